Background: an optimization exercise with open tools, aiming at small area and a short achievable clock period. Do not read the settings as production practice. RTL that was checked went through simulation tests only; none was proved equivalent to the original. Order is by start time. A run may have started before the one above it ended, and the first run may already hold edits. The series may have gaps, and a smaller design here may also do less where the tests do not look. Function not checked in runs 2 to 20, 25 to 27, 29, 33 to 35, 37, 38, 40 to 48, 50, 54, 58 to 61, 64, 75, 76, 83, 84, 86 and 88: the RTL went through the layout flow alone. Power figures rest on the tool's default switching activity, not on a simulated workload.

`design/flow/config.mk`:
```
export PLATFORM = sky130hd
export DESIGN_NAME = fp_mul
export DESIGN_NICKNAME = fp_mul
export VERILOG_FILES = /design/flow/design.v
export SDC_FILE = /design/flow/constraint.sdc
export NUM_CORES = 4
export LEC_CHECK = 0
export CAP_MARGIN = 20
export CORE_MARGIN = 2
export CORE_UTILIZATION = 40
export SLEW_MARGIN = 20
```
`design/flow/constraint.sdc`:
```
create_clock -name core_clock -period 5.3 [get_ports {clk}]
set_input_delay 1.0600 -clock core_clock [delete_from_list [all_inputs] [get_ports {clk}]]
set_output_delay 1.0600 -clock core_clock [all_outputs]
set_load 0.01 [all_outputs]
```
`design/flow/design.v`:
```
module fp1(sig1, sig2, exp1, exp2, sign1, sign2, signew, expnew, signnew);
input wire [10:0] sig1, sig2; 
input wire [3:0] exp1, exp2;
input wire sign1, sign2;
output wire [21:0] signew;
output wire [4:0] expnew;
output wire signnew;
assign expnew = exp1 + exp2 - 3'b111;
assign signew = sig1 * sig2;
assign signnew = sign1 ^ sign2;
endmodule
module fp2(sig, exp, sign, fp_result, under, over);
input wire [21:0] sig;
input wire [4:0] exp;
input wire sign;
output wire [15:0] fp_result;
output wire under, over;
reg [21:0] tempsig;
reg [4:0] tempexp;
reg underflow;
reg overflow;
always @(*)
begin
	if(sig[20]==1'b0)
		begin
			tempsig = sig >> 1;
			tempexp = exp + 1'b1;
		end
	else 
		begin
			tempsig = sig;
			tempexp = exp;
		end
	if (tempexp > 5'd24) underflow = 1'b1;
	else underflow = 1'b0;
	if (tempexp[4]==1) overflow = 1'b1;
	else overflow =1'b0;
end
assign fp_result = {sign, tempexp[3:0], tempsig[19:9] };
assign under = underflow;
assign over = overflow;
endmodule
module fp_mul(clk, op1, op2, result, under, over);
input wire clk;
input wire [15:0] op1, op2;
output reg [15:0] result;
output reg under, over;
reg [15:0] op1reg, op2reg;
wire [21:0] signew;
wire [4:0] expnew;
wire signnew;
wire [15:0] fp_result;
wire fp_under, fp_over;
always @(posedge clk)
begin
	op1reg <= op1;
	op2reg <= op2;
	result <= fp_result;
	under <= fp_under;
	over <= fp_over;
end
fp1 stage1(.sig1(op1reg[10:0]), .sig2(op2reg[10:0]), .exp1(op1reg[14:11]), .exp2(op2reg[14:11]),
	.sign1(op1reg[15]), .sign2(op2reg[15]), .signew(signew), .expnew(expnew), .signnew(signnew));
fp2 stage2(.sig(signew), .exp(expnew), .sign(signnew), .fp_result(fp_result), .under(fp_under), .over(fp_over));
endmodule
```
`design/flow/run.sh`:
```
#!/bin/bash
# synth_recipe.tcl (not shown) runs the flow's synth.tcl, then flattens the netlist and writes it again
# the make line also repeats each setting of config.mk as NAME=value (left out here)
make -C /OpenROAD-flow-scripts/flow DESIGN_CONFIG=/design/flow/config.mk WORK_HOME=/design/flow/orfs CLKGATE_MAP_FILE= SYNTH_SCRIPT=/design/flow/synth_recipe.tcl finish
```
==> impl_metrics.py, run 1 <==
metrics = {
    "hold_path": {
        "holdCritPathClass": "reg2reg",
        "hold_start": "op1reg[15]$_DFF_P_",
        "hold_end": "result[15]$_DFF_P_",
        "hold_depth": 1,
    },
    "cts": {
        "h-tree-depth": 2,
        "cts_buffers": 5,
        "cts_max_path_buffers": 2,
        "cts_hold_buf": 0,
        "clkTransAtPathRegs_ns": 0.08,
        "cts_root_buf": "clkbuf_16",
        "worstSkewPairLatency_ns": 0.31,
        "clock_sinks": 50,
        "cts_tree": "yes",
    },
    "die": {
        "pin_count": 51,
        "die_h_microns": 120,
        "die-area_sq_mm": 0.0144,
        "rows": 42,
        "die_x_microns": 120,
        "core_sq_mm": 0.0132,
        "start_util_pct": 40.7,
    },
    "route": {
        "antenna_left": 0,
        "dr.first_iter.drc_count": 121,
        "via_per_inst": 4.88,
        "vias": 4028,
        "dr.pass1.iters": 4,
        "drc": 0,
        "routedWlPerCell_microns": 14.1,
        "wirelength_microns": 11600,
    },
    "grt": {
        "met1_usage_pct": 22.0,
        "grt_pass1_vias": 4181,
        "overflow": 0,
        "grt_max_degree": 16,
        "grt-busiest-layer": "met2",
        "grt_usage_pct": 17.1,
        "grtUsageMet2_pct": 29.4,
        "grt_use_met3_pct": 2.95,
        "grt_antenna_before_repair": 0,
        "grt_pass1_wl_microns": 19400,
    },
    "setup_path": {
        "path_class": "reg2reg",
        "reg2reg_slack_ns": 0.20,
        "regToRegStartpoint": "op2reg[5]$_DFF_P_",
        "worstPathArrival_ns": 5.32,
        "reg2reg_depth": 17,
        "crit_path_start_kind": "flip-flop",
        "worstPathMaxFanout": 6,
        "crit_path_end_kind": "flip-flop",
        "required_ns": 5.52,
        "r2r-end": "result[7]$_DFF_P_",
    },
    "yosys": {
        "syn_area_sq_mm": 0.00537,
        "synth_top_flop_cell": "dfxtp_1",
        "syn_inst": 566,
        "yosys_warnings": 2,
        "seq_area_frac_synth_pct": 18.6,
        "async_flop_share_pct": 0,
        "syn_area_per_cell_sq_um": 9.49,
        "yosys.cell_types.count": 53,
        "ys_ff_latch": 50,
        "synth_edf_count": 0,
    },
    "sta": {
        "hold_viol": 0,
        "max_freq_mhz": 196,
        "setup_violations": 0,
        "fin_tns_setup_ns": 0,
        "tightest_slew_ns": 0.400,
        "post-route-min-period_ns": 5.10,
        "finalCritPeriodShare_pct": 96.2,
        "relSlewSlack_pct": 73.2,
        "drv_slew": 0,
        "finalClockSkew_ns": 0.0100,
    },
    "run_status": {
        "status": "timing/DRC/antenna clean",
    },
    "layout": {
        "drive_gt1_share_pct": 17.6,
        "diodes": 0,
        "stdcell_area_sq_mm": 0.00671,
        "syn2layout_area_growth_pct": 24.9,
        "final_util_pct": 50.9,
        "nFillCells": 1239,
        "instances_no_fill": 825,
        "num-nets-final": 823,
    },
    "placed_design": {
        "placedInstanceArea_sq_mm": 0.00633,
        "numPortBuffers": 50,
        "dp_cells": 813,
        "place_hpwl_microns": 9710,
        "gp_congestion": 0.836,
    },
    "power_and_ir_drop": {
        "power_uw": 3610,
        "vdd.ir_drop.worst_uv": 286,
        "p_leak_uw": 0.00326,
        "power.density_mw_per_mm2": 539,
    },
    "run": {
        "max_cap_violations": 0,
    },
}
## power breakdown
part	total [uW]	switching, uW	leakage (uW)	internal [uW]
sequential	510	37.9	0.000426	472
clock	331	157	0.0000701	174
combinational	2770	1380	0.00277	1390
## cell usage in the layout (no fill, tap or decap), types with 4 or more instances in the layout
cell type,n
xor2_1,7
dfxtp_2,5
clkbuf_16,5
a21oi_2,4
nand3_1,7
o21a_1,5
ha_4,4
fa_1,78
dfxtp_1,31
a21o_1,5
xnor2_1,10
o21ai_0,6
and2_1,63
buf_4,47
a21oi_1,8
nor3_1,8
dfxtp_4,14
nand2_1,59
ha_1,58
clkdlybuf4s50_1,50
inv_1,107
## repair_timing
action,CTS,global route
resized for setup,17,44
pin swaps,3,21
setup buffers,0,5
endpoints found under the setup margin,15,17
cloned,0,0
## final cells by class
cell class                 count  area, sq um  share of cell area, %
inverter                     110          413                   6.15
multi-input combinational    382         3980                   59.4
clock inverter                 2         13.8                  0.205
sequential                    50         1060                   15.8
tap                          176          220                   3.28
timing repair buffer         100          896                   13.3
clock buffer                   5          125                   1.86
## cell usage after synthesis, drive strengths merged (4+ instances only)
master | instances | area (sq um)
o21a | 5 | 37.5
buf | 4 | 22.5
a21oi | 12 | 63.8
o21ai | 10 | 50.0
fa | 79 | 1580
xnor2 | 11 | 104
nand2 | 61 | 229
ha | 62 | 776
clkbuf | 20 | 75.1
inv | 110 | 413
dfxtp | 50 | 1000
and2 | 65 | 407
nand3 | 7 | 35.0
a21o | 5 | 37.5
nor3 | 8 | 40.0
nor2 | 4 | 17.5
xor2 | 7 | 61.3
## flip-flops by register name (all words and copies together) (netlist names)
signal and cells:
over 1, under 1, op1reg 16, result 16
op2reg 16
## how the worst max path moves through the flow
stage / from / endpoint / cells after the start
2_1_floorplan: op2reg[10]$_DFF_P_ / result[4]$_DFF_P_ / 19
3_3_place_gp: op1reg[0]$_DFF_P_ / result[0]$_DFF_P_ / 19
3_5_place_dp: op1reg[0]$_DFF_P_ / result[0]$_DFF_P_ / 19
4_1_cts: op2reg[9]$_DFF_P_ / result[3]$_DFF_P_ / 19
5_1_grt: op2reg[5]$_DFF_P_ / result[7]$_DFF_P_ / 17
6_report: op2reg[5]$_DFF_P_ / result[7]$_DFF_P_ / 17
## critical path, cell delays in order, from the launching register on
cell,delay (ns)
dfxtp_4,0.37
buf_4,0.14
buf_4,0.13
and2_1,0.16
fa_1,0.50
fa_1,0.58
fa_1,0.44
fa_1,0.49
ha_1,0.32
ha_1,0.33
a21oi_1,0.17
o21ai_1,0.09
a31o_2,0.26
o21ai_4,0.15
nand4_1,0.21
buf_4,0.23
a31o_2,0.24
a221oi_2,0.19
## kinds of logic (layout without fill, tap and decap cells)
| group | count (synthesis) | after routing | share of synthesized area (%) |
|---|---|---|---|
| and+or+nand+nor | 158 | 158 | 15.5 |
| adders and majority gates | 141 | 141 | 43.9 |
| buffers and inverters | 134 | 217 | 9.50 |
| AOI/OAI and AO/OA | 60 | 60 | 8.32 |
| DFF | 50 | 50 | 18.6 |
| xor gates and xnor gates | 18 | 18 | 3.07 |
| muxes | 5 | 5 | 1.05 |
## metrics by stage
stage	worst slack, ns	hold WS (ns)
2_1_floorplan	0.0691	0.406
3_3_place_gp	-0.0520	0.415
3_5_place_dp	-0.114	0.416
4_1_cts	0.00152	0.434
5_1_grt	-0.00588	0.456
6_report	0.202	0.425
## per-layer routing
layer / vias up / routed length, microns
met3: 17 / 431
met1: 2000 / 5050
li1: 1938 / -
met4: 0 / 263
met5: - / 0
met2: 73 / 5880
## Run 2: large edit since run 1, in outline
design/flow/design.v: 65 -> 528 lines; modules unchanged: 0
  fp1: edited, 11 -> 487 lines, shown in part
  fp2: edited, 31 -> 12 lines
  fp_mul: edited, 23 -> 29 lines, not shown
==> module fp1, changes in run 2, first 18 of 498 lines <==
@@ -1,11 +1,487 @@
-module fp1(sig1, sig2, exp1, exp2, sign1, sign2, signew, expnew, signnew);
-input wire [10:0] sig1, sig2; 
-input wire [3:0] exp1, exp2;
-input wire sign1, sign2;
-output wire [21:0] signew;
-output wire [4:0] expnew;
-output wire signnew;
-assign expnew = exp1 + exp2 - 3'b111;
-assign signew = sig1 * sig2;
-assign signnew = sign1 ^ sign2;
+module fp1(sig1, sig2, rx, ry);
+input wire [10:0] sig1, sig2;
+output wire [21:0] rx, ry;    
+wire pp_0_0 = sig1[0] & sig2[0];
+wire pp_0_1 = sig1[0] & sig2[1];
+wire pp_0_2 = sig1[0] & sig2[2];
+wire pp_0_3 = sig1[0] & sig2[3];
==> module fp2 as of run 2 <==
module fp2(s, e, sign, fp_result, under, over);
input wire [20:9] s;
input wire [4:0] e;
input wire sign;
output wire [15:0] fp_result;
output wire under, over;
wire [4:0] te = s[20] ? e : e + 5'd1;
wire [10:0] ts = s[20] ? s[19:9] : s[20:10];
assign fp_result = {sign, te[3:0], ts};
assign under = te > 5'd24;
assign over = te[4];
endmodule
==> run 2 against run 1 <==
Net effect: still clean on timing, DRC and antenna; total power down 30%; sequential share of layout area up 0.43 points; setup slack better by 0.41 ns; clock power up 13%; global-route usage up 0.93 points; core utilization down 3.6 points; critical path type unchanged; largest power group unchanged.
==> impl_metrics.py, run 2 <==
metrics = {
    "grt": {
        "grt_max_degree": 17,
        "grt_pass1_wl_microns": 18200,
        "met1_usage_pct": 24.1,
        "grtUsageMet2_pct": 30.5,
        "grt-busiest-layer": "met2",
        "grt_antenna_before_repair": 0,
        "grt_usage_pct": 18.1,
    },
    "layout": {
        "num-nets-final": 705,
        "syn2layout_area_growth_pct": 15.6,
        "drive_gt1_share_pct": 5.04,
        "largest_reg_flops": 12,
        "stdcell_area_sq_mm": 0.00568,
    },
    "yosys": {
        "ys_ff_latch": 46,
        "syn_area_sq_mm": 0.00491,
        "syn_inst": 521,
        "post-synth-top-area-cell": "fa_1",
        "yosys.cell_types.count": 42,
        "yosys_warnings": 1,
        "synth_top_area_share_pct": 33.0,
        "synth.most_common_cell": "inv_1",
    },
    "die": {
        "core_sq_mm": 0.0120,
        "start_util_pct": 40.9,
        "die_h_microns": 115,
        "pin_count": 51,
        "die-area_sq_mm": 0.0132,
    },
    "setup_path": {
        "crit_family": "adder cells",
        "crit_cells": 17,
        "crit_chain": "and2_1, ha_1, inv_1, fa_1, fa_1, fa_1, inv_1, fa_1, inv_1, fa_1, inv_1, ha_1, a21oi_1, o21ai_0, or2_2, o31ai_1, xnor2_1",
        "cp_common_cell": "fa_1",
        "worstPathArrival_ns": 4.87,
        "crit_path_start_kind": "flip-flop",
        "crit_path_end_kind": "flip-flop",
    },
    "hold_path": {
        "hold_start": "e1[3]$_DFF_P_",
        "hold_end": "e2[3]$_DFF_P_",
    },
    "placed_design": {
        "gp_congestion": 0.837,
        "place_hpwl_microns": 8610,
    },
    "power_and_ir_drop": {
        "powerSeq_uw": 512,
        "power.density_mw_per_mm2": 447,
        "power_uw": 2540,
    },
    "cts": {
        "worstSkewPairLatency_ns": 0.30,
        "cts_setup_buffers": 0,
        "cts_tree": "yes",
    },
    "sta": {
        "max_freq_mhz": 213,
        "drv_slew": 0,
        "setup_violations": 0,
    },
    "run_status": {
        "status": "timing/DRC/antenna clean",
    },
    "run": {
        "max_cap_violations": 0,
    },
    "route": {
        "vias": 3395,
        "drc": 0,
    },
}
-- run 2: cell count changes after synthesis, sizes merged, moves of 4 or more --
cell,before,now
nor3,8,2
dfxtp,50,46
nand3,7,3
ha,62,36
inv,110,114
mux2,2,11
nand2,61,50
and2,65,74
-- run 2: layout make-up --
class	count	area, sq um	share of cell area (%)
repair buffers	52	515	9.08
well taps	147	184	3.24
multi-input cells	336	3460	60.9
clock inverters	3	48.8	0.859
flip-flops and latches	46	921	16.2
clock buffers	5	125	2.20
inverters	114	428	7.54
-- run 2: kinds of logic (layout without fill, tap and decap cells) --
| logic type | after synthesis | in the layout | synth area share (%) |
|---|---|---|---|
| XOR/XNOR | 20 | 20 | 3.57 |
| multiplexers | 11 | 11 | 2.52 |
| AO/OA/AOI/OAI | 38 | 38 | 5.81 |
| AND/OR/NAND/NOR | 150 | 150 | 16.3 |
| adder cells (fa/ha/maj) | 117 | 117 | 42.2 |
| buffers and inverters | 139 | 174 | 10.9 |
| flip-flops | 46 | 46 | 18.8 |
==> run 3: changes to the inputs <==
--- a/design/flow/config.mk
+++ b/design/flow/config.mk
@@ -8,4 +8,5 @@
 export CAP_MARGIN = 20
 export CORE_MARGIN = 2
 export CORE_UTILIZATION = 40
+export SETUP_SLACK_MARGIN = 1.6
 export SLEW_MARGIN = 20
==> run 3 against run 2 <==
Net effect: flip-flop and latch count unchanged; via count up 3.6%; total power up 27%; clock power down 2%; core utilization up 4.9 points; non-clock buffer count up 26; sequential power about the same; synthesized cell count unchanged; global-route usage down 0.098 points; final area up 10%; final cell count up 3.7%; hold slack worse by 0.0015 ns.
==> impl_metrics.py, run 3 <==
metrics = {
    "placed_design": {
        "place_hpwl_microns": 8160,
        "pre_cts_slack_ns": 0.931,
    },
    "route": {
        "routedWlPerCell_microns": 14.8,
        "wirelength_microns": 10800,
    },
    "sta": {
        "drv_slew": 0,
        "fin_tns_setup_ns": 0,
        "post-route-min-period_ns": 4.00,
        "hold_viol": 0,
        "finalCritPeriodShare_pct": 75.4,
        "relSlewSlack_pct": 61.0,
        "setup_violations": 0,
    },
    "yosys": {
        "syn_area_sq_mm": 0.00491,
        "synthTopCellsByCount": "inv_1 (114), fa_1 (81), and2_1 (74)",
        "seq_area_frac_synth_pct": 18.8,
    },
    "die": {
        "rows": 40,
        "die_h_microns": 115,
    },
    "layout": {
        "largest_reg_flops": 12,
        "final_common_cell": "inv_1",
        "stdcell_area_sq_mm": 0.00627,
        "largest-register": "s",
    },
    "hold_path": {
        "holdCritPathClass": "reg2reg",
    },
    "setup_path": {
        "path_class": "reg2reg",
        "crit_family": "adder cells",
        "critPathBufInv": 3,
        "cp_common_cell": "fa_1",
    },
    "cts": {
        "clkTransAtPathRegs_ns": 0.07,
        "cts_hold_buf": 0,
        "clock_sinks": 46,
        "cts_max_path_buffers": 2,
    },
    "power_and_ir_drop": {
        "p_leak_uw": 0.00288,
        "clkPwrFrac_pct": 11.3,
        "power_uw": 3230,
    },
    "run_status": {
        "status": "timing/DRC/antenna clean",
    },
    "grt": {
        "grt_use_met3_pct": 2.48,
    },
}
[run 3: cell type report]
cell class | count | area (sq um)
Tap cell | 147 | 184
Clock buffer | 5 | 125
Sequential cell | 46 | 990
Inverter | 114 | 428
Multi-Input combinational cell | 336 | 3750
Clock inverter | 3 | 43.8
Timing Repair Buffer | 78 | 749
Fill cell | 1111 | 5740
[run 3: kinds of logic after synthesis]
family | after synthesis | synth area share (%)
buffers and inverters | 139 | 10.9
flip-flops | 46 | 18.8
adder cells (fa/ha/maj) | 117 | 42.2
AO/OA/AOI/OAI | 38 | 5.81
XOR/XNOR | 20 | 3.57
AND/OR/NAND/NOR | 150 | 16.3
multiplexers | 11 | 2.52
[run 3: final timing paths]
kind	startpoint	endpoint	slack (ns)	cells past startpoint
worst max-delay path	sb[10]$_DFF_P_	s[15]$_DFF_P_	1.30	15
worst min-delay path	e1[3]$_DFF_P_	e2[3]$_DFF_P_	0.33	0
worst max register to register	sb[10]$_DFF_P_	s[15]$_DFF_P_	1.30	15
worst min register to register	e1[3]$_DFF_P_	e2[3]$_DFF_P_	0.33	0
==> run 4: changes to the inputs <==
--- a/design/flow/config.mk
+++ b/design/flow/config.mk
@@ -8,5 +8,5 @@
 export CAP_MARGIN = 20
 export CORE_MARGIN = 2
 export CORE_UTILIZATION = 40
-export SETUP_SLACK_MARGIN = 1.6
+export SETUP_SLACK_MARGIN = 1.0
 export SLEW_MARGIN = 20
==> run 4 against run 3 <==
Net effect: still clean on timing, DRC and antenna; final cell count shrank 2.7%; sequential power is essentially flat; clock skew hardly changed; area after synthesis did not move; global-route usage grew 0.11 points; hold slack improved by 0.0020 ns; non-clock buffer count shrank 20; register-to-register slack got worse by 0.15 ns; wire length down 0.97%; critical endpoint is now s[20]$_DFF_P_; largest cell class unchanged; largest power group unchanged.
==> impl_metrics.py, run 4 <==
metrics = {
    "yosys": {
        "synth_top_area_share_pct": 33.0,
        "synthTopCellsByCount": "inv_1 (114), fa_1 (81), and2_1 (74)",
        "synth.area.top_cells": "fa_1 (33%), dfxtp_1 (19%), and2_1 (9.4%)",
        "synth_edf_count": 0,
        "async_flop_share_pct": 0,
        "synthSimpleGateAreaFrac_pct": 16.3,
    },
    "power_and_ir_drop": {
        "power.density_mw_per_mm2": 462,
        "comb_power_share_pct": 67.3,
        "p_switching_uw": 1120,
        "clk-power_uw": 374,
        "pwr-share-seq_pct": 18.9,
        "pwr.group.combinational_uw": 1810,
    },
    "cts": {
        "cts_hold_buf": 0,
        "cts_root_buf": "clkbuf_16",
        "clkTransAtPathRegs_ns": 0.07,
        "cts_max_path_buffers": 2,
    },
    "placed_design": {
        "pre_cts_slack_ns": 0.762,
        "dp_cells": 694,
    },
    "layout": {
        "largest_reg_flops": 12,
    },
    "setup_path": {
        "crit_path_end_kind": "flip-flop",
        "reg2reg_slack_ns": 1.16,
        "regToRegStartpoint": "sb[9]$_DFF_P_",
        "max_stage_delay_ns": 0.41,
        "crit_end": "s[20]$_DFF_P_",
        "cp_common_cell": "fa_1",
    },
    "hold_path": {
        "hold_end": "e2[0]$_DFF_P_",
    },
    "grt": {
        "grtUsageMet2_pct": 30.3,
        "grt_max_degree": 17,
    },
    "sta": {
        "fin_tns_setup_ns": 0,
    },
    "run": {
        "max_cap_violations": 0,
    },
    "run_status": {
        "status": "timing/DRC/antenna clean",
    },
    "route": {
        "vias": 3475,
        "dr.pass1.iters": 4,
    },
    "die": {
        "core_sq_mm": 0.0120,
    },
}
-- run 4: cell counts after synthesis --
Identical to the previous run, type by type.
-- run 4: metrics by stage --
| stage | area (sq um) | hold slack (ns) | util, % |
|---|---|---|---|
| floorplan | 4910 | 0.310 | - |
| global placement | 5500 | 0.311 | 45.8 |
| detailed placement | 5500 | 0.314 | 45.8 |
| CTS | 5710 | 0.331 | 47.5 |
| global route | 5830 | 0.336 | 48.6 |
| finish | 5830 | 0.328 | 48.6 |
-- run 4: final cells by class --
cell class	instances	share of cell area [%]
multi-input cells	336	60.4
flip-flops and latches	46	16.6
repair buffers	58	9.52
inverters	114	7.34
well taps	147	3.15
clock buffers	5	2.15
clock inverters	3	0.837
-- run 4: layer usage --
layer / wire length [microns] / share of wire (%)
met1: 4760 / 45
met2: 5050 / 47
met3: 518 / 4.9
met4: 346 / 3.2
met5: 0 / 0
-- run 4: repair_timing --
action                                  in CTS  in global routing
buffers inserted                             0                  7
endpoints found under the hold margin        0                  0
endpoints found under the setup margin       5                  9
gates resized for setup                     22                 21
pin swaps                                    0                  4
==> run 5: changes to the inputs <==
==> design/flow/design.v (replaced) <==
module fp1(sig1, sig2, rx, ry);
input wire [10:0] sig1, sig2;
output wire [21:0] rx, ry;    
wire pp_0_0 = sig1[0] & sig2[0];
wire pp_0_1 = sig1[0] & sig2[1];
wire pp_0_2 = sig1[0] & sig2[2];
wire pp_0_3 = sig1[0] & sig2[3];
wire pp_0_4 = sig1[0] & sig2[4];
wire pp_0_5 = sig1[0] & sig2[5];
wire pp_0_6 = sig1[0] & sig2[6];
wire pp_0_7 = sig1[0] & sig2[7];
wire pp_0_8 = sig1[0] & sig2[8];
wire pp_0_9 = sig1[0] & sig2[9];
wire pp_0_10 = sig1[0] & sig2[10];
wire pp_1_0 = sig1[1] & sig2[0];
wire pp_1_1 = sig1[1] & sig2[1];
wire pp_1_2 = sig1[1] & sig2[2];
wire pp_1_3 = sig1[1] & sig2[3];
wire pp_1_4 = sig1[1] & sig2[4];
wire pp_1_5 = sig1[1] & sig2[5];
wire pp_1_6 = sig1[1] & sig2[6];
wire pp_1_7 = sig1[1] & sig2[7];
wire pp_1_8 = sig1[1] & sig2[8];
wire pp_1_9 = sig1[1] & sig2[9];
wire pp_1_10 = sig1[1] & sig2[10];
wire pp_2_0 = sig1[2] & sig2[0];
wire pp_2_1 = sig1[2] & sig2[1];
wire pp_2_2 = sig1[2] & sig2[2];
wire pp_2_3 = sig1[2] & sig2[3];
wire pp_2_4 = sig1[2] & sig2[4];
wire pp_2_5 = sig1[2] & sig2[5];
wire pp_2_6 = sig1[2] & sig2[6];
wire pp_2_7 = sig1[2] & sig2[7];
wire pp_2_8 = sig1[2] & sig2[8];
wire pp_2_9 = sig1[2] & sig2[9];
wire pp_2_10 = sig1[2] & sig2[10];
wire pp_3_0 = sig1[3] & sig2[0];
wire pp_3_1 = sig1[3] & sig2[1];
wire pp_3_2 = sig1[3] & sig2[2];
wire pp_3_3 = sig1[3] & sig2[3];
wire pp_3_4 = sig1[3] & sig2[4];
wire pp_3_5 = sig1[3] & sig2[5];
wire pp_3_6 = sig1[3] & sig2[6];
wire pp_3_7 = sig1[3] & sig2[7];
wire pp_3_8 = sig1[3] & sig2[8];
wire pp_3_9 = sig1[3] & sig2[9];
wire pp_3_10 = sig1[3] & sig2[10];
wire pp_4_0 = sig1[4] & sig2[0];
wire pp_4_1 = sig1[4] & sig2[1];
wire pp_4_2 = sig1[4] & sig2[2];
wire pp_4_3 = sig1[4] & sig2[3];
wire pp_4_4 = sig1[4] & sig2[4];
wire pp_4_5 = sig1[4] & sig2[5];
wire pp_4_6 = sig1[4] & sig2[6];
wire pp_4_7 = sig1[4] & sig2[7];
wire pp_4_8 = sig1[4] & sig2[8];
wire pp_4_9 = sig1[4] & sig2[9];
wire pp_4_10 = sig1[4] & sig2[10];
wire pp_5_0 = sig1[5] & sig2[0];
wire pp_5_1 = sig1[5] & sig2[1];
wire pp_5_2 = sig1[5] & sig2[2];
wire pp_5_3 = sig1[5] & sig2[3];
wire pp_5_4 = sig1[5] & sig2[4];
wire pp_5_5 = sig1[5] & sig2[5];
wire pp_5_6 = sig1[5] & sig2[6];
wire pp_5_7 = sig1[5] & sig2[7];
wire pp_5_8 = sig1[5] & sig2[8];
wire pp_5_9 = sig1[5] & sig2[9];
wire pp_5_10 = sig1[5] & sig2[10];
wire pp_6_0 = sig1[6] & sig2[0];
wire pp_6_1 = sig1[6] & sig2[1];
wire pp_6_2 = sig1[6] & sig2[2];
wire pp_6_3 = sig1[6] & sig2[3];
wire pp_6_4 = sig1[6] & sig2[4];
wire pp_6_5 = sig1[6] & sig2[5];
wire pp_6_6 = sig1[6] & sig2[6];
wire pp_6_7 = sig1[6] & sig2[7];
wire pp_6_8 = sig1[6] & sig2[8];
wire pp_6_9 = sig1[6] & sig2[9];
wire pp_6_10 = sig1[6] & sig2[10];
wire pp_7_0 = sig1[7] & sig2[0];
wire pp_7_1 = sig1[7] & sig2[1];
wire pp_7_2 = sig1[7] & sig2[2];
wire pp_7_3 = sig1[7] & sig2[3];
wire pp_7_4 = sig1[7] & sig2[4];
wire pp_7_5 = sig1[7] & sig2[5];
wire pp_7_6 = sig1[7] & sig2[6];
wire pp_7_7 = sig1[7] & sig2[7];
wire pp_7_8 = sig1[7] & sig2[8];
wire pp_7_9 = sig1[7] & sig2[9];
wire pp_7_10 = sig1[7] & sig2[10];
wire pp_8_0 = sig1[8] & sig2[0];
wire pp_8_1 = sig1[8] & sig2[1];
wire pp_8_2 = sig1[8] & sig2[2];
wire pp_8_3 = sig1[8] & sig2[3];
wire pp_8_4 = sig1[8] & sig2[4];
wire pp_8_5 = sig1[8] & sig2[5];
wire pp_8_6 = sig1[8] & sig2[6];
wire pp_8_7 = sig1[8] & sig2[7];
wire pp_8_8 = sig1[8] & sig2[8];
wire pp_8_9 = sig1[8] & sig2[9];
wire pp_8_10 = sig1[8] & sig2[10];
wire pp_9_0 = sig1[9] & sig2[0];
wire pp_9_1 = sig1[9] & sig2[1];
wire pp_9_2 = sig1[9] & sig2[2];
wire pp_9_3 = sig1[9] & sig2[3];
wire pp_9_4 = sig1[9] & sig2[4];
wire pp_9_5 = sig1[9] & sig2[5];
wire pp_9_6 = sig1[9] & sig2[6];
wire pp_9_7 = sig1[9] & sig2[7];
wire pp_9_8 = sig1[9] & sig2[8];
wire pp_9_9 = sig1[9] & sig2[9];
wire pp_9_10 = sig1[9] & sig2[10];
wire pp_10_0 = sig1[10] & sig2[0];
wire pp_10_1 = sig1[10] & sig2[1];
wire pp_10_2 = sig1[10] & sig2[2];
wire pp_10_3 = sig1[10] & sig2[3];
wire pp_10_4 = sig1[10] & sig2[4];
wire pp_10_5 = sig1[10] & sig2[5];
wire pp_10_6 = sig1[10] & sig2[6];
wire pp_10_7 = sig1[10] & sig2[7];
wire pp_10_8 = sig1[10] & sig2[8];
wire pp_10_9 = sig1[10] & sig2[9];
wire pp_10_10 = sig1[10] & sig2[10];
wire hs0;
wire hc0;
wire hs1;
wire hc1;
wire fs0;
wire fc0;
wire hs2;
wire hc2;
wire fs1;
wire fc1;
wire fs2;
wire fc2;
wire hs3;
wire hc3;
wire fs3;
wire fc3;
wire fs4;
wire fc4;
wire fs5;
wire fc5;
wire hs4;
wire hc4;
wire fs6;
wire fc6;
wire fs7;
wire fc7;
wire fs8;
wire fc8;
wire fs9;
wire fc9;
wire hs5;
wire hc5;
wire fs10;
wire fc10;
wire fs11;
wire fc11;
wire fs12;
wire fc12;
wire fs13;
wire fc13;
wire fs14;
wire fc14;
wire hs6;
wire hc6;
wire fs15;
wire fc15;
wire fs16;
wire fc16;
wire fs17;
wire fc17;
wire fs18;
wire fc18;
wire fs19;
wire fc19;
wire fs20;
wire fc20;
wire hs7;
wire hc7;
wire fs21;
wire fc21;
wire fs22;
wire fc22;
wire fs23;
wire fc23;
wire fs24;
wire fc24;
wire fs25;
wire fc25;
wire fs26;
wire fc26;
wire fs27;
wire fc27;
wire hs8;
wire hc8;
wire fs28;
wire fc28;
wire fs29;
wire fc29;
wire fs30;
wire fc30;
wire fs31;
wire fc31;
wire fs32;
wire fc32;
wire fs33;
wire fc33;
wire fs34;
wire fc34;
wire fs35;
wire fc35;
wire hs9;
wire hc9;
wire fs36;
wire fc36;
wire fs37;
wire fc37;
wire fs38;
wire fc38;
wire fs39;
wire fc39;
wire fs40;
wire fc40;
wire fs41;
wire fc41;
wire fs42;
wire fc42;
wire fs43;
wire fc43;
wire fs44;
wire fc44;
wire fs45;
wire fc45;
wire fs46;
wire fc46;
wire fs47;
wire fc47;
wire fs48;
wire fc48;
wire fs49;
wire fc49;
wire fs50;
wire fc50;
wire fs51;
wire fc51;
wire fs52;
wire fc52;
wire fs53;
wire fc53;
wire fs54;
wire fc54;
wire fs55;
wire fc55;
wire fs56;
wire fc56;
wire fs57;
wire fc57;
wire fs58;
wire fc58;
wire fs59;
wire fc59;
wire fs60;
wire fc60;
wire fs61;
wire fc61;
wire fs62;
wire fc62;
wire fs63;
wire fc63;
wire fs64;
wire fc64;
wire fs65;
wire fc65;
wire fs66;
wire fc66;
wire fs67;
wire fc67;
wire fs68;
wire fc68;
wire fs69;
wire fc69;
wire fs70;
wire fc70;
wire fs71;
wire fc71;
wire fs72;
wire fc72;
wire fs73;
wire fc73;
wire fs74;
wire fc74;
wire fs75;
wire fc75;
wire fs76;
wire fc76;
wire fs77;
wire fc77;
wire fs78;
wire fc78;
wire fs79;
wire fc79;
ha_c u_h0(.a(pp_0_2), .b(pp_1_1), .s(hs0), .co(hc0));
ha_c u_h1(.a(pp_0_3), .b(pp_1_2), .s(hs1), .co(hc1));
fa_c u_f0(.a(pp_2_1), .b(pp_3_0), .c(hc0), .s(fs0), .co(fc0));
ha_c u_h2(.a(pp_0_4), .b(pp_1_3), .s(hs2), .co(hc2));
fa_c u_f1(.a(pp_2_2), .b(pp_3_1), .c(pp_4_0), .s(fs1), .co(fc1));
fa_c u_f2(.a(hc1), .b(hs2), .c(fc0), .s(fs2), .co(fc2));
ha_c u_h3(.a(pp_0_5), .b(pp_1_4), .s(hs3), .co(hc3));
fa_c u_f3(.a(pp_2_3), .b(pp_3_2), .c(pp_4_1), .s(fs3), .co(fc3));
fa_c u_f4(.a(pp_5_0), .b(hc2), .c(hs3), .s(fs4), .co(fc4));
fa_c u_f5(.a(fc1), .b(fs3), .c(fs4), .s(fs5), .co(fc5));
ha_c u_h4(.a(pp_0_6), .b(pp_1_5), .s(hs4), .co(hc4));
fa_c u_f6(.a(pp_2_4), .b(pp_3_3), .c(pp_4_2), .s(fs6), .co(fc6));
fa_c u_f7(.a(pp_5_1), .b(pp_6_0), .c(hc3), .s(fs7), .co(fc7));
fa_c u_f8(.a(hs4), .b(fc3), .c(fs6), .s(fs8), .co(fc8));
fa_c u_f9(.a(fc4), .b(fs7), .c(fs8), .s(fs9), .co(fc9));
ha_c u_h5(.a(pp_0_7), .b(pp_1_6), .s(hs5), .co(hc5));
fa_c u_f10(.a(pp_2_5), .b(pp_3_4), .c(pp_4_3), .s(fs10), .co(fc10));
fa_c u_f11(.a(pp_5_2), .b(pp_6_1), .c(pp_7_0), .s(fs11), .co(fc11));
fa_c u_f12(.a(hc4), .b(hs5), .c(fc6), .s(fs12), .co(fc12));
fa_c u_f13(.a(fc7), .b(fs10), .c(fs11), .s(fs13), .co(fc13));
fa_c u_f14(.a(fc8), .b(fs12), .c(fs13), .s(fs14), .co(fc14));
ha_c u_h6(.a(pp_0_8), .b(pp_1_7), .s(hs6), .co(hc6));
fa_c u_f15(.a(pp_2_6), .b(pp_3_5), .c(pp_4_4), .s(fs15), .co(fc15));
fa_c u_f16(.a(pp_5_3), .b(pp_6_2), .c(pp_7_1), .s(fs16), .co(fc16));
fa_c u_f17(.a(pp_8_0), .b(hc5), .c(hs6), .s(fs17), .co(fc17));
fa_c u_f18(.a(fc10), .b(fc11), .c(fs15), .s(fs18), .co(fc18));
fa_c u_f19(.a(fs16), .b(fc12), .c(fs17), .s(fs19), .co(fc19));
fa_c u_f20(.a(fc13), .b(fs18), .c(fs19), .s(fs20), .co(fc20));
ha_c u_h7(.a(pp_0_9), .b(pp_1_8), .s(hs7), .co(hc7));
fa_c u_f21(.a(pp_2_7), .b(pp_3_6), .c(pp_4_5), .s(fs21), .co(fc21));
fa_c u_f22(.a(pp_5_4), .b(pp_6_3), .c(pp_7_2), .s(fs22), .co(fc22));
fa_c u_f23(.a(pp_8_1), .b(pp_9_0), .c(hc6), .s(fs23), .co(fc23));
fa_c u_f24(.a(hs7), .b(fc15), .c(fc16), .s(fs24), .co(fc24));
fa_c u_f25(.a(fs21), .b(fs22), .c(fc17), .s(fs25), .co(fc25));
fa_c u_f26(.a(fs23), .b(fc18), .c(fs24), .s(fs26), .co(fc26));
fa_c u_f27(.a(fs25), .b(fc19), .c(fs26), .s(fs27), .co(fc27));
ha_c u_h8(.a(pp_0_10), .b(pp_1_9), .s(hs8), .co(hc8));
fa_c u_f28(.a(pp_2_8), .b(pp_3_7), .c(pp_4_6), .s(fs28), .co(fc28));
fa_c u_f29(.a(pp_5_5), .b(pp_6_4), .c(pp_7_3), .s(fs29), .co(fc29));
fa_c u_f30(.a(pp_8_2), .b(pp_9_1), .c(pp_10_0), .s(fs30), .co(fc30));
fa_c u_f31(.a(hc7), .b(hs8), .c(fc21), .s(fs31), .co(fc31));
fa_c u_f32(.a(fc22), .b(fc23), .c(fs28), .s(fs32), .co(fc32));
fa_c u_f33(.a(fs29), .b(fs30), .c(fc24), .s(fs33), .co(fc33));
fa_c u_f34(.a(fs31), .b(fc25), .c(fs32), .s(fs34), .co(fc34));
fa_c u_f35(.a(fc26), .b(fs33), .c(fs34), .s(fs35), .co(fc35));
ha_c u_h9(.a(pp_1_10), .b(pp_2_9), .s(hs9), .co(hc9));
fa_c u_f36(.a(pp_3_8), .b(pp_4_7), .c(pp_5_6), .s(fs36), .co(fc36));
fa_c u_f37(.a(pp_6_5), .b(pp_7_4), .c(pp_8_3), .s(fs37), .co(fc37));
fa_c u_f38(.a(pp_9_2), .b(pp_10_1), .c(hc8), .s(fs38), .co(fc38));
fa_c u_f39(.a(hs9), .b(fc28), .c(fc29), .s(fs39), .co(fc39));
fa_c u_f40(.a(fc30), .b(fs36), .c(fs37), .s(fs40), .co(fc40));
fa_c u_f41(.a(fs38), .b(fc31), .c(fc32), .s(fs41), .co(fc41));
fa_c u_f42(.a(fs39), .b(fs40), .c(fc33), .s(fs42), .co(fc42));
fa_c u_f43(.a(fs41), .b(fc34), .c(fs42), .s(fs43), .co(fc43));
fa_c u_f44(.a(pp_2_10), .b(pp_3_9), .c(pp_4_8), .s(fs44), .co(fc44));
fa_c u_f45(.a(pp_5_7), .b(pp_6_6), .c(pp_7_5), .s(fs45), .co(fc45));
fa_c u_f46(.a(pp_8_4), .b(pp_9_3), .c(pp_10_2), .s(fs46), .co(fc46));
fa_c u_f47(.a(hc9), .b(fc36), .c(fc37), .s(fs47), .co(fc47));
fa_c u_f48(.a(fc38), .b(fs44), .c(fs45), .s(fs48), .co(fc48));
fa_c u_f49(.a(fs46), .b(fc39), .c(fc40), .s(fs49), .co(fc49));
fa_c u_f50(.a(fs47), .b(fs48), .c(fc41), .s(fs50), .co(fc50));
fa_c u_f51(.a(fs49), .b(fc42), .c(fs50), .s(fs51), .co(fc51));
fa_c u_f52(.a(pp_3_10), .b(pp_4_9), .c(pp_5_8), .s(fs52), .co(fc52));
fa_c u_f53(.a(pp_6_7), .b(pp_7_6), .c(pp_8_5), .s(fs53), .co(fc53));
fa_c u_f54(.a(pp_9_4), .b(pp_10_3), .c(fc44), .s(fs54), .co(fc54));
fa_c u_f55(.a(fc45), .b(fc46), .c(fs52), .s(fs55), .co(fc55));
fa_c u_f56(.a(fs53), .b(fc47), .c(fs54), .s(fs56), .co(fc56));
fa_c u_f57(.a(fc48), .b(fs55), .c(fc49), .s(fs57), .co(fc57));
fa_c u_f58(.a(fs56), .b(fc50), .c(fs57), .s(fs58), .co(fc58));
fa_c u_f59(.a(pp_4_10), .b(pp_5_9), .c(pp_6_8), .s(fs59), .co(fc59));
fa_c u_f60(.a(pp_7_7), .b(pp_8_6), .c(pp_9_5), .s(fs60), .co(fc60));
fa_c u_f61(.a(pp_10_4), .b(fc52), .c(fc53), .s(fs61), .co(fc61));
fa_c u_f62(.a(fs59), .b(fs60), .c(fc54), .s(fs62), .co(fc62));
fa_c u_f63(.a(fc55), .b(fs61), .c(fs62), .s(fs63), .co(fc63));
fa_c u_f64(.a(fc56), .b(fs63), .c(fc57), .s(fs64), .co(fc64));
fa_c u_f65(.a(pp_5_10), .b(pp_6_9), .c(pp_7_8), .s(fs65), .co(fc65));
fa_c u_f66(.a(pp_8_7), .b(pp_9_6), .c(pp_10_5), .s(fs66), .co(fc66));
fa_c u_f67(.a(fc59), .b(fc60), .c(fs65), .s(fs67), .co(fc67));
fa_c u_f68(.a(fs66), .b(fc61), .c(fs67), .s(fs68), .co(fc68));
fa_c u_f69(.a(fc62), .b(fs68), .c(fc63), .s(fs69), .co(fc69));
fa_c u_f70(.a(pp_6_10), .b(pp_7_9), .c(pp_8_8), .s(fs70), .co(fc70));
fa_c u_f71(.a(pp_9_7), .b(pp_10_6), .c(fc65), .s(fs71), .co(fc71));
fa_c u_f72(.a(fc66), .b(fs70), .c(fc67), .s(fs72), .co(fc72));
fa_c u_f73(.a(fs71), .b(fc68), .c(fs72), .s(fs73), .co(fc73));
fa_c u_f74(.a(pp_7_10), .b(pp_8_9), .c(pp_9_8), .s(fs74), .co(fc74));
fa_c u_f75(.a(pp_10_7), .b(fc70), .c(fs74), .s(fs75), .co(fc75));
fa_c u_f76(.a(fc71), .b(fs75), .c(fc72), .s(fs76), .co(fc76));
fa_c u_f77(.a(pp_8_10), .b(pp_9_9), .c(pp_10_8), .s(fs77), .co(fc77));
fa_c u_f78(.a(fc74), .b(fs77), .c(fc75), .s(fs78), .co(fc78));
fa_c u_f79(.a(pp_9_10), .b(pp_10_9), .c(fc77), .s(fs79), .co(fc79));
assign rx = {1'b0, pp_10_10, fc78, fc76, fc73, fc69, fc64, fc58, fc51, fc43, fc35, fc27, fc20, fc14, fc9, fc5, fc2, fs1, hs1, pp_2_0, pp_0_1, pp_0_0};
assign ry = {1'b0, fc79, fs79, fs78, fs76, fs73, fs69, fs64, fs58, fs51, fs43, fs35, fs27, fs20, fs14, fs9, fs5, fs2, fs0, hs0, pp_1_0, 1'b0};
endmodule
module fa_c(a, b, c, s, co);
input wire a, b, c;
output wire s, co;
assign s = a ^ b ^ c;
assign co = (a & b) | (c & (a ^ b));
endmodule
module ha_c(a, b, s, co);
input wire a, b;
output wire s, co;
assign s = a ^ b;
assign co = a & b;
endmodule
module fp2(s, e, sign, fp_result, under, over);
input wire [20:9] s;
input wire [4:0] e;
input wire sign;
output wire [15:0] fp_result;
output wire under, over;
wire [4:0] te = s[20] ? e : e + 5'd1;
wire [10:0] ts = s[20] ? s[19:9] : s[20:10];
assign fp_result = {sign, te[3:0], ts};
assign under = te > 5'd24;
assign over = te[4];
endmodule
module fp_mul(clk, op1, op2, result, under, over);
input wire clk;
input wire [15:0] op1, op2;
output wire [15:0] result;
output wire under, over;
reg [10:0] sa, sb;
reg [4:0] e1;
reg sg1;
always @(posedge clk)
begin
	sa <= op1[10:0];
	sb <= op2[10:0];
	e1 <= {1'b0, op1[14:11]} + {1'b0, op2[14:11]} - 5'd7;
	sg1 <= op1[15] ^ op2[15];
end
wire [21:0] rx, ry;
fp1 stage1(.sig1(sa), .sig2(sb), .rx(rx), .ry(ry));
wire [21:0] prod = rx + ry;
reg [20:9] s;
reg [4:0] e2;
reg sg2;
always @(posedge clk)
begin
	s <= prod[20:9];
	e2 <= e1;
	sg2 <= sg1;
end
fp2 stage2(.s(s), .e(e2), .sign(sg2), .fp_result(result), .under(under), .over(over));
endmodule
--- a/design/flow/config.mk
+++ b/design/flow/config.mk
@@ -8,5 +8,6 @@
 export CAP_MARGIN = 20
 export CORE_MARGIN = 2
 export CORE_UTILIZATION = 40
-export SETUP_SLACK_MARGIN = 1.0
 export SLEW_MARGIN = 20
+export SYNTH_HIERARCHICAL = 1
+export SYNTH_MINIMUM_KEEP_SIZE = 0
==> run 5 against run 4 <==
Net effect: still clean; hold slack lost 0.0019 ns; highest routed layer unchanged; global-route usage fell by 3.4 points; setup slack got worse by 0.39 ns; area after synthesis grew 5.2%; die area grew 5.1%; maximum frequency shrank 8.6%; critical path type unchanged; register-to-register slack lost 0.39 ns.
==> impl_metrics.py, run 5 <==
metrics = {
    "run_status": {
        "status": "timing/DRC/antenna clean",
    },
    "die": {
        "rows": 41,
        "pin_count": 51,
        "die_h_microns": 118,
        "core_sq_mm": 0.0126,
        "die-area_sq_mm": 0.0138,
        "start_util_pct": 40.9,
    },
    "route": {
        "routedWlPerCell_microns": 14.7,
        "antenna_left": 0,
        "vias": 3000,
        "drc": 0,
        "via_per_inst": 4.78,
    },
    "setup_path": {
        "reg2reg_depth": 14,
        "worstPathMaxFanout": 11,
        "regToRegStartpoint": "sb[8]$_DFF_P_",
        "worstPathArrival_ns": 4.71,
    },
    "grt": {
        "overflow": 0,
        "grt_pass1_wl_microns": 16200,
        "grt_use_met3_pct": 1.89,
        "grt_max_degree": 17,
        "grt_usage_pct": 14.6,
        "grtUsageMet2_pct": 27.6,
    },
    "layout": {
        "final-clk-cell-share_pct": 3.53,
        "syn2layout_area_growth_pct": 6.32,
        "sh_seq_area_pct": 16.8,
        "largest_cell_class": "multi-input gates",
        "multi_input_area_sq_mm": 0.00362,
        "clock_buffer_count": 5,
        "diodes": 0,
        "largest_reg_flops": 12,
        "stdcell_area_sq_mm": 0.00549,
        "design.seq.count": 46,
    },
    "cts": {
        "cts_buffers": 5,
        "cts_setup_buffers": 0,
        "cts_max_path_buffers": 2,
        "cts_tree": "yes",
        "h-tree-depth": 2,
    },
    "placed_design": {
        "placedInstanceArea_sq_mm": 0.00530,
        "place_hpwl_microns": 7660,
    },
    "hold_path": {
        "hold_end": "e2[2]$_DFF_P_",
        "holdCritPathClass": "reg2reg",
    },
    "sta": {
        "max_freq_mhz": 221,
        "worst_slack_ns": 0.771,
        "setup_violations": 0,
    },
    "power_and_ir_drop": {
        "vdd.ir_drop.worst_uv": 224,
        "power_uw": 2430,
        "power.density_mw_per_mm2": 442,
    },
    "yosys": {
        "syn_inst": 464,
        "syn_area_sq_mm": 0.00517,
    },
}
## run 5: power by group
part	internal (uW)	total, uW	switching, uW
Sequential	441	511	69.8
Combinational	789	1510	724
Clock	271	403	132
## run 5: worst max-delay path by stage
stage | start | to | slack [ns] | cells past startpoint
after floorplan | sa[2]$_DFF_P_ | s[20]$_DFF_P_ | 0.93 | 15
after global placement | sb[5]$_DFF_P_ | s[20]$_DFF_P_ | 0.86 | 13
after detailed placement | sb[8]$_DFF_P_ | s[18]$_DFF_P_ | 0.76 | 14
after CTS | sb[8]$_DFF_P_ | s[18]$_DFF_P_ | 0.75 | 14
after global routing | sb[8]$_DFF_P_ | s[19]$_DFF_P_ | 0.52 | 14
final | sb[8]$_DFF_P_ | s[18]$_DFF_P_ | 0.77 | 14
## run 5: critical path, cell delays in order, from the launching register on
cell,delay [ns]
dfxtp_1,0.44
and2_4,0.22
ha_1,0.21
fa_1,0.41
fa_1,0.43
fa_1,0.39
fa_1,0.50
fa_1,0.41
ha_1,0.34
o21ai_0,0.09
a32oi_1,0.31
nand4_1,0.15
a21oi_2,0.24
mux2i_1,0.21
nand2_1,0.06
==> run 6: changes to the inputs <==
--- a/design/flow/config.mk
+++ b/design/flow/config.mk
@@ -8,6 +8,7 @@
 export CAP_MARGIN = 20
 export CORE_MARGIN = 2
 export CORE_UTILIZATION = 40
+export SETUP_SLACK_MARGIN = 1.2
 export SLEW_MARGIN = 20
 export SYNTH_HIERARCHICAL = 1
 export SYNTH_MINIMUM_KEEP_SIZE = 0
==> run 6 against run 5 <==
Net effect: combinational power up 25%; wire length is 11% higher; clock power decreased by 12%; still clean; critical endpoint is now s[20]$_DFF_P_; non-clock buffer count increased by 23; core utilization up 2.8 points; largest cell class unchanged; area after synthesis is the same; total power grew 13%; final area increased by 6.3%; first-iteration DRC count is 15% lower; clock skew down 0.0029 ns; die area is the same; hold slack is essentially flat.
==> impl_metrics.py, run 6 <==
metrics = {
    "setup_path": {
        "crit_chain": "and2_1, fa_2, fa_2, fa_2, fa_1, fa_1, ha_4, a211oi_4, a32oi_2, nand4_1, a21oi_4, or4b_1, nand3_1",
        "crit_path_start_kind": "flip-flop",
        "crit_family": "adder cells",
        "reg2reg_depth": 13,
        "critPathLaunch": "sa[2]$_DFF_P_",
        "regToRegStartpoint": "sa[2]$_DFF_P_",
    },
    "run_status": {
        "status": "timing/DRC/antenna clean",
    },
    "placed_design": {
        "dp_cells": 619,
        "place_hpwl_microns": 7930,
    },
    "sta": {
        "fin_tns_setup_ns": 0,
        "hold_slack_ns": 0.326,
        "finalCritPeriodShare_pct": 78.6,
        "hold_viol": 0,
        "tightest_slew_ns": 0.595,
        "drv_slew": 0,
    },
    "layout": {
        "final_common_cell": "and2_1",
        "layout_common_cells": "and2_1 (99), fa_1 (66), clkdlybuf4s50_1 (50)",
        "diodes": 0,
        "final_util_pct": 46.3,
        "instances_no_fill": 650,
        "stdcell_area_sq_mm": 0.00584,
    },
    "power_and_ir_drop": {
        "p_int_uw": 1680,
        "clkPwrFrac_pct": 12.9,
        "power.density_mw_per_mm2": 469,
    },
    "run": {
        "max_cap_violations": 0,
    },
    "grt": {
        "grt_pass1_wl_microns": 17200,
        "grt_antenna_before_repair": 0,
        "grt_max_degree": 17,
        "overflow": 0,
    },
    "route": {
        "dr.first_iter.drc_count": 81,
    },
    "die": {
        "rows": 41,
        "die_x_microns": 118,
    },
    "cts": {
        "cts_root_buf": "clkbuf_16",
    },
    "yosys": {
        "syn_area_sq_mm": 0.00517,
    },
}
==> run 6: changes by cell type in the layout (fill, tap and decap cells not counted), sizes merged <==
cell    delta
buf       +18
clkbuf     +5
bufinv     -1
inv        +1
==> run 6: metal layers <==
layer / vias up / share of wire, % / GRT usage, %
li1: 1468 / - / -
met1: 1575 / 40 / 17.7
met2: 42 / 55 / 29.8
met3: 14 / 2.6 / 2.37
met4: 0 / 2.2 / 5.65
met5: - / 0 / 0
==> run 6: power by group through the flow <==
| stage | Sequential (uW) | Clock (uW) | Combinational (uW) |
|---|---|---|---|
| after floorplan | 472 | 0 | 1450 |
| after global placement | 521 | 0 | 1630 |
| after detailed placement | 523 | 0 | 1660 |
| after CTS | 515 | 367 | 1740 |
| after global routing | 522 | 383 | 2070 |
| final | 507 | 353 | 1880 |
==> run 6: cell type report <==
cell class                      count  area, sq um
Fill cell                        1218         6780
Multi-Input combinational cell    340         3770
Clock buffer                        5          125
Tap cell                          172          215
Timing Repair Buffer               73          658
Inverter                           11         41.3
Clock inverter                      3         43.8
Sequential cell                    46          991
==> run 7: too many edits to list; what changed since run 6 <==
design/flow/design.v: 450 -> 398 lines; modules unchanged: 2
  fp1: edited, 397 -> 316 lines, not shown
  bpp: new, 5 lines
  ha1_c: new, 6 lines
  fp2: edited, 12 -> 15 lines, not shown
  fp_mul: edited, 29 -> 44 lines, not shown
==> module bpp as of run 7 <==
module bpp(a0, a1, one, two, neg, p);
input wire a0, a1, one, two, neg;
output wire p;
assign p = ((one & a0) | (two & a1)) ^ neg;
endmodule
==> module ha1_c as of run 7 <==
module ha1_c(a, b, s, co);
input wire a, b;
output wire s, co;
assign s = ~(a ^ b);
assign co = a | b;
endmodule
==> run 7 against run 6 <==
Net effect: largest power group unchanged; clock skew up 0.0034 ns; wire length up 8.7%; synthesized cell count up 8.0%; clock power up 8.5%; global-route usage up 0.33 points; flip-flop and latch count up 6.
==> impl_metrics.py, run 7 <==
metrics = {
    "run_status": {
        "status": "timing/DRC/antenna clean",
    },
    "power_and_ir_drop": {
        "pwr.group.combinational_uw": 2750,
        "pwr-share-seq_pct": 17.0,
        "powerSeq_uw": 640,
        "p_int_uw": 2030,
        "vdd.ir_drop.worst_uv": 258,
    },
    "sta": {
        "hold_viol": 0,
        "setup_violations": 0,
        "tightest_slew_ns": 0.800,
        "worst_slack_ns": 1.27,
        "relSlewSlack_pct": 46.6,
    },
    "layout": {
        "reg.largest.list": "s x12, sa x11",
        "largest-register": "s",
        "largest_reg_flops": 12,
        "num-nets-final": 654,
        "final_common_cell": "xnor2_1",
    },
    "setup_path": {
        "path_class": "reg2reg",
        "r2r-end": "s[19]$_DFF_P_",
        "cp_common_cell": "fa_1",
        "crit_cells": 11,
        "regToRegStartpoint": "btwo[3]$_DFF_P_",
        "crit_path_end_kind": "flip-flop",
        "required_ns": 5.49,
        "max_stage_delay_ns": 0.59,
        "worstPathMaxFanout": 12,
    },
    "yosys": {
        "async_flop_share_pct": 0,
        "synth_top_family_by_area": "adder cells",
        "synth.area.top_cells": "dfxtp_1 (19%), a22oi_2 (16%), fa_1 (16%)",
        "synth_top_area_share_pct": 19.2,
        "synth_xor_area_share_pct": 14.9,
        "synth_edf_count": 0,
        "synthTopCellsByCount": "xnor2_1 (81), a22oi_2 (71), dfxtp_1 (52)",
        "synthMuxAreaShare_pct": 3.02,
    },
    "cts": {
        "cts_max_path_buffers": 2,
        "cts_setup_buffers": 0,
        "cts_buffers": 5,
        "clock_sinks": 52,
        "cts_hold_buf": 0,
        "cts_root_buf": "clkbuf_16",
    },
    "grt": {
        "grt_antenna_before_repair": 0,
        "overflow": 0,
        "grt_max_degree": 19,
        "grt_pass1_vias": 3652,
    },
    "route": {
        "vias": 3581,
        "antenna_left": 0,
        "dr.first_iter.drc_count": 125,
    },
    "placed_design": {
        "place_hpwl_microns": 8840,
        "placedInstanceArea_sq_mm": 0.00588,
    },
    "die": {
        "die_h_microns": 120,
    },
}
run 7: worst min path at each step:
stage | from | endpoint | slack, ns | depth (start not counted)
floorplan | e1[0]$_DFF_P_ | e2[0]$_DFF_P_ | 0.31 | 0
global placement | sg1$_DFF_P_ | sg2$_DFF_P_ | 0.31 | 0
detailed placement | e1[4]$_DFF_P_ | e2[4]$_DFF_P_ | 0.31 | 0
CTS | e1[4]$_DFF_P_ | e2[4]$_DFF_P_ | 0.33 | 0
global route | e1[3]$_DFF_P_ | e2[3]$_DFF_P_ | 0.33 | 0
finish | e1[4]$_DFF_P_ | e2[4]$_DFF_P_ | 0.33 | 0
run 7: cell type report:
class,count,area (sq um),area share [%]
Sequential cell,52,1110,18.1
Timing Repair Buffer,52,515,8.40
Inverter,31,116,1.90
Multi-Input combinational cell,393,4000,65.1
Clock inverter,2,38.8,0.632
Tap cell,176,220,3.59
Clock buffer,6,139,2.26
run 7: per-layer routing:
layer / track usage [%] / part of all wire (%)
met5: 0 / 0
met4: 4.80 / 1.4
met3: 3.16 / 4.2
met2: 25.7 / 45
met1: 21.9 / 49
==> run 8: changes to the inputs <==
--- a/design/flow/design.v
+++ b/design/flow/design.v
@@ -384,15 +384,22 @@
 end
 wire [20:0] rx, ry;
 fp1 stage1(.a(sa), .one(bone), .two(btwo), .neg(bneg), .rx(rx), .ry(ry));
-wire [20:0] prod = rx + ry;
-reg [20:9] s;
+wire [15:0] lo = {1'b0, rx[14:0]} + {1'b0, ry[14:0]};
+reg [5:0] hx, hy;
+reg hc;
+reg [5:0] lo2;
 reg [4:0] e2;
 reg sg2;
 always @(posedge clk)
 begin
-	s <= prod[20:9];
+	hx <= rx[20:15];
+	hy <= ry[20:15];
+	hc <= lo[15];
+	lo2 <= lo[14:9];
 	e2 <= e1;
 	sg2 <= sg1;
 end
+wire [5:0] hi = hx + hy + hc;
+wire [20:9] s = {hi, lo2};
 fp2 stage2(.s(s), .e(e2), .sign(sg2), .fp_result(result), .under(under), .over(over));
 endmodule
--- a/design/flow/config.mk
+++ b/design/flow/config.mk
@@ -8,7 +8,7 @@
 export CAP_MARGIN = 20
 export CORE_MARGIN = 2
 export CORE_UTILIZATION = 40
-export SETUP_SLACK_MARGIN = 1.2
+export SETUP_SLACK_MARGIN = 1.8
 export SLEW_MARGIN = 20
 export SYNTH_HIERARCHICAL = 1
 export SYNTH_MINIMUM_KEEP_SIZE = 0
==> run 8 against run 7 <==
Net effect: sequential power up 5.8%; hold slack worse by 0.0025 ns; combinational power up 37%; first-iteration DRC count down 6.4%; wire length up 3.6%; sequential share of layout area up 0.16 points; final area up 15%; maximum frequency up 12%; clock power up 58%; die area up 1.6%; flip-flop and latch count up 7; largest cell class unchanged; highest routed layer unchanged.
==> impl_metrics.py, run 8 <==
metrics = {
    "cts": {
        "worstSkewPairLatency_ns": 0.33,
        "cts_setup_buffers": 36,
    },
    "placed_design": {
        "placedInstanceArea_sq_mm": 0.00601,
        "gp_congestion": 0.833,
        "numPortBuffers": 50,
    },
    "route": {
        "via_per_inst": 4.94,
        "top_layer_used": "met4",
        "met2WireLength_microns": 5970,
        "wirelength_microns": 11500,
        "antenna_left": 0,
    },
    "power_and_ir_drop": {
        "vdd.ir_drop.worst_uv": 279,
    },
    "layout": {
        "num-nets-final": 704,
        "largest-register": "sa",
        "diodes": 0,
        "instances_no_fill": 765,
    },
    "setup_path": {
        "path_class": "reg2out",
        "crit_slowest_cell": "fa_2",
        "critPathLaunch": "hx[0]$_DFF_P_",
        "crit_path_end_kind": "output pin",
        "max_stage_delay_ns": 0.39,
    },
    "sta": {
        "relSlewSlack_pct": 59.1,
        "post-route-min-period_ns": 3.59,
        "worst_slack_ns": 1.71,
        "fin_tns_setup_ns": 0,
    },
    "die": {
        "pin_count": 51,
        "core_sq_mm": 0.0133,
        "die_x_microns": 121,
        "rows": 42,
    },
    "yosys": {
        "synth.most_common_cell": "xnor2_1",
        "synthMuxAreaShare_pct": 3.52,
    },
    "run_status": {
        "status": "timing/DRC/antenna clean",
    },
    "run": {
        "max_cap_violations": 0,
    },
    "hold_path": {
        "holdCritPathClass": "reg2reg",
    },
    "grt": {
        "overflow": 0,
    },
}
==> run 8: cell types whose count changed after synthesis, moves of 5 or more <==
| cell | before | now |
|---|---|---|
| dfxtp_1 | 52 | 59 |
| inv_1 | 31 | 36 |
| nand4_1 | 0 | 5 |
| nor2_1 | 7 | 12 |
| o21ai_0 | 16 | 11 |
| a21oi_1 | 18 | 9 |
==> run 8: power by group <==
part | total (uW) | internal [uW] | leakage, uW | switching, uW
registers | 677 | 574 | 0.000507 | 103
clock network | 605 | 414 | 0.000163 | 191
logic | 3760 | 2100 | 0.00220 | 1660
==> run 8: layout make-up <==
type                       count  area share, %
clock buffer                  12           3.94
clock inverter                 4          0.639
inverter                      36           1.92
multi-input combinational    380           58.6
sequential                    59           18.2
tap                          176           3.12
timing repair buffer          98           13.6
==> run 8: metal layers <==
layer,track usage [%],up-vias
met5,0,-
met3,3.81,15
met2,29.5,54
met4,6.39,0
li1,-,1854
met1,19.3,1856
==> run 8: stage by stage <==
step	total power (uW)	utilization [%]
final	5040	52.8
after global placement	3440	45.1
after CTS	4680	51.1
after detailed placement	3490	45.1
after floorplan	3010	-
after global routing	5460	52.8
==> run 9: changes to the inputs <==
==> design/flow/design.v: back to that of run 5 <==
--- a/design/flow/config.mk
+++ b/design/flow/config.mk
@@ -5,10 +5,11 @@
 export SDC_FILE = /design/flow/constraint.sdc
 export NUM_CORES = 4
 export LEC_CHECK = 0
+export ABC_AREA = 1
 export CAP_MARGIN = 20
 export CORE_MARGIN = 2
 export CORE_UTILIZATION = 40
-export SETUP_SLACK_MARGIN = 1.8
+export SETUP_SLACK_MARGIN = 1.2
 export SLEW_MARGIN = 20
 export SYNTH_HIERARCHICAL = 1
 export SYNTH_MINIMUM_KEEP_SIZE = 0
==> run 9 against run 8 <==
Net effect: still clean on timing, DRC and antenna; flip-flop and latch count decreased by 13; synthesized cell count increased by 54%; global-route usage increased by 0.41 points; count of clock-buffer cells in the layout decreased by 6; wire length increased by 2.0%; clock power decreased by about 50%; setup slack got worse by 0.31 ns; final cell count increased by 24%; clock skew decreased by 0.0017 ns; area after synthesis increased by 4.2%; non-clock buffer count decreased by 42; maximum frequency decreased by 8.0%.
==> impl_metrics.py, run 9 <==
metrics = {
    "power_and_ir_drop": {
        "comb_power_share_pct": 73.1,
        "p_int_uw": 1570,
        "power_uw": 3030,
        "power.group.top": "combinational cells",
        "clkPwrFrac_pct": 10.0,
    },
    "setup_path": {
        "regToRegStartpoint": "sa[2]$_DFF_P_",
        "worstPathMaxFanout": 11,
        "r2r-end": "s[19]$_DFF_P_",
        "max_stage_delay_ns": 0.50,
        "path_class": "reg2reg",
        "critPathBufInv": 2,
    },
    "route": {
        "drc": 0,
        "antenna_left": 0,
        "dr.pass1.iters": 4,
    },
    "placed_design": {
        "gp_congestion": 0.914,
    },
    "sta": {
        "worst_slack_ns": 1.39,
        "hold_viol": 0,
        "fin_tns_setup_ns": 0,
        "finalClockSkew_ns": 0.00417,
    },
    "layout": {
        "largest_reg_flops": 12,
        "multi_input_area_sq_mm": 0.00370,
        "nonClkBufAreaFrac_pct": 8.64,
        "final-clk-cell-share_pct": 2.26,
        "multi_input_area_share_pct": 58.6,
        "multi_input_cells": 468,
        "syn2layout_area_growth_pct": 10.0,
    },
    "grt": {
        "grt_usage_pct": 17.0,
        "overflow": 0,
        "grt_pass1_vias": 4248,
    },
    "run_status": {
        "status": "timing/DRC/antenna clean",
    },
    "run": {
        "max_cap_violations": 0,
    },
    "cts": {
        "cts_root_buf": "clkbuf_16",
        "cts_buffers": 5,
    },
    "die": {
        "die_h_microns": 124,
    },
}
run 9: worst max path at each step:
stage	startpoint	to	slack, ns	cells past startpoint
3_5_place_dp	sb[7]$_DFF_P_	s[19]$_DFF_P_	1.11	15
4_1_cts	sb[10]$_DFF_P_	s[19]$_DFF_P_	1.20	15
6_report	sa[2]$_DFF_P_	s[19]$_DFF_P_	1.39	15
2_1_floorplan	sb[8]$_DFF_P_	s[16]$_DFF_P_	1.34	16
3_3_place_gp	sb[7]$_DFF_P_	s[15]$_DFF_P_	1.13	15
5_1_grt	sa[2]$_DFF_P_	s[19]$_DFF_P_	1.21	15
run 9: per-stage QoR:
stage | hold WS, ns | cells
2_1_floorplan | 0.310 | 772
3_3_place_gp | 0.311 | 935
3_5_place_dp | 0.312 | 935
4_1_cts | 0.328 | 943
5_1_grt | 0.331 | 949
6_report | 0.326 | 949
run 9: per-layer routing:
metal	routed length (microns)	GRT usage [%]	vias up
li1	-	-	2163
met1	5380	22.7	1955
met3	370	1.83	18
met4	218	5.40	0
met5	0	0	-
met2	5780	28.9	77
==> run 10: changes to the inputs <==
==> design/flow/design.v: back to that of run 7 <==
--- a/design/flow/config.mk
+++ b/design/flow/config.mk
@@ -9,7 +9,7 @@
 export CAP_MARGIN = 20
 export CORE_MARGIN = 2
 export CORE_UTILIZATION = 40
-export SETUP_SLACK_MARGIN = 1.2
+export SETUP_SLACK_MARGIN = 1.6
 export SLEW_MARGIN = 20
 export SYNTH_HIERARCHICAL = 1
 export SYNTH_MINIMUM_KEEP_SIZE = 0
==> run 10 against run 9 <==
Net effect: first-iteration DRC count is 100% higher; combinational power hardly changed; setup slack better by 0.42 ns; synthesized cell count is 32% higher; wire length is 24% higher; clock power is 12% higher; register-to-register slack better by 0.42 ns; core utilization is 0.40 points higher; final cell count is 32% higher; total power is 4.7% higher; largest power group unchanged.
==> impl_metrics.py, run 10 <==
metrics = {
    "grt": {
        "met1_usage_pct": 26.3,
        "grt_pass1_vias": 5333,
        "grt_usage_pct": 18.9,
    },
    "yosys": {
        "syn_inst": 1019,
        "ys_ff_latch": 52,
    },
    "layout": {
        "sh_seq_area_pct": 15.9,
        "multi_input_cells": 793,
        "nonClkBufAreaFrac_pct": 7.31,
        "multi_input_area_sq_mm": 0.00435,
        "regArea_sq_mm": 0.00111,
        "largest_reg_flops": 12,
        "instances_no_fill": 1254,
        "diodes": 0,
    },
    "cts": {
        "cts_buffers": 5,
        "cts_hold_buf": 0,
        "h-tree-depth": 2,
    },
    "route": {
        "vias": 5788,
        "dr.first_iter.drc_count": 321,
        "met2WireLength_microns": 6500,
        "wirelength_microns": 14600,
        "routedWlPerCell_microns": 11.7,
    },
    "setup_path": {
        "crit_path_end_kind": "flip-flop",
        "worstPathMaxFanout": 12,
        "regToRegStartpoint": "sa[5]$_DFF_P_",
        "critPathBufInv": 0,
        "crit_chain": "nand2_1, nand3_1, nand2_1, fa_1, fa_1, fa_1, ha_1, a21oi_1, and2_1, nor2_1, nor2_1, nand2_1, nand2_1, nand2_1",
        "cp_common_cell": "nand2_1",
    },
    "power_and_ir_drop": {
        "pwr-share-seq_pct": 18.6,
        "pwr.group.combinational_uw": 2240,
    },
    "hold_path": {
        "hold_depth": 0,
    },
    "sta": {
        "hold_slack_ns": 0.329,
        "drv_slew": 0,
    },
    "die": {
        "core_sq_mm": 0.0152,
    },
    "run_status": {
        "status": "timing/DRC/antenna clean",
    },
}
-- run 10: logic make-up (layout without fill, tap and decap cells) --
kind of cell / Yosys count / count (layout) / synth area share [%]
flip-flops: 52 / 52 / 16.8
AO/OA/AOI/OAI: 30 / 30 / 2.58
adder cells (fa/ha/maj): 86 / 86 / 22.4
multiplexers: 4 / 4 / 0.726
other: 1 / 34 / 0.0604
AND/OR/NAND/NOR: 630 / 630 / 40.9
buffers and inverters: 207 / 221 / 15.3
XOR/XNOR: 9 / 9 / 1.27
-- run 10: worst max-delay path by stage --
stage / start / to / slack (ns) / depth (start not counted)
after CTS: sa[6]$_DFF_P_ / s[15]$_DFF_P_ / 1.61 / 16
after global routing: sa[2]$_DFF_P_ / s[19]$_DFF_P_ / 1.60 / 16
after floorplan: bneg[0]$_DFF_P_ / s[15]$_DFF_P_ / 1.71 / 17
final: sa[5]$_DFF_P_ / s[15]$_DFF_P_ / 1.82 / 14
after detailed placement: bneg[3]$_DFF_P_ / s[18]$_DFF_P_ / 1.46 / 14
after global placement: bneg[3]$_DFF_P_ / s[15]$_DFF_P_ / 1.47 / 14
==> run 11: too many edits to list; what changed since run 10 <==
design/flow/design.v: 398 -> 574 lines; modules unchanged: 2
  fp1: edited, 316 -> 518 lines, not shown
  hai_c: new, 6 lines, not shown
  fp_mul: edited, 44 -> 29 lines, not shown
  removed: bpp, ha_c, ha1_c
removed: design/flow/run.sh
==> design/flow/flow/run.sh (new file) <==
#!/bin/bash
# The standard layout (standard.sh), with plain buf_1 cells as the
# input and output port buffers instead of the ones buffer_ports picks.
export BUFFER_PORTS_ARGS="-buffer_cell sky130_fd_sc_hd__buf_1"
bash standard.sh > standard.log 2>&1
==> design/flow/standard.sh (new file) <==
#!/bin/bash
# synth_recipe.tcl (not shown) runs the flow's synth.tcl, then flattens the netlist and writes it again
# the make line also repeats each setting of config.mk as NAME=value (left out here)
make -C /OpenROAD-flow-scripts/flow DESIGN_CONFIG=/design/flow/config.mk WORK_HOME=/design/flow/orfs CLKGATE_MAP_FILE= SYNTH_SCRIPT=/design/flow/synth_recipe.tcl "${@:-finish}"
==> design/flow/config.mk (replaced) <==
export PLATFORM = sky130hd
export DESIGN_NAME = fp_mul
export DESIGN_NICKNAME = fp_mul
export VERILOG_FILES = /design/flow/design.v
export SDC_FILE = /design/flow/constraint.sdc
export NUM_CORES = 4
export LEC_CHECK = 0
export CAP_MARGIN = 20
export CORE_MARGIN = 2
export CORE_UTILIZATION = 40
export CTS_BUF_LIST = sky130_fd_sc_hd__clkbuf_8
export SLEW_MARGIN = 20
export SYNTH_HIERARCHICAL = 1
export SYNTH_MINIMUM_KEEP_SIZE = 0
==> run 11 against run 10 <==
Net effect: non-clock buffer count grew 2; maximum frequency shrank 25%; combinational power shrank 26%; total power shrank 23%; core utilization shrank 5.8 points.
==> impl_metrics.py, run 11 <==
metrics = {
    "power_and_ir_drop": {
        "p_switching_uw": 1120,
        "clk-power_uw": 268,
        "power.group.top": "combinational cells",
        "pwr.group.combinational_uw": 1660,
        "vdd.ir_drop.worst_uv": 251,
        "comb_power_share_pct": 67.7,
        "p_leak_uw": 0.00241,
        "pwr-share-seq_pct": 21.4,
        "clkPwrFrac_pct": 10.9,
        "powerSeq_uw": 524,
    },
    "grt": {
        "overflow": 0,
        "grt_pass1_wl_microns": 17700,
        "grt_antenna_before_repair": 0,
        "grt_usage_pct": 15.8,
        "grt_max_degree": 19,
    },
    "route": {
        "wl_met1_microns": 3970,
        "met2WireLength_microns": 5270,
        "vias": 3414,
        "dr.first_iter.drc_count": 132,
    },
    "setup_path": {
        "crit_path_end_kind": "flip-flop",
        "path_class": "reg2reg",
        "reg2reg_depth": 14,
        "max_stage_delay_ns": 0.66,
        "crit_family": "adder cells",
        "required_ns": 5.55,
    },
    "sta": {
        "drv_slew": 0,
        "finalCritPeriodShare_pct": 87.9,
        "fin_tns_setup_ns": 0,
        "setup_violations": 0,
    },
    "cts": {
        "clkTransAtPathRegs_ns": 0.09,
        "cts_hold_buf": 0,
        "cts_max_path_buffers": 2,
        "cts_setup_buffers": 0,
    },
    "layout": {
        "multi_input_area_sq_mm": 0.00342,
        "multi_input_cells": 347,
        "largest_cell_class": "multi-input gates",
        "regArea_sq_um": 921,
        "sh_seq_area_pct": 17.6,
        "largest-register": "s",
    },
    "yosys": {
        "synth_edf_count": 0,
        "synth.most_common_cell": "nand2_1",
        "synth_top_family_by_area": "adder cells",
        "syn_area_per_cell_sq_um": 9.58,
        "yosys_warnings": 7,
        "post-synth-top-area-cell": "fa_1",
    },
    "hold_path": {
        "hold_start": "e1[2]$_DFF_P_",
        "hold_depth": 0,
    },
    "run_status": {
        "status": "timing/DRC/antenna clean",
    },
    "die": {
        "die_x_microns": 119,
    },
}
-- run 11: changes by cell type after synthesis, sizes merged, moves of 4 or more --
cell / change
fa: +39
a21oi: -4
nand3: -87
nand2: -368
buf: +23
inv: -71
a21o: +7
xnor2: +8
ha: -5
dfxtp: -6
nor2: -25
mux2: +8
-- run 11: cell families (layout without fill, tap and decap cells) --
| group | count (synthesis) | in the layout |
|---|---|---|
| adders and majority gates | 120 | 120 |
| AOI/OAI and AO/OA | 43 | 43 |
| DFF | 46 | 46 |
| other | 1 | 1 |
| buffers and inverters | 159 | 152 |
| and+or+nand+nor | 155 | 155 |
| xor gates and xnor gates | 16 | 16 |
| muxes | 12 | 12 |
-- run 11: routing by layer --
layer	vias up	GRT usage [%]
met3	20	3.40
met5	-	0
li1	1616	-
met4	0	5.73
met1	1699	18.1
met2	79	29.0
-- run 11: through the flow --
| stage | cell area (sq um) | instances |
|---|---|---|
| 2_1_floorplan | 5290 | 552 |
| 3_3_place_gp | 5110 | 713 |
| 3_5_place_dp | 5110 | 713 |
| 4_1_cts | 5220 | 721 |
| 5_1_grt | 5220 | 721 |
| 6_report | 5220 | 721 |
--- run 12: outline of the changes from run 11 ---
design/flow/design.v: 574 -> 398 lines; modules unchanged: 2
  fp1: edited, 518 -> 316 lines, not shown
  bpp: new, 5 lines
  ha_c: new, 6 lines
  ha1_c: new, 6 lines
  fp_mul: edited, 29 -> 44 lines, not shown
  removed: hai_c
==> module bpp as of run 12 <==
module bpp(a0, a1, one, two, neg, p);
input wire a0, a1, one, two, neg;
output wire p;
assign p = ((one & a0) | (two & a1)) ^ neg;
endmodule
==> module ha_c as of run 12 <==
module ha_c(a, b, s, co);
input wire a, b;
output wire s, co;
assign s = a ^ b;
assign co = a & b;
endmodule
==> module ha1_c as of run 12 <==
module ha1_c(a, b, s, co);
input wire a, b;
output wire s, co;
assign s = ~(a ^ b);
assign co = a | b;
endmodule
==> run 12 against run 11 <==
Net effect: setup slack better by 0.24 ns; clock power down 8.2%; critical path type unchanged; final area increased by 8.6%; first-iteration DRC count rose by 21%; register-to-register slack gained 0.24 ns; core utilization is 2.9 points higher; sequential share of layout area is 0.72 points higher; via count up 2.9%; count of clock-buffer cells in the layout increased by 1; area after synthesis is 2.6% higher.
==> impl_metrics.py, run 12 <==
metrics = {
    "grt": {
        "overflow": 0,
        "grt_max_degree": 19,
    },
    "layout": {
        "stdcell_area_sq_mm": 0.00567,
        "instances_no_fill": 713,
        "nonClkBufAreaFrac_pct": 3.71,
        "final_common_cell": "xnor2_1",
        "largest-register": "s",
        "multi_input_area_sq_mm": 0.00399,
        "diodes": 0,
    },
    "route": {
        "routedWlPerCell_microns": 15.3,
    },
    "yosys": {
        "synth.most_common_cell": "xnor2_1",
        "syn_inst": 501,
        "syn_area_per_cell_sq_um": 10.8,
        "synth_top_flop_cell": "dfxtp_1",
        "synth_top_area_share_pct": 19.2,
    },
    "sta": {
        "finalClockSkew_ns": 0.0143,
        "post-route-min-period_ns": 4.42,
    },
    "setup_path": {
        "reg2reg_depth": 11,
        "required_ns": 5.51,
        "crit_end": "s[19]$_DFF_P_",
    },
    "power_and_ir_drop": {
        "p_leak_uw": 0.00217,
        "power.density_mw_per_mm2": 609,
        "power_uw": 3460,
        "vdd.ir_drop.worst_uv": 332,
    },
    "hold_path": {
        "hold_end": "e2[3]$_DFF_P_",
    },
    "cts": {
        "ctsResizeCount": 0,
        "cts_setup_buffers": 0,
    },
    "run_status": {
        "status": "timing/DRC/antenna clean",
    },
    "die": {
        "pin_count": 51,
        "core_sq_mm": 0.0132,
        "rows": 42,
        "die_h_microns": 120,
    },
    "run": {
        "max_cap_violations": 0,
    },
    "placed_design": {
        "numPortBuffers": 50,
    },
}
-- run 12: cell count changes in the layout (fill, tap and decap cells not counted), sizes merged, moves of 5 or more --
cell,previous run,this run
fa,81,42
inv,92,31
ha,39,44
xnor2,9,81
conb,1,23
a22oi,0,72
nand2,127,11
a21oi,11,18
o21ai,8,17
dfxtp,46,52
-- run 12: layer usage --
| metal | share of wire [%] | up-vias | global-route usage [%] |
|---|---|---|---|
| met5 | 0 | - | 0 |
| met3 | 4.9 | 7 | 3.82 |
| li1 | - | 1772 | - |
| met2 | 46 | 76 | 25.3 |
| met1 | 48 | 1659 | 22.5 |
| met4 | 1.1 | 0 | 4.36 |
-- run 12: where the power goes --
| group | leakage (uW) | total, uW | internal, uW | switching, uW |
|---|---|---|---|---|
| Combinational | 0.00168 | 2570 | 1160 | 1420 |
| Clock | 0.0000434 | 246 | 106 | 140 |
| Sequential | 0.000438 | 637 | 507 | 130 |
-- run 12: Yosys stat by module, one instance, submodules excluded --
module	cell area, sq um	cells
bpp	21.3	2
fa_c	20.0	1
fp1	338	48
fp2	330	33
fp_mul	2200	211
ha1_c	27.5	5
ha_c	12.5	1
## Run 13: large edit since run 12, in outline
design/flow/design.v: 398 -> 580 lines; modules unchanged: 4
  fp1: edited, 316 -> 518 lines, not shown
  fp_mul: edited, 44 -> 29 lines, not shown
  removed: bpp
==> run 13 against run 12 <==
Net effect: still clean on timing, DRC and antenna; core utilization fell by 2.0 points; die area decreased by 4.1%; count of clock-buffer cells in the layout shrank 1; critical path depth is 2 higher; final area decreased by 9.2%; hold slack gained 0.0028 ns; setup slack worse by 0.091 ns; sequential power is 18% lower; critical endpoint is now s[18]$_DFF_P_; highest routed layer unchanged.
==> impl_metrics.py, run 13 <==
metrics = {
    "placed_design": {
        "place_hpwl_microns": 7540,
    },
    "layout": {
        "final-clk-cell-share_pct": 2.19,
        "final_common_cell": "and2_1",
        "reg.largest.list": "s x12, sa x11, sb x11",
        "inv_count": 13,
        "sh_seq_area_pct": 17.9,
        "buffers": 50,
        "nonClkBufAreaFrac_pct": 3.65,
        "regArea_sq_um": 921,
    },
    "power_and_ir_drop": {
        "pwr-share-seq_pct": 23.7,
        "comb_power_share_pct": 64.2,
        "p_int_uw": 1270,
        "vdd.ir_drop.worst_uv": 198,
    },
    "run_status": {
        "status": "timing/DRC/antenna clean",
    },
    "cts": {
        "cts_buffers": 5,
        "cts_root_buf": "clkbuf_8",
        "h-tree-depth": 2,
    },
    "setup_path": {
        "crit_end": "s[18]$_DFF_P_",
        "worstPathArrival_ns": 4.72,
    },
    "sta": {
        "relSlewSlack_pct": 44.5,
        "post-route-min-period_ns": 4.51,
        "drv_slew": 0,
    },
    "route": {
        "antenna_left": 0,
        "met3_wirelength_microns": 332,
        "top_layer_used": "met4",
        "vias": 3010,
    },
    "yosys": {
        "async_flop_share_pct": 0,
        "synth_edf_count": 0,
        "synthMuxAreaShare_pct": 3.35,
        "synth_top_family_by_area": "adder cells",
    },
    "grt": {
        "grt_pass1_vias": 3413,
        "grtUsageMet2_pct": 27.5,
    },
    "die": {
        "tap_cells": 172,
    },
    "hold_path": {
        "hold_end": "e2[2]$_DFF_P_",
    },
}
==> run 13: cell types whose count changed in the layout (fill, tap and decap cells not counted), sizes merged, moves of 7 or more <==
cell / delta
a22oi: -72
conb: -22
xor2: -7
a21oi: -7
o21ai: -12
fa: +39
and2: +120
inv: -17
xnor2: -69
==> run 13: worst max-delay path, cell delays in order, from the launching register on <==
cell,delay [ns]
dfxtp_1,0.60
and2_4,0.22
fa_1,0.43
fa_1,0.43
fa_1,0.39
fa_1,0.50
fa_1,0.41
ha_1,0.33
o21ai_0,0.10
a32oi_1,0.30
nand4_1,0.16
a21oi_2,0.25
mux2i_1,0.21
nand2_1,0.06
==> run 13: through the flow <==
step | instances | worst slack, ns | util (%) | power, uW
after detailed placement | 628 | 0.782 | 39.9 | 1970
final | 636 | 0.785 | 40.8 | 2210
after global routing | 636 | 0.491 | 40.8 | 2460
after global placement | 628 | 0.854 | 39.9 | 1960
after CTS | 636 | 0.785 | 40.8 | 2250
after floorplan | 473 | 0.927 | - | 1880
==> run 14: changes to the inputs <==
--- a/design/flow/design.v
+++ b/design/flow/design.v
@@ -566,15 +566,23 @@
 end
 wire [20:0] rx, ry;
 fp1 stage1(.a(sa), .b(sb), .rx(rx), .ry(ry));
-wire [20:0] prod = rx + ry;
-reg [20:9] s;
+wire [20:0] px = rx, py = ry;
+wire [15:0] lo = {1'b0, px[14:0]} + {1'b0, py[14:0]};
+reg [5:0] hx, hy;
+reg hc;
+reg [5:0] lo2;
 reg [4:0] e2;
 reg sg2;
 always @(posedge clk)
 begin
-	s <= prod[20:9];
+	hx <= px[20:15];
+	hy <= py[20:15];
+	hc <= lo[15];
+	lo2 <= lo[14:9];
 	e2 <= e1;
 	sg2 <= sg1;
 end
+wire [5:0] hi = hx + hy + hc;
+wire [20:9] s = {hi, lo2};
 fp2 stage2(.s(s), .e(e2), .sign(sg2), .fp_result(result), .under(under), .over(over));
 endmodule
==> run 14 against run 13 <==
Net effect: first-iteration DRC count up 89%; maximum frequency is 5.4% higher; sequential power grew 6.1%; highest routed layer unchanged; core utilization is 0.47 points lower; setup slack gained 0.23 ns; critical endpoint is now hc$_DFF_P_; sequential share of layout area up 2.1 points; non-clock buffer count rose by 1; wire length grew 4.9%; combinational power grew 6%; clock skew shrank 0.0031 ns; count of clock-buffer cells in the layout unchanged; synthesized cell count is 3.0% higher.
==> impl_metrics.py, run 14 <==
metrics = {
    "run_status": {
        "status": "timing/DRC/antenna clean",
    },
    "die": {
        "pin_count": 51,
        "core_sq_mm": 0.0132,
        "die-area_sq_mm": 0.0144,
        "die_h_microns": 120,
        "start_util_pct": 40.7,
    },
    "yosys": {
        "synth_top_flop_cell": "dfxtp_1",
        "synthTopCellsByCount": "and2_1 (111), fa_1 (83), buf_4 (55)",
        "yosys_warnings": 7,
        "syn_area_sq_mm": 0.00537,
        "synth_edf_count": 0,
    },
    "grt": {
        "grt_max_degree": 19,
        "grt_antenna_before_repair": 0,
    },
    "power_and_ir_drop": {
        "power_uw": 2300,
        "power.density_mw_per_mm2": 433,
    },
    "placed_design": {
        "place_hpwl_microns": 8020,
        "pre_cts_slack_ns": 1.06,
    },
    "sta": {
        "relSlewSlack_pct": 63.4,
        "hold_viol": 0,
        "setup_violations": 0,
        "finalCritPeriodShare_pct": 80.8,
    },
    "setup_path": {
        "worstPathMaxFanout": 11,
        "max_stage_delay_ns": 0.61,
        "crit_path_start_kind": "flip-flop",
        "crit_family": "adder cells",
        "critPathLaunch": "sa[3]$_DFF_P_",
        "crit_path_end_kind": "flip-flop",
    },
    "layout": {
        "diodes": 0,
        "final_common_cell": "and2_1",
        "reg.largest.list": "sa x11, sb x11",
    },
    "route": {
        "met3_wirelength_microns": 358,
    },
    "hold_path": {
        "hold_depth": 0,
    },
    "cts": {
        "cts_buffers": 5,
        "cts_tree": "yes",
    },
}
==> run 14: layout make-up <==
cell class	count	area (sq um)	share of cell area (%)
inverter	19	71.3	1.34
sequential	53	1060	19.9
clock buffer	5	68.8	1.29
clock inverter	3	21.3	0.400
timing repair buffer	51	195	3.67
multi-input combinational	348	3680	69.2
tap	176	220	4.14
==> run 14: power by group <==
part | internal, uW | total (uW) | leakage, uW | switching, uW
Combinational | 700 | 1510 | 0.00191 | 807
Clock | 94.0 | 241 | 0.0000445 | 147
Sequential | 496 | 555 | 0.000446 | 58.7
==> run 14: worst reg2reg max path, stage by stage, from the launching register on <==
cell	delay, ns
dfxtp_1	0.61
and2_4	0.23
fa_1	0.44
fa_1	0.44
fa_1	0.40
fa_1	0.52
fa_1	0.43
ha_1	0.38
a21o_1	0.22
a21o_1	0.18
a221o_1	0.33
==> run 14: metal layers <==
layer	track usage, %	vias to the layer above
met3	3.14	10
met4	4.71	0
met2	24.3	59
met1	20.7	1524
li1	-	1478
met5	0	-
==> run 15: too many edits to list; what changed since run 14 <==
design/flow/design.v: 588 -> 406 lines; modules unchanged: 4
  fp1: edited, 518 -> 316 lines, not shown
  bpp: new, 5 lines
  fp_mul: edited, 37 -> 52 lines, not shown
==> module bpp as of run 15 <==
module bpp(a0, a1, one, two, neg, p);
input wire a0, a1, one, two, neg;
output wire p;
assign p = ((one & a0) | (two & a1)) ^ neg;
endmodule
--- a/design/flow/config.mk
+++ b/design/flow/config.mk
@@ -9,6 +9,7 @@
 export CORE_MARGIN = 2
 export CORE_UTILIZATION = 40
 export CTS_BUF_LIST = sky130_fd_sc_hd__clkbuf_8
+export SETUP_SLACK_MARGIN = 1.0
 export SLEW_MARGIN = 20
 export SYNTH_HIERARCHICAL = 1
 export SYNTH_MINIMUM_KEEP_SIZE = 0
==> run 15 against run 14 <==
Net effect: hold slack got worse by 0.0080 ns; total power rose by 60%; register-to-register slack improved by 0.27 ns; clock skew rose by 0.0025 ns; core utilization rose by 3.7 points; synthesized cell count rose by 2.7%; combinational power rose by 68%; final cell count rose by 9.6%; die area rose by 2.6%; clock power rose by 89%.
==> impl_metrics.py, run 15 <==
metrics = {
    "run_status": {
        "status": "timing/DRC/antenna clean",
    },
    "route": {
        "dr.pass1.iters": 4,
        "routedWlPerCell_microns": 14.2,
        "wirelength_microns": 10200,
        "dr.first_iter.drc_count": 178,
    },
    "die": {
        "pin_count": 51,
    },
    "layout": {
        "design.seq.count": 59,
        "nFillCells": 1326,
        "buffers": 51,
        "drive_gt1_share_pct": 19.6,
        "multi_input_cells": 380,
        "largest-register": "sa",
        "clock_buffer_count": 11,
    },
    "power_and_ir_drop": {
        "comb_power_share_pct": 68.9,
        "vdd.ir_drop.worst_uv": 261,
        "p_switching_uw": 1640,
        "clkPwrFrac_pct": 12.4,
    },
    "cts": {
        "clock_sinks": 59,
        "cts_root_buf": "clkbuf_8",
        "cts_tree": "yes",
        "cts_setup_buffers": 0,
    },
    "hold_path": {
        "holdCritPathClass": "reg2reg",
    },
    "sta": {
        "setup_violations": 0,
        "max_freq_mhz": 249,
        "relSlewSlack_pct": 42.2,
    },
    "setup_path": {
        "max_stage_delay_ns": 0.74,
        "required_ns": 5.52,
        "crit_slowest_cell": "dfxtp_1",
    },
    "grt": {
        "grt_max_degree": 19,
        "grt_pass1_vias": 3639,
        "grt_usage_pct": 15.0,
    },
    "yosys": {
        "yosys.cell_types.count": 44,
        "synth.most_common_cell": "xnor2_1",
    },
    "placed_design": {
        "gp_congestion": 0.878,
    },
}
run 15: cell types whose count changed in the layout (fill, tap and decap cells not counted), sizes merged, moves of 4 or more:
cell	change
nand3b	+4
xnor2	+73
nor3	+4
inv	+16
clkbuf	+6
o21ai	+6
a22oi	+71
dfxtp	+6
and2	-121
nand2b	+5
conb	+22
fa	-39
ha	+5
run 15: kinds of logic after synthesis:
kind of cell,after synthesis,share of synthesized area (%)
simple gates,56,5.31
mux,16,3.52
other cells,1,0.0681
xor+xnor,88,14.0
compound gates,110,20.9
buf+inv,83,9.04
flops,59,21.4
fa+ha+maj,87,25.7
run 15: power by group through the flow:
| stage | logic, uW | registers [uW] | clock network (uW) |
|---|---|---|---|
| after floorplan | 2340 | 669 | 0 |
| after global placement | 2500 | 696 | 0 |
| after detailed placement | 2550 | 699 | 0 |
| after CTS | 2570 | 690 | 472 |
| after global routing | 2870 | 704 | 492 |
| final | 2530 | 688 | 455 |
run 15: routing by layer:
metal	share of wire, %	wire [microns]
met3	3.8	382
met4	1.7	177
met1	44	4500
met2	50	5110
met5	0	0
==> run 16: changes to the inputs <==
--- a/design/flow/config.mk
+++ b/design/flow/config.mk
@@ -9,7 +9,6 @@
 export CORE_MARGIN = 2
 export CORE_UTILIZATION = 40
 export CTS_BUF_LIST = sky130_fd_sc_hd__clkbuf_8
-export SETUP_SLACK_MARGIN = 1.0
 export SLEW_MARGIN = 20
 export SYNTH_HIERARCHICAL = 1
 export SYNTH_MINIMUM_KEEP_SIZE = 0
==> run 16 against run 15 <==
Net effect: die area is the same; flip-flop and latch count is the same; critical path depth is the same; sequential share of layout area is the same; hold slack is the same; via count is the same; register-to-register slack is essentially flat; non-clock buffer count is the same; first-iteration DRC count is the same; core utilization is the same; largest cell class unchanged; highest routed layer unchanged.
==> impl_metrics.py, run 16 <==
metrics = {
    "sta": {
        "setup_violations": 0,
        "hold_viol": 0,
        "worst_slack_ns": 1.29,
        "max_freq_mhz": 249,
        "tightest_slew_ns": 0.866,
    },
    "yosys": {
        "seq_area_frac_synth_pct": 21.4,
        "async_flop_share_pct": 0,
        "synthTopCellsByCount": "xnor2_1 (78), a22oi_2 (71), dfxtp_1 (59)",
        "synth_top_area_share_pct": 21.4,
    },
    "hold_path": {
        "hold_end": "e2[2]$_DFF_P_",
        "holdCritPathClass": "reg2reg",
    },
    "layout": {
        "num-nets-final": 657,
        "layout_common_cells": "xnor2_1 (78), a22oi_2 (71), dfxtp_1 (59)",
        "largest_reg_flops": 11,
        "largest-register": "sa",
        "multi_input_area_sq_mm": 0.00392,
        "diodes": 0,
        "instances_no_fill": 718,
    },
    "power_and_ir_drop": {
        "powerSeq_uw": 688,
        "pwr-share-seq_pct": 18.7,
        "p_leak_uw": 0.00232,
        "clkPwrFrac_pct": 12.4,
        "p_int_uw": 2040,
        "power.density_mw_per_mm2": 625,
        "p_switching_uw": 1640,
        "comb_power_share_pct": 68.9,
    },
    "cts": {
        "clock_sinks": 59,
        "cts_tree": "yes",
        "cts_root_buf": "clkbuf_8",
        "cts_hold_buf": 0,
        "cts_setup_buffers": 0,
    },
    "setup_path": {
        "crit_path_start_kind": "flip-flop",
        "r2r-end": "lo2[4]$_DFF_P_",
        "crit_cells": 10,
        "reg2reg_depth": 10,
        "regToRegStartpoint": "bone[0]$_DFF_P_",
        "worstPathMaxFanout": 12,
        "crit_end": "lo2[4]$_DFF_P_",
    },
    "die": {
        "die_h_microns": 121,
    },
    "placed_design": {
        "numPortBuffers": 50,
        "place_hpwl_microns": 8200,
        "gp_congestion": 0.878,
        "placedInstanceArea_sq_mm": 0.00565,
    },
    "run_status": {
        "status": "timing/DRC/antenna clean",
    },
    "grt": {
        "grt_antenna_before_repair": 0,
        "grt-busiest-layer": "met2",
    },
    "route": {
        "antenna_left": 0,
        "met2WireLength_microns": 5110,
        "routedWlPerCell_microns": 14.2,
    },
}
-- run 16: Yosys stat by module (local to each module, per instance) --
| module | copies in the design | cells inside |
|---|---|---|
| ha1_c | 3 | 5 |
| ha_c | 11 | 1 |
| fp1 | 1 | 48 |
| fp2 | 1 | 33 |
| bpp | 71 | 2 |
| fa_c | 41 | 1 |
| fp_mul | 1 | 210 |
-- run 16: layout make-up --
class                   instances  share of cell area (%)
flip-flops and latches         59                    20.1
clock inverters                 5                    1.28
repair buffers                 51                    3.32
clock buffers                  11                    2.58
inverters                      36                    2.30
well taps                     176                    3.75
multi-input cells             380                    66.7
-- run 16: cells by family after synthesis --
family / after synthesis / share of synthesized area, %
multiplexers: 16 / 3.52
XOR/XNOR: 88 / 14.0
adder cells (fa/ha/maj): 87 / 25.7
other: 1 / 0.0681
flip-flops: 59 / 21.4
AND/OR/NAND/NOR: 56 / 5.31
buffers and inverters: 83 / 9.04
AO/OA/AOI/OAI: 110 / 20.9
==> run 17: changes to the inputs <==
==> design/flow/design.v: back to that of run 14 <==
--- a/design/flow/config.mk
+++ b/design/flow/config.mk
@@ -9,6 +9,7 @@
 export CORE_MARGIN = 2
 export CORE_UTILIZATION = 40
 export CTS_BUF_LIST = sky130_fd_sc_hd__clkbuf_8
+export SETUP_SLACK_MARGIN = 2.0
 export SLEW_MARGIN = 20
 export SYNTH_HIERARCHICAL = 1
 export SYNTH_MINIMUM_KEEP_SIZE = 0
==> run 17 against run 16 <==
Net effect: still clean on timing, DRC and antenna; flip-flop and latch count decreased by 6; hold slack improved by 0.0090 ns; via count fell by 4.4%; sequential power decreased by about 20%; clock power fell by 45%; critical endpoint is now hc$_DFF_P_.
==> impl_metrics.py, run 17 <==
metrics = {
    "power_and_ir_drop": {
        "clkPwrFrac_pct": 7.4,
        "p_switching_uw": 1360,
    },
    "die": {
        "start_util_pct": 40.7,
        "pin_count": 51,
        "die_h_microns": 120,
        "die-area_sq_mm": 0.0144,
    },
    "layout": {
        "layout_common_cells": "and2_1 (100), fa_1 (63), buf_6 (37)",
        "clock_buffer_count": 5,
        "num-nets-final": 688,
        "buffers": 107,
        "drive_gt1_share_pct": 37.2,
        "reg.largest.list": "sa x11, sb x11",
        "final_util_pct": 48.9,
    },
    "route": {
        "dr.pass1.iters": 4,
        "wl_met1_microns": 5080,
        "met3_wirelength_microns": 420,
    },
    "cts": {
        "h-tree-depth": 2,
        "cts_root_buf": "clkbuf_8",
    },
    "setup_path": {
        "regToRegStartpoint": "sb[8]$_DFF_P_",
        "path_class": "reg2reg",
        "crit_family": "adder cells",
        "crit_chain": "buf_6, and2_4, ha_4, fa_1, fa_2, fa_1, fa_1, ha_4, a21oi_2, o21ai_2, o21bai_4, a221o_1",
    },
    "grt": {
        "grt_usage_pct": 16.1,
        "grt_pass1_wl_microns": 18000,
        "met1_usage_pct": 20.6,
        "overflow": 0,
    },
    "yosys": {
        "yosys_warnings": 7,
        "synth.most_common_cell": "and2_1",
        "synth_edf_count": 0,
        "syn_area_sq_mm": 0.00537,
        "synth_top_area_share_pct": 31.0,
    },
    "sta": {
        "finalClockSkew_ns": 0.0116,
        "hold_slack_ns": 0.336,
    },
    "run_status": {
        "status": "timing/DRC/antenna clean",
    },
}
[run 17: cell types whose count changed after synthesis, sizes merged, moves of 6 or more]
cell	before	now
o21ai	13	7
fa	44	83
xnor2	78	5
buf	46	67
and2	1	122
inv	36	19
a22oi	71	0
dfxtp	59	53
[run 17: worst max-delay path by stage]
stage | end | slack, ns | cells past startpoint
after floorplan | hc$_DFF_P_ | 1.49 | 12
after global placement | hc$_DFF_P_ | 1.40 | 10
final | hc$_DFF_P_ | 1.46 | 12
after detailed placement | hc$_DFF_P_ | 1.29 | 10
after global routing | lo2[5]$_DFF_P_ | 1.27 | 11
after CTS | hc$_DFF_P_ | 1.42 | 10
[run 17: what timing repair did]
item | CTS | global route
setup buffers | 42 | 11
resized for setup | 121 | 36
endpoints found under the setup margin | 24 | 24
cloned | 3 | 0
pin swaps | 50 | 41
[run 17: cell families after synthesis]
logic type                 share of synthesized area (%)
AOI/OAI and AO/OA                                   5.20
xor gates and xnor gates                            2.28
adders and majority gates                           39.8
buffers and inverters                               11.7
DFF                                                 19.8
muxes                                               3.05
other                                             0.0699
and+or+nand+nor                                     18.1
==> run 18: changes to the inputs <==
--- a/design/flow/config.mk
+++ b/design/flow/config.mk
@@ -9,7 +9,7 @@
 export CORE_MARGIN = 2
 export CORE_UTILIZATION = 40
 export CTS_BUF_LIST = sky130_fd_sc_hd__clkbuf_8
-export SETUP_SLACK_MARGIN = 2.0
+export SETUP_SLACK_MARGIN = 1.5
 export SLEW_MARGIN = 20
 export SYNTH_HIERARCHICAL = 1
 export SYNTH_MINIMUM_KEEP_SIZE = 0
==> run 18 against run 17 <==
Net effect: hold slack about the same; area after synthesis did not move; non-clock buffer count decreased by 33; still clean on timing, DRC and antenna; flip-flop and latch count stayed put; first-iteration DRC count increased by 6.4%; final area fell by 10%; synthesized cell count stayed put; critical path type unchanged; core utilization decreased by 5.0 points; total power shrank 18%; wire length down 6.0%; sequential power hardly changed.
==> impl_metrics.py, run 18 <==
metrics = {
    "power_and_ir_drop": {
        "p_switching_uw": 1190,
        "clkPwrFrac_pct": 9.0,
        "comb_power_share_pct": 71.1,
        "clk-power_uw": 249,
        "power_uw": 2760,
        "switching_share_pct": 43.2,
    },
    "placed_design": {
        "pre_cts_slack_ns": 1.25,
        "dp_cells": 647,
        "gp_congestion": 0.810,
        "place_hpwl_microns": 7830,
    },
    "grt": {
        "met1_usage_pct": 20.6,
        "grt_pass1_vias": 3421,
        "grt_max_degree": 19,
        "grtUsageMet2_pct": 25.0,
        "grt-busiest-layer": "met2",
    },
    "sta": {
        "post-route-min-period_ns": 3.88,
        "finalClockSkew_ns": 0.00877,
        "max_freq_mhz": 258,
        "finalCritPeriodShare_pct": 73.2,
        "worst_slack_ns": 1.42,
        "hold_viol": 0,
    },
    "layout": {
        "largest_cell_class": "multi-input gates",
        "syn2layout_area_growth_pct": 7.83,
        "clock_buffer_count": 5,
        "stdcell_area_sq_mm": 0.00579,
        "design.seq.count": 53,
        "final-clk-cell-share_pct": 1.62,
        "multi_input_area_sq_mm": 0.00390,
    },
    "yosys": {
        "synthSimpleGateAreaFrac_pct": 18.1,
        "synth.most_common_cell": "and2_1",
        "synth_top_flop_cell": "dfxtp_1",
        "syn_inst": 487,
        "synth-adder-area-share_pct": 39.8,
        "post-synth-top-area-cell": "fa_1",
        "syn_area_per_cell_sq_um": 11.0,
        "synth.area.top_cells": "fa_1 (31%), dfxtp_1 (20%), and2_1 (13%)",
        "async_flop_share_pct": 0,
        "synth-compound-area-share_pct": 5.20,
        "seq_area_frac_synth_pct": 19.8,
    },
    "cts": {
        "clkTransAtPathRegs_ns": 0.11,
        "cts_hold_buf": 0,
        "cts_root_buf": "clkbuf_8",
    },
    "setup_path": {
        "cp_common_cell": "fa_2",
        "critPathLaunch": "sa[7]$_DFF_P_",
        "crit_path_start_kind": "flip-flop",
    },
    "route": {
        "dr.pass1.iters": 4,
        "wl_met1_microns": 4880,
        "routedWlPerCell_microns": 15.5,
    },
    "run_status": {
        "status": "timing/DRC/antenna clean",
    },
}
==> run 18: cell counts after synthesis <==
No cell type changed its count.
==> run 18: what timing repair did <==
action	CTS	global route
resized for setup	49	43
gates cloned	0	1
pin swaps	3	26
setup endpoints to repair	19	21
buffers inserted	5	17
==> run 18: worst min path at each step <==
| stage | startpoint | end | slack, ns | cells past startpoint |
|---|---|---|---|---|
| floorplan | e1[0]$_DFF_P_ | e2[0]$_DFF_P_ | 0.31 | 0 |
| detailed placement | e1[3]$_DFF_P_ | e2[3]$_DFF_P_ | 0.31 | 0 |
| CTS | e1[3]$_DFF_P_ | e2[3]$_DFF_P_ | 0.34 | 0 |
| finish | e1[3]$_DFF_P_ | e2[3]$_DFF_P_ | 0.34 | 0 |
| global placement | e1[1]$_DFF_P_ | e2[1]$_DFF_P_ | 0.31 | 0 |
| global route | e1[3]$_DFF_P_ | e2[3]$_DFF_P_ | 0.34 | 0 |
==> run 19: changes to the inputs <==
==> design/flow/design.v (replaced) <==
module fp1(a, one, two, neg, rx, ry);
input wire [10:0] a;
input wire [5:0] one, two;
input wire [4:0] neg;
wire [4:0] nneg = ~neg;
output wire [20:0] rx, ry;
wire pp_0_0;
wire pp_0_1;
wire pp_0_2;
wire pp_0_3;
wire pp_0_4;
wire pp_0_5;
wire pp_0_6;
wire pp_0_7;
wire pp_0_8;
wire pp_0_9;
wire pp_0_10;
wire pp_0_11;
wire pp_1_0;
wire pp_1_1;
wire pp_1_2;
wire pp_1_3;
wire pp_1_4;
wire pp_1_5;
wire pp_1_6;
wire pp_1_7;
wire pp_1_8;
wire pp_1_9;
wire pp_1_10;
wire pp_1_11;
wire pp_2_0;
wire pp_2_1;
wire pp_2_2;
wire pp_2_3;
wire pp_2_4;
wire pp_2_5;
wire pp_2_6;
wire pp_2_7;
wire pp_2_8;
wire pp_2_9;
wire pp_2_10;
wire pp_2_11;
wire pp_3_0;
wire pp_3_1;
wire pp_3_2;
wire pp_3_3;
wire pp_3_4;
wire pp_3_5;
wire pp_3_6;
wire pp_3_7;
wire pp_3_8;
wire pp_3_9;
wire pp_3_10;
wire pp_3_11;
wire pp_4_0;
wire pp_4_1;
wire pp_4_2;
wire pp_4_3;
wire pp_4_4;
wire pp_4_5;
wire pp_4_6;
wire pp_4_7;
wire pp_4_8;
wire pp_4_9;
wire pp_4_10;
wire pp_4_11;
wire pp_5_0;
wire pp_5_1;
wire pp_5_2;
wire pp_5_3;
wire pp_5_4;
wire pp_5_5;
wire pp_5_6;
wire pp_5_7;
wire pp_5_8;
wire pp_5_9;
wire pp_5_10;
wire hs0;
wire hc0;
wire hs1;
wire hc1;
wire hs2;
wire hc2;
wire fs0;
wire fc0;
wire hs3;
wire hc3;
wire fs1;
wire fc1;
wire hs4;
wire hc4;
wire fs2;
wire fc2;
wire fs3;
wire fc3;
wire hs5;
wire hc5;
wire fs4;
wire fc4;
wire fs5;
wire fc5;
wire hs6;
wire hc6;
wire fs6;
wire fc6;
wire fs7;
wire fc7;
wire fs8;
wire fc8;
wire hs7;
wire hc7;
wire fs9;
wire fc9;
wire fs10;
wire fc10;
wire fs11;
wire fc11;
wire fs12;
wire fc12;
wire fs13;
wire fc13;
wire fs14;
wire fc14;
wire fs15;
wire fc15;
wire fs16;
wire fc16;
wire fs17;
wire fc17;
wire fs18;
wire fc18;
wire fs19;
wire fc19;
wire fs20;
wire fc20;
wire fs21;
wire fc21;
wire fs22;
wire fc22;
wire fs23;
wire fc23;
wire fs24;
wire fc24;
wire fs25;
wire fc25;
wire fs26;
wire fc26;
wire fs27;
wire fc27;
wire fs28;
wire fc28;
wire fs29;
wire fc29;
wire fs30;
wire fc30;
wire fs31;
wire fc31;
wire gs0;
wire gc0;
wire hs8;
wire hc8;
wire fs32;
wire fc32;
wire fs33;
wire fc33;
wire fs34;
wire fc34;
wire fs35;
wire fc35;
wire fs36;
wire fc36;
wire gs1;
wire gc1;
wire hs9;
wire hc9;
wire fs37;
wire fc37;
wire fs38;
wire fc38;
wire fs39;
wire fc39;
wire gs2;
wire gc2;
wire hs10;
wire hc10;
wire fs40;
wire fc40;
assign pp_0_0 = (one[0] & a[0]) ^ neg[0];
assign pp_0_1 = ((one[0] & a[1]) | (two[0] & a[0])) ^ neg[0];
assign pp_0_2 = ((one[0] & a[2]) | (two[0] & a[1])) ^ neg[0];
assign pp_0_3 = ((one[0] & a[3]) | (two[0] & a[2])) ^ neg[0];
assign pp_0_4 = ((one[0] & a[4]) | (two[0] & a[3])) ^ neg[0];
assign pp_0_5 = ((one[0] & a[5]) | (two[0] & a[4])) ^ neg[0];
assign pp_0_6 = ((one[0] & a[6]) | (two[0] & a[5])) ^ neg[0];
assign pp_0_7 = ((one[0] & a[7]) | (two[0] & a[6])) ^ neg[0];
assign pp_0_8 = ((one[0] & a[8]) | (two[0] & a[7])) ^ neg[0];
assign pp_0_9 = ((one[0] & a[9]) | (two[0] & a[8])) ^ neg[0];
assign pp_0_10 = ((one[0] & a[10]) | (two[0] & a[9])) ^ neg[0];
assign pp_0_11 = (two[0] & a[10]) ^ neg[0];
assign pp_1_0 = (one[1] & a[0]) ^ neg[1];
assign pp_1_1 = ((one[1] & a[1]) | (two[1] & a[0])) ^ neg[1];
assign pp_1_2 = ((one[1] & a[2]) | (two[1] & a[1])) ^ neg[1];
assign pp_1_3 = ((one[1] & a[3]) | (two[1] & a[2])) ^ neg[1];
assign pp_1_4 = ((one[1] & a[4]) | (two[1] & a[3])) ^ neg[1];
assign pp_1_5 = ((one[1] & a[5]) | (two[1] & a[4])) ^ neg[1];
assign pp_1_6 = ((one[1] & a[6]) | (two[1] & a[5])) ^ neg[1];
assign pp_1_7 = ((one[1] & a[7]) | (two[1] & a[6])) ^ neg[1];
assign pp_1_8 = ((one[1] & a[8]) | (two[1] & a[7])) ^ neg[1];
assign pp_1_9 = ((one[1] & a[9]) | (two[1] & a[8])) ^ neg[1];
assign pp_1_10 = ((one[1] & a[10]) | (two[1] & a[9])) ^ neg[1];
assign pp_1_11 = (two[1] & a[10]) ^ neg[1];
assign pp_2_0 = (one[2] & a[0]) ^ neg[2];
assign pp_2_1 = ((one[2] & a[1]) | (two[2] & a[0])) ^ neg[2];
assign pp_2_2 = ((one[2] & a[2]) | (two[2] & a[1])) ^ neg[2];
assign pp_2_3 = ((one[2] & a[3]) | (two[2] & a[2])) ^ neg[2];
assign pp_2_4 = ((one[2] & a[4]) | (two[2] & a[3])) ^ neg[2];
assign pp_2_5 = ((one[2] & a[5]) | (two[2] & a[4])) ^ neg[2];
assign pp_2_6 = ((one[2] & a[6]) | (two[2] & a[5])) ^ neg[2];
assign pp_2_7 = ((one[2] & a[7]) | (two[2] & a[6])) ^ neg[2];
assign pp_2_8 = ((one[2] & a[8]) | (two[2] & a[7])) ^ neg[2];
assign pp_2_9 = ((one[2] & a[9]) | (two[2] & a[8])) ^ neg[2];
assign pp_2_10 = ((one[2] & a[10]) | (two[2] & a[9])) ^ neg[2];
assign pp_2_11 = (two[2] & a[10]) ^ neg[2];
assign pp_3_0 = (one[3] & a[0]) ^ neg[3];
assign pp_3_1 = ((one[3] & a[1]) | (two[3] & a[0])) ^ neg[3];
assign pp_3_2 = ((one[3] & a[2]) | (two[3] & a[1])) ^ neg[3];
assign pp_3_3 = ((one[3] & a[3]) | (two[3] & a[2])) ^ neg[3];
assign pp_3_4 = ((one[3] & a[4]) | (two[3] & a[3])) ^ neg[3];
assign pp_3_5 = ((one[3] & a[5]) | (two[3] & a[4])) ^ neg[3];
assign pp_3_6 = ((one[3] & a[6]) | (two[3] & a[5])) ^ neg[3];
assign pp_3_7 = ((one[3] & a[7]) | (two[3] & a[6])) ^ neg[3];
assign pp_3_8 = ((one[3] & a[8]) | (two[3] & a[7])) ^ neg[3];
assign pp_3_9 = ((one[3] & a[9]) | (two[3] & a[8])) ^ neg[3];
assign pp_3_10 = ((one[3] & a[10]) | (two[3] & a[9])) ^ neg[3];
assign pp_3_11 = (two[3] & a[10]) ^ neg[3];
assign pp_4_0 = (one[4] & a[0]) ^ neg[4];
assign pp_4_1 = ((one[4] & a[1]) | (two[4] & a[0])) ^ neg[4];
assign pp_4_2 = ((one[4] & a[2]) | (two[4] & a[1])) ^ neg[4];
assign pp_4_3 = ((one[4] & a[3]) | (two[4] & a[2])) ^ neg[4];
assign pp_4_4 = ((one[4] & a[4]) | (two[4] & a[3])) ^ neg[4];
assign pp_4_5 = ((one[4] & a[5]) | (two[4] & a[4])) ^ neg[4];
assign pp_4_6 = ((one[4] & a[6]) | (two[4] & a[5])) ^ neg[4];
assign pp_4_7 = ((one[4] & a[7]) | (two[4] & a[6])) ^ neg[4];
assign pp_4_8 = ((one[4] & a[8]) | (two[4] & a[7])) ^ neg[4];
assign pp_4_9 = ((one[4] & a[9]) | (two[4] & a[8])) ^ neg[4];
assign pp_4_10 = ((one[4] & a[10]) | (two[4] & a[9])) ^ neg[4];
assign pp_4_11 = (two[4] & a[10]) ^ neg[4];
assign pp_5_0 = (one[5] & a[0]);
assign pp_5_1 = ((one[5] & a[1]) | (two[5] & a[0]));
assign pp_5_2 = ((one[5] & a[2]) | (two[5] & a[1]));
assign pp_5_3 = ((one[5] & a[3]) | (two[5] & a[2]));
assign pp_5_4 = ((one[5] & a[4]) | (two[5] & a[3]));
assign pp_5_5 = ((one[5] & a[5]) | (two[5] & a[4]));
assign pp_5_6 = ((one[5] & a[6]) | (two[5] & a[5]));
assign pp_5_7 = ((one[5] & a[7]) | (two[5] & a[6]));
assign pp_5_8 = ((one[5] & a[8]) | (two[5] & a[7]));
assign pp_5_9 = ((one[5] & a[9]) | (two[5] & a[8]));
assign pp_5_10 = ((one[5] & a[10]) | (two[5] & a[9]));
ha_c u_h0(.a(neg[1]), .b(pp_0_2), .s(hs0), .co(hc0));
ha_c u_h1(.a(pp_0_3), .b(pp_1_1), .s(hs1), .co(hc1));
ha_c u_h2(.a(neg[2]), .b(pp_0_4), .s(hs2), .co(hc2));
fa_c u_f0(.a(pp_1_2), .b(pp_2_0), .c(hc1), .s(fs0), .co(fc0));
ha_c u_h3(.a(pp_0_5), .b(pp_1_3), .s(hs3), .co(hc3));
fa_c u_f1(.a(pp_2_1), .b(hc2), .c(hs3), .s(fs1), .co(fc1));
ha_c u_h4(.a(neg[3]), .b(pp_0_6), .s(hs4), .co(hc4));
fa_c u_f2(.a(pp_1_4), .b(pp_2_2), .c(pp_3_0), .s(fs2), .co(fc2));
fa_c u_f3(.a(hc3), .b(hs4), .c(fs2), .s(fs3), .co(fc3));
ha_c u_h5(.a(pp_0_7), .b(pp_1_5), .s(hs5), .co(hc5));
fa_c u_f4(.a(pp_2_3), .b(pp_3_1), .c(hc4), .s(fs4), .co(fc4));
fa_c u_f5(.a(hs5), .b(fc2), .c(fs4), .s(fs5), .co(fc5));
ha_c u_h6(.a(neg[4]), .b(pp_0_8), .s(hs6), .co(hc6));
fa_c u_f6(.a(pp_1_6), .b(pp_2_4), .c(pp_3_2), .s(fs6), .co(fc6));
fa_c u_f7(.a(pp_4_0), .b(hc5), .c(hs6), .s(fs7), .co(fc7));
fa_c u_f8(.a(fs6), .b(fc4), .c(fs7), .s(fs8), .co(fc8));
ha_c u_h7(.a(pp_0_9), .b(pp_1_7), .s(hs7), .co(hc7));
fa_c u_f9(.a(pp_2_5), .b(pp_3_3), .c(pp_4_1), .s(fs9), .co(fc9));
fa_c u_f10(.a(hc6), .b(hs7), .c(fc6), .s(fs10), .co(fc10));
fa_c u_f11(.a(fs9), .b(fc7), .c(fs10), .s(fs11), .co(fc11));
fa_c u_f12(.a(pp_0_10), .b(pp_1_8), .c(pp_2_6), .s(fs12), .co(fc12));
fa_c u_f13(.a(pp_3_4), .b(pp_4_2), .c(pp_5_0), .s(fs13), .co(fc13));
fa_c u_f14(.a(hc7), .b(fc9), .c(fs12), .s(fs14), .co(fc14));
fa_c u_f15(.a(fs13), .b(fc10), .c(fs14), .s(fs15), .co(fc15));
fa_c u_f16(.a(pp_0_11), .b(pp_1_9), .c(pp_2_7), .s(fs16), .co(fc16));
fa_c u_f17(.a(pp_3_5), .b(pp_4_3), .c(pp_5_1), .s(fs17), .co(fc17));
fa_c u_f18(.a(fc12), .b(fc13), .c(fs16), .s(fs18), .co(fc18));
fa_c u_f19(.a(fs17), .b(fc14), .c(fs18), .s(fs19), .co(fc19));
fa_c u_f20(.a(neg[0]), .b(pp_1_10), .c(pp_2_8), .s(fs20), .co(fc20));
fa_c u_f21(.a(pp_3_6), .b(pp_4_4), .c(pp_5_2), .s(fs21), .co(fc21));
fa_c u_f22(.a(fc16), .b(fc17), .c(fs20), .s(fs22), .co(fc22));
fa_c u_f23(.a(fs21), .b(fc18), .c(fs22), .s(fs23), .co(fc23));
fa_c u_f24(.a(neg[0]), .b(pp_1_11), .c(pp_2_9), .s(fs24), .co(fc24));
fa_c u_f25(.a(pp_3_7), .b(pp_4_5), .c(pp_5_3), .s(fs25), .co(fc25));
fa_c u_f26(.a(fc20), .b(fc21), .c(fs24), .s(fs26), .co(fc26));
fa_c u_f27(.a(fs25), .b(fc22), .c(fs26), .s(fs27), .co(fc27));
fa_c u_f28(.a(nneg[1]), .b(nneg[0]), .c(pp_2_10), .s(fs28), .co(fc28));
fa_c u_f29(.a(pp_3_8), .b(pp_4_6), .c(pp_5_4), .s(fs29), .co(fc29));
fa_c u_f30(.a(fc24), .b(fs28), .c(fc25), .s(fs30), .co(fc30));
fa_c u_f31(.a(fs29), .b(fc26), .c(fs30), .s(fs31), .co(fc31));
ha1_c u_g0(.a(pp_2_11), .b(pp_3_9), .s(gs0), .co(gc0));
ha_c u_h8(.a(pp_4_7), .b(pp_5_5), .s(hs8), .co(hc8));
fa_c u_f32(.a(gs0), .b(hs8), .c(fc28), .s(fs32), .co(fc32));
fa_c u_f33(.a(fc29), .b(fc30), .c(fs32), .s(fs33), .co(fc33));
fa_c u_f34(.a(nneg[2]), .b(pp_3_10), .c(pp_4_8), .s(fs34), .co(fc34));
fa_c u_f35(.a(pp_5_6), .b(gc0), .c(hc8), .s(fs35), .co(fc35));
fa_c u_f36(.a(fs34), .b(fc32), .c(fs35), .s(fs36), .co(fc36));
ha1_c u_g1(.a(pp_3_11), .b(pp_4_9), .s(gs1), .co(gc1));
ha_c u_h9(.a(pp_5_7), .b(gs1), .s(hs9), .co(hc9));
fa_c u_f37(.a(fc34), .b(hs9), .c(fc35), .s(fs37), .co(fc37));
fa_c u_f38(.a(nneg[3]), .b(pp_4_10), .c(pp_5_8), .s(fs38), .co(fc38));
fa_c u_f39(.a(gc1), .b(fs38), .c(hc9), .s(fs39), .co(fc39));
ha1_c u_g2(.a(pp_4_11), .b(pp_5_9), .s(gs2), .co(gc2));
ha_c u_h10(.a(gs2), .b(fc38), .s(hs10), .co(hc10));
fa_c u_f40(.a(nneg[4]), .b(pp_5_10), .c(gc2), .s(fs40), .co(fc40));
assign rx = {fs40, hs10, fc37, fc36, fc33, fc31, fc27, fc23, fc19, fc15, fc11, fc8, fc5, fc3, fc1, fc0, hs2, hc0, pp_1_0, pp_0_1, neg[0]};
assign ry = {hc10, fc39, fs39, fs37, fs36, fs33, fs31, fs27, fs23, fs19, fs15, fs11, fs8, fs5, fs3, fs1, fs0, hs1, hs0, 1'b0, pp_0_0};
endmodule
module fa_c(a, b, c, s, co);
input wire a, b, c;
output wire s, co;
assign s = a ^ b ^ c;
assign co = (a & b) | (c & (a ^ b));
endmodule
module ha_c(a, b, s, co);
input wire a, b;
output wire s, co;
assign s = a ^ b;
assign co = a & b;
endmodule
module ha1_c(a, b, s, co);
input wire a, b;
output wire s, co;
assign s = ~(a ^ b);
assign co = a | b;
endmodule
module fp2(s, e, sign, fp_result, under, over);
input wire [20:9] s;
input wire [4:0] e;
input wire sign;
output wire [15:0] fp_result;
output wire under, over;
wire [4:0] e_inc = e + 5'd1;
wire u0 = e > 5'd24;
wire u1 = (e > 5'd23) && (e != 5'd31);    
wire [4:0] te = s[20] ? e : e_inc;
wire [10:0] ts = s[20] ? s[19:9] : s[20:10];
assign fp_result = {sign, te[3:0], ts};
assign under = s[20] ? u0 : u1;
assign over = te[4];
endmodule
module fp_mul(clk, op1, op2, result, under, over);
input wire clk;
input wire [15:0] op1, op2;
output wire [15:0] result;
output wire under, over;
wire [13:0] bx = {2'b00, op2[10:0], 1'b0};
wire [5:0] one_d, two_d;
wire [4:0] neg_d;
genvar i;
generate for (i = 0; i < 6; i = i + 1) begin : g_booth
	assign one_d[i] = bx[2*i+1] ^ bx[2*i];
	assign two_d[i] = (bx[2*i+2] & ~bx[2*i+1] & ~bx[2*i]) | (~bx[2*i+2] & bx[2*i+1] & bx[2*i]);
	if (i < 5) begin : g_neg
		assign neg_d[i] = bx[2*i+2];
	end
end endgenerate
reg [10:0] sa;
reg [5:0] bone, btwo;
reg [4:0] bneg;
reg [4:0] e1;
reg sg1;
always @(posedge clk)
begin
	sa <= op1[10:0];
	bone <= one_d;
	btwo <= two_d;
	bneg <= neg_d;
	e1 <= {1'b0, op1[14:11]} + {1'b0, op2[14:11]} - 5'd7;
	sg1 <= op1[15] ^ op2[15];
end
wire [20:0] rx, ry;
fp1 stage1(.a(sa), .one(bone), .two(btwo), .neg(bneg), .rx(rx), .ry(ry));
wire [20:0] px = rx, py = ry;
wire [13:0] lo = {1'b0, px[12:0]} + {1'b0, py[12:0]};
reg [7:0] hx, hy;
reg hc;
reg [3:0] lo2;
reg [4:0] e2;
reg sg2;
always @(posedge clk)
begin
	hx <= px[20:13];
	hy <= py[20:13];
	hc <= lo[13];
	lo2 <= lo[12:9];
	e2 <= e1;
	sg2 <= sg1;
end
wire [7:0] hi = hx + hy + hc;
wire [20:9] s = {hi, lo2};
fp2 stage2(.s(s), .e(e2), .sign(sg2), .fp_result(result), .under(under), .over(over));
endmodule
--- a/design/flow/config.mk
+++ b/design/flow/config.mk
@@ -9,7 +9,6 @@
 export CORE_MARGIN = 2
 export CORE_UTILIZATION = 40
 export CTS_BUF_LIST = sky130_fd_sc_hd__clkbuf_8
-export SETUP_SLACK_MARGIN = 1.5
 export SLEW_MARGIN = 20
 export SYNTH_HIERARCHICAL = 1
 export SYNTH_MINIMUM_KEEP_SIZE = 0
==> run 19 against run 18 <==
Net effect: setup slack worse by 0.48 ns; sequential power up 23%; clock skew grew 0.0019 ns; core utilization is 2.7 points lower; sequential share of layout area increased by 2.9 points; area after synthesis rose by 0.86%; hold slack lost 0.0073 ns; final area shrank 5.9%; combinational power decreased by 3%; non-clock buffer count shrank 17; critical endpoint is now result[13]; highest routed layer unchanged.
==> impl_metrics.py, run 19 <==
metrics = {
    "power_and_ir_drop": {
        "pwr.group.combinational_uw": 1910,
        "pwr-share-seq_pct": 22.4,
        "vdd.ir_drop.worst_uv": 274,
        "switching_share_pct": 41.0,
    },
    "yosys": {
        "syn_area_sq_mm": 0.00541,
        "ys_ff_latch": 61,
        "synth_top_family_by_area": "adder cells",
        "syn_area_per_cell_sq_um": 11.1,
        "synth-adder-area-share_pct": 26.2,
        "syn_inst": 487,
    },
    "sta": {
        "setup_violations": 0,
        "finalCritPeriodShare_pct": 82.3,
        "worst_slack_ns": 0.937,
        "hold_slack_ns": 0.328,
        "tightest_slew_ns": 0.871,
    },
    "setup_path": {
        "crit_family": "compound AO/OA/AOI/OAI gates",
        "crit_slowest_cell": "o41ai_1",
        "critPathBufInv": 1,
        "crit_path_end_kind": "output pin",
    },
    "layout": {
        "reg.largest.list": "sa x11, hx x8, hy x8",
        "num-nets-final": 597,
        "multi_input_area_sq_mm": 0.00343,
        "instances_no_fill": 658,
        "regArea_sq_mm": 0.00122,
    },
    "placed_design": {
        "gp_congestion": 0.814,
    },
    "die": {
        "start_util_pct": 40.9,
        "core_sq_mm": 0.0132,
        "pin_count": 51,
        "die_x_microns": 120,
    },
    "run_status": {
        "status": "timing/DRC/antenna clean",
    },
    "route": {
        "antenna_left": 0,
        "vias": 3166,
    },
    "cts": {
        "ctsResizeCount": 0,
    },
    "grt": {
        "grt_usage_pct": 14.2,
    },
}
==> run 19: cell count changes in the layout (fill, tap and decap cells not counted), sizes merged, moves of 6 or more <==
cell / change
and2: -120
buf: -13
nand2b: +6
inv: +14
dfxtp: +8
a22o: +11
fa: -39
a22oi: +50
xnor2: +66
==> run 19: area by class of cell <==
type,count,share of cell area [%]
Multi-Input combinational cell,314,62.9
Sequential cell,61,22.4
Timing Repair Buffer,57,4.41
Tap cell,176,4.04
Clock buffer,11,2.78
Inverter,34,2.34
Clock inverter,5,1.08
==> run 19: path summary, 6_finish.rpt <==
check,slack (ns),depth (start not counted),startpoint,endpoint
worst min-delay path,0.33,0,e1[4]$_DFF_P_,e2[4]$_DFF_P_
worst max-delay path,0.94,9,hx[0]$_DFF_P_,result[13]
worst min register to register,0.33,0,e1[4]$_DFF_P_,e2[4]$_DFF_P_
worst max register to register,1.26,12,sa[6]$_DFF_P_,hc$_DFF_P_
==> run 19: routing by layer <==
layer	wire (microns)	track usage, %
met5	0	0
met4	174	5.01
met3	303	3.30
met2	4780	24.4
met1	4170	17.5
==> run 20: changes to the inputs <==
--- a/design/flow/design.v
+++ b/design/flow/design.v
@@ -380,22 +380,22 @@
 wire [20:0] rx, ry;
 fp1 stage1(.a(sa), .one(bone), .two(btwo), .neg(bneg), .rx(rx), .ry(ry));
 wire [20:0] px = rx, py = ry;
-wire [13:0] lo = {1'b0, px[12:0]} + {1'b0, py[12:0]};
-reg [7:0] hx, hy;
+wire [15:0] lo = {1'b0, px[14:0]} + {1'b0, py[14:0]};
+reg [5:0] hx, hy;
 reg hc;
-reg [3:0] lo2;
+reg [5:0] lo2;
 reg [4:0] e2;
 reg sg2;
 always @(posedge clk)
 begin
-	hx <= px[20:13];
-	hy <= py[20:13];
-	hc <= lo[13];
-	lo2 <= lo[12:9];
+	hx <= px[20:15];
+	hy <= py[20:15];
+	hc <= lo[15];
+	lo2 <= lo[14:9];
 	e2 <= e1;
 	sg2 <= sg1;
 end
-wire [7:0] hi = hx + hy + hc;
+wire [5:0] hi = hx + hy + hc;
 wire [20:9] s = {hi, lo2};
 fp2 stage2(.s(s), .e(e2), .sign(sg2), .fp_result(result), .under(under), .over(over));
 endmodule
==> run 20 against run 19 <==
Net effect: flip-flop and latch count is 2 lower; final cell count is 3.8% higher; sequential power hardly changed; combinational power increased by 13%; setup slack gained 0.50 ns; sequential share of layout area shrank 1.2 points; count of clock-buffer cells in the layout rose by 1; area after synthesis is 2.5% higher; first-iteration DRC count grew 130%; global-route usage grew 0.086 points; critical path type is now reg2reg; largest cell class unchanged; largest power group unchanged.
==> impl_metrics.py, run 20 <==
metrics = {
    "cts": {
        "h-tree-depth": 3,
        "ctsResizeCount": 0,
        "worstSkewPairLatency_ns": 0.36,
        "cts_root_buf": "clkbuf_8",
        "clock_sinks": 59,
    },
    "die": {
        "start_util_pct": 40.4,
        "pin_count": 51,
        "die_h_microns": 122,
    },
    "sta": {
        "tightest_slew_ns": 0.907,
        "relSlewSlack_pct": 39.5,
    },
    "grt": {
        "grtUsageMet2_pct": 22.3,
        "grt_pass1_wl_microns": 16500,
        "grt_pass1_vias": 3359,
        "grt-busiest-layer": "met2",
    },
    "yosys": {
        "synth.most_common_cell": "xnor2_1",
        "seq_area_frac_synth_pct": 21.3,
        "syn_inst": 514,
        "post-synth-top-area-cell": "dfxtp_1",
    },
    "hold_path": {
        "hold_start": "sg1$_DFF_P_",
        "holdCritPathClass": "reg2reg",
    },
    "run_status": {
        "status": "timing/DRC/antenna clean",
    },
    "route": {
        "wl_met1_microns": 4820,
        "met2WireLength_microns": 4470,
        "top_layer_used": "met4",
        "antenna_left": 0,
    },
    "layout": {
        "final_common_cell": "xnor2_1",
    },
    "setup_path": {
        "reg2reg_depth": 8,
        "crit_end": "hc$_DFF_P_",
        "crit_slowest_cell": "dfxtp_1",
        "critPathLaunch": "bneg[0]$_DFF_P_",
        "crit_family": "adder cells",
    },
    "placed_design": {
        "pre_cts_slack_ns": 1.42,
    },
    "power_and_ir_drop": {
        "power.density_mw_per_mm2": 599,
        "p_leak_uw": 0.00223,
    },
}
run 20: per-stage QoR:
stage	std cells	util [%]	hold slack, ns
2_1_floorplan	514	-	0.310
6_report	683	40.5	0.327
4_1_cts	683	40.5	0.329
5_1_grt	683	40.5	0.337
3_5_place_dp	667	38.8	0.312
3_3_place_gp	667	38.8	0.310
run 20: cell type report:
type	count	area [sq um]
fillers	1361	8170
multi-input cells	341	3580
flip-flops and latches	59	1180
well taps	180	225
repair buffers	51	195
clock buffers	12	165
inverters	36	135
clock inverters	4	72.6
run 20: report_power, final:
group | total, uW | leakage [uW] | internal (uW) | switching (uW)
clock network | 487 | 0.000124 | 302 | 185
registers | 675 | 0.000497 | 566 | 109
logic | 2160 | 0.00161 | 1020 | 1150
run 20: cells by family (layout without fill, tap and decap cells):
logic type                 Yosys count  count (layout)  share of synthesized area [%]
buffers and inverters              114             103                           14.2
AOI/OAI and AO/OA                  102             102                           18.3
adders and majority gates           87              87                           25.6
xor gates and xnor gates            78              78                           12.3
and+or+nand+nor                     60              60                           5.26
DFF                                 59              59                           21.3
muxes                               13              13                           2.96
other                                1               1                         0.0676
==> run 21: changes to the inputs <==
--- a/design/flow/design.v
+++ b/design/flow/design.v
@@ -155,10 +155,7 @@
 wire fc30;
 wire fs31;
 wire fc31;
-wire gs0;
-wire gc0;
-wire hs8;
-wire hc8;
+wire pp_2_11_n;
 wire fs32;
 wire fc32;
 wire fs33;
@@ -169,22 +166,22 @@
 wire fc35;
 wire fs36;
 wire fc36;
-wire gs1;
-wire gc1;
-wire hs9;
-wire hc9;
 wire fs37;
 wire fc37;
+wire pp_3_11_n;
 wire fs38;
 wire fc38;
 wire fs39;
 wire fc39;
-wire gs2;
-wire gc2;
-wire hs10;
-wire hc10;
 wire fs40;
 wire fc40;
+wire fs41;
+wire fc41;
+wire pp_4_11_n;
+wire fs42;
+wire fc42;
+wire fs43;
+wire fc43;
 assign pp_0_0 = (one[0] & a[0]) ^ neg[0];
 assign pp_0_1 = ((one[0] & a[1]) | (two[0] & a[0])) ^ neg[0];
 assign pp_0_2 = ((one[0] & a[2]) | (two[0] & a[1])) ^ neg[0];
@@ -296,23 +293,23 @@
 fa_c u_f29(.a(pp_3_8), .b(pp_4_6), .c(pp_5_4), .s(fs29), .co(fc29));
 fa_c u_f30(.a(fc24), .b(fs28), .c(fc25), .s(fs30), .co(fc30));
 fa_c u_f31(.a(fs29), .b(fc26), .c(fs30), .s(fs31), .co(fc31));
-ha1_c u_g0(.a(pp_2_11), .b(pp_3_9), .s(gs0), .co(gc0));
-ha_c u_h8(.a(pp_4_7), .b(pp_5_5), .s(hs8), .co(hc8));
-fa_c u_f32(.a(gs0), .b(hs8), .c(fc28), .s(fs32), .co(fc32));
-fa_c u_f33(.a(fc29), .b(fc30), .c(fs32), .s(fs33), .co(fc33));
-fa_c u_f34(.a(nneg[2]), .b(pp_3_10), .c(pp_4_8), .s(fs34), .co(fc34));
-fa_c u_f35(.a(pp_5_6), .b(gc0), .c(hc8), .s(fs35), .co(fc35));
-fa_c u_f36(.a(fs34), .b(fc32), .c(fs35), .s(fs36), .co(fc36));
-ha1_c u_g1(.a(pp_3_11), .b(pp_4_9), .s(gs1), .co(gc1));
-ha_c u_h9(.a(pp_5_7), .b(gs1), .s(hs9), .co(hc9));
-fa_c u_f37(.a(fc34), .b(hs9), .c(fc35), .s(fs37), .co(fc37));
-fa_c u_f38(.a(nneg[3]), .b(pp_4_10), .c(pp_5_8), .s(fs38), .co(fc38));
-fa_c u_f39(.a(gc1), .b(fs38), .c(hc9), .s(fs39), .co(fc39));
-ha1_c u_g2(.a(pp_4_11), .b(pp_5_9), .s(gs2), .co(gc2));
-ha_c u_h10(.a(gs2), .b(fc38), .s(hs10), .co(hc10));
-fa_c u_f40(.a(nneg[4]), .b(pp_5_10), .c(gc2), .s(fs40), .co(fc40));
-assign rx = {fs40, hs10, fc37, fc36, fc33, fc31, fc27, fc23, fc19, fc15, fc11, fc8, fc5, fc3, fc1, fc0, hs2, hc0, pp_1_0, pp_0_1, neg[0]};
-assign ry = {hc10, fc39, fs39, fs37, fs36, fs33, fs31, fs27, fs23, fs19, fs15, fs11, fs8, fs5, fs3, fs1, fs0, hs1, hs0, 1'b0, pp_0_0};
+assign pp_2_11_n = ~pp_2_11;
+fa_c u_f32(.a(pp_3_9), .b(pp_4_7), .c(pp_5_5), .s(fs32), .co(fc32));
+fa_c u_f33(.a(pp_2_11_n), .b(fc28), .c(fc29), .s(fs33), .co(fc33));
+fa_c u_f34(.a(fs32), .b(fc30), .c(fs33), .s(fs34), .co(fc34));
+fa_c u_f35(.a(nneg[2]), .b(pp_3_10), .c(pp_4_8), .s(fs35), .co(fc35));
+fa_c u_f36(.a(pp_5_6), .b(pp_2_11), .c(fc32), .s(fs36), .co(fc36));
+fa_c u_f37(.a(fs35), .b(fc33), .c(fs36), .s(fs37), .co(fc37));
+assign pp_3_11_n = ~pp_3_11;
+fa_c u_f38(.a(pp_4_9), .b(pp_5_7), .c(pp_3_11_n), .s(fs38), .co(fc38));
+fa_c u_f39(.a(fc35), .b(fs38), .c(fc36), .s(fs39), .co(fc39));
+fa_c u_f40(.a(nneg[3]), .b(pp_4_10), .c(pp_5_8), .s(fs40), .co(fc40));
+fa_c u_f41(.a(pp_3_11), .b(fc38), .c(fs40), .s(fs41), .co(fc41));
+assign pp_4_11_n = ~pp_4_11;
+fa_c u_f42(.a(pp_5_9), .b(pp_4_11_n), .c(fc40), .s(fs42), .co(fc42));
+fa_c u_f43(.a(nneg[4]), .b(pp_5_10), .c(pp_4_11), .s(fs43), .co(fc43));
+assign rx = {fs43, fs42, fs41, fs39, fc34, fc31, fc27, fc23, fc19, fc15, fc11, fc8, fc5, fc3, fc1, fc0, hs2, hc0, pp_1_0, pp_0_1, neg[0]};
+assign ry = {fc42, fc41, fc39, fc37, fs37, fs34, fs31, fs27, fs23, fs19, fs15, fs11, fs8, fs5, fs3, fs1, fs0, hs1, hs0, 1'b0, pp_0_0};
 endmodule
 module fa_c(a, b, c, s, co);
 input wire a, b, c;
--- a/design/flow/config.mk
+++ b/design/flow/config.mk
@@ -9,6 +9,7 @@
 export CORE_MARGIN = 2
 export CORE_UTILIZATION = 40
 export CTS_BUF_LIST = sky130_fd_sc_hd__clkbuf_8
+export SETUP_SLACK_MARGIN = 1.7
 export SLEW_MARGIN = 20
 export SYNTH_HIERARCHICAL = 1
 export SYNTH_MINIMUM_KEEP_SIZE = 0
==> run 21 against run 20 <==
Net effect: non-clock buffer count increased by 8; final area increased by 1.8%; setup slack improved by 0.31 ns; maximum frequency increased by 8.7%; sequential share of layout area increased by 0.93 points; total power increased by 15%; critical endpoint is now result[5]; largest power group unchanged; highest routed layer unchanged.
==> impl_metrics.py, run 21 <==
metrics = {
    "run_status": {
        "status": "timing/DRC/antenna clean",
    },
    "hold_path": {
        "hold_depth": 0,
    },
    "layout": {
        "largest_cell_class": "multi-input gates",
        "syn2layout_area_growth_pct": 7.16,
        "inv_count": 24,
        "diodes": 0,
        "num-nets-final": 611,
        "nFillCells": 1255,
        "final_common_cell": "xnor2_1",
    },
    "route": {
        "dr.pass1.iters": 5,
        "via_per_inst": 5.07,
        "antenna_left": 0,
        "met2WireLength_microns": 4850,
        "top_layer_used": "met4",
        "vias": 3402,
        "dr.first_iter.drc_count": 151,
        "drc": 0,
        "routedWlPerCell_microns": 15.3,
    },
    "die": {
        "start_util_pct": 41.5,
        "die-area_sq_mm": 0.0141,
        "rows": 41,
        "die_h_microns": 119,
        "core_sq_mm": 0.0127,
    },
    "placed_design": {
        "dp_cells": 647,
        "gp_congestion": 0.864,
        "pre_cts_slack_ns": 1.46,
        "placedInstanceArea_sq_mm": 0.00505,
    },
    "power_and_ir_drop": {
        "power.density_mw_per_mm2": 677,
        "p_leak_uw": 0.00231,
    },
    "cts": {
        "cts_tree": "yes",
        "worstSkewPairLatency_ns": 0.34,
        "clock_sinks": 59,
    },
    "sta": {
        "fin_tns_setup_ns": 0,
        "drv_slew": 0,
        "hold_viol": 0,
        "hold_slack_ns": 0.327,
        "post-route-min-period_ns": 3.55,
    },
    "yosys": {
        "synth_xor_area_share_pct": 13.4,
        "async_flop_share_pct": 0,
        "synthMuxAreaShare_pct": 3.11,
        "syn_area_sq_mm": 0.00528,
        "synth-compound-area-share_pct": 15.0,
        "synth_top_area_share_pct": 22.4,
    },
    "grt": {
        "grt_usage_pct": 14.9,
        "grt_pass1_wl_microns": 17000,
        "grt_max_degree": 18,
    },
    "setup_path": {
        "crit_path_end_kind": "output pin",
        "r2r-end": "hc$_DFF_P_",
        "path_class": "reg2out",
    },
}
[run 21: report_power, final]
group	internal [uW]	switching, uW
Combinational	1470	1280
Clock	219	192
Sequential	568	99.0
[run 21: worst max-delay path, stage by stage, from the launching register on]
cell and delay, ns:
dfxtp_2 0.32, inv_2 0.03, fa_2 0.40, nor2b_4 0.12, o21ai_2 0.08, a21boi_2 0.21, nor4_2 0.06, nor3b_2 0.18
buf_6 0.17, buf_8 0.14, mux2_4 0.31, buf_6 0.12
[run 21: timing repair]
item	in CTS	in global routing
pin swaps	3	6
setup endpoints to repair	23	23
resized for setup	38	82
hold buffers	0	0
cloned	2	1
setup buffers	3	2
[run 21: logic make-up (layout without fill, tap and decap cells)]
family / count (synthesis) / after routing
AO/OA/AOI/OAI: 102 / 102
buffers and inverters: 102 / 99
adder cells (fa/ha/maj): 84 / 84
XOR/XNOR: 81 / 81
AND/OR/NAND/NOR: 60 / 60
flip-flops: 59 / 59
multiplexers: 13 / 13
other: 1 / 1
==> run 22: changes to the inputs <==
--- a/design/flow/config.mk
+++ b/design/flow/config.mk
@@ -8,8 +8,7 @@
 export CAP_MARGIN = 20
 export CORE_MARGIN = 2
 export CORE_UTILIZATION = 40
-export CTS_BUF_LIST = sky130_fd_sc_hd__clkbuf_8
-export SETUP_SLACK_MARGIN = 1.7
+export CTS_BUF_LIST = sky130_fd_sc_hd__clkbuf_4 sky130_fd_sc_hd__clkbuf_8
 export SLEW_MARGIN = 20
 export SYNTH_HIERARCHICAL = 1
 export SYNTH_MINIMUM_KEEP_SIZE = 0
==> run 22 against run 21 <==
Net effect: combinational power down 22%; clock skew down 0.0015 ns; sequential share of layout area up 0.29 points; critical path type is now reg2reg; sequential power down 1%; core utilization down 3.2 points; still clean on timing, DRC and antenna.
==> impl_metrics.py, run 22 <==
metrics = {
    "cts": {
        "cts_root_buf": "clkbuf_8",
        "cts_hold_buf": 0,
        "h-tree-depth": 3,
        "cts_max_path_buffers": 2,
        "worstSkewPairLatency_ns": 0.34,
        "cts_setup_buffers": 0,
        "cts_buffers": 9,
    },
    "grt": {
        "grt_antenna_before_repair": 0,
        "grt_pass1_wl_microns": 16400,
        "overflow": 0,
        "grt_pass1_vias": 3405,
        "grt-busiest-layer": "met2",
    },
    "sta": {
        "tightest_slew_ns": 0.928,
        "setup_violations": 0,
        "hold_viol": 0,
        "relSlewSlack_pct": 38.0,
        "fin_tns_setup_ns": 0,
    },
    "die": {
        "rows": 41,
        "core_sq_mm": 0.0127,
        "pin_count": 51,
    },
    "run_status": {
        "status": "timing/DRC/antenna clean",
    },
    "yosys": {
        "yosys_warnings": 7,
        "seq_area_frac_synth_pct": 22.4,
        "async_flop_share_pct": 0,
        "synth_top_area_share_pct": 22.4,
        "synth_top_family_by_area": "adder cells",
        "synth_xor_area_share_pct": 13.4,
        "synth-compound-area-share_pct": 15.0,
        "synth_edf_count": 0,
    },
    "layout": {
        "syn2layout_area_growth_pct": -0.451,
        "stdcell_area_sq_mm": 0.00525,
        "diodes": 0,
    },
    "setup_path": {
        "crit_path_start_kind": "flip-flop",
        "path_class": "reg2reg",
        "crit_family": "adder cells",
        "critPathBufInv": 0,
        "reg2reg_depth": 8,
        "r2r-end": "hc$_DFF_P_",
        "worstPathMaxFanout": 17,
        "crit_cells": 8,
    },
    "route": {
        "via_per_inst": 5.00,
        "met3_wirelength_microns": 620,
    },
    "hold_path": {
        "hold_end": "e2[4]$_DFF_P_",
        "holdCritPathClass": "reg2reg",
    },
    "power_and_ir_drop": {
        "p_leak_uw": 0.00212,
        "vdd.ir_drop.worst_uv": 303,
    },
    "placed_design": {
        "gp_congestion": 0.864,
        "dp_cells": 647,
    },
    "run": {
        "max_cap_violations": 0,
    },
}
-- run 22: cell type report --
cell class	count	area [sq um]
clock buffer	9	124
inverter	24	90.1
tap	172	215
multi-input combinational	341	3370
fill	1292	7470
sequential	59	1180
timing repair buffer	51	195
clock inverter	7	78.8
-- run 22: Yosys stat by module (local to each module, per instance) --
module / copies in the design / flip-flops and latches / cells inside
fp_mul: 1 / 59 / 202
fa_c: 44 / 0 / 1
fp1: 1 / 0 / 215
fp2: 1 / 0 / 33
ha_c: 8 / 0 / 1
-- run 22: logic make-up after synthesis --
group | Yosys count
compound gates | 102
buf+inv | 102
fa+ha+maj | 84
xor+xnor | 81
simple gates | 60
flops | 59
mux | 13
other cells | 1
-- run 22: power by group --
group	leakage (uW)	internal (uW)	switching, uW	total (uW)
clock network	0.0000916	219	189	408
registers	0.000497	566	92.5	658
logic	0.00153	998	1140	2140
total	0.00212	1780	1430	3210
-- run 22: per-stage QoR --
step | utilization, % | hold slack, ns
after floorplan | - | 0.310
after global placement | 39.7 | 0.310
after detailed placement | 39.7 | 0.312
after CTS | 41.3 | 0.329
after global routing | 41.3 | 0.334
final | 41.3 | 0.327
==> run 23: changes to the inputs <==
--- a/design/flow/config.mk
+++ b/design/flow/config.mk
@@ -8,7 +8,9 @@
 export CAP_MARGIN = 20
 export CORE_MARGIN = 2
 export CORE_UTILIZATION = 40
-export CTS_BUF_LIST = sky130_fd_sc_hd__clkbuf_4 sky130_fd_sc_hd__clkbuf_8
+export CTS_BUF_LIST = sky130_fd_sc_hd__clkbuf_8
+export CTS_CLUSTER_DIAMETER = 200
+export CTS_CLUSTER_SIZE = 40
 export SLEW_MARGIN = 20
 export SYNTH_HIERARCHICAL = 1
 export SYNTH_MINIMUM_KEEP_SIZE = 0
==> run 23 against run 22 <==
Net effect: non-clock buffer count stayed put; final cell count stayed put; synthesized cell count stayed put; still clean; critical endpoint unchanged; largest power group unchanged; largest cell class unchanged.
==> impl_metrics.py, run 23 <==
metrics = {
    "sta": {
        "setup_violations": 0,
        "finalCritPeriodShare_pct": 72.9,
        "fin_tns_setup_ns": 0,
        "worst_slack_ns": 1.44,
        "max_freq_mhz": 259,
    },
    "power_and_ir_drop": {
        "p_leak_uw": 0.00212,
        "switching_share_pct": 44.4,
        "power.group.top": "combinational cells",
    },
    "yosys": {
        "ys_ff_latch": 59,
        "synthSimpleGateAreaFrac_pct": 5.53,
        "synth-compound-area-share_pct": 15.0,
        "syn_area_per_cell_sq_um": 10.5,
        "synth_top_family_by_area": "adder cells",
        "synth_edf_count": 0,
    },
    "layout": {
        "largest_reg_flops": 11,
        "final_common_cell": "xnor2_1",
        "largest-register": "sa",
        "num-nets-final": 603,
        "syn2layout_area_growth_pct": -0.451,
    },
    "setup_path": {
        "critPathLaunch": "bneg[0]$_DFF_P_",
        "crit_path_start_kind": "flip-flop",
        "path_class": "reg2reg",
        "worstPathMaxFanout": 17,
        "crit_path_end_kind": "flip-flop",
        "regToRegStartpoint": "bneg[0]$_DFF_P_",
        "required_ns": 5.52,
    },
    "cts": {
        "worstSkewPairLatency_ns": 0.34,
        "cts_buffers": 9,
        "cts_setup_buffers": 0,
        "cts_root_buf": "clkbuf_8",
        "clkTransAtPathRegs_ns": 0.07,
    },
    "route": {
        "vias": 3315,
        "met3_wirelength_microns": 620,
        "antenna_left": 0,
        "dr.first_iter.drc_count": 183,
        "wirelength_microns": 9660,
    },
    "placed_design": {
        "gp_congestion": 0.864,
    },
    "die": {
        "die-area_sq_mm": 0.0141,
        "rows": 41,
        "die_h_microns": 119,
        "pin_count": 51,
    },
    "run_status": {
        "status": "timing/DRC/antenna clean",
    },
    "grt": {
        "grt_antenna_before_repair": 0,
        "grtUsageMet2_pct": 23.0,
        "met1_usage_pct": 19.5,
        "grt_usage_pct": 14.4,
    },
    "run": {
        "max_cap_violations": 0,
    },
    "hold_path": {
        "holdCritPathClass": "reg2reg",
        "hold_depth": 0,
    },
}
run 23: cell counts after synthesis:
Identical to the previous run, type by type.
run 23: area by class of cell:
cell class	instances	area, sq um	share of cell area, %
clock buffers	9	124	2.36
clock inverters	7	78.8	1.50
well taps	172	215	4.10
repair buffers	51	195	3.72
flip-flops and latches	59	1180	22.5
inverters	24	90.1	1.72
multi-input cells	341	3370	64.1
run 23: worst max-delay path, stage by stage, from the launching register on:
cell and delay, ns:
dfxtp_1 0.93, xnor2_1 0.23, fa_1 0.49, fa_1 0.56
fa_1 0.43, ha_1 0.38, a21o_1 0.22, a21o_1 0.17
a221o_1 0.33
run 23: through the flow:
step / utilization [%] / instance area (sq um) / instances / total power, uW / hold WS, ns
2_1_floorplan: - / 5280 / 502 / 2640 / 0.310
3_3_place_gp: 39.7 / 5050 / 647 / 2780 / 0.310
3_5_place_dp: 39.7 / 5050 / 647 / 2820 / 0.312
4_1_cts: 41.3 / 5250 / 663 / 3250 / 0.329
5_1_grt: 41.3 / 5250 / 663 / 3560 / 0.334
6_report: 41.3 / 5250 / 663 / 3210 / 0.327
==> run 24: changes to the inputs <==
--- a/design/flow/config.mk
+++ b/design/flow/config.mk
@@ -9,8 +9,6 @@
 export CORE_MARGIN = 2
 export CORE_UTILIZATION = 40
 export CTS_BUF_LIST = sky130_fd_sc_hd__clkbuf_8
-export CTS_CLUSTER_DIAMETER = 200
-export CTS_CLUSTER_SIZE = 40
 export SLEW_MARGIN = 20
 export SYNTH_HIERARCHICAL = 1
 export SYNTH_MINIMUM_KEEP_SIZE = 0
==> run 24 against run 23 <==
Net effect: still clean on timing, DRC and antenna; clock skew unchanged; sequential power about the same; wire length unchanged; via count unchanged; hold slack unchanged; register-to-register slack about the same; synthesized cell count unchanged.
==> impl_metrics.py, run 24 <==
metrics = {
    "run_status": {
        "status": "timing/DRC/antenna clean",
    },
    "yosys": {
        "synthSimpleGateAreaFrac_pct": 5.53,
        "ys_ff_latch": 59,
        "synth.most_common_cell": "xnor2_1",
        "synth-compound-area-share_pct": 15.0,
        "yosys_warnings": 7,
        "synthMuxAreaShare_pct": 3.11,
        "synth.area.top_cells": "dfxtp_1 (22%), fa_1 (18%), xnor2_1 (11%)",
        "syn_inst": 502,
    },
    "setup_path": {
        "worstPathMaxFanout": 17,
        "crit_path_start_kind": "flip-flop",
        "crit_chain": "xnor2_1, fa_1, fa_1, fa_1, ha_1, a21o_1, a21o_1, a221o_1",
        "critPathBufInv": 0,
        "crit_family": "adder cells",
        "crit_path_end_kind": "flip-flop",
        "path_class": "reg2reg",
        "crit_end": "hc$_DFF_P_",
    },
    "die": {
        "core_sq_mm": 0.0127,
        "pin_count": 51,
        "die-area_sq_mm": 0.0141,
        "tap_cells": 172,
        "die_h_microns": 119,
    },
    "layout": {
        "multi_input_area_share_pct": 64.1,
        "design.seq.count": 59,
        "sh_seq_area_pct": 22.5,
        "drive_gt1_share_pct": 8.76,
        "syn2layout_area_growth_pct": -0.451,
        "buffers": 51,
        "nonClkBufAreaFrac_pct": 3.72,
    },
    "cts": {
        "ctsResizeCount": 0,
        "cts_setup_buffers": 0,
        "clock_sinks": 59,
        "h-tree-depth": 3,
    },
    "sta": {
        "finalCritPeriodShare_pct": 72.9,
        "tightest_slew_ns": 0.928,
        "drv_slew": 0,
    },
    "power_and_ir_drop": {
        "vdd.ir_drop.worst_uv": 303,
    },
    "route": {
        "dr.pass1.iters": 4,
        "routedWlPerCell_microns": 14.6,
        "vias": 3315,
        "dr.first_iter.drc_count": 183,
        "top_layer_used": "met4",
        "wirelength_microns": 9660,
        "met2WireLength_microns": 4380,
    },
    "hold_path": {
        "holdCritPathClass": "reg2reg",
        "hold_depth": 0,
    },
    "grt": {
        "grt_max_degree": 19,
        "grt_pass1_vias": 3405,
    },
    "run": {
        "max_cap_violations": 0,
    },
}
run 24: cell counts after synthesis:
Identical to the previous run, type by type.
run 24: report_power, final:
part	internal, uW	leakage [uW]	switching [uW]	total (uW)
Combinational	998	0.00153	1140	2140
Clock	219	0.0000916	189	408
Sequential	566	0.000497	92.5	658
Total	1780	0.00212	1430	3210
run 24: stage by stage:
stage	util (%)	cells	setup WS, ns	cell area (sq um)
floorplan	-	502	1.86	5280
global route	41.3	663	1.11	5250
finish	41.3	663	1.44	5250
detailed placement	39.7	647	1.46	5050
CTS	41.3	663	1.37	5250
global placement	39.7	647	1.51	5050
run 24: cells by family after synthesis:
group,after synthesis
flip-flops,59
AO/OA/AOI/OAI,102
XOR/XNOR,81
other,1
multiplexers,13
adder cells (fa/ha/maj),84
AND/OR/NAND/NOR,60
buffers and inverters,102
run 24: worst reg2reg max path: cells and delay by family, from the launching register on:
family / cells / cell delay, ns
AO/OA/AOI/OAI: 3 / 0.72
XOR/XNOR: 1 / 0.24
adder cells (fa/ha/maj): 4 / 1.86
flip-flops: 1 / 0.93
==> run 25: changes to the inputs <==
--- a/design/flow/design.v
+++ b/design/flow/design.v
@@ -377,22 +377,24 @@
 wire [20:0] rx, ry;
 fp1 stage1(.a(sa), .one(bone), .two(btwo), .neg(bneg), .rx(rx), .ry(ry));
 wire [20:0] px = rx, py = ry;
-wire [15:0] lo = {1'b0, px[14:0]} + {1'b0, py[14:0]};
-reg [5:0] hx, hy;
+wire [12:0] lo = {1'b0, px[11:0]} + {1'b0, py[11:0]};
+wire [8:0] h0 = px[20:12] + py[20:12];
+wire [8:0] h1 = px[20:12] + py[20:12] + 1'b1;
+reg [8:0] h0r, h1r;
 reg hc;
-reg [5:0] lo2;
+reg [2:0] lo2;
 reg [4:0] e2;
 reg sg2;
 always @(posedge clk)
 begin
-	hx <= px[20:15];
-	hy <= py[20:15];
-	hc <= lo[15];
-	lo2 <= lo[14:9];
+	h0r <= h0;
+	h1r <= h1;
+	hc <= lo[12];
+	lo2 <= lo[11:9];
 	e2 <= e1;
 	sg2 <= sg1;
 end
-wire [5:0] hi = hx + hy + hc;
+wire [8:0] hi = hc ? h1r : h0r;
 wire [20:9] s = {hi, lo2};
 fp2 stage2(.s(s), .e(e2), .sign(sg2), .fp_result(result), .under(under), .over(over));
 endmodule
==> design/flow/flow/run.sh (replaced) <==
#!/bin/bash
# The standard layout (standard.sh) with two changes: plain buf_1
# cells as the input and output port buffers instead of the ones
# buffer_ports picks, and clock tree synthesis without dummy load cells.
export BUFFER_PORTS_ARGS="-buffer_cell sky130_fd_sc_hd__buf_1"
export CTS_ARGS="-sink_clustering_enable -repair_clock_nets -buf_list sky130_fd_sc_hd__clkbuf_8 -dont_use_dummy_load"
bash standard.sh > standard.log 2>&1
--- a/design/flow/config.mk
+++ b/design/flow/config.mk
@@ -8,7 +8,6 @@
 export CAP_MARGIN = 20
 export CORE_MARGIN = 2
 export CORE_UTILIZATION = 40
-export CTS_BUF_LIST = sky130_fd_sc_hd__clkbuf_8
 export SLEW_MARGIN = 20
 export SYNTH_HIERARCHICAL = 1
 export SYNTH_MINIMUM_KEEP_SIZE = 0
==> run 25 against run 24 <==
Net effect: count of clock-buffer cells in the layout unchanged; area after synthesis up 2.8%; highest routed layer unchanged; combinational power up 8%; flip-flop and latch count up 3; total power up 4.2%; wire length up 1.4%; final area up 1.4%.
==> impl_metrics.py, run 25 <==
metrics = {
    "die": {
        "die-area_sq_mm": 0.0145,
        "pin_count": 51,
        "rows": 42,
    },
    "sta": {
        "hold_slack_ns": 0.317,
        "post-route-min-period_ns": 4.44,
        "drv_slew": 0,
    },
    "cts": {
        "worstSkewPairLatency_ns": 0.34,
    },
    "layout": {
        "largest_reg_flops": 11,
        "regArea_sq_mm": 0.00124,
        "final-clk-cell-share_pct": 2.33,
        "stdcell_area_sq_mm": 0.00532,
        "final_common_cell": "xnor2_1",
        "num-nets-final": 606,
    },
    "setup_path": {
        "worstPathMaxFanout": 14,
        "regToRegStartpoint": "bneg[3]$_DFF_P_",
        "crit_end": "h1r[7]$_DFF_P_",
        "r2r-end": "h1r[7]$_DFF_P_",
        "crit_path_end_kind": "flip-flop",
    },
    "power_and_ir_drop": {
        "p_switching_uw": 1460,
        "switching_share_pct": 43.7,
        "p_int_uw": 1880,
        "power_uw": 3340,
        "powerSeq_uw": 740,
        "power.density_mw_per_mm2": 628,
    },
    "placed_design": {
        "gp_congestion": 0.884,
    },
    "yosys": {
        "synth_edf_count": 0,
        "ys_ff_latch": 62,
    },
    "run_status": {
        "status": "timing/DRC/antenna clean",
    },
    "route": {
        "drc": 0,
        "antenna_left": 0,
        "met2WireLength_microns": 4260,
    },
    "grt": {
        "grtUsageMet2_pct": 21.7,
        "grt_antenna_before_repair": 0,
        "grt_use_met3_pct": 3.77,
    },
}
## run 25: worst min-delay path by stage
stage	from	end	slack, ns	cells after the start
global placement	e1[2]$_DFF_P_	e2[2]$_DFF_P_	0.31	0
CTS	e1[4]$_DFF_P_	e2[4]$_DFF_P_	0.32	0
detailed placement	e1[2]$_DFF_P_	e2[2]$_DFF_P_	0.31	0
floorplan	e1[0]$_DFF_P_	e2[0]$_DFF_P_	0.31	0
global route	e1[2]$_DFF_P_	e2[2]$_DFF_P_	0.33	0
finish	e1[4]$_DFF_P_	e2[4]$_DFF_P_	0.32	0
## run 25: worst max-delay path: stages (launching register included)
cell	delay (ns)
dfxtp_1	0.83
xnor2_1	0.25
fa_1	0.51
fa_1	0.54
fa_1	0.43
ha_1	0.23
fa_1	0.40
a21o_1	0.20
a21oi_1	0.19
xnor2_1	0.23
nand3_1	0.20
nor3_1	0.25
xnor2_1	0.13
## run 25: per-module statistics from Yosys (local to each module, per instance)
module	flops+latches	times used	area, sq um
fa_c	0	44	20.0
fp2	0	1	330
ha_c	0	8	12.5
fp_mul	62	1	2400
fp1	0	1	1710
==> run 26: changes to the inputs <==
--- a/design/flow/design.v
+++ b/design/flow/design.v
@@ -377,24 +377,24 @@
 wire [20:0] rx, ry;
 fp1 stage1(.a(sa), .one(bone), .two(btwo), .neg(bneg), .rx(rx), .ry(ry));
 wire [20:0] px = rx, py = ry;
-wire [12:0] lo = {1'b0, px[11:0]} + {1'b0, py[11:0]};
-wire [8:0] h0 = px[20:12] + py[20:12];
-wire [8:0] h1 = px[20:12] + py[20:12] + 1'b1;
-reg [8:0] h0r, h1r;
+wire [13:0] lo = {1'b0, px[12:0]} + {1'b0, py[12:0]};
+wire [7:0] h0 = px[20:13] + py[20:13];
+wire [7:0] h1 = px[20:13] + py[20:13] + 1'b1;
+reg [7:0] h0r, h1r;
 reg hc;
-reg [2:0] lo2;
+reg [3:0] lo2;
 reg [4:0] e2;
 reg sg2;
 always @(posedge clk)
 begin
 	h0r <= h0;
 	h1r <= h1;
-	hc <= lo[12];
-	lo2 <= lo[11:9];
+	hc <= lo[13];
+	lo2 <= lo[12:9];
 	e2 <= e1;
 	sg2 <= sg1;
 end
-wire [8:0] hi = hc ? h1r : h0r;
+wire [7:0] hi = hc ? h1r : h0r;
 wire [20:9] s = {hi, lo2};
 fp2 stage2(.s(s), .e(e2), .sign(sg2), .fp_result(result), .under(under), .over(over));
 endmodule
==> run 26 against run 25 <==
Net effect: sequential share of layout area is 0.25 points lower; still clean on timing, DRC and antenna; setup slack better by 0.21 ns; hold slack better by 0.010 ns; maximum frequency increased by 5.1%; highest routed layer unchanged.
==> impl_metrics.py, run 26 <==
metrics = {
    "run_status": {
        "status": "timing/DRC/antenna clean",
    },
    "hold_path": {
        "hold_end": "sg2$_DFF_P_",
        "hold_depth": 0,
    },
    "yosys": {
        "ys_ff_latch": 61,
        "synthMuxAreaShare_pct": 4.53,
        "yosys_warnings": 7,
        "synth-compound-area-share_pct": 13.7,
        "syn_inst": 488,
    },
    "setup_path": {
        "crit_cells": 13,
        "critPathLaunch": "sa[5]$_DFF_P_",
        "crit_chain": "a22oi_1, xnor2_1, fa_1, fa_1, fa_1, ha_1, fa_1, a21o_1, a21oi_2, xnor2_2, and3_1, nand3_1, xnor2_1",
        "critPathBufInv": 0,
        "regToRegStartpoint": "sa[5]$_DFF_P_",
        "path_class": "reg2reg",
    },
    "layout": {
        "stdcell_area_sq_mm": 0.00529,
        "final_util_pct": 40.1,
        "reg.largest.list": "sa x11, h0r x8, h1r x8",
    },
    "sta": {
        "max_freq_mhz": 237,
    },
    "power_and_ir_drop": {
        "vdd.ir_drop.worst_uv": 301,
        "pwr.group.combinational_uw": 2220,
        "clkPwrFrac_pct": 9.3,
        "p_leak_uw": 0.00215,
        "clk-power_uw": 302,
        "power_uw": 3240,
    },
    "placed_design": {
        "gp_congestion": 0.837,
    },
    "route": {
        "dr.first_iter.drc_count": 109,
        "vias": 3222,
        "top_layer_used": "met4",
        "met3_wirelength_microns": 380,
    },
    "cts": {
        "cts_buffers": 9,
        "cts_max_path_buffers": 2,
    },
    "run": {
        "max_cap_violations": 0,
    },
    "grt": {
        "overflow": 0,
        "grt-busiest-layer": "met2",
    },
}
==> run 26: changes by cell type in the layout (fill, tap and decap cells not counted), sizes merged, moves of 2 or more <==
cell	before	now
a31oi	0	2
and3	2	4
inv	20	17
mux2	22	20
nand2	16	11
nand2b	7	5
nand4	2	0
nor2	9	4
o21a	0	2
==> run 26: cells by family (layout without fill, tap and decap cells) <==
kind of cell | count (synthesis) | count (layout)
flip-flops | 61 | 61
adder cells (fa/ha/maj) | 85 | 85
XOR/XNOR | 89 | 89
buffers and inverters | 96 | 79
other | 1 | 1
multiplexers | 20 | 20
AND/OR/NAND/NOR | 41 | 41
AO/OA/AOI/OAI | 95 | 95
==> run 26: cell type report <==
type,count,share of cell area [%]
clock buffer,9,2.34
multi-input combinational,331,65.2
timing repair buffer,53,3.97
tap,176,4.16
inverter,17,1.21
sequential,61,23.1
==> run 26: modules after synthesis (local to each module, per instance) <==
module	cells inside	cell area [sq um]	copies in the design	flops+latches
fp_mul	188	2360	1	61
fp1	215	1710	1	0
fp2	33	330	1	0
fa_c	1	20.0	44	0
ha_c	1	12.5	8	0
==> run 27: changes to the inputs <==
--- a/design/flow/design.v
+++ b/design/flow/design.v
@@ -377,24 +377,24 @@
 wire [20:0] rx, ry;
 fp1 stage1(.a(sa), .one(bone), .two(btwo), .neg(bneg), .rx(rx), .ry(ry));
 wire [20:0] px = rx, py = ry;
-wire [13:0] lo = {1'b0, px[12:0]} + {1'b0, py[12:0]};
-wire [7:0] h0 = px[20:13] + py[20:13];
-wire [7:0] h1 = px[20:13] + py[20:13] + 1'b1;
-reg [7:0] h0r, h1r;
+wire [14:0] lo = {1'b0, px[13:0]} + {1'b0, py[13:0]};
+wire [6:0] h0 = px[20:14] + py[20:14];
+wire [6:0] h1 = px[20:14] + py[20:14] + 1'b1;
+reg [6:0] h0r, h1r;
 reg hc;
-reg [3:0] lo2;
+reg [4:0] lo2;
 reg [4:0] e2;
 reg sg2;
 always @(posedge clk)
 begin
 	h0r <= h0;
 	h1r <= h1;
-	hc <= lo[13];
-	lo2 <= lo[12:9];
+	hc <= lo[14];
+	lo2 <= lo[13:9];
 	e2 <= e1;
 	sg2 <= sg1;
 end
-wire [7:0] hi = hc ? h1r : h0r;
+wire [6:0] hi = hc ? h1r : h0r;
 wire [20:9] s = {hi, lo2};
 fp2 stage2(.s(s), .e(e2), .sign(sg2), .fp_result(result), .under(under), .over(over));
 endmodule
==> run 27 against run 26 <==
Net effect: register-to-register slack got worse by 0.03 ns; total power decreased by 6.4%; wire length increased by 1.1%; sequential share of layout area about the same; clock power about the same; flip-flop and latch count decreased by 1; critical path depth decreased by 1; synthesized cell count decreased by 0.41%; final cell count decreased by 0.31%; critical path type unchanged.
==> impl_metrics.py, run 27 <==
metrics = {
    "run_status": {
        "status": "timing/DRC/antenna clean",
    },
    "grt": {
        "grt_pass1_wl_microns": 15800,
        "grt-busiest-layer": "met2",
        "met1_usage_pct": 18.6,
        "overflow": 0,
    },
    "power_and_ir_drop": {
        "vdd.ir_drop.worst_uv": 257,
        "clk-power_uw": 304,
        "power.group.top": "combinational cells",
        "powerSeq_uw": 698,
    },
    "setup_path": {
        "critPathLaunch": "bneg[4]$_DFF_P_",
        "crit_end": "h1r[6]$_DFF_P_",
    },
    "route": {
        "via_per_inst": 4.94,
        "drc": 0,
        "wl_met1_microns": 4370,
        "wirelength_microns": 9350,
    },
    "yosys": {
        "synth.area.top_cells": "dfxtp_1 (23%), fa_1 (17%), xnor2_1 (12%)",
        "post-synth-top-area-cell": "dfxtp_1",
        "synth.most_common_cell": "xnor2_1",
    },
    "run": {
        "max_cap_violations": 0,
    },
    "sta": {
        "hold_slack_ns": 0.318,
        "hold_viol": 0,
        "finalClockSkew_ns": 0.0209,
        "tightest_slew_ns": 0.791,
    },
    "layout": {
        "multi_input_area_sq_mm": 0.00338,
        "syn2layout_area_growth_pct": -1.73,
        "reg.largest.list": "sa x11, h0r x7, h1r x7",
        "nonClkBufAreaFrac_pct": 4.04,
        "sh_seq_area_pct": 23.1,
        "largest_cell_class": "multi-input gates",
        "design.seq.count": 60,
    },
    "die": {
        "die_h_microns": 119,
    },
    "cts": {
        "cts_max_path_buffers": 2,
        "ctsResizeCount": 0,
    },
    "placed_design": {
        "gp_congestion": 0.845,
    },
}
==> run 27: worst min path at each step <==
stage                         end          start  cells after the start
global placement    e2[0]$_DFF_P_  e1[0]$_DFF_P_                      0
finish              e2[1]$_DFF_P_  e1[1]$_DFF_P_                      0
global route        e2[1]$_DFF_P_  e1[1]$_DFF_P_                      0
detailed placement  e2[3]$_DFF_P_  e1[3]$_DFF_P_                      0
CTS                 e2[1]$_DFF_P_  e1[1]$_DFF_P_                      0
floorplan           e2[0]$_DFF_P_  e1[0]$_DFF_P_                      0
==> run 27: worst register-to-register path, cell delays in order (launching register included) <==
cell	delay [ns]
dfxtp_1	0.83
xnor2_1	0.22
fa_1	0.45
fa_1	0.52
fa_1	0.42
ha_1	0.23
fa_1	0.41
a21o_1	0.17
a21oi_1	0.22
xnor2_1	0.20
and2_1	0.19
nand4_1	0.11
xnor2_1	0.15
==> run 27: per-module statistics from Yosys (local to each module, per instance) <==
module	cell area, sq um	cells inside	times used	flip-flops and latches
fa_c	20.0	1	44	0
ha_c	12.5	1	8	0
fp_mul	2270	186	1	60
fp2	330	33	1	0
fp1	1710	215	1	0
==> run 28: changes to the inputs <==
--- a/design/flow/design.v
+++ b/design/flow/design.v
@@ -377,24 +377,22 @@
 wire [20:0] rx, ry;
 fp1 stage1(.a(sa), .one(bone), .two(btwo), .neg(bneg), .rx(rx), .ry(ry));
 wire [20:0] px = rx, py = ry;
-wire [14:0] lo = {1'b0, px[13:0]} + {1'b0, py[13:0]};
-wire [6:0] h0 = px[20:14] + py[20:14];
-wire [6:0] h1 = px[20:14] + py[20:14] + 1'b1;
-reg [6:0] h0r, h1r;
+wire [15:0] lo = {1'b0, px[14:0]} + {1'b0, py[14:0]};
+reg [5:0] hx, hy;
 reg hc;
-reg [4:0] lo2;
+reg [5:0] lo2;
 reg [4:0] e2;
 reg sg2;
 always @(posedge clk)
 begin
-	h0r <= h0;
-	h1r <= h1;
-	hc <= lo[14];
-	lo2 <= lo[13:9];
+	hx <= px[20:15];
+	hy <= py[20:15];
+	hc <= lo[15];
+	lo2 <= lo[14:9];
 	e2 <= e1;
 	sg2 <= sg1;
 end
-wire [6:0] hi = hc ? h1r : h0r;
+wire [5:0] hi = hx + hy + hc;
 wire [20:9] s = {hi, lo2};
 fp2 stage2(.s(s), .e(e2), .sign(sg2), .fp_result(result), .under(under), .over(over));
 endmodule
==> run 28 against run 27 <==
Net effect: critical path type unchanged; wire length is 2.1% higher; maximum frequency is 11% higher; sequential share of layout area is 0.27 points lower; critical path depth is 3 lower; highest routed layer unchanged.
==> impl_metrics.py, run 28 <==
metrics = {
    "placed_design": {
        "dp_cells": 647,
        "gp_congestion": 0.864,
    },
    "setup_path": {
        "r2r-end": "hc$_DFF_P_",
        "reg2reg_depth": 9,
        "reg2reg_slack_ns": 1.45,
        "cp_common_cell": "fa_1",
        "path_class": "reg2reg",
        "crit_path_end_kind": "flip-flop",
        "crit_family": "adder cells",
        "critPathLaunch": "bneg[0]$_DFF_P_",
    },
    "die": {
        "start_util_pct": 41.5,
        "core_sq_mm": 0.0127,
        "die_x_microns": 119,
        "die-area_sq_mm": 0.0141,
        "pin_count": 51,
    },
    "sta": {
        "post-route-min-period_ns": 3.85,
        "worst_slack_ns": 1.45,
        "finalClockSkew_ns": 0.0202,
        "relSlewSlack_pct": 39.3,
        "drv_slew": 0,
        "hold_slack_ns": 0.323,
    },
    "hold_path": {
        "hold_start": "e1[4]$_DFF_P_",
    },
    "yosys": {
        "yosys_warnings": 7,
        "synth_top_flop_cell": "dfxtp_1",
        "synth_edf_count": 0,
        "synth.area.top_cells": "dfxtp_1 (22%), fa_1 (18%), xnor2_1 (11%)",
        "syn_inst": 502,
        "seq_area_frac_synth_pct": 22.4,
    },
    "grt": {
        "met1_usage_pct": 19.5,
        "grt_pass1_wl_microns": 16300,
    },
    "run_status": {
        "status": "timing/DRC/antenna clean",
    },
    "cts": {
        "cts_root_buf": "clkbuf_8",
        "cts_hold_buf": 0,
        "clock_sinks": 59,
        "worstSkewPairLatency_ns": 0.34,
        "ctsResizeCount": 0,
        "cts_max_path_buffers": 2,
        "clkTransAtPathRegs_ns": 0.05,
        "h-tree-depth": 3,
    },
    "layout": {
        "largest-register": "sa",
        "stdcell_area_sq_mm": 0.00517,
        "final_common_cell": "xnor2_1",
        "instances_no_fill": 656,
    },
    "route": {
        "drc": 0,
        "wirelength_microns": 9540,
        "routedWlPerCell_microns": 14.5,
        "met3_wirelength_microns": 593,
        "via_per_inst": 5.01,
    },
    "power_and_ir_drop": {
        "power.density_mw_per_mm2": 599,
    },
}
-- run 28: cell types whose count changed after synthesis, moves of 3 or more --
cell,before,now
nand2_1,13,23
nor2_1,5,11
o21ai_0,5,11
xnor2_1,75,68
a21oi_1,9,12
o21bai_1,4,1
nand4_1,1,4
inv_1,17,24
mux2_2,14,7
-- run 28: worst register-to-register path: stages (launching register included) --
cell	delay, ns
dfxtp_1	0.91
xnor2_1	0.22
fa_1	0.59
fa_1	0.42
fa_1	0.44
ha_1	0.35
a21oi_1	0.15
o21ai_0	0.12
o21bai_2	0.22
a221o_1	0.30
-- run 28: final cells by class --
type                    count  area, sq um
clock buffers               9          124
fillers                  1300         7550
inverters                  24         90.1
multi-input cells         341         3370
flip-flops and latches     59         1180
well taps                 172          215
repair buffers             51          195
-- run 28: power by group --
group	switching (uW)	internal, uW
combinational	1140	997
sequential	92.6	567
clock	146	150
total	1380	1710
-- run 28: Yosys stat by module (local to each module, per instance) --
module / cells inside / cell area [sq um]
fa_c: 1 / 20.0
fp1: 215 / 1710
fp_mul: 202 / 2250
ha_c: 1 / 12.5
fp2: 33 / 330
==> run 29: changes to the inputs <==
--- a/design/flow/design.v
+++ b/design/flow/design.v
@@ -377,22 +377,25 @@
 wire [20:0] rx, ry;
 fp1 stage1(.a(sa), .one(bone), .two(btwo), .neg(bneg), .rx(rx), .ry(ry));
 wire [20:0] px = rx, py = ry;
-wire [15:0] lo = {1'b0, px[14:0]} + {1'b0, py[14:0]};
-reg [5:0] hx, hy;
+wire [13:0] lo = {1'b0, px[12:0]} + {1'b0, py[12:0]};
+wire [7:0] h0 = px[20:13] + py[20:13];
+wire [8:0] h1w = {px[20:13], 1'b1} + {py[20:13], 1'b1};
+wire [7:0] h1 = h1w[8:1];    
+reg [7:0] h0r, h1r;
 reg hc;
-reg [5:0] lo2;
+reg [3:0] lo2;
 reg [4:0] e2;
 reg sg2;
 always @(posedge clk)
 begin
-	hx <= px[20:15];
-	hy <= py[20:15];
-	hc <= lo[15];
-	lo2 <= lo[14:9];
+	h0r <= h0;
+	h1r <= h1;
+	hc <= lo[13];
+	lo2 <= lo[12:9];
 	e2 <= e1;
 	sg2 <= sg1;
 end
-wire [5:0] hi = hx + hy + hc;
+wire [7:0] hi = hc ? h1r : h0r;
 wire [20:9] s = {hi, lo2};
 fp2 stage2(.s(s), .e(e2), .sign(sg2), .fp_result(result), .under(under), .over(over));
 endmodule
--- a/design/flow/config.mk
+++ b/design/flow/config.mk
@@ -5,6 +5,7 @@
 export SDC_FILE = /design/flow/constraint.sdc
 export NUM_CORES = 4
 export LEC_CHECK = 0
+export ABC_CLOCK_PERIOD_IN_PS = 1500
 export CAP_MARGIN = 20
 export CORE_MARGIN = 2
 export CORE_UTILIZATION = 40
==> run 29 against run 28 <==
Net effect: critical path type unchanged; first-iteration DRC count decreased by 35%; synthesized cell count up 1.2%; maximum frequency rose by 0.12%; largest power group unchanged; wire length up 2.1%; highest routed layer unchanged; flip-flop and latch count up 2; core utilization down 0.72 points; setup slack gained 0.0047 ns; total power decreased by 0.80%; global-route usage grew 0.19 points.
==> impl_metrics.py, run 29 <==
metrics = {
    "setup_path": {
        "max_stage_delay_ns": 0.69,
        "cp_common_cell": "fa_1",
        "required_ns": 5.53,
        "crit_cells": 11,
        "crit_path_start_kind": "flip-flop",
        "crit_path_end_kind": "flip-flop",
    },
    "sta": {
        "post-route-min-period_ns": 3.84,
        "drv_slew": 0,
        "worst_slack_ns": 1.46,
        "relSlewSlack_pct": 39.6,
        "hold_viol": 0,
        "finalClockSkew_ns": 0.0188,
    },
    "grt": {
        "grt_use_met3_pct": 4.39,
        "overflow": 0,
        "grt_antenna_before_repair": 0,
    },
    "yosys": {
        "synth_edf_count": 0,
        "synth.most_common_cell": "xnor2_1",
        "synth_top_flop_cell": "dfxtp_1",
        "synth_top_area_share_pct": 22.6,
        "syn_area_sq_mm": 0.00541,
        "ys_ff_latch": 61,
        "seq_area_frac_synth_pct": 22.6,
    },
    "die": {
        "die_h_microns": 120,
    },
    "cts": {
        "cts_hold_buf": 0,
        "cts_setup_buffers": 0,
        "cts_max_path_buffers": 2,
    },
    "layout": {
        "num-nets-final": 607,
        "final-clk-cell-share_pct": 2.34,
        "drive_gt1_share_pct": 8.85,
        "final_common_cell": "xnor2_1",
        "design.seq.count": 61,
        "nFillCells": 1324,
        "instances_no_fill": 662,
        "clock_buffer_count": 9,
        "largest_cell_class": "multi-input gates",
        "buffers": 50,
        "largest_reg_flops": 11,
        "multi_input_area_sq_mm": 0.00344,
        "inv_count": 25,
    },
    "hold_path": {
        "hold_depth": 0,
        "hold_start": "e1[0]$_DFF_P_",
        "hold_end": "e2[0]$_DFF_P_",
    },
    "run": {
        "max_cap_violations": 0,
    },
    "power_and_ir_drop": {
        "vdd.ir_drop.worst_uv": 206,
    },
    "route": {
        "dr.first_iter.drc_count": 104,
        "met3_wirelength_microns": 622,
        "via_per_inst": 4.96,
    },
    "placed_design": {
        "gp_congestion": 0.867,
    },
    "run_status": {
        "status": "timing/DRC/antenna clean",
    },
}
==> run 29: power breakdown <==
part	switching, uW	internal [uW]	leakage [uW]	total (uW)
clock network	146	150	0.0000647	295
registers	96.9	620	0.000514	717
logic	1070	992	0.00155	2060
total	1310	1760	0.00213	3070
==> run 29: modules after synthesis (local to each module, per instance) <==
module / cell area (sq um) / cells inside / times used
fa_c: 20.0 / 1 / 44
fp1: 1710 / 215 / 1
ha_c: 12.5 / 1 / 8
fp_mul: 2390 / 208 / 1
fp2: 330 / 33 / 1
==> run 29: cell families (layout without fill, tap and decap cells) <==
| family | Yosys count | in the layout | share of synthesized area, % |
|---|---|---|---|
| AOI/OAI and AO/OA | 96 | 96 | 13.5 |
| buffers and inverters | 106 | 84 | 13.8 |
| and+or+nand+nor | 49 | 49 | 4.72 |
| adders and majority gates | 86 | 86 | 26.4 |
| muxes | 20 | 20 | 4.51 |
| other | 1 | 1 | 0.0693 |
| xor gates and xnor gates | 89 | 89 | 14.4 |
| DFF | 61 | 61 | 22.6 |
==> run 30: changes to the inputs <==
--- a/design/flow/design.v
+++ b/design/flow/design.v
@@ -377,25 +377,22 @@
 wire [20:0] rx, ry;
 fp1 stage1(.a(sa), .one(bone), .two(btwo), .neg(bneg), .rx(rx), .ry(ry));
 wire [20:0] px = rx, py = ry;
-wire [13:0] lo = {1'b0, px[12:0]} + {1'b0, py[12:0]};
-wire [7:0] h0 = px[20:13] + py[20:13];
-wire [8:0] h1w = {px[20:13], 1'b1} + {py[20:13], 1'b1};
-wire [7:0] h1 = h1w[8:1];    
-reg [7:0] h0r, h1r;
+wire [15:0] lo = {1'b0, px[14:0]} + {1'b0, py[14:0]};
+reg [5:0] hx, hy;
 reg hc;
-reg [3:0] lo2;
+reg [5:0] lo2;
 reg [4:0] e2;
 reg sg2;
 always @(posedge clk)
 begin
-	h0r <= h0;
-	h1r <= h1;
-	hc <= lo[13];
-	lo2 <= lo[12:9];
+	hx <= px[20:15];
+	hy <= py[20:15];
+	hc <= lo[15];
+	lo2 <= lo[14:9];
 	e2 <= e1;
 	sg2 <= sg1;
 end
-wire [7:0] hi = hc ? h1r : h0r;
+wire [5:0] hi = hx + hy + hc;
 wire [20:9] s = {hi, lo2};
 fp2 stage2(.s(s), .e(e2), .sign(sg2), .fp_result(result), .under(under), .over(over));
 endmodule
--- a/design/flow/config.mk
+++ b/design/flow/config.mk
@@ -5,7 +5,7 @@
 export SDC_FILE = /design/flow/constraint.sdc
 export NUM_CORES = 4
 export LEC_CHECK = 0
-export ABC_CLOCK_PERIOD_IN_PS = 1500
+export ABC_CLOCK_PERIOD_IN_PS = 3000
 export CAP_MARGIN = 20
 export CORE_MARGIN = 2
 export CORE_UTILIZATION = 40
==> run 30 against run 29 <==
Net effect: final area down 2.2%; flip-flop and latch count down 2; sequential share of layout area down 0.25 points; hold slack worse by 0.0025 ns; global-route usage down 0.19 points; synthesized cell count down 1.2%; wire length down 2.1%; critical path type unchanged; first-iteration DRC count up 53%; sequential power down 8.1%; clock power about the same; largest power group unchanged; critical endpoint is now hc$_DFF_P_; total power up 0.81%.
==> impl_metrics.py, run 30 <==
metrics = {
    "yosys": {
        "synth_top_family_by_area": "adder cells",
        "synth-compound-area-share_pct": 15.0,
        "synth_edf_count": 0,
        "syn_inst": 502,
        "synthSimpleGateAreaFrac_pct": 5.53,
        "seq_area_frac_synth_pct": 22.4,
        "syn_area_sq_mm": 0.00528,
    },
    "route": {
        "met3_wirelength_microns": 593,
        "routedWlPerCell_microns": 14.5,
        "wl_met1_microns": 4620,
        "via_per_inst": 5.01,
        "antenna_left": 0,
        "met2WireLength_microns": 4250,
    },
    "hold_path": {
        "hold_start": "e1[4]$_DFF_P_",
    },
    "layout": {
        "layout_common_cells": "xnor2_1 (68), dfxtp_1 (59), buf_1 (50)",
        "largest_reg_flops": 11,
        "stdcell_area_sq_mm": 0.00517,
        "diodes": 0,
    },
    "setup_path": {
        "critPathLaunch": "bneg[0]$_DFF_P_",
        "path_class": "reg2reg",
        "cp_common_cell": "fa_1",
        "crit_family": "adder cells",
    },
    "power_and_ir_drop": {
        "p_leak_uw": 0.00209,
        "power_uw": 3100,
    },
    "run_status": {
        "status": "timing/DRC/antenna clean",
    },
    "sta": {
        "finalClockSkew_ns": 0.0202,
        "relSlewSlack_pct": 39.3,
    },
    "die": {
        "rows": 41,
        "die_x_microns": 119,
    },
    "placed_design": {
        "place_hpwl_microns": 7490,
        "numPortBuffers": 50,
    },
    "grt": {
        "grt_pass1_wl_microns": 16300,
        "grt_pass1_vias": 3385,
        "met1_usage_pct": 19.5,
    },
}
[run 30: cell types whose count changed after synthesis, sizes merged, moves of 3 or more]
cell,before,now
nor2,5,11
mux2,20,12
nand2,17,24
o21ai,8,11
xnor2,74,68
[run 30: path summary, 6_finish.rpt]
kind	to	slack, ns
setup / recovery	hc$_DFF_P_	1.45
hold / removal	e2[4]$_DFF_P_	0.32
setup reg to reg	hc$_DFF_P_	1.45
hold reg to reg	e2[4]$_DFF_P_	0.32
[run 30: power by group]
part,internal [uW],switching [uW],total (uW)
Combinational,997,1140,2140
Clock,150,146,296
Sequential,567,92.6,659
[run 30: logic make-up after synthesis]
kind of cell,count (synthesis)
fa+ha+maj,84
mux,13
xor+xnor,81
buf+inv,102
compound gates,102
other cells,1
simple gates,60
flops,59
[run 30: cell type report]
class | count | area [sq um] | area share (%)
multi-input combinational | 341 | 3370 | 65.1
tap | 172 | 215 | 4.16
sequential | 59 | 1180 | 22.8
clock buffer | 9 | 124 | 2.39
timing repair buffer | 51 | 195 | 3.77
inverter | 24 | 90.1 | 1.74
==> run 31: changes to the inputs <==
--- a/design/flow/config.mk
+++ b/design/flow/config.mk
@@ -5,7 +5,7 @@
 export SDC_FILE = /design/flow/constraint.sdc
 export NUM_CORES = 4
 export LEC_CHECK = 0
-export ABC_CLOCK_PERIOD_IN_PS = 3000
+export ABC_CLOCK_PERIOD_IN_PS = 1500
 export CAP_MARGIN = 20
 export CORE_MARGIN = 2
 export CORE_UTILIZATION = 40
==> run 31 against run 30 <==
Net effect: still clean on timing, DRC and antenna; hold slack is the same; sequential power about the same; non-clock buffer count unchanged; wire length unchanged; register-to-register slack about the same; total power is the same; core utilization unchanged; final cell count stayed put; critical path type unchanged; largest cell class unchanged; highest routed layer unchanged.
==> impl_metrics.py, run 31 <==
metrics = {
    "run_status": {
        "status": "timing/DRC/antenna clean",
    },
    "cts": {
        "cts_hold_buf": 0,
        "cts_setup_buffers": 0,
        "ctsResizeCount": 0,
        "cts_max_path_buffers": 2,
        "clkTransAtPathRegs_ns": 0.05,
    },
    "placed_design": {
        "gp_congestion": 0.864,
    },
    "yosys": {
        "synth.area.top_cells": "dfxtp_1 (22%), fa_1 (18%), xnor2_1 (11%)",
        "synth_top_flop_cell": "dfxtp_1",
        "synth.most_common_cell": "xnor2_1",
        "seq_area_frac_synth_pct": 22.4,
        "synth-adder-area-share_pct": 26.6,
    },
    "setup_path": {
        "crit_path_end_kind": "flip-flop",
        "critPathBufInv": 0,
        "path_class": "reg2reg",
        "worstPathArrival_ns": 4.05,
    },
    "route": {
        "drc": 0,
        "met3_wirelength_microns": 593,
        "vias": 3285,
        "antenna_left": 0,
        "wirelength_microns": 9540,
    },
    "power_and_ir_drop": {
        "vdd.ir_drop.worst_uv": 299,
        "power.density_mw_per_mm2": 599,
    },
    "grt": {
        "grt-busiest-layer": "met2",
        "grt_use_met3_pct": 3.21,
        "grtUsageMet2_pct": 22.7,
        "met1_usage_pct": 19.5,
    },
    "sta": {
        "fin_tns_setup_ns": 0,
        "hold_viol": 0,
        "worst_slack_ns": 1.45,
        "setup_violations": 0,
    },
    "run": {
        "max_cap_violations": 0,
    },
    "die": {
        "start_util_pct": 41.5,
        "core_sq_mm": 0.0127,
    },
}
[run 31: metrics by stage]
stage / hold slack, ns / instances
floorplan: 0.310 / 502
global placement: 0.310 / 647
global route: 0.330 / 656
finish: 0.323 / 656
detailed placement: 0.312 / 647
CTS: 0.325 / 656
[run 31: final timing paths]
check / start / slack, ns / endpoint / depth (start not counted)
max reg2reg: bneg[0]$_DFF_P_ / 1.45 / hc$_DFF_P_ / 9
min: e1[4]$_DFF_P_ / 0.32 / e2[4]$_DFF_P_ / 0
max: bneg[0]$_DFF_P_ / 1.45 / hc$_DFF_P_ / 9
min reg2reg: e1[4]$_DFF_P_ / 0.32 / e2[4]$_DFF_P_ / 0
[run 31: final cells by class]
class	instances	area, sq um	share of cell area (%)
Timing Repair Buffer	51	195	3.77
Sequential cell	59	1180	22.8
Multi-Input combinational cell	341	3370	65.1
Inverter	24	90.1	1.74
Clock buffer	9	124	2.39
Tap cell	172	215	4.16
[run 31: power by group]
group / internal, uW / switching [uW] / leakage [uW] / total [uW]
clock: 150 / 146 / 0.0000647 / 296
sequential: 567 / 92.6 / 0.000497 / 659
combinational: 997 / 1140 / 0.00153 / 2140
==> run 32: changes to the inputs <==
--- a/design/flow/config.mk
+++ b/design/flow/config.mk
@@ -5,10 +5,10 @@
 export SDC_FILE = /design/flow/constraint.sdc
 export NUM_CORES = 4
 export LEC_CHECK = 0
-export ABC_CLOCK_PERIOD_IN_PS = 1500
 export CAP_MARGIN = 20
 export CORE_MARGIN = 2
 export CORE_UTILIZATION = 40
+export SETUP_SLACK_MARGIN = 1.7
 export SLEW_MARGIN = 20
 export SYNTH_HIERARCHICAL = 1
 export SYNTH_MINIMUM_KEEP_SIZE = 0
==> run 32 against run 31 <==
Net effect: register-to-register slack improved by 0.41 ns; total power increased by 15%; hold slack better by 0.00054 ns; area after synthesis unchanged; setup slack better by 0.30 ns; sequential share of layout area about the same; global-route usage rose by 0.37 points; clock power about the same; via count is 2.2% higher; final area rose by 6.0%; combinational power grew 22%; largest cell class unchanged.
==> impl_metrics.py, run 32 <==
metrics = {
    "cts": {
        "cts_root_buf": "clkbuf_8",
        "worstSkewPairLatency_ns": 0.34,
        "cts_buffers": 9,
        "cts_hold_buf": 0,
    },
    "hold_path": {
        "hold_end": "e2[1]$_DFF_P_",
    },
    "layout": {
        "final-clk-cell-share_pct": 2.26,
        "buffers": 58,
        "stdcell_area_sq_mm": 0.00548,
    },
    "yosys": {
        "async_flop_share_pct": 0,
        "yosys.cell_types.count": 48,
        "synth.most_common_cell": "xnor2_1",
    },
    "setup_path": {
        "max_stage_delay_ns": 0.32,
        "regToRegStartpoint": "sa[8]$_DFF_P_",
        "cp_common_cell": "buf_6",
    },
    "power_and_ir_drop": {
        "p_int_uw": 2090,
        "vdd.ir_drop.worst_uv": 300,
        "power_uw": 3570,
        "powerSeq_uw": 662,
        "power.group.top": "combinational cells",
        "clk-power_uw": 299,
    },
    "die": {
        "core_sq_mm": 0.0127,
        "rows": 41,
        "pin_count": 51,
    },
    "run_status": {
        "status": "timing/DRC/antenna clean",
    },
    "route": {
        "drc": 0,
        "via_per_inst": 5.06,
        "dr.first_iter.drc_count": 197,
        "met3_wirelength_microns": 663,
    },
    "grt": {
        "grt-busiest-layer": "met2",
        "grt_max_degree": 18,
        "met1_usage_pct": 19.8,
    },
    "sta": {
        "post-route-min-period_ns": 3.55,
        "hold_viol": 0,
    },
    "placed_design": {
        "place_hpwl_microns": 7490,
    },
}
-- run 32: cell types whose count changed in the layout (fill, tap and decap cells not counted), moves of 2 or more --
| cell | before | now |
|---|---|---|
| dfxtp_1 | 59 | 30 |
| buf_6 | 0 | 9 |
| o21ai_0 | 11 | 9 |
| dfxtp_2 | 0 | 16 |
| buf_2 | 0 | 2 |
| clkbuf_2 | 0 | 3 |
| mux2_4 | 5 | 12 |
| buf_4 | 1 | 4 |
| dfxtp_4 | 0 | 13 |
| mux2_2 | 7 | 0 |
| buf_1 | 50 | 37 |
| ha_1 | 37 | 35 |
-- run 32: how the worst max path moves through the flow --
stage | startpoint | cells after the start | end | slack (ns)
after floorplan | bneg[1]$_DFF_P_ | 12 | hc$_DFF_P_ | 1.86
after global placement | bneg[0]$_DFF_P_ | 9 | hc$_DFF_P_ | 1.51
after detailed placement | bneg[0]$_DFF_P_ | 9 | hc$_DFF_P_ | 1.46
after CTS | hc$_DFF_P_ | 11 | result[5] | 1.69
after global routing | hx[0]$_DFF_P_ | 11 | result[2] | 1.61
final | hx[1]$_DFF_P_ | 10 | result[5] | 1.75
==> run 33: changes to the inputs <==
--- a/design/flow/design.v
+++ b/design/flow/design.v
@@ -377,22 +377,25 @@
 wire [20:0] rx, ry;
 fp1 stage1(.a(sa), .one(bone), .two(btwo), .neg(bneg), .rx(rx), .ry(ry));
 wire [20:0] px = rx, py = ry;
-wire [15:0] lo = {1'b0, px[14:0]} + {1'b0, py[14:0]};
-reg [5:0] hx, hy;
+wire [13:0] lo = {1'b0, px[12:0]} + {1'b0, py[12:0]};
+wire [7:0] h0 = px[20:13] + py[20:13];
+wire [8:0] h1w = {px[20:13], 1'b1} + {py[20:13], 1'b1};
+wire [7:0] h1 = h1w[8:1];    
+reg [7:0] h0r, h1r;
 reg hc;
-reg [5:0] lo2;
+reg [3:0] lo2;
 reg [4:0] e2;
 reg sg2;
 always @(posedge clk)
 begin
-	hx <= px[20:15];
-	hy <= py[20:15];
-	hc <= lo[15];
-	lo2 <= lo[14:9];
+	h0r <= h0;
+	h1r <= h1;
+	hc <= lo[13];
+	lo2 <= lo[12:9];
 	e2 <= e1;
 	sg2 <= sg1;
 end
-wire [5:0] hi = hx + hy + hc;
+wire [7:0] hi = hc ? h1r : h0r;
 wire [20:9] s = {hi, lo2};
 fp2 stage2(.s(s), .e(e2), .sign(sg2), .fp_result(result), .under(under), .over(over));
 endmodule
--- a/design/flow/config.mk
+++ b/design/flow/config.mk
@@ -8,7 +8,7 @@
 export CAP_MARGIN = 20
 export CORE_MARGIN = 2
 export CORE_UTILIZATION = 40
-export SETUP_SLACK_MARGIN = 1.7
+export SETUP_SLACK_MARGIN = 1.9
 export SLEW_MARGIN = 20
 export SYNTH_HIERARCHICAL = 1
 export SYNTH_MINIMUM_KEEP_SIZE = 0
==> run 33 against run 32 <==
Net effect: register-to-register slack improved by 0.03 ns; via count increased by 1.4%; count of clock-buffer cells in the layout unchanged; sequential share of layout area increased by 0.11 points; clock power about the same; first-iteration DRC count decreased by 8.1%; wire length increased by 4.5%; core utilization increased by 0.054 points; still clean; non-clock buffer count increased by 6.
==> impl_metrics.py, run 33 <==
metrics = {
    "run_status": {
        "status": "timing/DRC/antenna clean",
    },
    "route": {
        "dr.pass1.iters": 5,
        "met3_wirelength_microns": 617,
    },
    "layout": {
        "layout_common_cells": "xnor2_1 (69), buf_1 (50), fa_1 (39)",
        "stdcell_area_sq_mm": 0.00571,
        "reg.largest.list": "sa x11, h0r x8, h1r x8",
        "diodes": 0,
        "final_util_pct": 43.1,
        "syn2layout_area_growth_pct": 5.57,
    },
    "sta": {
        "setup_violations": 0,
        "max_freq_mhz": 293,
    },
    "die": {
        "die-area_sq_mm": 0.0145,
        "die_h_microns": 120,
    },
    "run": {
        "max_cap_violations": 0,
    },
    "yosys": {
        "synth-compound-area-share_pct": 13.5,
        "synthTopCellsByCount": "xnor2_1 (74), dfxtp_1 (61), buf_4 (47), fa_1 (47), a22oi_1 (45)",
        "synth_top_area_share_pct": 22.6,
        "synth.most_common_cell": "xnor2_1",
        "yosys.cell_types.count": 46,
        "yosys_warnings": 7,
    },
    "setup_path": {
        "path_class": "reg2reg",
        "r2r-end": "lo2[2]$_DFF_P_",
        "reg2reg_slack_ns": 1.89,
    },
    "grt": {
        "grt_antenna_before_repair": 0,
        "grt_usage_pct": 14.7,
        "grtUsageMet2_pct": 23.0,
    },
    "cts": {
        "cts_root_buf": "clkbuf_8",
        "cts_tree": "yes",
        "h-tree-depth": 3,
        "cts_max_path_buffers": 2,
    },
    "power_and_ir_drop": {
        "p_leak_uw": 0.00224,
        "vdd.ir_drop.worst_uv": 257,
        "p_switching_uw": 1450,
    },
    "hold_path": {
        "hold_depth": 0,
    },
}
-- run 33: changes by cell type in the layout (fill, tap and decap cells not counted), moves of 9 or more --
cell,change
a22oi_2,+10
mux2_2,+15
dfxtp_2,-12
dfxtp_4,+9
buf_1,+13
a22oi_1,-10
-- run 33: cell families (layout without fill, tap and decap cells) --
family / count (synthesis) / count (layout)
other cells: 1 / 1
flops: 61 / 61
simple gates: 49 / 49
xor+xnor: 89 / 89
buf+inv: 106 / 98
fa+ha+maj: 86 / 86
mux: 20 / 20
compound gates: 96 / 96
-- run 33: worst max-delay path, stage by stage, from the launching register on --
cell and delay, ns:
dfxtp_4 0.37, a22oi_2 0.21, xnor2_1 0.11, ha_1 0.31, fa_1 0.47, fa_1 0.53, ha_4 0.30, nand4_1 0.22
a211oi_2 0.29, a211oi_2 0.10, a21boi_1 0.23, xor2_1 0.18
-- run 33: area by class of cell --
type                            count  area share (%)
Timing Repair Buffer               64            5.26
Clock buffer                        9            2.17
Multi-Input combinational cell    341            64.2
Tap cell                          176            3.85
Inverter                           25            1.64
Sequential cell                    61            22.9
==> run 34: changes to the inputs <==
--- a/design/flow/design.v
+++ b/design/flow/design.v
@@ -377,25 +377,25 @@
 wire [20:0] rx, ry;
 fp1 stage1(.a(sa), .one(bone), .two(btwo), .neg(bneg), .rx(rx), .ry(ry));
 wire [20:0] px = rx, py = ry;
-wire [13:0] lo = {1'b0, px[12:0]} + {1'b0, py[12:0]};
-wire [7:0] h0 = px[20:13] + py[20:13];
-wire [8:0] h1w = {px[20:13], 1'b1} + {py[20:13], 1'b1};
-wire [7:0] h1 = h1w[8:1];    
-reg [7:0] h0r, h1r;
+wire [14:0] lo = {1'b0, px[13:0]} + {1'b0, py[13:0]};
+wire [6:0] h0 = px[20:14] + py[20:14];
+wire [7:0] h1w = {px[20:14], 1'b1} + {py[20:14], 1'b1};
+wire [6:0] h1 = h1w[7:1];    
+reg [6:0] h0r, h1r;
 reg hc;
-reg [3:0] lo2;
+reg [4:0] lo2;
 reg [4:0] e2;
 reg sg2;
 always @(posedge clk)
 begin
 	h0r <= h0;
 	h1r <= h1;
-	hc <= lo[13];
-	lo2 <= lo[12:9];
+	hc <= lo[14];
+	lo2 <= lo[13:9];
 	e2 <= e1;
 	sg2 <= sg1;
 end
-wire [7:0] hi = hc ? h1r : h0r;
+wire [6:0] hi = hc ? h1r : h0r;
 wire [20:9] s = {hi, lo2};
 fp2 stage2(.s(s), .e(e2), .sign(sg2), .fp_result(result), .under(under), .over(over));
 endmodule
==> run 34 against run 33 <==
Net effect: still clean on timing, DRC and antenna; flip-flop and latch count fell by 1; core utilization rose by 0.41 points; hold slack got worse by 0.016 ns; non-clock buffer count did not move; total power rose by 2.8%; first-iteration DRC count fell by 1.1%; synthesized cell count fell by 1.6%; global-route usage fell by 0.066 points; die area fell by 0.27%; count of clock-buffer cells in the layout did not move; critical path type unchanged.
==> impl_metrics.py, run 34 <==
metrics = {
    "power_and_ir_drop": {
        "clk-power_uw": 291,
    },
    "cts": {
        "clkTransAtPathRegs_ns": 0.06,
        "cts_tree": "yes",
        "cts_buffers": 9,
        "worstSkewPairLatency_ns": 0.33,
        "cts_max_path_buffers": 2,
        "h-tree-depth": 3,
    },
    "yosys": {
        "ys_ff_latch": 60,
        "synthTopCellsByCount": "xnor2_1 (76), dfxtp_1 (60), buf_4 (47), fa_1 (47), a22oi_1 (45)",
        "synth_edf_count": 0,
        "post-synth-top-area-cell": "dfxtp_1",
    },
    "setup_path": {
        "path_class": "reg2reg",
        "cp_common_cell": "a21o_1",
        "worstPathMaxFanout": 7,
        "worstPathArrival_ns": 3.61,
        "reg2reg_depth": 12,
    },
    "grt": {
        "grt-busiest-layer": "met2",
        "grt_pass1_vias": 3445,
        "grt_antenna_before_repair": 0,
        "grt_max_degree": 19,
        "overflow": 0,
    },
    "placed_design": {
        "place_hpwl_microns": 7640,
    },
    "hold_path": {
        "holdCritPathClass": "reg2reg",
    },
    "run": {
        "max_cap_violations": 0,
    },
    "layout": {
        "layout_common_cells": "xnor2_1 (74), buf_1 (50), fa_1 (37)",
        "largest_reg_flops": 11,
    },
    "sta": {
        "fin_tns_setup_ns": 0,
        "hold_slack_ns": 0.308,
        "hold_viol": 0,
    },
    "die": {
        "core_sq_mm": 0.0132,
        "start_util_pct": 40.9,
    },
    "route": {
        "dr.first_iter.drc_count": 179,
        "routedWlPerCell_microns": 15.2,
    },
    "run_status": {
        "status": "timing/DRC/antenna clean",
    },
}
-- run 34: changes by cell type in the layout (fill, tap and decap cells not counted), sizes merged, moves of 3 or more --
| cell | delta |
|---|---|
| a21oi | -4 |
| nand2 | -4 |
| a31oi | +5 |
| nand4 | -3 |
| a21o | +4 |
-- run 34: stage by stage --
step	setup WS, ns	cell area (sq um)	utilization, %
6_report	1.95	5740	43.5
5_1_grt	1.80	5740	43.5
4_1_cts	1.90	5380	40.8
3_5_place_dp	1.53	5160	39.1
3_3_place_gp	1.51	5160	39.1
2_1_floorplan	1.90	5430	-
-- run 34: area by class of cell --
type,instances,area (sq um)
well taps,176,220
repair buffers,64,338
fillers,1250,7450
clock buffers,9,124
multi-input cells,333,3670
flip-flops and latches,60,1290
inverters,26,97.6
-- run 34: cells by family after synthesis --
logic type | after synthesis | synth area share (%)
adder cells (fa/ha/maj) | 86 | 26.5
other | 1 | 0.0695
AND/OR/NAND/NOR | 38 | 3.71
multiplexers | 19 | 4.31
AO/OA/AOI/OAI | 100 | 14.5
buffers and inverters | 107 | 14.2
flip-flops | 60 | 22.3
XOR/XNOR | 89 | 14.4
==> run 35: changes to the inputs <==
--- a/design/flow/design.v
+++ b/design/flow/design.v
@@ -377,25 +377,25 @@
 wire [20:0] rx, ry;
 fp1 stage1(.a(sa), .one(bone), .two(btwo), .neg(bneg), .rx(rx), .ry(ry));
 wire [20:0] px = rx, py = ry;
-wire [14:0] lo = {1'b0, px[13:0]} + {1'b0, py[13:0]};
-wire [6:0] h0 = px[20:14] + py[20:14];
-wire [7:0] h1w = {px[20:14], 1'b1} + {py[20:14], 1'b1};
-wire [6:0] h1 = h1w[7:1];    
-reg [6:0] h0r, h1r;
+wire [15:0] lo = {1'b0, px[14:0]} + {1'b0, py[14:0]};
+wire [5:0] h0 = px[20:15] + py[20:15];
+wire [6:0] h1w = {px[20:15], 1'b1} + {py[20:15], 1'b1};
+wire [5:0] h1 = h1w[6:1];    
+reg [5:0] h0r, h1r;
 reg hc;
-reg [4:0] lo2;
+reg [5:0] lo2;
 reg [4:0] e2;
 reg sg2;
 always @(posedge clk)
 begin
 	h0r <= h0;
 	h1r <= h1;
-	hc <= lo[14];
-	lo2 <= lo[13:9];
+	hc <= lo[15];
+	lo2 <= lo[14:9];
 	e2 <= e1;
 	sg2 <= sg1;
 end
-wire [6:0] hi = hc ? h1r : h0r;
+wire [5:0] hi = hc ? h1r : h0r;
 wire [20:9] s = {hi, lo2};
 fp2 stage2(.s(s), .e(e2), .sign(sg2), .fp_result(result), .under(under), .over(over));
 endmodule
==> run 35 against run 34 <==
Net effect: global-route usage up 0.16 points; clock skew fell by 0.0018 ns; total power grew 2.8%; final cell count up 2.7%; die area up 1.6%; still clean; clock power hardly changed; critical path depth fell by 2; combinational power increased by 5%; critical path type unchanged; wire length up 0.63%; flip-flop and latch count down 1; area after synthesis rose by 1.6%.
==> impl_metrics.py, run 35 <==
metrics = {
    "run_status": {
        "status": "timing/DRC/antenna clean",
    },
    "setup_path": {
        "worstPathMaxFanout": 12,
        "critPathLaunch": "sa[8]$_DFF_P_",
        "crit_family": "adder cells",
        "crit_slowest_cell": "fa_1",
        "cp_common_cell": "fa_1",
        "crit_path_end_kind": "flip-flop",
    },
    "grt": {
        "grt_antenna_before_repair": 0,
    },
    "cts": {
        "cts_hold_buf": 0,
        "cts_setup_buffers": 4,
        "h-tree-depth": 3,
    },
    "die": {
        "rows": 42,
        "die-area_sq_mm": 0.0147,
        "die_h_microns": 121,
    },
    "yosys": {
        "async_flop_share_pct": 0,
        "yosys_warnings": 7,
        "synth_top_area_share_pct": 21.5,
    },
    "sta": {
        "relSlewSlack_pct": 61.8,
        "drv_slew": 0,
        "fin_tns_setup_ns": 0,
        "hold_viol": 0,
        "worst_slack_ns": 1.78,
    },
    "placed_design": {
        "pre_cts_slack_ns": 1.42,
        "numPortBuffers": 50,
    },
    "power_and_ir_drop": {
        "power_uw": 3630,
        "clk-power_uw": 292,
        "pwr-share-seq_pct": 18.8,
        "pwr.group.combinational_uw": 2660,
    },
    "layout": {
        "inv_count": 30,
        "stdcell_area_sq_mm": 0.00567,
        "final_common_cell": "xnor2_1",
    },
    "hold_path": {
        "holdCritPathClass": "reg2reg",
    },
    "route": {
        "drc": 0,
        "wirelength_microns": 10200,
    },
}
-- run 35: cell types whose count changed after synthesis, moves of 3 or more --
cell,delta
o21ai_0,+6
a21oi_1,+7
xor2_1,-6
inv_1,+4
nand2_1,+6
xnor2_1,+3
nor4_1,+3
-- run 35: kinds of logic (layout without fill, tap and decap cells) --
| family | after synthesis | after routing | share of synthesized area, % |
|---|---|---|---|
| muxes | 20 | 20 | 4.40 |
| and+or+nand+nor | 55 | 55 | 5.41 |
| other | 1 | 1 | 0.0684 |
| DFF | 59 | 59 | 21.5 |
| adders and majority gates | 86 | 86 | 26.0 |
| buffers and inverters | 114 | 95 | 14.3 |
| xor gates and xnor gates | 86 | 86 | 13.7 |
| AOI/OAI and AO/OA | 108 | 108 | 14.5 |
-- run 35: metal layers --
layer / share of wire, % / up-vias / track usage [%]
met5: 0 / - / 0
met4: 0.92 / 0 / 4.14
met3: 5.6 / 10 / 3.71
met2: 45 / 103 / 22.1
met1: 49 / 1646 / 21.0
li1: - / 1710 / -
==> run 36: changes to the inputs <==
--- a/design/flow/design.v
+++ b/design/flow/design.v
@@ -378,24 +378,21 @@
 fp1 stage1(.a(sa), .one(bone), .two(btwo), .neg(bneg), .rx(rx), .ry(ry));
 wire [20:0] px = rx, py = ry;
 wire [15:0] lo = {1'b0, px[14:0]} + {1'b0, py[14:0]};
-wire [5:0] h0 = px[20:15] + py[20:15];
-wire [6:0] h1w = {px[20:15], 1'b1} + {py[20:15], 1'b1};
-wire [5:0] h1 = h1w[6:1];    
-reg [5:0] h0r, h1r;
+reg [5:0] hx, hy;
 reg hc;
 reg [5:0] lo2;
 reg [4:0] e2;
 reg sg2;
 always @(posedge clk)
 begin
-	h0r <= h0;
-	h1r <= h1;
+	hx <= px[20:15];
+	hy <= py[20:15];
 	hc <= lo[15];
 	lo2 <= lo[14:9];
 	e2 <= e1;
 	sg2 <= sg1;
 end
-wire [5:0] hi = hc ? h1r : h0r;
+wire [5:0] hi = hx + hy + hc;
 wire [20:9] s = {hi, lo2};
 fp2 stage2(.s(s), .e(e2), .sign(sg2), .fp_result(result), .under(under), .over(over));
 endmodule
==> design/flow/flow/run.sh (replaced) <==
#!/bin/bash
# The standard layout (standard.sh) with two changes: plain buf_1
# cells as the input and output port buffers instead of the ones
# buffer_ports picks, and clock tree synthesis without dummy load cells.
export BUFFER_PORTS_ARGS="-buffer_cell sky130_fd_sc_hd__buf_1"
export CTS_ARGS="-repair_clock_nets -buf_list sky130_fd_sc_hd__clkbuf_8 -dont_use_dummy_load"
bash standard.sh > standard.log 2>&1
--- a/design/flow/config.mk
+++ b/design/flow/config.mk
@@ -8,7 +8,7 @@
 export CAP_MARGIN = 20
 export CORE_MARGIN = 2
 export CORE_UTILIZATION = 40
-export SETUP_SLACK_MARGIN = 1.9
+export SETUP_SLACK_MARGIN = 1.7
 export SLEW_MARGIN = 20
 export SYNTH_HIERARCHICAL = 1
 export SYNTH_MINIMUM_KEEP_SIZE = 0
==> run 36 against run 35 <==
Net effect: clock power rose by 2%; global-route usage fell by 0.069 points; register-to-register slack gained 0.08 ns; critical endpoint is now result[5]; sequential power decreased by 3.2%; sequential share of layout area up 0.39 points; flip-flop and latch count unchanged.
==> impl_metrics.py, run 36 <==
metrics = {
    "run_status": {
        "status": "timing/DRC/antenna clean",
    },
    "hold_path": {
        "holdCritPathClass": "reg2reg",
        "hold_start": "e1[1]$_DFF_P_",
    },
    "route": {
        "vias": 3356,
        "antenna_left": 0,
        "met3_wirelength_microns": 663,
        "dr.first_iter.drc_count": 197,
    },
    "layout": {
        "stdcell_area_sq_mm": 0.00548,
        "num-nets-final": 610,
        "design.seq.count": 59,
        "diodes": 0,
        "regArea_sq_mm": 0.00125,
        "multi_input_area_share_pct": 62.8,
        "buffers": 58,
        "final_common_cell": "xnor2_1",
        "nFillCells": 1275,
        "largest_cell_class": "multi-input gates",
    },
    "sta": {
        "post-route-min-period_ns": 3.55,
        "worst_slack_ns": 1.75,
        "finalClockSkew_ns": 0.0175,
        "fin_tns_setup_ns": 0,
        "setup_violations": 0,
        "max_freq_mhz": 282,
        "hold_viol": 0,
    },
    "die": {
        "core_sq_mm": 0.0127,
        "pin_count": 51,
        "die-area_sq_mm": 0.0141,
    },
    "yosys": {
        "synthTopCellsByCount": "xnor2_1 (68), dfxtp_1 (59), buf_4 (47), fa_1 (47), a22oi_1 (45)",
        "synth-compound-area-share_pct": 15.0,
        "seq_area_frac_synth_pct": 22.4,
        "synth.most_common_cell": "xnor2_1",
        "yosys_warnings": 7,
    },
    "power_and_ir_drop": {
        "comb_power_share_pct": 73.1,
        "p_int_uw": 2090,
        "p_leak_uw": 0.00224,
    },
    "setup_path": {
        "critPathLaunch": "hx[1]$_DFF_P_",
        "crit_path_end_kind": "output pin",
        "worstPathArrival_ns": 2.49,
        "crit_path_start_kind": "flip-flop",
        "regToRegStartpoint": "sa[8]$_DFF_P_",
    },
    "placed_design": {
        "placedInstanceArea_sq_mm": 0.00505,
        "gp_congestion": 0.864,
        "dp_cells": 647,
    },
    "cts": {
        "clock_sinks": 59,
        "cts_max_path_buffers": 2,
        "ctsResizeCount": 34,
        "cts_buffers": 9,
    },
    "grt": {
        "grt_use_met3_pct": 3.21,
        "met1_usage_pct": 19.8,
    },
}
## run 36: worst max-delay path: stages (launching register included)
cell and delay, ns:
dfxtp_2 0.32, ha_1 0.28, nor2b_4 0.13, o21ai_2 0.17, a21boi_2 0.10, o211a_1 0.23
nor3b_2 0.20, buf_6 0.16, buf_8 0.14, mux2_4 0.31, buf_6 0.12
## run 36: worst paths after layout
path,end,slack (ns)
worst max-delay path,result[5],1.75
worst min-delay path,e2[1]$_DFF_P_,0.32
worst max register to register,hc$_DFF_P_,1.86
worst min register to register,e2[1]$_DFF_P_,0.32
## run 36: power groups by stage
stage | clock (uW) | combinational, uW | sequential, uW
2_1_floorplan | 0 | 2030 | 612
3_3_place_gp | 0 | 2110 | 666
3_5_place_dp | 0 | 2150 | 669
4_1_cts | 315 | 2330 | 662
5_1_grt | 334 | 2930 | 676
6_report | 299 | 2610 | 662
## run 36: modules after synthesis, one instance, submodules excluded
module  times used  flip-flops and latches
fp1              1                       0
ha_c             8                       0
fa_c            44                       0
fp2              1                       0
fp_mul           1                      59
==> run 37: changes to the inputs <==
--- a/design/flow/design.v
+++ b/design/flow/design.v
@@ -377,22 +377,25 @@
 wire [20:0] rx, ry;
 fp1 stage1(.a(sa), .one(bone), .two(btwo), .neg(bneg), .rx(rx), .ry(ry));
 wire [20:0] px = rx, py = ry;
-wire [15:0] lo = {1'b0, px[14:0]} + {1'b0, py[14:0]};
-reg [5:0] hx, hy;
+wire [14:0] lo = {1'b0, px[13:0]} + {1'b0, py[13:0]};
+wire [6:0] h0 = px[20:14] + py[20:14];
+wire [7:0] h1w = {px[20:14], 1'b1} + {py[20:14], 1'b1};
+wire [6:0] h1 = h1w[7:1];    
+reg [6:0] h0r, h1r;
 reg hc;
-reg [5:0] lo2;
+reg [4:0] lo2;
 reg [4:0] e2;
 reg sg2;
 always @(posedge clk)
 begin
-	hx <= px[20:15];
-	hy <= py[20:15];
-	hc <= lo[15];
-	lo2 <= lo[14:9];
+	h0r <= h0;
+	h1r <= h1;
+	hc <= lo[14];
+	lo2 <= lo[13:9];
 	e2 <= e1;
 	sg2 <= sg1;
 end
-wire [5:0] hi = hx + hy + hc;
+wire [6:0] hi = hc ? h1r : h0r;
 wire [20:9] s = {hi, lo2};
 fp2 stage2(.s(s), .e(e2), .sign(sg2), .fp_result(result), .under(under), .over(over));
 endmodule
==> design/flow/flow/run.sh (replaced) <==
#!/bin/bash
# The standard layout (standard.sh) with two changes: plain buf_1
# cells as the input and output port buffers instead of the ones
# buffer_ports picks, and clock tree synthesis without dummy load cells.
export BUFFER_PORTS_ARGS="-buffer_cell sky130_fd_sc_hd__buf_1"
export CTS_ARGS="-sink_clustering_enable -repair_clock_nets -buf_list sky130_fd_sc_hd__clkbuf_8 -dont_use_dummy_load"
bash standard.sh > standard.log 2>&1
==> run 37 against run 36 <==
Net effect: still clean; area after synthesis is 2.3% higher; core utilization is 2.4 points lower; sequential share of layout area grew 0.95 points; flip-flop and latch count is 1 higher; total power shrank 12%; synthesized cell count shrank 0.40%; clock power decreased by 2%; first-iteration DRC count up 21%; largest power group unchanged.
==> impl_metrics.py, run 37 <==
metrics = {
    "run_status": {
        "status": "timing/DRC/antenna clean",
    },
    "sta": {
        "fin_tns_setup_ns": 0,
        "hold_slack_ns": 0.324,
        "drv_slew": 0,
    },
    "power_and_ir_drop": {
        "pwr.group.combinational_uw": 2150,
        "power.group.top": "combinational cells",
        "clk-power_uw": 293,
        "comb_power_share_pct": 68.4,
    },
    "layout": {
        "buffers": 51,
        "diodes": 0,
        "clock_buffer_count": 9,
        "final_common_cell": "xnor2_1",
        "final-clk-cell-share_pct": 2.31,
        "final_util_pct": 40.6,
    },
    "route": {
        "drc": 0,
        "dr.first_iter.drc_count": 239,
        "wl_met1_microns": 4650,
        "met2WireLength_microns": 4340,
    },
    "grt": {
        "grt_pass1_wl_microns": 16600,
        "grt-busiest-layer": "met2",
        "grt_antenna_before_repair": 0,
        "grt_use_met3_pct": 3.47,
    },
    "die": {
        "core_sq_mm": 0.0132,
    },
    "setup_path": {
        "worstPathArrival_ns": 3.72,
        "worstPathMaxFanout": 12,
        "crit_family": "adder cells",
        "crit_path_start_kind": "flip-flop",
    },
    "placed_design": {
        "pre_cts_slack_ns": 1.45,
        "placedInstanceArea_sq_mm": 0.00514,
    },
    "yosys": {
        "yosys_warnings": 7,
        "synth_top_flop_cell": "dfxtp_1",
    },
    "cts": {
        "worstSkewPairLatency_ns": 0.33,
        "cts_buffers": 9,
        "cts_root_buf": "clkbuf_8",
    },
}
[run 37: cell types whose count changed in the layout (fill, tap and decap cells not counted), sizes merged, moves of 5 or more]
cell and change:
a21oi -5, o21ai -5, mux2 +7, a31oi +5, xnor2 +8, nand2 -11
nor2 -8, a21o +6
[run 37: timing repair]
item	in CTS	in global routing
buffers inserted	0	1
setup endpoints to repair	12	11
pin swaps	0	1
gates resized for setup	21	26
gates cloned	0	0
hold endpoints to repair	0	0
[run 37: kinds of logic after synthesis]
group / synth area share (%)
AOI/OAI and AO/OA: 14.5
xor gates and xnor gates: 14.4
adders and majority gates: 26.5
buffers and inverters: 14.2
DFF: 22.3
muxes: 4.31
other: 0.0695
and+or+nand+nor: 3.71
[run 37: path summary, 6_finish.rpt]
kind	startpoint	end	slack [ns]	cells after the start
min	e1[1]$_DFF_P_	e2[1]$_DFF_P_	0.32	0
min reg2reg	e1[1]$_DFF_P_	e2[1]$_DFF_P_	0.32	0
max reg2reg	sa[6]$_DFF_P_	h0r[5]$_DFF_P_	1.84	11
max	sa[6]$_DFF_P_	h0r[5]$_DFF_P_	1.84	11
==> run 38: changes to the inputs <==
--- a/design/flow/config.mk
+++ b/design/flow/config.mk
@@ -8,7 +8,7 @@
 export CAP_MARGIN = 20
 export CORE_MARGIN = 2
 export CORE_UTILIZATION = 40
-export SETUP_SLACK_MARGIN = 1.7
+export SETUP_SLACK_MARGIN = 2.1
 export SLEW_MARGIN = 20
 export SYNTH_HIERARCHICAL = 1
 export SYNTH_MINIMUM_KEEP_SIZE = 0
==> run 38 against run 37 <==
Net effect: critical path depth rose by 1; global-route usage rose by 0.70 points; final cell count rose by 2.7%; wire length rose by 7.8%; combinational power rose by 25%; total power rose by 17%; maximum frequency rose by 2.8%; sequential power barely moved.
==> impl_metrics.py, run 38 <==
metrics = {
    "yosys": {
        "syn_area_per_cell_sq_um": 10.8,
        "synth_edf_count": 0,
        "synth.area.top_cells": "dfxtp_1 (22%), fa_1 (17%), xnor2_1 (12%)",
        "ys_ff_latch": 60,
        "syn_inst": 500,
    },
    "layout": {
        "diodes": 0,
        "drive_gt1_share_pct": 28.6,
    },
    "cts": {
        "worstSkewPairLatency_ns": 0.34,
        "cts_buffers": 9,
        "clock_sinks": 60,
        "cts_root_buf": "clkbuf_8",
    },
    "setup_path": {
        "crit_family": "adder cells",
        "crit_path_end_kind": "flip-flop",
        "r2r-end": "lo2[2]$_DFF_P_",
        "critPathLaunch": "sa[6]$_DFF_P_",
        "crit_chain": "buf_6, a22oi_2, xnor2_2, fa_2, fa_1, fa_1, ha_4, a21boi_2, a221oi_4, buf_6, o21bai_1, xor2_1",
    },
    "die": {
        "core_sq_mm": 0.0132,
        "start_util_pct": 40.9,
        "die-area_sq_mm": 0.0144,
    },
    "sta": {
        "hold_viol": 0,
        "worst_slack_ns": 1.93,
        "fin_tns_setup_ns": 0,
    },
    "power_and_ir_drop": {
        "switching_share_pct": 41.6,
        "comb_power_share_pct": 72.9,
        "p_switching_uw": 1530,
        "power_uw": 3670,
        "power.density_mw_per_mm2": 630,
        "powerSeq_uw": 700,
    },
    "route": {
        "via_per_inst": 5.00,
        "drc": 0,
        "dr.pass1.iters": 4,
    },
    "hold_path": {
        "hold_depth": 0,
    },
    "placed_design": {
        "dp_cells": 645,
    },
    "run_status": {
        "status": "timing/DRC/antenna clean",
    },
}
-- run 38: cell counts after synthesis --
No cell type changed its count.
-- run 38: kinds of logic (layout without fill, tap and decap cells) --
family / after synthesis / count (layout) / synth area share [%]
fa+ha+maj: 86 / 86 / 26.5
mux: 19 / 19 / 4.31
xor+xnor: 89 / 89 / 14.4
flops: 60 / 60 / 22.3
compound gates: 100 / 100 / 14.5
simple gates: 38 / 38 / 3.71
buf+inv: 107 / 104 / 14.2
other cells: 1 / 1 / 0.0695
-- run 38: layer usage --
| layer | track usage, % | routed length (microns) | vias up |
|---|---|---|---|
| met5 | 0 | 0 | - |
| met4 | 4.34 | 127 | 0 |
| met3 | 3.09 | 479 | 9 |
| met2 | 23.9 | 4790 | 88 |
| met1 | 20.8 | 5010 | 1634 |
| li1 | - | - | 1637 |
-- run 38: layout make-up --
| type | count | area, sq um |
|---|---|---|
| Sequential cell | 60 | 1300 |
| Timing Repair Buffer | 69 | 334 |
| Fill cell | 1253 | 7360 |
| Clock buffer | 9 | 124 |
| Tap cell | 176 | 220 |
| Multi-Input combinational cell | 333 | 3760 |
| Inverter | 26 | 97.6 |
==> run 39: changes to the inputs <==
--- a/design/flow/design.v
+++ b/design/flow/design.v
@@ -377,25 +377,22 @@
 wire [20:0] rx, ry;
 fp1 stage1(.a(sa), .one(bone), .two(btwo), .neg(bneg), .rx(rx), .ry(ry));
 wire [20:0] px = rx, py = ry;
-wire [14:0] lo = {1'b0, px[13:0]} + {1'b0, py[13:0]};
-wire [6:0] h0 = px[20:14] + py[20:14];
-wire [7:0] h1w = {px[20:14], 1'b1} + {py[20:14], 1'b1};
-wire [6:0] h1 = h1w[7:1];    
-reg [6:0] h0r, h1r;
+wire [15:0] lo = {1'b0, px[14:0]} + {1'b0, py[14:0]};
+reg [5:0] hx, hy;
 reg hc;
-reg [4:0] lo2;
+reg [5:0] lo2;
 reg [4:0] e2;
 reg sg2;
 always @(posedge clk)
 begin
-	h0r <= h0;
-	h1r <= h1;
-	hc <= lo[14];
-	lo2 <= lo[13:9];
+	hx <= px[20:15];
+	hy <= py[20:15];
+	hc <= lo[15];
+	lo2 <= lo[14:9];
 	e2 <= e1;
 	sg2 <= sg1;
 end
-wire [6:0] hi = hc ? h1r : h0r;
+wire [5:0] hi = hx + hy + hc;
 wire [20:9] s = {hi, lo2};
 fp2 stage2(.s(s), .e(e2), .sign(sg2), .fp_result(result), .under(under), .over(over));
 endmodule
--- a/design/flow/config.mk
+++ b/design/flow/config.mk
@@ -8,7 +8,7 @@
 export CAP_MARGIN = 20
 export CORE_MARGIN = 2
 export CORE_UTILIZATION = 40
-export SETUP_SLACK_MARGIN = 2.1
+export SETUP_SLACK_MARGIN = 1.9
 export SLEW_MARGIN = 20
 export SYNTH_HIERARCHICAL = 1
 export SYNTH_MINIMUM_KEEP_SIZE = 0
==> run 39 against run 38 <==
Net effect: still clean on timing, DRC and antenna; first-iteration DRC count grew 13%; setup slack got worse by 0.25 ns; global-route usage grew 0.60 points; area after synthesis is 2.2% lower; core utilization grew 2.6 points; non-clock buffer count grew 15; synthesized cell count is 0.40% higher; sequential power down 4.7%; via count up 7.2%; sequential share of layout area fell by 0.72 points; hold slack worse by 0.00099 ns; clock power rose by 2%; critical endpoint is now result[1]; largest cell class unchanged.
==> impl_metrics.py, run 39 <==
metrics = {
    "setup_path": {
        "critPathBufInv": 4,
        "max_stage_delay_ns": 0.39,
        "r2r-end": "lo2[5]$_DFF_P_",
        "crit_family": "buffers and inverters",
    },
    "layout": {
        "final_util_pct": 46.8,
        "drive_gt1_share_pct": 30.8,
        "stdcell_area_sq_mm": 0.00595,
        "nonClkBufAreaFrac_pct": 9.54,
        "layout_common_cells": "xnor2_1 (59), fa_1 (41), buf_1 (37)",
        "clock_buffer_count": 9,
    },
    "yosys": {
        "ys_ff_latch": 59,
        "synth.most_common_cell": "xnor2_1",
        "syn_area_sq_mm": 0.00528,
        "syn_inst": 502,
    },
    "route": {
        "dr.pass1.iters": 4,
        "wirelength_microns": 11300,
        "via_per_inst": 5.24,
        "wl_met1_microns": 4760,
    },
    "placed_design": {
        "pre_cts_slack_ns": 1.45,
        "gp_congestion": 0.885,
        "place_hpwl_microns": 7770,
    },
    "run_status": {
        "status": "timing/DRC/antenna clean",
    },
    "hold_path": {
        "hold_start": "e1[2]$_DFF_P_",
        "hold_end": "e2[2]$_DFF_P_",
        "hold_depth": 0,
    },
    "power_and_ir_drop": {
        "clkPwrFrac_pct": 7.5,
        "vdd.ir_drop.worst_uv": 294,
        "switching_share_pct": 40.8,
        "pwr.group.combinational_uw": 3020,
    },
    "cts": {
        "clkTransAtPathRegs_ns": 0.05,
    },
    "grt": {
        "grt_use_met3_pct": 4.36,
    },
    "die": {
        "start_util_pct": 41.5,
    },
    "sta": {
        "hold_viol": 0,
        "fin_tns_setup_ns": 0,
    },
}
==> run 39: cell types whose count changed in the layout (fill, tap and decap cells not counted), sizes merged, moves of 6 or more <==
| cell | before | now |
|---|---|---|
| buf | 69 | 83 |
| a21o | 9 | 3 |
| nor2 | 3 | 11 |
| xnor2 | 76 | 68 |
| mux2 | 19 | 12 |
| nand2 | 13 | 24 |
==> run 39: cell families (layout without fill, tap and decap cells) <==
family | count (synthesis) | after routing | synth area share, %
AOI/OAI and AO/OA | 102 | 102 | 15.0
xor gates and xnor gates | 81 | 81 | 13.4
adders and majority gates | 84 | 84 | 26.6
buffers and inverters | 102 | 117 | 13.9
DFF | 59 | 59 | 22.4
muxes | 13 | 13 | 3.11
other | 1 | 1 | 0.0711
and+or+nand+nor | 60 | 60 | 5.53
==> run 39: Yosys stat by module (local to each module, per instance) <==
module / times used / cells inside / flops+latches
fp_mul: 1 / 202 / 59
fp1: 1 / 215 / 0
fp2: 1 / 33 / 0
fa_c: 44 / 1 / 0
ha_c: 8 / 1 / 0
==> run 40: changes to the inputs <==
--- a/design/flow/design.v
+++ b/design/flow/design.v
@@ -377,22 +377,25 @@
 wire [20:0] rx, ry;
 fp1 stage1(.a(sa), .one(bone), .two(btwo), .neg(bneg), .rx(rx), .ry(ry));
 wire [20:0] px = rx, py = ry;
-wire [15:0] lo = {1'b0, px[14:0]} + {1'b0, py[14:0]};
-reg [5:0] hx, hy;
+wire [14:0] lo = {1'b0, px[13:0]} + {1'b0, py[13:0]};
+wire [6:0] h0 = px[20:14] + py[20:14];
+wire [7:0] h1w = {px[20:14], 1'b1} + {py[20:14], 1'b1};
+wire [6:0] h1 = h1w[7:1];    
+reg [6:0] h0r, h1r;
 reg hc;
-reg [5:0] lo2;
+reg [4:0] lo2;
 reg [4:0] e2;
 reg sg2;
 always @(posedge clk)
 begin
-	hx <= px[20:15];
-	hy <= py[20:15];
-	hc <= lo[15];
-	lo2 <= lo[14:9];
+	h0r <= h0;
+	h1r <= h1;
+	hc <= lo[14];
+	lo2 <= lo[13:9];
 	e2 <= e1;
 	sg2 <= sg1;
 end
-wire [5:0] hi = hx + hy + hc;
+wire [6:0] hi = hc ? h1r : h0r;
 wire [20:9] s = {hi, lo2};
 fp2 stage2(.s(s), .e(e2), .sign(sg2), .fp_result(result), .under(under), .over(over));
 endmodule
--- a/design/flow/config.mk
+++ b/design/flow/config.mk
@@ -8,7 +8,7 @@
 export CAP_MARGIN = 20
 export CORE_MARGIN = 2
 export CORE_UTILIZATION = 40
-export SETUP_SLACK_MARGIN = 1.9
+export SETUP_SLACK_MARGIN = 1.8
 export SLEW_MARGIN = 20
 export SYNTH_HIERARCHICAL = 1
 export SYNTH_MINIMUM_KEEP_SIZE = 0
==> run 40 against run 39 <==
Net effect: still clean on timing, DRC and antenna; synthesized cell count is 0.40% lower; via count is 8.4% lower; final cell count is 4.6% lower; clock skew is 0.010 ns lower; count of clock-buffer cells in the layout stayed put; setup slack better by 0.26 ns; non-clock buffer count is 31 lower; final area is 8.3% lower; critical path depth stayed put; sequential share of layout area is 2.2 points higher.
==> impl_metrics.py, run 40 <==
metrics = {
    "run_status": {
        "status": "timing/DRC/antenna clean",
    },
    "yosys": {
        "seq_area_frac_synth_pct": 22.3,
        "synth_top_flop_cell": "dfxtp_1",
        "synth_top_family_by_area": "adder cells",
        "syn_inst": 500,
        "async_flop_share_pct": 0,
        "synth-compound-area-share_pct": 14.5,
        "synthTopCellsByCount": "xnor2_1 (76), dfxtp_1 (60), buf_4 (47), fa_1 (47), a22oi_1 (45)",
    },
    "route": {
        "dr.first_iter.drc_count": 191,
        "wl_met1_microns": 4730,
        "wirelength_microns": 9950,
    },
    "cts": {
        "cts_tree": "yes",
        "cts_max_path_buffers": 2,
    },
    "layout": {
        "num-nets-final": 602,
        "diodes": 0,
        "largest_reg_flops": 11,
    },
    "power_and_ir_drop": {
        "power_uw": 3250,
    },
    "setup_path": {
        "crit_path_start_kind": "flip-flop",
        "critPathBufInv": 0,
        "reg2reg_depth": 11,
        "worstPathArrival_ns": 3.62,
        "required_ns": 5.57,
        "reg2reg_slack_ns": 1.95,
        "regToRegStartpoint": "sa[6]$_DFF_P_",
        "crit_chain": "a22oi_2, xnor2_1, fa_1, fa_1, fa_1, ha_4, a21o_1, a21o_1, a21o_1, a31oi_1, xnor2_1",
        "max_stage_delay_ns": 0.51,
    },
    "grt": {
        "met1_usage_pct": 20.7,
        "grt_use_met3_pct": 3.71,
    },
    "die": {
        "start_util_pct": 40.9,
        "rows": 42,
    },
    "sta": {
        "fin_tns_setup_ns": 0,
        "hold_slack_ns": 0.325,
    },
    "placed_design": {
        "placedInstanceArea_sq_mm": 0.00514,
    },
    "hold_path": {
        "hold_end": "e2[0]$_DFF_P_",
    },
}
[run 40: changes by cell type after synthesis, moves of 3 or more]
cell | previous run | this run
nor2_1 | 11 | 3
xnor2_1 | 68 | 76
a21oi_1 | 12 | 9
nand2_1 | 23 | 12
a21o_1 | 3 | 9
a31oi_1 | 1 | 6
mux2_2 | 7 | 14
nand4_1 | 4 | 0
o21ai_0 | 11 | 5
[run 40: how the worst max path moves through the flow]
stage,endpoint,cells after the start
after global routing,lo2[4]$_DFF_P_,11
after global placement,lo2[4]$_DFF_P_,10
final,h0r[5]$_DFF_P_,11
after floorplan,h0r[5]$_DFF_P_,14
after CTS,lo2[4]$_DFF_P_,11
after detailed placement,lo2[3]$_DFF_P_,10
[run 40: power by group]
part           internal [uW]  switching, uW  leakage [uW]
Clock                    150            148     0.0000647
Sequential               603           98.7      0.000515
Combinational           1110           1140       0.00157
Total                   1860           1380       0.00215
[run 40: area by class of cell]
type	instances	area [sq um]
Clock buffer	9	124
Fill cell	1316	7730
Inverter	26	97.6
Multi-Input combinational cell	333	3510
Sequential cell	60	1290
Tap cell	176	220
Timing Repair Buffer	53	210
==> run 41: changes to the inputs <==
--- a/design/flow/config.mk
+++ b/design/flow/config.mk
@@ -8,7 +8,7 @@
 export CAP_MARGIN = 20
 export CORE_MARGIN = 2
 export CORE_UTILIZATION = 40
-export SETUP_SLACK_MARGIN = 1.8
+export SETUP_SLACK_MARGIN = 1.5
 export SLEW_MARGIN = 20
 export SYNTH_HIERARCHICAL = 1
 export SYNTH_MINIMUM_KEEP_SIZE = 0
==> run 41 against run 40 <==
Net effect: still clean on timing, DRC and antenna; die area did not move; total power fell by 4.4%; critical path depth stayed put; maximum frequency shrank 7.2%; register-to-register slack lost 0.26 ns; setup slack worse by 0.26 ns; combinational power down 6%; critical endpoint unchanged; largest cell class unchanged.
==> impl_metrics.py, run 41 <==
metrics = {
    "run_status": {
        "status": "timing/DRC/antenna clean",
    },
    "layout": {
        "largest_reg_flops": 11,
        "final_util_pct": 40.1,
        "drive_gt1_share_pct": 13.2,
        "syn2layout_area_growth_pct": -1.92,
        "nFillCells": 1293,
        "reg.largest.list": "sa x11, h0r x7, h1r x7",
        "num-nets-final": 599,
    },
    "setup_path": {
        "r2r-end": "h0r[5]$_DFF_P_",
        "reg2reg_depth": 11,
        "crit_cells": 11,
        "max_stage_delay_ns": 0.52,
        "reg2reg_slack_ns": 1.69,
        "critPathLaunch": "sa[6]$_DFF_P_",
    },
    "hold_path": {
        "holdCritPathClass": "reg2reg",
        "hold_depth": 0,
    },
    "cts": {
        "cts_hold_buf": 0,
        "clkTransAtPathRegs_ns": 0.06,
        "cts_buffers": 9,
        "h-tree-depth": 3,
    },
    "yosys": {
        "yosys_warnings": 7,
        "ys_ff_latch": 60,
        "syn_area_per_cell_sq_um": 10.8,
        "synthTopCellsByCount": "xnor2_1 (76), dfxtp_1 (60), buf_4 (47), fa_1 (47), a22oi_1 (45)",
        "synthSimpleGateAreaFrac_pct": 3.71,
        "synth-adder-area-share_pct": 26.5,
    },
    "power_and_ir_drop": {
        "power.group.top": "combinational cells",
        "p_switching_uw": 1320,
        "pwr.group.combinational_uw": 2110,
        "pwr-share-seq_pct": 22.7,
        "clk-power_uw": 292,
        "vdd.ir_drop.worst_uv": 216,
    },
    "route": {
        "drc": 0,
        "top_layer_used": "met4",
        "dr.pass1.iters": 4,
    },
    "grt": {
        "met1_usage_pct": 20.3,
        "grt_use_met3_pct": 3.47,
        "grt_pass1_wl_microns": 16600,
        "overflow": 0,
        "grt_pass1_vias": 3376,
        "grt-busiest-layer": "met2",
    },
    "die": {
        "start_util_pct": 40.9,
        "core_sq_mm": 0.0132,
        "rows": 42,
    },
    "sta": {
        "hold_viol": 0,
        "fin_tns_setup_ns": 0,
    },
    "placed_design": {
        "dp_cells": 645,
        "numPortBuffers": 50,
        "place_hpwl_microns": 7640,
    },
}
run 41: cell counts after synthesis:
No cell type changed its count.
run 41: cell families (layout without fill, tap and decap cells):
family | count (synthesis) | in the layout
other cells | 1 | 1
xor+xnor | 89 | 89
mux | 19 | 19
fa+ha+maj | 86 | 86
compound gates | 100 | 100
buf+inv | 107 | 85
flops | 60 | 60
simple gates | 38 | 38
run 41: cell type report:
class                   instances  area [sq um]  area share, %
repair buffers                 50           188           3.55
multi-input cells             333          3430           64.8
flip-flops and latches         60          1230           23.3
well taps                     176           220           4.16
inverters                      26          97.6           1.84
clock buffers                   9           124           2.34
run 41: Yosys stat by module, one instance, submodules excluded:
| module | copies in the design | area, sq um | flip-flops and latches | cells inside |
|---|---|---|---|---|
| fp_mul | 1 | 2370 | 60 | 200 |
| fp1 | 1 | 1710 | 0 | 215 |
| fa_c | 44 | 20.0 | 0 | 1 |
| fp2 | 1 | 330 | 0 | 33 |
| ha_c | 8 | 12.5 | 0 | 1 |
==> run 42: changes to the inputs <==
--- a/design/flow/design.v
+++ b/design/flow/design.v
@@ -377,25 +377,25 @@
 wire [20:0] rx, ry;
 fp1 stage1(.a(sa), .one(bone), .two(btwo), .neg(bneg), .rx(rx), .ry(ry));
 wire [20:0] px = rx, py = ry;
-wire [14:0] lo = {1'b0, px[13:0]} + {1'b0, py[13:0]};
-wire [6:0] h0 = px[20:14] + py[20:14];
-wire [7:0] h1w = {px[20:14], 1'b1} + {py[20:14], 1'b1};
-wire [6:0] h1 = h1w[7:1];    
-reg [6:0] h0r, h1r;
+wire [13:0] lo = {1'b0, px[12:0]} + {1'b0, py[12:0]};
+wire [7:0] h0 = px[20:13] + py[20:13];
+wire [8:0] h1w = {px[20:13], 1'b1} + {py[20:13], 1'b1};
+wire [7:0] h1 = h1w[8:1];    
+reg [7:0] h0r, h1r;
 reg hc;
-reg [4:0] lo2;
+reg [3:0] lo2;
 reg [4:0] e2;
 reg sg2;
 always @(posedge clk)
 begin
 	h0r <= h0;
 	h1r <= h1;
-	hc <= lo[14];
-	lo2 <= lo[13:9];
+	hc <= lo[13];
+	lo2 <= lo[12:9];
 	e2 <= e1;
 	sg2 <= sg1;
 end
-wire [6:0] hi = hc ? h1r : h0r;
+wire [7:0] hi = hc ? h1r : h0r;
 wire [20:9] s = {hi, lo2};
 fp2 stage2(.s(s), .e(e2), .sign(sg2), .fp_result(result), .under(under), .over(over));
 endmodule
--- a/design/flow/config.mk
+++ b/design/flow/config.mk
@@ -8,7 +8,7 @@
 export CAP_MARGIN = 20
 export CORE_MARGIN = 2
 export CORE_UTILIZATION = 40
-export SETUP_SLACK_MARGIN = 1.5
+export SETUP_SLACK_MARGIN = 1.7
 export SLEW_MARGIN = 20
 export SYNTH_HIERARCHICAL = 1
 export SYNTH_MINIMUM_KEEP_SIZE = 0
==> run 42 against run 41 <==
Net effect: highest routed layer unchanged; maximum frequency up 5.6%; sequential power up 2%; setup slack better by 0.19 ns; sequential share of layout area up 0.40 points; critical path depth down 1; core utilization up 0.28 points; final cell count up 1.2%; largest cell class unchanged; clock power up 2%; global-route usage up 0.19 points.
==> impl_metrics.py, run 42 <==
metrics = {
    "layout": {
        "num-nets-final": 607,
        "reg.largest.list": "sa x11, h0r x8, h1r x8",
        "drive_gt1_share_pct": 15.2,
        "layout_common_cells": "xnor2_1 (74), buf_1 (50), fa_1 (46)",
    },
    "route": {
        "via_per_inst": 4.92,
        "top_layer_used": "met4",
        "dr.first_iter.drc_count": 102,
        "met3_wirelength_microns": 579,
        "routedWlPerCell_microns": 14.8,
    },
    "yosys": {
        "ys_ff_latch": 61,
        "yosys.cell_types.count": 46,
        "synthTopCellsByCount": "xnor2_1 (74), dfxtp_1 (61), buf_4 (47), fa_1 (47), a22oi_1 (45)",
        "seq_area_frac_synth_pct": 22.6,
        "synth_top_area_share_pct": 22.6,
    },
    "sta": {
        "hold_slack_ns": 0.326,
        "max_freq_mhz": 292,
        "drv_slew": 0,
    },
    "placed_design": {
        "pre_cts_slack_ns": 1.51,
        "placedInstanceArea_sq_mm": 0.00516,
    },
    "setup_path": {
        "crit_end": "hc$_DFF_P_",
        "crit_chain": "a22oi_1, xnor2_1, fa_1, fa_1, fa_1, ha_1, or2_2, a21oi_1, a21oi_2, a21o_1",
        "max_stage_delay_ns": 0.54,
    },
    "hold_path": {
        "hold_start": "e1[0]$_DFF_P_",
        "holdCritPathClass": "reg2reg",
    },
    "power_and_ir_drop": {
        "clk-power_uw": 297,
        "p_switching_uw": 1320,
        "comb_power_share_pct": 67.3,
    },
    "die": {
        "die-area_sq_mm": 0.0145,
        "rows": 42,
        "pin_count": 51,
        "start_util_pct": 40.9,
    },
    "grt": {
        "grt-busiest-layer": "met2",
    },
    "run_status": {
        "status": "timing/DRC/antenna clean",
    },
    "cts": {
        "clkTransAtPathRegs_ns": 0.06,
    },
}
-- run 42: cell types whose count changed after synthesis, moves of 2 or more --
cell / delta
nor2_1: +2
buf_6: -2
a21o_1: -4
xnor2_1: -2
a21oi_2: +2
o21ai_0: +3
a21oi_1: +2
nand2_1: +4
nand4_1: +3
xor2_1: +2
a31oi_1: -5
o21bai_1: +2
-- run 42: what timing repair did --
action | in CTS | in global routing
setup endpoints to repair | 13 | 14
pin swaps | 0 | 1
resized for setup | 13 | 24
-- run 42: final cells by class --
class | count | area, sq um
Sequential cell | 61 | 1270
Fill cell | 1321 | 7890
Tap cell | 176 | 220
Clock buffer | 9 | 124
Inverter | 25 | 93.8
Multi-Input combinational cell | 341 | 3460
Timing Repair Buffer | 50 | 188
-- run 42: cell families after synthesis --
kind of cell               count (synthesis)  synth area share [%]
buffers and inverters                    106                  13.8
DFF                                       61                  22.6
xor gates and xnor gates                  89                  14.4
other                                      1                0.0693
AOI/OAI and AO/OA                         96                  13.5
muxes                                     20                  4.51
adders and majority gates                 86                  26.4
and+or+nand+nor                           49                  4.72
==> run 43: changes to the inputs <==
--- a/design/flow/design.v
+++ b/design/flow/design.v
@@ -377,25 +377,25 @@
 wire [20:0] rx, ry;
 fp1 stage1(.a(sa), .one(bone), .two(btwo), .neg(bneg), .rx(rx), .ry(ry));
 wire [20:0] px = rx, py = ry;
-wire [13:0] lo = {1'b0, px[12:0]} + {1'b0, py[12:0]};
-wire [7:0] h0 = px[20:13] + py[20:13];
-wire [8:0] h1w = {px[20:13], 1'b1} + {py[20:13], 1'b1};
-wire [7:0] h1 = h1w[8:1];    
-reg [7:0] h0r, h1r;
+wire [12:0] lo = {1'b0, px[11:0]} + {1'b0, py[11:0]};
+wire [8:0] h0 = px[20:12] + py[20:12];
+wire [9:0] h1w = {px[20:12], 1'b1} + {py[20:12], 1'b1};
+wire [8:0] h1 = h1w[9:1];    
+reg [8:0] h0r, h1r;
 reg hc;
-reg [3:0] lo2;
+reg [2:0] lo2;
 reg [4:0] e2;
 reg sg2;
 always @(posedge clk)
 begin
 	h0r <= h0;
 	h1r <= h1;
-	hc <= lo[13];
-	lo2 <= lo[12:9];
+	hc <= lo[12];
+	lo2 <= lo[11:9];
 	e2 <= e1;
 	sg2 <= sg1;
 end
-wire [7:0] hi = hc ? h1r : h0r;
+wire [8:0] hi = hc ? h1r : h0r;
 wire [20:9] s = {hi, lo2};
 fp2 stage2(.s(s), .e(e2), .sign(sg2), .fp_result(result), .under(under), .over(over));
 endmodule
==> run 43 against run 42 <==
Net effect: count of clock-buffer cells in the layout unchanged; wire length increased by 7.5%; still clean; clock power increased by 2%; register-to-register slack got worse by 0.22 ns; critical path type unchanged.
==> impl_metrics.py, run 43 <==
metrics = {
    "run_status": {
        "status": "timing/DRC/antenna clean",
    },
    "layout": {
        "inv_count": 27,
        "final_common_cell": "xnor2_1",
        "buffers": 72,
        "final_util_pct": 42.5,
        "nonClkBufAreaFrac_pct": 6.04,
        "syn2layout_area_growth_pct": 4.58,
        "largest_cell_class": "multi-input gates",
        "num-nets-final": 653,
        "regArea_sq_mm": 0.00133,
    },
    "setup_path": {
        "worstPathMaxFanout": 8,
        "crit_family": "adder cells",
        "crit_chain": "a22oi_1, xnor2_1, fa_2, fa_1, fa_1, ha_2, fa_2, a21o_1, a21oi_2, buf_4, o21ai_2, xor2_1",
        "crit_slowest_cell": "fa_2",
        "reg2reg_slack_ns": 1.66,
        "crit_cells": 12,
        "crit_path_start_kind": "flip-flop",
        "worstPathArrival_ns": 3.86,
    },
    "grt": {
        "grt_usage_pct": 14.9,
        "grtUsageMet2_pct": 23.7,
        "grt_antenna_before_repair": 0,
    },
    "yosys": {
        "yosys.cell_types.count": 50,
        "syn_inst": 533,
        "syn_area_per_cell_sq_um": 10.4,
        "synth_top_flop_cell": "dfxtp_1",
        "synth.area.top_cells": "dfxtp_1 (22%), fa_1 (17%), xnor2_1 (12%)",
        "seq_area_frac_synth_pct": 22.3,
    },
    "route": {
        "dr.first_iter.drc_count": 188,
        "via_per_inst": 4.97,
        "wirelength_microns": 10500,
    },
    "power_and_ir_drop": {
        "power_uw": 3740,
    },
    "placed_design": {
        "gp_congestion": 0.911,
        "dp_cells": 681,
        "numPortBuffers": 50,
    },
    "sta": {
        "hold_slack_ns": 0.306,
        "finalClockSkew_ns": 0.0178,
        "max_freq_mhz": 274,
        "worst_slack_ns": 1.66,
    },
    "die": {
        "pin_count": 51,
        "die_h_microns": 122,
    },
    "cts": {
        "h-tree-depth": 3,
        "cts_root_buf": "clkbuf_8",
        "ctsResizeCount": 48,
        "cts_hold_buf": 0,
        "cts_buffers": 9,
        "clkTransAtPathRegs_ns": 0.08,
    },
    "run": {
        "max_cap_violations": 0,
    },
    "hold_path": {
        "holdCritPathClass": "reg2reg",
        "hold_depth": 0,
    },
}
## run 43: cell types whose count changed in the layout (fill, tap and decap cells not counted), moves of 4 or more
cell,delta
buf_4,+19
dfxtp_2,-18
dfxtp_4,+18
a22oi_1,-7
a22oi_2,+7
fa_1,-7
fa_2,+7
nor2_1,+7
ha_1,-5
o21ai_2,+4
## run 43: where the power goes
group	switching [uW]	total [uW]	internal (uW)
registers	95.6	727	631
logic	1360	2710	1350
clock network	152	303	151
total	1610	3740	2130
## run 43: cell families (layout without fill, tap and decap cells)
logic type | count (synthesis) | after routing | synth area share, %
and+or+nand+nor | 62 | 62 | 5.80
AOI/OAI and AO/OA | 102 | 102 | 13.7
other | 1 | 1 | 0.0673
DFF | 62 | 62 | 22.3
buffers and inverters | 109 | 108 | 13.7
xor gates and xnor gates | 88 | 88 | 13.8
muxes | 23 | 23 | 4.94
adders and majority gates | 86 | 86 | 25.7
## run 43: metal layers
metal	vias up	wire length (microns)
met5	-	0
met4	0	171
met3	20	655
met2	135	4710
met1	1641	4960
li1	1744	-
==> run 44: changes to the inputs <==
--- a/design/flow/design.v
+++ b/design/flow/design.v
@@ -379,9 +379,7 @@
 wire [20:0] px = rx, py = ry;
 wire [12:0] lo = {1'b0, px[11:0]} + {1'b0, py[11:0]};
 wire [8:0] h0 = px[20:12] + py[20:12];
-wire [9:0] h1w = {px[20:12], 1'b1} + {py[20:12], 1'b1};
-wire [8:0] h1 = h1w[9:1];    
-reg [8:0] h0r, h1r;
+reg [8:0] h0r;
 reg hc;
 reg [2:0] lo2;
 reg [4:0] e2;
@@ -389,13 +387,12 @@
 always @(posedge clk)
 begin
 	h0r <= h0;
-	h1r <= h1;
 	hc <= lo[12];
 	lo2 <= lo[11:9];
 	e2 <= e1;
 	sg2 <= sg1;
 end
-wire [8:0] hi = hc ? h1r : h0r;
+wire [8:0] hi = h0r + hc;
 wire [20:9] s = {hi, lo2};
 fp2 stage2(.s(s), .e(e2), .sign(sg2), .fp_result(result), .under(under), .over(over));
 endmodule
==> run 44 against run 43 <==
Net effect: maximum frequency up 0.40%; global-route usage shrank 0.80 points; wire length decreased by 9.5%; setup slack improved by 0.015 ns; die area is 7.5% lower; clock power decreased by 34%; critical path depth did not move; final area fell by 7.5%; critical endpoint is now h0r[8]$_DFF_P_; largest cell class unchanged.
==> impl_metrics.py, run 44 <==
metrics = {
    "setup_path": {
        "max_stage_delay_ns": 0.49,
        "cp_common_cell": "fa_1",
        "worstPathMaxFanout": 12,
    },
    "yosys": {
        "async_flop_share_pct": 0,
        "synth.area.top_cells": "dfxtp_1 (21%), fa_1 (18%), xnor2_1 (13%)",
        "yosys_warnings": 7,
        "syn_area_sq_mm": 0.00514,
        "synth-compound-area-share_pct": 13.3,
    },
    "power_and_ir_drop": {
        "power.density_mw_per_mm2": 514,
        "power.group.top": "combinational cells",
        "p_int_uw": 1590,
        "p_leak_uw": 0.00210,
        "p_switching_uw": 1180,
    },
    "route": {
        "drc": 0,
        "vias": 3259,
    },
    "sta": {
        "max_freq_mhz": 276,
        "finalCritPeriodShare_pct": 68.5,
    },
    "layout": {
        "instances_no_fill": 653,
        "drive_gt1_share_pct": 20.0,
        "multi_input_cells": 335,
        "num-nets-final": 602,
        "clock_buffer_count": 5,
        "syn2layout_area_growth_pct": 4.82,
    },
    "die": {
        "rows": 41,
        "tap_cells": 172,
    },
    "cts": {
        "cts_max_path_buffers": 2,
        "cts_root_buf": "clkbuf_8",
        "clkTransAtPathRegs_ns": 0.09,
    },
    "grt": {
        "overflow": 0,
        "grt_use_met3_pct": 3.02,
        "grtUsageMet2_pct": 22.2,
    },
    "hold_path": {
        "holdCritPathClass": "reg2reg",
    },
    "run_status": {
        "status": "timing/DRC/antenna clean",
    },
    "run": {
        "max_cap_violations": 0,
    },
}
## run 44: worst reg2reg max path, stage by stage (launching register included)
cell      delay [ns]
dfxtp_4         0.40
a22oi_1         0.24
xnor2_1         0.18
fa_1            0.48
fa_1            0.42
fa_1            0.49
ha_2            0.21
fa_2            0.35
a21o_1          0.20
a211oi_2        0.19
nor2_1          0.08
o22ai_1         0.18
xnor2_1         0.09
## run 44: metrics by stage
stage	util (%)	setup slack (ns)	instance area (sq um)	hold WS, ns
2_1_floorplan	-	1.67	5150	0.310
3_3_place_gp	39.2	1.44	4930	0.310
3_5_place_dp	39.2	1.35	4930	0.312
4_1_cts	40.7	1.63	5120	0.335
5_1_grt	42.9	1.57	5390	0.345
6_report	42.9	1.67	5390	0.334
## run 44: final timing paths
path,slack (ns),from,to,depth (start not counted)
setup / recovery,1.67,sa[6]$_DFF_P_,h0r[8]$_DFF_P_,12
hold / removal,0.33,e1[1]$_DFF_P_,e2[1]$_DFF_P_,0
setup reg to reg,1.67,sa[6]$_DFF_P_,h0r[8]$_DFF_P_,12
hold reg to reg,0.33,e1[1]$_DFF_P_,e2[1]$_DFF_P_,0
==> run 45: changes to the inputs <==
--- a/design/flow/design.v
+++ b/design/flow/design.v
@@ -377,22 +377,22 @@
 wire [20:0] rx, ry;
 fp1 stage1(.a(sa), .one(bone), .two(btwo), .neg(bneg), .rx(rx), .ry(ry));
 wire [20:0] px = rx, py = ry;
-wire [12:0] lo = {1'b0, px[11:0]} + {1'b0, py[11:0]};
-wire [8:0] h0 = px[20:12] + py[20:12];
-reg [8:0] h0r;
+wire [13:0] lo = {1'b0, px[12:0]} + {1'b0, py[12:0]};
+wire [7:0] h0 = px[20:13] + py[20:13];
+reg [7:0] h0r;
 reg hc;
-reg [2:0] lo2;
+reg [3:0] lo2;
 reg [4:0] e2;
 reg sg2;
 always @(posedge clk)
 begin
 	h0r <= h0;
-	hc <= lo[12];
-	lo2 <= lo[11:9];
+	hc <= lo[13];
+	lo2 <= lo[12:9];
 	e2 <= e1;
 	sg2 <= sg1;
 end
-wire [8:0] hi = h0r + hc;
+wire [7:0] hi = h0r + hc;
 wire [20:9] s = {hi, lo2};
 fp2 stage2(.s(s), .e(e2), .sign(sg2), .fp_result(result), .under(under), .over(over));
 endmodule
==> run 45 against run 44 <==
Net effect: synthesized cell count down 1.4%; sequential share of layout area up 0.84 points; total power down 7.0%; largest power group unchanged; first-iteration DRC count down 10%; sequential power up 0.8%; largest cell class unchanged; via count down 3.2%.
==> impl_metrics.py, run 45 <==
metrics = {
    "setup_path": {
        "reg2reg_depth": 11,
    },
    "layout": {
        "final-clk-cell-share_pct": 1.34,
        "drive_gt1_share_pct": 16.0,
        "nFillCells": 1274,
        "reg.largest.list": "sa x11, h0r x8",
        "largest-register": "sa",
    },
    "sta": {
        "max_freq_mhz": 285,
        "setup_violations": 0,
        "hold_slack_ns": 0.332,
        "finalCritPeriodShare_pct": 66.3,
    },
    "cts": {
        "clkTransAtPathRegs_ns": 0.10,
        "cts_max_path_buffers": 2,
        "cts_hold_buf": 0,
    },
    "power_and_ir_drop": {
        "p_int_uw": 1480,
        "pwr.group.combinational_uw": 1760,
        "powerSeq_uw": 613,
    },
    "placed_design": {
        "numPortBuffers": 50,
        "pre_cts_slack_ns": 1.33,
    },
    "yosys": {
        "syn_area_sq_mm": 0.00509,
        "synth.area.top_cells": "dfxtp_1 (21%), fa_1 (18%), xnor2_1 (13%)",
        "post-synth-top-area-cell": "dfxtp_1",
    },
    "grt": {
        "met1_usage_pct": 20.6,
        "grt_usage_pct": 14.0,
        "grt_pass1_wl_microns": 15200,
        "grt-busiest-layer": "met2",
    },
    "route": {
        "met2WireLength_microns": 4090,
        "dr.pass1.iters": 4,
        "wirelength_microns": 9350,
        "drc": 0,
    },
    "hold_path": {
        "hold_end": "sg2$_DFF_P_",
    },
    "die": {
        "core_sq_mm": 0.0125,
        "die_x_microns": 117,
        "die_h_microns": 117,
    },
    "run_status": {
        "status": "timing/DRC/antenna clean",
    },
}
==> run 45: what timing repair did <==
item | CTS | global route
cloned | 0 | 0
setup endpoints to repair | 17 | 6
pin swaps | 0 | 4
buffers inserted | 0 | 7
resized for setup | 36 | 19
==> run 45: per-module statistics from Yosys, one instance, submodules excluded <==
module | flops+latches | cells | area [sq um]
fp2 | 0 | 33 | 330
ha_c | 0 | 1 | 12.5
fp_mul | 53 | 179 | 2070
fp1 | 0 | 215 | 1710
fa_c | 0 | 1 | 20.0
==> run 45: metrics by stage <==
stage	util (%)	instances	total power [uW]	instance area, sq um
2_1_floorplan	-	479	2260	5100
3_3_place_gp	38.9	623	2300	4860
3_5_place_dp	38.9	623	2340	4860
4_1_cts	39.9	628	2570	5000
5_1_grt	41.0	635	2860	5130
6_report	41.0	635	2570	5130
==> run 45: worst max-delay path, stage by stage (launching register included) <==
cell	delay (ns)
dfxtp_2	0.49
a22oi_1	0.15
xnor2_1	0.17
fa_1	0.45
fa_1	0.51
fa_1	0.47
ha_1	0.30
a21oi_1	0.15
nor2b_1	0.08
o31a_1	0.27
o41ai_2	0.25
xnor2_1	0.16
==> run 46: changes to the inputs <==
--- a/design/flow/design.v
+++ b/design/flow/design.v
@@ -377,22 +377,20 @@
 wire [20:0] rx, ry;
 fp1 stage1(.a(sa), .one(bone), .two(btwo), .neg(bneg), .rx(rx), .ry(ry));
 wire [20:0] px = rx, py = ry;
-wire [13:0] lo = {1'b0, px[12:0]} + {1'b0, py[12:0]};
-wire [7:0] h0 = px[20:13] + py[20:13];
-reg [7:0] h0r;
+wire [9:0] lo = {1'b0, px[8:0]} + {1'b0, py[8:0]};
+wire [11:0] h0 = px[20:9] + py[20:9];
+reg [11:0] h0r;
 reg hc;
-reg [3:0] lo2;
 reg [4:0] e2;
 reg sg2;
 always @(posedge clk)
 begin
 	h0r <= h0;
-	hc <= lo[13];
-	lo2 <= lo[12:9];
+	hc <= lo[9];
 	e2 <= e1;
 	sg2 <= sg1;
 end
-wire [7:0] hi = h0r + hc;
-wire [20:9] s = {hi, lo2};
+wire [11:0] hi = h0r + hc;
+wire [20:9] s = hi;
 fp2 stage2(.s(s), .e(e2), .sign(sg2), .fp_result(result), .under(under), .over(over));
 endmodule
==> run 46 against run 45 <==
Net effect: via count grew 7.6%; maximum frequency decreased by 5.2%; critical endpoint is now h0r[8]$_DFF_P_; sequential share of layout area is 1.7 points lower; setup slack got worse by 0.19 ns; critical path type unchanged; core utilization rose by 3.2 points; still clean; die area rose by 2.7%.
==> impl_metrics.py, run 46 <==
metrics = {
    "run_status": {
        "status": "timing/DRC/antenna clean",
    },
    "setup_path": {
        "path_class": "reg2reg",
        "worstPathArrival_ns": 3.88,
    },
    "route": {
        "top_layer_used": "met4",
        "dr.first_iter.drc_count": 122,
        "met3_wirelength_microns": 482,
        "antenna_left": 0,
        "routedWlPerCell_microns": 14.2,
    },
    "layout": {
        "multi_input_cells": 346,
        "buffers": 79,
        "largest-register": "h0r",
        "clock_buffer_count": 5,
        "multi_input_area_sq_mm": 0.00368,
    },
    "cts": {
        "h-tree-depth": 2,
        "cts_max_path_buffers": 2,
        "worstSkewPairLatency_ns": 0.31,
        "clock_sinks": 53,
        "cts_buffers": 5,
    },
    "yosys": {
        "synth_top_flop_cell": "dfxtp_1",
        "yosys_warnings": 7,
        "synth.area.top_cells": "dfxtp_1 (20%), fa_1 (18%), xnor2_1 (14%)",
        "yosys.cell_types.count": 47,
    },
    "power_and_ir_drop": {
        "p_leak_uw": 0.00219,
        "p_switching_uw": 1370,
        "clkPwrFrac_pct": 6.1,
    },
    "placed_design": {
        "gp_congestion": 0.898,
    },
    "die": {
        "tap_cells": 172,
        "rows": 41,
    },
    "sta": {
        "drv_slew": 0,
        "max_freq_mhz": 270,
        "finalClockSkew_ns": 0.0217,
    },
    "hold_path": {
        "hold_end": "e2[0]$_DFF_P_",
    },
    "grt": {
        "grt_pass1_wl_microns": 15700,
    },
    "run": {
        "max_cap_violations": 0,
    },
}
==> run 46: cell types whose count changed in the layout (fill, tap and decap cells not counted), sizes merged, moves of 2 or more <==
| cell | delta |
|---|---|
| a2111oi | +2 |
| a21oi | +4 |
| and2 | +2 |
| and3 | +5 |
| buf | +22 |
| nand3 | +6 |
| nor2 | -7 |
| o21ai | +3 |
| xnor2 | +4 |
==> run 46: cell families (layout without fill, tap and decap cells) <==
logic type               count (synthesis)  count (layout)  synth area share [%]
AO/OA/AOI/OAI                           97              97                  14.5
buffers and inverters                   97             102                  13.6
XOR/XNOR                                94              94                  15.7
adder cells (fa/ha/maj)                 86              86                  27.2
AND/OR/NAND/NOR                         56              56                  5.72
flip-flops                              53              53                  20.3
multiplexers                            12              12                  2.94
other                                    1               1                0.0717
==> run 46: per-stage QoR <==
stage	total power (uW)	instances	instance area, sq um	utilization [%]
floorplan	2540	496	5270	-
global placement	2630	641	5050	39.8
detailed placement	2660	641	5050	39.8
CTS	3010	653	5330	42.0
global route	3590	673	5590	44.1
finish	3260	673	5590	44.1
==> run 47: changes to the inputs <==
--- a/design/flow/design.v
+++ b/design/flow/design.v
@@ -377,20 +377,22 @@
 wire [20:0] rx, ry;
 fp1 stage1(.a(sa), .one(bone), .two(btwo), .neg(bneg), .rx(rx), .ry(ry));
 wire [20:0] px = rx, py = ry;
-wire [9:0] lo = {1'b0, px[8:0]} + {1'b0, py[8:0]};
-wire [11:0] h0 = px[20:9] + py[20:9];
-reg [11:0] h0r;
+wire [14:0] lo = {1'b0, px[13:0]} + {1'b0, py[13:0]};
+wire [6:0] h0 = px[20:14] + py[20:14];
+reg [6:0] h0r;
 reg hc;
+reg [4:0] lo2;
 reg [4:0] e2;
 reg sg2;
 always @(posedge clk)
 begin
 	h0r <= h0;
-	hc <= lo[9];
+	hc <= lo[14];
+	lo2 <= lo[13:9];
 	e2 <= e1;
 	sg2 <= sg1;
 end
-wire [11:0] hi = h0r + hc;
-wire [20:9] s = hi;
+wire [6:0] hi = h0r + hc;
+wire [20:9] s = {hi, lo2};
 fp2 stage2(.s(s), .e(e2), .sign(sg2), .fp_result(result), .under(under), .over(over));
 endmodule
==> run 47 against run 46 <==
Net effect: still clean; final area fell by 4.7%; core utilization fell by 1.9 points; first-iteration DRC count up 91%; final cell count down 3.0%; critical path depth stayed put; highest routed layer unchanged.
==> impl_metrics.py, run 47 <==
metrics = {
    "setup_path": {
        "crit_path_end_kind": "flip-flop",
        "max_stage_delay_ns": 0.55,
        "crit_family": "adder cells",
    },
    "layout": {
        "reg.largest.list": "sa x11, h0r x7",
        "clock_buffer_count": 5,
        "buffers": 64,
        "largest-register": "sa",
        "syn2layout_area_growth_pct": 2.92,
        "regArea_sq_mm": 0.00115,
        "multi_input_area_sq_mm": 0.00352,
        "design.seq.count": 53,
        "num-nets-final": 602,
        "largest_cell_class": "multi-input gates",
        "largest_reg_flops": 11,
    },
    "cts": {
        "cts_setup_buffers": 0,
        "ctsResizeCount": 37,
        "cts_hold_buf": 0,
        "cts_root_buf": "clkbuf_8",
        "cts_max_path_buffers": 2,
        "cts_tree": "yes",
    },
    "die": {
        "start_util_pct": 41.1,
        "die_h_microns": 118,
        "die_x_microns": 118,
    },
    "sta": {
        "worst_slack_ns": 1.80,
        "drv_slew": 0,
        "finalClockSkew_ns": 0.0176,
        "fin_tns_setup_ns": 0,
    },
    "yosys": {
        "syn_area_per_cell_sq_um": 10.6,
        "yosys_warnings": 7,
        "synth_top_flop_cell": "dfxtp_1",
        "syn_area_sq_mm": 0.00518,
        "synthTopCellsByCount": "xnor2_1 (75), dfxtp_1 (53), buf_4 (47)",
        "post-synth-top-area-cell": "dfxtp_1",
    },
    "grt": {
        "grt_usage_pct": 13.8,
        "grt_pass1_vias": 3338,
        "grt-busiest-layer": "met2",
        "grt_use_met3_pct": 2.62,
        "grt_antenna_before_repair": 0,
    },
    "power_and_ir_drop": {
        "p_switching_uw": 1250,
        "clk-power_uw": 198,
    },
    "placed_design": {
        "dp_cells": 634,
        "place_hpwl_microns": 7380,
    },
    "route": {
        "dr.pass1.iters": 5,
        "antenna_left": 0,
        "wl_met1_microns": 4400,
        "met2WireLength_microns": 4440,
        "top_layer_used": "met4",
    },
    "hold_path": {
        "holdCritPathClass": "reg2reg",
    },
    "run_status": {
        "status": "timing/DRC/antenna clean",
    },
}
run 47: cell count changes in the layout (fill, tap and decap cells not counted), moves of 4 or more:
cell	change
a22oi_2	-4
inv_1	+5
o21ai_0	-4
a22oi_1	+4
ha_4	-4
buf_4	-15
nand3_1	-5
run 47: final timing paths:
| check | depth (start not counted) | slack (ns) | end | from |
|---|---|---|---|---|
| setup / recovery | 12 | 1.80 | hc$_DFF_P_ | sa[5]$_DFF_P_ |
| hold / removal | 0 | 0.33 | e2[3]$_DFF_P_ | e1[3]$_DFF_P_ |
| setup reg to reg | 12 | 1.80 | hc$_DFF_P_ | sa[5]$_DFF_P_ |
| hold reg to reg | 0 | 0.33 | e2[3]$_DFF_P_ | e1[3]$_DFF_P_ |
run 47: cell families after synthesis:
| kind of cell | Yosys count | share of synthesized area (%) |
|---|---|---|
| compound gates | 99 | 14.7 |
| xor+xnor | 87 | 14.7 |
| fa+ha+maj | 86 | 27.4 |
| buf+inv | 101 | 14.1 |
| flops | 53 | 20.5 |
| mux | 12 | 2.97 |
| other cells | 1 | 0.0724 |
| simple gates | 51 | 5.58 |
==> run 48: changes to the inputs <==
--- a/design/flow/design.v
+++ b/design/flow/design.v
@@ -377,22 +377,111 @@
 wire [20:0] rx, ry;
 fp1 stage1(.a(sa), .one(bone), .two(btwo), .neg(bneg), .rx(rx), .ry(ry));
 wire [20:0] px = rx, py = ry;
-wire [14:0] lo = {1'b0, px[13:0]} + {1'b0, py[13:0]};
-wire [6:0] h0 = px[20:14] + py[20:14];
-reg [6:0] h0r;
+wire [20:0] p, g;
+wire q1, q2, q3, q4, q5, q6, q7, q8, q9, q10, q11, q12, q13, q14, q15, q16, q17, q18, q19, q20, q21, q22, q23, q24, q25, q26, q27, q28, q29, q30, q31, q32, q33, q34, q35, q36, q37, q38, q39, q40, q41, q42, q43, q44, q45, q46;
+ha_c u_pg0(.a(px[0]), .b(py[0]), .s(p[0]), .co(g[0]));
+assign p[1] = px[1];
+assign g[1] = 1'b0;
+ha_c u_pg2(.a(px[2]), .b(py[2]), .s(p[2]), .co(g[2]));
+ha_c u_pg3(.a(px[3]), .b(py[3]), .s(p[3]), .co(g[3]));
+ha_c u_pg4(.a(px[4]), .b(py[4]), .s(p[4]), .co(g[4]));
+ha_c u_pg5(.a(px[5]), .b(py[5]), .s(p[5]), .co(g[5]));
+ha_c u_pg6(.a(px[6]), .b(py[6]), .s(p[6]), .co(g[6]));
+ha_c u_pg7(.a(px[7]), .b(py[7]), .s(p[7]), .co(g[7]));
+ha_c u_pg8(.a(px[8]), .b(py[8]), .s(p[8]), .co(g[8]));
+ha_c u_pg9(.a(px[9]), .b(py[9]), .s(p[9]), .co(g[9]));
+ha_c u_pg10(.a(px[10]), .b(py[10]), .s(p[10]), .co(g[10]));
+ha_c u_pg11(.a(px[11]), .b(py[11]), .s(p[11]), .co(g[11]));
+ha_c u_pg12(.a(px[12]), .b(py[12]), .s(p[12]), .co(g[12]));
+ha_c u_pg13(.a(px[13]), .b(py[13]), .s(p[13]), .co(g[13]));
+ha_c u_pg14(.a(px[14]), .b(py[14]), .s(p[14]), .co(g[14]));
+ha_c u_pg15(.a(px[15]), .b(py[15]), .s(p[15]), .co(g[15]));
+ha_c u_pg16(.a(px[16]), .b(py[16]), .s(p[16]), .co(g[16]));
+ha_c u_pg17(.a(px[17]), .b(py[17]), .s(p[17]), .co(g[17]));
+ha_c u_pg18(.a(px[18]), .b(py[18]), .s(p[18]), .co(g[18]));
+ha_c u_pg19(.a(px[19]), .b(py[19]), .s(p[19]), .co(g[19]));
+ha_c u_pg20(.a(px[20]), .b(py[20]), .s(p[20]), .co(g[20]));
+assign q1 = p[1] & g[0];
+pg_c u_q2(.gh(g[3]), .ph(p[3]), .gl(g[2]), .pl(p[2]), .g(q2), .p(q3));
+pg_c u_q4(.gh(g[5]), .ph(p[5]), .gl(g[4]), .pl(p[4]), .g(q4), .p(q5));
+pg_c u_q6(.gh(g[7]), .ph(p[7]), .gl(g[6]), .pl(p[6]), .g(q6), .p(q7));
+pg_c u_q8(.gh(g[9]), .ph(p[9]), .gl(g[8]), .pl(p[8]), .g(q8), .p(q9));
+pg_c u_q10(.gh(g[11]), .ph(p[11]), .gl(g[10]), .pl(p[10]), .g(q10), .p(q11));
+g_c u_q12(.gh(g[2]), .ph(p[2]), .gl(q1), .g(q12));
+g_c u_q13(.gh(q2), .ph(q3), .gl(q1), .g(q13));
+pg_c u_q14(.gh(g[6]), .ph(p[6]), .gl(q4), .pl(q5), .g(q14), .p(q15));
+pg_c u_q16(.gh(q6), .ph(q7), .gl(q4), .pl(q5), .g(q16), .p(q17));
+pg_c u_q18(.gh(g[10]), .ph(p[10]), .gl(q8), .pl(q9), .g(q18), .p(q19));
+pg_c u_q20(.gh(q10), .ph(q11), .gl(q8), .pl(q9), .g(q20), .p(q21));
+g_c u_q22(.gh(g[4]), .ph(p[4]), .gl(q13), .g(q22));
+g_c u_q23(.gh(q4), .ph(q5), .gl(q13), .g(q23));
+g_c u_q24(.gh(q14), .ph(q15), .gl(q13), .g(q24));
+g_c u_q25(.gh(q16), .ph(q17), .gl(q13), .g(q25));
+g_c u_q26(.gh(g[8]), .ph(p[8]), .gl(q25), .g(q26));
+g_c u_q27(.gh(q8), .ph(q9), .gl(q25), .g(q27));
+g_c u_q28(.gh(q18), .ph(q19), .gl(q25), .g(q28));
+g_c u_q29(.gh(q20), .ph(q21), .gl(q25), .g(q29));
+g_c u_q30(.gh(g[13]), .ph(p[13]), .gl(g[12]), .g(q30));
+pg_c u_q31(.gh(g[15]), .ph(p[15]), .gl(g[14]), .pl(p[14]), .g(q31), .p(q32));
+pg_c u_q33(.gh(g[17]), .ph(p[17]), .gl(g[16]), .pl(p[16]), .g(q33), .p(q34));
+pg_c u_q35(.gh(g[19]), .ph(p[19]), .gl(g[18]), .pl(p[18]), .g(q35), .p(q36));
+g_c u_q37(.gh(g[14]), .ph(p[14]), .gl(q30), .g(q37));
+g_c u_q38(.gh(q31), .ph(q32), .gl(q30), .g(q38));
+pg_c u_q39(.gh(g[18]), .ph(p[18]), .gl(q33), .pl(q34), .g(q39), .p(q40));
+pg_c u_q41(.gh(q35), .ph(q36), .gl(q33), .pl(q34), .g(q41), .p(q42));
+g_c u_q43(.gh(g[16]), .ph(p[16]), .gl(q38), .g(q43));
+g_c u_q44(.gh(q33), .ph(q34), .gl(q38), .g(q44));
+g_c u_q45(.gh(q39), .ph(q40), .gl(q38), .g(q45));
+g_c u_q46(.gh(q41), .ph(q42), .gl(q38), .g(q46));
+wire [12:0] lo;
+assign lo[12] = q29;
+assign lo[9] = p[9] ^ q26;
+assign lo[10] = p[10] ^ q27;
+assign lo[11] = p[11] ^ q28;
+assign lo[0] = 1'b0;    
+assign lo[1] = 1'b0;    
+assign lo[2] = 1'b0;    
+assign lo[3] = 1'b0;    
+assign lo[4] = 1'b0;    
+assign lo[5] = 1'b0;    
+assign lo[6] = 1'b0;    
+assign lo[7] = 1'b0;    
+assign lo[8] = 1'b0;    
+wire [8:0] h0;
+assign h0[0] = p[12];
+assign h0[1] = p[13] ^ g[12];
+assign h0[2] = p[14] ^ q30;
+assign h0[3] = p[15] ^ q37;
+assign h0[4] = p[16] ^ q38;
+assign h0[5] = p[17] ^ q43;
+assign h0[6] = p[18] ^ q44;
+assign h0[7] = p[19] ^ q45;
+assign h0[8] = p[20] ^ q46;
+reg [8:0] h0r;
 reg hc;
-reg [4:0] lo2;
+reg [2:0] lo2;
 reg [4:0] e2;
 reg sg2;
 always @(posedge clk)
 begin
 	h0r <= h0;
-	hc <= lo[14];
-	lo2 <= lo[13:9];
+	hc <= lo[12];
+	lo2 <= lo[11:9];
 	e2 <= e1;
 	sg2 <= sg1;
 end
-wire [6:0] hi = h0r + hc;
+wire [8:0] hi = h0r + hc;
 wire [20:9] s = {hi, lo2};
 fp2 stage2(.s(s), .e(e2), .sign(sg2), .fp_result(result), .under(under), .over(over));
 endmodule
+module pg_c(gh, ph, gl, pl, g, p);
+input wire gh, ph, gl, pl;
+output wire g, p;
+assign g = gh | (ph & gl);
+assign p = ph & pl;
+endmodule
+module g_c(gh, ph, gl, g);
+input wire gh, ph, gl;
+output wire g;
+assign g = gh | (ph & gl);
+endmodule
==> run 48 against run 47 <==
Net effect: setup slack lost 0.030 ns; largest cell class unchanged; still clean; clock skew grew 0.011 ns; flip-flop and latch count is the same; critical path type unchanged; total power shrank 11%; count of clock-buffer cells in the layout is the same; critical endpoint is now h0r[7]$_DFF_P_; clock power is essentially flat; synthesized cell count shrank 1.4%.
==> impl_metrics.py, run 48 <==
metrics = {
    "run_status": {
        "status": "timing/DRC/antenna clean",
    },
    "layout": {
        "clock_buffer_count": 5,
        "multi_input_area_share_pct": 67.2,
        "final-clk-cell-share_pct": 1.35,
        "inv_count": 18,
        "nonClkBufAreaFrac_pct": 4.09,
        "reg.largest.list": "sa x11, h0r x9",
        "stdcell_area_sq_mm": 0.00508,
        "sh_seq_area_pct": 21.8,
        "regArea_sq_mm": 0.00111,
        "largest_cell_class": "multi-input gates",
    },
    "sta": {
        "hold_slack_ns": 0.331,
        "fin_tns_setup_ns": 0,
        "worst_slack_ns": 1.77,
    },
    "route": {
        "dr.pass1.iters": 4,
        "via_per_inst": 4.96,
        "vias": 3143,
    },
    "setup_path": {
        "path_class": "reg2reg",
        "max_stage_delay_ns": 0.55,
        "crit_slowest_cell": "fa_1",
    },
    "die": {
        "core_sq_mm": 0.0126,
        "tap_cells": 172,
        "die_x_microns": 118,
    },
    "cts": {
        "cts_root_buf": "clkbuf_8",
        "cts_tree": "yes",
        "h-tree-depth": 2,
    },
    "power_and_ir_drop": {
        "power_uw": 2540,
        "clkPwrFrac_pct": 7.7,
        "vdd.ir_drop.worst_uv": 212,
        "power.group.top": "combinational cells",
        "pwr.group.combinational_uw": 1720,
    },
    "yosys": {
        "yosys_warnings": 7,
    },
    "placed_design": {
        "gp_congestion": 0.886,
        "place_hpwl_microns": 7030,
    },
}
## run 48: repair_timing
item,CTS,global route
resized for setup,20,12
setup endpoints to repair,25,8
setup buffers,1,0
pin swaps,1,0
## run 48: path summary, 6_finish.rpt
check / slack [ns] / end / startpoint / cells after the start
max: 1.77 / h0r[7]$_DFF_P_ / btwo[4]$_DFF_P_ / 10
min: 0.33 / e2[1]$_DFF_P_ / e1[1]$_DFF_P_ / 0
max reg2reg: 1.77 / h0r[7]$_DFF_P_ / btwo[4]$_DFF_P_ / 10
min reg2reg: 0.33 / e2[1]$_DFF_P_ / e1[1]$_DFF_P_ / 0
## run 48: worst max-delay path: cells and delay by family (launching register included)
family / cells / cell delay, ns
XOR/XNOR: 2 / 0.34
adder cells (fa/ha/maj): 4 / 1.76
AO/OA/AOI/OAI: 4 / 0.80
flip-flops: 1 / 0.50
## run 48: per-layer routing
layer / vias up / routed length [microns] / share of wire, %
li1: 1536 / - / -
met3: 10 / 531 / 5.9
met5: - / 0 / 0
met4: 0 / 63 / 0.70
met1: 1510 / 4360 / 48
met2: 87 / 4080 / 45
==> run 49: changes to the inputs <==
--- a/design/flow/design.v
+++ b/design/flow/design.v
@@ -378,7 +378,7 @@
 fp1 stage1(.a(sa), .one(bone), .two(btwo), .neg(bneg), .rx(rx), .ry(ry));
 wire [20:0] px = rx, py = ry;
 wire [20:0] p, g;
-wire q1, q2, q3, q4, q5, q6, q7, q8, q9, q10, q11, q12, q13, q14, q15, q16, q17, q18, q19, q20, q21, q22, q23, q24, q25, q26, q27, q28, q29, q30, q31, q32, q33, q34, q35, q36, q37, q38, q39, q40, q41, q42, q43, q44, q45, q46;
+wire q1, q2, q3, q4, q5, q6, q7, q8, q9, q10, q11, q12, q13, q14, q15, q16, q17, q18, q19, q20, q21, q22, q23, q24, q25, q26, q27, q28, q29, q30, q31, q32, q33, q34, q35, q36, q37, q38, q39, q40, q41, q42, q43, q44;
 ha_c u_pg0(.a(px[0]), .b(py[0]), .s(p[0]), .co(g[0]));
 assign p[1] = px[1];
 assign g[1] = 1'b0;
@@ -417,27 +417,27 @@
 g_c u_q23(.gh(q4), .ph(q5), .gl(q13), .g(q23));
 g_c u_q24(.gh(q14), .ph(q15), .gl(q13), .g(q24));
 g_c u_q25(.gh(q16), .ph(q17), .gl(q13), .g(q25));
-g_c u_q26(.gh(g[8]), .ph(p[8]), .gl(q25), .g(q26));
-g_c u_q27(.gh(q8), .ph(q9), .gl(q25), .g(q27));
-g_c u_q28(.gh(q18), .ph(q19), .gl(q25), .g(q28));
-g_c u_q29(.gh(q20), .ph(q21), .gl(q25), .g(q29));
-g_c u_q30(.gh(g[13]), .ph(p[13]), .gl(g[12]), .g(q30));
-pg_c u_q31(.gh(g[15]), .ph(p[15]), .gl(g[14]), .pl(p[14]), .g(q31), .p(q32));
-pg_c u_q33(.gh(g[17]), .ph(p[17]), .gl(g[16]), .pl(p[16]), .g(q33), .p(q34));
-pg_c u_q35(.gh(g[19]), .ph(p[19]), .gl(g[18]), .pl(p[18]), .g(q35), .p(q36));
-g_c u_q37(.gh(g[14]), .ph(p[14]), .gl(q30), .g(q37));
-g_c u_q38(.gh(q31), .ph(q32), .gl(q30), .g(q38));
-pg_c u_q39(.gh(g[18]), .ph(p[18]), .gl(q33), .pl(q34), .g(q39), .p(q40));
-pg_c u_q41(.gh(q35), .ph(q36), .gl(q33), .pl(q34), .g(q41), .p(q42));
-g_c u_q43(.gh(g[16]), .ph(p[16]), .gl(q38), .g(q43));
-g_c u_q44(.gh(q33), .ph(q34), .gl(q38), .g(q44));
-g_c u_q45(.gh(q39), .ph(q40), .gl(q38), .g(q45));
-g_c u_q46(.gh(q41), .ph(q42), .gl(q38), .g(q46));
-wire [12:0] lo;
-assign lo[12] = q29;
-assign lo[9] = p[9] ^ q26;
-assign lo[10] = p[10] ^ q27;
-assign lo[11] = p[11] ^ q28;
+pg_c u_q26(.gh(g[12]), .ph(p[12]), .gl(q20), .pl(q21), .g(q26), .p(q27));
+g_c u_q28(.gh(g[8]), .ph(p[8]), .gl(q25), .g(q28));
+g_c u_q29(.gh(q8), .ph(q9), .gl(q25), .g(q29));
+g_c u_q30(.gh(q18), .ph(q19), .gl(q25), .g(q30));
+g_c u_q31(.gh(q20), .ph(q21), .gl(q25), .g(q31));
+g_c u_q32(.gh(q26), .ph(q27), .gl(q25), .g(q32));
+g_c u_q33(.gh(g[14]), .ph(p[14]), .gl(g[13]), .g(q33));
+pg_c u_q34(.gh(g[16]), .ph(p[16]), .gl(g[15]), .pl(p[15]), .g(q34), .p(q35));
+pg_c u_q36(.gh(g[18]), .ph(p[18]), .gl(g[17]), .pl(p[17]), .g(q36), .p(q37));
+g_c u_q38(.gh(g[15]), .ph(p[15]), .gl(q33), .g(q38));
+g_c u_q39(.gh(q34), .ph(q35), .gl(q33), .g(q39));
+pg_c u_q40(.gh(g[19]), .ph(p[19]), .gl(q36), .pl(q37), .g(q40), .p(q41));
+g_c u_q42(.gh(g[17]), .ph(p[17]), .gl(q39), .g(q42));
+g_c u_q43(.gh(q36), .ph(q37), .gl(q39), .g(q43));
+g_c u_q44(.gh(q40), .ph(q41), .gl(q39), .g(q44));
+wire [13:0] lo;
+assign lo[13] = q32;
+assign lo[9] = p[9] ^ q28;
+assign lo[10] = p[10] ^ q29;
+assign lo[11] = p[11] ^ q30;
+assign lo[12] = p[12] ^ q31;
 assign lo[0] = 1'b0;    
 assign lo[1] = 1'b0;    
 assign lo[2] = 1'b0;    
@@ -447,30 +447,29 @@
 assign lo[6] = 1'b0;    
 assign lo[7] = 1'b0;    
 assign lo[8] = 1'b0;    
-wire [8:0] h0;
-assign h0[0] = p[12];
-assign h0[1] = p[13] ^ g[12];
-assign h0[2] = p[14] ^ q30;
-assign h0[3] = p[15] ^ q37;
-assign h0[4] = p[16] ^ q38;
-assign h0[5] = p[17] ^ q43;
-assign h0[6] = p[18] ^ q44;
-assign h0[7] = p[19] ^ q45;
-assign h0[8] = p[20] ^ q46;
-reg [8:0] h0r;
+wire [7:0] h0;
+assign h0[0] = p[13];
+assign h0[1] = p[14] ^ g[13];
+assign h0[2] = p[15] ^ q33;
+assign h0[3] = p[16] ^ q38;
+assign h0[4] = p[17] ^ q39;
+assign h0[5] = p[18] ^ q42;
+assign h0[6] = p[19] ^ q43;
+assign h0[7] = p[20] ^ q44;
+reg [7:0] h0r;
 reg hc;
-reg [2:0] lo2;
+reg [3:0] lo2;
 reg [4:0] e2;
 reg sg2;
 always @(posedge clk)
 begin
 	h0r <= h0;
-	hc <= lo[12];
-	lo2 <= lo[11:9];
+	hc <= lo[13];
+	lo2 <= lo[12:9];
 	e2 <= e1;
 	sg2 <= sg1;
 end
-wire [8:0] hi = h0r + hc;
+wire [7:0] hi = h0r + hc;
 wire [20:9] s = {hi, lo2};
 fp2 stage2(.s(s), .e(e2), .sign(sg2), .fp_result(result), .under(under), .over(over));
 endmodule
--- a/design/flow/config.mk
+++ b/design/flow/config.mk
@@ -8,7 +8,7 @@
 export CAP_MARGIN = 20
 export CORE_MARGIN = 2
 export CORE_UTILIZATION = 40
-export SETUP_SLACK_MARGIN = 1.7
+export SETUP_SLACK_MARGIN = 1.9
 export SLEW_MARGIN = 20
 export SYNTH_HIERARCHICAL = 1
 export SYNTH_MINIMUM_KEEP_SIZE = 0
==> run 49 against run 48 <==
Net effect: maximum frequency rose by 6.1%; final area rose by 4.8%; clock skew fell by 0.015 ns; critical path depth did not move; global-route usage rose by 1.2 points; largest cell class unchanged.
==> impl_metrics.py, run 49 <==
metrics = {
    "run_status": {
        "status": "timing/DRC/antenna clean",
    },
    "route": {
        "met3_wirelength_microns": 432,
        "top_layer_used": "met4",
        "dr.first_iter.drc_count": 205,
        "drc": 0,
        "dr.pass1.iters": 5,
        "antenna_left": 0,
        "via_per_inst": 5.00,
    },
    "cts": {
        "cts_hold_buf": 0,
        "cts_buffers": 5,
        "clock_sinks": 53,
        "cts_tree": "yes",
        "clkTransAtPathRegs_ns": 0.10,
        "cts_max_path_buffers": 2,
    },
    "grt": {
        "grt_pass1_wl_microns": 15900,
        "grt_max_degree": 17,
        "grt_antenna_before_repair": 0,
    },
    "sta": {
        "relSlewSlack_pct": 72.5,
        "tightest_slew_ns": 0.412,
        "finalClockSkew_ns": 0.0139,
        "hold_viol": 0,
        "worst_slack_ns": 1.97,
    },
    "layout": {
        "drive_gt1_share_pct": 19.6,
        "diodes": 0,
        "largest_reg_flops": 11,
        "instances_no_fill": 642,
        "reg.largest.list": "sa x11, h0r x8",
        "syn2layout_area_growth_pct": 3.88,
        "final_common_cell": "xnor2_1",
    },
    "placed_design": {
        "place_hpwl_microns": 7140,
        "numPortBuffers": 50,
    },
    "power_and_ir_drop": {
        "p_int_uw": 1590,
        "p_leak_uw": 0.00223,
        "switching_share_pct": 41.1,
    },
    "run": {
        "max_cap_violations": 0,
    },
    "die": {
        "rows": 41,
        "die_h_microns": 117,
        "die-area_sq_mm": 0.0137,
    },
    "hold_path": {
        "holdCritPathClass": "reg2reg",
    },
    "setup_path": {
        "reg2reg_depth": 10,
        "regToRegStartpoint": "btwo[2]$_DFF_P_",
        "path_class": "reg2reg",
        "critPathLaunch": "btwo[2]$_DFF_P_",
        "required_ns": 5.51,
        "critPathBufInv": 0,
        "worstPathMaxFanout": 6,
        "crit_path_end_kind": "flip-flop",
        "crit_cells": 10,
    },
    "yosys": {
        "syn_area_sq_mm": 0.00512,
    },
}
[run 49: changes by cell type in the layout (fill, tap and decap cells not counted), sizes merged, moves of 2 or more]
cell	change
and3	+2
buf	+13
nand2	-3
nand3	+2
xor2	-2
[run 49: what timing repair did]
action / CTS / global route
gates resized for setup: 28 / 48
endpoints found under the setup margin: 27 / 8
pin swaps: 1 / 12
gates cloned: 0 / 0
buffers inserted: 3 / 12
[run 49: area by class of cell]
type                            instances  area, sq um  share of cell area (%)
Tap cell                              172          215                    4.04
Inverter                               18         67.6                    1.27
Sequential cell                        53         1150                    21.7
Timing Repair Buffer                   65          313                    5.88
Multi-Input combinational cell        329         3510                    65.9
Clock buffer                            5         68.8                    1.29
[run 49: power groups by stage]
stage	Combinational (uW)	Clock (uW)	Sequential (uW)
6_report	1870	210	614
2_1_floorplan	1690	0	561
4_1_cts	1740	221	619
5_1_grt	2150	238	630
3_3_place_gp	1660	0	622
3_5_place_dp	1690	0	623
[run 49: per-layer routing]
metal	GRT usage [%]	vias to the layer above
met5	0	-
met2	24.8	89
met3	2.42	8
met4	2.82	0
li1	-	1546
met1	20.3	1564
==> run 50: changes to the inputs <==
--- a/design/flow/design.v
+++ b/design/flow/design.v
@@ -378,7 +378,7 @@
 fp1 stage1(.a(sa), .one(bone), .two(btwo), .neg(bneg), .rx(rx), .ry(ry));
 wire [20:0] px = rx, py = ry;
 wire [20:0] p, g;
-wire q1, q2, q3, q4, q5, q6, q7, q8, q9, q10, q11, q12, q13, q14, q15, q16, q17, q18, q19, q20, q21, q22, q23, q24, q25, q26, q27, q28, q29, q30, q31, q32, q33, q34, q35, q36, q37, q38, q39, q40, q41, q42, q43, q44;
+wire q1, q2, q3, q4, q5, q6, q7, q8, q9, q10, q11, q12, q13, q14, q15, q16, q17, q18, q19, q20, q21, q22, q23, q24, q25, q26, q27, q28, q29, q30, q31, q32, q33, q34, q35, q36, q37, q38, q39, q40, q41, q42, q43, q44, q45, q46;
 ha_c u_pg0(.a(px[0]), .b(py[0]), .s(p[0]), .co(g[0]));
 assign p[1] = px[1];
 assign g[1] = 1'b0;
@@ -407,37 +407,39 @@
 pg_c u_q6(.gh(g[7]), .ph(p[7]), .gl(g[6]), .pl(p[6]), .g(q6), .p(q7));
 pg_c u_q8(.gh(g[9]), .ph(p[9]), .gl(g[8]), .pl(p[8]), .g(q8), .p(q9));
 pg_c u_q10(.gh(g[11]), .ph(p[11]), .gl(g[10]), .pl(p[10]), .g(q10), .p(q11));
-g_c u_q12(.gh(g[2]), .ph(p[2]), .gl(q1), .g(q12));
-g_c u_q13(.gh(q2), .ph(q3), .gl(q1), .g(q13));
-pg_c u_q14(.gh(g[6]), .ph(p[6]), .gl(q4), .pl(q5), .g(q14), .p(q15));
-pg_c u_q16(.gh(q6), .ph(q7), .gl(q4), .pl(q5), .g(q16), .p(q17));
-pg_c u_q18(.gh(g[10]), .ph(p[10]), .gl(q8), .pl(q9), .g(q18), .p(q19));
-pg_c u_q20(.gh(q10), .ph(q11), .gl(q8), .pl(q9), .g(q20), .p(q21));
-g_c u_q22(.gh(g[4]), .ph(p[4]), .gl(q13), .g(q22));
-g_c u_q23(.gh(q4), .ph(q5), .gl(q13), .g(q23));
-g_c u_q24(.gh(q14), .ph(q15), .gl(q13), .g(q24));
-g_c u_q25(.gh(q16), .ph(q17), .gl(q13), .g(q25));
-pg_c u_q26(.gh(g[12]), .ph(p[12]), .gl(q20), .pl(q21), .g(q26), .p(q27));
-g_c u_q28(.gh(g[8]), .ph(p[8]), .gl(q25), .g(q28));
-g_c u_q29(.gh(q8), .ph(q9), .gl(q25), .g(q29));
-g_c u_q30(.gh(q18), .ph(q19), .gl(q25), .g(q30));
-g_c u_q31(.gh(q20), .ph(q21), .gl(q25), .g(q31));
-g_c u_q32(.gh(q26), .ph(q27), .gl(q25), .g(q32));
-g_c u_q33(.gh(g[14]), .ph(p[14]), .gl(g[13]), .g(q33));
-pg_c u_q34(.gh(g[16]), .ph(p[16]), .gl(g[15]), .pl(p[15]), .g(q34), .p(q35));
-pg_c u_q36(.gh(g[18]), .ph(p[18]), .gl(g[17]), .pl(p[17]), .g(q36), .p(q37));
-g_c u_q38(.gh(g[15]), .ph(p[15]), .gl(q33), .g(q38));
-g_c u_q39(.gh(q34), .ph(q35), .gl(q33), .g(q39));
-pg_c u_q40(.gh(g[19]), .ph(p[19]), .gl(q36), .pl(q37), .g(q40), .p(q41));
-g_c u_q42(.gh(g[17]), .ph(p[17]), .gl(q39), .g(q42));
-g_c u_q43(.gh(q36), .ph(q37), .gl(q39), .g(q43));
-g_c u_q44(.gh(q40), .ph(q41), .gl(q39), .g(q44));
-wire [13:0] lo;
-assign lo[13] = q32;
-assign lo[9] = p[9] ^ q28;
-assign lo[10] = p[10] ^ q29;
-assign lo[11] = p[11] ^ q30;
-assign lo[12] = p[12] ^ q31;
+pg_c u_q12(.gh(g[13]), .ph(p[13]), .gl(g[12]), .pl(p[12]), .g(q12), .p(q13));
+g_c u_q14(.gh(g[2]), .ph(p[2]), .gl(q1), .g(q14));
+g_c u_q15(.gh(q2), .ph(q3), .gl(q1), .g(q15));
+pg_c u_q16(.gh(g[6]), .ph(p[6]), .gl(q4), .pl(q5), .g(q16), .p(q17));
+pg_c u_q18(.gh(q6), .ph(q7), .gl(q4), .pl(q5), .g(q18), .p(q19));
+pg_c u_q20(.gh(g[10]), .ph(p[10]), .gl(q8), .pl(q9), .g(q20), .p(q21));
+pg_c u_q22(.gh(q10), .ph(q11), .gl(q8), .pl(q9), .g(q22), .p(q23));
+g_c u_q24(.gh(g[4]), .ph(p[4]), .gl(q15), .g(q24));
+g_c u_q25(.gh(q4), .ph(q5), .gl(q15), .g(q25));
+g_c u_q26(.gh(q16), .ph(q17), .gl(q15), .g(q26));
+g_c u_q27(.gh(q18), .ph(q19), .gl(q15), .g(q27));
+pg_c u_q28(.gh(g[12]), .ph(p[12]), .gl(q22), .pl(q23), .g(q28), .p(q29));
+pg_c u_q30(.gh(q12), .ph(q13), .gl(q22), .pl(q23), .g(q30), .p(q31));
+g_c u_q32(.gh(g[8]), .ph(p[8]), .gl(q27), .g(q32));
+g_c u_q33(.gh(q8), .ph(q9), .gl(q27), .g(q33));
+g_c u_q34(.gh(q20), .ph(q21), .gl(q27), .g(q34));
+g_c u_q35(.gh(q22), .ph(q23), .gl(q27), .g(q35));
+g_c u_q36(.gh(q28), .ph(q29), .gl(q27), .g(q36));
+g_c u_q37(.gh(q30), .ph(q31), .gl(q27), .g(q37));
+g_c u_q38(.gh(g[15]), .ph(p[15]), .gl(g[14]), .g(q38));
+pg_c u_q39(.gh(g[17]), .ph(p[17]), .gl(g[16]), .pl(p[16]), .g(q39), .p(q40));
+pg_c u_q41(.gh(g[19]), .ph(p[19]), .gl(g[18]), .pl(p[18]), .g(q41), .p(q42));
+g_c u_q43(.gh(g[16]), .ph(p[16]), .gl(q38), .g(q43));
+g_c u_q44(.gh(q39), .ph(q40), .gl(q38), .g(q44));
+g_c u_q45(.gh(g[18]), .ph(p[18]), .gl(q44), .g(q45));
+g_c u_q46(.gh(q41), .ph(q42), .gl(q44), .g(q46));
+wire [14:0] lo;
+assign lo[14] = q37;
+assign lo[9] = p[9] ^ q32;
+assign lo[10] = p[10] ^ q33;
+assign lo[11] = p[11] ^ q34;
+assign lo[12] = p[12] ^ q35;
+assign lo[13] = p[13] ^ q36;
 assign lo[0] = 1'b0;    
 assign lo[1] = 1'b0;    
 assign lo[2] = 1'b0;    
@@ -447,29 +449,28 @@
 assign lo[6] = 1'b0;    
 assign lo[7] = 1'b0;    
 assign lo[8] = 1'b0;    
-wire [7:0] h0;
-assign h0[0] = p[13];
-assign h0[1] = p[14] ^ g[13];
-assign h0[2] = p[15] ^ q33;
-assign h0[3] = p[16] ^ q38;
-assign h0[4] = p[17] ^ q39;
-assign h0[5] = p[18] ^ q42;
-assign h0[6] = p[19] ^ q43;
-assign h0[7] = p[20] ^ q44;
-reg [7:0] h0r;
+wire [6:0] h0;
+assign h0[0] = p[14];
+assign h0[1] = p[15] ^ g[14];
+assign h0[2] = p[16] ^ q38;
+assign h0[3] = p[17] ^ q43;
+assign h0[4] = p[18] ^ q44;
+assign h0[5] = p[19] ^ q45;
+assign h0[6] = p[20] ^ q46;
+reg [6:0] h0r;
 reg hc;
-reg [3:0] lo2;
+reg [4:0] lo2;
 reg [4:0] e2;
 reg sg2;
 always @(posedge clk)
 begin
 	h0r <= h0;
-	hc <= lo[13];
-	lo2 <= lo[12:9];
+	hc <= lo[14];
+	lo2 <= lo[13:9];
 	e2 <= e1;
 	sg2 <= sg1;
 end
-wire [7:0] hi = h0r + hc;
+wire [6:0] hi = h0r + hc;
 wire [20:9] s = {hi, lo2};
 fp2 stage2(.s(s), .e(e2), .sign(sg2), .fp_result(result), .under(under), .over(over));
 endmodule
--- a/design/flow/config.mk
+++ b/design/flow/config.mk
@@ -8,7 +8,7 @@
 export CAP_MARGIN = 20
 export CORE_MARGIN = 2
 export CORE_UTILIZATION = 40
-export SETUP_SLACK_MARGIN = 1.9
+export SETUP_SLACK_MARGIN = 1.7
 export SLEW_MARGIN = 20
 export SYNTH_HIERARCHICAL = 1
 export SYNTH_MINIMUM_KEEP_SIZE = 0
==> run 50 against run 49 <==
Net effect: maximum frequency shrank 3.4%; global-route usage fell by 1.3 points; flip-flop and latch count is the same; first-iteration DRC count down 13%; final cell count decreased by 2.5%; die area decreased by 0.21%; area after synthesis down 0.22%; critical path depth grew 1; clock skew about the same.
==> impl_metrics.py, run 50 <==
metrics = {
    "layout": {
        "layout_common_cells": "xnor2_1 (70), buf_1 (50), fa_1 (45)",
        "stdcell_area_sq_mm": 0.00508,
        "nFillCells": 1245,
        "syn2layout_area_growth_pct": -0.612,
        "reg.largest.list": "sa x11, h0r x7",
        "diodes": 0,
    },
    "setup_path": {
        "required_ns": 5.50,
        "crit_end": "lo2[4]$_DFF_P_",
        "reg2reg_depth": 11,
        "critPathLaunch": "sa[6]$_DFF_P_",
        "worstPathArrival_ns": 3.65,
        "crit_path_start_kind": "flip-flop",
        "crit_path_end_kind": "flip-flop",
        "critPathBufInv": 0,
        "reg2reg_slack_ns": 1.85,
    },
    "die": {
        "die-area_sq_mm": 0.0137,
        "die_h_microns": 117,
        "die_x_microns": 117,
        "pin_count": 51,
    },
    "route": {
        "dr.pass1.iters": 5,
        "vias": 3121,
        "antenna_left": 0,
        "via_per_inst": 4.99,
        "dr.first_iter.drc_count": 178,
    },
    "grt": {
        "grt_antenna_before_repair": 0,
        "grt_max_degree": 19,
        "overflow": 0,
        "grt_pass1_vias": 3074,
    },
    "hold_path": {
        "hold_start": "sg1$_DFF_P_",
        "hold_end": "sg2$_DFF_P_",
    },
    "sta": {
        "setup_violations": 0,
        "tightest_slew_ns": 0.638,
        "max_freq_mhz": 290,
        "worst_slack_ns": 1.85,
    },
    "cts": {
        "cts_root_buf": "clkbuf_8",
        "h-tree-depth": 2,
        "clock_sinks": 53,
        "worstSkewPairLatency_ns": 0.31,
        "cts_tree": "yes",
    },
    "yosys": {
        "syn_inst": 476,
        "syn_area_per_cell_sq_um": 10.7,
    },
    "power_and_ir_drop": {
        "power.density_mw_per_mm2": 494,
        "vdd.ir_drop.worst_uv": 171,
    },
    "run": {
        "max_cap_violations": 0,
    },
    "placed_design": {
        "dp_cells": 621,
        "pre_cts_slack_ns": 1.44,
        "placedInstanceArea_sq_mm": 0.00489,
        "numPortBuffers": 50,
    },
    "run_status": {
        "status": "timing/DRC/antenna clean",
    },
}
==> run 50: layer usage <==
layer	part of all wire, %	global-route usage, %
met3	4.7	2.68
met1	46	17.5
met5	0	0
met4	1.2	3.22
met2	49	23.3
==> run 50: what timing repair did <==
| item | CTS | global route |
|---|---|---|
| endpoints found under the setup margin | 19 | 6 |
| pin swaps | 0 | 0 |
| endpoints found under the hold margin | 0 | 0 |
| gates resized for setup | 14 | 39 |
| gates cloned | 0 | 0 |
==> run 50: area by class of cell <==
| type | instances | area, sq um | area share [%] |
|---|---|---|---|
| Tap cell | 172 | 215 | 4.23 |
| Sequential cell | 53 | 1140 | 22.5 |
| Multi-Input combinational cell | 328 | 3400 | 66.9 |
| Clock buffer | 5 | 68.8 | 1.35 |
| Inverter | 18 | 67.6 | 1.33 |
| Timing Repair Buffer | 50 | 188 | 3.69 |
==> run 50: where the power goes <==
group	leakage [uW]	switching, uW	internal (uW)
Clock	0.0000359	113	85.3
Combinational	0.00166	813	884
Sequential	0.000455	105	511
Total	0.00215	1030	1480
==> run 51: changes to the inputs <==
==> design/flow/design.v: back to that of run 49 <==
==> run 51 against run 50 <==
Net effect: global-route usage grew 0.33 points; total power shrank 0.25%; maximum frequency shrank 0.72%; clock power is essentially flat; setup slack lost 0.025 ns; first-iteration DRC count grew 18%; final area shrank 1.4%; non-clock buffer count is the same; sequential share of layout area shrank 0.71 points; synthesized cell count grew 0.21%; area after synthesis grew 0.22%.
==> impl_metrics.py, run 51 <==
metrics = {
    "run_status": {
        "status": "timing/DRC/antenna clean",
    },
    "power_and_ir_drop": {
        "p_switching_uw": 1040,
        "vdd.ir_drop.worst_uv": 182,
        "power.density_mw_per_mm2": 500,
    },
    "layout": {
        "diodes": 0,
        "reg.largest.list": "sa x11, h0r x8",
        "stdcell_area_sq_mm": 0.00501,
        "layout_common_cells": "xnor2_1 (71), buf_1 (50), fa_1 (45), a22oi_1 (45), ha_1 (41)",
    },
    "cts": {
        "cts_buffers": 5,
        "cts_setup_buffers": 0,
        "cts_root_buf": "clkbuf_8",
        "worstSkewPairLatency_ns": 0.30,
    },
    "route": {
        "vias": 3081,
        "drc": 0,
        "dr.pass1.iters": 5,
        "wirelength_microns": 8920,
    },
    "grt": {
        "grt_usage_pct": 13.8,
        "overflow": 0,
        "grt_pass1_wl_microns": 14900,
        "grt_pass1_vias": 3017,
    },
    "sta": {
        "hold_viol": 0,
        "finalClockSkew_ns": 0.0107,
        "hold_slack_ns": 0.333,
        "post-route-min-period_ns": 3.47,
        "drv_slew": 0,
    },
    "setup_path": {
        "crit_chain": "a22oi_1, xnor2_1, fa_1, fa_1, fa_1, ha_1, a21o_1, a21o_1, a21o_1, xor2_1",
        "crit_path_end_kind": "flip-flop",
        "path_class": "reg2reg",
        "crit_slowest_cell": "dfxtp_1",
        "critPathBufInv": 0,
    },
    "placed_design": {
        "placedInstanceArea_sq_mm": 0.00490,
        "place_hpwl_microns": 6990,
        "numPortBuffers": 50,
    },
    "die": {
        "core_sq_mm": 0.0126,
    },
}
[run 51: metrics by stage]
step,cells,power [uW]
2_1_floorplan,477,2250
3_3_place_gp,622,2280
3_5_place_dp,622,2320
4_1_cts,627,2530
5_1_grt,627,2810
6_report,627,2500
[run 51: cell type report]
type	instances	area, sq um
Multi-Input combinational cell	329	3380
Sequential cell	53	1090
Clock buffer	5	68.8
Timing Repair Buffer	50	188
Tap cell	172	215
Fill cell	1249	7560
Inverter	18	67.6
[run 51: routing by layer]
layer | vias to the layer above | GRT usage, %
li1 | 1513 | -
met1 | 1456 | 20.1
met4 | 0 | 3.37
met5 | - | 0
met3 | 8 | 2.63
met2 | 104 | 21.3
[run 51: worst paths after layout]
check,end,start,depth (start not counted),slack (ns)
hold reg to reg,e2[4]$_DFF_P_,e1[4]$_DFF_P_,0,0.33
setup / recovery,h0r[6]$_DFF_P_,bone[4]$_DFF_P_,10,1.83
hold / removal,e2[4]$_DFF_P_,e1[4]$_DFF_P_,0,0.33
setup reg to reg,h0r[6]$_DFF_P_,bone[4]$_DFF_P_,10,1.83
==> run 52: changes to the inputs <==
--- a/design/flow/config.mk
+++ b/design/flow/config.mk
@@ -8,7 +8,7 @@
 export CAP_MARGIN = 20
 export CORE_MARGIN = 2
 export CORE_UTILIZATION = 40
-export SETUP_SLACK_MARGIN = 1.7
+export SETUP_SLACK_MARGIN = 1.8
 export SLEW_MARGIN = 20
 export SYNTH_HIERARCHICAL = 1
 export SYNTH_MINIMUM_KEEP_SIZE = 0
==> run 52 against run 51 <==
Net effect: still clean on timing, DRC and antenna; global-route usage about the same; total power up 2.0%; final cell count up 1.1%; hold slack worse by 0.00055 ns; combinational power up 4%; flip-flop and latch count unchanged; wire length up 1.0%; setup slack better by 0.11 ns; maximum frequency up 3.2%; largest power group unchanged.
==> impl_metrics.py, run 52 <==
metrics = {
    "setup_path": {
        "reg2reg_slack_ns": 1.94,
        "required_ns": 5.48,
        "crit_path_end_kind": "flip-flop",
        "crit_family": "adder cells",
    },
    "sta": {
        "max_freq_mhz": 297,
        "hold_viol": 0,
        "hold_slack_ns": 0.332,
        "fin_tns_setup_ns": 0,
        "finalCritPeriodShare_pct": 63.5,
    },
    "route": {
        "via_per_inst": 4.88,
    },
    "cts": {
        "h-tree-depth": 2,
        "cts_hold_buf": 0,
        "clkTransAtPathRegs_ns": 0.08,
        "cts_root_buf": "clkbuf_8",
        "clock_sinks": 53,
    },
    "power_and_ir_drop": {
        "power.density_mw_per_mm2": 496,
        "power_uw": 2550,
    },
    "hold_path": {
        "hold_start": "e1[3]$_DFF_P_",
        "hold_depth": 0,
    },
    "grt": {
        "grt_antenna_before_repair": 0,
        "grt_usage_pct": 13.8,
        "grtUsageMet2_pct": 21.3,
        "grt_use_met3_pct": 2.63,
    },
    "die": {
        "core_sq_mm": 0.0126,
        "die_h_microns": 117,
    },
    "yosys": {
        "syn_area_sq_mm": 0.00512,
        "yosys_warnings": 7,
    },
    "placed_design": {
        "place_hpwl_microns": 6990,
    },
    "layout": {
        "layout_common_cells": "xnor2_1 (71), buf_1 (50), fa_1 (45)",
        "drive_gt1_share_pct": 13.9,
        "stdcell_area_sq_mm": 0.00515,
        "largest_reg_flops": 11,
        "final_common_cell": "xnor2_1",
    },
    "run_status": {
        "status": "timing/DRC/antenna clean",
    },
}
-- run 52: power by group --
group | switching (uW) | internal [uW]
clock network | 114 | 85.3
registers | 102 | 512
logic | 835 | 905
total | 1050 | 1500
-- run 52: repair_timing --
item | CTS | global route
cloned | 0 | 0
endpoints found under the setup margin | 25 | 10
pin swaps | 0 | 5
setup buffers | 0 | 7
gates resized for setup | 20 | 25
-- run 52: area by class of cell --
type                            instances  area (sq um)  area share, %
Clock buffer                            5          68.8           1.34
Inverter                               18          67.6           1.31
Sequential cell                        53          1130           22.0
Tap cell                              172           215           4.18
Timing Repair Buffer                   57           265           5.15
Multi-Input combinational cell        329          3400           66.1
-- run 52: through the flow --
| stage | instances | setup slack (ns) |
|---|---|---|
| 2_1_floorplan | 477 | 1.82 |
| 3_3_place_gp | 622 | 1.65 |
| 3_5_place_dp | 622 | 1.57 |
| 4_1_cts | 627 | 1.79 |
| 5_1_grt | 634 | 1.79 |
| 6_report | 634 | 1.94 |
-- run 52: layer usage --
metal / wire length [microns] / up-vias
met5: 0 / -
met4: 95 / 0
met3: 520 / 8
met2: 4070 / 95
met1: 4330 / 1460
li1: - / 1528
==> run 53: changes to the inputs <==
--- a/design/flow/config.mk
+++ b/design/flow/config.mk
@@ -8,7 +8,7 @@
 export CAP_MARGIN = 20
 export CORE_MARGIN = 2
 export CORE_UTILIZATION = 40
-export SETUP_SLACK_MARGIN = 1.8
+export SETUP_SLACK_MARGIN = 1.6
 export SLEW_MARGIN = 20
 export SYNTH_HIERARCHICAL = 1
 export SYNTH_MINIMUM_KEEP_SIZE = 0
==> run 53 against run 52 <==
Net effect: still clean on timing, DRC and antenna; hold slack better by 0.00055 ns; non-clock buffer count shrank 7; die area unchanged; flip-flop and latch count is the same.
==> impl_metrics.py, run 53 <==
metrics = {
    "run_status": {
        "status": "timing/DRC/antenna clean",
    },
    "grt": {
        "grt_use_met3_pct": 2.63,
        "grtUsageMet2_pct": 21.3,
        "overflow": 0,
        "grt_pass1_wl_microns": 14900,
    },
    "setup_path": {
        "path_class": "reg2reg",
        "max_stage_delay_ns": 0.61,
        "crit_path_end_kind": "flip-flop",
        "crit_slowest_cell": "dfxtp_1",
        "crit_path_start_kind": "flip-flop",
    },
    "sta": {
        "fin_tns_setup_ns": 0,
        "hold_slack_ns": 0.333,
        "drv_slew": 0,
        "finalCritPeriodShare_pct": 67.2,
        "hold_viol": 0,
    },
    "layout": {
        "final-clk-cell-share_pct": 1.38,
        "reg.largest.list": "sa x11, h0r x8",
        "largest-register": "sa",
        "num-nets-final": 576,
        "regArea_sq_mm": 0.00108,
        "nFillCells": 1248,
        "final_util_pct": 39.8,
        "drive_gt1_share_pct": 9.67,
        "largest_cell_class": "multi-input gates",
    },
    "route": {
        "met3_wirelength_microns": 471,
        "via_per_inst": 4.93,
        "dr.pass1.iters": 5,
        "wl_met1_microns": 4420,
    },
    "power_and_ir_drop": {
        "power.density_mw_per_mm2": 501,
        "power_uw": 2500,
        "clkPwrFrac_pct": 7.9,
        "p_leak_uw": 0.00214,
    },
    "placed_design": {
        "dp_cells": 622,
        "gp_congestion": 0.838,
        "placedInstanceArea_sq_mm": 0.00490,
        "pre_cts_slack_ns": 1.57,
    },
    "die": {
        "core_sq_mm": 0.0126,
        "die_h_microns": 117,
        "rows": 41,
        "start_util_pct": 40.8,
        "pin_count": 51,
    },
    "cts": {
        "clock_sinks": 53,
        "clkTransAtPathRegs_ns": 0.09,
        "h-tree-depth": 2,
        "cts_max_path_buffers": 2,
        "cts_tree": "yes",
        "worstSkewPairLatency_ns": 0.30,
    },
    "run": {
        "max_cap_violations": 0,
    },
    "yosys": {
        "syn_inst": 477,
    },
}
run 53: cell count changes in the layout (fill, tap and decap cells not counted), sizes merged:
cell / before / now
buf: 57 / 50
run 53: power groups by stage:
stage          combinational [uW]  sequential (uW)  clock, uW
2_1_floorplan                1690              561          0
5_1_grt                      1940              633        227
3_5_place_dp                 1690              625          0
6_report                     1690              619        199
4_1_cts                      1710              616        211
3_3_place_gp                 1660              623          0
run 53: worst register-to-register path: stages (launching register included):
cell and delay (ns):
dfxtp_1 0.61, a22oi_1 0.19, xnor2_1 0.18, fa_1 0.45
fa_1 0.52, fa_1 0.42, ha_1 0.32, a21o_1 0.22
a21o_1 0.21, a21o_1 0.18, xor2_1 0.16
run 53: path summary, 6_finish.rpt:
path	to	startpoint	depth (start not counted)	slack [ns]
worst max register to register	h0r[6]$_DFF_P_	btwo[3]$_DFF_P_	10	1.74
worst max-delay path	h0r[6]$_DFF_P_	btwo[3]$_DFF_P_	10	1.74
worst min register to register	e2[4]$_DFF_P_	e1[4]$_DFF_P_	0	0.33
worst min-delay path	e2[4]$_DFF_P_	e1[4]$_DFF_P_	0	0.33
==> run 54: changes to the inputs <==
==> design/flow/design.v: back to that of run 50 <==
--- a/design/flow/config.mk
+++ b/design/flow/config.mk
@@ -8,7 +8,7 @@
 export CAP_MARGIN = 20
 export CORE_MARGIN = 2
 export CORE_UTILIZATION = 40
-export SETUP_SLACK_MARGIN = 1.6
+export SETUP_SLACK_MARGIN = 1.8
 export SLEW_MARGIN = 20
 export SYNTH_HIERARCHICAL = 1
 export SYNTH_MINIMUM_KEEP_SIZE = 0
==> run 54 against run 53 <==
Net effect: largest cell class unchanged; critical endpoint is now lo2[4]$_DFF_P_; synthesized cell count fell by 0.21%; die area down 0.21%; combinational power increased by 4%; still clean.
==> impl_metrics.py, run 54 <==
metrics = {
    "run_status": {
        "status": "timing/DRC/antenna clean",
    },
    "cts": {
        "cts_tree": "yes",
        "cts_root_buf": "clkbuf_8",
        "cts_max_path_buffers": 2,
        "h-tree-depth": 2,
        "cts_buffers": 5,
        "ctsResizeCount": 16,
    },
    "sta": {
        "max_freq_mhz": 289,
        "finalCritPeriodShare_pct": 65.3,
        "drv_slew": 0,
        "finalClockSkew_ns": 0.0161,
        "tightest_slew_ns": 0.381,
        "hold_slack_ns": 0.332,
    },
    "run": {
        "max_cap_violations": 0,
    },
    "layout": {
        "reg.largest.list": "sa x11, h0r x7",
        "syn2layout_area_growth_pct": 0.0735,
        "final_common_cell": "xnor2_1",
        "stdcell_area_sq_mm": 0.00512,
        "final_util_pct": 40.7,
        "num-nets-final": 576,
        "diodes": 0,
        "largest-register": "sa",
        "nFillCells": 1224,
        "drive_gt1_share_pct": 13.2,
    },
    "route": {
        "dr.pass1.iters": 5,
        "wirelength_microns": 8700,
        "antenna_left": 0,
        "drc": 0,
    },
    "placed_design": {
        "numPortBuffers": 50,
        "dp_cells": 621,
        "placedInstanceArea_sq_mm": 0.00490,
    },
    "grt": {
        "grt_usage_pct": 13.7,
        "overflow": 0,
        "grt_pass1_wl_microns": 14800,
        "grt_max_degree": 19,
    },
    "hold_path": {
        "holdCritPathClass": "reg2reg",
    },
    "setup_path": {
        "crit_path_end_kind": "flip-flop",
        "worstPathArrival_ns": 3.67,
        "critPathBufInv": 0,
        "crit_path_start_kind": "flip-flop",
        "crit_slowest_cell": "fa_1",
    },
    "power_and_ir_drop": {
        "power.density_mw_per_mm2": 502,
        "p_leak_uw": 0.00216,
    },
    "yosys": {
        "yosys_warnings": 7,
        "syn_inst": 476,
        "syn_area_sq_mm": 0.00511,
    },
    "die": {
        "start_util_pct": 40.7,
        "pin_count": 51,
        "core_sq_mm": 0.0126,
    },
}
run 54: final cells by class:
cell class | instances | area (sq um) | area share (%)
clock buffers | 5 | 68.8 | 1.34
multi-input cells | 328 | 3410 | 66.6
inverters | 18 | 67.6 | 1.32
well taps | 172 | 215 | 4.21
repair buffers | 51 | 208 | 4.06
flip-flops and latches | 53 | 1150 | 22.4
run 54: power by group:
group	switching (uW)	internal, uW
sequential	102	510
combinational	839	922
clock	112	85.2
total	1050	1520
run 54: path summary, 6_finish.rpt:
path,cells past startpoint,endpoint,from,slack [ns]
worst max register to register,11,lo2[4]$_DFF_P_,sa[9]$_DFF_P_,1.84
worst min register to register,0,sg2$_DFF_P_,sg1$_DFF_P_,0.33
worst max-delay path,11,lo2[4]$_DFF_P_,sa[9]$_DFF_P_,1.84
worst min-delay path,0,sg2$_DFF_P_,sg1$_DFF_P_,0.33
run 54: layer usage:
metal / track usage [%] / share of wire [%] / vias up
met5: 0 / 0 / -
met4: 5.33 / 2.6 / 0
met3: 2.47 / 4.1 / 17
met2: 23.5 / 51 / 70
met1: 17.1 / 43 / 1529
li1: - / - / 1512
==> run 55: changes to the inputs <==
==> design/flow/design.v: back to that of run 49 <==
==> design/flow/flow/run.sh (replaced) <==
#!/bin/bash
# The standard layout (standard.sh) with changes: plain buf_1
# cells as the input and output port buffers instead of the ones
# buffer_ports picks, clock tree synthesis without dummy load cells,
# and the ORFS settings below.
export BUFFER_PORTS_ARGS="-buffer_cell sky130_fd_sc_hd__buf_1"
export CTS_ARGS="-sink_clustering_enable -repair_clock_nets -buf_list sky130_fd_sc_hd__clkbuf_8 -dont_use_dummy_load"
export RECOVER_POWER=100
bash standard.sh > standard.log 2>&1
--- a/design/flow/config.mk
+++ b/design/flow/config.mk
@@ -8,7 +8,7 @@
 export CAP_MARGIN = 20
 export CORE_MARGIN = 2
 export CORE_UTILIZATION = 40
-export SETUP_SLACK_MARGIN = 1.8
+export SETUP_SLACK_MARGIN = 1.7
 export SLEW_MARGIN = 20
 export SYNTH_HIERARCHICAL = 1
 export SYNTH_MINIMUM_KEEP_SIZE = 0
==> run 55 against run 54 <==
Net effect: now fails the layout checks on capacitance limit, slew limit; first-iteration DRC count rose by 50%; core utilization decreased by 1.1 points; critical endpoint is now under; hold slack gained 0.00054 ns.
==> impl_metrics.py, run 55 <==
metrics = {
    "run": {
        "max_cap_violations": 1,
    },
    "sta": {
        "setup_violations": 0,
        "drv_slew": 19,
        "finalClockSkew_ns": 0.00959,
        "relSlewSlack_pct": -20.0,
        "hold_viol": 0,
    },
    "grt": {
        "overflow": 0,
        "grt_pass1_wl_microns": 14900,
        "grt_usage_pct": 13.8,
        "grt_antenna_before_repair": 0,
    },
    "power_and_ir_drop": {
        "vdd.ir_drop.worst_uv": 182,
        "power.density_mw_per_mm2": 500,
    },
    "setup_path": {
        "crit_end": "under",
        "crit_family": "XOR/XNOR gates",
        "critPathLaunch": "h0r[0]$_DFF_P_",
        "r2r-end": "lo2[3]$_DFF_P_",
        "path_class": "reg2out",
        "regToRegStartpoint": "bneg[0]$_DFF_P_",
        "max_stage_delay_ns": 1.36,
        "required_ns": 4.24,
        "reg2reg_depth": 9,
    },
    "route": {
        "via_per_inst": 4.87,
        "antenna_left": 0,
        "met2WireLength_microns": 3950,
        "routedWlPerCell_microns": 14.2,
        "vias": 3053,
    },
    "cts": {
        "clock_sinks": 53,
        "cts_tree": "yes",
        "cts_root_buf": "clkbuf_8",
        "cts_max_path_buffers": 2,
        "clkTransAtPathRegs_ns": 0.08,
        "h-tree-depth": 2,
        "cts_buffers": 5,
    },
    "layout": {
        "drive_gt1_share_pct": 10.8,
        "buffers": 50,
        "stdcell_area_sq_mm": 0.00498,
        "diodes": 0,
        "nonClkBufAreaFrac_pct": 3.77,
        "multi_input_area_sq_mm": 0.00336,
        "design.seq.count": 53,
    },
    "die": {
        "pin_count": 51,
        "die-area_sq_mm": 0.0137,
        "rows": 41,
    },
    "yosys": {
        "syn_area_sq_mm": 0.00512,
        "syn_inst": 477,
    },
    "placed_design": {
        "numPortBuffers": 50,
    },
    "run_status": {
        "status": "finished with violations",
        "so_faults": "capacitance limit, slew limit",
    },
    "hold_path": {
        "hold_end": "e2[4]$_DFF_P_",
    },
}
[run 55: cell types whose count changed in the layout (fill, tap and decap cells not counted), moves of 3 or more]
cell / delta
a22oi_1: +4
a22oi_2: -4
and2_0: +4
and2_1: -5
dfxtp_1: +3
dfxtp_2: +19
dfxtp_4: -22
xnor2_1: +3
[run 55: metal layers]
layer,vias up,global-route usage [%]
met3,8,2.63
li1,1513,-
met2,93,21.3
met5,-,0
met1,1439,20.1
met4,0,3.37
[run 55: where the power goes]
group	leakage, uW	internal (uW)	switching [uW]
clock network	0.0000359	85.3	114
logic	0.00164	858	819
registers	0.000448	515	101
total	0.00212	1460	1030
[run 55: through the flow]
| step | util (%) | power, uW | std cells | hold WS, ns |
|---|---|---|---|---|
| floorplan | - | 2250 | 477 | 0.310 |
| global route | 39.7 | 2790 | 627 | 0.342 |
| detailed placement | 39.0 | 2320 | 622 | 0.313 |
| global placement | 39.0 | 2280 | 622 | 0.312 |
| finish | 39.7 | 2490 | 627 | 0.333 |
| CTS | 39.7 | 2530 | 627 | 0.335 |
==> run 56: changes to the inputs <==
--- a/design/flow/flow/run.sh
+++ b/design/flow/flow/run.sh
@@ -5,5 +5,5 @@
 # and the ORFS settings below.
 export BUFFER_PORTS_ARGS="-buffer_cell sky130_fd_sc_hd__buf_1"
 export CTS_ARGS="-sink_clustering_enable -repair_clock_nets -buf_list sky130_fd_sc_hd__clkbuf_8 -dont_use_dummy_load"
-export RECOVER_POWER=100
+export SETUP_MOVE_SEQUENCE="unbuffer,sizeup,swap"
 bash standard.sh > standard.log 2>&1
--- a/design/flow/config.mk
+++ b/design/flow/config.mk
@@ -8,7 +8,7 @@
 export CAP_MARGIN = 20
 export CORE_MARGIN = 2
 export CORE_UTILIZATION = 40
-export SETUP_SLACK_MARGIN = 1.7
+export SETUP_SLACK_MARGIN = 1.8
 export SLEW_MARGIN = 20
 export SYNTH_HIERARCHICAL = 1
 export SYNTH_MINIMUM_KEEP_SIZE = 0
==> run 56 against run 55 <==
Net effect: the run now finishes clean; wire length up 0.20%; count of clock-buffer cells in the layout unchanged; first-iteration DRC count up 5.7%; combinational power about the same; die area unchanged; clock power about the same; sequential share of layout area up 0.43 points; final area up 1.8%; critical path type is now reg2reg; largest power group unchanged; highest routed layer unchanged.
==> impl_metrics.py, run 56 <==
metrics = {
    "run_status": {
        "status": "timing/DRC/antenna clean",
    },
    "cts": {
        "cts_buffers": 5,
        "clock_sinks": 53,
        "clkTransAtPathRegs_ns": 0.09,
        "cts_max_path_buffers": 2,
        "cts_tree": "yes",
        "cts_setup_buffers": 0,
    },
    "power_and_ir_drop": {
        "power.group.top": "combinational cells",
        "pwr-share-seq_pct": 24.4,
        "power_uw": 2530,
        "clkPwrFrac_pct": 7.9,
        "pwr.group.combinational_uw": 1710,
        "p_switching_uw": 1050,
        "vdd.ir_drop.worst_uv": 183,
    },
    "layout": {
        "final_util_pct": 40.4,
        "largest_cell_class": "multi-input gates",
        "stdcell_area_sq_mm": 0.00507,
        "design.seq.count": 53,
        "inv_count": 18,
        "largest_reg_flops": 11,
        "final_common_cell": "xnor2_1",
        "multi_input_area_share_pct": 67.1,
        "regArea_sq_mm": 0.00113,
    },
    "sta": {
        "post-route-min-period_ns": 3.37,
        "max_freq_mhz": 297,
        "hold_viol": 0,
        "finalCritPeriodShare_pct": 63.6,
        "hold_slack_ns": 0.333,
    },
    "setup_path": {
        "critPathBufInv": 0,
        "r2r-end": "h0r[6]$_DFF_P_",
        "reg2reg_depth": 10,
        "reg2reg_slack_ns": 1.93,
        "crit_path_end_kind": "flip-flop",
        "worstPathArrival_ns": 3.55,
        "crit_family": "adder cells",
    },
    "grt": {
        "grt_usage_pct": 13.8,
        "grt_max_degree": 19,
        "grt_pass1_vias": 3012,
    },
    "route": {
        "dr.pass1.iters": 4,
        "routedWlPerCell_microns": 14.2,
    },
    "hold_path": {
        "holdCritPathClass": "reg2reg",
        "hold_depth": 0,
    },
    "die": {
        "tap_cells": 172,
        "core_sq_mm": 0.0126,
    },
    "placed_design": {
        "pre_cts_slack_ns": 1.57,
        "placedInstanceArea_sq_mm": 0.00490,
    },
    "run": {
        "max_cap_violations": 0,
    },
    "yosys": {
        "syn_area_per_cell_sq_um": 10.7,
        "syn_inst": 477,
    },
}
[run 56: worst max path at each step]
stage,from,endpoint,slack (ns),cells past startpoint
floorplan,bneg[0]$_DFF_P_,h0r[6]$_DFF_P_,1.82,12
global placement,bneg[0]$_DFF_P_,h0r[7]$_DFF_P_,1.65,9
detailed placement,bneg[0]$_DFF_P_,h0r[5]$_DFF_P_,1.57,9
CTS,sa[0]$_DFF_P_,lo2[3]$_DFF_P_,1.79,10
global route,bone[0]$_DFF_P_,lo2[3]$_DFF_P_,1.79,10
finish,btwo[2]$_DFF_P_,h0r[6]$_DFF_P_,1.93,10
[run 56: per-layer routing]
layer / global-route usage (%) / wire [microns] / up-vias
li1: - / - / 1511
met1: 20.1 / 4290 / 1470
met2: 21.3 / 3960 / 100
met3: 2.63 / 551 / 10
met4: 3.37 / 97 / 0
met5: 0 / 0 / -
[run 56: repair_timing]
action                                 CTS  global route
setup endpoints to repair               25            10
gates resized for setup                 20            25
pin swaps                                0             5
hold buffers                             0             0
endpoints found under the hold margin    0             0
==> run 57: changes to the inputs <==
--- a/design/flow/flow/run.sh
+++ b/design/flow/flow/run.sh
@@ -5,5 +5,5 @@
 # and the ORFS settings below.
 export BUFFER_PORTS_ARGS="-buffer_cell sky130_fd_sc_hd__buf_1"
 export CTS_ARGS="-sink_clustering_enable -repair_clock_nets -buf_list sky130_fd_sc_hd__clkbuf_8 -dont_use_dummy_load"
-export SETUP_MOVE_SEQUENCE="unbuffer,sizeup,swap"
+export SKIP_GATE_CLONING=1
 bash standard.sh > standard.log 2>&1
==> run 57 against run 56 <==
Net effect: count of clock-buffer cells in the layout did not move; core utilization rose by 0.62 points; global-route usage is the same; critical endpoint unchanged; first-iteration DRC count down 11%; critical path depth unchanged; synthesized cell count did not move; via count stayed put; flip-flop and latch count is the same; combinational power hardly changed.
==> impl_metrics.py, run 57 <==
metrics = {
    "run_status": {
        "status": "timing/DRC/antenna clean",
    },
    "cts": {
        "worstSkewPairLatency_ns": 0.30,
        "h-tree-depth": 2,
        "ctsResizeCount": 20,
        "cts_setup_buffers": 0,
        "cts_root_buf": "clkbuf_8",
        "cts_max_path_buffers": 2,
    },
    "hold_path": {
        "holdCritPathClass": "reg2reg",
    },
    "die": {
        "core_sq_mm": 0.0126,
        "rows": 41,
        "tap_cells": 172,
        "die-area_sq_mm": 0.0137,
    },
    "layout": {
        "layout_common_cells": "xnor2_1 (71), buf_1 (50), fa_1 (45)",
        "largest-register": "sa",
        "multi_input_cells": 329,
        "regArea_sq_mm": 0.00113,
        "largest_reg_flops": 11,
        "reg.largest.list": "sa x11, h0r x8",
        "nFillCells": 1240,
    },
    "placed_design": {
        "numPortBuffers": 50,
    },
    "power_and_ir_drop": {
        "power.density_mw_per_mm2": 496,
        "power_uw": 2550,
        "pwr.group.combinational_uw": 1740,
    },
    "setup_path": {
        "reg2reg_slack_ns": 1.94,
        "worstPathArrival_ns": 3.55,
    },
    "yosys": {
        "syn_inst": 477,
    },
    "route": {
        "routedWlPerCell_microns": 14.2,
        "antenna_left": 0,
        "wirelength_microns": 9010,
        "via_per_inst": 4.88,
        "dr.pass1.iters": 5,
        "vias": 3091,
    },
    "grt": {
        "grt_pass1_vias": 3012,
        "grt_pass1_wl_microns": 14900,
    },
}
-- run 57: through the flow --
step	setup slack, ns	utilization (%)	instances
2_1_floorplan	1.82	-	477
3_3_place_gp	1.65	39.0	622
3_5_place_dp	1.57	39.0	622
4_1_cts	1.79	39.8	627
5_1_grt	1.79	41.0	634
6_report	1.94	41.0	634
-- run 57: layer usage --
metal,wire length [microns],up-vias,share of wire (%)
met1,4330,1460,48
met4,95,0,1.1
met2,4070,95,45
li1,-,1528,-
met3,520,8,5.8
met5,0,-,0
-- run 57: how the worst max path moves through the flow --
stage | startpoint | endpoint | slack, ns | cells past startpoint
floorplan | bneg[0]$_DFF_P_ | h0r[6]$_DFF_P_ | 1.82 | 12
global placement | bneg[0]$_DFF_P_ | h0r[7]$_DFF_P_ | 1.65 | 9
detailed placement | bneg[0]$_DFF_P_ | h0r[5]$_DFF_P_ | 1.57 | 9
CTS | sa[0]$_DFF_P_ | lo2[3]$_DFF_P_ | 1.79 | 10
global route | bone[0]$_DFF_P_ | lo2[3]$_DFF_P_ | 1.79 | 10
finish | btwo[3]$_DFF_P_ | h0r[6]$_DFF_P_ | 1.94 | 10
==> run 58: changes to the inputs <==
--- a/design/flow/design.v
+++ b/design/flow/design.v
@@ -378,7 +378,7 @@
 fp1 stage1(.a(sa), .one(bone), .two(btwo), .neg(bneg), .rx(rx), .ry(ry));
 wire [20:0] px = rx, py = ry;
 wire [20:0] p, g;
-wire q1, q2, q3, q4, q5, q6, q7, q8, q9, q10, q11, q12, q13, q14, q15, q16, q17, q18, q19, q20, q21, q22, q23, q24, q25, q26, q27, q28, q29, q30, q31, q32, q33, q34, q35, q36, q37, q38, q39, q40, q41, q42, q43, q44;
+wire q1, q2, q3, q4, q5, q6, q7, q8, q9, q10, q11, q12, q13, q14, q15, q16, q17, q18, q19, q20, q21, q22, q23, q24, q25, q26, q27, q28, q29, q30, q31, q32, q33, q34, q35, q36, q37, q38, q39, q40, q41;
 ha_c u_pg0(.a(px[0]), .b(py[0]), .s(p[0]), .co(g[0]));
 assign p[1] = px[1];
 assign g[1] = 1'b0;
@@ -405,72 +405,65 @@
 pg_c u_q2(.gh(g[3]), .ph(p[3]), .gl(g[2]), .pl(p[2]), .g(q2), .p(q3));
 pg_c u_q4(.gh(g[5]), .ph(p[5]), .gl(g[4]), .pl(p[4]), .g(q4), .p(q5));
 pg_c u_q6(.gh(g[7]), .ph(p[7]), .gl(g[6]), .pl(p[6]), .g(q6), .p(q7));
-pg_c u_q8(.gh(g[9]), .ph(p[9]), .gl(g[8]), .pl(p[8]), .g(q8), .p(q9));
-pg_c u_q10(.gh(g[11]), .ph(p[11]), .gl(g[10]), .pl(p[10]), .g(q10), .p(q11));
-g_c u_q12(.gh(g[2]), .ph(p[2]), .gl(q1), .g(q12));
-g_c u_q13(.gh(q2), .ph(q3), .gl(q1), .g(q13));
-pg_c u_q14(.gh(g[6]), .ph(p[6]), .gl(q4), .pl(q5), .g(q14), .p(q15));
-pg_c u_q16(.gh(q6), .ph(q7), .gl(q4), .pl(q5), .g(q16), .p(q17));
-pg_c u_q18(.gh(g[10]), .ph(p[10]), .gl(q8), .pl(q9), .g(q18), .p(q19));
-pg_c u_q20(.gh(q10), .ph(q11), .gl(q8), .pl(q9), .g(q20), .p(q21));
-g_c u_q22(.gh(g[4]), .ph(p[4]), .gl(q13), .g(q22));
-g_c u_q23(.gh(q4), .ph(q5), .gl(q13), .g(q23));
-g_c u_q24(.gh(q14), .ph(q15), .gl(q13), .g(q24));
-g_c u_q25(.gh(q16), .ph(q17), .gl(q13), .g(q25));
-pg_c u_q26(.gh(g[12]), .ph(p[12]), .gl(q20), .pl(q21), .g(q26), .p(q27));
-g_c u_q28(.gh(g[8]), .ph(p[8]), .gl(q25), .g(q28));
-g_c u_q29(.gh(q8), .ph(q9), .gl(q25), .g(q29));
-g_c u_q30(.gh(q18), .ph(q19), .gl(q25), .g(q30));
-g_c u_q31(.gh(q20), .ph(q21), .gl(q25), .g(q31));
-g_c u_q32(.gh(q26), .ph(q27), .gl(q25), .g(q32));
-g_c u_q33(.gh(g[14]), .ph(p[14]), .gl(g[13]), .g(q33));
-pg_c u_q34(.gh(g[16]), .ph(p[16]), .gl(g[15]), .pl(p[15]), .g(q34), .p(q35));
-pg_c u_q36(.gh(g[18]), .ph(p[18]), .gl(g[17]), .pl(p[17]), .g(q36), .p(q37));
-g_c u_q38(.gh(g[15]), .ph(p[15]), .gl(q33), .g(q38));
-g_c u_q39(.gh(q34), .ph(q35), .gl(q33), .g(q39));
-pg_c u_q40(.gh(g[19]), .ph(p[19]), .gl(q36), .pl(q37), .g(q40), .p(q41));
-g_c u_q42(.gh(g[17]), .ph(p[17]), .gl(q39), .g(q42));
-g_c u_q43(.gh(q36), .ph(q37), .gl(q39), .g(q43));
-g_c u_q44(.gh(q40), .ph(q41), .gl(q39), .g(q44));
-wire [13:0] lo;
-assign lo[13] = q32;
-assign lo[9] = p[9] ^ q28;
-assign lo[10] = p[10] ^ q29;
-assign lo[11] = p[11] ^ q30;
-assign lo[12] = p[12] ^ q31;
-assign lo[0] = 1'b0;    
-assign lo[1] = 1'b0;    
-assign lo[2] = 1'b0;    
-assign lo[3] = 1'b0;    
-assign lo[4] = 1'b0;    
-assign lo[5] = 1'b0;    
-assign lo[6] = 1'b0;    
-assign lo[7] = 1'b0;    
-assign lo[8] = 1'b0;    
-wire [7:0] h0;
-assign h0[0] = p[13];
-assign h0[1] = p[14] ^ g[13];
-assign h0[2] = p[15] ^ q33;
-assign h0[3] = p[16] ^ q38;
-assign h0[4] = p[17] ^ q39;
-assign h0[5] = p[18] ^ q42;
-assign h0[6] = p[19] ^ q43;
-assign h0[7] = p[20] ^ q44;
-reg [7:0] h0r;
+g_c u_q8(.gh(g[2]), .ph(p[2]), .gl(q1), .g(q8));
+g_c u_q9(.gh(q2), .ph(q3), .gl(q1), .g(q9));
+pg_c u_q10(.gh(g[6]), .ph(p[6]), .gl(q4), .pl(q5), .g(q10), .p(q11));
+pg_c u_q12(.gh(q6), .ph(q7), .gl(q4), .pl(q5), .g(q12), .p(q13));
+g_c u_q14(.gh(g[4]), .ph(p[4]), .gl(q9), .g(q14));
+g_c u_q15(.gh(q4), .ph(q5), .gl(q9), .g(q15));
+g_c u_q16(.gh(q10), .ph(q11), .gl(q9), .g(q16));
+g_c u_q17(.gh(q12), .ph(q13), .gl(q9), .g(q17));
+g_c u_q18(.gh(g[8]), .ph(p[8]), .gl(q17), .g(q18));
+pg_c u_q19(.gh(g[10]), .ph(p[10]), .gl(g[9]), .pl(p[9]), .g(q19), .p(q20));
+pg_c u_q21(.gh(g[12]), .ph(p[12]), .gl(g[11]), .pl(p[11]), .g(q21), .p(q22));
+pg_c u_q23(.gh(g[11]), .ph(p[11]), .gl(q19), .pl(q20), .g(q23), .p(q24));
+pg_c u_q25(.gh(q21), .ph(q22), .gl(q19), .pl(q20), .g(q25), .p(q26));
+wire [3:0] bs0 = {p[12] ^ q23, p[11] ^ q19, p[10] ^ g[9], p[9]};
+pg_c u_q27(.gh(g[14]), .ph(p[14]), .gl(g[13]), .pl(p[13]), .g(q27), .p(q28));
+pg_c u_q29(.gh(g[16]), .ph(p[16]), .gl(g[15]), .pl(p[15]), .g(q29), .p(q30));
+pg_c u_q31(.gh(g[15]), .ph(p[15]), .gl(q27), .pl(q28), .g(q31), .p(q32));
+pg_c u_q33(.gh(q29), .ph(q30), .gl(q27), .pl(q28), .g(q33), .p(q34));
+wire [3:0] bs1 = {p[16] ^ q31, p[15] ^ q27, p[14] ^ g[13], p[13]};
+g_c u_q35(.gh(g[18]), .ph(p[18]), .gl(g[17]), .g(q35));
+pg_c u_q36(.gh(g[20]), .ph(p[20]), .gl(g[19]), .pl(p[19]), .g(q36), .p(q37));
+g_c u_q38(.gh(g[19]), .ph(p[19]), .gl(q35), .g(q38));
+g_c u_q39(.gh(q36), .ph(q37), .gl(q35), .g(q39));
+wire [3:0] bs2 = {p[20] ^ q38, p[19] ^ q35, p[18] ^ g[17], p[17]};
+assign q40 = p[17] & p[18];
+assign q41 = q40 & p[19];
 reg hc;
-reg [3:0] lo2;
+reg [3:0] bs0r;
+reg bg0;
+reg bp0;
+reg [3:0] bs1r;
+reg bg1;
+reg bp1;
+reg [3:0] bs2r;
+reg bt;
 reg [4:0] e2;
 reg sg2;
 always @(posedge clk)
 begin
-	h0r <= h0;
-	hc <= lo[13];
-	lo2 <= lo[12:9];
+	hc <= q18;
+	bs0r <= bs0;
+	bg0 <= q25;
+	bp0 <= q26;
+	bs1r <= bs1;
+	bg1 <= q33;
+	bp1 <= q34;
+	bs2r <= bs2;
+	bt <= q41;
 	e2 <= e1;
 	sg2 <= sg1;
 end
-wire [7:0] hi = h0r + hc;
-wire [20:9] s = {hi, lo2};
+wire c0 = hc;
+wire c1 = bg0 | (bp0 & c0);
+wire c2 = bg1 | (bp1 & c1);
+wire [3:0] bi0 = bs0r + c0;
+wire [3:0] bi1 = bs1r + c1;
+wire [3:0] bi2 = bs2r + c2;
+wire s20 = bs2r[3] ^ (c2 & bt);
+wire [20:9] s = {s20, bi2[2:0], bi1, bi0};
 fp2 stage2(.s(s), .e(e2), .sign(sg2), .fp_result(result), .under(under), .over(over));
 endmodule
 module pg_c(gh, ph, gl, pl, g, p);
--- a/design/flow/flow/run.sh
+++ b/design/flow/flow/run.sh
@@ -5,5 +5,5 @@
 # and the ORFS settings below.
 export BUFFER_PORTS_ARGS="-buffer_cell sky130_fd_sc_hd__buf_1"
 export CTS_ARGS="-sink_clustering_enable -repair_clock_nets -buf_list sky130_fd_sc_hd__clkbuf_8 -dont_use_dummy_load"
-export SKIP_GATE_CLONING=1
+export SETUP_MOVE_SEQUENCE="unbuffer,sizeup,swap"
 bash standard.sh > standard.log 2>&1
==> run 58 against run 57 <==
Net effect: critical path depth shrank 1; total power rose by 0.19%; area after synthesis increased by 1.3%; combinational power decreased by 8%; register-to-register slack improved by 0.04 ns; maximum frequency up 1.1%; critical path type unchanged; critical endpoint is now bs1r[3]$_DFF_P_.
==> impl_metrics.py, run 58 <==
metrics = {
    "layout": {
        "drive_gt1_share_pct": 11.6,
        "layout_common_cells": "xnor2_1 (69), buf_1 (50), fa_1 (45), ha_1 (45), a22oi_1 (45)",
        "syn2layout_area_growth_pct": -1.20,
        "final_util_pct": 40.5,
        "num-nets-final": 582,
        "final_common_cell": "xnor2_1",
        "multi_input_area_sq_mm": 0.00335,
        "largest_reg_flops": 11,
    },
    "power_and_ir_drop": {
        "clk-power_uw": 288,
        "p_int_uw": 1530,
        "pwr-share-seq_pct": 26.0,
        "switching_share_pct": 40.0,
        "p_leak_uw": 0.00218,
        "clkPwrFrac_pct": 11.3,
        "p_switching_uw": 1020,
        "power.density_mw_per_mm2": 498,
    },
    "placed_design": {
        "place_hpwl_microns": 7060,
        "dp_cells": 620,
        "gp_congestion": 0.898,
    },
    "die": {
        "pin_count": 51,
        "die-area_sq_mm": 0.0139,
        "die_h_microns": 118,
    },
    "setup_path": {
        "crit_path_start_kind": "flip-flop",
        "worstPathMaxFanout": 11,
        "crit_path_end_kind": "flip-flop",
    },
    "hold_path": {
        "holdCritPathClass": "reg2reg",
    },
    "cts": {
        "cts_root_buf": "clkbuf_8",
        "worstSkewPairLatency_ns": 0.33,
        "cts_buffers": 9,
        "clock_sinks": 58,
        "cts_tree": "yes",
        "h-tree-depth": 3,
        "clkTransAtPathRegs_ns": 0.06,
        "cts_hold_buf": 0,
    },
    "sta": {
        "max_freq_mhz": 300,
        "drv_slew": 0,
        "hold_slack_ns": 0.315,
        "fin_tns_setup_ns": 0,
    },
    "run_status": {
        "status": "timing/DRC/antenna clean",
    },
    "route": {
        "drc": 0,
        "dr.pass1.iters": 5,
        "wl_met1_microns": 4080,
        "routedWlPerCell_microns": 14.2,
        "dr.first_iter.drc_count": 199,
        "met3_wirelength_microns": 622,
        "wirelength_microns": 8940,
    },
    "grt": {
        "grt_usage_pct": 13.9,
        "met1_usage_pct": 18.9,
        "grtUsageMet2_pct": 22.0,
    },
}
## run 58: worst paths after layout
path | startpoint | endpoint | slack, ns | depth (start not counted)
setup / recovery | btwo[4]$_DFF_P_ | bs1r[3]$_DFF_P_ | 1.97 | 9
hold / removal | e1[2]$_DFF_P_ | e2[2]$_DFF_P_ | 0.32 | 0
setup reg to reg | btwo[4]$_DFF_P_ | bs1r[3]$_DFF_P_ | 1.97 | 9
hold reg to reg | e1[2]$_DFF_P_ | e2[2]$_DFF_P_ | 0.32 | 0
## run 58: critical path, cell delays in order, from the launching register on
cell     delay, ns
dfxtp_1       0.57
a22oi_1       0.17
xnor2_1       0.18
fa_1          0.42
fa_1          0.53
fa_1          0.43
ha_1          0.35
a21o_1        0.21
a21o_1        0.20
xor2_1        0.15
## run 58: repair_timing
item,CTS,global route
pin swaps,0,0
resized for setup,4,18
setup endpoints to repair,2,17
## run 58: final cells by class
class | instances | area share, %
inverters | 18 | 1.32
multi-input cells | 322 | 65.3
flip-flops and latches | 58 | 23.1
clock buffers | 9 | 2.41
well taps | 172 | 4.19
repair buffers | 50 | 3.66
==> run 59: changes to the inputs <==
--- a/design/flow/design.v
+++ b/design/flow/design.v
@@ -378,7 +378,7 @@
 fp1 stage1(.a(sa), .one(bone), .two(btwo), .neg(bneg), .rx(rx), .ry(ry));
 wire [20:0] px = rx, py = ry;
 wire [20:0] p, g;
-wire q1, q2, q3, q4, q5, q6, q7, q8, q9, q10, q11, q12, q13, q14, q15, q16, q17, q18, q19, q20, q21, q22, q23, q24, q25, q26, q27, q28, q29, q30, q31, q32, q33, q34, q35, q36, q37, q38, q39, q40, q41;
+wire q1, q2, q3, q4, q5, q6, q7, q8, q9, q10, q11, q12, q13, q14, q15, q16, q17, q18, q19, q20, q21, q22, q23, q24, q25, q26, q27, q28, q29, q30, q31, q32, q33;
 ha_c u_pg0(.a(px[0]), .b(py[0]), .s(p[0]), .co(g[0]));
 assign p[1] = px[1];
 assign g[1] = 1'b0;
@@ -415,30 +415,29 @@
 g_c u_q17(.gh(q12), .ph(q13), .gl(q9), .g(q17));
 g_c u_q18(.gh(g[8]), .ph(p[8]), .gl(q17), .g(q18));
 pg_c u_q19(.gh(g[10]), .ph(p[10]), .gl(g[9]), .pl(p[9]), .g(q19), .p(q20));
-pg_c u_q21(.gh(g[12]), .ph(p[12]), .gl(g[11]), .pl(p[11]), .g(q21), .p(q22));
-pg_c u_q23(.gh(g[11]), .ph(p[11]), .gl(q19), .pl(q20), .g(q23), .p(q24));
-pg_c u_q25(.gh(q21), .ph(q22), .gl(q19), .pl(q20), .g(q25), .p(q26));
-wire [3:0] bs0 = {p[12] ^ q23, p[11] ^ q19, p[10] ^ g[9], p[9]};
-pg_c u_q27(.gh(g[14]), .ph(p[14]), .gl(g[13]), .pl(p[13]), .g(q27), .p(q28));
-pg_c u_q29(.gh(g[16]), .ph(p[16]), .gl(g[15]), .pl(p[15]), .g(q29), .p(q30));
-pg_c u_q31(.gh(g[15]), .ph(p[15]), .gl(q27), .pl(q28), .g(q31), .p(q32));
-pg_c u_q33(.gh(q29), .ph(q30), .gl(q27), .pl(q28), .g(q33), .p(q34));
-wire [3:0] bs1 = {p[16] ^ q31, p[15] ^ q27, p[14] ^ g[13], p[13]};
-g_c u_q35(.gh(g[18]), .ph(p[18]), .gl(g[17]), .g(q35));
-pg_c u_q36(.gh(g[20]), .ph(p[20]), .gl(g[19]), .pl(p[19]), .g(q36), .p(q37));
-g_c u_q38(.gh(g[19]), .ph(p[19]), .gl(q35), .g(q38));
-g_c u_q39(.gh(q36), .ph(q37), .gl(q35), .g(q39));
-wire [3:0] bs2 = {p[20] ^ q38, p[19] ^ q35, p[18] ^ g[17], p[17]};
-assign q40 = p[17] & p[18];
-assign q41 = q40 & p[19];
+pg_c u_q21(.gh(g[11]), .ph(p[11]), .gl(q19), .pl(q20), .g(q21), .p(q22));
+wire [2:0] bs0 = {p[11] ^ q19, p[10] ^ g[9], p[9]};
+pg_c u_q23(.gh(g[13]), .ph(p[13]), .gl(g[12]), .pl(p[12]), .g(q23), .p(q24));
+pg_c u_q25(.gh(g[14]), .ph(p[14]), .gl(q23), .pl(q24), .g(q25), .p(q26));
+wire [2:0] bs1 = {p[14] ^ q23, p[13] ^ g[12], p[12]};
+pg_c u_q27(.gh(g[16]), .ph(p[16]), .gl(g[15]), .pl(p[15]), .g(q27), .p(q28));
+pg_c u_q29(.gh(g[17]), .ph(p[17]), .gl(q27), .pl(q28), .g(q29), .p(q30));
+wire [2:0] bs2 = {p[17] ^ q27, p[16] ^ g[15], p[15]};
+g_c u_q31(.gh(g[19]), .ph(p[19]), .gl(g[18]), .g(q31));
+g_c u_q32(.gh(g[20]), .ph(p[20]), .gl(q31), .g(q32));
+wire [2:0] bs3 = {p[20] ^ q31, p[19] ^ g[18], p[18]};
+assign q33 = p[18] & p[19];
 reg hc;
-reg [3:0] bs0r;
+reg [2:0] bs0r;
 reg bg0;
 reg bp0;
-reg [3:0] bs1r;
+reg [2:0] bs1r;
 reg bg1;
 reg bp1;
-reg [3:0] bs2r;
+reg [2:0] bs2r;
+reg bg2;
+reg bp2;
+reg [2:0] bs3r;
 reg bt;
 reg [4:0] e2;
 reg sg2;
@@ -446,24 +445,29 @@
 begin
 	hc <= q18;
 	bs0r <= bs0;
-	bg0 <= q25;
-	bp0 <= q26;
+	bg0 <= q21;
+	bp0 <= q22;
 	bs1r <= bs1;
-	bg1 <= q33;
-	bp1 <= q34;
+	bg1 <= q25;
+	bp1 <= q26;
 	bs2r <= bs2;
-	bt <= q41;
+	bg2 <= q29;
+	bp2 <= q30;
+	bs3r <= bs3;
+	bt <= q33;
 	e2 <= e1;
 	sg2 <= sg1;
 end
 wire c0 = hc;
 wire c1 = bg0 | (bp0 & c0);
 wire c2 = bg1 | (bp1 & c1);
-wire [3:0] bi0 = bs0r + c0;
-wire [3:0] bi1 = bs1r + c1;
-wire [3:0] bi2 = bs2r + c2;
-wire s20 = bs2r[3] ^ (c2 & bt);
-wire [20:9] s = {s20, bi2[2:0], bi1, bi0};
+wire c3 = bg2 | (bp2 & c2);
+wire [2:0] bi0 = bs0r + c0;
+wire [2:0] bi1 = bs1r + c1;
+wire [2:0] bi2 = bs2r + c2;
+wire [2:0] bi3 = bs3r + c3;
+wire s20 = bs3r[2] ^ (c3 & bt);
+wire [20:9] s = {s20, bi3[1:0], bi2, bi1, bi0};
 fp2 stage2(.s(s), .e(e2), .sign(sg2), .fp_result(result), .under(under), .over(over));
 endmodule
 module pg_c(gh, ph, gl, pl, g, p);
==> run 59 against run 58 <==
Net effect: still clean on timing, DRC and antenna; non-clock buffer count unchanged; combinational power is essentially flat; first-iteration DRC count increased by 23%; count of clock-buffer cells in the layout unchanged; flip-flop and latch count increased by 2; setup slack improved by 0.0092 ns; via count increased by 0.13%; final area down 0.24%; hold slack gained 0.010 ns; sequential share of layout area grew 0.35 points; critical path depth fell by 1; critical path type unchanged; critical endpoint is now bg1$_DFF_P_.
==> impl_metrics.py, run 59 <==
metrics = {
    "setup_path": {
        "critPathLaunch": "sa[3]$_DFF_P_",
        "crit_slowest_cell": "dfxtp_1",
        "crit_path_start_kind": "flip-flop",
        "path_class": "reg2reg",
        "crit_path_end_kind": "flip-flop",
        "crit_cells": 8,
        "required_ns": 5.51,
        "max_stage_delay_ns": 0.69,
        "worstPathArrival_ns": 3.53,
        "reg2reg_depth": 8,
        "critPathBufInv": 0,
    },
    "die": {
        "core_sq_mm": 0.0127,
        "rows": 41,
    },
    "hold_path": {
        "holdCritPathClass": "reg2reg",
    },
    "grt": {
        "grt_usage_pct": 13.9,
        "grt-busiest-layer": "met2",
        "grt_max_degree": 19,
        "grt_antenna_before_repair": 0,
    },
    "yosys": {
        "syn_inst": 472,
        "yosys_warnings": 7,
        "syn_area_per_cell_sq_um": 11.0,
    },
    "layout": {
        "nFillCells": 1254,
        "largest_reg_flops": 11,
    },
    "route": {
        "drc": 0,
        "met2WireLength_microns": 3980,
        "wl_met1_microns": 4400,
        "antenna_left": 0,
    },
    "run_status": {
        "status": "timing/DRC/antenna clean",
    },
    "sta": {
        "tightest_slew_ns": 0.821,
        "post-route-min-period_ns": 3.32,
        "hold_viol": 0,
    },
    "cts": {
        "cts_tree": "yes",
        "clkTransAtPathRegs_ns": 0.06,
        "cts_root_buf": "clkbuf_8",
    },
}
[run 59: metrics by stage]
| stage | util [%] | worst slack [ns] | std cells | area, sq um |
|---|---|---|---|---|
| 5_1_grt | 40.4 | 1.83 | 626 | 5120 |
| 3_5_place_dp | 39.3 | 1.89 | 617 | 4980 |
| 6_report | 40.4 | 1.98 | 626 | 5120 |
| 4_1_cts | 40.4 | 1.89 | 626 | 5120 |
| 2_1_floorplan | - | 2.25 | 472 | 5210 |
| 3_3_place_gp | 39.3 | 1.98 | 617 | 4980 |
[run 59: layout make-up]
cell class	instances	area (sq um)	area share (%)
Clock buffer	9	124	2.42
Inverter	18	67.6	1.32
Multi-Input combinational cell	317	3320	64.9
Sequential cell	60	1200	23.5
Tap cell	172	215	4.20
Timing Repair Buffer	50	188	3.67
[run 59: repair_timing]
item | 4_1_cts | 5_1_grt
setup buffers | 0 | 0
setup endpoints to repair | 9 | 4
resized for setup | 1 | 1
[run 59: report_power, final]
part / switching [uW] / total, uW / internal, uW
Combinational: 767 / 1580 / 816
Clock: 140 / 290 / 150
Sequential: 102 / 685 / 583
==> run 60: changes to the inputs <==
--- a/design/flow/design.v
+++ b/design/flow/design.v
@@ -378,7 +378,7 @@
 fp1 stage1(.a(sa), .one(bone), .two(btwo), .neg(bneg), .rx(rx), .ry(ry));
 wire [20:0] px = rx, py = ry;
 wire [20:0] p, g;
-wire q1, q2, q3, q4, q5, q6, q7, q8, q9, q10, q11, q12, q13, q14, q15, q16, q17, q18, q19, q20, q21, q22, q23, q24, q25, q26, q27, q28, q29, q30, q31, q32, q33;
+wire q1, q2, q3, q4, q5, q6, q7, q8, q9, q10, q11, q12, q13, q14, q15, q16, q17, q18, q19, q20, q21, q22, q23, q24, q25, q26, q27, q28, q29, q30, q31, q32, q33, q34, q35, q36, q37, q38, q39, q40, q41, q42, q43, q44, q45;
 ha_c u_pg0(.a(px[0]), .b(py[0]), .s(p[0]), .co(g[0]));
 assign p[1] = px[1];
 assign g[1] = 1'b0;
@@ -415,29 +415,30 @@
 g_c u_q17(.gh(q12), .ph(q13), .gl(q9), .g(q17));
 g_c u_q18(.gh(g[8]), .ph(p[8]), .gl(q17), .g(q18));
 pg_c u_q19(.gh(g[10]), .ph(p[10]), .gl(g[9]), .pl(p[9]), .g(q19), .p(q20));
-pg_c u_q21(.gh(g[11]), .ph(p[11]), .gl(q19), .pl(q20), .g(q21), .p(q22));
-wire [2:0] bs0 = {p[11] ^ q19, p[10] ^ g[9], p[9]};
-pg_c u_q23(.gh(g[13]), .ph(p[13]), .gl(g[12]), .pl(p[12]), .g(q23), .p(q24));
-pg_c u_q25(.gh(g[14]), .ph(p[14]), .gl(q23), .pl(q24), .g(q25), .p(q26));
-wire [2:0] bs1 = {p[14] ^ q23, p[13] ^ g[12], p[12]};
-pg_c u_q27(.gh(g[16]), .ph(p[16]), .gl(g[15]), .pl(p[15]), .g(q27), .p(q28));
-pg_c u_q29(.gh(g[17]), .ph(p[17]), .gl(q27), .pl(q28), .g(q29), .p(q30));
-wire [2:0] bs2 = {p[17] ^ q27, p[16] ^ g[15], p[15]};
-g_c u_q31(.gh(g[19]), .ph(p[19]), .gl(g[18]), .g(q31));
-g_c u_q32(.gh(g[20]), .ph(p[20]), .gl(q31), .g(q32));
-wire [2:0] bs3 = {p[20] ^ q31, p[19] ^ g[18], p[18]};
-assign q33 = p[18] & p[19];
+pg_c u_q21(.gh(g[12]), .ph(p[12]), .gl(g[11]), .pl(p[11]), .g(q21), .p(q22));
+pg_c u_q23(.gh(g[14]), .ph(p[14]), .gl(g[13]), .pl(p[13]), .g(q23), .p(q24));
+pg_c u_q25(.gh(g[11]), .ph(p[11]), .gl(q19), .pl(q20), .g(q25), .p(q26));
+pg_c u_q27(.gh(q21), .ph(q22), .gl(q19), .pl(q20), .g(q27), .p(q28));
+pg_c u_q29(.gh(g[13]), .ph(p[13]), .gl(q27), .pl(q28), .g(q29), .p(q30));
+pg_c u_q31(.gh(q23), .ph(q24), .gl(q27), .pl(q28), .g(q31), .p(q32));
+wire [5:0] bs0 = {p[14] ^ q29, p[13] ^ q27, p[12] ^ q25, p[11] ^ q19, p[10] ^ g[9], p[9]};
+g_c u_q33(.gh(g[16]), .ph(p[16]), .gl(g[15]), .g(q33));
+pg_c u_q34(.gh(g[18]), .ph(p[18]), .gl(g[17]), .pl(p[17]), .g(q34), .p(q35));
+pg_c u_q36(.gh(g[20]), .ph(p[20]), .gl(g[19]), .pl(p[19]), .g(q36), .p(q37));
+g_c u_q38(.gh(g[17]), .ph(p[17]), .gl(q33), .g(q38));
+g_c u_q39(.gh(q34), .ph(q35), .gl(q33), .g(q39));
+g_c u_q40(.gh(g[19]), .ph(p[19]), .gl(q39), .g(q40));
+g_c u_q41(.gh(q36), .ph(q37), .gl(q39), .g(q41));
+wire [5:0] bs1 = {p[20] ^ q40, p[19] ^ q39, p[18] ^ q38, p[17] ^ q33, p[16] ^ g[15], p[15]};
+assign q42 = p[15] & p[16];
+assign q43 = p[17] & p[18];
+assign q44 = q42 & q43;
+assign q45 = q44 & p[19];
 reg hc;
-reg [2:0] bs0r;
+reg [5:0] bs0r;
 reg bg0;
 reg bp0;
-reg [2:0] bs1r;
-reg bg1;
-reg bp1;
-reg [2:0] bs2r;
-reg bg2;
-reg bp2;
-reg [2:0] bs3r;
+reg [5:0] bs1r;
 reg bt;
 reg [4:0] e2;
 reg sg2;
@@ -445,29 +446,19 @@
 begin
 	hc <= q18;
 	bs0r <= bs0;
-	bg0 <= q21;
-	bp0 <= q22;
+	bg0 <= q31;
+	bp0 <= q32;
 	bs1r <= bs1;
-	bg1 <= q25;
-	bp1 <= q26;
-	bs2r <= bs2;
-	bg2 <= q29;
-	bp2 <= q30;
-	bs3r <= bs3;
-	bt <= q33;
+	bt <= q45;
 	e2 <= e1;
 	sg2 <= sg1;
 end
 wire c0 = hc;
 wire c1 = bg0 | (bp0 & c0);
-wire c2 = bg1 | (bp1 & c1);
-wire c3 = bg2 | (bp2 & c2);
-wire [2:0] bi0 = bs0r + c0;
-wire [2:0] bi1 = bs1r + c1;
-wire [2:0] bi2 = bs2r + c2;
-wire [2:0] bi3 = bs3r + c3;
-wire s20 = bs3r[2] ^ (c3 & bt);
-wire [20:9] s = {s20, bi3[1:0], bi2, bi1, bi0};
+wire [5:0] bi0 = bs0r + c0;
+wire [5:0] bi1 = bs1r + c1;
+wire s20 = bs1r[5] ^ (c1 & bt);
+wire [20:9] s = {s20, bi1[4:0], bi0};
 fp2 stage2(.s(s), .e(e2), .sign(sg2), .fp_result(result), .under(under), .over(over));
 endmodule
 module pg_c(gh, ph, gl, pl, g, p);
==> run 60 against run 59 <==
Net effect: first-iteration DRC count shrank 9.4%; wire length grew 3.1%; total power is essentially flat; non-clock buffer count grew 1; sequential share of layout area shrank 0.20 points; critical path type unchanged; setup slack lost 0.046 ns; area after synthesis shrank 0.55%.
==> impl_metrics.py, run 60 <==
metrics = {
    "run_status": {
        "status": "timing/DRC/antenna clean",
    },
    "sta": {
        "tightest_slew_ns": 0.992,
        "drv_slew": 0,
        "hold_viol": 0,
        "hold_slack_ns": 0.334,
        "post-route-min-period_ns": 3.36,
        "fin_tns_setup_ns": 0,
    },
    "power_and_ir_drop": {
        "clkPwrFrac_pct": 8.2,
        "power.density_mw_per_mm2": 495,
        "vdd.ir_drop.worst_uv": 218,
        "pwr-share-seq_pct": 25.2,
        "p_leak_uw": 0.00216,
        "comb_power_share_pct": 66.6,
        "p_int_uw": 1500,
        "power_uw": 2560,
    },
    "route": {
        "antenna_left": 0,
        "top_layer_used": "met4",
        "drc": 0,
        "wirelength_microns": 9290,
        "wl_met1_microns": 4370,
        "met3_wirelength_microns": 560,
    },
    "setup_path": {
        "crit_slowest_cell": "fa_1",
        "worstPathArrival_ns": 3.55,
        "critPathLaunch": "bone[0]$_DFF_P_",
        "path_class": "reg2reg",
        "reg2reg_depth": 10,
        "worstPathMaxFanout": 11,
        "crit_path_end_kind": "flip-flop",
    },
    "grt": {
        "grt_use_met3_pct": 2.62,
        "grt_pass1_wl_microns": 15900,
        "grt_max_degree": 19,
        "grt_pass1_vias": 3172,
    },
    "die": {
        "rows": 41,
        "die-area_sq_mm": 0.0139,
        "core_sq_mm": 0.0126,
    },
    "layout": {
        "layout_common_cells": "xnor2_1 (70), buf_1 (50), fa_1 (45)",
        "instances_no_fill": 630,
        "final_util_pct": 40.9,
        "drive_gt1_share_pct": 13.3,
        "num-nets-final": 581,
    },
    "cts": {
        "cts_buffers": 5,
        "cts_max_path_buffers": 2,
        "cts_tree": "yes",
        "clkTransAtPathRegs_ns": 0.09,
    },
    "hold_path": {
        "hold_end": "sg2$_DFF_P_",
        "hold_depth": 0,
        "holdCritPathClass": "reg2reg",
    },
    "placed_design": {
        "place_hpwl_microns": 7140,
    },
    "yosys": {
        "yosys_warnings": 7,
    },
}
run 60: changes by cell type in the layout (fill, tap and decap cells not counted), sizes merged:
cell,before,now
xnor2,67,73
and2,14,13
a22o,11,10
xor2,19,18
nor2,2,3
nand2,11,13
dfxtp,60,56
buf,50,51
ha,46,43
nand3,1,7
a21o,19,21
clkbuf,9,5
run 60: area by class of cell:
type	count	area share, %
Sequential cell	56	23.3
Inverter	18	1.31
Tap cell	172	4.17
Clock buffer	5	1.33
Timing Repair Buffer	51	3.85
Multi-Input combinational cell	328	66.0
run 60: worst max-delay path: cells and delay by family (launching register included):
| kind | cells | cell delay, ns |
|---|---|---|
| xor+xnor | 2 | 0.31 |
| flops | 1 | 0.45 |
| fa+ha+maj | 4 | 1.76 |
| compound gates | 4 | 0.73 |
run 60: through the flow:
stage	worst slack, ns	cell area, sq um
4_1_cts	1.80	5060
3_5_place_dp	1.62	4960
3_3_place_gp	1.65	4960
2_1_floorplan	1.87	5180
6_report	1.94	5160
5_1_grt	1.81	5160
run 60: timing repair:
item / in CTS / in global routing
resized for setup: 23 / 30
setup endpoints to repair: 5 / 2
pin swaps: 0 / 3
==> run 61: changes to the inputs <==
==> design/flow/design.v: back to that of run 58 <==
--- a/design/flow/config.mk
+++ b/design/flow/config.mk
@@ -8,7 +8,7 @@
 export CAP_MARGIN = 20
 export CORE_MARGIN = 2
 export CORE_UTILIZATION = 40
-export SETUP_SLACK_MARGIN = 1.8
+export SETUP_SLACK_MARGIN = 2.0
 export SLEW_MARGIN = 20
 export SYNTH_HIERARCHICAL = 1
 export SYNTH_MINIMUM_KEEP_SIZE = 0
==> run 61 against run 60 <==
Net effect: critical path depth fell by 1; final area rose by 0.53%; clock power rose by 38%; highest routed layer unchanged.
==> impl_metrics.py, run 61 <==
metrics = {
    "power_and_ir_drop": {
        "p_switching_uw": 1030,
        "power_uw": 2560,
        "clkPwrFrac_pct": 11.2,
        "pwr.group.combinational_uw": 1610,
        "p_int_uw": 1530,
        "p_leak_uw": 0.00219,
        "power.density_mw_per_mm2": 493,
    },
    "placed_design": {
        "numPortBuffers": 50,
        "pre_cts_slack_ns": 1.73,
        "placedInstanceArea_sq_mm": 0.00497,
        "dp_cells": 620,
        "gp_congestion": 0.898,
    },
    "setup_path": {
        "regToRegStartpoint": "sa[9]$_DFF_P_",
        "r2r-end": "bs1r[3]$_DFF_P_",
        "reg2reg_slack_ns": 2.07,
        "critPathBufInv": 0,
        "worstPathMaxFanout": 12,
        "crit_family": "adder cells",
        "crit_slowest_cell": "fa_1",
    },
    "yosys": {
        "syn_area_sq_mm": 0.00519,
        "syn_area_per_cell_sq_um": 10.9,
    },
    "cts": {
        "worstSkewPairLatency_ns": 0.33,
        "clock_sinks": 58,
        "cts_setup_buffers": 0,
        "cts_buffers": 9,
        "cts_max_path_buffers": 2,
        "h-tree-depth": 3,
        "ctsResizeCount": 24,
    },
    "die": {
        "die_x_microns": 118,
        "rows": 41,
        "start_util_pct": 41.0,
    },
    "run_status": {
        "status": "timing/DRC/antenna clean",
    },
    "grt": {
        "grt_usage_pct": 13.9,
        "grt_pass1_wl_microns": 15800,
        "grt_antenna_before_repair": 0,
    },
    "route": {
        "wirelength_microns": 9000,
        "drc": 0,
        "vias": 3075,
        "dr.pass1.iters": 5,
        "dr.first_iter.drc_count": 186,
        "routedWlPerCell_microns": 14.3,
    },
    "layout": {
        "largest_reg_flops": 11,
        "drive_gt1_share_pct": 13.3,
        "reg.largest.list": "sa x11, bone x6, btwo x6",
        "syn2layout_area_growth_pct": -0.0722,
        "stdcell_area_sq_mm": 0.00519,
    },
    "sta": {
        "finalCritPeriodShare_pct": 60.9,
        "worst_slack_ns": 2.07,
        "relSlewSlack_pct": 60.4,
    },
}
[run 61: worst max-delay path by stage]
stage                     from               to  depth (start not counted)
6_report         sa[9]$_DFF_P_  bs1r[3]$_DFF_P_                          9
3_5_place_dp   bneg[0]$_DFF_P_  bs1r[3]$_DFF_P_                          8
4_1_cts        btwo[4]$_DFF_P_  bs1r[3]$_DFF_P_                          9
5_1_grt        btwo[3]$_DFF_P_  bs1r[3]$_DFF_P_                          9
3_3_place_gp   bneg[0]$_DFF_P_  bs0r[3]$_DFF_P_                          8
2_1_floorplan  bneg[0]$_DFF_P_  bs1r[3]$_DFF_P_                         11
[run 61: routing by layer]
layer | up-vias | GRT usage (%) | wire, microns
met1 | 1471 | 18.9 | 4190
met3 | 10 | 3.83 | 542
li1 | 1512 | - | -
met4 | 0 | 3.16 | 89
met2 | 82 | 21.9 | 4170
met5 | - | 0 | 0
[run 61: area by class of cell]
type                       count  area (sq um)
clock buffer                   9           124
fill                        1242          7480
inverter                      18          67.6
multi-input combinational    322          3360
sequential                    58          1230
tap                          172           215
timing repair buffer          50           188
==> run 62: changes to the inputs <==
--- a/design/flow/design.v
+++ b/design/flow/design.v
@@ -378,7 +378,7 @@
 fp1 stage1(.a(sa), .one(bone), .two(btwo), .neg(bneg), .rx(rx), .ry(ry));
 wire [20:0] px = rx, py = ry;
 wire [20:0] p, g;
-wire q1, q2, q3, q4, q5, q6, q7, q8, q9, q10, q11, q12, q13, q14, q15, q16, q17, q18, q19, q20, q21, q22, q23, q24, q25, q26, q27, q28, q29, q30, q31, q32, q33, q34, q35, q36, q37, q38, q39, q40, q41;
+wire q1, q2, q3, q4, q5, q6, q7, q8, q9, q10, q11, q12, q13, q14, q15, q16, q17, q18, q19, q20, q21, q22, q23, q24, q25, q26, q27, q28, q29, q30, q31, q32, q33, q34, q35, q36, q37, q38, q39, q40, q41, q42, q43, q44, q45, q46, q47, q48, q49, q50, q51, q52, q53, q54;
 ha_c u_pg0(.a(px[0]), .b(py[0]), .s(p[0]), .co(g[0]));
 assign p[1] = px[1];
 assign g[1] = 1'b0;
@@ -414,23 +414,38 @@
 g_c u_q16(.gh(q10), .ph(q11), .gl(q9), .g(q16));
 g_c u_q17(.gh(q12), .ph(q13), .gl(q9), .g(q17));
 g_c u_q18(.gh(g[8]), .ph(p[8]), .gl(q17), .g(q18));
-pg_c u_q19(.gh(g[10]), .ph(p[10]), .gl(g[9]), .pl(p[9]), .g(q19), .p(q20));
-pg_c u_q21(.gh(g[12]), .ph(p[12]), .gl(g[11]), .pl(p[11]), .g(q21), .p(q22));
-pg_c u_q23(.gh(g[11]), .ph(p[11]), .gl(q19), .pl(q20), .g(q23), .p(q24));
-pg_c u_q25(.gh(q21), .ph(q22), .gl(q19), .pl(q20), .g(q25), .p(q26));
-wire [3:0] bs0 = {p[12] ^ q23, p[11] ^ q19, p[10] ^ g[9], p[9]};
-pg_c u_q27(.gh(g[14]), .ph(p[14]), .gl(g[13]), .pl(p[13]), .g(q27), .p(q28));
-pg_c u_q29(.gh(g[16]), .ph(p[16]), .gl(g[15]), .pl(p[15]), .g(q29), .p(q30));
-pg_c u_q31(.gh(g[15]), .ph(p[15]), .gl(q27), .pl(q28), .g(q31), .p(q32));
-pg_c u_q33(.gh(q29), .ph(q30), .gl(q27), .pl(q28), .g(q33), .p(q34));
-wire [3:0] bs1 = {p[16] ^ q31, p[15] ^ q27, p[14] ^ g[13], p[13]};
-g_c u_q35(.gh(g[18]), .ph(p[18]), .gl(g[17]), .g(q35));
-pg_c u_q36(.gh(g[20]), .ph(p[20]), .gl(g[19]), .pl(p[19]), .g(q36), .p(q37));
-g_c u_q38(.gh(g[19]), .ph(p[19]), .gl(q35), .g(q38));
-g_c u_q39(.gh(q36), .ph(q37), .gl(q35), .g(q39));
-wire [3:0] bs2 = {p[20] ^ q38, p[19] ^ q35, p[18] ^ g[17], p[17]};
-assign q40 = p[17] & p[18];
-assign q41 = q40 & p[19];
+gt2_c u_q19(.x1(px[10]), .y1(py[10]), .x0(px[9]), .y0(py[9]), .g(q19), .t(q20));
+gt2_c u_q21(.x1(px[12]), .y1(py[12]), .x0(px[11]), .y0(py[11]), .g(q21), .t(q22));
+mj_c u_q23(.a(px[11]), .b(py[11]), .c(q19), .m(q23));
+assign q26 = px[9] & py[9];
+xr_c u_q27(.a(px[9]), .b(py[9]), .y(q27));
+xr_c u_q28(.a(px[10]), .b(py[10]), .y(q28));
+xr_c u_q29(.a(px[11]), .b(py[11]), .y(q29));
+xr_c u_q30(.a(px[12]), .b(py[12]), .y(q30));
+wire [3:0] bs0 = {q30 ^ q23, q29 ^ q19, q28 ^ q26, q27};
+g_c u_q24(.gh(q21), .ph(q22), .gl(q19), .g(q24));
+assign q25 = q22 & q20;
+gt2_c u_q31(.x1(px[14]), .y1(py[14]), .x0(px[13]), .y0(py[13]), .g(q31), .t(q32));
+gt2_c u_q33(.x1(px[16]), .y1(py[16]), .x0(px[15]), .y0(py[15]), .g(q33), .t(q34));
+mj_c u_q35(.a(px[15]), .b(py[15]), .c(q31), .m(q35));
+assign q38 = px[13] & py[13];
+xr_c u_q39(.a(px[13]), .b(py[13]), .y(q39));
+xr_c u_q40(.a(px[14]), .b(py[14]), .y(q40));
+xr_c u_q41(.a(px[15]), .b(py[15]), .y(q41));
+xr_c u_q42(.a(px[16]), .b(py[16]), .y(q42));
+wire [3:0] bs1 = {q42 ^ q35, q41 ^ q31, q40 ^ q38, q39};
+g_c u_q36(.gh(q33), .ph(q34), .gl(q31), .g(q36));
+assign q37 = q34 & q32;
+gt2_c u_q43(.x1(px[18]), .y1(py[18]), .x0(px[17]), .y0(py[17]), .g(q43), .t(q44));
+gt2_c u_q45(.x1(px[20]), .y1(py[20]), .x0(px[19]), .y0(py[19]), .g(q45), .t(q46));
+mj_c u_q47(.a(px[19]), .b(py[19]), .c(q43), .m(q47));
+assign q50 = px[17] & py[17];
+xr_c u_q51(.a(px[17]), .b(py[17]), .y(q51));
+xr_c u_q52(.a(px[18]), .b(py[18]), .y(q52));
+xr_c u_q53(.a(px[19]), .b(py[19]), .y(q53));
+xr_c u_q54(.a(px[20]), .b(py[20]), .y(q54));
+wire [3:0] bs2 = {q54 ^ q47, q53 ^ q43, q52 ^ q50, q51};
+assign q49 = q51 & q52 & q53;
 reg hc;
 reg [3:0] bs0r;
 reg bg0;
@@ -446,13 +461,13 @@
 begin
 	hc <= q18;
 	bs0r <= bs0;
-	bg0 <= q25;
-	bp0 <= q26;
+	bg0 <= q24;
+	bp0 <= q25;
 	bs1r <= bs1;
-	bg1 <= q33;
-	bp1 <= q34;
+	bg1 <= q36;
+	bp1 <= q37;
 	bs2r <= bs2;
-	bt <= q41;
+	bt <= q49;
 	e2 <= e1;
 	sg2 <= sg1;
 end
@@ -466,6 +481,22 @@
 wire [20:9] s = {s20, bi2[2:0], bi1, bi0};
 fp2 stage2(.s(s), .e(e2), .sign(sg2), .fp_result(result), .under(under), .over(over));
 endmodule
+module gt2_c(x1, y1, x0, y0, g, t);
+input wire x1, y1, x0, y0;
+output wire g, t;
+assign g = (x1 & y1) | ((x1 | y1) & x0 & y0);
+assign t = (x1 | y1) & (x0 | y0);
+endmodule
+module mj_c(a, b, c, m);
+input wire a, b, c;
+output wire m;
+assign m = (a & b) | ((a | b) & c);
+endmodule
+module xr_c(a, b, y);
+input wire a, b;
+output wire y;
+assign y = a ^ b;
+endmodule
 module pg_c(gh, ph, gl, pl, g, p);
 input wire gh, ph, gl, pl;
 output wire g, p;
--- a/design/flow/config.mk
+++ b/design/flow/config.mk
@@ -8,7 +8,7 @@
 export CAP_MARGIN = 20
 export CORE_MARGIN = 2
 export CORE_UTILIZATION = 40
-export SETUP_SLACK_MARGIN = 2.0
+export SETUP_SLACK_MARGIN = 1.8
 export SLEW_MARGIN = 20
 export SYNTH_HIERARCHICAL = 1
 export SYNTH_MINIMUM_KEEP_SIZE = 0
==> run 62 against run 61 <==
Net effect: hold slack gained 0.014 ns; via count up 3.1%; first-iteration DRC count rose by 58%; still clean on timing, DRC and antenna; die area is 0.55% higher; register-to-register slack worse by 0.18 ns; critical endpoint unchanged; count of clock-buffer cells in the layout unchanged; core utilization down 0.33 points; setup slack worse by 0.18 ns.
==> impl_metrics.py, run 62 <==
metrics = {
    "layout": {
        "diodes": 0,
        "largest_reg_flops": 11,
        "stdcell_area_sq_mm": 0.00515,
        "instances_no_fill": 642,
    },
    "setup_path": {
        "crit_path_start_kind": "flip-flop",
        "required_ns": 5.49,
        "crit_slowest_cell": "dfxtp_1",
        "cp_common_cell": "fa_1",
        "path_class": "reg2reg",
    },
    "power_and_ir_drop": {
        "pwr.group.combinational_uw": 1770,
        "comb_power_share_pct": 64.8,
        "pwr-share-seq_pct": 24.6,
        "p_int_uw": 1610,
        "powerSeq_uw": 672,
    },
    "placed_design": {
        "dp_cells": 633,
        "pre_cts_slack_ns": 1.76,
    },
    "route": {
        "wl_met1_microns": 4260,
        "antenna_left": 0,
        "dr.pass1.iters": 5,
        "vias": 3171,
        "met2WireLength_microns": 4270,
    },
    "cts": {
        "clkTransAtPathRegs_ns": 0.07,
    },
    "yosys": {
        "yosys_warnings": 7,
        "syn_inst": 488,
    },
    "sta": {
        "hold_slack_ns": 0.329,
        "setup_violations": 0,
        "max_freq_mhz": 293,
    },
    "grt": {
        "grt_max_degree": 19,
        "overflow": 0,
        "grt_antenna_before_repair": 0,
        "grt_usage_pct": 13.7,
    },
    "hold_path": {
        "holdCritPathClass": "reg2reg",
    },
    "run": {
        "max_cap_violations": 0,
    },
    "run_status": {
        "status": "timing/DRC/antenna clean",
    },
}
## run 62: cell types whose count changed in the layout (fill, tap and decap cells not counted), moves of 5 or more
cell | previous run | this run
dfxtp_4 | 16 | 0
dfxtp_1 | 32 | 47
ha_1 | 45 | 33
xor2_1 | 18 | 27
a21o_1 | 20 | 12
nor2_1 | 2 | 8
a21oi_1 | 0 | 5
a31oi_1 | 0 | 5
## run 62: path summary, 6_finish.rpt
path	from	to	slack (ns)	cells after the start
max	sa[10]$_DFF_P_	bs1r[3]$_DFF_P_	1.89	9
max reg2reg	sa[10]$_DFF_P_	bs1r[3]$_DFF_P_	1.89	9
min	sg1$_DFF_P_	sg2$_DFF_P_	0.33	0
min reg2reg	sg1$_DFF_P_	sg2$_DFF_P_	0.33	0
## run 62: final cells by class
class | count | share of cell area [%]
multi-input combinational | 335 | 65.6
sequential | 58 | 22.8
tap | 172 | 4.18
timing repair buffer | 50 | 3.65
clock buffer | 9 | 2.41
inverter | 18 | 1.31
## run 62: what timing repair did
item,CTS,global route
setup buffers,0,0
pin swaps,0,0
resized for setup,1,11
hold buffers,0,0
endpoints found under the setup margin,1,18
gates cloned,0,0
==> run 63: changes to the inputs <==
--- a/design/flow/config.mk
+++ b/design/flow/config.mk
@@ -8,7 +8,7 @@
 export CAP_MARGIN = 20
 export CORE_MARGIN = 2
 export CORE_UTILIZATION = 40
-export SETUP_SLACK_MARGIN = 1.8
+export SETUP_SLACK_MARGIN = 2.2
 export SLEW_MARGIN = 20
 export SYNTH_HIERARCHICAL = 1
 export SYNTH_MINIMUM_KEEP_SIZE = 0
==> run 63 against run 62 <==
Net effect: critical endpoint unchanged; sequential share of layout area up 0.11 points; still clean on timing, DRC and antenna; non-clock buffer count unchanged; setup slack better by 0.30 ns; final area up 6.0%; largest power group unchanged; critical path type unchanged; area after synthesis unchanged; global-route usage down 0.40 points; synthesized cell count unchanged; highest routed layer unchanged.
==> impl_metrics.py, run 63 <==
metrics = {
    "hold_path": {
        "hold_start": "sg1$_DFF_P_",
        "holdCritPathClass": "reg2reg",
    },
    "setup_path": {
        "crit_end": "bs1r[3]$_DFF_P_",
        "crit_path_start_kind": "flip-flop",
        "crit_chain": "a22oi_2, xnor2_1, fa_1, fa_1, fa_2, a31oi_1, nor2_2, maj3_2, xor2_1",
        "r2r-end": "bs1r[3]$_DFF_P_",
        "max_stage_delay_ns": 0.51,
        "reg2reg_slack_ns": 2.18,
        "crit_family": "adder cells",
        "crit_slowest_cell": "fa_1",
        "cp_common_cell": "fa_1",
    },
    "grt": {
        "overflow": 0,
        "grt_pass1_vias": 3194,
        "grt_max_degree": 19,
    },
    "sta": {
        "drv_slew": 0,
        "post-route-min-period_ns": 3.12,
        "tightest_slew_ns": 0.682,
        "fin_tns_setup_ns": 0,
        "setup_violations": 0,
        "hold_slack_ns": 0.314,
        "max_freq_mhz": 321,
    },
    "run_status": {
        "status": "timing/DRC/antenna clean",
    },
    "layout": {
        "reg.largest.list": "sa x11, bone x6, btwo x6",
        "nonClkBufAreaFrac_pct": 4.56,
        "multi_input_area_share_pct": 65.1,
        "clock_buffer_count": 9,
        "syn2layout_area_growth_pct": 4.46,
        "stdcell_area_sq_mm": 0.00546,
        "num-nets-final": 583,
        "multi_input_cells": 335,
        "diodes": 0,
        "inv_count": 18,
        "largest-register": "sa",
    },
    "placed_design": {
        "gp_congestion": 0.864,
        "place_hpwl_microns": 7060,
    },
    "yosys": {
        "yosys_warnings": 7,
        "syn_inst": 488,
        "syn_area_sq_mm": 0.00522,
    },
    "cts": {
        "cts_tree": "yes",
        "h-tree-depth": 3,
        "worstSkewPairLatency_ns": 0.33,
        "cts_root_buf": "clkbuf_8",
    },
    "route": {
        "routedWlPerCell_microns": 14.2,
        "vias": 3152,
        "antenna_left": 0,
    },
    "run": {
        "max_cap_violations": 0,
    },
    "power_and_ir_drop": {
        "power.density_mw_per_mm2": 552,
    },
    "die": {
        "die_h_microns": 118,
        "die-area_sq_mm": 0.0140,
    },
}
## run 63: per-stage QoR
step | power [uW] | utilization (%) | setup slack [ns]
3_3_place_gp | 2420 | 39.6 | 1.93
6_report | 3010 | 43.1 | 2.18
2_1_floorplan | 2340 | - | 2.22
4_1_cts | 2870 | 41.9 | 2.14
5_1_grt | 3300 | 43.1 | 2.05
3_5_place_dp | 2450 | 39.6 | 1.86
## run 63: where the power goes
part           leakage, uW  switching (uW)  internal (uW)
sequential        0.000497             112            565
clock            0.0000647             140            150
combinational      0.00166             945           1100
total              0.00222            1200           1810
## run 63: metal layers
| metal | GRT usage, % | vias up |
|---|---|---|
| met1 | 17.7 | 1524 |
| li1 | - | 1558 |
| met2 | 21.7 | 65 |
| met4 | 3.24 | 0 |
| met3 | 3.04 | 5 |
| met5 | 0 | - |
## run 63: what timing repair did
item,4_1_cts,5_1_grt
setup endpoints to repair,25,21
resized for setup,68,43
hold buffers,0,0
pin swaps,2,4
==> run 64: changes to the inputs <==
==> design/flow/design.v: back to that of run 59 <==
--- a/design/flow/config.mk
+++ b/design/flow/config.mk
@@ -8,7 +8,7 @@
 export CAP_MARGIN = 20
 export CORE_MARGIN = 2
 export CORE_UTILIZATION = 40
-export SETUP_SLACK_MARGIN = 2.2
+export SETUP_SLACK_MARGIN = 2.0
 export SLEW_MARGIN = 20
 export SYNTH_HIERARCHICAL = 1
 export SYNTH_MINIMUM_KEEP_SIZE = 0
==> run 64 against run 63 <==
Net effect: critical path type is now reg2out; area after synthesis is 0.34% lower; via count is 3.0% lower; register-to-register slack got worse by 0.08 ns; critical endpoint is now result[13]; first-iteration DRC count grew 45%.
==> impl_metrics.py, run 64 <==
metrics = {
    "cts": {
        "cts_root_buf": "clkbuf_8",
        "cts_tree": "yes",
        "ctsResizeCount": 4,
        "clkTransAtPathRegs_ns": 0.06,
        "cts_hold_buf": 0,
        "cts_setup_buffers": 0,
        "clock_sinks": 60,
    },
    "setup_path": {
        "critPathBufInv": 1,
        "crit_path_end_kind": "output pin",
        "max_stage_delay_ns": 0.60,
        "critPathLaunch": "bg1$_DFF_P_",
        "crit_chain": "a21o_1, a22o_1, xor2_4, nand2b_4, xnor2_2, buf_2",
        "crit_slowest_cell": "xor2_4",
        "reg2reg_depth": 8,
        "crit_path_start_kind": "flip-flop",
        "reg2reg_slack_ns": 2.10,
    },
    "grt": {
        "grt_pass1_wl_microns": 15500,
        "overflow": 0,
        "grt_use_met3_pct": 3.34,
    },
    "route": {
        "dr.first_iter.drc_count": 203,
        "wirelength_microns": 9040,
        "met2WireLength_microns": 4130,
    },
    "yosys": {
        "syn_inst": 472,
        "syn_area_per_cell_sq_um": 11.0,
        "syn_area_sq_mm": 0.00521,
    },
    "hold_path": {
        "holdCritPathClass": "reg2reg",
        "hold_depth": 0,
        "hold_start": "e1[4]$_DFF_P_",
    },
    "sta": {
        "relSlewSlack_pct": 53.2,
        "finalClockSkew_ns": 0.0167,
        "fin_tns_setup_ns": 0,
        "hold_viol": 0,
        "hold_slack_ns": 0.325,
        "drv_slew": 0,
        "max_freq_mhz": 308,
        "setup_violations": 0,
    },
    "layout": {
        "final_util_pct": 41.5,
        "final_common_cell": "xnor2_1",
        "reg.largest.list": "sa x11, bone x6, btwo x6",
        "largest_reg_flops": 11,
        "diodes": 0,
        "num-nets-final": 580,
    },
    "die": {
        "die-area_sq_mm": 0.0139,
        "rows": 41,
        "core_sq_mm": 0.0127,
        "pin_count": 51,
        "die_x_microns": 118,
    },
    "placed_design": {
        "place_hpwl_microns": 6960,
    },
    "run_status": {
        "status": "timing/DRC/antenna clean",
    },
}
run 64: cell count changes in the layout (fill, tap and decap cells not counted), moves of 5 or more:
cell | before | now
dfxtp_1 | 30 | 37
a22oi_2 | 14 | 5
fa_2 | 5 | 0
xor2_1 | 27 | 18
a21o_1 | 12 | 19
fa_1 | 40 | 45
dfxtp_4 | 22 | 0
a22oi_1 | 36 | 45
and2_1 | 9 | 14
dfxtp_2 | 6 | 23
ha_1 | 33 | 46
run 64: power by group:
group | total [uW] | switching, uW | leakage [uW] | internal (uW)
clock | 290 | 140 | 0.0000647 | 150
combinational | 1770 | 792 | 0.00172 | 975
sequential | 689 | 102 | 0.000506 | 587
total | 2750 | 1030 | 0.00229 | 1710
run 64: final cells by class:
type,count,area (sq um),share of cell area [%]
multi-input cells,317,3370,64.0
flip-flops and latches,60,1230,23.4
repair buffers,50,254,4.83
well taps,172,215,4.09
clock buffers,9,124,2.36
inverters,18,67.6,1.29
run 64: per-stage QoR:
step	instance area (sq um)	setup slack [ns]
floorplan	5210	2.25
global placement	4980	1.98
detailed placement	4980	1.89
CTS	5120	1.99
global route	5260	1.92
finish	5260	2.06
==> run 65: changes to the inputs <==
==> design/flow/design.v: back to that of run 62 <==
==> run 65 against run 64 <==
Net effect: clock skew increased by 0.00058 ns; sequential share of layout area increased by 0.14 points; maximum frequency increased by 2.0%; synthesized cell count grew 3.4%; hold slack improved by 0.0037 ns; combinational power barely moved; die area increased by 0.32%; area after synthesis rose by 0.34%; via count increased by 4.2%; total power grew 0.27%; core utilization shrank 0.20 points.
==> impl_metrics.py, run 65 <==
metrics = {
    "run_status": {
        "status": "timing/DRC/antenna clean",
    },
    "power_and_ir_drop": {
        "clkPwrFrac_pct": 10.4,
        "power.density_mw_per_mm2": 526,
        "p_leak_uw": 0.00211,
        "vdd.ir_drop.worst_uv": 229,
        "power.group.top": "combinational cells",
    },
    "placed_design": {
        "numPortBuffers": 50,
    },
    "setup_path": {
        "crit_path_end_kind": "flip-flop",
        "regToRegStartpoint": "bneg[1]$_DFF_P_",
        "cp_common_cell": "fa_1",
        "max_stage_delay_ns": 0.60,
        "crit_path_start_kind": "flip-flop",
    },
    "layout": {
        "largest_cell_class": "multi-input gates",
        "diodes": 0,
        "nFillCells": 1261,
        "drive_gt1_share_pct": 15.1,
        "clock_buffer_count": 9,
        "layout_common_cells": "xnor2_1 (71), buf_1 (50), a22oi_1 (45)",
    },
    "route": {
        "routedWlPerCell_microns": 14.3,
        "wirelength_microns": 9160,
        "drc": 0,
    },
    "cts": {
        "cts_setup_buffers": 0,
        "worstSkewPairLatency_ns": 0.33,
        "clkTransAtPathRegs_ns": 0.07,
    },
    "die": {
        "die_x_microns": 118,
        "rows": 41,
        "start_util_pct": 41.2,
    },
    "hold_path": {
        "hold_end": "sg2$_DFF_P_",
    },
    "sta": {
        "tightest_slew_ns": 0.581,
    },
    "grt": {
        "grt_pass1_wl_microns": 15500,
        "grt_usage_pct": 13.7,
        "overflow": 0,
    },
    "yosys": {
        "syn_area_sq_mm": 0.00522,
        "syn_inst": 488,
    },
}
-- run 65: changes by cell type in the layout (fill, tap and decap cells not counted), moves of 7 or more --
cell     before  now
dfxtp_4       0   15
dfxtp_2      23   11
a21o_1       19   12
xor2_1       18   27
mux2_2        0    7
buf_6         8    0
buf_1        37   50
ha_1         46   33
mux2_4       12    5
-- run 65: metal layers --
| layer | track usage (%) | up-vias | wire (microns) |
|---|---|---|---|
| met5 | 0 | - | 0 |
| met4 | 4.74 | 0 | 76 |
| met3 | 3.43 | 8 | 589 |
| met2 | 21.5 | 91 | 4350 |
| met1 | 18.2 | 1529 | 4150 |
| li1 | - | 1559 | - |
-- run 65: per-stage QoR --
step	power, uW	hold WS, ns	cells	instance area (sq um)	util (%)
final	2750	0.329	642	5230	41.3
after global routing	3060	0.338	642	5230	41.3
after CTS	2780	0.332	642	5160	40.7
after detailed placement	2460	0.312	633	5000	39.5
after global placement	2420	0.314	633	5000	39.5
after floorplan	2340	0.310	488	5220	-
-- run 65: repair_timing --
action                                  CTS  global route
gates resized for setup                  19            29
endpoints found under the setup margin   20            15
pin swaps                                 0             1
hold buffers                              0             0
==> run 66: changes to the inputs <==
--- a/design/flow/config.mk
+++ b/design/flow/config.mk
@@ -5,6 +5,7 @@
 export SDC_FILE = /design/flow/constraint.sdc
 export NUM_CORES = 4
 export LEC_CHECK = 0
+export ABC_AREA = 1
 export CAP_MARGIN = 20
 export CORE_MARGIN = 2
 export CORE_UTILIZATION = 40
==> run 66 against run 65 <==
Net effect: still clean; maximum frequency decreased by 2.9%; synthesized cell count increased by 73%; combinational power decreased by 14%; setup slack got worse by 0.097 ns; first-iteration DRC count increased by 46%.
==> impl_metrics.py, run 66 <==
metrics = {
    "hold_path": {
        "hold_start": "e1[3]$_DFF_P_",
        "holdCritPathClass": "reg2reg",
    },
    "die": {
        "core_sq_mm": 0.0140,
        "die-area_sq_mm": 0.0155,
        "rows": 43,
        "start_util_pct": 41.4,
        "die_h_microns": 124,
    },
    "setup_path": {
        "reg2reg_depth": 10,
        "path_class": "reg2reg",
        "crit_end": "bs1r[3]$_DFF_P_",
        "worstPathMaxFanout": 13,
        "reg2reg_slack_ns": 2.03,
        "r2r-end": "bs1r[3]$_DFF_P_",
    },
    "layout": {
        "final_common_cell": "nand2_1",
        "largest-register": "sa",
        "drive_gt1_share_pct": 7.37,
        "reg.largest.list": "sa x11, bone x6, btwo x6",
        "largest_reg_flops": 11,
        "num-nets-final": 941,
    },
    "sta": {
        "drv_slew": 0,
        "post-route-min-period_ns": 3.27,
        "finalClockSkew_ns": 0.0126,
        "worst_slack_ns": 2.03,
        "hold_viol": 0,
    },
    "grt": {
        "met1_usage_pct": 22.3,
        "grt_max_degree": 18,
        "grt-busiest-layer": "met2",
        "grt_usage_pct": 15.7,
        "overflow": 0,
        "grt_antenna_before_repair": 0,
    },
    "power_and_ir_drop": {
        "vdd.ir_drop.worst_uv": 200,
    },
    "placed_design": {
        "pre_cts_slack_ns": 1.64,
        "placedInstanceArea_sq_mm": 0.00558,
        "place_hpwl_microns": 9020,
        "numPortBuffers": 50,
    },
    "yosys": {
        "syn_area_sq_mm": 0.00579,
    },
    "cts": {
        "cts_hold_buf": 0,
        "clock_sinks": 58,
        "cts_setup_buffers": 0,
        "ctsResizeCount": 10,
        "cts_tree": "yes",
        "clkTransAtPathRegs_ns": 0.06,
    },
    "run": {
        "max_cap_violations": 0,
    },
    "route": {
        "met2WireLength_microns": 4880,
        "drc": 0,
        "dr.first_iter.drc_count": 358,
        "wl_met1_microns": 6000,
        "top_layer_used": "met4",
    },
    "run_status": {
        "status": "timing/DRC/antenna clean",
    },
}
run 66: metrics by stage:
stage	cells	utilization, %	hold slack (ns)	power [uW]
2_1_floorplan	846	-	0.310	2010
3_3_place_gp	999	39.9	0.312	2140
3_5_place_dp	999	39.9	0.314	2160
4_1_cts	1008	40.9	0.319	2460
5_1_grt	1008	41.4	0.332	2780
6_report	1008	41.4	0.322	2480
run 66: critical path, cell delays in order (launching register included):
cell and delay, ns:
dfxtp_4 0.44, clkinvlp_4 0.30, xor2_2 0.26, fa_1 0.46, fa_1 0.50, fa_2 0.59, nand2_2 0.08, a21oi_4 0.21
nand2_2 0.08, a21oi_2 0.13, xor2_1 0.15
run 66: layout make-up:
type / instances / area, sq um / share of cell area [%]
sequential: 58 / 1190 / 20.5
inverter: 83 / 320 / 5.53
clock buffer: 9 / 124 / 2.14
multi-input combinational: 628 / 3740 / 64.7
timing repair buffer: 50 / 188 / 3.24
tap: 180 / 225 / 3.89
run 66: where the power goes:
| group | internal (uW) | switching, uW |
|---|---|---|
| Sequential | 554 | 89.8 |
| Clock | 150 | 145 |
| Combinational | 627 | 912 |
| Total | 1330 | 1150 |
==> run 67: changes to the inputs <==
==> design/flow/flow/run.sh (replaced) <==
#!/bin/bash
# The standard layout (standard.sh) with changes: plain buf_1
# cells as the input and output port buffers instead of the ones
# buffer_ports picks, clock tree synthesis without dummy load cells,
# and the ORFS settings below.
export BUFFER_PORTS_ARGS="-buffer_cell sky130_fd_sc_hd__buf_1"
export CTS_ARGS="-sink_clustering_enable -repair_clock_nets -buf_list sky130_fd_sc_hd__clkbuf_8 -dont_use_dummy_load -sink_clustering_size 30 -sink_clustering_max_diameter 200"
export SETUP_MOVE_SEQUENCE="unbuffer,sizeup,swap"
bash standard.sh > standard.log 2>&1
--- a/design/flow/config.mk
+++ b/design/flow/config.mk
@@ -5,7 +5,6 @@
 export SDC_FILE = /design/flow/constraint.sdc
 export NUM_CORES = 4
 export LEC_CHECK = 0
-export ABC_AREA = 1
 export CAP_MARGIN = 20
 export CORE_MARGIN = 2
 export CORE_UTILIZATION = 40
==> run 67 against run 66 <==
Net effect: critical path depth down 2; setup slack better by 0.097 ns; area after synthesis down 9.8%; synthesized cell count down 42%; total power up 11%; clock power down 3%; combinational power up 16%; global-route usage down 2.1 points; critical path type unchanged.
==> impl_metrics.py, run 67 <==
metrics = {
    "layout": {
        "diodes": 0,
        "final_common_cell": "xnor2_1",
        "clock_buffer_count": 9,
        "multi_input_cells": 335,
        "design.seq.count": 58,
        "regArea_sq_mm": 0.00123,
        "drive_gt1_share_pct": 15.1,
        "syn2layout_area_growth_pct": 0.144,
        "buffers": 50,
    },
    "sta": {
        "fin_tns_setup_ns": 0,
        "finalClockSkew_ns": 0.0173,
        "post-route-min-period_ns": 3.18,
        "max_freq_mhz": 315,
        "relSlewSlack_pct": 61.2,
    },
    "placed_design": {
        "gp_congestion": 0.884,
    },
    "grt": {
        "grtUsageMet2_pct": 21.5,
        "grt_pass1_vias": 3205,
        "grt_pass1_wl_microns": 15500,
        "overflow": 0,
        "grt_use_met3_pct": 3.43,
        "grt-busiest-layer": "met2",
    },
    "setup_path": {
        "critPathBufInv": 0,
        "worstPathMaxFanout": 14,
        "worstPathArrival_ns": 3.37,
        "path_class": "reg2reg",
        "crit_end": "bs1r[3]$_DFF_P_",
        "r2r-end": "bs1r[3]$_DFF_P_",
    },
    "route": {
        "wirelength_microns": 9160,
        "wl_met1_microns": 4150,
        "top_layer_used": "met4",
        "antenna_left": 0,
        "met3_wirelength_microns": 589,
    },
    "power_and_ir_drop": {
        "p_int_uw": 1620,
        "powerSeq_uw": 673,
        "p_switching_uw": 1130,
        "clkPwrFrac_pct": 10.4,
        "pwr-share-seq_pct": 24.4,
        "p_leak_uw": 0.00211,
        "clk-power_uw": 286,
    },
    "run_status": {
        "status": "timing/DRC/antenna clean",
    },
    "die": {
        "die-area_sq_mm": 0.0140,
        "start_util_pct": 41.2,
    },
    "run": {
        "max_cap_violations": 0,
    },
    "cts": {
        "cts_hold_buf": 0,
        "cts_max_path_buffers": 2,
        "cts_setup_buffers": 0,
        "cts_tree": "yes",
    },
    "yosys": {
        "syn_inst": 488,
        "syn_area_sq_mm": 0.00522,
    },
}
run 67: worst min path at each step:
stage                              from            end  slack (ns)  cells after the start
after floorplan           e1[0]$_DFF_P_  e2[0]$_DFF_P_        0.31                      0
after global placement    e1[2]$_DFF_P_  e2[2]$_DFF_P_        0.31                      0
after detailed placement  e1[2]$_DFF_P_  e2[2]$_DFF_P_        0.31                      0
after CTS                   sg1$_DFF_P_    sg2$_DFF_P_        0.33                      0
after global routing        sg1$_DFF_P_    sg2$_DFF_P_        0.34                      0
final                       sg1$_DFF_P_    sg2$_DFF_P_        0.33                      0
run 67: metrics by stage:
step                      util [%]  setup slack, ns  power, uW  instances
final                         41.3             2.12       2750        642
after detailed placement      39.5             1.76       2460        633
after floorplan                  -             2.13       2340        488
after CTS                     40.7             1.95       2780        642
after global routing          41.3             1.99       3060        642
after global placement        39.5             1.86       2420        633
run 67: timing repair:
action,in CTS,in global routing
gates resized for setup,19,29
endpoints found under the setup margin,20,15
pin swaps,0,1
cloned,0,0
==> run 68: changes to the inputs <==
==> design/flow/flow/run.sh (replaced) <==
#!/bin/bash
# The standard layout (standard.sh) with changes: plain buf_1
# cells as the input and output port buffers instead of the ones
# buffer_ports picks, clock tree synthesis without dummy load cells,
# and the ORFS settings below.
export BUFFER_PORTS_ARGS="-buffer_cell sky130_fd_sc_hd__buf_1"
export CTS_ARGS="-sink_clustering_enable -repair_clock_nets -buf_list sky130_fd_sc_hd__clkbuf_8 -dont_use_dummy_load"
export SETUP_MOVE_SEQUENCE="unbuffer,sizeup,swap"
bash standard.sh > standard.log 2>&1
--- a/design/flow/config.mk
+++ b/design/flow/config.mk
@@ -8,7 +8,7 @@
 export CAP_MARGIN = 20
 export CORE_MARGIN = 2
 export CORE_UTILIZATION = 40
-export SETUP_SLACK_MARGIN = 2.0
+export SETUP_SLACK_MARGIN = 1.9
 export SLEW_MARGIN = 20
 export SYNTH_HIERARCHICAL = 1
 export SYNTH_MINIMUM_KEEP_SIZE = 0
==> run 68 against run 67 <==
Net effect: still clean; final cell count unchanged; maximum frequency down 2.5%; total power down 0.82%; first-iteration DRC count up 6.5%; final area down 1.3%; setup slack worse by 0.083 ns; register-to-register slack worse by 0.08 ns; clock skew up 0.0012 ns; flip-flop and latch count unchanged; die area unchanged.
==> impl_metrics.py, run 68 <==
metrics = {
    "run_status": {
        "status": "timing/DRC/antenna clean",
    },
    "route": {
        "vias": 3179,
        "wl_met1_microns": 4260,
        "top_layer_used": "met4",
        "dr.pass1.iters": 4,
    },
    "grt": {
        "grt_use_met3_pct": 3.43,
        "met1_usage_pct": 18.2,
        "grt_max_degree": 19,
        "grt_pass1_wl_microns": 15500,
        "grt_antenna_before_repair": 0,
        "grt-busiest-layer": "met2",
        "grt_pass1_vias": 3206,
    },
    "layout": {
        "reg.largest.list": "sa x11, bone x6, btwo x6",
        "nFillCells": 1255,
        "layout_common_cells": "xnor2_1 (72), buf_1 (50), fa_1 (45), a22oi_1 (45), dfxtp_1 (34)",
        "largest-register": "sa",
        "final_util_pct": 40.8,
    },
    "sta": {
        "max_freq_mhz": 307,
        "hold_viol": 0,
        "tightest_slew_ns": 0.581,
        "fin_tns_setup_ns": 0,
    },
    "setup_path": {
        "r2r-end": "bs0r[3]$_DFF_P_",
        "reg2reg_depth": 9,
        "crit_path_start_kind": "flip-flop",
    },
    "cts": {
        "h-tree-depth": 3,
        "worstSkewPairLatency_ns": 0.33,
    },
    "hold_path": {
        "holdCritPathClass": "reg2reg",
        "hold_start": "sg1$_DFF_P_",
    },
    "placed_design": {
        "place_hpwl_microns": 7060,
        "pre_cts_slack_ns": 1.76,
    },
    "power_and_ir_drop": {
        "p_leak_uw": 0.00210,
        "p_int_uw": 1610,
    },
    "yosys": {
        "syn_area_sq_mm": 0.00522,
    },
    "die": {
        "die_h_microns": 118,
    },
}
[run 68: critical path, cell delays in order, from the launching register on]
cell and delay [ns]:
dfxtp_1 0.54, a22oi_1 0.18, xnor2_1 0.18, fa_1 0.57, fa_1 0.43, fa_1 0.50, a31oi_1 0.17, nor2_1 0.10
maj3_2 0.32, xor2_1 0.16
[run 68: worst max-delay path by stage]
stage          slack [ns]       startpoint               to
2_1_floorplan        2.13  bneg[0]$_DFF_P_  bs1r[3]$_DFF_P_
3_3_place_gp         1.86  bneg[0]$_DFF_P_  bs1r[3]$_DFF_P_
3_5_place_dp         1.76  bneg[0]$_DFF_P_  bs1r[3]$_DFF_P_
4_1_cts              1.87    sa[5]$_DFF_P_  bs1r[3]$_DFF_P_
5_1_grt              1.86    sa[5]$_DFF_P_  bs1r[3]$_DFF_P_
6_report             2.04  bone[0]$_DFF_P_  bs0r[3]$_DFF_P_
[run 68: final cells by class]
cell class	instances	area share (%)
Multi-Input combinational cell	335	65.4
Sequential cell	58	23.1
Tap cell	172	4.17
Timing Repair Buffer	50	3.63
Clock buffer	9	2.40
Inverter	18	1.31
==> run 69: changes to the inputs <==
--- a/design/flow/config.mk
+++ b/design/flow/config.mk
@@ -8,7 +8,7 @@
 export CAP_MARGIN = 20
 export CORE_MARGIN = 2
 export CORE_UTILIZATION = 40
-export SETUP_SLACK_MARGIN = 1.9
+export SETUP_SLACK_MARGIN = 2.1
 export SLEW_MARGIN = 20
 export SYNTH_HIERARCHICAL = 1
 export SYNTH_MINIMUM_KEEP_SIZE = 0
==> run 69 against run 68 <==
Net effect: still clean; non-clock buffer count is the same; clock skew down 0.0012 ns; final area grew 3.2%; count of clock-buffer cells in the layout unchanged; sequential power hardly changed; final cell count unchanged; core utilization up 1.3 points; via count is 0.85% higher; critical path type unchanged; critical endpoint is now bs1r[3]$_DFF_P_; highest routed layer unchanged.
==> impl_metrics.py, run 69 <==
metrics = {
    "run_status": {
        "status": "timing/DRC/antenna clean",
    },
    "layout": {
        "instances_no_fill": 642,
        "num-nets-final": 583,
        "drive_gt1_share_pct": 18.3,
        "regArea_sq_mm": 0.00124,
        "final_common_cell": "xnor2_1",
        "largest_reg_flops": 11,
        "largest-register": "sa",
        "layout_common_cells": "xnor2_1 (70), a22oi_1 (45), fa_1 (44)",
        "multi_input_area_sq_mm": 0.00345,
        "nFillCells": 1251,
    },
    "power_and_ir_drop": {
        "p_switching_uw": 1150,
        "power_uw": 2890,
        "power.group.top": "combinational cells",
        "powerSeq_uw": 676,
        "p_int_uw": 1740,
        "switching_share_pct": 39.8,
        "clk-power_uw": 287,
    },
    "cts": {
        "ctsResizeCount": 30,
        "cts_root_buf": "clkbuf_8",
        "cts_buffers": 9,
        "h-tree-depth": 3,
        "cts_max_path_buffers": 2,
        "worstSkewPairLatency_ns": 0.33,
        "cts_setup_buffers": 0,
    },
    "die": {
        "pin_count": 51,
        "die_h_microns": 118,
        "core_sq_mm": 0.0127,
    },
    "route": {
        "drc": 0,
        "routedWlPerCell_microns": 14.4,
        "vias": 3206,
        "dr.first_iter.drc_count": 265,
        "wirelength_microns": 9210,
        "antenna_left": 0,
    },
    "placed_design": {
        "pre_cts_slack_ns": 1.76,
        "placedInstanceArea_sq_mm": 0.00500,
        "dp_cells": 633,
    },
    "grt": {
        "grt_usage_pct": 13.7,
        "grt_pass1_vias": 3203,
        "overflow": 0,
    },
    "sta": {
        "tightest_slew_ns": 0.704,
        "hold_slack_ns": 0.329,
        "finalClockSkew_ns": 0.0173,
        "drv_slew": 0,
    },
    "hold_path": {
        "holdCritPathClass": "reg2reg",
    },
    "yosys": {
        "syn_inst": 488,
        "yosys_warnings": 7,
    },
    "setup_path": {
        "crit_path_start_kind": "flip-flop",
        "path_class": "reg2reg",
    },
}
-- run 69: cell type report --
class	count	share of cell area, %
clock buffers	9	2.32
inverters	18	1.27
multi-input cells	335	64.7
flip-flops and latches	58	23.3
well taps	172	4.04
repair buffers	50	4.32
-- run 69: critical path, cell delays in order (launching register included) --
cell	delay [ns]
dfxtp_4	0.40
a22oi_1	0.22
xnor2_1	0.12
fa_1	0.46
fa_1	0.56
fa_2	0.50
a31oi_2	0.21
nor2_2	0.07
maj3_2	0.31
xor2_1	0.16
-- run 69: path summary, 6_finish.rpt --
kind                            depth (start not counted)     startpoint  slack (ns)              end
worst min register to register                          0    sg1$_DFF_P_        0.33      sg2$_DFF_P_
worst max-delay path                                    9  sa[5]$_DFF_P_        2.15  bs1r[3]$_DFF_P_
worst max register to register                          9  sa[5]$_DFF_P_        2.15  bs1r[3]$_DFF_P_
worst min-delay path                                    0    sg1$_DFF_P_        0.33      sg2$_DFF_P_
-- run 69: metal layers --
layer	part of all wire [%]	vias to the layer above
met5	0	-
met4	0.89	0
met3	4.9	10
met2	48	82
met1	46	1554
li1	-	1560
==> run 70: changes to the inputs <==
--- a/design/flow/design.v
+++ b/design/flow/design.v
@@ -256,60 +256,60 @@
 ha_c u_h0(.a(neg[1]), .b(pp_0_2), .s(hs0), .co(hc0));
 ha_c u_h1(.a(pp_0_3), .b(pp_1_1), .s(hs1), .co(hc1));
 ha_c u_h2(.a(neg[2]), .b(pp_0_4), .s(hs2), .co(hc2));
-fa_c u_f0(.a(pp_1_2), .b(pp_2_0), .c(hc1), .s(fs0), .co(fc0));
+fa_c u_f0(.a(pp_2_0), .b(pp_1_2), .c(hc1), .s(fs0), .co(fc0));
 ha_c u_h3(.a(pp_0_5), .b(pp_1_3), .s(hs3), .co(hc3));
-fa_c u_f1(.a(pp_2_1), .b(hc2), .c(hs3), .s(fs1), .co(fc1));
+fa_c u_f1(.a(hc2), .b(pp_2_1), .c(hs3), .s(fs1), .co(fc1));
 ha_c u_h4(.a(neg[3]), .b(pp_0_6), .s(hs4), .co(hc4));
-fa_c u_f2(.a(pp_1_4), .b(pp_2_2), .c(pp_3_0), .s(fs2), .co(fc2));
-fa_c u_f3(.a(hc3), .b(hs4), .c(fs2), .s(fs3), .co(fc3));
+fa_c u_f2(.a(pp_2_2), .b(pp_1_4), .c(pp_3_0), .s(fs2), .co(fc2));
+fa_c u_f3(.a(hs4), .b(hc3), .c(fs2), .s(fs3), .co(fc3));
 ha_c u_h5(.a(pp_0_7), .b(pp_1_5), .s(hs5), .co(hc5));
-fa_c u_f4(.a(pp_2_3), .b(pp_3_1), .c(hc4), .s(fs4), .co(fc4));
-fa_c u_f5(.a(hs5), .b(fc2), .c(fs4), .s(fs5), .co(fc5));
+fa_c u_f4(.a(pp_3_1), .b(pp_2_3), .c(hc4), .s(fs4), .co(fc4));
+fa_c u_f5(.a(fc2), .b(hs5), .c(fs4), .s(fs5), .co(fc5));
 ha_c u_h6(.a(neg[4]), .b(pp_0_8), .s(hs6), .co(hc6));
-fa_c u_f6(.a(pp_1_6), .b(pp_2_4), .c(pp_3_2), .s(fs6), .co(fc6));
-fa_c u_f7(.a(pp_4_0), .b(hc5), .c(hs6), .s(fs7), .co(fc7));
-fa_c u_f8(.a(fs6), .b(fc4), .c(fs7), .s(fs8), .co(fc8));
+fa_c u_f6(.a(pp_2_4), .b(pp_1_6), .c(pp_3_2), .s(fs6), .co(fc6));
+fa_c u_f7(.a(hc5), .b(pp_4_0), .c(hs6), .s(fs7), .co(fc7));
+fa_c u_f8(.a(fc4), .b(fs6), .c(fs7), .s(fs8), .co(fc8));
 ha_c u_h7(.a(pp_0_9), .b(pp_1_7), .s(hs7), .co(hc7));
-fa_c u_f9(.a(pp_2_5), .b(pp_3_3), .c(pp_4_1), .s(fs9), .co(fc9));
-fa_c u_f10(.a(hc6), .b(hs7), .c(fc6), .s(fs10), .co(fc10));
-fa_c u_f11(.a(fs9), .b(fc7), .c(fs10), .s(fs11), .co(fc11));
-fa_c u_f12(.a(pp_0_10), .b(pp_1_8), .c(pp_2_6), .s(fs12), .co(fc12));
-fa_c u_f13(.a(pp_3_4), .b(pp_4_2), .c(pp_5_0), .s(fs13), .co(fc13));
-fa_c u_f14(.a(hc7), .b(fc9), .c(fs12), .s(fs14), .co(fc14));
-fa_c u_f15(.a(fs13), .b(fc10), .c(fs14), .s(fs15), .co(fc15));
-fa_c u_f16(.a(pp_0_11), .b(pp_1_9), .c(pp_2_7), .s(fs16), .co(fc16));
-fa_c u_f17(.a(pp_3_5), .b(pp_4_3), .c(pp_5_1), .s(fs17), .co(fc17));
-fa_c u_f18(.a(fc12), .b(fc13), .c(fs16), .s(fs18), .co(fc18));
-fa_c u_f19(.a(fs17), .b(fc14), .c(fs18), .s(fs19), .co(fc19));
-fa_c u_f20(.a(neg[0]), .b(pp_1_10), .c(pp_2_8), .s(fs20), .co(fc20));
-fa_c u_f21(.a(pp_3_6), .b(pp_4_4), .c(pp_5_2), .s(fs21), .co(fc21));
-fa_c u_f22(.a(fc16), .b(fc17), .c(fs20), .s(fs22), .co(fc22));
-fa_c u_f23(.a(fs21), .b(fc18), .c(fs22), .s(fs23), .co(fc23));
-fa_c u_f24(.a(neg[0]), .b(pp_1_11), .c(pp_2_9), .s(fs24), .co(fc24));
-fa_c u_f25(.a(pp_3_7), .b(pp_4_5), .c(pp_5_3), .s(fs25), .co(fc25));
-fa_c u_f26(.a(fc20), .b(fc21), .c(fs24), .s(fs26), .co(fc26));
-fa_c u_f27(.a(fs25), .b(fc22), .c(fs26), .s(fs27), .co(fc27));
-fa_c u_f28(.a(nneg[1]), .b(nneg[0]), .c(pp_2_10), .s(fs28), .co(fc28));
-fa_c u_f29(.a(pp_3_8), .b(pp_4_6), .c(pp_5_4), .s(fs29), .co(fc29));
+fa_c u_f9(.a(pp_3_3), .b(pp_2_5), .c(pp_4_1), .s(fs9), .co(fc9));
+fa_c u_f10(.a(hs7), .b(hc6), .c(fc6), .s(fs10), .co(fc10));
+fa_c u_f11(.a(fc7), .b(fs9), .c(fs10), .s(fs11), .co(fc11));
+fa_c u_f12(.a(pp_1_8), .b(pp_0_10), .c(pp_2_6), .s(fs12), .co(fc12));
+fa_c u_f13(.a(pp_4_2), .b(pp_3_4), .c(pp_5_0), .s(fs13), .co(fc13));
+fa_c u_f14(.a(fc9), .b(hc7), .c(fs12), .s(fs14), .co(fc14));
+fa_c u_f15(.a(fc10), .b(fs13), .c(fs14), .s(fs15), .co(fc15));
+fa_c u_f16(.a(pp_1_9), .b(pp_0_11), .c(pp_2_7), .s(fs16), .co(fc16));
+fa_c u_f17(.a(pp_4_3), .b(pp_3_5), .c(pp_5_1), .s(fs17), .co(fc17));
+fa_c u_f18(.a(fc13), .b(fc12), .c(fs16), .s(fs18), .co(fc18));
+fa_c u_f19(.a(fc14), .b(fs17), .c(fs18), .s(fs19), .co(fc19));
+fa_c u_f20(.a(pp_1_10), .b(neg[0]), .c(pp_2_8), .s(fs20), .co(fc20));
+fa_c u_f21(.a(pp_4_4), .b(pp_3_6), .c(pp_5_2), .s(fs21), .co(fc21));
+fa_c u_f22(.a(fc17), .b(fc16), .c(fs20), .s(fs22), .co(fc22));
+fa_c u_f23(.a(fc18), .b(fs21), .c(fs22), .s(fs23), .co(fc23));
+fa_c u_f24(.a(pp_1_11), .b(neg[0]), .c(pp_2_9), .s(fs24), .co(fc24));
+fa_c u_f25(.a(pp_4_5), .b(pp_3_7), .c(pp_5_3), .s(fs25), .co(fc25));
+fa_c u_f26(.a(fc21), .b(fc20), .c(fs24), .s(fs26), .co(fc26));
+fa_c u_f27(.a(fc22), .b(fs25), .c(fs26), .s(fs27), .co(fc27));
+fa_c u_f28(.a(nneg[0]), .b(nneg[1]), .c(pp_2_10), .s(fs28), .co(fc28));
+fa_c u_f29(.a(pp_4_6), .b(pp_3_8), .c(pp_5_4), .s(fs29), .co(fc29));
 fa_c u_f30(.a(fc24), .b(fs28), .c(fc25), .s(fs30), .co(fc30));
-fa_c u_f31(.a(fs29), .b(fc26), .c(fs30), .s(fs31), .co(fc31));
+fa_c u_f31(.a(fc26), .b(fs29), .c(fs30), .s(fs31), .co(fc31));
 assign pp_2_11_n = ~pp_2_11;
-fa_c u_f32(.a(pp_3_9), .b(pp_4_7), .c(pp_5_5), .s(fs32), .co(fc32));
-fa_c u_f33(.a(pp_2_11_n), .b(fc28), .c(fc29), .s(fs33), .co(fc33));
-fa_c u_f34(.a(fs32), .b(fc30), .c(fs33), .s(fs34), .co(fc34));
-fa_c u_f35(.a(nneg[2]), .b(pp_3_10), .c(pp_4_8), .s(fs35), .co(fc35));
-fa_c u_f36(.a(pp_5_6), .b(pp_2_11), .c(fc32), .s(fs36), .co(fc36));
-fa_c u_f37(.a(fs35), .b(fc33), .c(fs36), .s(fs37), .co(fc37));
+fa_c u_f32(.a(pp_4_7), .b(pp_3_9), .c(pp_5_5), .s(fs32), .co(fc32));
+fa_c u_f33(.a(fc28), .b(pp_2_11_n), .c(fc29), .s(fs33), .co(fc33));
+fa_c u_f34(.a(fs33), .b(fs32), .c(fc30), .s(fs34), .co(fc34));
+fa_c u_f35(.a(pp_3_10), .b(nneg[2]), .c(pp_4_8), .s(fs35), .co(fc35));
+fa_c u_f36(.a(pp_2_11), .b(pp_5_6), .c(fc32), .s(fs36), .co(fc36));
+fa_c u_f37(.a(fc33), .b(fs35), .c(fs36), .s(fs37), .co(fc37));
 assign pp_3_11_n = ~pp_3_11;
-fa_c u_f38(.a(pp_4_9), .b(pp_5_7), .c(pp_3_11_n), .s(fs38), .co(fc38));
-fa_c u_f39(.a(fc35), .b(fs38), .c(fc36), .s(fs39), .co(fc39));
-fa_c u_f40(.a(nneg[3]), .b(pp_4_10), .c(pp_5_8), .s(fs40), .co(fc40));
-fa_c u_f41(.a(pp_3_11), .b(fc38), .c(fs40), .s(fs41), .co(fc41));
+fa_c u_f38(.a(pp_5_7), .b(pp_4_9), .c(pp_3_11_n), .s(fs38), .co(fc38));
+fa_c u_f39(.a(fs38), .b(fc35), .c(fc36), .s(fs39), .co(fc39));
+fa_c u_f40(.a(pp_4_10), .b(nneg[3]), .c(pp_5_8), .s(fs40), .co(fc40));
+fa_c u_f41(.a(fc38), .b(pp_3_11), .c(fs40), .s(fs41), .co(fc41));
 assign pp_4_11_n = ~pp_4_11;
-fa_c u_f42(.a(pp_5_9), .b(pp_4_11_n), .c(fc40), .s(fs42), .co(fc42));
-fa_c u_f43(.a(nneg[4]), .b(pp_5_10), .c(pp_4_11), .s(fs43), .co(fc43));
-assign rx = {fs43, fs42, fs41, fs39, fc34, fc31, fc27, fc23, fc19, fc15, fc11, fc8, fc5, fc3, fc1, fc0, hs2, hc0, pp_1_0, pp_0_1, neg[0]};
-assign ry = {fc42, fc41, fc39, fc37, fs37, fs34, fs31, fs27, fs23, fs19, fs15, fs11, fs8, fs5, fs3, fs1, fs0, hs1, hs0, 1'b0, pp_0_0};
+fa_c u_f42(.a(pp_4_11_n), .b(pp_5_9), .c(fc40), .s(fs42), .co(fc42));
+fa_c u_f43(.a(pp_5_10), .b(nneg[4]), .c(pp_4_11), .s(fs43), .co(fc43));
+assign rx = {fs43, fs42, fs41, fs39, fs37, fs34, fc27, fc23, fc19, fc15, fc11, fc8, fc5, fc3, fc1, fc0, hs2, hc0, pp_1_0, pp_0_1, neg[0]};
+assign ry = {fc42, fc41, fc39, fc37, fc34, fc31, fs31, fs27, fs23, fs19, fs15, fs11, fs8, fs5, fs3, fs1, fs0, hs1, hs0, 1'b0, pp_0_0};
 endmodule
 module fa_c(a, b, c, s, co);
 input wire a, b, c;
--- a/design/flow/config.mk
+++ b/design/flow/config.mk
@@ -8,7 +8,7 @@
 export CAP_MARGIN = 20
 export CORE_MARGIN = 2
 export CORE_UTILIZATION = 40
-export SETUP_SLACK_MARGIN = 2.1
+export SETUP_SLACK_MARGIN = 2.0
 export SLEW_MARGIN = 20
 export SYNTH_HIERARCHICAL = 1
 export SYNTH_MINIMUM_KEEP_SIZE = 0
==> run 70 against run 69 <==
Net effect: combinational power shrank 7%; die area is the same; sequential power shrank 0.6%; clock power is essentially flat; critical path depth shrank 1; clock skew shrank 0.0068 ns; first-iteration DRC count shrank 20%; sequential share of layout area grew 0.30 points; final area shrank 1.9%; non-clock buffer count is the same; global-route usage grew 0.080 points; still clean on timing, DRC and antenna; via count grew 0.28%.
==> impl_metrics.py, run 70 <==
metrics = {
    "layout": {
        "multi_input_area_sq_mm": 0.00340,
        "largest_reg_flops": 11,
        "layout_common_cells": "xnor2_1 (72), buf_1 (50), fa_1 (44), a22oi_1 (44), ha_1 (33)",
        "drive_gt1_share_pct": 14.9,
        "nFillCells": 1244,
        "syn2layout_area_growth_pct": 0.0239,
    },
    "route": {
        "top_layer_used": "met4",
        "vias": 3215,
    },
    "sta": {
        "worst_slack_ns": 2.12,
        "hold_slack_ns": 0.326,
        "drv_slew": 0,
    },
    "setup_path": {
        "max_stage_delay_ns": 0.58,
        "worstPathArrival_ns": 3.38,
    },
    "yosys": {
        "syn_inst": 488,
        "yosys_warnings": 7,
        "syn_area_sq_mm": 0.00522,
    },
    "cts": {
        "worstSkewPairLatency_ns": 0.32,
        "cts_root_buf": "clkbuf_8",
        "clkTransAtPathRegs_ns": 0.06,
    },
    "die": {
        "core_sq_mm": 0.0127,
        "die-area_sq_mm": 0.0140,
        "die_h_microns": 118,
        "start_util_pct": 41.2,
    },
    "run_status": {
        "status": "timing/DRC/antenna clean",
    },
    "grt": {
        "overflow": 0,
        "grt_max_degree": 19,
        "grt-busiest-layer": "met2",
        "met1_usage_pct": 18.4,
        "grt_pass1_wl_microns": 15800,
    },
    "power_and_ir_drop": {
        "power.density_mw_per_mm2": 526,
        "vdd.ir_drop.worst_uv": 268,
    },
    "placed_design": {
        "pre_cts_slack_ns": 1.82,
        "gp_congestion": 0.864,
    },
    "run": {
        "max_cap_violations": 0,
    },
}
-- run 70: final timing paths --
path / startpoint / to / depth (start not counted)
worst max register to register: bneg[4]$_DFF_P_ / bs1r[3]$_DFF_P_ / 8
worst max-delay path: bneg[4]$_DFF_P_ / bs1r[3]$_DFF_P_ / 8
worst min register to register: e1[1]$_DFF_P_ / e2[1]$_DFF_P_ / 0
worst min-delay path: e1[1]$_DFF_P_ / e2[1]$_DFF_P_ / 0
-- run 70: repair_timing --
| action | 4_1_cts | 5_1_grt |
|---|---|---|
| pin swaps | 0 | 2 |
| setup endpoints to repair | 20 | 17 |
| resized for setup | 20 | 28 |
-- run 70: power breakdown --
| group | total [uW] | switching [uW] | internal, uW |
|---|---|---|---|
| Combinational | 1790 | 888 | 901 |
| Clock | 288 | 137 | 150 |
| Sequential | 672 | 108 | 564 |
| Total | 2750 | 1130 | 1620 |
-- run 70: cell type report --
class                      count  area share [%]
clock buffer                   9            2.37
sequential                    58            23.6
multi-input combinational    335            65.0
timing repair buffer          50            3.59
tap                          172            4.12
inverter                      18            1.29
==> run 71: changes to the inputs <==
--- a/design/flow/config.mk
+++ b/design/flow/config.mk
@@ -8,7 +8,7 @@
 export CAP_MARGIN = 20
 export CORE_MARGIN = 2
 export CORE_UTILIZATION = 40
-export SETUP_SLACK_MARGIN = 2.0
+export SETUP_SLACK_MARGIN = 1.9
 export SLEW_MARGIN = 20
 export SYNTH_HIERARCHICAL = 1
 export SYNTH_MINIMUM_KEEP_SIZE = 0
==> run 71 against run 70 <==
Net effect: area after synthesis stayed put; still clean on timing, DRC and antenna; maximum frequency is 3.1% lower; core utilization is 0.43 points lower; clock power hardly changed; clock skew is 0.00058 ns lower; setup slack worse by 0.10 ns; global-route usage hardly changed.
==> impl_metrics.py, run 71 <==
metrics = {
    "sta": {
        "setup_violations": 0,
        "max_freq_mhz": 305,
        "relSlewSlack_pct": 59.7,
        "hold_slack_ns": 0.326,
        "finalClockSkew_ns": 0.00988,
        "post-route-min-period_ns": 3.28,
    },
    "die": {
        "pin_count": 51,
        "start_util_pct": 41.2,
    },
    "placed_design": {
        "place_hpwl_microns": 7150,
        "numPortBuffers": 50,
        "gp_congestion": 0.864,
    },
    "layout": {
        "syn2layout_area_growth_pct": -1.03,
        "sh_seq_area_pct": 23.1,
        "layout_common_cells": "xnor2_1 (72), buf_1 (50), fa_1 (45), a22oi_1 (45), ha_1 (33)",
        "nonClkBufAreaFrac_pct": 3.63,
        "design.seq.count": 58,
        "largest_cell_class": "multi-input gates",
        "multi_input_area_share_pct": 65.4,
        "multi_input_cells": 335,
        "final-clk-cell-share_pct": 2.40,
        "drive_gt1_share_pct": 14.0,
        "largest_reg_flops": 11,
    },
    "route": {
        "wl_met1_microns": 4280,
        "dr.pass1.iters": 5,
        "routedWlPerCell_microns": 14.2,
        "wirelength_microns": 9110,
        "antenna_left": 0,
        "vias": 3207,
        "dr.first_iter.drc_count": 188,
    },
    "power_and_ir_drop": {
        "vdd.ir_drop.worst_uv": 266,
        "power.density_mw_per_mm2": 531,
    },
    "grt": {
        "grt_usage_pct": 13.7,
        "overflow": 0,
        "grt-busiest-layer": "met2",
        "met1_usage_pct": 18.4,
        "grt_use_met3_pct": 2.94,
    },
    "cts": {
        "cts_setup_buffers": 0,
        "cts_hold_buf": 0,
        "worstSkewPairLatency_ns": 0.32,
        "h-tree-depth": 3,
        "clock_sinks": 58,
    },
    "run": {
        "max_cap_violations": 0,
    },
    "setup_path": {
        "worstPathMaxFanout": 11,
        "path_class": "reg2reg",
        "critPathBufInv": 0,
        "crit_family": "adder cells",
        "crit_slowest_cell": "fa_1",
    },
    "yosys": {
        "syn_area_per_cell_sq_um": 10.7,
    },
    "run_status": {
        "status": "timing/DRC/antenna clean",
    },
}
-- run 71: worst register-to-register path: cells and delay by family (launching register included) --
kind,cells,cell delay [ns]
compound gates,2,0.38
fa+ha+maj,4,1.78
xor+xnor,2,0.44
flops,1,0.48
simple gates,1,0.08
-- run 71: through the flow --
step,utilization [%],cell area [sq um],setup slack (ns),std cells
floorplan,-,5220,2.12,488
global placement,39.5,5000,1.87,633
detailed placement,39.5,5000,1.82,633
CTS,40.6,5140,1.86,642
global route,40.8,5170,1.87,642
finish,40.8,5170,2.02,642
-- run 71: power breakdown --
part           leakage, uW  switching, uW  internal [uW]
logic              0.00154            885            894
registers         0.000490            105            568
clock network    0.0000647            140            150
-- run 71: worst paths after layout --
path	start	to	slack [ns]	cells past startpoint
setup / recovery	sa[10]$_DFF_P_	bs1r[3]$_DFF_P_	2.02	9
hold / removal	e1[1]$_DFF_P_	e2[1]$_DFF_P_	0.33	0
setup reg to reg	sa[10]$_DFF_P_	bs1r[3]$_DFF_P_	2.02	9
hold reg to reg	e1[1]$_DFF_P_	e2[1]$_DFF_P_	0.33	0
==> run 72: changes to the inputs <==
--- a/design/flow/config.mk
+++ b/design/flow/config.mk
@@ -7,8 +7,8 @@
 export LEC_CHECK = 0
 export CAP_MARGIN = 20
 export CORE_MARGIN = 2
-export CORE_UTILIZATION = 40
-export SETUP_SLACK_MARGIN = 1.9
+export CORE_UTILIZATION = 60
+export SETUP_SLACK_MARGIN = 2.0
 export SLEW_MARGIN = 20
 export SYNTH_HIERARCHICAL = 1
 export SYNTH_MINIMUM_KEEP_SIZE = 0
==> run 72 against run 71 <==
Net effect: total power shrank 1.3%; largest power group unchanged; largest cell class unchanged; global-route usage grew 6.2 points; sequential share of layout area grew 0.64 points; first-iteration DRC count shrank 17%; non-clock buffer count is the same; critical path type unchanged.
==> impl_metrics.py, run 72 <==
metrics = {
    "setup_path": {
        "worstPathMaxFanout": 12,
        "crit_path_start_kind": "flip-flop",
        "regToRegStartpoint": "sa[2]$_DFF_P_",
        "critPathLaunch": "sa[2]$_DFF_P_",
        "crit_slowest_cell": "fa_1",
    },
    "power_and_ir_drop": {
        "power.density_mw_per_mm2": 529,
        "switching_share_pct": 40.4,
        "pwr-share-seq_pct": 24.9,
        "p_leak_uw": 0.00210,
        "comb_power_share_pct": 64.5,
        "powerSeq_uw": 674,
    },
    "sta": {
        "hold_slack_ns": 0.307,
        "finalCritPeriodShare_pct": 60.3,
        "relSlewSlack_pct": 60.9,
        "hold_viol": 0,
        "post-route-min-period_ns": 3.20,
        "setup_violations": 0,
    },
    "yosys": {
        "syn_area_sq_mm": 0.00522,
        "yosys_warnings": 7,
        "syn_inst": 488,
    },
    "route": {
        "wl_met1_microns": 4120,
        "met2WireLength_microns": 4250,
        "via_per_inst": 5.53,
        "top_layer_used": "met4",
        "vias": 3199,
        "drc": 0,
        "antenna_left": 0,
    },
    "layout": {
        "nFillCells": 761,
        "instances_no_fill": 578,
        "largest_reg_flops": 11,
        "stdcell_area_sq_mm": 0.00512,
        "largest-register": "sa",
    },
    "cts": {
        "cts_root_buf": "clkbuf_8",
        "clkTransAtPathRegs_ns": 0.06,
        "cts_tree": "yes",
        "cts_buffers": 9,
        "cts_hold_buf": 0,
    },
    "grt": {
        "grt_pass1_vias": 3227,
        "grt_usage_pct": 19.9,
        "grt_use_met3_pct": 3.53,
        "grt_pass1_wl_microns": 15100,
        "overflow": 0,
        "grtUsageMet2_pct": 33.5,
    },
    "die": {
        "rows": 34,
        "start_util_pct": 60.8,
    },
    "placed_design": {
        "gp_congestion": 0.915,
        "numPortBuffers": 50,
    },
    "hold_path": {
        "hold_start": "e1[2]$_DFF_P_",
    },
    "run_status": {
        "status": "timing/DRC/antenna clean",
    },
}
[run 72: worst max-delay path, delay by kind of cell (launching register included)]
family                   cells  cell delay, ns
flip-flops                   1            0.47
adder cells (fa/ha/maj)      4            1.82
AO/OA/AOI/OAI                2            0.33
XOR/XNOR                     2            0.35
AND/OR/NAND/NOR              1            0.10
[run 72: worst paths after layout]
check                                        to  depth (start not counted)  slack (ns)
worst max-delay path            bs0r[3]$_DFF_P_                          9        2.10
worst min register to register    e2[2]$_DFF_P_                          0        0.31
worst max register to register  bs0r[3]$_DFF_P_                          9        2.10
worst min-delay path              e2[2]$_DFF_P_                          0        0.31
[run 72: repair_timing]
item / CTS / global route
pin swaps: 0 / 1
gates cloned: 0 / 0
setup endpoints to repair: 21 / 12
resized for setup: 18 / 22
[run 72: final cells by class]
type	count	area [sq um]	area share [%]
multi-input combinational	335	3390	66.2
sequential	58	1220	23.7
timing repair buffer	50	188	3.66
tap	108	135	2.64
clock buffer	9	124	2.42
inverter	18	67.6	1.32
==> run 73: changes to the inputs <==
--- a/design/flow/config.mk
+++ b/design/flow/config.mk
@@ -8,6 +8,7 @@
 export CAP_MARGIN = 20
 export CORE_MARGIN = 2
 export CORE_UTILIZATION = 60
+export PLACE_DENSITY = 0.75
 export SETUP_SLACK_MARGIN = 2.0
 export SLEW_MARGIN = 20
 export SYNTH_HIERARCHICAL = 1
==> run 73 against run 72 <==
Net effect: critical path depth down 1; register-to-register slack worse by 0.02 ns; hold slack better by 0.019 ns; maximum frequency down 0.58%; clock power up 4%; global-route usage up 0.39 points; flip-flop and latch count unchanged; critical path type unchanged; largest power group unchanged.
==> impl_metrics.py, run 73 <==
metrics = {
    "grt": {
        "grt_antenna_before_repair": 0,
        "grt_use_met3_pct": 6.04,
        "grt-busiest-layer": "met2",
    },
    "cts": {
        "h-tree-depth": 3,
        "cts_root_buf": "clkbuf_8",
        "cts_max_path_buffers": 2,
    },
    "yosys": {
        "syn_area_per_cell_sq_um": 10.7,
    },
    "layout": {
        "largest-register": "sa",
        "clock_buffer_count": 9,
        "inv_count": 18,
        "layout_common_cells": "xnor2_1 (71), buf_1 (50), fa_1 (44), a22oi_1 (44), ha_1 (33)",
    },
    "setup_path": {
        "cp_common_cell": "fa_1",
        "critPathLaunch": "bneg[1]$_DFF_P_",
        "r2r-end": "bs1r[3]$_DFF_P_",
        "crit_family": "adder cells",
        "crit_cells": 8,
        "max_stage_delay_ns": 0.58,
    },
    "die": {
        "start_util_pct": 60.8,
        "tap_cells": 108,
        "die_h_microns": 97.3,
        "rows": 34,
    },
    "power_and_ir_drop": {
        "p_int_uw": 1610,
        "power.density_mw_per_mm2": 533,
        "switching_share_pct": 41.1,
        "clkPwrFrac_pct": 10.9,
        "power_uw": 2740,
    },
    "sta": {
        "hold_viol": 0,
        "finalCritPeriodShare_pct": 60.7,
        "post-route-min-period_ns": 3.21,
        "relSlewSlack_pct": 59.6,
    },
    "route": {
        "via_per_inst": 5.61,
        "vias": 3240,
        "wl_met1_microns": 3950,
    },
    "run_status": {
        "status": "timing/DRC/antenna clean",
    },
}
## run 73: cell types whose count changed in the layout (fill, tap and decap cells not counted)
cell     delta
dfxtp_4     +5
xnor2_2     +1
dfxtp_2     -5
xnor2_1     -1
## run 73: timing repair
action                     CTS  global route
hold endpoints to repair     0             0
pin swaps                    0             1
buffers inserted             0             0
resized for setup           19            27
setup endpoints to repair   21            15
## run 73: metrics by stage
step           cells  worst slack (ns)  util (%)
2_1_floorplan    488              2.12         -
3_3_place_gp     569              1.89      57.3
3_5_place_dp     569              1.79      57.3
4_1_cts          578              1.95      59.1
5_1_grt          578              1.96      59.9
6_report         578              2.09      59.9
## run 73: worst min path at each step
stage                     to  slack, ns  cells past startpoint
6_report         sg2$_DFF_P_       0.33                      0
5_1_grt        e2[2]$_DFF_P_       0.33                      0
4_1_cts          sg2$_DFF_P_       0.33                      0
3_5_place_dp   e2[2]$_DFF_P_       0.31                      0
3_3_place_gp     sg2$_DFF_P_       0.31                      0
2_1_floorplan  e2[0]$_DFF_P_       0.31                      0
==> run 74: changes to the inputs <==
--- a/design/flow/config.mk
+++ b/design/flow/config.mk
@@ -7,8 +7,8 @@
 export LEC_CHECK = 0
 export CAP_MARGIN = 20
 export CORE_MARGIN = 2
-export CORE_UTILIZATION = 60
-export PLACE_DENSITY = 0.75
+export CORE_UTILIZATION = 50
+export PLACE_DENSITY = 0.6
 export SETUP_SLACK_MARGIN = 2.0
 export SLEW_MARGIN = 20
 export SYNTH_HIERARCHICAL = 1
==> run 74 against run 73 <==
Net effect: still clean; wire length increased by 0.89%; die area increased by 19%; sequential share of layout area decreased by 0.22 points; combinational power about the same; non-clock buffer count unchanged.
==> impl_metrics.py, run 74 <==
metrics = {
    "cts": {
        "cts_buffers": 9,
        "h-tree-depth": 3,
        "clkTransAtPathRegs_ns": 0.07,
        "cts_max_path_buffers": 2,
    },
    "sta": {
        "max_freq_mhz": 313,
        "hold_slack_ns": 0.323,
        "hold_viol": 0,
        "worst_slack_ns": 2.10,
        "tightest_slew_ns": 0.602,
        "post-route-min-period_ns": 3.20,
    },
    "setup_path": {
        "crit_slowest_cell": "fa_1",
        "max_stage_delay_ns": 0.58,
        "critPathLaunch": "btwo[4]$_DFF_P_",
        "crit_chain": "a22oi_1, xnor2_1, fa_1, fa_1, fa_2, a31oi_2, nor2_2, maj3_2, xor2_1",
    },
    "layout": {
        "stdcell_area_sq_mm": 0.00518,
        "nFillCells": 903,
        "final_util_pct": 50.7,
    },
    "yosys": {
        "syn_inst": 488,
    },
    "route": {
        "met3_wirelength_microns": 497,
        "drc": 0,
        "met2WireLength_microns": 4340,
        "vias": 3177,
    },
    "grt": {
        "grt_use_met3_pct": 2.88,
        "grtUsageMet2_pct": 28.9,
        "grt_max_degree": 19,
    },
    "die": {
        "die_h_microns": 106,
        "die-area_sq_mm": 0.0113,
        "start_util_pct": 51.1,
    },
    "power_and_ir_drop": {
        "power_uw": 2740,
        "p_leak_uw": 0.00211,
        "vdd.ir_drop.worst_uv": 226,
    },
    "run_status": {
        "status": "timing/DRC/antenna clean",
    },
    "placed_design": {
        "dp_cells": 597,
        "placedInstanceArea_sq_mm": 0.00495,
    },
}
[run 74: changes by cell type in the layout (fill, tap and decap cells not counted), sizes merged]
cell    before  now
clkbuf       9   10
buf         50   49
[run 74: area by class of cell]
class / instances / area [sq um] / area share (%)
timing repair buffer: 50 / 189 / 3.65
sequential: 58 / 1230 / 23.7
tap: 136 / 170 / 3.28
inverter: 18 / 67.6 / 1.30
multi-input combinational: 335 / 3410 / 65.7
clock buffer: 9 / 124 / 2.39
[run 74: timing repair]
item / in CTS / in global routing
setup endpoints to repair: 20 / 15
gates cloned: 0 / 0
pin swaps: 0 / 2
resized for setup: 22 / 25
hold buffers: 0 / 0
[run 74: path summary, 6_finish.rpt]
kind                     end  slack (ns)
max          bs1r[3]$_DFF_P_        2.10
min            e2[3]$_DFF_P_        0.32
max reg2reg  bs1r[3]$_DFF_P_        2.10
min reg2reg    e2[3]$_DFF_P_        0.32
[run 74: power by group]
part	internal [uW]	leakage (uW)	switching, uW	total [uW]
Sequential	565	0.000494	109	674
Combinational	909	0.00155	878	1790
Clock	150	0.0000647	133	283
Total	1620	0.00211	1120	2740
## Run 75: large edit since run 74, in outline
design/flow/design.v: 510 -> 439 lines; modules unchanged: 9
  fp1: edited, 313 -> 235 lines, not shown
  fp_mul: edited, 137 -> 144 lines, not shown
--- a/design/flow/config.mk
+++ b/design/flow/config.mk
@@ -7,9 +7,8 @@
 export LEC_CHECK = 0
 export CAP_MARGIN = 20
 export CORE_MARGIN = 2
-export CORE_UTILIZATION = 50
-export PLACE_DENSITY = 0.6
-export SETUP_SLACK_MARGIN = 2.0
+export CORE_UTILIZATION = 40
+export SETUP_SLACK_MARGIN = 2.2
 export SLEW_MARGIN = 20
 export SYNTH_HIERARCHICAL = 1
 export SYNTH_MINIMUM_KEEP_SIZE = 0
==> run 75 against run 74 <==
Net effect: synthesized cell count rose by 22%; register-to-register slack better by 0.02 ns; die area is 43% higher; hold slack improved by 0.0079 ns; wire length increased by 11%; critical path depth grew 3; sequential share of layout area fell by 3.3 points; global-route usage shrank 4.3 points; non-clock buffer count did not move; setup slack got worse by 0.47 ns; largest cell class unchanged; highest routed layer unchanged.
==> impl_metrics.py, run 75 <==
metrics = {
    "cts": {
        "cts_buffers": 9,
        "cts_tree": "yes",
        "cts_hold_buf": 0,
        "clock_sinks": 65,
        "h-tree-depth": 3,
        "ctsResizeCount": 69,
    },
    "power_and_ir_drop": {
        "p_leak_uw": 0.00285,
        "switching_share_pct": 39.3,
        "power_uw": 3170,
        "pwr-share-seq_pct": 23.9,
        "clkPwrFrac_pct": 9.8,
        "vdd.ir_drop.worst_uv": 226,
    },
    "setup_path": {
        "cp_common_cell": "fa_1",
        "r2r-end": "bs1r[3]$_DFF_P_",
        "required_ns": 5.51,
        "worstPathMaxFanout": 5,
    },
    "layout": {
        "reg.largest.list": "plo x13, sa x11",
        "syn2layout_area_growth_pct": 7.15,
        "drive_gt1_share_pct": 26.3,
        "nFillCells": 1431,
        "final_common_cell": "dfxtp_1",
        "largest-register": "plo",
    },
    "sta": {
        "max_freq_mhz": 273,
        "hold_viol": 0,
        "setup_violations": 0,
    },
    "die": {
        "die-area_sq_mm": 0.0161,
        "core_sq_mm": 0.0146,
        "die_x_microns": 127,
        "die_h_microns": 127,
    },
    "route": {
        "via_per_inst": 4.95,
        "dr.pass1.iters": 4,
        "routedWlPerCell_microns": 13.3,
        "antenna_left": 0,
        "wirelength_microns": 10200,
        "drc": 0,
        "vias": 3808,
    },
    "grt": {
        "grt_antenna_before_repair": 0,
        "grt_pass1_vias": 3862,
        "overflow": 0,
        "grt_pass1_wl_microns": 17700,
        "grt_max_degree": 19,
    },
    "placed_design": {
        "place_hpwl_microns": 8410,
    },
    "yosys": {
        "syn_inst": 594,
        "syn_area_sq_mm": 0.00605,
    },
    "hold_path": {
        "hold_end": "e2[2]$_DFF_P_",
        "hold_depth": 0,
        "holdCritPathClass": "reg2reg",
    },
    "run": {
        "max_cap_violations": 0,
    },
    "run_status": {
        "status": "timing/DRC/antenna clean",
    },
}
run 75: cell types whose count changed in the layout (fill, tap and decap cells not counted), moves of 13 or more:
cell,before,now
a22oi_1,45,2
a22oi_2,5,28
and2_1,9,28
and2_4,0,13
buf_1,49,22
dfxtp_1,32,54
inv_1,18,37
xnor2_1,71,49
run 75: worst max-delay path: cells and delay by family:
family / cells / cell delay, ns
adders and majority gates: 3 / 1.25
and+or+nand+nor: 3 / 0.84
AOI/OAI and AO/OA: 2 / 0.41
buffers and inverters: 3 / 0.20
muxes: 1 / 0.13
run 75: layout make-up:
class / instances / area [sq um] / area share (%)
Timing Repair Buffer: 50 / 324 / 5.00
Tap cell: 184 / 230 / 3.55
Clock buffer: 9 / 124 / 1.91
Sequential cell: 65 / 1320 / 20.3
Inverter: 47 / 176 / 2.72
Multi-Input combinational cell: 414 / 4310 / 66.5
run 75: layer usage:
metal / up-vias / routed length (microns) / global-route usage, %
li1: 1913 / - / -
met1: 1824 / 4740 / 16.6
met2: 59 / 4990 / 23.0
met3: 12 / 264 / 2.14
met4: 0 / 197 / 6.21
met5: - / 0 / 0
==> run 76: changes to the inputs <==
--- a/design/flow/config.mk
+++ b/design/flow/config.mk
@@ -8,7 +8,7 @@
 export CAP_MARGIN = 20
 export CORE_MARGIN = 2
 export CORE_UTILIZATION = 40
-export SETUP_SLACK_MARGIN = 2.2
+export SETUP_SLACK_MARGIN = 2.0
 export SLEW_MARGIN = 20
 export SYNTH_HIERARCHICAL = 1
 export SYNTH_MINIMUM_KEEP_SIZE = 0
==> run 76 against run 75 <==
Net effect: maximum frequency decreased by 0.39%; count of clock-buffer cells in the layout unchanged; area after synthesis unchanged; non-clock buffer count unchanged; largest cell class unchanged; largest power group unchanged.
==> impl_metrics.py, run 76 <==
metrics = {
    "run_status": {
        "status": "timing/DRC/antenna clean",
    },
    "grt": {
        "grt_max_degree": 19,
        "grt_pass1_vias": 3881,
        "overflow": 0,
        "grt_pass1_wl_microns": 17800,
        "grt_usage_pct": 13.2,
    },
    "cts": {
        "h-tree-depth": 3,
        "cts_max_path_buffers": 2,
        "clkTransAtPathRegs_ns": 0.06,
        "cts_buffers": 9,
        "cts_setup_buffers": 0,
        "cts_root_buf": "clkbuf_8",
    },
    "yosys": {
        "syn_area_sq_mm": 0.00605,
    },
    "layout": {
        "sh_seq_area_pct": 20.6,
        "multi_input_area_sq_mm": 0.00427,
        "final-clk-cell-share_pct": 1.94,
        "num-nets-final": 723,
        "nFillCells": 1418,
        "drive_gt1_share_pct": 22.6,
        "buffers": 50,
        "syn2layout_area_growth_pct": 5.77,
        "diodes": 0,
        "regArea_sq_mm": 0.00132,
        "largest_reg_flops": 13,
        "nonClkBufAreaFrac_pct": 4.34,
    },
    "power_and_ir_drop": {
        "pwr.group.combinational_uw": 2060,
        "power.group.top": "combinational cells",
        "pwr-share-seq_pct": 24.2,
        "clkPwrFrac_pct": 9.8,
        "p_int_uw": 1880,
        "power.density_mw_per_mm2": 488,
        "comb_power_share_pct": 66.0,
        "p_leak_uw": 0.00281,
        "switching_share_pct": 39.8,
    },
    "die": {
        "die_h_microns": 127,
        "die-area_sq_mm": 0.0161,
        "rows": 44,
    },
    "placed_design": {
        "pre_cts_slack_ns": 1.01,
        "dp_cells": 760,
        "placedInstanceArea_sq_mm": 0.00605,
    },
    "sta": {
        "relSlewSlack_pct": 51.9,
        "post-route-min-period_ns": 3.68,
    },
    "setup_path": {
        "crit_slowest_cell": "fa_1",
        "path_class": "in2reg",
        "reg2reg_depth": 8,
        "max_stage_delay_ns": 0.52,
        "crit_path_end_kind": "flip-flop",
    },
    "route": {
        "via_per_inst": 4.98,
        "dr.pass1.iters": 4,
    },
}
run 76: changes by cell type in the layout (fill, tap and decap cells not counted), moves of 2 or more:
cell / delta
buf_1: +10
buf_2: -5
inv_1: +5
inv_2: -5
and2_1: +3
and2_4: -3
nand2_1: +2
nand2_2: -2
run 76: critical path, delay by kind of cell:
kind | cells | cell delay, ns
fa+ha+maj | 3 | 1.36
simple gates | 3 | 0.80
compound gates | 1 | 0.30
buf+inv | 3 | 0.26
mux | 1 | 0.10
run 76: path summary, 6_finish.rpt:
path,start,to,slack (ns)
worst max-delay path,op1[6],plo[14]$_DFF_P_,1.62
worst min-delay path,e1[1]$_DFF_P_,e2[1]$_DFF_P_,0.32
worst max register to register,bneg[0]$_DFF_P_,bs1r[3]$_DFF_P_,2.13
worst min register to register,e1[1]$_DFF_P_,e2[1]$_DFF_P_,0.32
run 76: routing by layer:
layer / part of all wire [%] / GRT usage [%]
met1: 46 / 17.0
met2: 49 / 22.6
met3: 3.3 / 2.47
met4: 1.8 / 4.14
met5: 0 / 0
==> run 77: changes to the inputs <==
==> design/flow/design.v: back to that of run 70 <==
--- a/design/flow/config.mk
+++ b/design/flow/config.mk
@@ -8,7 +8,8 @@
 export CAP_MARGIN = 20
 export CORE_MARGIN = 2
 export CORE_UTILIZATION = 40
-export SETUP_SLACK_MARGIN = 2.0
+export SETUP_SLACK_MARGIN = 2.2
 export SLEW_MARGIN = 20
 export SYNTH_HIERARCHICAL = 1
 export SYNTH_MINIMUM_KEEP_SIZE = 0
+export TNS_END_PERCENT = 10
==> run 77 against run 76 <==
Net effect: core utilization fell by 1.5 points; die area fell by 13%; total power fell by 9.3%; final cell count fell by 17%; sequential share of layout area rose by 2.8 points; critical path depth fell by 2; largest cell class unchanged; largest power group unchanged; highest routed layer unchanged.
==> impl_metrics.py, run 77 <==
metrics = {
    "grt": {
        "grt_pass1_wl_microns": 15800,
        "met1_usage_pct": 18.3,
        "grt_pass1_vias": 3317,
        "grtUsageMet2_pct": 22.7,
        "grt_max_degree": 19,
    },
    "layout": {
        "regArea_sq_mm": 0.00125,
        "final_common_cell": "xnor2_1",
        "nFillCells": 1254,
        "final_util_pct": 42.2,
        "syn2layout_area_growth_pct": 2.35,
        "layout_common_cells": "xnor2_1 (69), buf_1 (50), fa_1 (39)",
        "stdcell_area_sq_mm": 0.00535,
        "largest_reg_flops": 11,
    },
    "setup_path": {
        "regToRegStartpoint": "sa[9]$_DFF_P_",
        "critPathLaunch": "sa[9]$_DFF_P_",
        "worstPathArrival_ns": 3.29,
        "crit_path_start_kind": "flip-flop",
        "path_class": "reg2reg",
        "reg2reg_depth": 9,
    },
    "power_and_ir_drop": {
        "vdd.ir_drop.worst_uv": 197,
        "pwr-share-seq_pct": 23.7,
        "p_int_uw": 1660,
        "clk-power_uw": 283,
        "power.density_mw_per_mm2": 529,
        "power.group.top": "combinational cells",
    },
    "route": {
        "met2WireLength_microns": 4210,
        "met3_wirelength_microns": 451,
        "dr.pass1.iters": 4,
        "dr.first_iter.drc_count": 181,
        "drc": 0,
    },
    "cts": {
        "clkTransAtPathRegs_ns": 0.06,
        "cts_setup_buffers": 0,
        "cts_max_path_buffers": 2,
    },
    "sta": {
        "drv_slew": 0,
        "relSlewSlack_pct": 60.9,
        "hold_slack_ns": 0.321,
        "finalClockSkew_ns": 0.00932,
        "post-route-min-period_ns": 3.10,
        "fin_tns_setup_ns": 0,
        "finalCritPeriodShare_pct": 58.6,
    },
    "die": {
        "core_sq_mm": 0.0127,
        "die_x_microns": 118,
        "die-area_sq_mm": 0.0140,
        "start_util_pct": 41.2,
        "die_h_microns": 118,
    },
    "hold_path": {
        "hold_depth": 0,
    },
    "run": {
        "max_cap_violations": 0,
    },
    "yosys": {
        "syn_inst": 488,
    },
    "run_status": {
        "status": "timing/DRC/antenna clean",
    },
}
run 77: how the worst max path moves through the flow:
| stage | to | slack (ns) |
|---|---|---|
| 6_report | bs1r[3]$_DFF_P_ | 2.20 |
| 5_1_grt | under | 2.05 |
| 3_3_place_gp | bs1r[3]$_DFF_P_ | 1.88 |
| 4_1_cts | result[3] | 2.16 |
| 3_5_place_dp | bs1r[3]$_DFF_P_ | 1.84 |
| 2_1_floorplan | bs0r[3]$_DFF_P_ | 2.20 |
run 77: critical path, stage by stage (launching register included):
cell	delay (ns)
dfxtp_4	0.45
a22oi_1	0.13
xnor2_1	0.24
fa_1	0.47
fa_1	0.41
fa_1	0.54
a31oi_2	0.21
nor2_2	0.08
maj3_2	0.30
xor2_1	0.16
run 77: area by class of cell:
| type | count | area share, % |
|---|---|---|
| Multi-Input combinational cell | 335 | 65.4 |
| Clock buffer | 9 | 2.32 |
| Inverter | 18 | 1.26 |
| Timing Repair Buffer | 50 | 3.51 |
| Sequential cell | 58 | 23.4 |
| Tap cell | 172 | 4.03 |
==> run 78: changes to the inputs <==
--- a/design/flow/config.mk
+++ b/design/flow/config.mk
@@ -8,8 +8,8 @@
 export CAP_MARGIN = 20
 export CORE_MARGIN = 2
 export CORE_UTILIZATION = 40
-export SETUP_SLACK_MARGIN = 2.2
+export SETUP_SLACK_MARGIN = 2.0
 export SLEW_MARGIN = 20
 export SYNTH_HIERARCHICAL = 1
 export SYNTH_MINIMUM_KEEP_SIZE = 0
-export TNS_END_PERCENT = 10
+export TNS_END_PERCENT = 0
==> run 78 against run 77 <==
Net effect: still clean; via count rose by 0.38%; global-route usage rose by 0.057 points; final cell count stayed put; combinational power is 5% lower; hold slack improved by 0.0047 ns; synthesized cell count did not move; maximum frequency decreased by 2.5%; clock power increased by 2%; sequential power about the same; die area stayed put; non-clock buffer count is the same; flip-flop and latch count is the same; largest cell class unchanged; largest power group unchanged.
==> impl_metrics.py, run 78 <==
metrics = {
    "run_status": {
        "status": "timing/DRC/antenna clean",
    },
    "layout": {
        "largest_cell_class": "multi-input gates",
        "design.seq.count": 58,
        "final_util_pct": 41.1,
        "inv_count": 18,
        "nonClkBufAreaFrac_pct": 3.61,
        "multi_input_cells": 335,
        "multi_input_area_share_pct": 65.2,
        "buffers": 50,
        "instances_no_fill": 642,
        "regArea_sq_mm": 0.00122,
        "sh_seq_area_pct": 23.4,
        "clock_buffer_count": 9,
    },
    "grt": {
        "grt_usage_pct": 13.7,
        "grt-busiest-layer": "met2",
        "grt_max_degree": 19,
        "grt_use_met3_pct": 2.94,
    },
    "die": {
        "start_util_pct": 41.2,
        "rows": 41,
        "tap_cells": 172,
        "die_x_microns": 118,
        "die_h_microns": 118,
    },
    "run": {
        "max_cap_violations": 0,
    },
    "sta": {
        "relSlewSlack_pct": 59.6,
        "fin_tns_setup_ns": 0,
        "max_freq_mhz": 314,
        "hold_slack_ns": 0.326,
    },
    "setup_path": {
        "crit_end": "bs1r[3]$_DFF_P_",
        "regToRegStartpoint": "bneg[4]$_DFF_P_",
        "required_ns": 5.50,
        "worstPathMaxFanout": 14,
        "reg2reg_depth": 8,
        "path_class": "reg2reg",
        "worstPathArrival_ns": 3.38,
        "crit_path_start_kind": "flip-flop",
        "crit_path_end_kind": "flip-flop",
        "crit_cells": 8,
    },
    "cts": {
        "clkTransAtPathRegs_ns": 0.06,
        "h-tree-depth": 3,
        "cts_max_path_buffers": 2,
    },
    "route": {
        "met2WireLength_microns": 4340,
        "antenna_left": 0,
        "dr.pass1.iters": 5,
        "wl_met1_microns": 4220,
        "drc": 0,
    },
    "power_and_ir_drop": {
        "power.density_mw_per_mm2": 528,
        "p_leak_uw": 0.00210,
    },
    "yosys": {
        "syn_area_sq_mm": 0.00522,
        "yosys_warnings": 7,
    },
}
-- run 78: worst min-delay path by stage --
| stage | to | slack (ns) | startpoint | cells past startpoint |
|---|---|---|---|---|
| 2_1_floorplan | e2[0]$_DFF_P_ | 0.31 | e1[0]$_DFF_P_ | 0 |
| 3_3_place_gp | e2[2]$_DFF_P_ | 0.31 | e1[2]$_DFF_P_ | 0 |
| 3_5_place_dp | e2[3]$_DFF_P_ | 0.31 | e1[3]$_DFF_P_ | 0 |
| 4_1_cts | e2[3]$_DFF_P_ | 0.33 | e1[3]$_DFF_P_ | 0 |
| 5_1_grt | e2[3]$_DFF_P_ | 0.33 | e1[3]$_DFF_P_ | 0 |
| 6_report | e2[1]$_DFF_P_ | 0.33 | e1[1]$_DFF_P_ | 0 |
-- run 78: report_power, final --
part           total [uW]  leakage, uW  internal (uW)  switching [uW]
sequential            673     0.000493            566             107
clock                 288    0.0000647            150             137
combinational        1790      0.00154            901             887
==> run 79: changes to the inputs <==
==> design/flow/flow/run.sh (replaced) <==
#!/bin/bash
# The standard layout (standard.sh) with changes: plain buf_1
# cells as the input and output port buffers instead of the ones
# buffer_ports picks, clock tree synthesis without dummy load cells,
# and the ORFS settings below.
export BUFFER_PORTS_ARGS="-buffer_cell sky130_fd_sc_hd__buf_1"
export CTS_ARGS="-sink_clustering_enable -repair_clock_nets -buf_list {sky130_fd_sc_hd__clkbuf_4 sky130_fd_sc_hd__clkbuf_8} -dont_use_dummy_load"
export SETUP_MOVE_SEQUENCE="unbuffer,sizeup,swap"
bash standard.sh > standard.log 2>&1
--- a/design/flow/config.mk
+++ b/design/flow/config.mk
@@ -12,4 +12,4 @@
 export SLEW_MARGIN = 20
 export SYNTH_HIERARCHICAL = 1
 export SYNTH_MINIMUM_KEEP_SIZE = 0
-export TNS_END_PERCENT = 0
+export TNS_END_PERCENT = 10
==> run 79 against run 78 <==
Net effect: still clean; combinational power barely moved; first-iteration DRC count is the same; final area unchanged; register-to-register slack about the same; count of clock-buffer cells in the layout is the same; total power stayed put; non-clock buffer count unchanged; area after synthesis is the same; die area stayed put; sequential share of layout area stayed put; highest routed layer unchanged.
==> impl_metrics.py, run 79 <==
metrics = {
    "setup_path": {
        "crit_path_end_kind": "flip-flop",
        "worstPathMaxFanout": 14,
    },
    "run": {
        "max_cap_violations": 0,
    },
    "yosys": {
        "syn_area_per_cell_sq_um": 10.7,
        "syn_inst": 488,
    },
    "cts": {
        "cts_buffers": 9,
        "clkTransAtPathRegs_ns": 0.06,
        "worstSkewPairLatency_ns": 0.32,
        "cts_root_buf": "clkbuf_8",
    },
    "power_and_ir_drop": {
        "power_uw": 2750,
    },
    "placed_design": {
        "pre_cts_slack_ns": 1.82,
        "place_hpwl_microns": 7150,
        "gp_congestion": 0.864,
        "placedInstanceArea_sq_mm": 0.00500,
    },
    "die": {
        "start_util_pct": 41.2,
        "rows": 41,
        "core_sq_mm": 0.0127,
    },
    "layout": {
        "drive_gt1_share_pct": 14.7,
        "final_util_pct": 41.1,
        "diodes": 0,
    },
    "sta": {
        "drv_slew": 0,
        "tightest_slew_ns": 0.605,
        "hold_slack_ns": 0.326,
        "fin_tns_setup_ns": 0,
        "worst_slack_ns": 2.12,
    },
    "grt": {
        "met1_usage_pct": 18.4,
        "grt-busiest-layer": "met2",
        "grt_max_degree": 19,
        "grt_pass1_vias": 3262,
        "grt_usage_pct": 13.8,
    },
    "route": {
        "wirelength_microns": 9080,
        "drc": 0,
        "vias": 3190,
    },
    "run_status": {
        "status": "timing/DRC/antenna clean",
    },
}
run 79: per-layer routing:
metal	vias up	share of wire (%)
li1	1564	-
met3	6	4.8
met4	0	0.89
met1	1545	47
met5	-	0
met2	75	48
run 79: power by group:
group | switching [uW] | internal (uW)
logic | 887 | 901
registers | 107 | 566
clock network | 137 | 150
total | 1130 | 1620
run 79: final timing paths:
kind | endpoint | slack, ns | cells after the start
setup / recovery | bs1r[3]$_DFF_P_ | 2.12 | 8
hold / removal | e2[1]$_DFF_P_ | 0.33 | 0
setup reg to reg | bs1r[3]$_DFF_P_ | 2.12 | 8
hold reg to reg | e2[1]$_DFF_P_ | 0.33 | 0
run 79: area by class of cell:
type / count / area [sq um]
clock buffer: 9 / 124
inverter: 18 / 67.6
fill: 1247 / 7470
timing repair buffer: 50 / 188
sequential: 58 / 1220
multi-input combinational: 335 / 3390
tap: 172 / 215
run 79: timing repair:
action / CTS / global route
endpoints found under the setup margin: 20 / 17
pin swaps: 0 / 1
hold buffers: 0 / 0
gates resized for setup: 20 / 20
==> run 80: changes to the inputs <==
==> design/flow/flow/run.sh (replaced) <==
#!/bin/bash
# The standard layout (standard.sh) with changes: plain buf_1
# cells as the input and output port buffers instead of the ones
# buffer_ports picks, clock tree synthesis without dummy load cells,
# and the ORFS settings below.
export BUFFER_PORTS_ARGS="-buffer_cell sky130_fd_sc_hd__buf_1"
export CTS_ARGS="-sink_clustering_enable -repair_clock_nets -buf_list sky130_fd_sc_hd__clkbuf_8 -dont_use_dummy_load"
export SETUP_MOVE_SEQUENCE="unbuffer,sizeup,swap"
bash standard.sh > standard.log 2>&1
--- a/design/flow/config.mk
+++ b/design/flow/config.mk
@@ -8,7 +8,7 @@
 export CAP_MARGIN = 20
 export CORE_MARGIN = 2
 export CORE_UTILIZATION = 40
-export SETUP_SLACK_MARGIN = 2.0
+export SETUP_SLACK_MARGIN = 2.1
 export SLEW_MARGIN = 20
 export SYNTH_HIERARCHICAL = 1
 export SYNTH_MINIMUM_KEEP_SIZE = 0
==> run 80 against run 79 <==
Net effect: still clean; count of clock-buffer cells in the layout unchanged; critical path depth increased by 1; final cell count is the same; total power up 0.47%; critical path type unchanged; critical endpoint unchanged; largest cell class unchanged; highest routed layer unchanged.
==> impl_metrics.py, run 80 <==
metrics = {
    "sta": {
        "finalCritPeriodShare_pct": 59.6,
        "tightest_slew_ns": 0.605,
        "hold_slack_ns": 0.325,
        "drv_slew": 0,
        "relSlewSlack_pct": 59.6,
    },
    "hold_path": {
        "hold_end": "e2[1]$_DFF_P_",
        "hold_start": "e1[1]$_DFF_P_",
    },
    "layout": {
        "stdcell_area_sq_mm": 0.00527,
        "largest_reg_flops": 11,
        "instances_no_fill": 642,
        "drive_gt1_share_pct": 16.2,
        "reg.largest.list": "sa x11, bone x6, btwo x6",
    },
    "grt": {
        "grt_antenna_before_repair": 0,
        "grt_pass1_vias": 3270,
        "grt_use_met3_pct": 2.94,
        "grt_usage_pct": 13.7,
        "grt-busiest-layer": "met2",
    },
    "setup_path": {
        "r2r-end": "bs1r[3]$_DFF_P_",
        "reg2reg_slack_ns": 2.14,
        "reg2reg_depth": 9,
    },
    "placed_design": {
        "pre_cts_slack_ns": 1.82,
        "dp_cells": 633,
        "numPortBuffers": 50,
        "gp_congestion": 0.864,
    },
    "power_and_ir_drop": {
        "comb_power_share_pct": 65.3,
        "power_uw": 2760,
        "power.group.top": "combinational cells",
        "clk-power_uw": 288,
        "p_switching_uw": 1140,
        "switching_share_pct": 41.2,
        "vdd.ir_drop.worst_uv": 269,
    },
    "die": {
        "start_util_pct": 41.2,
        "core_sq_mm": 0.0127,
        "rows": 41,
        "pin_count": 51,
    },
    "cts": {
        "cts_setup_buffers": 0,
        "h-tree-depth": 3,
        "clkTransAtPathRegs_ns": 0.06,
        "cts_max_path_buffers": 2,
    },
    "route": {
        "top_layer_used": "met4",
        "drc": 0,
        "vias": 3210,
        "antenna_left": 0,
        "met3_wirelength_microns": 475,
        "wl_met1_microns": 4180,
        "dr.pass1.iters": 5,
    },
    "run": {
        "max_cap_violations": 0,
    },
    "yosys": {
        "syn_area_sq_mm": 0.00522,
    },
    "run_status": {
        "status": "timing/DRC/antenna clean",
    },
}
-- run 80: cell count changes in the layout (fill, tap and decap cells not counted) --
| cell | change |
|---|---|
| a22oi_1 | -4 |
| a22oi_2 | +4 |
| buf_1 | -1 |
| clkbuf_2 | +1 |
| dfxtp_2 | -15 |
| dfxtp_4 | +15 |
| fa_1 | -2 |
| fa_2 | +2 |
-- run 80: repair_timing --
action	in CTS	in global routing
resized for setup	34	28
pin swaps	0	4
endpoints found under the setup margin	24	18
-- run 80: worst max-delay path: stages, from the launching register on --
cell,delay (ns)
dfxtp_4,0.44
a22oi_2,0.10
xnor2_1,0.30
fa_1,0.47
fa_1,0.42
fa_2,0.53
a31oi_1,0.22
nor2_2,0.08
maj3_2,0.32
xor2_1,0.16
-- run 80: final cells by class --
cell class	instances	area, sq um
multi-input cells	335	3420
repair buffers	50	189
fillers	1242	7400
clock buffers	9	124
inverters	18	67.6
flip-flops and latches	58	1250
well taps	172	215
==> run 81: changes to the inputs <==
--- a/design/flow/config.mk
+++ b/design/flow/config.mk
@@ -8,7 +8,7 @@
 export CAP_MARGIN = 20
 export CORE_MARGIN = 2
 export CORE_UTILIZATION = 40
-export SETUP_SLACK_MARGIN = 2.1
+export SETUP_SLACK_MARGIN = 1.95
 export SLEW_MARGIN = 20
 export SYNTH_HIERARCHICAL = 1
 export SYNTH_MINIMUM_KEEP_SIZE = 0
==> run 81 against run 80 <==
Net effect: die area unchanged; hold slack about the same; core utilization is 0.64 points lower; still clean; global-route usage barely moved; total power down 0.79%; largest cell class unchanged; first-iteration DRC count increased by 2.7%; combinational power is essentially flat; count of clock-buffer cells in the layout stayed put; final cell count is the same.
==> impl_metrics.py, run 81 <==
metrics = {
    "die": {
        "die-area_sq_mm": 0.0140,
        "die_h_microns": 118,
        "pin_count": 51,
    },
    "sta": {
        "setup_violations": 0,
        "finalCritPeriodShare_pct": 60.8,
        "tightest_slew_ns": 0.604,
        "finalClockSkew_ns": 0.00988,
        "hold_viol": 0,
    },
    "cts": {
        "worstSkewPairLatency_ns": 0.32,
        "cts_root_buf": "clkbuf_8",
    },
    "layout": {
        "diodes": 0,
        "sh_seq_area_pct": 23.3,
        "design.seq.count": 58,
        "nFillCells": 1243,
        "multi_input_area_sq_mm": 0.00338,
        "nonClkBufAreaFrac_pct": 3.62,
        "largest_reg_flops": 11,
        "largest-register": "sa",
        "inv_count": 18,
    },
    "route": {
        "wirelength_microns": 9110,
        "vias": 3201,
    },
    "run_status": {
        "status": "timing/DRC/antenna clean",
    },
    "setup_path": {
        "path_class": "reg2reg",
        "max_stage_delay_ns": 0.57,
        "cp_common_cell": "fa_1",
        "critPathBufInv": 0,
        "crit_family": "adder cells",
    },
    "run": {
        "max_cap_violations": 0,
    },
    "grt": {
        "grt_pass1_vias": 3248,
        "grt_max_degree": 19,
    },
    "hold_path": {
        "hold_depth": 0,
        "hold_start": "e1[1]$_DFF_P_",
    },
    "placed_design": {
        "gp_congestion": 0.864,
        "place_hpwl_microns": 7150,
    },
}
==> run 81: cell types whose count changed in the layout (fill, tap and decap cells not counted), sizes merged <==
cell    delta
buf        +1
clkbuf     -1
==> run 81: per-stage QoR <==
stage          cells  setup slack [ns]  cell area [sq um]
2_1_floorplan    488              2.12               5220
3_5_place_dp     633              1.82               5000
6_report         642              2.08               5180
4_1_cts          642              1.85               5140
3_3_place_gp     633              1.87               5000
5_1_grt          642              1.91               5180
==> run 81: routing by layer <==
layer	vias up	share of wire [%]	track usage, %
met5	-	0	0
met2	93	47	22.4
met1	1537	46	18.4
met3	8	5.3	2.94
met4	0	1.1	3.77
li1	1563	-	-
==> run 81: report_power, final <==
group | internal, uW | total (uW) | switching (uW)
clock | 150 | 290 | 139
combinational | 895 | 1780 | 884
sequential | 567 | 672 | 106
total | 1610 | 2740 | 1130
==> run 81: what timing repair did <==
item	CTS	global route
pin swaps	0	1
setup endpoints to repair	19	12
gates resized for setup	5	29
setup buffers	0	0
hold buffers	0	0
==> run 82: changes to the inputs <==
--- a/design/flow/config.mk
+++ b/design/flow/config.mk
@@ -8,7 +8,7 @@
 export CAP_MARGIN = 20
 export CORE_MARGIN = 2
 export CORE_UTILIZATION = 40
-export SETUP_SLACK_MARGIN = 1.95
+export SETUP_SLACK_MARGIN = 2.05
 export SLEW_MARGIN = 20
 export SYNTH_HIERARCHICAL = 1
 export SYNTH_MINIMUM_KEEP_SIZE = 0
==> run 82 against run 81 <==
Net effect: first-iteration DRC count unchanged; highest routed layer unchanged; critical endpoint is now bs0r[3]$_DFF_P_; maximum frequency is 2.2% higher; via count rose by 0.53%.
==> impl_metrics.py, run 82 <==
metrics = {
    "run_status": {
        "status": "timing/DRC/antenna clean",
    },
    "power_and_ir_drop": {
        "p_leak_uw": 0.00211,
        "clkPwrFrac_pct": 10.4,
        "pwr-share-seq_pct": 24.2,
        "comb_power_share_pct": 65.5,
        "power.density_mw_per_mm2": 526,
    },
    "placed_design": {
        "numPortBuffers": 50,
    },
    "yosys": {
        "syn_inst": 488,
        "syn_area_sq_mm": 0.00522,
        "yosys_warnings": 7,
    },
    "grt": {
        "overflow": 0,
        "grt_usage_pct": 13.8,
        "grt_pass1_wl_microns": 15800,
        "grt_max_degree": 19,
    },
    "hold_path": {
        "holdCritPathClass": "reg2reg",
        "hold_depth": 0,
    },
    "cts": {
        "cts_setup_buffers": 0,
        "cts_buffers": 9,
        "clkTransAtPathRegs_ns": 0.06,
        "clock_sinks": 58,
        "cts_root_buf": "clkbuf_8",
        "h-tree-depth": 3,
    },
    "setup_path": {
        "path_class": "reg2reg",
        "worstPathArrival_ns": 3.35,
        "crit_chain": "a22oi_2, xnor2_2, fa_1, fa_1, fa_1, a31oi_2, nor2_2, maj3_2, xor2_1",
        "crit_family": "adder cells",
        "worstPathMaxFanout": 11,
        "crit_path_end_kind": "flip-flop",
        "cp_common_cell": "fa_1",
    },
    "layout": {
        "num-nets-final": 583,
        "stdcell_area_sq_mm": 0.00529,
        "largest_reg_flops": 11,
        "diodes": 0,
        "largest-register": "sa",
    },
    "sta": {
        "fin_tns_setup_ns": 0,
        "max_freq_mhz": 317,
        "hold_viol": 0,
        "worst_slack_ns": 2.15,
        "post-route-min-period_ns": 3.15,
        "finalCritPeriodShare_pct": 59.5,
    },
    "route": {
        "antenna_left": 0,
        "dr.first_iter.drc_count": 191,
        "dr.pass1.iters": 4,
        "vias": 3218,
        "drc": 0,
    },
    "die": {
        "die_x_microns": 118,
        "pin_count": 51,
        "start_util_pct": 41.2,
    },
    "run": {
        "max_cap_violations": 0,
    },
}
==> run 82: cell types whose count changed in the layout (fill, tap and decap cells not counted), sizes merged <==
| cell | previous run | this run |
|---|---|---|
| clkbuf | 9 | 10 |
| buf | 50 | 49 |
==> run 82: area by class of cell <==
cell class	instances	area (sq um)
fill	1241	7380
multi-input combinational	335	3440
sequential	58	1250
tap	172	215
timing repair buffer	50	189
clock buffer	9	124
inverter	18	67.6
==> run 82: what timing repair did <==
item	4_1_cts	5_1_grt
resized for setup	24	42
endpoints found under the setup margin	22	21
pin swaps	0	7
endpoints found under the hold margin	0	0
hold buffers	0	0
==> run 82: layer usage <==
metal	wire [microns]	part of all wire, %	vias up	global-route usage [%]
met5	0	0	-	0
met4	95	1.0	0	3.77
met3	416	4.6	10	2.94
li1	-	-	1566	-
met2	4380	48	68	22.5
met1	4210	46	1574	18.4
==> run 82: power by group through the flow <==
stage	logic [uW]	registers (uW)	clock network, uW
floorplan	1720	614	0
global placement	1750	675	0
detailed placement	1780	678	0
CTS	1800	675	300
global route	2050	688	320
finish	1820	672	288
## Run 83: large edit since run 82, in outline
design/flow/design.v: 510 -> 409 lines; modules unchanged: 9
  fp1: edited, 313 -> 202 lines, not shown
  fp_mul: edited, 137 -> 147 lines, not shown
--- a/design/flow/config.mk
+++ b/design/flow/config.mk
@@ -8,7 +8,7 @@
 export CAP_MARGIN = 20
 export CORE_MARGIN = 2
 export CORE_UTILIZATION = 40
-export SETUP_SLACK_MARGIN = 2.05
+export SETUP_SLACK_MARGIN = 2.0
 export SLEW_MARGIN = 20
 export SYNTH_HIERARCHICAL = 1
 export SYNTH_MINIMUM_KEEP_SIZE = 0
==> run 83 against run 82 <==
Net effect: still clean on timing, DRC and antenna; die area grew 12%; non-clock buffer count is the same; register-to-register slack is essentially flat; setup slack lost 0.086 ns; combinational power shrank 12%; total power shrank 1.7%; hold slack gained 0.0027 ns; critical endpoint is now result[0]; largest cell class unchanged.
==> impl_metrics.py, run 83 <==
metrics = {
    "sta": {
        "relSlewSlack_pct": 39.7,
        "drv_slew": 0,
        "tightest_slew_ns": 0.904,
        "worst_slack_ns": 2.06,
    },
    "layout": {
        "num-nets-final": 670,
        "diodes": 0,
        "syn2layout_area_growth_pct": 0.789,
        "largest_cell_class": "multi-input gates",
        "design.seq.count": 72,
        "reg.largest.list": "sa3 x12, sa x11",
        "layout_common_cells": "dfxtp_1 (71), xnor2_1 (54), ha_1 (50)",
        "drive_gt1_share_pct": 12.8,
    },
    "hold_path": {
        "holdCritPathClass": "reg2reg",
    },
    "setup_path": {
        "crit_path_start_kind": "flip-flop",
        "crit_chain": "a21o_1, a21o_1, nand2_2, xnor2_4, mux2_2, buf_1",
        "cp_common_cell": "a21o_1",
        "path_class": "reg2out",
        "max_stage_delay_ns": 0.59,
        "crit_family": "XOR/XNOR gates",
    },
    "grt": {
        "met1_usage_pct": 19.4,
        "grt_pass1_wl_microns": 18900,
        "grt_pass1_vias": 3943,
        "grtUsageMet2_pct": 22.9,
        "grt_usage_pct": 14.3,
        "grt_max_degree": 19,
    },
    "cts": {
        "cts_max_path_buffers": 2,
        "cts_buffers": 9,
        "clkTransAtPathRegs_ns": 0.07,
        "cts_hold_buf": 0,
        "h-tree-depth": 3,
    },
    "power_and_ir_drop": {
        "vdd.ir_drop.worst_uv": 166,
        "power_uw": 2730,
        "power.density_mw_per_mm2": 462,
        "pwr-share-seq_pct": 29.9,
    },
    "die": {
        "die_x_microns": 125,
        "pin_count": 51,
        "core_sq_mm": 0.0144,
    },
    "route": {
        "vias": 4045,
        "top_layer_used": "met4",
        "met3_wirelength_microns": 645,
        "dr.pass1.iters": 6,
        "antenna_left": 0,
        "wirelength_microns": 10900,
        "wl_met1_microns": 5170,
    },
    "placed_design": {
        "gp_congestion": 0.890,
        "place_hpwl_microns": 8770,
    },
    "run_status": {
        "status": "timing/DRC/antenna clean",
    },
    "yosys": {
        "syn_area_per_cell_sq_um": 10.1,
    },
    "run": {
        "max_cap_violations": 0,
    },
}
==> run 83: timing repair <==
item | in CTS | in global routing
gates cloned | 0 | 0
hold endpoints to repair | 0 | 0
endpoints found under the setup margin | 17 | 16
pin swaps | 0 | 4
resized for setup | 1 | 8
==> run 83: power groups by stage <==
stage | clock network, uW | logic (uW) | registers, uW
floorplan | 0 | 1540 | 742
global placement | 0 | 1560 | 819
detailed placement | 0 | 1590 | 821
CTS | 331 | 1600 | 812
global route | 353 | 1800 | 832
finish | 317 | 1600 | 816
==> run 83: final timing paths <==
kind | startpoint | end | slack (ns) | cells past startpoint
setup / recovery | hc$_DFF_P_ | result[0] | 2.06 | 6
hold / removal | e1[4]$_DFF_P_ | e2[4]$_DFF_P_ | 0.33 | 0
setup reg to reg | sa[8]$_DFF_P_ | bs2r[3]$_DFF_P_ | 2.16 | 9
hold reg to reg | e1[4]$_DFF_P_ | e2[4]$_DFF_P_ | 0.33 | 0
==> run 84: changes to the inputs <==
--- a/design/flow/config.mk
+++ b/design/flow/config.mk
@@ -8,7 +8,7 @@
 export CAP_MARGIN = 20
 export CORE_MARGIN = 2
 export CORE_UTILIZATION = 40
-export SETUP_SLACK_MARGIN = 2.0
+export SETUP_SLACK_MARGIN = 2.2
 export SLEW_MARGIN = 20
 export SYNTH_HIERARCHICAL = 1
 export SYNTH_MINIMUM_KEEP_SIZE = 0
==> run 84 against run 83 <==
Net effect: hold slack about the same; still clean; clock power about the same; total power is 1.5% higher; wire length rose by 0.18%; setup slack improved by 0.0034 ns; maximum frequency grew 0.11%; final cell count unchanged; synthesized cell count is the same; combinational power up 2%; largest power group unchanged; via count is essentially flat; first-iteration DRC count fell by 24%; non-clock buffer count is the same.
==> impl_metrics.py, run 84 <==
metrics = {
    "cts": {
        "cts_max_path_buffers": 2,
        "cts_setup_buffers": 0,
        "cts_buffers": 9,
        "cts_tree": "yes",
    },
    "setup_path": {
        "worstPathArrival_ns": 2.18,
        "critPathBufInv": 1,
        "worstPathMaxFanout": 18,
    },
    "sta": {
        "finalCritPeriodShare_pct": 61.1,
        "setup_violations": 0,
        "fin_tns_setup_ns": 0,
    },
    "yosys": {
        "syn_inst": 581,
        "yosys_warnings": 7,
    },
    "layout": {
        "largest-register": "sa3",
        "nFillCells": 1442,
        "stdcell_area_sq_mm": 0.00593,
    },
    "route": {
        "drc": 0,
        "met3_wirelength_microns": 584,
        "top_layer_used": "met4",
        "routedWlPerCell_microns": 14.7,
    },
    "placed_design": {
        "place_hpwl_microns": 8770,
        "numPortBuffers": 50,
        "gp_congestion": 0.890,
    },
    "power_and_ir_drop": {
        "p_leak_uw": 0.00251,
    },
    "die": {
        "die_h_microns": 125,
        "core_sq_mm": 0.0144,
        "pin_count": 51,
        "rows": 44,
    },
    "grt": {
        "met1_usage_pct": 19.2,
        "grt_pass1_vias": 3962,
        "grt_use_met3_pct": 3.21,
        "grt_max_degree": 19,
        "grt_antenna_before_repair": 0,
        "grtUsageMet2_pct": 23.0,
    },
    "run_status": {
        "status": "timing/DRC/antenna clean",
    },
}
==> run 84: cell count changes in the layout (fill, tap and decap cells not counted), sizes merged <==
cell | before | now
buf | 50 | 49
clkbuf | 9 | 10
==> run 84: final timing paths <==
kind	to	slack, ns	startpoint
hold / removal	e2[4]$_DFF_P_	0.33	e1[4]$_DFF_P_
hold reg to reg	e2[4]$_DFF_P_	0.33	e1[4]$_DFF_P_
setup reg to reg	bs2r[3]$_DFF_P_	2.17	sa[8]$_DFF_P_
setup / recovery	result[13]	2.06	hc$_DFF_P_
==> run 84: area by class of cell <==
type / count / area (sq um) / area share [%]
timing repair buffer: 50 / 191 / 3.23
tap: 184 / 230 / 3.88
sequential: 72 / 1440 / 24.3
clock buffer: 9 / 124 / 2.09
inverter: 31 / 116 / 1.96
multi-input combinational: 399 / 3830 / 64.5
==> run 84: where the power goes <==
part / internal [uW] / leakage [uW] / switching, uW
registers: 681 / 0.000604 / 136
clock network: 151 / 0.0000647 / 165
logic: 856 / 0.00184 / 783
==> run 84: what timing repair did <==
action,4_1_cts,5_1_grt
setup endpoints to repair,19,21
pin swaps,4,4
gates resized for setup,13,2
==> run 85: changes to the inputs <==
==> design/flow/design.v: back to that of run 70 <==
--- a/design/flow/config.mk
+++ b/design/flow/config.mk
@@ -8,7 +8,7 @@
 export CAP_MARGIN = 20
 export CORE_MARGIN = 2
 export CORE_UTILIZATION = 40
-export SETUP_SLACK_MARGIN = 2.2
+export SETUP_SLACK_MARGIN = 2.0
 export SLEW_MARGIN = 20
 export SYNTH_HIERARCHICAL = 1
 export SYNTH_MINIMUM_KEEP_SIZE = 0
==> run 85 against run 84 <==
Net effect: still clean; final cell count shrank 14%; sequential power shrank 18%; clock power shrank 8.9%; hold slack lost 0.0028 ns; total power shrank 0.84%; synthesized cell count shrank 16%; critical path depth grew 1; clock skew shrank 0.011 ns; global-route usage shrank 0.51 points; largest power group unchanged.
==> impl_metrics.py, run 85 <==
metrics = {
    "cts": {
        "clock_sinks": 58,
        "cts_buffers": 9,
        "worstSkewPairLatency_ns": 0.32,
        "clkTransAtPathRegs_ns": 0.06,
        "cts_setup_buffers": 0,
    },
    "layout": {
        "final_util_pct": 41.1,
        "final_common_cell": "xnor2_1",
        "diodes": 0,
        "stdcell_area_sq_mm": 0.00520,
        "num-nets-final": 583,
        "drive_gt1_share_pct": 14.7,
    },
    "sta": {
        "relSlewSlack_pct": 59.6,
        "hold_viol": 0,
        "post-route-min-period_ns": 3.18,
        "fin_tns_setup_ns": 0,
        "drv_slew": 0,
        "finalClockSkew_ns": 0.0102,
        "finalCritPeriodShare_pct": 60.1,
        "worst_slack_ns": 2.12,
    },
    "placed_design": {
        "place_hpwl_microns": 7150,
        "placedInstanceArea_sq_mm": 0.00500,
    },
    "grt": {
        "grtUsageMet2_pct": 22.5,
        "grt_pass1_vias": 3262,
        "grt_antenna_before_repair": 0,
        "overflow": 0,
        "met1_usage_pct": 18.4,
    },
    "yosys": {
        "yosys_warnings": 7,
    },
    "setup_path": {
        "crit_slowest_cell": "dfxtp_2",
        "r2r-end": "bs1r[3]$_DFF_P_",
        "crit_cells": 8,
        "reg2reg_depth": 8,
        "path_class": "reg2reg",
        "cp_common_cell": "fa_1",
        "crit_path_end_kind": "flip-flop",
        "critPathBufInv": 0,
    },
    "route": {
        "via_per_inst": 4.97,
        "vias": 3190,
        "top_layer_used": "met4",
        "dr.pass1.iters": 5,
        "drc": 0,
        "antenna_left": 0,
        "met3_wirelength_microns": 440,
        "met2WireLength_microns": 4340,
    },
    "die": {
        "pin_count": 51,
        "rows": 41,
    },
    "run_status": {
        "status": "timing/DRC/antenna clean",
    },
    "power_and_ir_drop": {
        "power.density_mw_per_mm2": 528,
        "p_leak_uw": 0.00210,
    },
    "hold_path": {
        "hold_depth": 0,
    },
}
## run 85: cell count changes in the layout (fill, tap and decap cells not counted), moves of 8 or more
cell / before / now
a22oi_1: 24 / 45
fa_1: 24 / 44
dfxtp_4: 0 / 9
nor2_1: 26 / 6
dfxtp_1: 71 / 32
a21oi_1: 13 / 5
inv_1: 31 / 18
a22o_1: 19 / 8
a222oi_1: 8 / 0
a221oi_2: 23 / 0
ha_1: 50 / 33
xnor2_1: 54 / 72
dfxtp_2: 1 / 17
## run 85: final cells by class
type	count	area, sq um	share of cell area, %
sequential	58	1220	23.4
timing repair buffer	50	188	3.61
clock buffer	9	124	2.38
tap	172	215	4.14
inverter	18	67.6	1.30
multi-input combinational	335	3390	65.2
## run 85: power by group
group          switching [uW]  total, uW  internal [uW]
logic                     887       1790            901
registers                 107        673            566
clock network             137        288            150
total                    1130       2750           1620
## run 85: timing repair
item | 4_1_cts | 5_1_grt
endpoints found under the hold margin | 0 | 0
resized for setup | 20 | 20
pin swaps | 0 | 1
hold buffers | 0 | 0
endpoints found under the setup margin | 20 | 17
cloned | 0 | 0
==> run 86: changes to the inputs <==
--- a/design/flow/design.v
+++ b/design/flow/design.v
@@ -448,31 +448,29 @@
 assign q49 = q51 & q52 & q53;
 reg hc;
 reg [3:0] bs0r;
-reg bg0;
-reg bp0;
 reg [3:0] bs1r;
 reg bg1;
 reg bp1;
 reg [3:0] bs2r;
 reg bt;
+reg c1r;
 reg [4:0] e2;
 reg sg2;
 always @(posedge clk)
 begin
 	hc <= q18;
 	bs0r <= bs0;
-	bg0 <= q24;
-	bp0 <= q25;
 	bs1r <= bs1;
 	bg1 <= q36;
 	bp1 <= q37;
 	bs2r <= bs2;
 	bt <= q49;
+	c1r <= q24 | (q25 & q18);
 	e2 <= e1;
 	sg2 <= sg1;
 end
 wire c0 = hc;
-wire c1 = bg0 | (bp0 & c0);
+wire c1 = c1r;
 wire c2 = bg1 | (bp1 & c1);
 wire [3:0] bi0 = bs0r + c0;
 wire [3:0] bi1 = bs1r + c1;
==> run 86 against run 85 <==
Net effect: synthesized cell count decreased by 0.82%; critical endpoint unchanged; count of clock-buffer cells in the layout unchanged; total power decreased by 0.95%; largest cell class unchanged; flip-flop and latch count decreased by 1; final area decreased by 0.43%; critical path type unchanged; critical path depth increased by 1; core utilization about the same; clock power about the same; area after synthesis decreased by 0.72%; via count increased by 0.41%; first-iteration DRC count decreased by 1.3%; wire length increased by 0.91%; still clean on timing, DRC and antenna.
==> impl_metrics.py, run 86 <==
metrics = {
    "run_status": {
        "status": "timing/DRC/antenna clean",
    },
    "placed_design": {
        "pre_cts_slack_ns": 1.77,
        "dp_cells": 629,
        "gp_congestion": 0.871,
    },
    "setup_path": {
        "crit_family": "adder cells",
        "regToRegStartpoint": "sa[3]$_DFF_P_",
        "crit_path_start_kind": "flip-flop",
        "crit_slowest_cell": "fa_1",
        "required_ns": 5.49,
        "reg2reg_slack_ns": 2.07,
    },
    "layout": {
        "multi_input_area_sq_mm": 0.00337,
        "nonClkBufAreaFrac_pct": 3.62,
        "largest_reg_flops": 11,
        "buffers": 50,
        "largest-register": "sa",
        "final-clk-cell-share_pct": 2.39,
        "sh_seq_area_pct": 23.5,
    },
    "die": {
        "tap_cells": 172,
        "die-area_sq_mm": 0.0139,
        "pin_count": 51,
    },
    "cts": {
        "cts_root_buf": "clkbuf_8",
        "cts_hold_buf": 0,
        "cts_max_path_buffers": 2,
    },
    "route": {
        "wirelength_microns": 9170,
        "dr.first_iter.drc_count": 227,
    },
    "yosys": {
        "yosys_warnings": 7,
    },
    "power_and_ir_drop": {
        "switching_share_pct": 40.8,
        "p_int_uw": 1610,
        "comb_power_share_pct": 65.5,
    },
    "grt": {
        "grtUsageMet2_pct": 21.9,
        "grt-busiest-layer": "met2",
    },
    "sta": {
        "setup_violations": 0,
        "hold_viol": 0,
        "hold_slack_ns": 0.321,
    },
}
-- run 86: power by group through the flow --
stage | Combinational, uW | Sequential (uW) | Clock (uW)
5_1_grt | 2020 | 666 | 316
3_5_place_dp | 1780 | 659 | 0
3_3_place_gp | 1750 | 658 | 0
2_1_floorplan | 1730 | 598 | 0
6_report | 1780 | 651 | 289
4_1_cts | 1800 | 655 | 301
-- run 86: metal layers --
layer	part of all wire (%)	wire length [microns]
met3	5.9	541
met5	0	0
met1	48	4440
met4	1.3	123
met2	44	4060
-- run 86: worst max path at each step --
stage	from	end	slack [ns]	cells after the start
CTS	btwo[4]$_DFF_P_	bs1r[3]$_DFF_P_	1.86	9
finish	sa[3]$_DFF_P_	bs1r[3]$_DFF_P_	2.07	9
global route	sa[1]$_DFF_P_	bs1r[3]$_DFF_P_	1.95	9
global placement	bneg[4]$_DFF_P_	bs1r[3]$_DFF_P_	1.86	8
floorplan	bneg[0]$_DFF_P_	c1r$_DFF_P_	2.03	13
detailed placement	bneg[0]$_DFF_P_	c1r$_DFF_P_	1.77	10
==> run 87: changes to the inputs <==
--- a/design/flow/design.v
+++ b/design/flow/design.v
@@ -448,29 +448,31 @@
 assign q49 = q51 & q52 & q53;
 reg hc;
 reg [3:0] bs0r;
+reg bg0;
+reg bp0;
 reg [3:0] bs1r;
 reg bg1;
 reg bp1;
 reg [3:0] bs2r;
 reg bt;
-reg c1r;
 reg [4:0] e2;
 reg sg2;
 always @(posedge clk)
 begin
 	hc <= q18;
 	bs0r <= bs0;
+	bg0 <= q24;
+	bp0 <= q25;
 	bs1r <= bs1;
 	bg1 <= q36;
 	bp1 <= q37;
 	bs2r <= bs2;
 	bt <= q49;
-	c1r <= q24 | (q25 & q18);
 	e2 <= e1;
 	sg2 <= sg1;
 end
 wire c0 = hc;
-wire c1 = c1r;
+wire c1 = bg0 | (bp0 & c0);
 wire c2 = bg1 | (bp1 & c1);
 wire [3:0] bi0 = bs0r + c0;
 wire [3:0] bi1 = bs1r + c1;
--- a/design/flow/flow/run.sh
+++ b/design/flow/flow/run.sh
@@ -5,5 +5,5 @@
 # and the ORFS settings below.
 export BUFFER_PORTS_ARGS="-buffer_cell sky130_fd_sc_hd__buf_1"
 export CTS_ARGS="-sink_clustering_enable -repair_clock_nets -buf_list sky130_fd_sc_hd__clkbuf_8 -dont_use_dummy_load"
-export SETUP_MOVE_SEQUENCE="unbuffer,sizeup,swap"
+export SETUP_MOVE_SEQUENCE="unbuffer,sizeup,swap,buffer"
 bash standard.sh > standard.log 2>&1
--- a/design/flow/config.mk
+++ b/design/flow/config.mk
@@ -8,7 +8,7 @@
 export CAP_MARGIN = 20
 export CORE_MARGIN = 2
 export CORE_UTILIZATION = 40
-export SETUP_SLACK_MARGIN = 2.0
+export SETUP_SLACK_MARGIN = 2.2
 export SLEW_MARGIN = 20
 export SYNTH_HIERARCHICAL = 1
 export SYNTH_MINIMUM_KEEP_SIZE = 0
==> run 87 against run 86 <==
Net effect: count of clock-buffer cells in the layout unchanged; still clean on timing, DRC and antenna; first-iteration DRC count decreased by 11%; largest cell class unchanged; sequential share of layout area decreased by 0.51 points; area after synthesis increased by 0.72%.
==> impl_metrics.py, run 87 <==
metrics = {
    "setup_path": {
        "max_stage_delay_ns": 0.54,
        "crit_slowest_cell": "fa_1",
        "worstPathMaxFanout": 7,
        "crit_path_end_kind": "flip-flop",
        "reg2reg_slack_ns": 2.21,
        "crit_cells": 9,
        "critPathLaunch": "sa[9]$_DFF_P_",
        "worstPathArrival_ns": 3.28,
        "reg2reg_depth": 9,
        "path_class": "reg2reg",
        "cp_common_cell": "fa_1",
        "crit_path_start_kind": "flip-flop",
    },
    "die": {
        "rows": 41,
        "die_h_microns": 118,
        "die_x_microns": 118,
        "core_sq_mm": 0.0127,
    },
    "grt": {
        "grt_pass1_wl_microns": 15800,
        "grt_antenna_before_repair": 0,
        "met1_usage_pct": 18.1,
        "grtUsageMet2_pct": 23.0,
    },
    "sta": {
        "finalCritPeriodShare_pct": 58.4,
        "fin_tns_setup_ns": 0,
        "tightest_slew_ns": 0.421,
        "hold_viol": 0,
        "hold_slack_ns": 0.321,
        "max_freq_mhz": 323,
    },
    "placed_design": {
        "gp_congestion": 0.901,
        "dp_cells": 633,
    },
    "route": {
        "dr.first_iter.drc_count": 202,
        "wl_met1_microns": 4380,
        "met3_wirelength_microns": 404,
        "wirelength_microns": 9230,
        "dr.pass1.iters": 4,
    },
    "layout": {
        "drive_gt1_share_pct": 21.6,
        "diodes": 0,
        "largest_reg_flops": 11,
        "syn2layout_area_growth_pct": 4.67,
        "layout_common_cells": "xnor2_1 (68), buf_1 (50), a22oi_1 (38)",
    },
    "yosys": {
        "syn_area_sq_mm": 0.00522,
        "yosys_warnings": 7,
        "syn_area_per_cell_sq_um": 10.7,
    },
    "cts": {
        "clkTransAtPathRegs_ns": 0.06,
        "cts_tree": "yes",
        "worstSkewPairLatency_ns": 0.31,
        "clock_sinks": 58,
        "cts_max_path_buffers": 2,
    },
    "power_and_ir_drop": {
        "power.density_mw_per_mm2": 523,
    },
    "hold_path": {
        "hold_start": "e1[1]$_DFF_P_",
    },
    "run_status": {
        "status": "timing/DRC/antenna clean",
    },
}
-- run 87: what timing repair did --
action	CTS	global route
pin swaps	4	11
gates resized for setup	47	28
hold buffers	0	0
setup buffers	11	5
endpoints found under the setup margin	26	5
-- run 87: power breakdown --
| part | total (uW) | leakage (uW) | internal, uW | switching [uW] |
|---|---|---|---|---|
| sequential | 667 | 0.000498 | 562 | 104 |
| clock | 284 | 0.0000647 | 150 | 133 |
| combinational | 1910 | 0.00165 | 990 | 920 |
| total | 2860 | 0.00221 | 1700 | 1160 |
-- run 87: stage by stage --
| step | instance area (sq um) | setup WS [ns] |
|---|---|---|
| CTS | 5330 | 2.13 |
| detailed placement | 5000 | 1.84 |
| global placement | 5000 | 1.88 |
| floorplan | 5230 | 2.20 |
| global route | 5470 | 2.09 |
| finish | 5470 | 2.21 |
-- run 87: area by class of cell --
class	count	area share, %
multi-input combinational	335	63.7
clock buffer	9	2.27
tap	172	3.94
timing repair buffer	66	5.86
sequential	58	23.0
inverter	18	1.24
==> run 88: changes to the inputs <==
--- a/design/flow/design.v
+++ b/design/flow/design.v
@@ -448,31 +448,29 @@
 assign q49 = q51 & q52 & q53;
 reg hc;
 reg [3:0] bs0r;
-reg bg0;
-reg bp0;
 reg [3:0] bs1r;
 reg bg1;
 reg bp1;
 reg [3:0] bs2r;
 reg bt;
+reg c1r;
 reg [4:0] e2;
 reg sg2;
 always @(posedge clk)
 begin
 	hc <= q18;
 	bs0r <= bs0;
-	bg0 <= q24;
-	bp0 <= q25;
 	bs1r <= bs1;
 	bg1 <= q36;
 	bp1 <= q37;
 	bs2r <= bs2;
 	bt <= q49;
+	c1r <= q24 | (q25 & q18);
 	e2 <= e1;
 	sg2 <= sg1;
 end
 wire c0 = hc;
-wire c1 = bg0 | (bp0 & c0);
+wire c1 = c1r;
 wire c2 = bg1 | (bp1 & c1);
 wire [3:0] bi0 = bs0r + c0;
 wire [3:0] bi1 = bs1r + c1;
--- a/design/flow/flow/run.sh
+++ b/design/flow/flow/run.sh
@@ -5,5 +5,5 @@
 # and the ORFS settings below.
 export BUFFER_PORTS_ARGS="-buffer_cell sky130_fd_sc_hd__buf_1"
 export CTS_ARGS="-sink_clustering_enable -repair_clock_nets -buf_list sky130_fd_sc_hd__clkbuf_8 -dont_use_dummy_load"
-export SETUP_MOVE_SEQUENCE="unbuffer,sizeup,swap,buffer"
+export SETUP_MOVE_SEQUENCE="unbuffer,sizeup,swap"
 bash standard.sh > standard.log 2>&1
==> run 88 against run 87 <==
Net effect: sequential share of layout area up 0.47 points; final area is 4.0% lower; combinational power is 5% lower; maximum frequency decreased by 1.9%; setup slack got worse by 0.060 ns; via count down 2.4%; clock power hardly changed; largest power group unchanged; still clean; first-iteration DRC count shrank 30%; count of clock-buffer cells in the layout is the same; core utilization is 1.5 points lower.
==> impl_metrics.py, run 88 <==
metrics = {
    "yosys": {
        "syn_area_per_cell_sq_um": 10.7,
    },
    "setup_path": {
        "worstPathArrival_ns": 3.35,
        "path_class": "reg2reg",
        "r2r-end": "bs0r[3]$_DFF_P_",
    },
    "sta": {
        "relSlewSlack_pct": 59.2,
        "finalClockSkew_ns": 0.0194,
        "hold_slack_ns": 0.328,
        "setup_violations": 0,
        "finalCritPeriodShare_pct": 59.5,
    },
    "power_and_ir_drop": {
        "power_uw": 2760,
        "p_switching_uw": 1120,
        "p_leak_uw": 0.00210,
        "comb_power_share_pct": 66.1,
    },
    "cts": {
        "clkTransAtPathRegs_ns": 0.06,
        "worstSkewPairLatency_ns": 0.33,
        "cts_buffers": 9,
        "cts_root_buf": "clkbuf_8",
        "cts_tree": "yes",
    },
    "placed_design": {
        "gp_congestion": 0.872,
    },
    "route": {
        "dr.first_iter.drc_count": 142,
        "via_per_inst": 4.93,
        "dr.pass1.iters": 4,
        "met2WireLength_microns": 4130,
        "wirelength_microns": 8950,
    },
    "grt": {
        "grt_pass1_wl_microns": 15500,
        "grt_max_degree": 19,
        "overflow": 0,
    },
    "die": {
        "core_sq_mm": 0.0126,
        "start_util_pct": 41.1,
        "die_h_microns": 118,
    },
    "run_status": {
        "status": "timing/DRC/antenna clean",
    },
    "layout": {
        "instances_no_fill": 638,
        "stdcell_area_sq_mm": 0.00525,
        "reg.largest.list": "sa x11, bone x6, btwo x6",
    },
}
## run 88: worst max-delay path: stages (launching register included)
cell and delay [ns]:
dfxtp_4 0.44, a22oi_1 0.12, xnor2_1 0.30, fa_1 0.48
fa_1 0.51, fa_1 0.46, a31oi_1 0.16, nor2_1 0.09
maj3_2 0.31, xor2_1 0.16
## run 88: how the worst min path moves through the flow
| stage | from | end | slack (ns) | cells after the start |
|---|---|---|---|---|
| floorplan | e1[0]$_DFF_P_ | e2[0]$_DFF_P_ | 0.31 | 0 |
| detailed placement | e1[1]$_DFF_P_ | e2[1]$_DFF_P_ | 0.32 | 0 |
| CTS | e1[1]$_DFF_P_ | e2[1]$_DFF_P_ | 0.33 | 0 |
| global placement | sg1$_DFF_P_ | sg2$_DFF_P_ | 0.31 | 0 |
| finish | e1[4]$_DFF_P_ | e2[4]$_DFF_P_ | 0.33 | 0 |
| global route | e1[4]$_DFF_P_ | e2[4]$_DFF_P_ | 0.33 | 0 |
## run 88: layout make-up
type	count	area (sq um)
clock buffer	9	124
fill	1265	7370
inverter	18	67.6
multi-input combinational	332	3420
sequential	57	1230
tap	172	215
timing repair buffer	50	188
==> run 89: changes to the inputs <==
--- a/design/flow/design.v
+++ b/design/flow/design.v
@@ -448,29 +448,31 @@
 assign q49 = q51 & q52 & q53;
 reg hc;
 reg [3:0] bs0r;
+reg bg0;
+reg bp0;
 reg [3:0] bs1r;
 reg bg1;
 reg bp1;
 reg [3:0] bs2r;
 reg bt;
-reg c1r;
 reg [4:0] e2;
 reg sg2;
 always @(posedge clk)
 begin
 	hc <= q18;
 	bs0r <= bs0;
+	bg0 <= q24;
+	bp0 <= q25;
 	bs1r <= bs1;
 	bg1 <= q36;
 	bp1 <= q37;
 	bs2r <= bs2;
 	bt <= q49;
-	c1r <= q24 | (q25 & q18);
 	e2 <= e1;
 	sg2 <= sg1;
 end
 wire c0 = hc;
-wire c1 = c1r;
+wire c1 = bg0 | (bp0 & c0);
 wire c2 = bg1 | (bp1 & c1);
 wire [3:0] bi0 = bs0r + c0;
 wire [3:0] bi1 = bs1r + c1;
--- a/design/flow/flow/run.sh
+++ b/design/flow/flow/run.sh
@@ -5,5 +5,5 @@
 # and the ORFS settings below.
 export BUFFER_PORTS_ARGS="-buffer_cell sky130_fd_sc_hd__buf_1"
 export CTS_ARGS="-sink_clustering_enable -repair_clock_nets -buf_list sky130_fd_sc_hd__clkbuf_8 -dont_use_dummy_load"
-export SETUP_MOVE_SEQUENCE="unbuffer,sizeup,swap"
+export SETUP_MOVE_SEQUENCE="unbuffer,sizeup,swap,clone"
 bash standard.sh > standard.log 2>&1
--- a/design/flow/config.mk
+++ b/design/flow/config.mk
@@ -8,7 +8,7 @@
 export CAP_MARGIN = 20
 export CORE_MARGIN = 2
 export CORE_UTILIZATION = 40
-export SETUP_SLACK_MARGIN = 2.2
+export SETUP_SLACK_MARGIN = 2.0
 export SLEW_MARGIN = 20
 export SYNTH_HIERARCHICAL = 1
 export SYNTH_MINIMUM_KEEP_SIZE = 0
==> run 89 against run 88 <==
Net effect: count of clock-buffer cells in the layout is the same; sequential power grew 4.3%; flip-flop and latch count grew 1; first-iteration DRC count grew 65%; maximum frequency shrank 1.5%; clock skew shrank 0.0081 ns; total power grew 0.27%; final cell count grew 0.78%; clock power grew 1%; register-to-register slack lost 0.05 ns; final area shrank 0.60%; non-clock buffer count is the same; largest cell class unchanged.
==> impl_metrics.py, run 89 <==
metrics = {
    "route": {
        "vias": 3227,
        "met2WireLength_microns": 4380,
        "dr.first_iter.drc_count": 235,
        "wirelength_microns": 9200,
        "wl_met1_microns": 4250,
        "dr.pass1.iters": 4,
    },
    "grt": {
        "grt_max_degree": 19,
        "grt_pass1_vias": 3262,
        "grt_usage_pct": 13.8,
        "grt_antenna_before_repair": 0,
    },
    "cts": {
        "cts_hold_buf": 0,
        "clkTransAtPathRegs_ns": 0.06,
        "cts_setup_buffers": 0,
        "cts_root_buf": "clkbuf_8",
        "h-tree-depth": 3,
        "cts_tree": "yes",
        "worstSkewPairLatency_ns": 0.32,
    },
    "placed_design": {
        "pre_cts_slack_ns": 1.82,
    },
    "yosys": {
        "yosys_warnings": 7,
        "syn_area_sq_mm": 0.00522,
        "syn_area_per_cell_sq_um": 10.7,
    },
    "hold_path": {
        "hold_depth": 0,
        "hold_end": "e2[1]$_DFF_P_",
        "holdCritPathClass": "reg2reg",
    },
    "sta": {
        "worst_slack_ns": 2.10,
        "drv_slew": 0,
        "finalClockSkew_ns": 0.0113,
        "tightest_slew_ns": 0.451,
        "finalCritPeriodShare_pct": 60.4,
        "hold_viol": 0,
    },
    "setup_path": {
        "cp_common_cell": "fa_1",
        "reg2reg_depth": 9,
        "path_class": "reg2reg",
        "crit_family": "adder cells",
        "crit_path_end_kind": "flip-flop",
        "max_stage_delay_ns": 0.58,
        "worstPathArrival_ns": 3.40,
    },
    "run_status": {
        "status": "timing/DRC/antenna clean",
    },
    "power_and_ir_drop": {
        "power_uw": 2760,
        "p_leak_uw": 0.00211,
        "power.group.top": "combinational cells",
        "clk-power_uw": 288,
        "vdd.ir_drop.worst_uv": 268,
    },
    "layout": {
        "reg.largest.list": "sa x11, bone x6, btwo x6",
        "largest-register": "sa",
        "drive_gt1_share_pct": 14.4,
        "largest_reg_flops": 11,
    },
    "die": {
        "pin_count": 51,
        "die_h_microns": 118,
    },
}
==> run 89: routing by layer <==
metal / GRT usage [%] / up-vias
met1: 18.4 / 1559
met3: 2.94 / 12
met4: 3.77 / 0
met5: 0 / -
li1: - / 1568
met2: 22.5 / 88
==> run 89: timing repair <==
item	4_1_cts	5_1_grt
cloned	0	1
resized for setup	20	18
endpoints found under the setup margin	20	17
pin swaps	0	1
==> run 89: final cells by class <==
type                    count  area [sq um]  share of cell area [%]
multi-input cells         336          3410                    65.4
flip-flops and latches     58          1210                    23.3
clock buffers               9           124                    2.37
well taps                 172           215                    4.12
inverters                  18          67.6                    1.29
repair buffers             50           188                    3.60
==> run 89: through the flow <==
stage / util (%) / cells / cell area (sq um)
floorplan: - / 488 / 5220
global placement: 39.5 / 633 / 5000
finish: 41.2 / 643 / 5220
global route: 41.2 / 643 / 5220
CTS: 40.7 / 642 / 5160
detailed placement: 39.5 / 633 / 5000
==> run 90: changes to the inputs <==
--- a/design/flow/flow/run.sh
+++ b/design/flow/flow/run.sh
@@ -5,5 +5,5 @@
 # and the ORFS settings below.
 export BUFFER_PORTS_ARGS="-buffer_cell sky130_fd_sc_hd__buf_1"
 export CTS_ARGS="-sink_clustering_enable -repair_clock_nets -buf_list sky130_fd_sc_hd__clkbuf_8 -dont_use_dummy_load"
-export SETUP_MOVE_SEQUENCE="unbuffer,sizeup,swap,clone"
+export SETUP_MOVE_SEQUENCE="unbuffer,sizeup,swap"
 bash standard.sh > standard.log 2>&1
--- a/design/flow/config.mk
+++ b/design/flow/config.mk
@@ -8,8 +8,8 @@
 export CAP_MARGIN = 20
 export CORE_MARGIN = 2
 export CORE_UTILIZATION = 40
-export SETUP_SLACK_MARGIN = 2.0
+export SETUP_SLACK_MARGIN = 2.1
 export SLEW_MARGIN = 20
 export SYNTH_HIERARCHICAL = 1
 export SYNTH_MINIMUM_KEEP_SIZE = 0
-export TNS_END_PERCENT = 10
+export TNS_END_PERCENT = 5
==> run 90 against run 89 <==
Net effect: synthesized cell count unchanged; critical path depth unchanged; combinational power about the same; global-route usage about the same; highest routed layer unchanged.
==> impl_metrics.py, run 90 <==
metrics = {
    "run_status": {
        "status": "timing/DRC/antenna clean",
    },
    "layout": {
        "diodes": 0,
        "syn2layout_area_growth_pct": 0.814,
        "instances_no_fill": 642,
        "regArea_sq_mm": 0.00125,
        "reg.largest.list": "sa x11, bone x6, btwo x6",
        "drive_gt1_share_pct": 16.2,
        "largest_reg_flops": 11,
    },
    "sta": {
        "worst_slack_ns": 2.14,
        "drv_slew": 0,
        "setup_violations": 0,
        "relSlewSlack_pct": 59.6,
        "hold_viol": 0,
        "post-route-min-period_ns": 3.16,
        "finalCritPeriodShare_pct": 59.6,
    },
    "yosys": {
        "syn_inst": 488,
        "syn_area_sq_mm": 0.00522,
        "yosys_warnings": 7,
    },
    "setup_path": {
        "required_ns": 5.50,
        "max_stage_delay_ns": 0.53,
        "r2r-end": "bs1r[3]$_DFF_P_",
        "crit_end": "bs1r[3]$_DFF_P_",
        "crit_path_start_kind": "flip-flop",
        "reg2reg_depth": 9,
        "critPathBufInv": 0,
        "crit_chain": "a22oi_2, xnor2_1, fa_1, fa_1, fa_2, a31oi_1, nor2_2, maj3_2, xor2_1",
        "worstPathMaxFanout": 11,
    },
    "power_and_ir_drop": {
        "p_leak_uw": 0.00211,
    },
    "grt": {
        "grt_pass1_vias": 3270,
        "grt_antenna_before_repair": 0,
    },
    "placed_design": {
        "place_hpwl_microns": 7150,
        "pre_cts_slack_ns": 1.82,
        "placedInstanceArea_sq_mm": 0.00500,
    },
    "die": {
        "die_x_microns": 118,
        "rows": 41,
        "pin_count": 51,
        "core_sq_mm": 0.0127,
    },
    "cts": {
        "cts_max_path_buffers": 2,
        "h-tree-depth": 3,
        "cts_hold_buf": 0,
        "cts_buffers": 9,
        "clkTransAtPathRegs_ns": 0.06,
    },
    "hold_path": {
        "hold_depth": 0,
        "hold_end": "e2[1]$_DFF_P_",
        "holdCritPathClass": "reg2reg",
    },
    "route": {
        "vias": 3210,
        "routedWlPerCell_microns": 14.2,
        "antenna_left": 0,
    },
    "run": {
        "max_cap_violations": 0,
    },
}
==> run 90: power by group <==
group / total, uW / switching (uW) / internal (uW) / leakage [uW]
sequential: 671 / 109 / 563 / 0.000498
combinational: 1800 / 891 / 912 / 0.00155
clock: 288 / 137 / 150 / 0.0000647
total: 2760 / 1140 / 1630 / 0.00211
==> run 90: area by class of cell <==
cell class | instances | share of cell area (%)
Multi-Input combinational cell | 335 | 64.9
Sequential cell | 58 | 23.8
Tap cell | 172 | 4.09
Timing Repair Buffer | 50 | 3.59
Clock buffer | 9 | 2.35
Inverter | 18 | 1.28
==> run 90: layer usage <==
| metal | up-vias | track usage [%] | wire length, microns |
|---|---|---|---|
| li1 | 1566 | - | - |
| met1 | 1549 | 18.3 | 4180 |
| met2 | 85 | 22.5 | 4370 |
| met3 | 10 | 2.94 | 475 |
| met4 | 0 | 3.77 | 112 |
| met5 | - | 0 | 0 |
==> run 90: what timing repair did <==
action / CTS / global route
setup endpoints to repair: 24 / 18
endpoints found under the hold margin: 0 / 0
resized for setup: 33 / 29
setup buffers: 0 / 0
pin swaps: 0 / 4
gates cloned: 0 / 0
==> run 91: changes to the inputs <==
--- a/design/flow/flow/run.sh
+++ b/design/flow/flow/run.sh
@@ -5,5 +5,5 @@
 # and the ORFS settings below.
 export BUFFER_PORTS_ARGS="-buffer_cell sky130_fd_sc_hd__buf_1"
 export CTS_ARGS="-sink_clustering_enable -repair_clock_nets -buf_list sky130_fd_sc_hd__clkbuf_8 -dont_use_dummy_load"
-export SETUP_MOVE_SEQUENCE="unbuffer,sizeup,swap"
+
 bash standard.sh > standard.log 2>&1
--- a/design/flow/config.mk
+++ b/design/flow/config.mk
@@ -8,8 +8,8 @@
 export CAP_MARGIN = 20
 export CORE_MARGIN = 2
 export CORE_UTILIZATION = 40
-export SETUP_SLACK_MARGIN = 2.1
+export SETUP_SLACK_MARGIN = 2.0
 export SLEW_MARGIN = 20
 export SYNTH_HIERARCHICAL = 1
 export SYNTH_MINIMUM_KEEP_SIZE = 0
-export TNS_END_PERCENT = 5
+export TNS_END_PERCENT = 10
==> run 91 against run 90 <==
Net effect: still clean on timing, DRC and antenna; via count is 0.40% lower; count of clock-buffer cells in the layout stayed put; maximum frequency is 2.3% lower; critical path depth stayed put; total power is 0.11% higher; sequential power hardly changed; clock skew is 0.00076 ns lower; critical path type unchanged; critical endpoint unchanged.
==> impl_metrics.py, run 91 <==
metrics = {
    "run_status": {
        "status": "timing/DRC/antenna clean",
    },
    "power_and_ir_drop": {
        "p_leak_uw": 0.00211,
        "power_uw": 2760,
    },
    "die": {
        "die_x_microns": 118,
        "start_util_pct": 41.2,
        "rows": 41,
        "die_h_microns": 118,
    },
    "cts": {
        "cts_max_path_buffers": 2,
        "cts_buffers": 9,
    },
    "sta": {
        "setup_violations": 0,
        "tightest_slew_ns": 0.452,
        "fin_tns_setup_ns": 0,
    },
    "grt": {
        "grt_pass1_wl_microns": 15800,
        "grt_max_degree": 19,
        "grt_pass1_vias": 3262,
    },
    "placed_design": {
        "gp_congestion": 0.864,
        "dp_cells": 633,
    },
    "route": {
        "wirelength_microns": 9080,
        "met2WireLength_microns": 4300,
        "dr.pass1.iters": 4,
        "wl_met1_microns": 4250,
    },
    "layout": {
        "reg.largest.list": "sa x11, bone x6, btwo x6",
        "regArea_sq_mm": 0.00121,
        "multi_input_area_sq_mm": 0.00338,
        "instances_no_fill": 643,
        "final_util_pct": 41.1,
        "largest-register": "sa",
        "diodes": 0,
    },
    "yosys": {
        "yosys_warnings": 7,
        "syn_area_sq_mm": 0.00522,
        "syn_area_per_cell_sq_um": 10.7,
    },
    "setup_path": {
        "critPathBufInv": 0,
        "crit_path_start_kind": "flip-flop",
    },
    "hold_path": {
        "holdCritPathClass": "reg2reg",
    },
}
run 91: routing by layer:
| metal | up-vias | global-route usage (%) |
|---|---|---|
| li1 | 1566 | - |
| met1 | 1541 | 18.4 |
| met2 | 80 | 22.5 |
| met3 | 10 | 2.94 |
| met4 | 0 | 3.77 |
| met5 | - | 0 |
run 91: worst paths after layout:
check | cells after the start | start | slack, ns | endpoint
max reg2reg | 9 | sa[2]$_DFF_P_ | 2.07 | bs1r[3]$_DFF_P_
min reg2reg | 0 | e1[1]$_DFF_P_ | 0.33 | e2[1]$_DFF_P_
min | 0 | e1[1]$_DFF_P_ | 0.33 | e2[1]$_DFF_P_
max | 9 | sa[2]$_DFF_P_ | 2.07 | bs1r[3]$_DFF_P_
run 91: cell type report:
cell class	count	share of cell area [%]
multi-input combinational	335	64.9
sequential	58	23.3
tap	172	4.13
timing repair buffer	51	3.99
clock buffer	9	2.38
inverter	18	1.30
run 91: power by group:
part           switching [uW]  internal, uW
Clock                     138           150
Combinational             889           915
Sequential                106           566
Total                    1130          1630
==> run 92: changes to the inputs <==
==> design/flow/flow/run.sh (replaced) <==
#!/bin/bash
# The standard layout (standard.sh) with changes: plain buf_1
# cells as the input and output port buffers instead of the ones
# buffer_ports picks, clock tree synthesis without dummy load cells,
# and the ORFS settings below.
export BUFFER_PORTS_ARGS="-buffer_cell sky130_fd_sc_hd__buf_1"
export CTS_ARGS="-repair_clock_nets -buf_list sky130_fd_sc_hd__clkbuf_16 -dont_use_dummy_load -sink_clustering_size 30 -sink_clustering_max_diameter 300 -sink_clustering_enable"
export SETUP_MOVE_SEQUENCE="unbuffer,sizeup,swap"
bash standard.sh > standard.log 2>&1
==> run 92 against run 91 <==
Net effect: total power rose by 5.4%; flip-flop and latch count did not move; clock skew fell by 0.0015 ns; count of clock-buffer cells in the layout did not move; global-route usage rose by 0.14 points; critical path depth fell by 1; clock power rose by 57%; via count did not move; sequential power barely moved; area after synthesis did not move; highest routed layer unchanged.
==> impl_metrics.py, run 92 <==
metrics = {
    "sta": {
        "hold_slack_ns": 0.323,
        "relSlewSlack_pct": 59.6,
        "hold_viol": 0,
        "max_freq_mhz": 314,
        "tightest_slew_ns": 0.605,
        "finalClockSkew_ns": 0.00778,
    },
    "cts": {
        "worstSkewPairLatency_ns": 0.32,
        "cts_buffers": 9,
        "clkTransAtPathRegs_ns": 0.05,
        "clock_sinks": 58,
        "cts_root_buf": "clkbuf_16",
    },
    "setup_path": {
        "crit_path_start_kind": "flip-flop",
        "worstPathArrival_ns": 3.38,
        "reg2reg_depth": 8,
        "crit_slowest_cell": "dfxtp_2",
        "reg2reg_slack_ns": 2.11,
        "path_class": "reg2reg",
        "critPathBufInv": 0,
        "crit_end": "bs1r[3]$_DFF_P_",
        "crit_path_end_kind": "flip-flop",
        "max_stage_delay_ns": 0.58,
        "worstPathMaxFanout": 14,
    },
    "grt": {
        "grt_usage_pct": 13.9,
        "grt_pass1_vias": 3246,
    },
    "power_and_ir_drop": {
        "switching_share_pct": 39.5,
        "pwr-share-seq_pct": 23.2,
        "powerSeq_uw": 675,
        "p_switching_uw": 1150,
        "power.density_mw_per_mm2": 548,
        "pwr.group.combinational_uw": 1790,
        "clk-power_uw": 453,
    },
    "placed_design": {
        "place_hpwl_microns": 7150,
        "gp_congestion": 0.864,
        "numPortBuffers": 50,
    },
    "die": {
        "die_h_microns": 118,
        "pin_count": 51,
        "rows": 41,
    },
    "layout": {
        "largest-register": "sa",
        "drive_gt1_share_pct": 14.7,
        "layout_common_cells": "xnor2_1 (72), buf_1 (50), a22oi_1 (45)",
        "final_util_pct": 41.9,
    },
    "route": {
        "routedWlPerCell_microns": 14.3,
        "via_per_inst": 4.98,
        "antenna_left": 0,
    },
    "hold_path": {
        "holdCritPathClass": "reg2reg",
        "hold_depth": 0,
        "hold_end": "e2[3]$_DFF_P_",
    },
    "yosys": {
        "syn_inst": 488,
    },
    "run_status": {
        "status": "timing/DRC/antenna clean",
    },
}
-- run 92: timing repair --
action / in CTS / in global routing
setup endpoints to repair: 20 / 16
gates resized for setup: 20 / 24
cloned: 0 / 0
setup buffers: 0 / 0
pin swaps: 0 / 1
-- run 92: per-stage QoR --
step           instance area (sq um)  power (uW)  cells
2_1_floorplan                   5220        2340    488
3_5_place_dp                    5000        2460    633
4_1_cts                         5260        2940    642
3_3_place_gp                    5000        2420    633
5_1_grt                         5310        3190    642
6_report                        5310        2910    642
-- run 92: final cells by class --
class | instances | area (sq um)
Fill cell | 1235 | 7360
Multi-Input combinational cell | 335 | 3390
Sequential cell | 58 | 1230
Clock buffer | 9 | 225
Tap cell | 172 | 215
Timing Repair Buffer | 50 | 188
Inverter | 18 | 67.6
-- run 92: layer usage --
layer  global-route usage [%]  up-vias  wire length, microns
li1                         -     1566                     -
met1                     18.4     1544                  4310
met2                     22.6       79                  4310
met3                     3.23        8                   458
met4                     4.07        0                   114
met5                        0        -                     0
==> run 93: changes to the inputs <==
==> design/flow/flow/run.sh (replaced) <==
#!/bin/bash
# The standard layout (standard.sh) with changes: plain buf_1
# cells as the input and output port buffers instead of the ones
# buffer_ports picks, clock tree synthesis without dummy load cells,
# and the ORFS settings below.
export BUFFER_PORTS_ARGS="-buffer_cell sky130_fd_sc_hd__buf_1"
export CTS_ARGS="-sink_clustering_enable -repair_clock_nets -buf_list sky130_fd_sc_hd__clkbuf_8 -dont_use_dummy_load -sink_buffer_max_cap_derate 1.0"
export SETUP_MOVE_SEQUENCE="unbuffer,sizeup,swap"
bash standard.sh > standard.log 2>&1
==> run 93 against run 92 <==
Net effect: still clean; synthesized cell count unchanged; die area stayed put; first-iteration DRC count up 7.0%.
==> impl_metrics.py, run 93 <==
metrics = {
    "run_status": {
        "status": "timing/DRC/antenna clean",
    },
    "grt": {
        "met1_usage_pct": 18.4,
        "overflow": 0,
        "grt_antenna_before_repair": 0,
        "grt_use_met3_pct": 2.94,
    },
    "die": {
        "rows": 41,
        "die-area_sq_mm": 0.0140,
        "core_sq_mm": 0.0127,
        "start_util_pct": 41.2,
    },
    "yosys": {
        "syn_inst": 488,
        "syn_area_sq_mm": 0.00522,
        "yosys_warnings": 7,
    },
    "route": {
        "met3_wirelength_microns": 440,
        "wirelength_microns": 9080,
        "vias": 3190,
        "top_layer_used": "met4",
        "dr.pass1.iters": 5,
        "drc": 0,
        "routedWlPerCell_microns": 14.1,
    },
    "power_and_ir_drop": {
        "p_switching_uw": 1130,
        "power.density_mw_per_mm2": 528,
        "vdd.ir_drop.worst_uv": 267,
        "power.group.top": "combinational cells",
        "powerSeq_uw": 673,
        "power_uw": 2750,
        "p_leak_uw": 0.00210,
        "pwr-share-seq_pct": 24.5,
    },
    "hold_path": {
        "hold_end": "e2[1]$_DFF_P_",
    },
    "setup_path": {
        "worstPathArrival_ns": 3.38,
        "required_ns": 5.50,
        "r2r-end": "bs1r[3]$_DFF_P_",
        "critPathBufInv": 0,
        "reg2reg_slack_ns": 2.12,
    },
    "layout": {
        "final_common_cell": "xnor2_1",
        "largest_reg_flops": 11,
        "stdcell_area_sq_mm": 0.00520,
        "largest-register": "sa",
        "drive_gt1_share_pct": 14.7,
    },
    "cts": {
        "clock_sinks": 58,
        "worstSkewPairLatency_ns": 0.32,
        "cts_root_buf": "clkbuf_8",
        "cts_hold_buf": 0,
    },
    "sta": {
        "finalClockSkew_ns": 0.0102,
        "fin_tns_setup_ns": 0,
        "drv_slew": 0,
        "hold_viol": 0,
        "post-route-min-period_ns": 3.18,
    },
    "placed_design": {
        "gp_congestion": 0.864,
        "numPortBuffers": 50,
    },
}
## run 93: changes by cell type in the layout (fill, tap and decap cells not counted)
cell       before  now
clkbuf_16       9    0
clkbuf_8        0    9
dfxtp_2        13   17
dfxtp_4        13    9
## run 93: layout make-up
type                       count  area [sq um]
fill                        1247          7470
multi-input combinational    335          3390
sequential                    58          1220
tap                          172           215
timing repair buffer          50           188
clock buffer                   9           124
inverter                      18          67.6
## run 93: how the worst max path moves through the flow
stage	end	slack, ns
2_1_floorplan	bs1r[3]$_DFF_P_	2.12
3_3_place_gp	bs1r[3]$_DFF_P_	1.87
3_5_place_dp	bs1r[3]$_DFF_P_	1.82
4_1_cts	bs1r[3]$_DFF_P_	1.93
5_1_grt	bs0r[3]$_DFF_P_	1.95
6_report	bs1r[3]$_DFF_P_	2.12
## run 93: timing repair
action	CTS	global route
pin swaps	0	1
setup buffers	0	0
setup endpoints to repair	20	17
gates cloned	0	0
gates resized for setup	20	20

-- separate check: timing with driven ports --
Ports are ideal in the flow. The routed layouts listed here were re-timed in OpenROAD.
Step 1, drivers: a clkbuf_16 drives clk and a buf_2 each remaining input, both assumed.
Step 2 times the ports against the registers' clock, not the clock port: input delays grow and output delays shrink by t, the midpoint of the rising clock arrivals with the driver on.
Slacks: ideal / step 1 / step 2; pairs: ideal / step 1.
run | shift t [ns] | setup slack, ns | hold slack, ns
run 1 | 0.342 | 0.202 / 0.202 / 0.202 | 0.425 / 0.425 / 0.425
run 2 | 0.333 | 0.613 / 0.613 / 0.613 | 0.328 / 0.328 / 0.328
run 3 | 0.327 | 1.304 / 1.304 / 1.304 | 0.326 / 0.326 / 0.326
run 4 | 0.332 | 1.159 / 1.159 / 1.159 | 0.328 / 0.328 / 0.328
run 5 | 0.323 | 0.771 / 0.771 / 0.771 | 0.326 / 0.326 / 0.326
run 6 | 0.326 | 1.135 / 1.135 / 1.135 | 0.326 / 0.326 / 0.326
run 7 | 0.336 | 1.269 / 1.269 / 1.269 | 0.326 / 0.326 / 0.326
run 8 | 0.365 | 1.705 / 1.666 / 1.761 | 0.324 / 0.324 / 0.324
run 9 | 0.321 | 1.394 / 1.394 / 1.394 | 0.326 / 0.326 / 0.326
run 10 | 0.342 | 1.816 / 1.816 / 1.816 | 0.329 / 0.329 / 0.329
run 11 | 0.350 | 0.640 / 0.640 / 0.640 | 0.332 / 0.332 / 0.332
run 12 | 0.357 | 0.876 / 0.876 / 0.876 | 0.332 / 0.332 / 0.332
run 13 | 0.336 | 0.785 / 0.785 / 0.785 | 0.335 / 0.335 / 0.335
run 14 | 0.366 | 1.017 / 1.017 / 1.017 | 0.335 / 0.335 / 0.335
run 15 | 0.375 | 1.291 / 1.291 / 1.291 | 0.327 / 0.327 / 0.327
run 16 | 0.375 | 1.291 / 1.291 / 1.291 | 0.327 / 0.327 / 0.327
run 17 | 0.365 | 1.457 / 1.457 / 1.457 | 0.336 / 0.336 / 0.336
run 18 | 0.364 | 1.421 / 1.421 / 1.421 | 0.336 / 0.336 / 0.336
run 19 | 0.385 | 0.937 / 0.903 / 1.255 | 0.328 / 0.328 / 0.328
run 20 | 0.393 | 1.440 / 1.431 / 1.440 | 0.327 / 0.327 / 0.327
run 21 | 0.372 | 1.748 / 1.714 / 1.858 | 0.327 / 0.327 / 0.327
run 22 | 0.368 | 1.437 / 1.437 / 1.437 | 0.327 / 0.327 / 0.327
run 23 | 0.368 | 1.437 / 1.437 / 1.437 | 0.327 / 0.327 / 0.327
run 24 | 0.368 | 1.437 / 1.437 / 1.437 | 0.327 / 0.327 / 0.327
run 25 | 0.362 | 0.857 / 0.857 / 0.857 | 0.317 / 0.317 / 0.317
run 26 | 0.380 | 1.072 / 1.072 / 1.072 | 0.327 / 0.327 / 0.327
run 27 | 0.373 | 1.043 / 1.043 / 1.043 | 0.318 / 0.318 / 0.318
run 28 | 0.364 | 1.453 / 1.442 / 1.453 | 0.323 / 0.323 / 0.323
run 29 | 0.367 | 1.458 / 1.458 / 1.458 | 0.326 / 0.326 / 0.326
run 30 | 0.364 | 1.453 / 1.442 / 1.453 | 0.323 / 0.323 / 0.323
run 31 | 0.364 | 1.453 / 1.442 / 1.453 | 0.323 / 0.323 / 0.323
run 32 | 0.364 | 1.752 / 1.718 / 1.857 | 0.324 / 0.324 / 0.324
run 33 | 0.368 | 1.892 / 1.892 / 1.892 | 0.324 / 0.324 / 0.324
run 34 | 0.353 | 1.950 / 1.950 / 1.950 | 0.308 / 0.308 / 0.308
run 35 | 0.358 | 1.779 / 1.779 / 1.779 | 0.323 / 0.323 / 0.323
run 36 | 0.364 | 1.752 / 1.718 / 1.857 | 0.324 / 0.324 / 0.324
run 37 | 0.353 | 1.838 / 1.838 / 1.838 | 0.324 / 0.324 / 0.324
run 38 | 0.360 | 1.932 / 1.932 / 1.932 | 0.327 / 0.327 / 0.327
run 39 | 0.376 | 1.683 / 1.649 / 1.869 | 0.326 / 0.326 / 0.326
run 40 | 0.360 | 1.947 / 1.947 / 1.947 | 0.325 / 0.325 / 0.325
run 41 | 0.354 | 1.687 / 1.687 / 1.687 | 0.324 / 0.324 / 0.324
run 42 | 0.369 | 1.877 / 1.877 / 1.877 | 0.326 / 0.326 / 0.326
run 43 | 0.367 | 1.657 / 1.657 / 1.657 | 0.306 / 0.306 / 0.306
run 44 | 0.337 | 1.671 / 1.671 / 1.671 | 0.334 / 0.334 / 0.334
run 45 | 0.332 | 1.785 / 1.785 / 1.785 | 0.332 / 0.332 / 0.332
run 46 | 0.326 | 1.592 / 1.592 / 1.592 | 0.332 / 0.332 / 0.332
run 47 | 0.325 | 1.799 / 1.799 / 1.799 | 0.329 / 0.329 / 0.329
run 48 | 0.322 | 1.769 / 1.769 / 1.769 | 0.331 / 0.331 / 0.331
run 49 | 0.337 | 1.971 / 1.971 / 1.971 | 0.330 / 0.330 / 0.330
run 50 | 0.332 | 1.853 / 1.853 / 1.853 | 0.333 / 0.333 / 0.333
run 51 | 0.328 | 1.828 / 1.828 / 1.828 | 0.333 / 0.333 / 0.333
run 52 | 0.328 | 1.935 / 1.935 / 1.935 | 0.332 / 0.332 / 0.332
run 53 | 0.328 | 1.740 / 1.740 / 1.740 | 0.333 / 0.333 / 0.333
run 54 | 0.330 | 1.837 / 1.837 / 1.837 | 0.332 / 0.332 / 0.332
run 55 | 0.328 | 1.185 / 1.151 / 1.479 | 0.333 / 0.333 / 0.333
run 56 | 0.327 | 1.930 / 1.930 / 1.930 | 0.333 / 0.333 / 0.333
run 57 | 0.328 | 1.935 / 1.935 / 1.935 | 0.332 / 0.332 / 0.332
run 58 | 0.348 | 1.972 / 1.972 / 1.972 | 0.315 / 0.315 / 0.315
run 59 | 0.356 | 1.981 / 1.981 / 1.981 | 0.325 / 0.325 / 0.325
run 60 | 0.326 | 1.935 / 1.935 / 1.935 | 0.334 / 0.334 / 0.334
run 61 | 0.349 | 2.071 / 2.071 / 2.071 | 0.316 / 0.316 / 0.316
run 62 | 0.351 | 1.887 / 1.887 / 1.887 | 0.329 / 0.329 / 0.329
run 63 | 0.347 | 2.182 / 2.165 / 2.182 | 0.314 / 0.314 / 0.314
run 64 | 0.357 | 2.058 / 2.025 / 2.104 | 0.325 / 0.325 / 0.325
run 65 | 0.349 | 2.122 / 2.122 / 2.122 | 0.329 / 0.329 / 0.329
run 66 | 0.366 | 2.025 / 2.025 / 2.025 | 0.322 / 0.322 / 0.322
run 67 | 0.349 | 2.122 / 2.122 / 2.122 | 0.329 / 0.329 / 0.329
run 68 | 0.350 | 2.039 / 2.039 / 2.039 | 0.329 / 0.329 / 0.329
run 69 | 0.349 | 2.146 / 2.146 / 2.146 | 0.329 / 0.329 / 0.329
run 70 | 0.344 | 2.121 / 2.121 / 2.121 | 0.326 / 0.326 / 0.326
run 71 | 0.349 | 2.019 / 2.019 / 2.019 | 0.326 / 0.326 / 0.326
run 72 | 0.350 | 2.104 / 2.104 / 2.104 | 0.307 / 0.307 / 0.307
run 73 | 0.358 | 2.085 / 2.085 / 2.085 | 0.326 / 0.326 / 0.326
run 74 | 0.353 | 2.104 / 2.104 / 2.104 | 0.323 / 0.323 / 0.323
run 75 | 0.377 | 1.634 / 1.633 / 1.257 | 0.331 / 0.331 / 0.331
run 76 | 0.367 | 1.619 / 1.614 / 1.247 | 0.324 / 0.324 / 0.324
run 77 | 0.340 | 2.196 / 2.180 / 2.196 | 0.321 / 0.321 / 0.321
run 78 | 0.343 | 2.116 / 2.116 / 2.116 | 0.326 / 0.326 / 0.326
run 79 | 0.343 | 2.116 / 2.116 / 2.116 | 0.326 / 0.326 / 0.326
run 80 | 0.346 | 2.140 / 2.140 / 2.140 | 0.325 / 0.325 / 0.325
run 81 | 0.347 | 2.075 / 2.075 / 2.075 | 0.325 / 0.325 / 0.325
run 82 | 0.346 | 2.145 / 2.145 / 2.145 | 0.325 / 0.325 / 0.325
run 83 | 0.370 | 2.059 / 2.023 / 2.160 | 0.328 / 0.328 / 0.328
run 84 | 0.368 | 2.062 / 2.027 / 2.166 | 0.328 / 0.328 / 0.328
run 85 | 0.343 | 2.116 / 2.116 / 2.116 | 0.326 / 0.326 / 0.326
run 86 | 0.348 | 2.074 / 2.074 / 2.074 | 0.321 / 0.321 / 0.321
run 87 | 0.340 | 2.207 / 2.207 / 2.207 | 0.321 / 0.321 / 0.321
run 88 | 0.349 | 2.147 / 2.147 / 2.147 | 0.328 / 0.328 / 0.328
run 89 | 0.346 | 2.098 / 2.098 / 2.098 | 0.326 / 0.326 / 0.326
run 90 | 0.346 | 2.140 / 2.140 / 2.140 | 0.325 / 0.325 / 0.325
run 91 | 0.346 | 2.065 / 2.065 / 2.065 | 0.326 / 0.326 / 0.326
run 92 | 0.349 | 2.114 / 2.114 / 2.114 | 0.323 / 0.323 / 0.323
run 93 | 0.343 | 2.116 / 2.116 / 2.116 | 0.326 / 0.326 / 0.326
The setup slack of run 75, which loses most, moves by -0.001 ns with the drivers and by -0.377 ns with both steps.
